Source: an optimization exercise on an open RTL-to-GDS flow (aim: small area). Production flows keep margins and buffers that such runs may drop.
RTL that was checked went through simulation tests only; none was proved equivalent to the original.
Order is by start time. A run may have started before the one above it ended, and the first run may already hold edits.
Some runs may be left out. An edit can pass the tests and still lose a function that they never use.
For run 1, only the layout was checked, not whether the RTL still works.
Power and IR drop assume default switching activity.

==> flow/design.v <==
module exponent_multiplier (
    i_clk, i_rst_n,
    i_load, i_start, i_select,
    i_A, i_B,
    o_done, led_select, o_P,
	seg_i_A_ten, seg_i_A_unit, 
	seg_i_B_ten, seg_i_B_unit, 
	seg_o_P_thousand, seg_o_P_hundred, seg_o_P_ten, seg_o_P_unit
);
    input wire i_clk, i_rst_n;
    input wire i_load, i_start, i_select;
    input [3:0] i_A, i_B;
    output reg o_done, led_select;
    output reg [29:0] o_P;
	output reg [6:0] seg_i_A_ten, seg_i_A_unit;
	output reg [6:0] seg_i_B_ten, seg_i_B_unit;
	output reg [6:0] seg_o_P_thousand, seg_o_P_hundred, seg_o_P_ten, seg_o_P_unit;
    parameter IDLE = 3'b000, LOAD = 3'b001, CALC = 3'b010, FINISH = 3'b011;
    reg [2:0] current_state;
    reg [3:0] reg_A, reg_B;
	reg [3:0] led_reg_A, led_reg_B;
    reg [19:0] reg_A_shift;
    reg [29:0] reg_P_exp;
    reg [7:0] reg_P_mul;
    reg [3:0] counter_exp;
    reg [2:0] index_bit_B;
    reg exp_done, mul_done;
    always @(posedge i_clk or negedge i_rst_n) begin
        if (!i_rst_n) begin
            reg_A <= 4'b0;
            reg_B <= 4'b0;
            reg_P_exp <= 30'b1;
            reg_P_mul <= 8'b0;
            reg_A_shift <= 20'b0;
			led_reg_A <= 4'b0;	
			led_reg_B <= 4'b0;	
            o_done <= 0;
			led_select <= 0;
            o_P <= 30'b0;
            counter_exp <= 4'b0;
            index_bit_B <= 3'b0;
            exp_done <= 0;
            mul_done <= 0;
            current_state <= IDLE;
        end
        else begin
            case (current_state)
                IDLE: begin
                    reg_A <= 4'b0;
                    reg_B <= 4'b0;
                    reg_P_exp <= 30'b1;
                    reg_P_mul <= 8'b0;
                    reg_A_shift <= 20'b0;
                    o_done <= 0;
					led_select <= 0;
                    o_P <= 30'b0;
                    counter_exp <= 4'b0;
                    index_bit_B <= 3'b0;
                    exp_done <= 0;
                    mul_done <= 0;
                    if (!i_load) begin 
                        reg_A <= i_A;
						led_reg_A <= i_A;
                        reg_B <= i_B;
						led_reg_B <= i_B;
                        reg_A_shift <= {16'b0, i_A};
                        current_state <= LOAD;
                    end                    
                end    
                LOAD: begin                    
                    current_state <= (!i_start) ? CALC : LOAD;
                end
                CALC: begin
                    if (i_start) begin
                        if (!exp_done) begin
                            if (counter_exp < reg_B) begin
                                reg_P_exp <= reg_P_exp * reg_A;
                                counter_exp <= counter_exp + 1;
                            end
                            else begin
                                exp_done <= 1;
                            end
                        end
                        if (!mul_done) begin
                            if (index_bit_B < 4) begin
                                if (reg_B[index_bit_B]) begin
                                    reg_P_mul <= reg_P_mul + reg_A_shift[7:0];
                                end
                                reg_A_shift <= reg_A_shift << 1;
                                index_bit_B <= index_bit_B + 1;
                            end
                            else begin
                                mul_done <= 1;
                            end
                        end
                        if (exp_done && mul_done) begin
                            current_state <= FINISH;
                        end
                    end
                end
                FINISH: begin
                    o_done <= 1;
                    led_select <= !i_select;
                    if (!i_select) begin
                        o_P <= reg_P_exp;
                    end
                    else if (i_select) begin
                        o_P <= {22'b0, reg_P_mul};
                    end
                    if (!i_start) begin
                        current_state <= IDLE;
                    end
                end
            endcase
        end
    end
	always @(*) begin                 
		case (led_reg_A % 10)
			4'd0: seg_i_A_unit = 7'b1000000;
			4'd1: seg_i_A_unit = 7'b1111001;
			4'd2: seg_i_A_unit = 7'b0100100;
			4'd3: seg_i_A_unit = 7'b0110000;
			4'd4: seg_i_A_unit = 7'b0011001;
			4'd5: seg_i_A_unit = 7'b0010010;
			4'd6: seg_i_A_unit = 7'b0000010;
			4'd7: seg_i_A_unit = 7'b1111000;
			4'd8: seg_i_A_unit = 7'b0000000;
			4'd9: seg_i_A_unit = 7'b0010000;
			default: seg_i_A_unit = 7'b1000000;
		endcase
		case (led_reg_A / 10)
			4'd0: seg_i_A_ten = 7'b1000000;
			4'd1: seg_i_A_ten = 7'b1111001;
			4'd2: seg_i_A_ten = 7'b0100100;
			4'd3: seg_i_A_ten = 7'b0110000;
			4'd4: seg_i_A_ten = 7'b0011001;
			4'd5: seg_i_A_ten = 7'b0010010;
			4'd6: seg_i_A_ten = 7'b0000010;
			4'd7: seg_i_A_ten = 7'b1111000;
			4'd8: seg_i_A_ten = 7'b0000000;
			4'd9: seg_i_A_ten = 7'b0010000;
			default: seg_i_A_ten = 7'b1000000;
		endcase
		case (led_reg_B % 10)
			4'd0: seg_i_B_unit = 7'b1000000;
			4'd1: seg_i_B_unit = 7'b1111001;
			4'd2: seg_i_B_unit = 7'b0100100;
			4'd3: seg_i_B_unit = 7'b0110000;
			4'd4: seg_i_B_unit = 7'b0011001;
			4'd5: seg_i_B_unit = 7'b0010010;
			4'd6: seg_i_B_unit = 7'b0000010;
			4'd7: seg_i_B_unit = 7'b1111000;
			4'd8: seg_i_B_unit = 7'b0000000;
			4'd9: seg_i_B_unit = 7'b0010000;
			default: seg_i_B_unit = 7'b1000000;
		endcase
		case (led_reg_B / 10)
			4'd0: seg_i_B_ten = 7'b1000000;
			4'd1: seg_i_B_ten = 7'b1111001;
			4'd2: seg_i_B_ten = 7'b0100100;
			4'd3: seg_i_B_ten = 7'b0110000;
			4'd4: seg_i_B_ten = 7'b0011001;
			4'd5: seg_i_B_ten = 7'b0010010;
			4'd6: seg_i_B_ten = 7'b0000010;
			4'd7: seg_i_B_ten = 7'b1111000;
			4'd8: seg_i_B_ten = 7'b0000000;
			4'd9: seg_i_B_ten = 7'b0010000;
			default: seg_i_B_ten = 7'b1000000;
		endcase
		case (o_P % 10)
			4'd0: seg_o_P_unit = 7'b1000000;
			4'd1: seg_o_P_unit = 7'b1111001;
			4'd2: seg_o_P_unit = 7'b0100100;
			4'd3: seg_o_P_unit = 7'b0110000;
			4'd4: seg_o_P_unit = 7'b0011001;
			4'd5: seg_o_P_unit = 7'b0010010;
			4'd6: seg_o_P_unit = 7'b0000010;
			4'd7: seg_o_P_unit = 7'b1111000;
			4'd8: seg_o_P_unit = 7'b0000000;
			4'd9: seg_o_P_unit = 7'b0010000;
			default: seg_o_P_unit = 7'b1000000;
		endcase
		case ((o_P / 10) % 10)
			4'd0: seg_o_P_ten = 7'b1000000;
			4'd1: seg_o_P_ten = 7'b1111001;
			4'd2: seg_o_P_ten = 7'b0100100;
			4'd3: seg_o_P_ten = 7'b0110000;
			4'd4: seg_o_P_ten = 7'b0011001;
			4'd5: seg_o_P_ten = 7'b0010010;
			4'd6: seg_o_P_ten = 7'b0000010;
			4'd7: seg_o_P_ten = 7'b1111000;
			4'd8: seg_o_P_ten = 7'b0000000;
			4'd9: seg_o_P_ten = 7'b0010000;
			default: seg_o_P_ten = 7'b1000000;
		endcase
		case ((o_P / 100) % 10)
			4'd0: seg_o_P_hundred = 7'b1000000;
			4'd1: seg_o_P_hundred = 7'b1111001;
			4'd2: seg_o_P_hundred = 7'b0100100;
			4'd3: seg_o_P_hundred = 7'b0110000;
			4'd4: seg_o_P_hundred = 7'b0011001;
			4'd5: seg_o_P_hundred = 7'b0010010;
			4'd6: seg_o_P_hundred = 7'b0000010;
			4'd7: seg_o_P_hundred = 7'b1111000;
			4'd8: seg_o_P_hundred = 7'b0000000;
			4'd9: seg_o_P_hundred = 7'b0010000;
			default: seg_o_P_hundred = 7'b1000000;
		endcase
		case ((o_P / 1000) % 10)
			4'd0: seg_o_P_thousand = 7'b1000000;
			4'd1: seg_o_P_thousand = 7'b1111001;
			4'd2: seg_o_P_thousand = 7'b0100100;
			4'd3: seg_o_P_thousand = 7'b0110000;
			4'd4: seg_o_P_thousand = 7'b0011001;
			4'd5: seg_o_P_thousand = 7'b0010010;
			4'd6: seg_o_P_thousand = 7'b0000010;
			4'd7: seg_o_P_thousand = 7'b1111000;
			4'd8: seg_o_P_thousand = 7'b0000000;
			4'd9: seg_o_P_thousand = 7'b0010000;
			default: seg_o_P_thousand = 7'b1000000;		
		endcase
    end
endmodule
==> flow/run.sh <==
#!/bin/bash
# synth_recipe.tcl (not shown) runs the flow's synth.tcl, then flattens the netlist and writes it again
# the make line also repeats each setting of config.mk as NAME=value (left out here)
make -C /OpenROAD-flow-scripts/flow DESIGN_CONFIG=/design/flow/config.mk WORK_HOME=/design/flow/orfs CLKGATE_MAP_FILE= SYNTH_SCRIPT=/design/flow/synth_recipe.tcl finish
==> flow/config.mk <==
export PLATFORM = sky130hd
export DESIGN_NAME = exponent_multiplier
export DESIGN_NICKNAME = exponent_multiplier
export VERILOG_FILES = /design/flow/design.v
export SDC_FILE = /design/flow/constraint.sdc
export NUM_CORES = 4
export LEC_CHECK = 0
export CAP_MARGIN = 20
export CORE_MARGIN = 2
export CORE_UTILIZATION = 40
export PLACE_DENSITY = 0.6
export SLEW_MARGIN = 20
==> flow/constraint.sdc <==
create_clock -name core_clock -period 50.0 [get_ports {i_clk}]
set_input_delay 10.0000 -clock core_clock [delete_from_list [all_inputs] [get_ports {i_clk}]]
set_output_delay 10.0000 -clock core_clock [all_outputs]
set_load 0.01 [all_outputs]
==> flow_summary.json, run 1 <==
{
  "synth_edf_count": 0,
  "first_iter_violations": 4111,
  "fin_cells": 6257,
  "setup_viol": 0,
  "via_per_inst": 6.424,
  "fin_crit_ns": 47.90,
  "track_usage_pct": 25.78,
  "fmax_ghz": 0.02088,
  "critPathCaptureType": "output pin",
  "area_delta_synth_final_pct": 9.095,
  "dp_hpwl_mm": 95.12,
  "outcome": "timing/DRC/antenna clean",
  "top_usage_layer": "met2",
  "die_h_um": 302.0,
  "min_path_type": "flip-flop to flip-flop",
  "core_area_mm2": 0.08824,
  "drive_above_1_share_pct": 10.29,
  "yosysTopAreaCell": "dfrtp_1",
  "arrival_ns": 37.90,
  "antenna_found_initial": 0,
  "pin_count": 101,
  "start_util_pct": 40.25,
  "htree_levels": 3,
  "clkTransAtPathRegs_ns": 0.08,
  "synth.ff_latch_count": 105,
  "ys_types": 160,
  "first_pass_iters": 6,
  "nNetsFinal": 5251,
  "peakVddDrop_mv": 0.04130,
  "insertion_delay_ns": 0.37,
  "drc": 0,
  "slew-limit-headroom_pct": 24.44,
  "syn_area_per_cell_um2": 6.954,
  "worst_pin_slew_ns": 1.133,
  "setup-tns-final_ns": 0,
  "die_x_um": 302.0,
  "clockBufferDepth": 2,
  "grt_util_met1_pct": 36.42,
  "overflow": 0,
  "maxSlewViolCount": 0,
  "slowest_delay_ns": 0.70,
  "vias": 40200,
  "postRouteWirelength_mm": 123.2,
  "ys_seq_area_share_pct": 7.401,
  "final-seq-area_mm2": 0.002634,
  "cap_violations": 0,
  "ctsHoldBuffers": 0,
  "cp_max_fo": 22,
  "cp-start-kind": "flip-flop",
  "cts.sinks": 105,
  "die_area_mm2": 0.09120,
  "hold_violations": 0,
  "ant_nets": 0,
  "grt_use_met3_pct": 2.593,
  "antennaDiodeCount": 0,
  "critPathMostFrequentCell": "buf_4",
  "cts_buffers": 9,
  "grt_pass1_vias": 36450,
  "criticalPathCategory": "flip-flop to output pin",
  "synth_warnings": 1,
  "io_buffers": 94,
  "grt_max_degree": 62,
  "rows": 109,
  "multi_input_area_mm2": 0.03130,
  "fin_skew_ns": 0.008892,
  "cts_tree": "done",
  "use_met2_pct": 42.04,
  "synthArstFlopShare_pct": 100.0,
  "synth_top_area_share_pct": 7.327,
  "synth_area_mm2": 0.03552,
  "route.detailed.wl_per_inst_um": 19.68,
  "cts-root-buf": "clkbuf_16",
  "yosys-top-cells-area": "dfrtp_1, xnor2_1, nand2_1",
  "cp.required_ns": 40.00,
  "grt_pass1_wl_mm": 197.2,
  "power.leakage_uw": 0.01620,
  "fillers": 9111,
  "rrSetupSlack_ns": 42.98,
  "ys.flop_type": "dfrtp_1",
  "syn_inst": 5108,
  "p_per_area_mw_per_mm2": 8.990,
  "placed_cells": 6217,
  "finalCritPeriodShare_pct": 95.80,
  "slowest_stage": "or4b_1",
  "place_congestion": 0.9559
}
flip-flops by register name, indices dropped and copies added (netlist names), named ones only:
register,cells
counter_exp,4
mul_done,1
reg_A_shift,8
exp_done,1
led_reg_A,4
current_state,1
o_P,30
reg_A,4
reg_P_mul,8
index_bit_B,3
o_done,1
led_select,1
reg_B,4
led_reg_B,4
reg_P_exp,30
path summary, 6_finish.rpt:
kind,to,cells after the start,from
max reg2reg,reg_P_exp[29],34,reg_A[3]
max in group asynchronous,o_P[26],2,i_rst_n
min in group asynchronous,reg_P_exp[3],1,i_rst_n
max,seg_o_P_thousand[6],111,o_P[24]
min,led_select,1,led_select
min reg2reg,led_select,1,led_select
critical path, delay by kind of cell (launching register included):
family | cells | cell delay [ns]
muxes | 4 | 1.68
adders and majority gates | 2 | 0.61
buffers and inverters | 11 | 2.93
DFF | 1 | 0.50
xor gates and xnor gates | 4 | 0.97
and+or+nand+nor | 36 | 13.63
AOI/OAI and AO/OA | 54 | 17.15
power breakdown:
group          switching, uW  internal, uW
registers               11.7          96.0
clock network           37.9          34.9
logic                    104          63.9
total                    154           195
cells in the mapped netlist (all sizes together), types with 29 or more instances:
master / n
a2111oi: 42
a211o: 29
a211oi: 74
a21o: 45
a21oi: 335
a22o: 61
a311oi: 42
a31oi: 88
and2: 110
and3: 60
and4: 35
buf: 105
clkbuf: 204
dfrtp: 104
fa: 54
ha: 97
inv: 200
mux2: 36
mux2i: 76
nand2: 556
nand2b: 53
nand3: 196
nand4: 82
nor2: 430
nor2b: 39
nor3: 196
nor4: 105
o211ai: 82
o21a: 52
o21ai: 324
o21bai: 32
o22ai: 48
o31ai: 67
o32ai: 29
or2: 63
or3: 60
or4: 39
xnor2: 271
xor2: 102
final cells by class:
class	count	share of cell area, %
Timing Repair Buffer	273	5.954
Inverter	204	1.976
Clock inverter	7	0.1647
Clock buffer	9	0.5812
Sequential cell	105	6.797
Tap cell	1165	3.762
Multi-Input combinational cell	4494	80.77
stage by stage:
stage	utilization, %	power [uW]	worst slack [ns]	hold slack [ns]	instance area (um2)
final	43.91	348.4	2.099	0.4876	38750
after global routing	43.91	375.5	-0.04497	0.5020	38750
after global placement	42.82	277.3	0.7083	0.4640	37790
after floorplan	-	210.3	7.516	0.4692	35530
after detailed placement	42.83	276.9	0.1970	0.4771	37790
after CTS	43.21	351.7	0.06558	0.4940	38130
cells by family after synthesis:
group	Yosys count	synth area share, %
compound gates	1710	35.37
xor+xnor	375	9.515
fa+ha+maj	166	6.890
buf+inv	513	6.006
flops	105	7.401
mux	114	3.442
other cells	2	0.02114
simple gates	2123	31.35
cell usage in the layout, fill, tap and decap left out, drive strengths merged, types with 105 or more instances in the layout:
master and n:
buf 180, a21oi 335, o21ai 324, and2 110
nand2 556, nor3 196, nor2 430, nor4 105
inv 202, nand3 196, xnor2 271
timing repair:
item,4_1_cts,5_1_grt
endpoints found under the setup margin,7,7
gates resized for setup,4,76
cloned,0,0
setup buffers,3,21
pin swaps,3,8
layer usage:
layer	part of all wire, %	up-vias
met5	0	-
met2	46	1498
li1	-	19370
met1	46	19140
met3	6.2	199
met4	2.2	0
==> run 2, diff against run 1 <==
==> flow/design.v (replaced) <==
module exponent_multiplier (
    i_clk, i_rst_n,
    i_load, i_start, i_select,
    i_A, i_B,
    o_done, led_select, o_P,
    seg_i_A_ten, seg_i_A_unit,
    seg_i_B_ten, seg_i_B_unit,
    seg_o_P_thousand, seg_o_P_hundred, seg_o_P_ten, seg_o_P_unit
);
    input wire i_clk, i_rst_n;
    input wire i_load, i_start, i_select;
    input [3:0] i_A, i_B;
    output reg o_done, led_select;
    output wire [29:0] o_P;
    output reg [6:0] seg_i_A_ten, seg_i_A_unit;
    output reg [6:0] seg_i_B_ten, seg_i_B_unit;
    output wire [6:0] seg_o_P_thousand, seg_o_P_hundred, seg_o_P_ten, seg_o_P_unit;
    reg [1:0] state;
    reg [4:0] cnt;
    reg [3:0] reg_A, reg_B;
    always @(posedge i_clk or negedge i_rst_n) begin
        if (!i_rst_n) begin
            state <= 2'd0;
            cnt <= 5'd0;
            reg_A <= 4'd0;
            reg_B <= 4'd0;
            o_done <= 1'b0;
            led_select <= 1'b0;
        end else begin
            case (state)
            2'd0: begin
                o_done <= 1'b0;
                led_select <= 1'b0;
                cnt <= 5'd0;
                if (!i_load) begin
                    reg_A <= i_A;
                    reg_B <= i_B;
                    state <= 2'd1;
                end
            end
            2'd1: if (!i_start) state <= 2'd2;
            2'd2: if (i_start) begin
                if (cnt > {1'b0, reg_B} && cnt >= 5'd5) state <= 2'd3;
                cnt <= cnt + 5'd1;
            end
            2'd3: begin
                o_done <= 1'b1;
                led_select <= !i_select;
                if (!i_start) state <= 2'd0;
            end
            endcase
        end
    end
    reg [29:0] pexp;
    always @(*) begin
        case ({reg_A, reg_B})
            8'd0: pexp = 30'd1;
            8'd1: pexp = 30'd0;
            8'd2: pexp = 30'd0;
            8'd3: pexp = 30'd0;
            8'd4: pexp = 30'd0;
            8'd5: pexp = 30'd0;
            8'd6: pexp = 30'd0;
            8'd7: pexp = 30'd0;
            8'd8: pexp = 30'd0;
            8'd9: pexp = 30'd0;
            8'd10: pexp = 30'd0;
            8'd11: pexp = 30'd0;
            8'd12: pexp = 30'd0;
            8'd13: pexp = 30'd0;
            8'd14: pexp = 30'd0;
            8'd15: pexp = 30'd0;
            8'd16: pexp = 30'd1;
            8'd17: pexp = 30'd1;
            8'd18: pexp = 30'd1;
            8'd19: pexp = 30'd1;
            8'd20: pexp = 30'd1;
            8'd21: pexp = 30'd1;
            8'd22: pexp = 30'd1;
            8'd23: pexp = 30'd1;
            8'd24: pexp = 30'd1;
            8'd25: pexp = 30'd1;
            8'd26: pexp = 30'd1;
            8'd27: pexp = 30'd1;
            8'd28: pexp = 30'd1;
            8'd29: pexp = 30'd1;
            8'd30: pexp = 30'd1;
            8'd31: pexp = 30'd1;
            8'd32: pexp = 30'd1;
            8'd33: pexp = 30'd2;
            8'd34: pexp = 30'd4;
            8'd35: pexp = 30'd8;
            8'd36: pexp = 30'd16;
            8'd37: pexp = 30'd32;
            8'd38: pexp = 30'd64;
            8'd39: pexp = 30'd128;
            8'd40: pexp = 30'd256;
            8'd41: pexp = 30'd512;
            8'd42: pexp = 30'd1024;
            8'd43: pexp = 30'd2048;
            8'd44: pexp = 30'd4096;
            8'd45: pexp = 30'd8192;
            8'd46: pexp = 30'd16384;
            8'd47: pexp = 30'd32768;
            8'd48: pexp = 30'd1;
            8'd49: pexp = 30'd3;
            8'd50: pexp = 30'd9;
            8'd51: pexp = 30'd27;
            8'd52: pexp = 30'd81;
            8'd53: pexp = 30'd243;
            8'd54: pexp = 30'd729;
            8'd55: pexp = 30'd2187;
            8'd56: pexp = 30'd6561;
            8'd57: pexp = 30'd19683;
            8'd58: pexp = 30'd59049;
            8'd59: pexp = 30'd177147;
            8'd60: pexp = 30'd531441;
            8'd61: pexp = 30'd1594323;
            8'd62: pexp = 30'd4782969;
            8'd63: pexp = 30'd14348907;
            8'd64: pexp = 30'd1;
            8'd65: pexp = 30'd4;
            8'd66: pexp = 30'd16;
            8'd67: pexp = 30'd64;
            8'd68: pexp = 30'd256;
            8'd69: pexp = 30'd1024;
            8'd70: pexp = 30'd4096;
            8'd71: pexp = 30'd16384;
            8'd72: pexp = 30'd65536;
            8'd73: pexp = 30'd262144;
            8'd74: pexp = 30'd1048576;
            8'd75: pexp = 30'd4194304;
            8'd76: pexp = 30'd16777216;
            8'd77: pexp = 30'd67108864;
            8'd78: pexp = 30'd268435456;
            8'd79: pexp = 30'd0;
            8'd80: pexp = 30'd1;
            8'd81: pexp = 30'd5;
            8'd82: pexp = 30'd25;
            8'd83: pexp = 30'd125;
            8'd84: pexp = 30'd625;
            8'd85: pexp = 30'd3125;
            8'd86: pexp = 30'd15625;
            8'd87: pexp = 30'd78125;
            8'd88: pexp = 30'd390625;
            8'd89: pexp = 30'd1953125;
            8'd90: pexp = 30'd9765625;
            8'd91: pexp = 30'd48828125;
            8'd92: pexp = 30'd244140625;
            8'd93: pexp = 30'd146961301;
            8'd94: pexp = 30'd734806505;
            8'd95: pexp = 30'd452807053;
            8'd96: pexp = 30'd1;
            8'd97: pexp = 30'd6;
            8'd98: pexp = 30'd36;
            8'd99: pexp = 30'd216;
            8'd100: pexp = 30'd1296;
            8'd101: pexp = 30'd7776;
            8'd102: pexp = 30'd46656;
            8'd103: pexp = 30'd279936;
            8'd104: pexp = 30'd1679616;
            8'd105: pexp = 30'd10077696;
            8'd106: pexp = 30'd60466176;
            8'd107: pexp = 30'd362797056;
            8'd108: pexp = 30'd29298688;
            8'd109: pexp = 30'd175792128;
            8'd110: pexp = 30'd1054752768;
            8'd111: pexp = 30'd959807488;
            8'd112: pexp = 30'd1;
            8'd113: pexp = 30'd7;
            8'd114: pexp = 30'd49;
            8'd115: pexp = 30'd343;
            8'd116: pexp = 30'd2401;
            8'd117: pexp = 30'd16807;
            8'd118: pexp = 30'd117649;
            8'd119: pexp = 30'd823543;
            8'd120: pexp = 30'd5764801;
            8'd121: pexp = 30'd40353607;
            8'd122: pexp = 30'd282475249;
            8'd123: pexp = 30'd903584919;
            8'd124: pexp = 30'd956385313;
            8'd125: pexp = 30'd252246247;
            8'd126: pexp = 30'd691981905;
            8'd127: pexp = 30'd548906039;
            8'd128: pexp = 30'd1;
            8'd129: pexp = 30'd8;
            8'd130: pexp = 30'd64;
            8'd131: pexp = 30'd512;
            8'd132: pexp = 30'd4096;
            8'd133: pexp = 30'd32768;
            8'd134: pexp = 30'd262144;
            8'd135: pexp = 30'd2097152;
            8'd136: pexp = 30'd16777216;
            8'd137: pexp = 30'd134217728;
            8'd138: pexp = 30'd0;
            8'd139: pexp = 30'd0;
            8'd140: pexp = 30'd0;
            8'd141: pexp = 30'd0;
            8'd142: pexp = 30'd0;
            8'd143: pexp = 30'd0;
            8'd144: pexp = 30'd1;
            8'd145: pexp = 30'd9;
            8'd146: pexp = 30'd81;
            8'd147: pexp = 30'd729;
            8'd148: pexp = 30'd6561;
            8'd149: pexp = 30'd59049;
            8'd150: pexp = 30'd531441;
            8'd151: pexp = 30'd4782969;
            8'd152: pexp = 30'd43046721;
            8'd153: pexp = 30'd387420489;
            8'd154: pexp = 30'd265558929;
            8'd155: pexp = 30'd242546713;
            8'd156: pexp = 30'd35436769;
            8'd157: pexp = 30'd318930921;
            8'd158: pexp = 30'd722894641;
            8'd159: pexp = 30'd63600825;
            8'd160: pexp = 30'd1;
            8'd161: pexp = 30'd10;
            8'd162: pexp = 30'd100;
            8'd163: pexp = 30'd1000;
            8'd164: pexp = 30'd10000;
            8'd165: pexp = 30'd100000;
            8'd166: pexp = 30'd1000000;
            8'd167: pexp = 30'd10000000;
            8'd168: pexp = 30'd100000000;
            8'd169: pexp = 30'd1000000000;
            8'd170: pexp = 30'd336323584;
            8'd171: pexp = 30'd142010368;
            8'd172: pexp = 30'd346361856;
            8'd173: pexp = 30'd242393088;
            8'd174: pexp = 30'd276447232;
            8'd175: pexp = 30'd616988672;
            8'd176: pexp = 30'd1;
            8'd177: pexp = 30'd11;
            8'd178: pexp = 30'd121;
            8'd179: pexp = 30'd1331;
            8'd180: pexp = 30'd14641;
            8'd181: pexp = 30'd161051;
            8'd182: pexp = 30'd1771561;
            8'd183: pexp = 30'd19487171;
            8'd184: pexp = 30'd214358881;
            8'd185: pexp = 30'd210464043;
            8'd186: pexp = 30'd167620825;
            8'd187: pexp = 30'd770087251;
            8'd188: pexp = 30'd954766993;
            8'd189: pexp = 30'd838760507;
            8'd190: pexp = 30'd636430985;
            8'd191: pexp = 30'd558289891;
            8'd192: pexp = 30'd1;
            8'd193: pexp = 30'd12;
            8'd194: pexp = 30'd144;
            8'd195: pexp = 30'd1728;
            8'd196: pexp = 30'd20736;
            8'd197: pexp = 30'd248832;
            8'd198: pexp = 30'd2985984;
            8'd199: pexp = 30'd35831808;
            8'd200: pexp = 30'd429981696;
            8'd201: pexp = 30'd864813056;
            8'd202: pexp = 30'd714080256;
            8'd203: pexp = 30'd1052770304;
            8'd204: pexp = 30'd822083584;
            8'd205: pexp = 30'd201326592;
            8'd206: pexp = 30'd268435456;
            8'd207: pexp = 30'd0;
            8'd208: pexp = 30'd1;
            8'd209: pexp = 30'd13;
            8'd210: pexp = 30'd169;
            8'd211: pexp = 30'd2197;
            8'd212: pexp = 30'd28561;
            8'd213: pexp = 30'd371293;
            8'd214: pexp = 30'd4826809;
            8'd215: pexp = 30'd62748517;
            8'd216: pexp = 30'd815730721;
            8'd217: pexp = 30'd940822957;
            8'd218: pexp = 30'd419538377;
            8'd219: pexp = 30'd85289781;
            8'd220: pexp = 30'd35025329;
            8'd221: pexp = 30'd455329277;
            8'd222: pexp = 30'd550571481;
            8'd223: pexp = 30'd714978309;
            8'd224: pexp = 30'd1;
            8'd225: pexp = 30'd14;
            8'd226: pexp = 30'd196;
            8'd227: pexp = 30'd2744;
            8'd228: pexp = 30'd38416;
            8'd229: pexp = 30'd537824;
            8'd230: pexp = 30'd7529536;
            8'd231: pexp = 30'd105413504;
            8'd232: pexp = 30'd402047232;
            8'd233: pexp = 30'd259952128;
            8'd234: pexp = 30'd418104320;
            8'd235: pexp = 30'd484751360;
            8'd236: pexp = 30'd344068096;
            8'd237: pexp = 30'd521986048;
            8'd238: pexp = 30'd865353728;
            8'd239: pexp = 30'd303792128;
            8'd240: pexp = 30'd1;
            8'd241: pexp = 30'd15;
            8'd242: pexp = 30'd225;
            8'd243: pexp = 30'd3375;
            8'd244: pexp = 30'd50625;
            8'd245: pexp = 30'd759375;
            8'd246: pexp = 30'd11390625;
            8'd247: pexp = 30'd170859375;
            8'd248: pexp = 30'd415406977;
            8'd249: pexp = 30'd862395535;
            8'd250: pexp = 30'd51031137;
            8'd251: pexp = 30'd765467055;
            8'd252: pexp = 30'd744587585;
            8'd253: pexp = 30'd431395535;
            8'd254: pexp = 30'd28482081;
            8'd255: pexp = 30'd427231215;
            default: pexp = 30'd0;
        endcase
    end
    wire [7:0] pmul = reg_A * reg_B;
    assign o_P = o_done ? (led_select ? pexp : {22'd0, pmul}) : 30'd0;
    reg [15:0] dexp, dmul;
    always @(*) begin
        case ({reg_A, reg_B})
            8'd0: begin dexp = 16'h0001; dmul = 16'h0000; end
            8'd1: begin dexp = 16'h0000; dmul = 16'h0000; end
            8'd2: begin dexp = 16'h0000; dmul = 16'h0000; end
            8'd3: begin dexp = 16'h0000; dmul = 16'h0000; end
            8'd4: begin dexp = 16'h0000; dmul = 16'h0000; end
            8'd5: begin dexp = 16'h0000; dmul = 16'h0000; end
            8'd6: begin dexp = 16'h0000; dmul = 16'h0000; end
            8'd7: begin dexp = 16'h0000; dmul = 16'h0000; end
            8'd8: begin dexp = 16'h0000; dmul = 16'h0000; end
            8'd9: begin dexp = 16'h0000; dmul = 16'h0000; end
            8'd10: begin dexp = 16'h0000; dmul = 16'h0000; end
            8'd11: begin dexp = 16'h0000; dmul = 16'h0000; end
            8'd12: begin dexp = 16'h0000; dmul = 16'h0000; end
            8'd13: begin dexp = 16'h0000; dmul = 16'h0000; end
            8'd14: begin dexp = 16'h0000; dmul = 16'h0000; end
            8'd15: begin dexp = 16'h0000; dmul = 16'h0000; end
            8'd16: begin dexp = 16'h0001; dmul = 16'h0000; end
            8'd17: begin dexp = 16'h0001; dmul = 16'h0001; end
            8'd18: begin dexp = 16'h0001; dmul = 16'h0002; end
            8'd19: begin dexp = 16'h0001; dmul = 16'h0003; end
            8'd20: begin dexp = 16'h0001; dmul = 16'h0004; end
            8'd21: begin dexp = 16'h0001; dmul = 16'h0005; end
            8'd22: begin dexp = 16'h0001; dmul = 16'h0006; end
            8'd23: begin dexp = 16'h0001; dmul = 16'h0007; end
            8'd24: begin dexp = 16'h0001; dmul = 16'h0008; end
            8'd25: begin dexp = 16'h0001; dmul = 16'h0009; end
            8'd26: begin dexp = 16'h0001; dmul = 16'h0010; end
            8'd27: begin dexp = 16'h0001; dmul = 16'h0011; end
            8'd28: begin dexp = 16'h0001; dmul = 16'h0012; end
            8'd29: begin dexp = 16'h0001; dmul = 16'h0013; end
            8'd30: begin dexp = 16'h0001; dmul = 16'h0014; end
            8'd31: begin dexp = 16'h0001; dmul = 16'h0015; end
            8'd32: begin dexp = 16'h0001; dmul = 16'h0000; end
            8'd33: begin dexp = 16'h0002; dmul = 16'h0002; end
            8'd34: begin dexp = 16'h0004; dmul = 16'h0004; end
            8'd35: begin dexp = 16'h0008; dmul = 16'h0006; end
            8'd36: begin dexp = 16'h0016; dmul = 16'h0008; end
            8'd37: begin dexp = 16'h0032; dmul = 16'h0010; end
            8'd38: begin dexp = 16'h0064; dmul = 16'h0012; end
            8'd39: begin dexp = 16'h0128; dmul = 16'h0014; end
            8'd40: begin dexp = 16'h0256; dmul = 16'h0016; end
            8'd41: begin dexp = 16'h0512; dmul = 16'h0018; end
            8'd42: begin dexp = 16'h1024; dmul = 16'h0020; end
            8'd43: begin dexp = 16'h2048; dmul = 16'h0022; end
            8'd44: begin dexp = 16'h4096; dmul = 16'h0024; end
            8'd45: begin dexp = 16'h8192; dmul = 16'h0026; end
            8'd46: begin dexp = 16'h6384; dmul = 16'h0028; end
            8'd47: begin dexp = 16'h2768; dmul = 16'h0030; end
            8'd48: begin dexp = 16'h0001; dmul = 16'h0000; end
            8'd49: begin dexp = 16'h0003; dmul = 16'h0003; end
            8'd50: begin dexp = 16'h0009; dmul = 16'h0006; end
            8'd51: begin dexp = 16'h0027; dmul = 16'h0009; end
            8'd52: begin dexp = 16'h0081; dmul = 16'h0012; end
            8'd53: begin dexp = 16'h0243; dmul = 16'h0015; end
            8'd54: begin dexp = 16'h0729; dmul = 16'h0018; end
            8'd55: begin dexp = 16'h2187; dmul = 16'h0021; end
            8'd56: begin dexp = 16'h6561; dmul = 16'h0024; end
            8'd57: begin dexp = 16'h9683; dmul = 16'h0027; end
            8'd58: begin dexp = 16'h9049; dmul = 16'h0030; end
            8'd59: begin dexp = 16'h7147; dmul = 16'h0033; end
            8'd60: begin dexp = 16'h1441; dmul = 16'h0036; end
            8'd61: begin dexp = 16'h4323; dmul = 16'h0039; end
            8'd62: begin dexp = 16'h2969; dmul = 16'h0042; end
            8'd63: begin dexp = 16'h8907; dmul = 16'h0045; end
            8'd64: begin dexp = 16'h0001; dmul = 16'h0000; end
            8'd65: begin dexp = 16'h0004; dmul = 16'h0004; end
            8'd66: begin dexp = 16'h0016; dmul = 16'h0008; end
            8'd67: begin dexp = 16'h0064; dmul = 16'h0012; end
            8'd68: begin dexp = 16'h0256; dmul = 16'h0016; end
            8'd69: begin dexp = 16'h1024; dmul = 16'h0020; end
            8'd70: begin dexp = 16'h4096; dmul = 16'h0024; end
            8'd71: begin dexp = 16'h6384; dmul = 16'h0028; end
            8'd72: begin dexp = 16'h5536; dmul = 16'h0032; end
            8'd73: begin dexp = 16'h2144; dmul = 16'h0036; end
            8'd74: begin dexp = 16'h8576; dmul = 16'h0040; end
            8'd75: begin dexp = 16'h4304; dmul = 16'h0044; end
            8'd76: begin dexp = 16'h7216; dmul = 16'h0048; end
            8'd77: begin dexp = 16'h8864; dmul = 16'h0052; end
            8'd78: begin dexp = 16'h5456; dmul = 16'h0056; end
            8'd79: begin dexp = 16'h0000; dmul = 16'h0060; end
            8'd80: begin dexp = 16'h0001; dmul = 16'h0000; end
            8'd81: begin dexp = 16'h0005; dmul = 16'h0005; end
            8'd82: begin dexp = 16'h0025; dmul = 16'h0010; end
            8'd83: begin dexp = 16'h0125; dmul = 16'h0015; end
            8'd84: begin dexp = 16'h0625; dmul = 16'h0020; end
            8'd85: begin dexp = 16'h3125; dmul = 16'h0025; end
            8'd86: begin dexp = 16'h5625; dmul = 16'h0030; end
            8'd87: begin dexp = 16'h8125; dmul = 16'h0035; end
            8'd88: begin dexp = 16'h0625; dmul = 16'h0040; end
            8'd89: begin dexp = 16'h3125; dmul = 16'h0045; end
            8'd90: begin dexp = 16'h5625; dmul = 16'h0050; end
            8'd91: begin dexp = 16'h8125; dmul = 16'h0055; end
            8'd92: begin dexp = 16'h0625; dmul = 16'h0060; end
            8'd93: begin dexp = 16'h1301; dmul = 16'h0065; end
            8'd94: begin dexp = 16'h6505; dmul = 16'h0070; end
            8'd95: begin dexp = 16'h7053; dmul = 16'h0075; end
            8'd96: begin dexp = 16'h0001; dmul = 16'h0000; end
            8'd97: begin dexp = 16'h0006; dmul = 16'h0006; end
            8'd98: begin dexp = 16'h0036; dmul = 16'h0012; end
            8'd99: begin dexp = 16'h0216; dmul = 16'h0018; end
            8'd100: begin dexp = 16'h1296; dmul = 16'h0024; end
            8'd101: begin dexp = 16'h7776; dmul = 16'h0030; end
            8'd102: begin dexp = 16'h6656; dmul = 16'h0036; end
            8'd103: begin dexp = 16'h9936; dmul = 16'h0042; end
            8'd104: begin dexp = 16'h9616; dmul = 16'h0048; end
            8'd105: begin dexp = 16'h7696; dmul = 16'h0054; end
            8'd106: begin dexp = 16'h6176; dmul = 16'h0060; end
            8'd107: begin dexp = 16'h7056; dmul = 16'h0066; end
            8'd108: begin dexp = 16'h8688; dmul = 16'h0072; end
            8'd109: begin dexp = 16'h2128; dmul = 16'h0078; end
            8'd110: begin dexp = 16'h2768; dmul = 16'h0084; end
            8'd111: begin dexp = 16'h7488; dmul = 16'h0090; end
            8'd112: begin dexp = 16'h0001; dmul = 16'h0000; end
            8'd113: begin dexp = 16'h0007; dmul = 16'h0007; end
            8'd114: begin dexp = 16'h0049; dmul = 16'h0014; end
            8'd115: begin dexp = 16'h0343; dmul = 16'h0021; end
            8'd116: begin dexp = 16'h2401; dmul = 16'h0028; end
            8'd117: begin dexp = 16'h6807; dmul = 16'h0035; end
            8'd118: begin dexp = 16'h7649; dmul = 16'h0042; end
            8'd119: begin dexp = 16'h3543; dmul = 16'h0049; end
            8'd120: begin dexp = 16'h4801; dmul = 16'h0056; end
            8'd121: begin dexp = 16'h3607; dmul = 16'h0063; end
            8'd122: begin dexp = 16'h5249; dmul = 16'h0070; end
            8'd123: begin dexp = 16'h4919; dmul = 16'h0077; end
            8'd124: begin dexp = 16'h5313; dmul = 16'h0084; end
            8'd125: begin dexp = 16'h6247; dmul = 16'h0091; end
            8'd126: begin dexp = 16'h1905; dmul = 16'h0098; end
            8'd127: begin dexp = 16'h6039; dmul = 16'h0105; end
            8'd128: begin dexp = 16'h0001; dmul = 16'h0000; end
            8'd129: begin dexp = 16'h0008; dmul = 16'h0008; end
            8'd130: begin dexp = 16'h0064; dmul = 16'h0016; end
            8'd131: begin dexp = 16'h0512; dmul = 16'h0024; end
            8'd132: begin dexp = 16'h4096; dmul = 16'h0032; end
            8'd133: begin dexp = 16'h2768; dmul = 16'h0040; end
            8'd134: begin dexp = 16'h2144; dmul = 16'h0048; end
            8'd135: begin dexp = 16'h7152; dmul = 16'h0056; end
            8'd136: begin dexp = 16'h7216; dmul = 16'h0064; end
            8'd137: begin dexp = 16'h7728; dmul = 16'h0072; end
            8'd138: begin dexp = 16'h0000; dmul = 16'h0080; end
            8'd139: begin dexp = 16'h0000; dmul = 16'h0088; end
            8'd140: begin dexp = 16'h0000; dmul = 16'h0096; end
            8'd141: begin dexp = 16'h0000; dmul = 16'h0104; end
            8'd142: begin dexp = 16'h0000; dmul = 16'h0112; end
            8'd143: begin dexp = 16'h0000; dmul = 16'h0120; end
            8'd144: begin dexp = 16'h0001; dmul = 16'h0000; end
            8'd145: begin dexp = 16'h0009; dmul = 16'h0009; end
            8'd146: begin dexp = 16'h0081; dmul = 16'h0018; end
            8'd147: begin dexp = 16'h0729; dmul = 16'h0027; end
            8'd148: begin dexp = 16'h6561; dmul = 16'h0036; end
            8'd149: begin dexp = 16'h9049; dmul = 16'h0045; end
            8'd150: begin dexp = 16'h1441; dmul = 16'h0054; end
            8'd151: begin dexp = 16'h2969; dmul = 16'h0063; end
            8'd152: begin dexp = 16'h6721; dmul = 16'h0072; end
            8'd153: begin dexp = 16'h0489; dmul = 16'h0081; end
            8'd154: begin dexp = 16'h8929; dmul = 16'h0090; end
            8'd155: begin dexp = 16'h6713; dmul = 16'h0099; end
            8'd156: begin dexp = 16'h6769; dmul = 16'h0108; end
            8'd157: begin dexp = 16'h0921; dmul = 16'h0117; end
            8'd158: begin dexp = 16'h4641; dmul = 16'h0126; end
            8'd159: begin dexp = 16'h0825; dmul = 16'h0135; end
            8'd160: begin dexp = 16'h0001; dmul = 16'h0000; end
            8'd161: begin dexp = 16'h0010; dmul = 16'h0010; end
            8'd162: begin dexp = 16'h0100; dmul = 16'h0020; end
            8'd163: begin dexp = 16'h1000; dmul = 16'h0030; end
            8'd164: begin dexp = 16'h0000; dmul = 16'h0040; end
            8'd165: begin dexp = 16'h0000; dmul = 16'h0050; end
            8'd166: begin dexp = 16'h0000; dmul = 16'h0060; end
            8'd167: begin dexp = 16'h0000; dmul = 16'h0070; end
            8'd168: begin dexp = 16'h0000; dmul = 16'h0080; end
            8'd169: begin dexp = 16'h0000; dmul = 16'h0090; end
            8'd170: begin dexp = 16'h3584; dmul = 16'h0100; end
            8'd171: begin dexp = 16'h0368; dmul = 16'h0110; end
            8'd172: begin dexp = 16'h1856; dmul = 16'h0120; end
            8'd173: begin dexp = 16'h3088; dmul = 16'h0130; end
            8'd174: begin dexp = 16'h7232; dmul = 16'h0140; end
            8'd175: begin dexp = 16'h8672; dmul = 16'h0150; end
            8'd176: begin dexp = 16'h0001; dmul = 16'h0000; end
            8'd177: begin dexp = 16'h0011; dmul = 16'h0011; end
            8'd178: begin dexp = 16'h0121; dmul = 16'h0022; end
            8'd179: begin dexp = 16'h1331; dmul = 16'h0033; end
            8'd180: begin dexp = 16'h4641; dmul = 16'h0044; end
            8'd181: begin dexp = 16'h1051; dmul = 16'h0055; end
            8'd182: begin dexp = 16'h1561; dmul = 16'h0066; end
            8'd183: begin dexp = 16'h7171; dmul = 16'h0077; end
            8'd184: begin dexp = 16'h8881; dmul = 16'h0088; end
            8'd185: begin dexp = 16'h4043; dmul = 16'h0099; end
            8'd186: begin dexp = 16'h0825; dmul = 16'h0110; end
            8'd187: begin dexp = 16'h7251; dmul = 16'h0121; end
            8'd188: begin dexp = 16'h6993; dmul = 16'h0132; end
            8'd189: begin dexp = 16'h0507; dmul = 16'h0143; end
            8'd190: begin dexp = 16'h0985; dmul = 16'h0154; end
            8'd191: begin dexp = 16'h9891; dmul = 16'h0165; end
            8'd192: begin dexp = 16'h0001; dmul = 16'h0000; end
            8'd193: begin dexp = 16'h0012; dmul = 16'h0012; end
            8'd194: begin dexp = 16'h0144; dmul = 16'h0024; end
            8'd195: begin dexp = 16'h1728; dmul = 16'h0036; end
            8'd196: begin dexp = 16'h0736; dmul = 16'h0048; end
            8'd197: begin dexp = 16'h8832; dmul = 16'h0060; end
            8'd198: begin dexp = 16'h5984; dmul = 16'h0072; end
            8'd199: begin dexp = 16'h1808; dmul = 16'h0084; end
            8'd200: begin dexp = 16'h1696; dmul = 16'h0096; end
            8'd201: begin dexp = 16'h3056; dmul = 16'h0108; end
            8'd202: begin dexp = 16'h0256; dmul = 16'h0120; end
            8'd203: begin dexp = 16'h0304; dmul = 16'h0132; end
            8'd204: begin dexp = 16'h3584; dmul = 16'h0144; end
            8'd205: begin dexp = 16'h6592; dmul = 16'h0156; end
            8'd206: begin dexp = 16'h5456; dmul = 16'h0168; end
            8'd207: begin dexp = 16'h0000; dmul = 16'h0180; end
            8'd208: begin dexp = 16'h0001; dmul = 16'h0000; end
            8'd209: begin dexp = 16'h0013; dmul = 16'h0013; end
            8'd210: begin dexp = 16'h0169; dmul = 16'h0026; end
            8'd211: begin dexp = 16'h2197; dmul = 16'h0039; end
            8'd212: begin dexp = 16'h8561; dmul = 16'h0052; end
            8'd213: begin dexp = 16'h1293; dmul = 16'h0065; end
            8'd214: begin dexp = 16'h6809; dmul = 16'h0078; end
            8'd215: begin dexp = 16'h8517; dmul = 16'h0091; end
            8'd216: begin dexp = 16'h0721; dmul = 16'h0104; end
            8'd217: begin dexp = 16'h2957; dmul = 16'h0117; end
            8'd218: begin dexp = 16'h8377; dmul = 16'h0130; end
            8'd219: begin dexp = 16'h9781; dmul = 16'h0143; end
            8'd220: begin dexp = 16'h5329; dmul = 16'h0156; end
            8'd221: begin dexp = 16'h9277; dmul = 16'h0169; end
            8'd222: begin dexp = 16'h1481; dmul = 16'h0182; end
            8'd223: begin dexp = 16'h8309; dmul = 16'h0195; end
            8'd224: begin dexp = 16'h0001; dmul = 16'h0000; end
            8'd225: begin dexp = 16'h0014; dmul = 16'h0014; end
            8'd226: begin dexp = 16'h0196; dmul = 16'h0028; end
            8'd227: begin dexp = 16'h2744; dmul = 16'h0042; end
            8'd228: begin dexp = 16'h8416; dmul = 16'h0056; end
            8'd229: begin dexp = 16'h7824; dmul = 16'h0070; end
            8'd230: begin dexp = 16'h9536; dmul = 16'h0084; end
            8'd231: begin dexp = 16'h3504; dmul = 16'h0098; end
            8'd232: begin dexp = 16'h7232; dmul = 16'h0112; end
            8'd233: begin dexp = 16'h2128; dmul = 16'h0126; end
            8'd234: begin dexp = 16'h4320; dmul = 16'h0140; end
            8'd235: begin dexp = 16'h1360; dmul = 16'h0154; end
            8'd236: begin dexp = 16'h8096; dmul = 16'h0168; end
            8'd237: begin dexp = 16'h6048; dmul = 16'h0182; end
            8'd238: begin dexp = 16'h3728; dmul = 16'h0196; end
            8'd239: begin dexp = 16'h2128; dmul = 16'h0210; end
            8'd240: begin dexp = 16'h0001; dmul = 16'h0000; end
            8'd241: begin dexp = 16'h0015; dmul = 16'h0015; end
            8'd242: begin dexp = 16'h0225; dmul = 16'h0030; end
            8'd243: begin dexp = 16'h3375; dmul = 16'h0045; end
            8'd244: begin dexp = 16'h0625; dmul = 16'h0060; end
            8'd245: begin dexp = 16'h9375; dmul = 16'h0075; end
            8'd246: begin dexp = 16'h0625; dmul = 16'h0090; end
            8'd247: begin dexp = 16'h9375; dmul = 16'h0105; end
            8'd248: begin dexp = 16'h6977; dmul = 16'h0120; end
            8'd249: begin dexp = 16'h5535; dmul = 16'h0135; end
            8'd250: begin dexp = 16'h1137; dmul = 16'h0150; end
            8'd251: begin dexp = 16'h7055; dmul = 16'h0165; end
            8'd252: begin dexp = 16'h7585; dmul = 16'h0180; end
            8'd253: begin dexp = 16'h5535; dmul = 16'h0195; end
            8'd254: begin dexp = 16'h2081; dmul = 16'h0210; end
            8'd255: begin dexp = 16'h1215; dmul = 16'h0225; end
            default: begin dexp = 16'h0000; dmul = 16'h0000; end
        endcase
    end
    wire [15:0] dig = o_done ? (led_select ? dexp : dmul) : 16'h0000;
    function [6:0] seg7(input [3:0] d);
        case (d)
            4'd0: seg7 = 7'b1000000;
            4'd1: seg7 = 7'b1111001;
            4'd2: seg7 = 7'b0100100;
            4'd3: seg7 = 7'b0110000;
            4'd4: seg7 = 7'b0011001;
            4'd5: seg7 = 7'b0010010;
            4'd6: seg7 = 7'b0000010;
            4'd7: seg7 = 7'b1111000;
            4'd8: seg7 = 7'b0000000;
            4'd9: seg7 = 7'b0010000;
            default: seg7 = 7'b1000000;
        endcase
    endfunction
    assign seg_o_P_thousand = seg7(dig[15:12]);
    assign seg_o_P_hundred  = seg7(dig[11:8]);
    assign seg_o_P_ten      = seg7(dig[7:4]);
    assign seg_o_P_unit     = seg7(dig[3:0]);
    always @(*) begin
        seg_i_A_unit = seg7(reg_A % 10);
        seg_i_A_ten  = seg7(reg_A / 10);
        seg_i_B_unit = seg7(reg_B % 10);
        seg_i_B_ten  = seg7(reg_B / 10);
    end
endmodule
--- a/flow/config.mk
+++ b/flow/config.mk
@@ -5,8 +5,9 @@
 export SDC_FILE = /design/flow/constraint.sdc
 export NUM_CORES = 4
 export LEC_CHECK = 0
+export ABC_AREA = 1
 export CAP_MARGIN = 20
 export CORE_MARGIN = 2
-export CORE_UTILIZATION = 40
-export PLACE_DENSITY = 0.6
+export CORE_UTILIZATION = 60
+export PLACE_DENSITY = 0.75
 export SLEW_MARGIN = 20
==> flow_summary.json, run 2 <==
{
  "outcome": "did not finish",
  "first-error": "ERROR: TCL interpreter returned an error: Source files actually used in the design:",
  "stop_stage": "1_2_yosys",
  "synth_warnings": 1
}
==> run 3, diff against run 2 <==
--- a/flow/config.mk
+++ b/flow/config.mk
@@ -11,3 +11,4 @@
 export CORE_UTILIZATION = 60
 export PLACE_DENSITY = 0.75
 export SLEW_MARGIN = 20
+export SYNTH_MEMORY_MAX_BITS = 100000
==> flow_summary.json, run 3 <==
{
  "post_cts_buffers": 0,
  "synth.ff_latch_count": 17,
  "synth_edf_count": 0,
  "overflow": 166,
  "synth_warnings": 1,
  "synth_most_common_cell": "nand2_1",
  "place_congestion": 1.605,
  "synthArstFlopShare_pct": 100.0,
  "yosys-top-cells-area": "nand2_1, nand3_1, ha_1",
  "cts_resized": 0,
  "grt_max_degree": 71,
  "io_buffers": 94,
  "syn_area_per_cell_um2": 5.162,
  "die_x_um": 135.9,
  "pin_count": 101,
  "ctsHoldBuffers": 0,
  "outcome": "did not finish",
  "dp_hpwl_mm": 45.05,
  "ys.flop_type": "dfrtp_1",
  "first-error": "[ERROR GRT-0116] Global routing finished with congestion. Check the congestion regions in the DRC Viewer.",
  "ys_seq_area_share_pct": 4.076,
  "start_util_pct": 60.77,
  "syn_inst": 2022,
  "grt_pass1_wl_mm": 109.4,
  "placed_area_mm2": 0.01112,
  "htree_levels": 1,
  "track_usage_pct": 80.03,
  "cts-root-buf": "clkbuf_16",
  "synth_top_area_share_pct": 21.65,
  "stop_stage": "5_1_grt",
  "clockBufferDepth": 2,
  "ys_types": 56,
  "grt_pass1_vias": 16670,
  "cts_buffers": 3,
  "rows": 48,
  "synthTopCellsByCount": "nand2_1, nand3_1, nor2_1, inv_1, o21ai_0",
  "cts.sinks": 17,
  "yosysTopAreaCell": "nand2_1",
  "synth_area_mm2": 0.01044,
  "die_h_um": 135.9
}
[run 3: stage by stage]
stage,util [%],setup WS [ns],instances
CTS,65.18,34.69,2242
detailed placement,64.72,34.97,2238
global placement,64.72,35.05,2238
floorplan,-,36.65,2026
[run 3: logic make-up after synthesis]
family | count (synthesis) | share of synthesized area [%]
xor+xnor | 3 | 0.2518
other cells | 2 | 0.07195
simple gates | 1120 | 45.55
buf+inv | 336 | 14.47
flops | 17 | 4.076
compound gates | 468 | 26.18
fa+ha+maj | 76 | 9.398
[run 3: worst max path at each step]
stage | from | end | slack (ns) | depth (start not counted)
3_3_place_gp | reg_B[0] | seg_o_P_ten[3] | 35.05 | 20
3_5_place_dp | reg_B[0] | seg_o_P_ten[3] | 34.97 | 20
4_1_cts | reg_B[0] | seg_o_P_ten[3] | 34.69 | 20
2_1_floorplan | reg_A[2] | o_P[7] | 36.65 | 16
[run 3: metal layers]
layer | GRT overflow | GRT usage, %
met3 | 20 | 72.18
met5 | 4 | 55.00
met2 | 73 | 89.34
met4 | 58 | 75.98
met1 | 11 | 80.91
--- run 4: outline of the changes from run 3 ---
flow/design.v: 606 -> 1958 lines; modules unchanged: 0
  exponent_multiplier: edited, 606 -> 139 lines
  rom_e: new, 1819 lines, shown in part
==> module exponent_multiplier as of run 4 <==
module exponent_multiplier (
    i_clk, i_rst_n,
    i_load, i_start, i_select,
    i_A, i_B,
    o_done, led_select, o_P,
    seg_i_A_ten, seg_i_A_unit,
    seg_i_B_ten, seg_i_B_unit,
    seg_o_P_thousand, seg_o_P_hundred, seg_o_P_ten, seg_o_P_unit
);
    input wire i_clk, i_rst_n;
    input wire i_load, i_start, i_select;
    input [3:0] i_A, i_B;
    output reg o_done, led_select;
    output wire [29:0] o_P;
    output wire [6:0] seg_i_A_ten, seg_i_A_unit;
    output wire [6:0] seg_i_B_ten, seg_i_B_unit;
    output wire [6:0] seg_o_P_thousand, seg_o_P_hundred, seg_o_P_ten, seg_o_P_unit;
    reg [1:0] state;
    reg [4:0] cnt;
    reg [3:0] reg_A, reg_B;
    reg [15:0] dexp;
    wire [29:0] pexp;
    rom_e u_rom (.a(reg_A), .b(reg_B), .e(pexp));
    always @(posedge i_clk or negedge i_rst_n) begin
        if (!i_rst_n) begin
            state <= 2'd0;
            reg_A <= 4'd0;
            reg_B <= 4'd0;
            o_done <= 1'b0;
            led_select <= 1'b0;
        end else begin
            case (state)
            2'd0: begin
                o_done <= 1'b0;
                led_select <= 1'b0;
                if (!i_load) begin
                    reg_A <= i_A;
                    reg_B <= i_B;
                    state <= 2'd1;
                end
            end
            2'd1: if (!i_start) state <= 2'd2;
            2'd2: if (i_start && cnt > {1'b0, reg_B} && cnt >= 5'd5) state <= 2'd3;
            2'd3: begin
                o_done <= 1'b1;
                led_select <= !i_select;
                if (!i_start) state <= 2'd0;
            end
            endcase
        end
    end
    always @(posedge i_clk) begin
        if (state == 2'd0) cnt <= 5'd0;
        else if (state == 2'd2 && i_start) cnt <= cnt + 5'd1;
    end
    function [3:0] add3(input [3:0] d);
        add3 = (d >= 4'd5) ? d + 4'd3 : d;
    endfunction
    function [15:0] dd4(input [15:0] d, input [3:0] c);
        integer i;
        reg [15:0] t;
        begin
            t = d;
            for (i = 3; i >= 0; i = i - 1) begin
                t = {add3(t[15:12]), add3(t[11:8]), add3(t[7:4]), add3(t[3:0])};
                t = {t[14:0], c[i]};
            end
            dd4 = t;
        end
    endfunction
    function [7:0] bcd6(input [5:0] v);
        integer i;
        reg [7:0] t;
        begin
            t = 8'd0;
            for (i = 5; i >= 0; i = i - 1) begin
                t = {add3(t[7:4]), add3(t[3:0])};
                t = {t[6:0], v[i]};
            end
            bcd6 = t;
        end
    endfunction
    reg [3:0] chunk;
    always @(*) begin
        case (cnt[2:0])
            3'd0: chunk = pexp[23:20];
            3'd1: chunk = pexp[19:16];
            3'd2: chunk = pexp[15:12];
            3'd3: chunk = pexp[11:8];
            3'd4: chunk = pexp[7:4];
            default: chunk = pexp[3:0];
        endcase
    end
    always @(posedge i_clk) begin
        if (!state[1]) dexp <= {8'd0, bcd6(pexp[29:24])};
        else if (state == 2'd2 && i_start && cnt < 5'd6) dexp <= dd4(dexp, chunk);
    end
    wire [7:0] pmul = reg_A * reg_B;
    assign o_P = o_done ? (led_select ? pexp : {22'd0, pmul}) : 30'd0;
    function [11:0] bcd8(input [7:0] v);
        integer i;
        reg [11:0] t;
        begin
            t = 12'd0;
            for (i = 7; i >= 0; i = i - 1) begin
                t = {add3(t[11:8]), add3(t[7:4]), add3(t[3:0])};
                t = {t[10:0], v[i]};
            end
            bcd8 = t;
        end
    endfunction
    wire [11:0] dmul = bcd8(pmul);
    wire [15:0] dig = o_done ? (led_select ? dexp : {4'd0, dmul}) : 16'h0000;
    function [6:0] seg7(input [3:0] d);
        case (d)
            4'd0: seg7 = 7'b1000000;
            4'd1: seg7 = 7'b1111001;
            4'd2: seg7 = 7'b0100100;
            4'd3: seg7 = 7'b0110000;
            4'd4: seg7 = 7'b0011001;
            4'd5: seg7 = 7'b0010010;
            4'd6: seg7 = 7'b0000010;
            4'd7: seg7 = 7'b1111000;
            4'd8: seg7 = 7'b0000000;
            4'd9: seg7 = 7'b0010000;
            default: seg7 = 7'b1000000;
        endcase
    endfunction
    assign seg_o_P_thousand = seg7(dig[15:12]);
    assign seg_o_P_hundred  = seg7(dig[11:8]);
    assign seg_o_P_ten      = seg7(dig[7:4]);
    assign seg_o_P_unit     = seg7(dig[3:0]);
    wire a_ge10 = reg_A[3] & (reg_A[2] | reg_A[1]);
    wire b_ge10 = reg_B[3] & (reg_B[2] | reg_B[1]);
    assign seg_i_A_unit = seg7(a_ge10 ? reg_A - 4'd10 : reg_A);
    assign seg_i_A_ten  = seg7({3'd0, a_ge10});
    assign seg_i_B_unit = seg7(b_ge10 ? reg_B - 4'd10 : reg_B);
    assign seg_i_B_ten  = seg7({3'd0, b_ge10});
endmodule
==> module rom_e as of run 4, first 94 of 1819 lines <==
module rom_e(a, b, e);
    input [3:0] a;
    input [3:0] b;
    output [29:0] e;
    wire new_n100;
    wire new_n101;
    wire new_n103;
    wire new_n104;
    wire new_n105;
    wire new_n106;
    wire new_n107;
    wire new_n108;
    wire new_n109;
    wire new_n110;
    wire new_n111;
    wire new_n112;
    wire new_n113;
    wire new_n114;
    wire new_n115;
    wire new_n116;
    wire new_n117;
    wire new_n118;
    wire new_n119;
    wire new_n120;
    wire new_n121;
    wire new_n122;
    wire new_n123;
    wire new_n124;
    wire new_n125;
    wire new_n126;
    wire new_n127;
    wire new_n128;
    wire new_n129;
    wire new_n130;
    wire new_n131;
    wire new_n132;
    wire new_n133;
    wire new_n134;
    wire new_n135;
    wire new_n136;
    wire new_n137;
    wire new_n138;
    wire new_n139;
    wire new_n140;
    wire new_n141;
    wire new_n142;
    wire new_n143;
    wire new_n144;
    wire new_n145;
    wire new_n146;
    wire new_n147;
    wire new_n149;
    wire new_n150;
    wire new_n151;
    wire new_n152;
    wire new_n153;
    wire new_n154;
    wire new_n155;
    wire new_n156;
    wire new_n157;
    wire new_n158;
    wire new_n159;
    wire new_n160;
    wire new_n161;
    wire new_n162;
    wire new_n163;
    wire new_n164;
    wire new_n165;
    wire new_n166;
    wire new_n167;
    wire new_n168;
    wire new_n169;
    wire new_n170;
    wire new_n171;
    wire new_n172;
    wire new_n173;
    wire new_n174;
    wire new_n175;
    wire new_n176;
    wire new_n177;
    wire new_n178;
    wire new_n179;
    wire new_n180;
    wire new_n181;
    wire new_n182;
    wire new_n183;
    wire new_n184;
    wire new_n185;
    wire new_n187;
    wire new_n188;
    wire new_n189;
    wire new_n190;
    wire new_n191;
    wire new_n192;
--- a/flow/config.mk
+++ b/flow/config.mk
@@ -6,9 +6,9 @@
 export NUM_CORES = 4
 export LEC_CHECK = 0
 export ABC_AREA = 1
+export ABC_CLOCK_PERIOD_IN_PS = 50000
 export CAP_MARGIN = 20
 export CORE_MARGIN = 2
-export CORE_UTILIZATION = 60
-export PLACE_DENSITY = 0.75
+export CORE_UTILIZATION = 40
+export PLACE_DENSITY = 0.6
 export SLEW_MARGIN = 20
-export SYNTH_MEMORY_MAX_BITS = 100000
==> flow_summary.json, run 4 <==
{
  "worst_pin_slew_ns": 1.063,
  "cp.required_ns": 40.00,
  "grt_max_degree": 31,
  "overflow": 0,
  "arrival_ns": 8.90,
  "postRouteWirelength_mm": 49.57,
  "synth_edf_count": 8,
  "cts-root-buf": "clkbuf_16",
  "clockBufferDepth": 2,
  "pre_cts_ws_ns": 31.60,
  "syn_area_per_cell_um2": 5.710,
  "yosys-top-cells-area": "ha_1, nand2_1, inv_1",
  "cts_tree": "done",
  "ys_seq_area_share_pct": 8.187,
  "cts.sinks": 33,
  "io_buffers": 94,
  "multi_input_area_mm2": 0.007559,
  "antennaDiodeCount": 0,
  "route.detailed.wl_per_inst_um": 23.48,
  "syn_inst": 1713,
  "synthTopCellsByCount": "nand2_1, inv_1, nor2_1, ha_1, o21ai_0",
  "hold_slack_ns": 0.5011,
  "ys_types": 64,
  "fillers": 2657,
  "core_area_mm2": 0.02418,
  "regMostFlops": "dexp",
  "yosysTopAreaCell": "ha_1",
  "grt_pass1_wl_mm": 73.21,
  "setup-tns-final_ns": 0,
  "first_iter_violations": 1840,
  "slowest_delay_ns": 0.61,
  "setup_viol": 0,
  "critPathMostFrequentCell": "nand2_1",
  "fmax_ghz": 0.05292,
  "cts_resized": 0,
  "synth_warnings": 1,
  "track_usage_pct": 37.76,
  "criticalPathCategory": "flip-flop to output pin",
  "hold_violations": 0,
  "synth_top_area_share_pct": 17.01,
  "synth_area_mm2": 0.009781,
  "htree_levels": 2,
  "start_util_pct": 40.45,
  "insertion_delay_ns": 0.30,
  "layout_setup_ws_ns": 31.10,
  "ctsHoldBuffers": 0,
  "rows": 57,
  "fin_crit_ns": 18.90,
  "fin_skew_ns": 0.01034,
  "final_cell_mix": "nand2_1, inv_1, nor2_1",
  "via_per_inst": 6.039,
  "slew-limit-headroom_pct": 28.51,
  "ant_nets": 0,
  "die_x_um": 160.4,
  "die_area_mm2": 0.02572,
  "area_delta_synth_final_pct": 14.07,
  "outcome": "timing/DRC/antenna clean",
  "synthArstFlopShare_pct": 36.36,
  "place_congestion": 1.157,
  "cp-start-kind": "flip-flop",
  "die_h_um": 160.4,
  "pin_count": 101,
  "ys.flop_type": "dfxtp_1",
  "vias": 12750,
  "rsz0062_at_grt": "false",
  "final-seq-area_um2": 800.8,
  "final_common_cell": "nand2_1",
  "dp_hpwl_mm": 38.93,
  "drive_above_1_share_pct": 5.260,
  "grt_pass1_vias": 12040,
  "antenna_found_initial": 0,
  "slowest_stage": "fa_1",
  "first_pass_iters": 8,
  "cap_violations": 0,
  "finalCritPeriodShare_pct": 37.80,
  "cts_buffers": 5,
  "cp_max_fo": 25,
  "clkTransAtPathRegs_ns": 0.06,
  "synth.ff_latch_count": 33,
  "post_cts_buffers": 0,
  "min_path_type": "flip-flop to flip-flop",
  "critPathCaptureType": "output pin",
  "maxSlewViolCount": 0,
  "drc": 0,
  "synth_most_common_cell": "nand2_1",
  "nNetsFinal": 1936,
  "top_regs": "dexp: 16 flops, cnt: 5 flops",
  "largest_reg_flops": 16
}
[run 4: cell types whose count changed after synthesis, moves of 18 or more]
cell      delta
a31oi_1     -18
nand3_1    -123
o211ai_1    -19
o21ai_0     -24
ha_1        +61
buf_2       -51
a21oi_1     -22
nand2_1    -218
inv_1      +105
[run 4: through the flow]
stage | cells | util [%] | cell area, um2
floorplan | 1717 | - | 9796
global placement | 2103 | 45.44 | 10990
detailed placement | 2103 | 45.44 | 10990
CTS | 2111 | 46.15 | 11160
global route | 2111 | 46.15 | 11160
finish | 2111 | 46.15 | 11160
[run 4: logic make-up after synthesis]
logic type / Yosys count / synth area share, %
adder cells (fa/ha/maj): 137 / 17.83
AND/OR/NAND/NOR: 788 / 34.98
buffers and inverters: 356 / 14.69
XOR/XNOR: 21 / 1.957
AO/OA/AOI/OAI: 376 / 22.28
other: 2 / 0.07678
flip-flops: 33 / 8.187
[run 4: final timing paths]
check	from	depth (start not counted)	slack, ns	endpoint
worst max register to register	reg_B[0]	32	42.65	dexp[2]
max in group asynchronous	i_rst_n	1	39.51	reg_A[1]
worst min-delay path	cnt[3]	1	0.50	cnt[3]
worst max-delay path	reg_B[2]	54	31.10	seg_o_P_ten[4]
worst min register to register	cnt[3]	1	0.50	cnt[3]
min in group asynchronous	i_rst_n	1	10.08	state[0]
[run 4: final cells by class]
class | instances | share of cell area, %
multi-input cells | 1328 | 67.75
inverters | 307 | 10.33
repair buffers | 111 | 9.577
flip-flops and latches | 33 | 7.177
well taps | 324 | 3.633
clock buffers | 5 | 1.121
clock inverters | 3 | 0.4149
[run 4: critical path, delay by kind of cell, from the launching register on]
kind | cells | cell delay, ns
compound gates | 1 | 0.25
simple gates | 27 | 2.74
flops | 1 | 0.32
buf+inv | 15 | 2.36
fa+ha+maj | 11 | 2.90
[run 4: metal layers]
metal | routed length, um | vias up | global-route usage (%)
met5 | 0 | - | 0
met4 | 3231 | 0 | 19.82
met3 | 6737 | 233 | 13.17
met2 | 19380 | 935 | 54.51
met1 | 20220 | 5829 | 49.42
li1 | - | 5751 | -
Power of run 4 is left out: the tool's default activity adds up to more than one toggle a clock period on the data nets, which glitch-free logic cannot reach.
==> run 5, diff against run 4 <==
==> flow/flow/run.sh (new file) <==
#!/bin/bash
# Standard synthesis, then the combinational logic between the standard
# synthesis's registers is re-mapped by ABC for area (registers, their names
# and cell types are kept), then the standard flow from floorplan to finish.
set -euo pipefail
W=$(pwd)
R=$W/orfs/results/$FLOW_PLATFORM/exponent_multiplier/base
YOSYS=$FLOW_HOME/../tools/install/yosys/bin/yosys
bash standard.sh "$R/1_2_yosys.v" > "$W/1_standard_synth.log" 2>&1
cp "$R/1_2_yosys.v" "$W/1_2_yosys.standard.v"
LIBFILE=$FLOW_HOME/platforms/$FLOW_PLATFORM/lib/sky130_fd_sc_hd__tt_025C_1v80.lib \
IN_V=$W/1_2_yosys.standard.v OUT_V=$W/1_2_yosys.reopt.v \
ABC_SCRIPT=$W/flow/area.abc ABC_CONSTR=$W/flow/abc.constr STAT_OUT=$W/reopt_stat.txt \
  "$YOSYS" -c "$W/flow/reopt.tcl" > "$W/2_reopt.log" 2>&1
cp "$W/1_2_yosys.reopt.v" "$R/1_2_yosys.v"
rm -f "$R/1_synth.odb" "$R/1_synth.sdc"
bash standard.sh finish > "$W/3_standard_finish.log" 2>&1
==> flow/flow/abc.constr (new file) <==
set_driving_cell sky130_fd_sc_hd__buf_1
set_load 5
==> flow/flow/area.abc (new file) <==
strash; dc2; &get -n; &deepsyn -T 120; &put; dch; amap; topo; dnsize
==> flow/flow/reopt.tcl (new file) <==
# Re-optimise the combinational logic of the standard synthesis netlist.
# Registers (and tie cells) stay the same instances with the same names.
set lib $::env(LIBFILE)
yosys read_liberty -ignore_miss_func $lib
yosys read_verilog $::env(IN_V)
yosys hierarchy -top exponent_multiplier
yosys select -module exponent_multiplier
yosys select -clear
foreach pat {sky130_fd_sc_hd__df* sky130_fd_sc_hd__edf* sky130_fd_sc_hd__sdf* sky130_fd_sc_hd__conb_1} {
  yosys setattr -mod -set keep_hierarchy 1 $pat
}
yosys flatten
yosys opt_clean -purge
yosys stat
yosys opt -purge
yosys abc -script $::env(ABC_SCRIPT) -liberty $lib -dont_use *probe* -dont_use *lpflow* -dont_use *clkbuf* -dont_use *clkinv* -dont_use *dly* -dont_use *ha_* -dont_use *fa_* -dont_use *fah* -constr $::env(ABC_CONSTR) -D 50000 exponent_multiplier
yosys opt_clean -purge
yosys hilomap -singleton -hicell sky130_fd_sc_hd__conb_1 HI -locell sky130_fd_sc_hd__conb_1 LO exponent_multiplier
yosys splitnets
yosys opt_clean -purge
yosys tee -o $::env(STAT_OUT) stat -liberty $lib exponent_multiplier
yosys select exponent_multiplier
yosys write_verilog -noattr -noexpr -nohex -nodec -selected $::env(OUT_V)
==> flow/standard.sh (new file) <==
#!/bin/bash
# synth_recipe.tcl (not shown) runs the flow's synth.tcl, then flattens the netlist and writes it again
# the make line also repeats each setting of config.mk as NAME=value (left out here)
make -C /OpenROAD-flow-scripts/flow DESIGN_CONFIG=/design/flow/config.mk WORK_HOME=/design/flow/orfs CLKGATE_MAP_FILE= SYNTH_SCRIPT=/design/flow/synth_recipe.tcl "${@:-finish}"
removed: flow/run.sh
==> flow_summary.json, run 5 <==
{
  "top_layer": "met5",
  "clkTransAtPathRegs_ns": 0.06,
  "rsz0062_at_grt": "false",
  "cap_violations": 0,
  "min_path_type": "flip-flop to flip-flop",
  "cts-root-buf": "clkbuf_16",
  "hold_violations": 0,
  "drive_above_1_share_pct": 3.067,
  "grt_pass1_wl_mm": 60.20,
  "die_x_um": 130.8,
  "cts_buffers": 5,
  "rrSetupSlack_ns": 42.34,
  "largest_reg_flops": 16,
  "nNetsFinal": 1349,
  "clockBufferDepth": 2,
  "htree_levels": 2,
  "outcome": "timing/DRC/antenna clean",
  "first_pass_iters": 13,
  "cp-start-kind": "flip-flop",
  "drc": 0,
  "cts_resized": 0,
  "rows": 46,
  "slowest_stage": "clkdlybuf4s50_1",
  "crit_end": "seg_o_P_unit[2]",
  "final-seq-area_um2": 800.8,
  "finalCritPeriodShare_pct": 37.85,
  "setup-tns-final_ns": 0,
  "dp_hpwl_mm": 31.91,
  "r2r-start": "reg_A[3]",
  "route.detailed.wl_per_inst_um": 27.27,
  "setup_viol": 0,
  "pin_count": 101,
  "fillers": 1683,
  "die_area_mm2": 0.01710,
  "slew-limit-headroom_pct": 15.66,
  "syn_area_per_cell_um2": 5.361,
  "critPathCaptureType": "output pin",
  "die_h_um": 130.8,
  "final_cell_mix": "nor2_1, inv_1, o21ai_0",
  "top_regs": "dexp: 16 flops, cnt: 5 flops",
  "vias": 10790,
  "post_cts_buffers": 0,
  "route.met3.wl_mm": 7.769,
  "fmax_ghz": 0.05283,
  "reg2reg_to": "dexp[1]",
  "via_per_inst": 6.943,
  "criticalPathCategory": "flip-flop to output pin",
  "place_congestion": 1.183,
  "synth_warnings": 1,
  "wl_met2_mm": 15.95,
  "slowest_delay_ns": 0.56,
  "synth_area_mm2": 0.006427,
  "postRouteWirelength_mm": 42.38,
  "maxSlewViolCount": 0,
  "utilization_pct": 51.03,
  "met1_length_mm": 14.93,
  "regMostFlops": "dexp",
  "track_usage_pct": 48.28,
  "reg2reg_depth": 34,
  "io_buffers": 94,
  "cts_tree": "done",
  "cp.required_ns": 40.00,
  "multi_input_area_mm2": 0.005077,
  "insertion_delay_ns": 0.28,
  "overflow": 0,
  "grt_max_degree": 44,
  "fin_skew_ns": 0.006189,
  "grt_pass1_vias": 9524,
  "cts.sinks": 33,
  "critPathMostFrequentCell": "nor2_1",
  "syn_inst": 1199,
  "worst_pin_slew_ns": 1.260,
  "arrival_ns": 8.93,
  "start_util_pct": 40.76,
  "cp_max_fo": 19,
  "fin_crit_ns": 18.93,
  "final_common_cell": "nor2_1",
  "crit_start": "reg_B[3]",
  "core_area_mm2": 0.01577,
  "area_delta_synth_final_pct": 25.21,
  "ctsHoldBuffers": 0,
  "hold_slack_ns": 0.5014,
  "first_iter_violations": 2345,
  "ant_nets": 0,
  "antenna_found_initial": 4
}
## run 5: area by class of cell
class | count | area share [%]
inverter | 153 | 7.136
tap | 216 | 3.358
sequential | 33 | 9.950
antenna | 1 | 0.03109
timing repair buffer | 126 | 14.68
clock inverter | 3 | 0.2021
multi-input combinational | 1017 | 63.09
clock buffer | 5 | 1.555
## run 5: layer usage
metal / GRT usage (%) / vias to the layer above
li1: - / 4529
met1: 61.07 / 4786
met2: 64.68 / 1140
met3: 25.45 / 329
met4: 27.97 / 6
met5: 0 / -
## run 5: per-stage QoR
stage / setup WS (ns) / instances / cell area [um2]
2_1_floorplan: 32.70 / 1203 / 6442
3_3_place_gp: 32.38 / 1544 / 7890
3_5_place_dp: 31.83 / 1544 / 7890
4_1_cts: 31.51 / 1552 / 8031
5_1_grt: 30.36 / 1553 / 8045
6_report: 31.07 / 1554 / 8048
## run 5: critical path, delay by kind of cell, from the launching register on
kind	cells	cell delay (ns)
DFF	1	0.32
buffers and inverters	8	1.95
AOI/OAI and AO/OA	17	3.59
and+or+nand+nor	20	2.77
## run 5: how the worst min path moves through the flow
stage / startpoint / endpoint / slack, ns / cells past startpoint
6_report: cnt[4] / cnt[4] / 0.50 / 1
5_1_grt: cnt[4] / cnt[4] / 0.53 / 1
4_1_cts: cnt[4] / cnt[4] / 0.50 / 1
3_5_place_dp: cnt[4] / cnt[4] / 0.49 / 1
3_3_place_gp: cnt[4] / cnt[4] / 0.46 / 1
2_1_floorplan: cnt[4] / cnt[4] / 0.45 / 1
Power of run 5 is left out for the same reason.
==> run 6, diff against run 5 <==
--- a/flow/design.v
+++ b/flow/design.v
@@ -54,7 +54,12 @@
         else if (state == 2'd2 && i_start) cnt <= cnt + 5'd1;
     end
     function [3:0] add3(input [3:0] d);
-        add3 = (d >= 4'd5) ? d + 4'd3 : d;
+        reg ge5;
+        begin
+            ge5 = d[3] | (d[2] & (d[1] | d[0]));
+            add3 = {ge5, (d[2] & ~ge5) | (d[3] & d[0]),
+                    ge5 ? ((d[1] & d[0]) | (d[3] & ~d[0])) : d[1], d[0] ^ ge5};
+        end
     endfunction
     function [15:0] dd4(input [15:0] d, input [3:0] c);
         integer i;
--- a/flow/flow/run.sh
+++ b/flow/flow/run.sh
@@ -14,4 +14,4 @@
   "$YOSYS" -c "$W/flow/reopt.tcl" > "$W/2_reopt.log" 2>&1
 cp "$W/1_2_yosys.reopt.v" "$R/1_2_yosys.v"
 rm -f "$R/1_synth.odb" "$R/1_synth.sdc"
-bash standard.sh finish > "$W/3_standard_finish.log" 2>&1
+bash standard.sh "BUFFER_PORTS_ARGS=-buffer_cell sky130_fd_sc_hd__buf_1" finish > "$W/3_standard_finish.log" 2>&1
--- a/flow/config.mk
+++ b/flow/config.mk
@@ -10,5 +10,6 @@
 export CAP_MARGIN = 20
 export CORE_MARGIN = 2
 export CORE_UTILIZATION = 40
+export CTS_BUF_LIST = sky130_fd_sc_hd__clkbuf_2 sky130_fd_sc_hd__clkbuf_4 sky130_fd_sc_hd__clkbuf_8
 export PLACE_DENSITY = 0.6
 export SLEW_MARGIN = 20
==> flow_summary.json, run 6 <==
{
  "htree_levels": 2,
  "grt_max_degree": 33,
  "design_area_mm2": 0.007228,
  "route.detailed.wl_per_inst_um": 29.21,
  "worst_pin_slew_ns": 1.191,
  "die_x_um": 129.2,
  "syn_area_per_cell_um2": 5.419,
  "crit_start": "reg_B[3]",
  "slew-limit-headroom_pct": 19.50,
  "syn_inst": 1157,
  "hold_violations": 0,
  "largest_reg_flops": 16,
  "postRouteWirelength_mm": 43.97,
  "io_buffers": 94,
  "regMostFlops": "dexp",
  "setup-tns-final_ns": 0,
  "insertion_delay_ns": 0.30,
  "fmax_ghz": 0.05317,
  "first_iter_violations": 2343,
  "layout_setup_ws_ns": 31.19,
  "die_h_um": 129.2,
  "antennaDiodeCount": 0,
  "pre_cts_ws_ns": 32.07,
  "clkTransAtPathRegs_ns": 0.07,
  "fin_skew_ns": 0.01169,
  "cp-start-kind": "flip-flop",
  "ant_nets": 0,
  "arrival_ns": 8.81,
  "top_regs": "dexp: 16 flops, cnt: 5 flops",
  "post_cts_buffers": 0,
  "cts.sinks": 33,
  "cts_resized": 0,
  "hp-start": "cnt[4]",
  "final_cell_mix": "nor2_1, inv_1, nand2_1",
  "r2r-start": "reg_B[3]",
  "nNetsFinal": 1306,
  "dp_hpwl_mm": 32.93,
  "grt_pass1_vias": 9582,
  "drive_above_1_share_pct": 3.091,
  "overflow": 0,
  "fin_crit_ns": 18.81,
  "first_pass_iters": 13,
  "synth_warnings": 1,
  "drc": 0,
  "cts_tree": "done",
  "maxSlewViolCount": 0,
  "final_common_cell": "nor2_1",
  "cts_buffers": 5,
  "slowest_stage": "inv_1",
  "crit_family": "compound AO/OA/AOI/OAI gates",
  "clockBufferDepth": 2,
  "vias": 10850,
  "rows": 45,
  "critPathCaptureType": "output pin",
  "cp_max_fo": 18,
  "placed_area_mm2": 0.007134,
  "start_util_pct": 41.09,
  "critPathMostFrequentCell": "o21ai_0",
  "via_per_inst": 7.211,
  "cts-root-buf": "clkbuf_8",
  "slowest_delay_ns": 0.57,
  "setup_viol": 0,
  "synth_area_mm2": 0.006270,
  "cp.required_ns": 40.00,
  "track_usage_pct": 51.27,
  "grt_pass1_wl_mm": 62.45,
  "hold_slack_ns": 0.4849,
  "cap_violations": 0,
  "core_area_mm2": 0.01526,
  "antenna_found_initial": 0,
  "area_delta_synth_final_pct": 15.29,
  "criticalPathCategory": "flip-flop to output pin",
  "finalCritPeriodShare_pct": 37.62,
  "pin_count": 101,
  "die_area_mm2": 0.01669,
  "min_path_type": "flip-flop to flip-flop",
  "place_congestion": 1.191,
  "ctsHoldBuffers": 0,
  "outcome": "timing/DRC/antenna clean",
  "critPathBufInv": 8,
  "rsz0062_at_grt": "false"
}
## run 6: worst register-to-register path: cells and delay by family, from the launching register on
family / cells / cell delay [ns]
DFF: 1 / 0.36
AOI/OAI and AO/OA: 8 / 1.81
buffers and inverters: 8 / 2.34
and+or+nand+nor: 15 / 3.14
## run 6: path summary, 6_finish.rpt
kind	to	slack, ns	cells after the start
min in group asynchronous	state[0]	9.73	1
max	seg_o_P_unit[2]	31.19	44
max reg2reg	dexp[2]	42.21	31
min	cnt[4]	0.48	1
min reg2reg	cnt[4]	0.48	1
max in group asynchronous	reg_B[2]	39.81	1
## run 6: metal layers
metal	share of wire (%)	track usage, %
met1	34	64.44
met2	37	69.69
met3	19	24.94
met4	9.3	31.71
met5	0.075	0
## run 6: cell type report
type	instances	area (um2)
tap	211	264.0
inverter	162	608.1
fill	1669	8030
timing repair buffer	125	585.6
clock inverter	2	10.01
clock buffer	6	76.32
sequential	33	790.8
multi-input combinational	966	4893
## run 6: stage by stage
step / utilization, % / std cells
2_1_floorplan: - / 1161
3_3_place_gp: 46.76 / 1497
3_5_place_dp: 46.76 / 1497
4_1_cts: 47.32 / 1505
5_1_grt: 47.37 / 1505
6_report: 47.37 / 1505
Power of run 6 is left out for the same reason.
==> run 7: too many edits to list; what changed since run 6 <==
flow/design.v: 1963 -> 1881 lines; modules unchanged: 0
  exponent_multiplier: edited, 144 -> 150 lines
  rom_e: edited, 1819 -> 1731 lines, shown in part
==> module exponent_multiplier, changes in run 7 <==
@@ -101,7 +101,7 @@
         else if (state == 2'd2 && i_start && cnt < 5'd6) dexp <= dd4(dexp, chunk);
     end
     wire [7:0] pmul = reg_A * reg_B;
-    assign o_P = o_done ? (led_select ? pexp : {22'd0, pmul}) : 30'd0;
+    assign o_P = led_select ? pexp : (o_done ? {22'd0, pmul} : 30'd0);
     function [11:0] bcd8(input [7:0] v);
         integer i;
         reg [11:0] t;
@@ -115,7 +115,7 @@
         end
     endfunction
     wire [11:0] dmul = bcd8(pmul);
-    wire [15:0] dig = o_done ? (led_select ? dexp : {4'd0, dmul}) : 16'h0000;
+    wire [15:0] dig = led_select ? dexp : (o_done ? {4'd0, dmul} : 16'h0000);
     function [6:0] seg7(input [3:0] d);
         case (d)
             4'd0: seg7 = 7'b1000000;
@@ -128,6 +128,12 @@
             4'd7: seg7 = 7'b1111000;
             4'd8: seg7 = 7'b0000000;
             4'd9: seg7 = 7'b0010000;
+            4'd10: seg7 = 7'b0100100;
+            4'd11: seg7 = 7'b0110000;
+            4'd12: seg7 = 7'b0011001;
+            4'd13: seg7 = 7'b0010010;
+            4'd14: seg7 = 7'b0000010;
+            4'd15: seg7 = 7'b1111000;
             default: seg7 = 7'b1000000;
         endcase
     endfunction
==> module rom_e, changes in run 7, first 90 of 2223 lines <==
@@ -4,6 +4,7 @@
     output [29:0] e;
     wire new_n100;
     wire new_n101;
+    wire new_n102;
     wire new_n103;
     wire new_n104;
     wire new_n105;
@@ -49,6 +50,7 @@
     wire new_n145;
     wire new_n146;
     wire new_n147;
+    wire new_n148;
     wire new_n149;
     wire new_n150;
     wire new_n151;
@@ -86,6 +88,7 @@
     wire new_n183;
     wire new_n184;
     wire new_n185;
+    wire new_n186;
     wire new_n187;
     wire new_n188;
     wire new_n189;
@@ -94,7 +97,6 @@
     wire new_n192;
     wire new_n193;
     wire new_n194;
-    wire new_n195;
     wire new_n196;
     wire new_n197;
     wire new_n198;
@@ -104,7 +106,6 @@
     wire new_n202;
     wire new_n203;
     wire new_n204;
-    wire new_n205;
     wire new_n206;
     wire new_n207;
     wire new_n208;
@@ -122,12 +123,12 @@
     wire new_n220;
     wire new_n221;
     wire new_n222;
+    wire new_n223;
     wire new_n224;
     wire new_n225;
     wire new_n226;
     wire new_n227;
     wire new_n228;
-    wire new_n229;
     wire new_n230;
     wire new_n231;
     wire new_n232;
@@ -151,6 +152,7 @@
     wire new_n250;
     wire new_n251;
     wire new_n252;
+    wire new_n253;
     wire new_n254;
     wire new_n255;
     wire new_n256;
@@ -179,7 +181,7 @@
     wire new_n279;
     wire new_n280;
     wire new_n281;
-    wire new_n282;
+    wire new_n283;
     wire new_n284;
     wire new_n285;
     wire new_n286;
@@ -190,7 +192,6 @@
     wire new_n291;
     wire new_n292;
     wire new_n293;
-    wire new_n294;
     wire new_n295;
     wire new_n296;
     wire new_n297;
@@ -211,7 +212,6 @@
     wire new_n312;
     wire new_n313;
     wire new_n314;
-    wire new_n315;
     wire new_n316;
     wire new_n317;
     wire new_n318;
@@ -221,10 +221,10 @@
     wire new_n322;
     wire new_n323;
--- a/flow/config.mk
+++ b/flow/config.mk
@@ -9,7 +9,7 @@
 export ABC_CLOCK_PERIOD_IN_PS = 50000
 export CAP_MARGIN = 20
 export CORE_MARGIN = 2
-export CORE_UTILIZATION = 40
+export CORE_UTILIZATION = 30
 export CTS_BUF_LIST = sky130_fd_sc_hd__clkbuf_2 sky130_fd_sc_hd__clkbuf_4 sky130_fd_sc_hd__clkbuf_8
-export PLACE_DENSITY = 0.6
+export PLACE_DENSITY = 0.5
 export SLEW_MARGIN = 20
==> flow_summary.json, run 7 <==
{
  "hold_depth": 1,
  "final_common_cell": "nor2_1",
  "first_pass_iters": 7,
  "final_cell_mix": "nor2_1, inv_1, o21ai_0",
  "cts.sinks": 33,
  "pin_count": 101,
  "reg2reg_depth": 34,
  "min_path_type": "flip-flop to flip-flop",
  "die_x_um": 146.9,
  "cp-start-kind": "flip-flop",
  "worst_pin_slew_ns": 1.299,
  "grt_pass1_wl_mm": 61.85,
  "ctsHoldBuffers": 0,
  "insertion_delay_ns": 0.31,
  "via_per_inst": 6.484,
  "clkTransAtPathRegs_ns": 0.08,
  "arrival_ns": 8.29,
  "largest_reg_flops": 16,
  "start_util_pct": 30.47,
  "fin_skew_ns": 0.007522,
  "cts-root-buf": "clkbuf_8",
  "synth_warnings": 1,
  "slew-limit-headroom_pct": 12.70,
  "htree_levels": 2,
  "area_delta_synth_final_pct": 18.75,
  "drive_above_1_share_pct": 3.994,
  "crit_start": "reg_A[1]",
  "grt_max_degree": 40,
  "hold_violations": 0,
  "cp.required_ns": 40.00,
  "vias": 10040,
  "crit_end": "seg_o_P_unit[5]",
  "die_h_um": 146.9,
  "overflow": 0,
  "rrSetupSlack_ns": 40.55,
  "place_congestion": 1.171,
  "rsz0062_at_grt": "false",
  "drc": 0,
  "cts_tree": "done",
  "cp_max_fo": 19,
  "clockBufferDepth": 2,
  "reg2reg_to": "dexp[3]",
  "antenna_found_initial": 2,
  "cts_resized": 0,
  "fin_crit_ns": 18.29,
  "nNetsFinal": 1289,
  "syn_area_per_cell_um2": 5.431,
  "grt_pass1_vias": 8934,
  "postRouteWirelength_mm": 43.84,
  "core_area_mm2": 0.02010,
  "r2r-start": "reg_A[1]",
  "slowest_stage": "o21ai_0",
  "finalCritPeriodShare_pct": 36.58,
  "synth_area_mm2": 0.006126,
  "cap_violations": 0,
  "regMostFlops": "dexp",
  "critPathCaptureType": "output pin",
  "syn_inst": 1128,
  "top_regs": "dexp: 16 flops, cnt: 5 flops",
  "io_buffers": 94,
  "dp_hpwl_mm": 34.16,
  "post_cts_buffers": 0,
  "setup-tns-final_ns": 0,
  "cts_buffers": 5,
  "die_area_mm2": 0.02158,
  "ant_nets": 0,
  "fmax_ghz": 0.05467,
  "first_iter_violations": 1527,
  "outcome": "timing/DRC/antenna clean",
  "slowest_delay_ns": 0.47,
  "route.detailed.wl_per_inst_um": 28.30,
  "criticalPathCategory": "flip-flop to output pin",
  "setup_viol": 0,
  "maxSlewViolCount": 0,
  "track_usage_pct": 39.14,
  "rows": 52
}
## run 7: worst min path at each step
stage,from,endpoint,slack [ns]
6_report,cnt[4],cnt[4],0.48
3_3_place_gp,cnt[4],cnt[4],0.46
3_5_place_dp,cnt[4],cnt[4],0.47
5_1_grt,cnt[4],cnt[4],0.53
4_1_cts,cnt[4],cnt[4],0.48
2_1_floorplan,cnt[4],cnt[4],0.44
## run 7: final cells by class
type / count / area, um2
diodes: 2 / 5.005
clock buffers: 5 / 68.82
clock inverters: 3 / 45.04
fillers: 2342 / 12830
inverters: 150 / 563.0
multi-input cells: 949 / 4788
flip-flops and latches: 33 / 790.8
well taps: 270 / 337.8
repair buffers: 137 / 675.6
## run 7: worst max-delay path: cells and delay by family, from the launching register on
family / cells / cell delay [ns]
AOI/OAI and AO/OA: 17 / 3.47
and+or+nand+nor: 16 / 2.17
buffers and inverters: 11 / 2.01
DFF: 1 / 0.33
## run 7: per-stage QoR
stage | area [um2] | hold WS, ns | utilization [%] | setup WS, ns | instances
after global placement | 7156 | 0.4637 | 35.59 | 32.36 | 1539
after CTS | 7269 | 0.4799 | 36.16 | 31.90 | 1547
after floorplan | 6141 | 0.4425 | - | 32.84 | 1132
after detailed placement | 7156 | 0.4682 | 35.59 | 32.24 | 1539
final | 7274 | 0.4752 | 36.18 | 31.71 | 1549
after global routing | 7269 | 0.5275 | 36.16 | 30.85 | 1547
## run 7: routing by layer
metal	global-route usage, %	vias to the layer above	wire, um
met2	51.31	848	16120
li1	-	4310	-
met5	0	-	10
met1	53.60	4621	17590
met4	20.05	2	3029
met3	17.08	263	7095
Power of run 7 is left out for the same reason.
==> run 8, diff against run 7 <==
--- a/flow/config.mk
+++ b/flow/config.mk
@@ -10,6 +10,9 @@
 export CAP_MARGIN = 20
 export CORE_MARGIN = 2
 export CORE_UTILIZATION = 30
-export CTS_BUF_LIST = sky130_fd_sc_hd__clkbuf_2 sky130_fd_sc_hd__clkbuf_4 sky130_fd_sc_hd__clkbuf_8
+export CTS_BUF_LIST = sky130_fd_sc_hd__clkbuf_4 sky130_fd_sc_hd__clkbuf_8
+export CTS_CLUSTER_DIAMETER = 300
+export CTS_CLUSTER_SIZE = 40
+export GPL_TIMING_DRIVEN = 0
 export PLACE_DENSITY = 0.5
 export SLEW_MARGIN = 20
==> flow_summary.json, run 8 <==
{
  "outcome": "timing/DRC/antenna clean",
  "cts_buffers": 5,
  "worst_pin_slew_ns": 1.236,
  "hold_slack_ns": 0.4848,
  "cp.required_ns": 40.00,
  "io_buffers": 94,
  "syn_inst": 1128,
  "grt_pass1_vias": 8769,
  "die_x_um": 146.9,
  "rows": 52,
  "criticalPathCategory": "flip-flop to output pin",
  "rsz0062_at_grt": "false",
  "pre_cts_ws_ns": 30.58,
  "cts.sinks": 33,
  "pin_count": 101,
  "critPathBufInv": 10,
  "final_cell_mix": "nor2_1, inv_1, o21ai_0",
  "grt_pass1_wl_mm": 60.08,
  "cap_violations": 0,
  "hold_violations": 0,
  "antenna_found_initial": 2,
  "grt_max_degree": 41,
  "fmax_ghz": 0.04985,
  "slowest_delay_ns": 1.06,
  "track_usage_pct": 38.08,
  "drive_above_1_share_pct": 1.211,
  "insertion_delay_ns": 0.29,
  "setup-tns-final_ns": 0,
  "dp_hpwl_mm": 33.25,
  "cts_resized": 0,
  "post_cts_buffers": 0,
  "cts-root-buf": "clkbuf_8",
  "fin_skew_ns": 0.009050,
  "nNetsFinal": 1251,
  "fin_crit_ns": 20.06,
  "setup_viol": 0,
  "postRouteWirelength_mm": 42.54,
  "die_h_um": 146.9,
  "critPathCaptureType": "output pin",
  "place_congestion": 1.073,
  "crit_family": "compound AO/OA/AOI/OAI gates",
  "ant_nets": 0,
  "synth_area_mm2": 0.006126,
  "r2r-start": "reg_B[2]",
  "core_area_mm2": 0.02010,
  "clockBufferDepth": 2,
  "via_per_inst": 6.389,
  "final_common_cell": "nor2_1",
  "area_delta_synth_final_pct": 14.60,
  "die_area_mm2": 0.02158,
  "slowest_stage": "dfrtp_1",
  "maxSlewViolCount": 0,
  "largest_reg_flops": 16,
  "first_iter_violations": 1265,
  "finalCritPeriodShare_pct": 40.12,
  "start_util_pct": 30.47,
  "utilization_pct": 34.92,
  "cp_max_fo": 24,
  "slew-limit-headroom_pct": 17.30,
  "top_regs": "dexp: 16 flops, cnt: 5 flops",
  "layout_setup_ws_ns": 29.94,
  "first_pass_iters": 6,
  "overflow": 0,
  "route.detailed.wl_per_inst_um": 28.17,
  "arrival_ns": 10.06,
  "cp-start-kind": "flip-flop",
  "hp-start": "cnt[4]",
  "min_path_type": "flip-flop to flip-flop",
  "regMostFlops": "dexp",
  "htree_levels": 2,
  "crit_start": "reg_B[2]",
  "syn_area_per_cell_um2": 5.431,
  "cts_tree": "done",
  "vias": 9648,
  "clkTransAtPathRegs_ns": 0.07,
  "synth_warnings": 1,
  "critPathMostFrequentCell": "inv_1",
  "ctsHoldBuffers": 0,
  "drc": 0
}
[run 8: cell types whose count changed in the layout (fill, tap and decap cells not counted), sizes merged]
cell / change
inv: -1
diode: -1
clkbuf: +1
buf: -38
[run 8: area by class of cell]
cell class	instances	area [um2]
Antenna cell	1	2.502
Fill cell	2405	13080
Inverter	150	563.0
Clock buffer	6	76.32
Tap cell	270	337.8
Clock inverter	2	35.03
Sequential cell	33	790.8
Timing Repair Buffer	99	414.1
Multi-Input combinational cell	949	4801
[run 8: path summary, 6_finish.rpt]
kind / cells after the start / endpoint / slack (ns)
worst max register to register: 32 / dexp[3] / 39.26
worst max-delay path: 43 / seg_o_P_unit[5] / 29.94
min in group asynchronous: 1 / reg_A[1] / 9.69
max in group asynchronous: 1 / o_done / 39.90
worst min-delay path: 1 / cnt[4] / 0.48
worst min register to register: 1 / cnt[4] / 0.48
[run 8: per-stage QoR]
stage | cell area, um2 | cells
floorplan | 6141 | 1132
global placement | 6832 | 1496
detailed placement | 6907 | 1501
CTS | 7018 | 1509
global route | 7018 | 1509
finish | 7020 | 1510
[run 8: worst reg2reg max path: cells and delay by family (launching register included)]
kind            cells  cell delay (ns)
buf+inv             8             2.40
simple gates        7             1.97
flops               1             1.06
compound gates     17             5.08
[run 8: metal layers]
| metal | global-route usage [%] | share of wire, % | wire (um) |
|---|---|---|---|
| met5 | 0 | 0 | 0 |
| met4 | 20.00 | 6.5 | 2765 |
| met3 | 12.76 | 14 | 5899 |
| met2 | 53.33 | 39 | 16580 |
| met1 | 51.56 | 41 | 17290 |
Power of run 8 is left out for the same reason.
==> run 9, diff against run 8 <==
==> flow/design.v (replaced) <==
module exponent_multiplier (
    i_clk, i_rst_n,
    i_load, i_start, i_select,
    i_A, i_B,
    o_done, led_select, o_P,
    seg_i_A_ten, seg_i_A_unit,
    seg_i_B_ten, seg_i_B_unit,
    seg_o_P_thousand, seg_o_P_hundred, seg_o_P_ten, seg_o_P_unit
);
    input wire i_clk, i_rst_n;
    input wire i_load, i_start, i_select;
    input [3:0] i_A, i_B;
    output reg o_done, led_select;
    output wire [29:0] o_P;
    output wire [6:0] seg_i_A_ten, seg_i_A_unit;
    output wire [6:0] seg_i_B_ten, seg_i_B_unit;
    output wire [6:0] seg_o_P_thousand, seg_o_P_hundred, seg_o_P_ten, seg_o_P_unit;
    reg [1:0] state;
    reg [4:0] cnt;
    reg [3:0] reg_A, reg_B;
    reg [15:0] dexp;
    wire [29:0] pexp;
    rom_e u_rom (.a(reg_A), .b(reg_B), .e(pexp));
    always @(posedge i_clk or negedge i_rst_n) begin
        if (!i_rst_n) begin
            state <= 2'd0;
            reg_A <= 4'd0;
            reg_B <= 4'd0;
            o_done <= 1'b0;
            led_select <= 1'b0;
        end else begin
            case (state)
            2'd0: begin
                o_done <= 1'b0;
                led_select <= 1'b0;
                if (!i_load) begin
                    reg_A <= i_A;
                    reg_B <= i_B;
                    state <= 2'd1;
                end
            end
            2'd1: if (!i_start) state <= 2'd2;
            2'd2: if (i_start && cnt > {1'b0, reg_B} && cnt >= 5'd5) state <= 2'd3;
            2'd3: begin
                o_done <= 1'b1;
                led_select <= !i_select;
                if (!i_start) state <= 2'd0;
            end
            endcase
        end
    end
    always @(posedge i_clk) begin
        if (state == 2'd0) cnt <= 5'd0;
        else if (state == 2'd2 && i_start) cnt <= cnt + 5'd1;
    end
    function [3:0] add3(input [3:0] d);
        reg ge5;
        begin
            ge5 = d[3] | (d[2] & (d[1] | d[0]));
            add3 = {ge5, (d[2] & ~ge5) | (d[3] & d[0]),
                    ge5 ? ((d[1] & d[0]) | (d[3] & ~d[0])) : d[1], d[0] ^ ge5};
        end
    endfunction
    function [15:0] dd4(input [15:0] d, input [3:0] c);
        integer i;
        reg [15:0] t;
        begin
            t = d;
            for (i = 3; i >= 0; i = i - 1) begin
                t = {add3(t[15:12]), add3(t[11:8]), add3(t[7:4]), add3(t[3:0])};
                t = {t[14:0], c[i]};
            end
            dd4 = t;
        end
    endfunction
    function [7:0] bcd6(input [5:0] v);
        integer i;
        reg [7:0] t;
        begin
            t = 8'd0;
            for (i = 5; i >= 0; i = i - 1) begin
                t = {add3(t[7:4]), add3(t[3:0])};
                t = {t[6:0], v[i]};
            end
            bcd6 = t;
        end
    endfunction
    reg [3:0] chunk;
    always @(*) begin
        case (cnt[2:0])
            3'd0: chunk = pexp[23:20];
            3'd1: chunk = pexp[19:16];
            3'd2: chunk = pexp[15:12];
            3'd3: chunk = pexp[11:8];
            3'd4: chunk = pexp[7:4];
            default: chunk = pexp[3:0];
        endcase
    end
    always @(posedge i_clk) begin
        if (!state[1]) dexp <= {8'd0, bcd6(pexp[29:24])};
        else if (state == 2'd2 && i_start && cnt < 5'd6) dexp <= dd4(dexp, chunk);
    end
    wire [7:0] pmul = reg_A * reg_B;
    assign o_P = led_select ? pexp : (o_done ? {22'd0, pmul} : 30'd0);
    function [11:0] bcd8(input [7:0] v);
        integer i;
        reg [11:0] t;
        begin
            t = 12'd0;
            for (i = 7; i >= 0; i = i - 1) begin
                t = {add3(t[11:8]), add3(t[7:4]), add3(t[3:0])};
                t = {t[10:0], v[i]};
            end
            bcd8 = t;
        end
    endfunction
    wire [11:0] dmul = bcd8(pmul);
    wire [15:0] dig = led_select ? dexp : (o_done ? {4'd0, dmul} : 16'h0000);
    function [6:0] seg7(input [3:0] d);
        case (d)
            4'd0: seg7 = 7'b1000000;
            4'd1: seg7 = 7'b1111001;
            4'd2: seg7 = 7'b0100100;
            4'd3: seg7 = 7'b0110000;
            4'd4: seg7 = 7'b0011001;
            4'd5: seg7 = 7'b0010010;
            4'd6: seg7 = 7'b0000010;
            4'd7: seg7 = 7'b1111000;
            4'd8: seg7 = 7'b0000000;
            4'd9: seg7 = 7'b0010000;
            4'd10: seg7 = 7'b0100100;
            4'd11: seg7 = 7'b0110000;
            4'd12: seg7 = 7'b0011001;
            4'd13: seg7 = 7'b0010010;
            4'd14: seg7 = 7'b0000010;
            4'd15: seg7 = 7'b1111000;
            default: seg7 = 7'b1000000;
        endcase
    endfunction
    assign seg_o_P_thousand = seg7(dig[15:12]);
    assign seg_o_P_hundred  = seg7(dig[11:8]);
    assign seg_o_P_ten      = seg7(dig[7:4]);
    assign seg_o_P_unit     = seg7(dig[3:0]);
    wire a_ge10 = reg_A[3] & (reg_A[2] | reg_A[1]);
    wire b_ge10 = reg_B[3] & (reg_B[2] | reg_B[1]);
    assign seg_i_A_unit = seg7(a_ge10 ? reg_A - 4'd10 : reg_A);
    assign seg_i_A_ten  = seg7({3'd0, a_ge10});
    assign seg_i_B_unit = seg7(b_ge10 ? reg_B - 4'd10 : reg_B);
    assign seg_i_B_ten  = seg7({3'd0, b_ge10});
endmodule
module rom_e(a, b, e);
    input [3:0] a;
    input [3:0] b;
    output [29:0] e;
    wire new_n100;
    wire new_n101;
    wire new_n102;
    wire new_n103;
    wire new_n104;
    wire new_n105;
    wire new_n106;
    wire new_n107;
    wire new_n108;
    wire new_n109;
    wire new_n110;
    wire new_n111;
    wire new_n112;
    wire new_n113;
    wire new_n114;
    wire new_n115;
    wire new_n116;
    wire new_n117;
    wire new_n118;
    wire new_n119;
    wire new_n120;
    wire new_n121;
    wire new_n122;
    wire new_n123;
    wire new_n124;
    wire new_n125;
    wire new_n126;
    wire new_n127;
    wire new_n128;
    wire new_n129;
    wire new_n130;
    wire new_n131;
    wire new_n132;
    wire new_n133;
    wire new_n134;
    wire new_n135;
    wire new_n136;
    wire new_n137;
    wire new_n138;
    wire new_n139;
    wire new_n140;
    wire new_n141;
    wire new_n142;
    wire new_n143;
    wire new_n144;
    wire new_n145;
    wire new_n146;
    wire new_n147;
    wire new_n148;
    wire new_n149;
    wire new_n150;
    wire new_n151;
    wire new_n152;
    wire new_n153;
    wire new_n154;
    wire new_n155;
    wire new_n156;
    wire new_n157;
    wire new_n158;
    wire new_n159;
    wire new_n160;
    wire new_n161;
    wire new_n162;
    wire new_n163;
    wire new_n164;
    wire new_n165;
    wire new_n166;
    wire new_n167;
    wire new_n168;
    wire new_n169;
    wire new_n170;
    wire new_n171;
    wire new_n172;
    wire new_n173;
    wire new_n174;
    wire new_n175;
    wire new_n176;
    wire new_n177;
    wire new_n178;
    wire new_n179;
    wire new_n180;
    wire new_n181;
    wire new_n182;
    wire new_n183;
    wire new_n184;
    wire new_n185;
    wire new_n186;
    wire new_n187;
    wire new_n188;
    wire new_n189;
    wire new_n190;
    wire new_n191;
    wire new_n192;
    wire new_n193;
    wire new_n194;
    wire new_n196;
    wire new_n197;
    wire new_n198;
    wire new_n199;
    wire new_n200;
    wire new_n201;
    wire new_n202;
    wire new_n203;
    wire new_n204;
    wire new_n205;
    wire new_n206;
    wire new_n207;
    wire new_n208;
    wire new_n209;
    wire new_n210;
    wire new_n211;
    wire new_n212;
    wire new_n213;
    wire new_n214;
    wire new_n215;
    wire new_n216;
    wire new_n217;
    wire new_n218;
    wire new_n219;
    wire new_n220;
    wire new_n221;
    wire new_n222;
    wire new_n223;
    wire new_n224;
    wire new_n225;
    wire new_n226;
    wire new_n227;
    wire new_n228;
    wire new_n229;
    wire new_n231;
    wire new_n232;
    wire new_n233;
    wire new_n234;
    wire new_n235;
    wire new_n236;
    wire new_n237;
    wire new_n238;
    wire new_n239;
    wire new_n240;
    wire new_n241;
    wire new_n242;
    wire new_n243;
    wire new_n244;
    wire new_n245;
    wire new_n246;
    wire new_n247;
    wire new_n248;
    wire new_n249;
    wire new_n250;
    wire new_n252;
    wire new_n253;
    wire new_n254;
    wire new_n255;
    wire new_n256;
    wire new_n257;
    wire new_n258;
    wire new_n259;
    wire new_n260;
    wire new_n261;
    wire new_n262;
    wire new_n263;
    wire new_n264;
    wire new_n265;
    wire new_n266;
    wire new_n267;
    wire new_n268;
    wire new_n269;
    wire new_n270;
    wire new_n271;
    wire new_n272;
    wire new_n273;
    wire new_n274;
    wire new_n275;
    wire new_n276;
    wire new_n277;
    wire new_n278;
    wire new_n279;
    wire new_n280;
    wire new_n281;
    wire new_n282;
    wire new_n283;
    wire new_n285;
    wire new_n286;
    wire new_n287;
    wire new_n288;
    wire new_n289;
    wire new_n290;
    wire new_n291;
    wire new_n292;
    wire new_n293;
    wire new_n294;
    wire new_n295;
    wire new_n296;
    wire new_n297;
    wire new_n298;
    wire new_n299;
    wire new_n300;
    wire new_n301;
    wire new_n302;
    wire new_n303;
    wire new_n304;
    wire new_n305;
    wire new_n306;
    wire new_n308;
    wire new_n309;
    wire new_n310;
    wire new_n311;
    wire new_n312;
    wire new_n313;
    wire new_n314;
    wire new_n315;
    wire new_n317;
    wire new_n318;
    wire new_n319;
    wire new_n320;
    wire new_n321;
    wire new_n322;
    wire new_n323;
    wire new_n324;
    wire new_n325;
    wire new_n326;
    wire new_n327;
    wire new_n328;
    wire new_n330;
    wire new_n331;
    wire new_n332;
    wire new_n333;
    wire new_n334;
    wire new_n335;
    wire new_n336;
    wire new_n337;
    wire new_n338;
    wire new_n339;
    wire new_n340;
    wire new_n341;
    wire new_n342;
    wire new_n343;
    wire new_n344;
    wire new_n345;
    wire new_n346;
    wire new_n347;
    wire new_n348;
    wire new_n349;
    wire new_n350;
    wire new_n351;
    wire new_n352;
    wire new_n353;
    wire new_n354;
    wire new_n355;
    wire new_n356;
    wire new_n357;
    wire new_n358;
    wire new_n359;
    wire new_n360;
    wire new_n361;
    wire new_n362;
    wire new_n363;
    wire new_n364;
    wire new_n365;
    wire new_n366;
    wire new_n367;
    wire new_n368;
    wire new_n369;
    wire new_n370;
    wire new_n371;
    wire new_n372;
    wire new_n373;
    wire new_n374;
    wire new_n375;
    wire new_n376;
    wire new_n377;
    wire new_n378;
    wire new_n380;
    wire new_n381;
    wire new_n382;
    wire new_n383;
    wire new_n384;
    wire new_n385;
    wire new_n386;
    wire new_n387;
    wire new_n388;
    wire new_n389;
    wire new_n39;
    wire new_n390;
    wire new_n391;
    wire new_n392;
    wire new_n393;
    wire new_n394;
    wire new_n395;
    wire new_n396;
    wire new_n397;
    wire new_n398;
    wire new_n40;
    wire new_n400;
    wire new_n401;
    wire new_n402;
    wire new_n403;
    wire new_n404;
    wire new_n405;
    wire new_n406;
    wire new_n407;
    wire new_n408;
    wire new_n409;
    wire new_n41;
    wire new_n410;
    wire new_n411;
    wire new_n412;
    wire new_n413;
    wire new_n414;
    wire new_n415;
    wire new_n416;
    wire new_n417;
    wire new_n418;
    wire new_n419;
    wire new_n42;
    wire new_n420;
    wire new_n421;
    wire new_n422;
    wire new_n423;
    wire new_n424;
    wire new_n425;
    wire new_n426;
    wire new_n427;
    wire new_n428;
    wire new_n429;
    wire new_n43;
    wire new_n430;
    wire new_n431;
    wire new_n432;
    wire new_n433;
    wire new_n434;
    wire new_n435;
    wire new_n436;
    wire new_n437;
    wire new_n438;
    wire new_n44;
    wire new_n440;
    wire new_n441;
    wire new_n442;
    wire new_n443;
    wire new_n444;
    wire new_n445;
    wire new_n446;
    wire new_n447;
    wire new_n448;
    wire new_n449;
    wire new_n45;
    wire new_n450;
    wire new_n451;
    wire new_n452;
    wire new_n453;
    wire new_n454;
    wire new_n455;
    wire new_n456;
    wire new_n457;
    wire new_n458;
    wire new_n459;
    wire new_n46;
    wire new_n460;
    wire new_n461;
    wire new_n462;
    wire new_n463;
    wire new_n464;
    wire new_n465;
    wire new_n466;
    wire new_n467;
    wire new_n468;
    wire new_n469;
    wire new_n47;
    wire new_n470;
    wire new_n471;
    wire new_n472;
    wire new_n474;
    wire new_n475;
    wire new_n476;
    wire new_n477;
    wire new_n478;
    wire new_n479;
    wire new_n48;
    wire new_n480;
    wire new_n481;
    wire new_n482;
    wire new_n483;
    wire new_n484;
    wire new_n485;
    wire new_n486;
    wire new_n487;
    wire new_n488;
    wire new_n489;
    wire new_n49;
    wire new_n490;
    wire new_n491;
    wire new_n492;
    wire new_n493;
    wire new_n494;
    wire new_n495;
    wire new_n496;
    wire new_n497;
    wire new_n498;
    wire new_n499;
    wire new_n50;
    wire new_n500;
    wire new_n501;
    wire new_n502;
    wire new_n503;
    wire new_n504;
    wire new_n505;
    wire new_n506;
    wire new_n507;
    wire new_n508;
    wire new_n509;
    wire new_n51;
    wire new_n511;
    wire new_n512;
    wire new_n513;
    wire new_n514;
    wire new_n515;
    wire new_n516;
    wire new_n517;
    wire new_n518;
    wire new_n519;
    wire new_n52;
    wire new_n520;
    wire new_n521;
    wire new_n522;
    wire new_n523;
    wire new_n524;
    wire new_n525;
    wire new_n526;
    wire new_n527;
    wire new_n528;
    wire new_n529;
    wire new_n53;
    wire new_n530;
    wire new_n531;
    wire new_n532;
    wire new_n533;
    wire new_n534;
    wire new_n535;
    wire new_n536;
    wire new_n537;
    wire new_n538;
    wire new_n539;
    wire new_n54;
    wire new_n540;
    wire new_n541;
    wire new_n542;
    wire new_n543;
    wire new_n544;
    wire new_n545;
    wire new_n546;
    wire new_n547;
    wire new_n548;
    wire new_n549;
    wire new_n55;
    wire new_n551;
    wire new_n552;
    wire new_n553;
    wire new_n554;
    wire new_n555;
    wire new_n556;
    wire new_n557;
    wire new_n558;
    wire new_n559;
    wire new_n56;
    wire new_n560;
    wire new_n561;
    wire new_n562;
    wire new_n563;
    wire new_n564;
    wire new_n565;
    wire new_n566;
    wire new_n567;
    wire new_n568;
    wire new_n569;
    wire new_n57;
    wire new_n570;
    wire new_n571;
    wire new_n572;
    wire new_n573;
    wire new_n574;
    wire new_n575;
    wire new_n576;
    wire new_n577;
    wire new_n578;
    wire new_n58;
    wire new_n580;
    wire new_n581;
    wire new_n582;
    wire new_n583;
    wire new_n584;
    wire new_n585;
    wire new_n586;
    wire new_n587;
    wire new_n588;
    wire new_n589;
    wire new_n59;
    wire new_n590;
    wire new_n591;
    wire new_n592;
    wire new_n593;
    wire new_n594;
    wire new_n595;
    wire new_n597;
    wire new_n598;
    wire new_n599;
    wire new_n60;
    wire new_n600;
    wire new_n601;
    wire new_n602;
    wire new_n603;
    wire new_n604;
    wire new_n605;
    wire new_n606;
    wire new_n607;
    wire new_n608;
    wire new_n609;
    wire new_n61;
    wire new_n610;
    wire new_n611;
    wire new_n612;
    wire new_n613;
    wire new_n614;
    wire new_n615;
    wire new_n616;
    wire new_n617;
    wire new_n618;
    wire new_n619;
    wire new_n62;
    wire new_n620;
    wire new_n621;
    wire new_n622;
    wire new_n623;
    wire new_n624;
    wire new_n625;
    wire new_n626;
    wire new_n627;
    wire new_n629;
    wire new_n63;
    wire new_n630;
    wire new_n631;
    wire new_n632;
    wire new_n633;
    wire new_n634;
    wire new_n635;
    wire new_n636;
    wire new_n637;
    wire new_n638;
    wire new_n639;
    wire new_n64;
    wire new_n640;
    wire new_n641;
    wire new_n642;
    wire new_n643;
    wire new_n644;
    wire new_n645;
    wire new_n646;
    wire new_n647;
    wire new_n648;
    wire new_n649;
    wire new_n65;
    wire new_n650;
    wire new_n651;
    wire new_n652;
    wire new_n653;
    wire new_n654;
    wire new_n655;
    wire new_n656;
    wire new_n657;
    wire new_n658;
    wire new_n659;
    wire new_n66;
    wire new_n660;
    wire new_n661;
    wire new_n662;
    wire new_n664;
    wire new_n665;
    wire new_n666;
    wire new_n667;
    wire new_n668;
    wire new_n669;
    wire new_n67;
    wire new_n670;
    wire new_n671;
    wire new_n672;
    wire new_n673;
    wire new_n674;
    wire new_n675;
    wire new_n676;
    wire new_n677;
    wire new_n678;
    wire new_n679;
    wire new_n68;
    wire new_n680;
    wire new_n682;
    wire new_n683;
    wire new_n684;
    wire new_n685;
    wire new_n686;
    wire new_n687;
    wire new_n688;
    wire new_n689;
    wire new_n69;
    wire new_n690;
    wire new_n691;
    wire new_n692;
    wire new_n693;
    wire new_n694;
    wire new_n695;
    wire new_n696;
    wire new_n697;
    wire new_n698;
    wire new_n699;
    wire new_n70;
    wire new_n700;
    wire new_n701;
    wire new_n702;
    wire new_n703;
    wire new_n704;
    wire new_n705;
    wire new_n706;
    wire new_n707;
    wire new_n708;
    wire new_n709;
    wire new_n71;
    wire new_n710;
    wire new_n711;
    wire new_n712;
    wire new_n713;
    wire new_n714;
    wire new_n715;
    wire new_n716;
    wire new_n717;
    wire new_n718;
    wire new_n72;
    wire new_n720;
    wire new_n721;
    wire new_n722;
    wire new_n723;
    wire new_n724;
    wire new_n725;
    wire new_n726;
    wire new_n727;
    wire new_n728;
    wire new_n729;
    wire new_n73;
    wire new_n730;
    wire new_n731;
    wire new_n732;
    wire new_n733;
    wire new_n734;
    wire new_n735;
    wire new_n736;
    wire new_n737;
    wire new_n738;
    wire new_n739;
    wire new_n74;
    wire new_n741;
    wire new_n742;
    wire new_n743;
    wire new_n744;
    wire new_n745;
    wire new_n746;
    wire new_n747;
    wire new_n748;
    wire new_n749;
    wire new_n75;
    wire new_n750;
    wire new_n751;
    wire new_n752;
    wire new_n753;
    wire new_n754;
    wire new_n755;
    wire new_n756;
    wire new_n757;
    wire new_n758;
    wire new_n759;
    wire new_n76;
    wire new_n760;
    wire new_n761;
    wire new_n762;
    wire new_n763;
    wire new_n764;
    wire new_n765;
    wire new_n767;
    wire new_n768;
    wire new_n769;
    wire new_n77;
    wire new_n770;
    wire new_n771;
    wire new_n772;
    wire new_n773;
    wire new_n774;
    wire new_n775;
    wire new_n776;
    wire new_n777;
    wire new_n778;
    wire new_n779;
    wire new_n78;
    wire new_n780;
    wire new_n781;
    wire new_n782;
    wire new_n783;
    wire new_n784;
    wire new_n785;
    wire new_n786;
    wire new_n787;
    wire new_n788;
    wire new_n789;
    wire new_n79;
    wire new_n790;
    wire new_n791;
    wire new_n792;
    wire new_n793;
    wire new_n794;
    wire new_n795;
    wire new_n797;
    wire new_n798;
    wire new_n799;
    wire new_n80;
    wire new_n800;
    wire new_n801;
    wire new_n802;
    wire new_n803;
    wire new_n804;
    wire new_n805;
    wire new_n806;
    wire new_n807;
    wire new_n808;
    wire new_n809;
    wire new_n81;
    wire new_n810;
    wire new_n811;
    wire new_n812;
    wire new_n813;
    wire new_n814;
    wire new_n815;
    wire new_n816;
    wire new_n817;
    wire new_n818;
    wire new_n819;
    wire new_n82;
    wire new_n820;
    wire new_n821;
    wire new_n822;
    wire new_n823;
    wire new_n824;
    wire new_n825;
    wire new_n827;
    wire new_n828;
    wire new_n829;
    wire new_n83;
    wire new_n830;
    wire new_n831;
    wire new_n832;
    wire new_n833;
    wire new_n834;
    wire new_n835;
    wire new_n836;
    wire new_n837;
    wire new_n838;
    wire new_n839;
    wire new_n84;
    wire new_n840;
    wire new_n841;
    wire new_n842;
    wire new_n843;
    wire new_n844;
    wire new_n845;
    wire new_n846;
    wire new_n848;
    wire new_n849;
    wire new_n85;
    wire new_n850;
    wire new_n851;
    wire new_n852;
    wire new_n853;
    wire new_n854;
    wire new_n855;
    wire new_n856;
    wire new_n857;
    wire new_n858;
    wire new_n859;
    wire new_n86;
    wire new_n860;
    wire new_n861;
    wire new_n862;
    wire new_n863;
    wire new_n864;
    wire new_n865;
    wire new_n866;
    wire new_n867;
    wire new_n868;
    wire new_n87;
    wire new_n870;
    wire new_n871;
    wire new_n872;
    wire new_n873;
    wire new_n874;
    wire new_n875;
    wire new_n876;
    wire new_n877;
    wire new_n879;
    wire new_n88;
    wire new_n880;
    wire new_n882;
    wire new_n883;
    wire new_n884;
    wire new_n885;
    wire new_n887;
    wire new_n888;
    wire new_n89;
    wire new_n90;
    wire new_n91;
    wire new_n92;
    wire new_n93;
    wire new_n94;
    wire new_n95;
    wire new_n96;
    wire new_n97;
    wire new_n98;
    wire new_n99;
    assign new_n39 = (~a[3] & b[2]);
    assign new_n40 = (a[0] & ~b[1]);
    assign new_n41 = (b[0] & new_n40);
    assign new_n42 = (a[2] & a[0]);
    assign new_n43 = (b[2] & new_n42);
    assign new_n44 = (~a[1] & a[0]);
    assign new_n45 = (b[1] & ~new_n44);
    assign new_n46 = (~b[0] & ~new_n45);
    assign new_n47 = (~new_n43 & new_n46);
    assign new_n48 = (~new_n41 & ~new_n47);
    assign new_n49 = (a[2] & b[0]);
    assign new_n50 = (a[1] & b[2]);
    assign new_n51 = (new_n49 & new_n50);
    assign new_n52 = (new_n48 & ~new_n51);
    assign new_n53 = (a[3] & b[2]);
    assign new_n54 = (~a[1] & b[3]);
    assign new_n55 = (new_n53 & ~new_n54);
    assign new_n56 = (a[3] & b[3]);
    assign new_n57 = (a[1] & ~b[3]);
    assign new_n58 = (~new_n56 & ~new_n57);
    assign new_n59 = (a[2] & ~new_n58);
    assign new_n60 = (~new_n55 & ~new_n59);
    assign new_n61 = (b[3] & ~new_n60);
    assign new_n62 = (~new_n52 & new_n61);
    assign new_n63 = (~a[3] & a[2]);
    assign new_n64 = (a[1] & a[0]);
    assign new_n65 = (b[3] & new_n64);
    assign new_n66 = (~b[2] & new_n65);
    assign new_n67 = (new_n63 & new_n66);
    assign new_n68 = (new_n48 & new_n67);
    assign new_n69 = (~b[1] & b[0]);
    assign new_n70 = (a[0] & b[2]);
    assign new_n71 = (a[2] & b[3]);
    assign new_n72 = (a[3] & b[0]);
    assign new_n73 = (~new_n71 & new_n72);
    assign new_n74 = (new_n70 & new_n73);
    assign new_n75 = (~new_n69 & ~new_n74);
    assign new_n76 = (~a[1] & ~a[0]);
    assign new_n77 = (~new_n64 & ~new_n76);
    assign new_n78 = (b[3] & new_n77);
    assign new_n79 = (new_n63 & new_n78);
    assign new_n80 = (a[2] & ~b[2]);
    assign new_n81 = (new_n76 & new_n80);
    assign new_n82 = (a[3] & a[1]);
    assign new_n83 = (~a[2] & ~new_n70);
    assign new_n84 = (new_n82 & ~new_n83);
    assign new_n85 = (~new_n81 & ~new_n84);
    assign new_n86 = (b[3] & new_n69);
    assign new_n87 = (~new_n85 & new_n86);
    assign new_n88 = (~new_n79 & ~new_n87);
    assign new_n89 = (new_n48 & ~new_n88);
    assign new_n90 = (a[0] & b[0]);
    assign new_n91 = (~new_n89 & ~new_n90);
    assign new_n92 = (a[2] & b[2]);
    assign new_n93 = (a[1] & b[3]);
    assign new_n94 = (~a[0] & new_n93);
    assign new_n95 = (a[3] & a[0]);
    assign new_n96 = (a[3] & ~b[1]);
    assign new_n97 = (~a[1] & ~new_n56);
    assign new_n98 = (~new_n96 & ~new_n97);
    assign new_n99 = (new_n95 & new_n98);
    assign new_n100 = (~new_n94 & ~new_n99);
    assign new_n101 = (new_n92 & ~new_n100);
    assign new_n102 = (a[0] & b[3]);
    assign new_n103 = (a[3] & b[1]);
    assign new_n104 = (~a[2] & ~b[2]);
    assign new_n105 = (new_n103 & new_n104);
    assign new_n106 = (new_n102 & new_n105);
    assign new_n107 = (~new_n101 & ~new_n106);
    assign new_n108 = (~new_n91 & ~new_n107);
    assign new_n109 = (new_n69 & new_n94);
    assign new_n110 = (a[3] & new_n109);
    assign new_n111 = (~new_n108 & ~new_n110);
    assign new_n112 = (a[2] & b[1]);
    assign new_n113 = (~new_n102 & ~new_n112);
    assign new_n114 = (a[0] & b[1]);
    assign new_n115 = (new_n71 & new_n114);
    assign new_n116 = (~new_n113 & ~new_n115);
    assign new_n117 = (new_n111 & ~new_n116);
    assign new_n118 = (a[3] & ~new_n80);
    assign new_n119 = (~new_n117 & new_n118);
    assign new_n120 = (~a[1] & new_n119);
    assign new_n121 = (a[1] & b[1]);
    assign new_n122 = (~new_n119 & new_n121);
    assign new_n123 = (b[2] & b[0]);
    assign new_n124 = (~new_n49 & ~new_n123);
    assign new_n125 = (~b[1] & new_n82);
    assign new_n126 = (new_n124 & new_n125);
    assign new_n127 = (a[2] & ~a[0]);
    assign new_n128 = (a[3] & ~a[1]);
    assign new_n129 = (~new_n121 & ~new_n128);
    assign new_n130 = (new_n127 & ~new_n129);
    assign new_n131 = (~new_n126 & ~new_n130);
    assign new_n132 = (a[0] & ~new_n92);
    assign new_n133 = (new_n82 & new_n132);
    assign new_n134 = (new_n131 & ~new_n133);
    assign new_n135 = (b[2] & new_n102);
    assign new_n136 = (~new_n87 & ~new_n135);
    assign new_n137 = (new_n111 & new_n136);
    assign new_n138 = (~new_n134 & ~new_n137);
    assign new_n139 = (~new_n122 & ~new_n138);
    assign new_n140 = (~new_n120 & new_n139);
    assign new_n141 = (~new_n75 & ~new_n140);
    assign new_n142 = (b[1] & b[0]);
    assign new_n143 = (new_n70 & ~new_n142);
    assign new_n144 = (~new_n70 & new_n142);
    assign new_n145 = (~new_n143 & ~new_n144);
    assign new_n146 = (~a[3] & a[1]);
    assign new_n147 = (new_n71 & new_n146);
    assign new_n148 = (~new_n145 & new_n147);
    assign new_n149 = (~new_n141 & ~new_n148);
    assign new_n150 = (~new_n68 & new_n149);
    assign new_n151 = (~new_n48 & new_n51);
    assign new_n152 = (~new_n150 & ~new_n151);
    assign new_n153 = (~new_n62 & ~new_n152);
    assign new_n154 = (new_n39 & ~new_n153);
    assign new_n155 = (~a[3] & ~a[0]);
    assign new_n156 = (new_n89 & ~new_n155);
    assign new_n157 = (~b[3] & b[0]);
    assign new_n158 = (~new_n78 & ~new_n157);
    assign new_n159 = (new_n119 & ~new_n158);
    assign new_n160 = (~new_n156 & ~new_n159);
    assign new_n161 = (b[2] & b[1]);
    assign new_n162 = (~b[0] & new_n161);
    assign new_n163 = (~new_n160 & new_n162);
    assign new_n164 = (a[1] & b[0]);
    assign new_n165 = (new_n115 & new_n164);
    assign new_n166 = (~a[0] & b[0]);
    assign new_n167 = (b[3] & new_n166);
    assign new_n168 = (~a[3] & new_n42);
    assign new_n169 = (~new_n167 & ~new_n168);
    assign new_n170 = (~new_n71 & new_n169);
    assign new_n171 = (~b[2] & ~b[1]);
    assign new_n172 = (new_n42 & ~new_n171);
    assign new_n173 = (a[2] & ~a[1]);
    assign new_n174 = (a[3] & new_n173);
    assign new_n175 = (~new_n172 & new_n174);
    assign new_n176 = (~new_n161 & ~new_n175);
    assign new_n177 = (~new_n170 & ~new_n176);
    assign new_n178 = (~new_n165 & ~new_n177);
    assign new_n179 = (~new_n128 & ~new_n146);
    assign new_n180 = (new_n42 & ~new_n57);
    assign new_n181 = (~new_n102 & ~new_n180);
    assign new_n182 = (~new_n179 & ~new_n181);
    assign new_n183 = (a[3] & ~a[2]);
    assign new_n184 = (a[1] & ~a[0]);
    assign new_n185 = (new_n183 & new_n184);
    assign new_n186 = (~new_n182 & ~new_n185);
    assign new_n187 = (~b[1] & ~b[0]);
    assign new_n188 = (~b[2] & new_n187);
    assign new_n189 = (~new_n123 & ~new_n161);
    assign new_n190 = (~new_n188 & new_n189);
    assign new_n191 = (new_n186 & ~new_n190);
    assign new_n192 = (~new_n178 & ~new_n191);
    assign new_n193 = (~new_n163 & ~new_n192);
    assign new_n194 = (~new_n138 & new_n193);
    assign e[29] = ~((~new_n154 & new_n194));
    assign new_n196 = (a[3] & ~b[2]);
    assign new_n197 = (new_n115 & new_n196);
    assign new_n198 = (a[3] & new_n93);
    assign new_n199 = (new_n131 & new_n198);
    assign new_n200 = (new_n186 & new_n199);
    assign new_n201 = (new_n149 & ~new_n200);
    assign new_n202 = (~new_n197 & new_n201);
    assign new_n203 = (b[1] & ~b[0]);
    assign new_n204 = (a[0] & new_n203);
    assign new_n205 = (~new_n160 & new_n204);
    assign new_n206 = (new_n202 & ~new_n205);
    assign new_n207 = (b[3] & b[1]);
    assign new_n208 = (~new_n166 & new_n207);
    assign new_n209 = (b[3] & new_n196);
    assign new_n210 = (a[2] & new_n209);
    assign new_n211 = (~new_n208 & ~new_n210);
    assign new_n212 = (~new_n82 & ~new_n92);
    assign new_n213 = (new_n208 & new_n212);
    assign new_n214 = (~new_n211 & ~new_n213);
    assign new_n215 = (new_n206 & new_n214);
    assign new_n216 = (new_n153 & ~new_n215);
    assign new_n217 = (~a[1] & ~new_n69);
    assign new_n218 = (a[3] & ~b[0]);
    assign new_n219 = (~new_n40 & new_n218);
    assign new_n220 = (~a[0] & b[2]);
    assign new_n221 = (~new_n219 & ~new_n220);
    assign new_n222 = (new_n56 & new_n221);
    assign new_n223 = (new_n149 & new_n222);
    assign new_n224 = (~new_n217 & new_n223);
    assign new_n225 = (new_n79 & ~new_n132);
    assign new_n226 = (~a[1] & new_n225);
    assign new_n227 = (~new_n224 & ~new_n226);
    assign new_n228 = (a[0] & new_n161);
    assign new_n229 = (new_n227 & new_n228);
    assign e[28] = (~new_n216 & ~new_n229);
    assign new_n231 = (new_n63 & ~new_n203);
    assign new_n232 = (~new_n42 & ~new_n231);
    assign new_n233 = (~new_n40 & ~new_n232);
    assign new_n234 = (~new_n142 & new_n183);
    assign new_n235 = (~new_n233 & ~new_n234);
    assign new_n236 = (~b[0] & ~new_n196);
    assign new_n237 = (new_n92 & new_n187);
    assign new_n238 = (new_n71 & ~new_n161);
    assign new_n239 = (~new_n171 & new_n238);
    assign new_n240 = (~new_n237 & ~new_n239);
    assign new_n241 = (~new_n236 & ~new_n240);
    assign new_n242 = (new_n235 & new_n241);
    assign new_n243 = (new_n227 & ~new_n242);
    assign new_n244 = (b[3] & ~b[2]);
    assign new_n245 = (new_n173 & new_n244);
    assign new_n246 = (new_n219 & new_n245);
    assign new_n247 = (~new_n106 & ~new_n246);
    assign new_n248 = (new_n111 & new_n247);
    assign new_n249 = (~new_n205 & new_n248);
    assign new_n250 = (~new_n154 & new_n249);
    assign e[27] = ~((new_n243 & new_n250));
    assign new_n252 = (b[0] & ~new_n201);
    assign new_n253 = (~new_n138 & ~new_n252);
    assign new_n254 = (new_n153 & ~new_n253);
    assign new_n255 = (~b[2] & new_n142);
    assign new_n256 = (new_n71 & new_n255);
    assign new_n257 = (a[1] & new_n256);
    assign new_n258 = (~b[0] & ~new_n54);
    assign new_n259 = (~b[3] & new_n92);
    assign new_n260 = (new_n103 & new_n184);
    assign new_n261 = (new_n259 & new_n260);
    assign new_n262 = (~new_n106 & ~new_n261);
    assign new_n263 = (~new_n258 & ~new_n262);
    assign new_n264 = (~new_n257 & ~new_n263);
    assign new_n265 = (~b[2] & b[0]);
    assign new_n266 = (~a[0] & ~new_n112);
    assign new_n267 = (~a[2] & ~a[1]);
    assign new_n268 = (~new_n146 & ~new_n267);
    assign new_n269 = (new_n266 & new_n268);
    assign new_n270 = (~new_n265 & new_n269);
    assign new_n271 = (a[0] & new_n183);
    assign new_n272 = (new_n171 & new_n271);
    assign new_n273 = (a[3] & new_n80);
    assign new_n274 = (new_n142 & new_n273);
    assign new_n275 = (~new_n272 & ~new_n274);
    assign new_n276 = (~new_n270 & new_n275);
    assign new_n277 = (~a[1] & ~b[0]);
    assign new_n278 = (b[3] & ~new_n277);
    assign new_n279 = (~new_n162 & new_n278);
    assign new_n280 = (~new_n276 & new_n279);
    assign new_n281 = (new_n264 & ~new_n280);
    assign new_n282 = (new_n40 & new_n89);
    assign new_n283 = (new_n281 & ~new_n282);
    assign e[26] = ~((~new_n254 & new_n283));
    assign new_n285 = (~new_n42 & ~new_n89);
    assign new_n286 = (new_n194 & new_n285);
    assign new_n287 = (~new_n269 & new_n286);
    assign new_n288 = (new_n93 & ~new_n265);
    assign new_n289 = (new_n225 & ~new_n288);
    assign new_n290 = (~new_n142 & ~new_n187);
    assign new_n291 = (new_n56 & ~new_n290);
    assign new_n292 = (~new_n53 & ~new_n291);
    assign new_n293 = (b[2] & ~new_n290);
    assign new_n294 = (new_n65 & ~new_n293);
    assign new_n295 = (~new_n292 & new_n294);
    assign new_n296 = (~new_n289 & ~new_n295);
    assign new_n297 = (~new_n69 & ~new_n186);
    assign new_n298 = (a[2] & a[1]);
    assign new_n299 = (~new_n267 & ~new_n298);
    assign new_n300 = (~new_n103 & new_n299);
    assign new_n301 = (~b[3] & ~new_n299);
    assign new_n302 = (~new_n300 & ~new_n301);
    assign new_n303 = (~new_n293 & new_n302);
    assign new_n304 = (~new_n297 & new_n303);
    assign new_n305 = (new_n296 & new_n304);
    assign new_n306 = (~new_n287 & new_n305);
    assign e[25] = ~((new_n160 & ~new_n306));
    assign new_n308 = (~new_n39 & new_n236);
    assign new_n309 = (new_n306 & new_n308);
    assign new_n310 = (a[2] & ~new_n82);
    assign new_n311 = (new_n220 & ~new_n310);
    assign new_n312 = (b[3] & new_n187);
    assign new_n313 = (~new_n221 & new_n312);
    assign new_n314 = (~new_n311 & new_n313);
    assign new_n315 = (new_n206 & ~new_n314);
    assign e[24] = ~((~new_n309 & new_n315));
    assign new_n317 = (b[1] & new_n123);
    assign new_n318 = (~new_n186 & new_n317);
    assign new_n319 = (new_n40 & new_n209);
    assign new_n320 = (new_n107 & ~new_n319);
    assign new_n321 = (~b[0] & ~new_n320);
    assign new_n322 = (~a[3] & ~b[2]);
    assign new_n323 = (new_n115 & new_n322);
    assign new_n324 = (b[3] & ~new_n92);
    assign new_n325 = (~new_n131 & new_n324);
    assign new_n326 = (~new_n323 & ~new_n325);
    assign new_n327 = (new_n296 & new_n326);
    assign new_n328 = (~new_n321 & new_n327);
    assign e[23] = ~((~new_n318 & new_n328));
    assign new_n330 = (new_n202 & new_n256);
    assign new_n331 = (~new_n127 & ~new_n246);
    assign new_n332 = (new_n302 & ~new_n331);
    assign new_n333 = (a[1] & ~new_n43);
    assign new_n334 = (new_n72 & ~new_n333);
    assign new_n335 = (a[1] & new_n218);
    assign new_n336 = (~a[2] & b[2]);
    assign new_n337 = (new_n335 & ~new_n336);
    assign new_n338 = (~new_n334 & ~new_n337);
    assign new_n339 = (~new_n142 & ~new_n338);
    assign new_n340 = (~new_n332 & ~new_n339);
    assign new_n341 = (~new_n76 & new_n244);
    assign new_n342 = (~b[3] & b[2]);
    assign new_n343 = (~new_n43 & ~new_n342);
    assign new_n344 = (~new_n341 & new_n343);
    assign new_n345 = (~new_n340 & ~new_n344);
    assign new_n346 = (new_n40 & new_n92);
    assign new_n347 = (new_n345 & new_n346);
    assign new_n348 = (~new_n121 & ~new_n347);
    assign new_n349 = (~new_n243 & ~new_n348);
    assign new_n350 = (~new_n224 & ~new_n349);
    assign new_n351 = (~b[0] & ~new_n350);
    assign new_n352 = (new_n95 & new_n267);
    assign new_n353 = (~new_n207 & new_n352);
    assign new_n354 = (~new_n145 & new_n353);
    assign new_n355 = (~new_n184 & ~new_n354);
    assign new_n356 = (new_n291 & ~new_n355);
    assign new_n357 = (~b[1] & new_n306);
    assign new_n358 = (~new_n356 & ~new_n357);
    assign new_n359 = (~b[2] & ~new_n358);
    assign new_n360 = (new_n63 & ~new_n142);
    assign new_n361 = (new_n94 & new_n360);
    assign new_n362 = (~new_n79 & ~new_n198);
    assign new_n363 = (~new_n298 & ~new_n362);
    assign new_n364 = (~new_n361 & ~new_n363);
    assign new_n365 = (b[1] & new_n299);
    assign new_n366 = (new_n72 & new_n365);
    assign new_n367 = (~new_n72 & ~new_n365);
    assign new_n368 = (a[0] & ~new_n367);
    assign new_n369 = (~new_n366 & new_n368);
    assign new_n370 = (~new_n63 & ~new_n96);
    assign new_n371 = (~new_n57 & new_n370);
    assign new_n372 = (new_n369 & new_n371);
    assign new_n373 = (new_n364 & ~new_n372);
    assign new_n374 = (~new_n189 & ~new_n373);
    assign new_n375 = (~new_n67 & new_n262);
    assign new_n376 = (~new_n374 & new_n375);
    assign new_n377 = (~new_n359 & new_n376);
    assign new_n378 = (~new_n351 & new_n377);
    assign e[22] = ~((~new_n330 & new_n378));
    assign new_n380 = (~new_n53 & new_n142);
    assign new_n381 = (~new_n160 & new_n380);
    assign new_n382 = (~b[3] & b[1]);
    assign new_n383 = (~a[0] & new_n382);
    assign new_n384 = (~new_n164 & ~new_n277);
    assign new_n385 = (new_n383 & ~new_n384);
    assign new_n386 = (b[1] & ~new_n72);
    assign new_n387 = (~new_n207 & ~new_n386);
    assign new_n388 = (~new_n385 & new_n387);
    assign new_n389 = (~new_n345 & ~new_n388);
    assign new_n390 = (~new_n161 & ~new_n246);
    assign new_n391 = (~new_n372 & ~new_n390);
    assign new_n392 = (~new_n389 & new_n391);
    assign new_n393 = (~b[2] & ~new_n372);
    assign new_n394 = (new_n93 & ~new_n235);
    assign new_n395 = (~new_n393 & new_n394);
    assign new_n396 = (~new_n392 & ~new_n395);
    assign new_n397 = (~new_n381 & new_n396);
    assign new_n398 = (~new_n349 & new_n397);
    assign e[21] = ~((~new_n359 & new_n398));
    assign new_n400 = (new_n184 & new_n342);
    assign new_n401 = (~new_n290 & new_n400);
    assign new_n402 = (new_n70 & new_n299);
    assign new_n403 = (~new_n401 & ~new_n402);
    assign new_n404 = (new_n164 & ~new_n403);
    assign new_n405 = (~new_n223 & ~new_n404);
    assign new_n406 = (~new_n186 & ~new_n405);
    assign new_n407 = (~new_n76 & new_n92);
    assign new_n408 = (~new_n57 & new_n407);
    assign new_n409 = (~new_n258 & ~new_n408);
    assign new_n410 = (new_n54 & new_n103);
    assign new_n411 = (~new_n142 & ~new_n410);
    assign new_n412 = (~new_n106 & new_n411);
    assign new_n413 = (~new_n409 & ~new_n412);
    assign new_n414 = (~b[2] & b[1]);
    assign new_n415 = (a[1] & ~new_n40);
    assign new_n416 = (~new_n414 & new_n415);
    assign new_n417 = (~new_n293 & new_n416);
    assign new_n418 = (new_n123 & new_n125);
    assign new_n419 = (~new_n69 & ~new_n70);
    assign new_n420 = (new_n146 & new_n419);
    assign new_n421 = (~new_n418 & ~new_n420);
    assign new_n422 = (~new_n417 & new_n421);
    assign new_n423 = (new_n114 & new_n267);
    assign new_n424 = (~b[0] & new_n112);
    assign new_n425 = (~new_n41 & ~new_n424);
    assign new_n426 = (~a[1] & ~b[2]);
    assign new_n427 = (~new_n425 & new_n426);
    assign new_n428 = (~new_n423 & ~new_n427);
    assign new_n429 = (new_n422 & new_n428);
    assign new_n430 = (~new_n372 & ~new_n429);
    assign new_n431 = (~new_n413 & ~new_n430);
    assign new_n432 = (a[0] & new_n299);
    assign new_n433 = (~a[0] & ~new_n299);
    assign new_n434 = (~new_n432 & ~new_n433);
    assign new_n435 = (new_n103 & ~new_n434);
    assign new_n436 = (~new_n56 & ~new_n71);
    assign new_n437 = (~new_n435 & new_n436);
    assign new_n438 = (~new_n431 & ~new_n437);
    assign e[20] = ~((~new_n406 & ~new_n438));
    assign new_n440 = (new_n146 & e[26]);
    assign new_n441 = (~b[1] & new_n265);
    assign new_n442 = (~new_n127 & ~new_n441);
    assign new_n443 = (~new_n364 & ~new_n442);
    assign new_n444 = (~new_n54 & ~new_n57);
    assign new_n445 = (~new_n179 & new_n203);
    assign new_n446 = (new_n444 & new_n445);
    assign new_n447 = (~a[3] & ~new_n114);
    assign new_n448 = (~new_n102 & new_n164);
    assign new_n449 = (~new_n447 & new_n448);
    assign new_n450 = (~new_n446 & ~new_n449);
    assign new_n451 = (new_n92 & ~new_n450);
    assign new_n452 = (~new_n65 & ~new_n103);
    assign new_n453 = (new_n70 & ~new_n452);
    assign new_n454 = (~new_n302 & new_n453);
    assign new_n455 = (~new_n451 & ~new_n454);
    assign new_n456 = (~new_n156 & new_n455);
    assign new_n457 = (~new_n443 & new_n456);
    assign new_n458 = (~new_n93 & new_n142);
    assign new_n459 = (new_n54 & new_n187);
    assign new_n460 = (~new_n458 & ~new_n459);
    assign new_n461 = (new_n53 & ~new_n76);
    assign new_n462 = (~new_n460 & new_n461);
    assign new_n463 = (~new_n346 & new_n462);
    assign new_n464 = (new_n102 & new_n187);
    assign new_n465 = (~new_n74 & ~new_n464);
    assign new_n466 = (new_n173 & ~new_n465);
    assign new_n467 = (new_n121 & new_n218);
    assign new_n468 = (~new_n466 & ~new_n467);
    assign new_n469 = (~new_n209 & ~new_n336);
    assign new_n470 = (~new_n468 & ~new_n469);
    assign new_n471 = (~new_n463 & ~new_n470);
    assign new_n472 = (new_n457 & new_n471);
    assign e[19] = ~((~new_n440 & new_n472));
    assign new_n474 = (~new_n153 & ~new_n290);
    assign new_n475 = (~new_n244 & ~new_n293);
    assign new_n476 = (~new_n193 & ~new_n475);
    assign new_n477 = (new_n193 & new_n475);
    assign new_n478 = (~a[0] & ~b[0]);
    assign new_n479 = (a[3] & ~new_n478);
    assign new_n480 = (~new_n123 & ~new_n479);
    assign new_n481 = (~new_n121 & ~new_n203);
    assign new_n482 = (~new_n480 & new_n481);
    assign new_n483 = (new_n42 & ~new_n482);
    assign new_n484 = (~new_n477 & new_n483);
    assign new_n485 = (~new_n476 & new_n484);
    assign new_n486 = (~new_n474 & new_n485);
    assign new_n487 = (new_n171 & new_n486);
    assign new_n488 = (~new_n194 & new_n317);
    assign new_n489 = (~new_n487 & ~new_n488);
    assign new_n490 = (~new_n64 & new_n119);
    assign new_n491 = (~new_n51 & ~new_n289);
    assign new_n492 = (~new_n119 & new_n491);
    assign new_n493 = (b[1] & ~new_n492);
    assign new_n494 = (~new_n490 & new_n493);
    assign new_n495 = (new_n63 & new_n203);
    assign new_n496 = (new_n281 & ~new_n495);
    assign new_n497 = (new_n102 & ~new_n496);
    assign new_n498 = (new_n218 & new_n382);
    assign new_n499 = (~new_n407 & ~new_n498);
    assign new_n500 = (~new_n59 & new_n220);
    assign new_n501 = (~new_n499 & new_n500);
    assign new_n502 = (~new_n497 & ~new_n501);
    assign new_n503 = (~new_n164 & ~new_n502);
    assign new_n504 = (~new_n92 & new_n356);
    assign new_n505 = (~new_n87 & ~new_n466);
    assign new_n506 = (~new_n504 & new_n505);
    assign new_n507 = (~new_n503 & new_n506);
    assign new_n508 = (~new_n163 & new_n507);
    assign new_n509 = (~new_n494 & new_n508);
    assign e[18] = ~((new_n489 & new_n509));
    assign new_n511 = (~new_n72 & ~new_n121);
    assign new_n512 = (new_n102 & ~new_n511);
    assign new_n513 = (new_n40 & ~new_n444);
    assign new_n514 = (~new_n235 & new_n513);
    assign new_n515 = (~new_n512 & ~new_n514);
    assign new_n516 = (~new_n359 & new_n515);
    assign new_n517 = (new_n153 & ~new_n516);
    assign new_n518 = (~new_n171 & new_n517);
    assign new_n519 = (~new_n289 & ~new_n518);
    assign new_n520 = (new_n69 & ~new_n519);
    assign new_n521 = (new_n49 & ~new_n276);
    assign new_n522 = (~a[2] & ~b[0]);
    assign new_n523 = (new_n93 & ~new_n522);
    assign new_n524 = (~new_n521 & new_n523);
    assign new_n525 = (~new_n520 & ~new_n524);
    assign new_n526 = (~new_n163 & ~new_n346);
    assign new_n527 = (~new_n525 & new_n526);
    assign new_n528 = (new_n102 & new_n300);
    assign new_n529 = (~new_n161 & ~new_n290);
    assign new_n530 = (~new_n217 & ~new_n529);
    assign new_n531 = (new_n528 & new_n530);
    assign new_n532 = (~new_n95 & ~new_n173);
    assign new_n533 = (new_n166 & new_n342);
    assign new_n534 = (~new_n51 & ~new_n533);
    assign new_n535 = (~new_n532 & ~new_n534);
    assign new_n536 = (b[1] & ~new_n336);
    assign new_n537 = (new_n102 & new_n128);
    assign new_n538 = (~new_n536 & new_n537);
    assign new_n539 = (~b[2] & new_n93);
    assign new_n540 = (~new_n538 & ~new_n539);
    assign new_n541 = (~new_n535 & new_n540);
    assign new_n542 = (~new_n531 & new_n541);
    assign new_n543 = (~new_n517 & ~new_n542);
    assign new_n544 = (new_n161 & new_n335);
    assign new_n545 = (~new_n101 & new_n544);
    assign new_n546 = (~new_n543 & ~new_n545);
    assign new_n547 = (~new_n527 & new_n546);
    assign new_n548 = (new_n240 & new_n447);
    assign new_n549 = (new_n378 & new_n548);
    assign e[17] = (~new_n547 & ~new_n549);
    assign new_n551 = (a[1] & ~new_n169);
    assign new_n552 = (~new_n161 & ~new_n209);
    assign new_n553 = (new_n253 & new_n552);
    assign new_n554 = (new_n551 & ~new_n553);
    assign new_n555 = (a[3] & ~new_n433);
    assign new_n556 = (~new_n271 & new_n555);
    assign new_n557 = (~new_n554 & ~new_n556);
    assign new_n558 = (~new_n342 & ~new_n528);
    assign new_n559 = (new_n290 & ~new_n558);
    assign new_n560 = (~new_n557 & new_n559);
    assign new_n561 = (~b[0] & new_n70);
    assign new_n562 = (e[26] & new_n561);
    assign new_n563 = (~new_n63 & ~new_n183);
    assign new_n564 = (new_n93 & ~new_n203);
    assign new_n565 = (~new_n563 & new_n564);
    assign new_n566 = (new_n480 & new_n565);
    assign new_n567 = (~new_n413 & ~new_n566);
    assign new_n568 = (~new_n562 & new_n567);
    assign new_n569 = (new_n57 & new_n453);
    assign new_n570 = (new_n184 & new_n203);
    assign new_n571 = (~new_n41 & ~new_n570);
    assign new_n572 = (new_n209 & ~new_n571);
    assign new_n573 = (new_n102 & ~new_n298);
    assign new_n574 = (~new_n459 & ~new_n573);
    assign new_n575 = (new_n80 & ~new_n574);
    assign new_n576 = (~new_n572 & ~new_n575);
    assign new_n577 = (~new_n569 & new_n576);
    assign new_n578 = (new_n568 & new_n577);
    assign e[16] = ~((~new_n560 & new_n578));
    assign new_n580 = (new_n372 & ~new_n558);
    assign new_n581 = (a[1] & new_n403);
    assign new_n582 = (~a[3] & ~new_n581);
    assign new_n583 = (~new_n155 & new_n403);
    assign new_n584 = (new_n259 & ~new_n583);
    assign new_n585 = (~new_n582 & new_n584);
    assign new_n586 = (~new_n580 & ~new_n585);
    assign new_n587 = (new_n119 & new_n529);
    assign new_n588 = (new_n123 & new_n269);
    assign new_n589 = (~new_n345 & ~new_n588);
    assign new_n590 = (~new_n587 & new_n589);
    assign new_n591 = (new_n586 & new_n590);
    assign new_n592 = (a[2] & ~new_n203);
    assign new_n593 = (~new_n345 & new_n592);
    assign new_n594 = (~new_n591 & ~new_n593);
    assign new_n595 = (~new_n554 & ~new_n594);
    assign e[15] = ~((new_n489 & new_n595));
    assign new_n597 = (~new_n74 & ~new_n531);
    assign new_n598 = (new_n92 & new_n290);
    assign new_n599 = (new_n551 & new_n598);
    assign new_n600 = (~new_n82 & ~new_n93);
    assign new_n601 = (~a[0] & new_n124);
    assign new_n602 = (~new_n600 & new_n601);
    assign new_n603 = (~new_n552 & new_n602);
    assign new_n604 = (~new_n599 & ~new_n603);
    assign new_n605 = (new_n597 & new_n604);
    assign new_n606 = (new_n69 & ~new_n532);
    assign new_n607 = (~new_n466 & new_n606);
    assign new_n608 = (a[2] & new_n335);
    assign new_n609 = (new_n184 & ~new_n370);
    assign new_n610 = (~new_n608 & ~new_n609);
    assign new_n611 = (~new_n607 & new_n610);
    assign new_n612 = (new_n193 & new_n611);
    assign new_n613 = (~a[2] & ~new_n196);
    assign new_n614 = (new_n464 & ~new_n613);
    assign new_n615 = (new_n612 & new_n614);
    assign new_n616 = (new_n259 & ~new_n365);
    assign new_n617 = (new_n556 & new_n616);
    assign new_n618 = (~new_n615 & ~new_n617);
    assign new_n619 = (~new_n163 & ~new_n289);
    assign new_n620 = (new_n618 & new_n619);
    assign new_n621 = (new_n605 & ~new_n620);
    assign new_n622 = (~new_n605 & new_n618);
    assign new_n623 = (~new_n127 & ~new_n281);
    assign new_n624 = (~a[0] & new_n259);
    assign new_n625 = (~new_n623 & ~new_n624);
    assign new_n626 = (new_n458 & ~new_n625);
    assign new_n627 = (~new_n622 & ~new_n626);
    assign e[14] = ~((~new_n621 & new_n627));
    assign new_n629 = (a[1] & new_n135);
    assign new_n630 = (new_n568 & new_n629);
    assign new_n631 = (new_n290 & new_n328);
    assign new_n632 = (new_n66 & ~new_n631);
    assign new_n633 = (~new_n319 & ~new_n632);
    assign new_n634 = (~new_n487 & new_n633);
    assign new_n635 = (~new_n630 & new_n634);
    assign new_n636 = (~new_n520 & new_n635);
    assign new_n637 = (new_n457 & ~new_n636);
    assign new_n638 = (new_n360 & new_n637);
    assign new_n639 = (new_n296 & new_n518);
    assign new_n640 = (~new_n56 & ~new_n177);
    assign new_n641 = (new_n44 & ~new_n291);
    assign new_n642 = (~new_n640 & new_n641);
    assign new_n643 = (b[1] & new_n642);
    assign new_n644 = (~e[23] & new_n643);
    assign new_n645 = (~new_n93 & new_n187);
    assign new_n646 = (~new_n186 & new_n645);
    assign new_n647 = (~b[3] & new_n77);
    assign new_n648 = (new_n424 & new_n647);
    assign new_n649 = (new_n44 & new_n73);
    assign new_n650 = (~new_n109 & ~new_n649);
    assign new_n651 = (~new_n648 & new_n650);
    assign new_n652 = (~new_n646 & new_n651);
    assign new_n653 = (b[2] & ~new_n652);
    assign new_n654 = (~new_n85 & new_n533);
    assign new_n655 = (new_n64 & new_n290);
    assign new_n656 = (~b[2] & new_n478);
    assign new_n657 = (~new_n655 & ~new_n656);
    assign new_n658 = (~new_n364 & ~new_n657);
    assign new_n659 = (~new_n654 & ~new_n658);
    assign new_n660 = (~new_n653 & new_n659);
    assign new_n661 = (~new_n644 & new_n660);
    assign new_n662 = (~new_n639 & new_n661);
    assign e[13] = ~((~new_n638 & new_n662));
    assign new_n664 = (~new_n422 & new_n598);
    assign new_n665 = (new_n177 & new_n664);
    assign new_n666 = (~b[3] & ~new_n218);
    assign new_n667 = (~new_n177 & ~new_n664);
    assign new_n668 = (new_n666 & ~new_n667);
    assign new_n669 = (~new_n665 & new_n668);
    assign new_n670 = (new_n48 & ~new_n528);
    assign new_n671 = (~new_n271 & ~new_n444);
    assign new_n672 = (~new_n301 & new_n671);
    assign new_n673 = (b[2] & ~new_n666);
    assign new_n674 = (~new_n672 & new_n673);
    assign new_n675 = (~new_n670 & new_n674);
    assign new_n676 = (new_n385 & new_n598);
    assign new_n677 = (~new_n462 & ~new_n676);
    assign new_n678 = (new_n264 & new_n677);
    assign new_n679 = (~new_n675 & new_n678);
    assign new_n680 = (~new_n669 & new_n679);
    assign e[12] = ~((~new_n637 & new_n680));
    assign new_n682 = (new_n96 & ~new_n173);
    assign new_n683 = (~new_n384 & new_n682);
    assign new_n684 = (new_n112 & new_n218);
    assign new_n685 = (~new_n231 & ~new_n684);
    assign new_n686 = (~new_n683 & new_n685);
    assign new_n687 = (new_n102 & ~new_n686);
    assign new_n688 = (e[19] & new_n687);
    assign new_n689 = (new_n98 & new_n561);
    assign new_n690 = (~new_n286 & new_n689);
    assign new_n691 = (~new_n39 & new_n93);
    assign new_n692 = (~new_n112 & new_n691);
    assign new_n693 = (~new_n53 & ~new_n93);
    assign new_n694 = (new_n132 & ~new_n164);
    assign new_n695 = (~new_n693 & new_n694);
    assign new_n696 = (~new_n692 & new_n695);
    assign new_n697 = (~new_n345 & new_n696);
    assign new_n698 = (~new_n50 & ~new_n80);
    assign new_n699 = (new_n458 & ~new_n698);
    assign new_n700 = (new_n94 & new_n142);
    assign new_n701 = (~new_n400 & ~new_n700);
    assign new_n702 = (~new_n699 & new_n701);
    assign new_n703 = (~new_n69 & ~new_n95);
    assign new_n704 = (new_n310 & new_n703);
    assign new_n705 = (~new_n311 & ~new_n704);
    assign new_n706 = (~new_n702 & new_n705);
    assign new_n707 = (new_n173 & new_n342);
    assign new_n708 = (~new_n539 & ~new_n707);
    assign new_n709 = (new_n63 & new_n204);
    assign new_n710 = (new_n69 & ~new_n155);
    assign new_n711 = (new_n40 & ~new_n63);
    assign new_n712 = (~new_n710 & ~new_n711);
    assign new_n713 = (~new_n709 & new_n712);
    assign new_n714 = (~new_n708 & ~new_n713);
    assign new_n715 = (new_n264 & ~new_n714);
    assign new_n716 = (~new_n706 & new_n715);
    assign new_n717 = (~new_n697 & new_n716);
    assign new_n718 = (~new_n690 & new_n717);
    assign e[11] = ~((~new_n688 & new_n718));
    assign new_n720 = (~new_n53 & ~new_n162);
    assign new_n721 = (new_n180 & ~new_n720);
    assign new_n722 = (b[0] & ~new_n77);
    assign new_n723 = (new_n555 & new_n722);
    assign new_n724 = (~new_n531 & ~new_n723);
    assign new_n725 = (~b[2] & ~new_n724);
    assign new_n726 = (~new_n721 & ~new_n725);
    assign new_n727 = (new_n590 & new_n726);
    assign new_n728 = (~new_n50 & ~new_n590);
    assign new_n729 = (~new_n727 & ~new_n728);
    assign new_n730 = (new_n612 & new_n729);
    assign new_n731 = (new_n70 & ~new_n179);
    assign new_n732 = (~new_n342 & ~new_n731);
    assign new_n733 = (~new_n612 & ~new_n732);
    assign new_n734 = (~b[1] & new_n49);
    assign new_n735 = (~new_n203 & ~new_n734);
    assign new_n736 = (new_n94 & ~new_n735);
    assign new_n737 = (~new_n687 & ~new_n736);
    assign new_n738 = (~b[2] & ~new_n737);
    assign new_n739 = (~new_n733 & ~new_n738);
    assign e[10] = ~((~new_n730 & new_n739));
    assign new_n741 = (~new_n161 & new_n169);
    assign new_n742 = (new_n93 & ~new_n741);
    assign new_n743 = (~new_n50 & ~new_n255);
    assign new_n744 = (new_n92 & new_n131);
    assign new_n745 = (new_n95 & ~new_n744);
    assign new_n746 = (new_n326 & new_n745);
    assign new_n747 = (~new_n743 & ~new_n746);
    assign new_n748 = (~new_n742 & ~new_n747);
    assign new_n749 = (a[3] & ~b[3]);
    assign new_n750 = (~new_n92 & new_n749);
    assign new_n751 = (~new_n95 & ~new_n750);
    assign new_n752 = (~new_n528 & new_n751);
    assign new_n753 = (new_n747 & new_n752);
    assign new_n754 = (~new_n748 & ~new_n753);
    assign new_n755 = (a[3] & new_n281);
    assign new_n756 = (new_n44 & ~new_n240);
    assign new_n757 = (~new_n755 & new_n756);
    assign new_n758 = (b[0] & new_n354);
    assign new_n759 = (new_n64 & ~new_n103);
    assign new_n760 = (~new_n352 & ~new_n759);
    assign new_n761 = (~b[0] & ~new_n552);
    assign new_n762 = (~new_n760 & new_n761);
    assign new_n763 = (~new_n758 & ~new_n762);
    assign new_n764 = (new_n586 & new_n763);
    assign new_n765 = (~new_n757 & new_n764);
    assign e[9] = ~((~new_n754 & new_n765));
    assign new_n767 = (~new_n299 & new_n342);
    assign new_n768 = (new_n636 & ~new_n767);
    assign new_n769 = (~new_n183 & ~new_n360);
    assign new_n770 = (a[0] & ~new_n288);
    assign new_n771 = (~new_n769 & new_n770);
    assign new_n772 = (new_n338 & new_n771);
    assign new_n773 = (~new_n768 & new_n772);
    assign new_n774 = (~a[2] & new_n82);
    assign new_n775 = (~new_n310 & ~new_n774);
    assign new_n776 = (new_n342 & ~new_n775);
    assign new_n777 = (~new_n539 & ~new_n776);
    assign new_n778 = (~new_n48 & new_n777);
    assign new_n779 = (~new_n290 & ~new_n778);
    assign new_n780 = (~a[0] & ~new_n51);
    assign new_n781 = (~new_n60 & ~new_n780);
    assign new_n782 = (~new_n177 & new_n781);
    assign new_n783 = (new_n42 & ~new_n96);
    assign new_n784 = (new_n82 & new_n783);
    assign new_n785 = (~new_n57 & new_n103);
    assign new_n786 = (new_n104 & ~new_n785);
    assign new_n787 = (~new_n452 & new_n786);
    assign new_n788 = (~new_n784 & ~new_n787);
    assign new_n789 = (~new_n478 & new_n788);
    assign new_n790 = (~new_n782 & new_n789);
    assign new_n791 = (new_n454 & new_n790);
    assign new_n792 = (~new_n779 & new_n791);
    assign new_n793 = (new_n779 & ~new_n790);
    assign new_n794 = (~new_n642 & ~new_n793);
    assign new_n795 = (~new_n792 & new_n794);
    assign e[8] = ~((~new_n773 & new_n795));
    assign new_n797 = (a[3] & new_n533);
    assign new_n798 = (~b[3] & new_n39);
    assign new_n799 = (~new_n173 & ~new_n798);
    assign new_n800 = (~new_n474 & new_n799);
    assign new_n801 = (a[0] & ~new_n800);
    assign new_n802 = (~new_n797 & ~new_n801);
    assign new_n803 = (a[1] & ~new_n187);
    assign new_n804 = (new_n196 & new_n382);
    assign new_n805 = (~new_n803 & ~new_n804);
    assign new_n806 = (~e[22] & new_n805);
    assign new_n807 = (~new_n802 & ~new_n806);
    assign new_n808 = (~new_n254 & new_n262);
    assign new_n809 = (~new_n235 & ~new_n808);
    assign new_n810 = (~new_n322 & new_n734);
    assign new_n811 = (~a[2] & new_n146);
    assign new_n812 = (~new_n161 & new_n811);
    assign new_n813 = (new_n80 & new_n236);
    assign new_n814 = (~new_n812 & ~new_n813);
    assign new_n815 = (~new_n810 & new_n814);
    assign new_n816 = (new_n102 & ~new_n815);
    assign new_n817 = (~new_n164 & ~new_n273);
    assign new_n818 = (new_n383 & ~new_n817);
    assign new_n819 = (new_n814 & new_n818);
    assign new_n820 = (~new_n93 & new_n218);
    assign new_n821 = (new_n172 & new_n820);
    assign new_n822 = (~new_n354 & ~new_n821);
    assign new_n823 = (~new_n819 & new_n822);
    assign new_n824 = (~new_n816 & new_n823);
    assign new_n825 = (~new_n809 & new_n824);
    assign e[7] = ~((~new_n807 & new_n825));
    assign new_n827 = (~new_n141 & ~new_n352);
    assign new_n828 = (new_n382 & ~new_n827);
    assign new_n829 = (new_n65 & ~new_n236);
    assign new_n830 = (new_n612 & new_n829);
    assign new_n831 = (new_n40 & ~new_n92);
    assign new_n832 = (~new_n160 & new_n831);
    assign new_n833 = (b[0] & ~new_n269);
    assign new_n834 = (~new_n173 & new_n804);
    assign new_n835 = (~new_n833 & new_n834);
    assign new_n836 = (new_n400 & ~new_n735);
    assign new_n837 = (~b[3] & new_n265);
    assign new_n838 = (new_n704 & new_n837);
    assign new_n839 = (new_n143 & new_n811);
    assign new_n840 = (~new_n838 & ~new_n839);
    assign new_n841 = (~new_n836 & new_n840);
    assign new_n842 = (~new_n835 & new_n841);
    assign new_n843 = (~new_n347 & new_n842);
    assign new_n844 = (~new_n832 & new_n843);
    assign new_n845 = (~new_n830 & new_n844);
    assign new_n846 = (~new_n828 & new_n845);
    assign e[6] = ~((~new_n486 & new_n846));
    assign new_n848 = (a[2] & new_n57);
    assign new_n849 = (new_n414 & new_n848);
    assign new_n850 = (~new_n573 & ~new_n849);
    assign new_n851 = (new_n80 & ~new_n386);
    assign new_n852 = (a[3] & ~new_n104);
    assign new_n853 = (~new_n112 & ~new_n522);
    assign new_n854 = (new_n852 & new_n853);
    assign new_n855 = (~new_n495 & ~new_n854);
    assign new_n856 = (~new_n851 & new_n855);
    assign new_n857 = (new_n586 & new_n856);
    assign new_n858 = (~new_n850 & ~new_n857);
    assign new_n859 = (~b[2] & ~new_n369);
    assign new_n860 = (~a[3] & new_n203);
    assign new_n861 = (~new_n54 & new_n783);
    assign new_n862 = (new_n57 & new_n69);
    assign new_n863 = (~new_n95 & new_n862);
    assign new_n864 = (~new_n861 & ~new_n863);
    assign new_n865 = (~new_n860 & ~new_n864);
    assign new_n866 = (~new_n859 & new_n865);
    assign new_n867 = (~new_n696 & new_n788);
    assign new_n868 = (~new_n866 & new_n867);
    assign e[5] = ~((~new_n858 & new_n868));
    assign new_n870 = (b[0] & new_n299);
    assign new_n871 = (new_n563 & ~new_n870);
    assign new_n872 = (new_n114 & ~new_n871);
    assign new_n873 = (~new_n385 & ~new_n403);
    assign new_n874 = (~new_n872 & new_n873);
    assign new_n875 = (new_n403 & new_n872);
    assign new_n876 = (new_n80 & new_n385);
    assign new_n877 = (~new_n875 & ~new_n876);
    assign e[4] = ~((~new_n874 & new_n877));
    assign new_n879 = (~new_n96 & ~new_n385);
    assign new_n880 = (new_n837 & ~new_n879);
    assign e[3] = ~((~new_n369 & ~new_n880));
    assign new_n882 = (~new_n570 & ~new_n734);
    assign new_n883 = (~b[3] & ~b[2]);
    assign new_n884 = (~new_n882 & new_n883);
    assign new_n885 = (b[0] & new_n42);
    assign e[2] = ~((~new_n884 & ~new_n885));
    assign new_n887 = (~b[3] & new_n171);
    assign new_n888 = (~a[0] & ~new_n887);
    assign e[1] = (new_n164 & ~new_n888);
    assign e[0] = (~new_n166 & ~new_n888);
endmodule
--- a/flow/flow/run.sh
+++ b/flow/flow/run.sh
@@ -14,4 +14,7 @@
   "$YOSYS" -c "$W/flow/reopt.tcl" > "$W/2_reopt.log" 2>&1
 cp "$W/1_2_yosys.reopt.v" "$R/1_2_yosys.v"
 rm -f "$R/1_synth.odb" "$R/1_synth.sdc"
-bash standard.sh "BUFFER_PORTS_ARGS=-buffer_cell sky130_fd_sc_hd__buf_1" finish > "$W/3_standard_finish.log" 2>&1
+# Port buffers: the smallest buffer. Clock tree: clkbuf_4 buffers, no dummy loads.
+bash standard.sh "BUFFER_PORTS_ARGS=-buffer_cell sky130_fd_sc_hd__buf_1" \
+  "CTS_ARGS=-sink_clustering_enable -repair_clock_nets -dont_use_dummy_load -buf_list sky130_fd_sc_hd__clkbuf_4 -root_buf sky130_fd_sc_hd__clkbuf_4" \
+  finish > "$W/3_standard_finish.log" 2>&1
==> flow/flow/area.abc (replaced) <==
strash; dc2; &get -n; &deepsyn -T 120; &put; dch -f; amap; topo; dnsize
--- a/flow/config.mk
+++ b/flow/config.mk
@@ -10,9 +10,6 @@
 export CAP_MARGIN = 20
 export CORE_MARGIN = 2
 export CORE_UTILIZATION = 30
-export CTS_BUF_LIST = sky130_fd_sc_hd__clkbuf_4 sky130_fd_sc_hd__clkbuf_8
-export CTS_CLUSTER_DIAMETER = 300
-export CTS_CLUSTER_SIZE = 40
 export GPL_TIMING_DRIVEN = 0
 export PLACE_DENSITY = 0.5
 export SLEW_MARGIN = 20
==> flow_summary.json, run 9 <==
{
  "clkTransAtPathRegs_ns": 0.12,
  "cts_tree": "done",
  "min_path_type": "flip-flop to flip-flop",
  "top_regs": "dexp: 16 flops, cnt: 5 flops",
  "outcome": "timing/DRC/antenna clean",
  "fmax_ghz": 0.04609,
  "core_area_mm2": 0.02004,
  "htree_levels": 2,
  "cap_violations": 0,
  "die_area_mm2": 0.02142,
  "nNetsFinal": 1236,
  "setup-tns-final_ns": 0,
  "setup_viol": 0,
  "syn_area_per_cell_um2": 5.442,
  "worst_pin_slew_ns": 1.188,
  "rows": 52,
  "io_buffers": 94,
  "slowest_delay_ns": 1.30,
  "final_cell_mix": "nor2_1, inv_1, buf_1",
  "hold_violations": 0,
  "ctsHoldBuffers": 0,
  "finalCritPeriodShare_pct": 43.40,
  "fin_crit_ns": 21.70,
  "cts_resized": 0,
  "slowest_stage": "nor2_1",
  "route.detailed.wl_per_inst_um": 27.60,
  "place_congestion": 1.104,
  "cts-root-buf": "clkbuf_4",
  "via_per_inst": 6.395,
  "track_usage_pct": 37.14,
  "maxSlewViolCount": 0,
  "area_delta_synth_final_pct": 12.58,
  "arrival_ns": 11.70,
  "insertion_delay_ns": 0.37,
  "cp-start-kind": "flip-flop",
  "die_h_um": 146.3,
  "criticalPathCategory": "flip-flop to output pin",
  "reg2reg_depth": 42,
  "pin_count": 101,
  "ant_nets": 0,
  "final_common_cell": "nor2_1",
  "cts.sinks": 33,
  "hold_depth": 1,
  "slew-limit-headroom_pct": 20.52,
  "synth_warnings": 1,
  "synth_area_mm2": 0.006078,
  "overflow": 0,
  "grt_max_degree": 43,
  "syn_inst": 1117,
  "drive_above_1_share_pct": 0.9009,
  "clockBufferDepth": 2,
  "postRouteWirelength_mm": 41.18,
  "cp_max_fo": 25,
  "first_iter_violations": 1270,
  "grt_pass1_wl_mm": 58.66,
  "dp_hpwl_mm": 31.65,
  "critPathCaptureType": "output pin",
  "start_util_pct": 30.33,
  "cts_buffers": 5,
  "die_x_um": 146.3,
  "regMostFlops": "dexp",
  "vias": 9541,
  "drc": 0,
  "first_pass_iters": 5,
  "largest_reg_flops": 16,
  "fin_skew_ns": 0.03215,
  "post_cts_buffers": 0,
  "cp.required_ns": 40.00,
  "rsz0062_at_grt": "false",
  "antenna_found_initial": 1,
  "critPathMostFrequentCell": "o21ai_0",
  "grt_pass1_vias": 8672
}
run 9: path summary, 6_finish.rpt:
path	start	to	slack (ns)
worst min-delay path	cnt[4]	cnt[4]	0.49
worst min register to register	cnt[4]	cnt[4]	0.49
worst max register to register	reg_B[0]	dexp[2]	36.19
min in group asynchronous	i_rst_n	state[1]	9.62
worst max-delay path	reg_B[0]	o_P[8]	28.30
max in group asynchronous	i_rst_n	reg_B[2]	39.88
run 9: layer usage:
layer	global-route usage, %	vias up	share of wire [%]	wire (um)
met5	0	-	0	0
met4	18.83	0	6.1	2522
met3	14.44	164	15	5997
met2	49.46	763	37	15400
met1	51.33	4422	42	17260
li1	-	4192	-	-
run 9: cell type report:
| cell class | count | area [um2] |
|---|---|---|
| Antenna cell | 1 | 2.502 |
| Clock buffer | 5 | 37.54 |
| Fill cell | 2440 | 13200 |
| Inverter | 160 | 600.6 |
| Multi-Input combinational cell | 928 | 4716 |
| Sequential cell | 33 | 792.0 |
| Tap cell | 270 | 337.8 |
| Timing Repair Buffer | 95 | 356.6 |
run 9: metrics by stage:
step / hold slack [ns] / util (%) / std cells / setup slack, ns / instance area (um2)
2_1_floorplan: 0.4534 / - / 1121 / 33.84 / 6093
3_3_place_gp: 0.4704 / 33.85 / 1485 / 28.74 / 6784
3_5_place_dp: 0.4718 / 33.91 / 1486 / 30.00 / 6795
4_1_cts: 0.4902 / 34.10 / 1491 / 29.58 / 6833
5_1_grt: 0.5102 / 34.13 / 1491 / 27.98 / 6840
6_report: 0.4885 / 34.15 / 1492 / 28.30 / 6843
run 9: worst max-delay path: cells and delay by family (launching register included):
kind | cells | cell delay [ns]
compound gates | 12 | 4.01
simple gates | 11 | 4.21
flops | 1 | 0.88
buf+inv | 5 | 2.23
Power of run 9 is left out for the same reason.
==> run 10, diff against run 9 <==
--- a/flow/design.v
+++ b/flow/design.v
@@ -73,32 +73,22 @@
             dd4 = t;
         end
     endfunction
-    function [7:0] bcd6(input [5:0] v);
-        integer i;
-        reg [7:0] t;
-        begin
-            t = 8'd0;
-            for (i = 5; i >= 0; i = i - 1) begin
-                t = {add3(t[7:4]), add3(t[3:0])};
-                t = {t[6:0], v[i]};
-            end
-            bcd6 = t;
-        end
-    endfunction
     reg [3:0] chunk;
     always @(*) begin
-        case (cnt[2:0])
-            3'd0: chunk = pexp[23:20];
-            3'd1: chunk = pexp[19:16];
-            3'd2: chunk = pexp[15:12];
-            3'd3: chunk = pexp[11:8];
-            3'd4: chunk = pexp[7:4];
-            default: chunk = pexp[3:0];
+        if (state[0]) chunk = pexp[3:0];
+        else case (cnt[2:0])
+            3'd0: chunk = pexp[27:24];
+            3'd1: chunk = pexp[23:20];
+            3'd2: chunk = pexp[19:16];
+            3'd3: chunk = pexp[15:12];
+            3'd4: chunk = pexp[11:8];
+            default: chunk = pexp[7:4];
         endcase
     end
     always @(posedge i_clk) begin
-        if (!state[1]) dexp <= {8'd0, bcd6(pexp[29:24])};
-        else if (state == 2'd2 && i_start && cnt < 5'd6) dexp <= dd4(dexp, chunk);
+        if (!state[1]) dexp <= {14'd0, pexp[29:28]};
+        else if ((state == 2'd2 && i_start && cnt < 5'd6) || (state == 2'd3 && !o_done))
+            dexp <= dd4(dexp, chunk);
     end
     wire [7:0] pmul = reg_A * reg_B;
     assign o_P = led_select ? pexp : (o_done ? {22'd0, pmul} : 30'd0);
==> flow_summary.json, run 10 <==
{
  "multi_input_area_mm2": 0.004613,
  "die_x_um": 144.5,
  "final_cell_mix": "nor2_1, inv_1, o21ai_0",
  "core_area_mm2": 0.01940,
  "final-seq-area_um2": 742.0,
  "slowest_stage": "a31oi_1",
  "placed_cells": 1466,
  "first_iter_violations": 1670,
  "critPathMostFrequentCell": "inv_1",
  "cp.required_ns": 40.00,
  "cts_buffers": 5,
  "grt_pass1_wl_mm": 57.58,
  "final_common_cell": "nor2_1",
  "synth_warnings": 1,
  "cts-root-buf": "clkbuf_4",
  "rsz0062_at_grt": "false",
  "postRouteWirelength_mm": 41.70,
  "cp_max_fo": 20,
  "fmax_ghz": 0.04866,
  "outcome": "timing/DRC/antenna clean",
  "cts_resized": 0,
  "start_util_pct": 30.52,
  "fin_crit_ns": 20.55,
  "regMostFlops": "dexp",
  "cts.sinks": 33,
  "maxSlewViolCount": 0,
  "drc": 0,
  "layout_setup_ws_ns": 29.45,
  "synth_area_mm2": 0.005921,
  "via_per_inst": 6.381,
  "fillers": 2348,
  "fin_cells": 1474,
  "die_area_mm2": 0.02088,
  "cap_violations": 0,
  "slowest_delay_ns": 0.84,
  "min_path_type": "flip-flop to flip-flop",
  "setup-tns-final_ns": 0,
  "htree_levels": 2,
  "critPathCaptureType": "output pin",
  "antenna_found_initial": 2,
  "clockBufferDepth": 2,
  "largest_reg_flops": 16,
  "cp-start-kind": "flip-flop",
  "nNetsFinal": 1222,
  "track_usage_pct": 38.74,
  "design_area_mm2": 0.006726,
  "grt_max_degree": 45,
  "route.detailed.wl_per_inst_um": 28.29,
  "slew-limit-headroom_pct": 8.798,
  "rows": 51,
  "arrival_ns": 10.55,
  "criticalPathCategory": "flip-flop to output pin",
  "syn_area_per_cell_um2": 5.387,
  "io_buffers": 94,
  "cts_tree": "done",
  "finalCritPeriodShare_pct": 41.10,
  "top_regs": "dexp: 16 flops, cnt: 5 flops",
  "first_pass_iters": 7,
  "grt_pass1_vias": 8349,
  "pin_count": 101,
  "clkTransAtPathRegs_ns": 0.11,
  "overflow": 0,
  "drive_above_1_share_pct": 1.243,
  "place_congestion": 1.106,
  "syn_inst": 1099,
  "area_delta_synth_final_pct": 13.61,
  "ctsHoldBuffers": 0,
  "dp_hpwl_mm": 32.01,
  "vias": 9406,
  "worst_pin_slew_ns": 1.363,
  "post_cts_buffers": 0,
  "hold_violations": 0,
  "ant_nets": 0,
  "fin_skew_ns": 0.02707,
  "die_h_um": 144.5,
  "setup_viol": 0,
  "pre_cts_ws_ns": 30.61,
  "insertion_delay_ns": 0.34,
  "placed_area_mm2": 0.006676
}
## run 10: metrics by stage
stage | hold slack (ns) | utilization (%)
global route | 0.5494 | 34.65
detailed placement | 0.4959 | 34.42
floorplan | 0.4545 | -
global placement | 0.4858 | 34.13
finish | 0.5156 | 34.67
CTS | 0.5147 | 34.61
## run 10: layout make-up
| type | count | area share [%] |
|---|---|---|
| Antenna cell | 2 | 0.07440 |
| Clock buffer | 5 | 0.5580 |
| Inverter | 158 | 8.817 |
| Multi-Input combinational cell | 912 | 68.58 |
| Sequential cell | 33 | 11.03 |
| Tap cell | 265 | 4.929 |
| Timing Repair Buffer | 99 | 6.008 |
## run 10: per-layer routing
metal / up-vias / global-route usage [%] / part of all wire, %
met5: - / 0 / 0
met4: 0 / 17.83 / 5.9
met3: 180 / 12.78 / 13
met2: 721 / 52.76 / 38
met1: 4388 / 54.49 / 43
li1: 4117 / - / -
## run 10: final timing paths
kind / startpoint / to / slack [ns] / depth (start not counted)
hold / removal: cnt[4] / cnt[4] / 0.52 / 1
hold reg to reg: cnt[4] / cnt[4] / 0.52 / 1
max in group asynchronous: i_rst_n / reg_B[2] / 39.88 / 1
setup / recovery: reg_A[2] / o_P[12] / 29.45 / 32
setup reg to reg: reg_A[2] / dexp[5] / 37.54 / 43
min in group asynchronous: i_rst_n / state[0] / 9.65 / 1
## run 10: critical path, delay by kind of cell, from the launching register on
family	cells	cell delay, ns
buf+inv	7	1.75
flops	1	0.80
compound gates	15	4.80
simple gates	10	2.83
Power of run 10 is left out for the same reason.
==> run 11, diff against run 10 <==
--- a/flow/flow/run.sh
+++ b/flow/flow/run.sh
@@ -14,7 +14,7 @@
   "$YOSYS" -c "$W/flow/reopt.tcl" > "$W/2_reopt.log" 2>&1
 cp "$W/1_2_yosys.reopt.v" "$R/1_2_yosys.v"
 rm -f "$R/1_synth.odb" "$R/1_synth.sdc"
-# Port buffers: the smallest buffer. Clock tree: clkbuf_4 buffers, no dummy loads.
+# Port buffers: the smallest buffer. Clock tree: clkbuf_8 buffers, no dummy loads.
 bash standard.sh "BUFFER_PORTS_ARGS=-buffer_cell sky130_fd_sc_hd__buf_1" \
-  "CTS_ARGS=-sink_clustering_enable -repair_clock_nets -dont_use_dummy_load -buf_list sky130_fd_sc_hd__clkbuf_4 -root_buf sky130_fd_sc_hd__clkbuf_4" \
+  "CTS_ARGS=-sink_clustering_enable -repair_clock_nets -dont_use_dummy_load -buf_list sky130_fd_sc_hd__clkbuf_8 -root_buf sky130_fd_sc_hd__clkbuf_8" \
   finish > "$W/3_standard_finish.log" 2>&1
==> flow_summary.json, run 11 <==
{
  "overflow": 0,
  "syn_inst": 1099,
  "final_common_cell": "nor2_1",
  "grt_pass1_vias": 8345,
  "rsz0062_at_grt": "false",
  "cts-root-buf": "clkbuf_8",
  "fin_crit_ns": 20.51,
  "start_util_pct": 30.52,
  "die_x_um": 144.5,
  "fin_skew_ns": 0.01553,
  "rows": 51,
  "critPathMostFrequentCell": "inv_1",
  "r2r-start": "reg_A[2]",
  "cts_buffers": 5,
  "via_per_inst": 6.387,
  "grt_util_met1_pct": 54.51,
  "cts_resized": 0,
  "rrSetupSlack_ns": 37.52,
  "antenna_found_initial": 2,
  "clockBufferDepth": 2,
  "htree_levels": 2,
  "track_usage_pct": 38.75,
  "hold_depth": 1,
  "reg2reg_depth": 43,
  "min_path_type": "flip-flop to flip-flop",
  "reg2reg_to": "dexp[5]",
  "final_cell_mix": "nor2_1, inv_1, o21ai_0",
  "placed_cells": 1466,
  "setup_viol": 0,
  "first_pass_iters": 9,
  "synth_area_mm2": 0.005921,
  "fmax_ghz": 0.04876,
  "top_regs": "dexp: 16 flops, cnt: 5 flops",
  "slowest_delay_ns": 0.88,
  "clkTransAtPathRegs_ns": 0.07,
  "pin_count": 101,
  "post_cts_buffers": 0,
  "placed_area_mm2": 0.006676,
  "ctsHoldBuffers": 0,
  "dp_hpwl_mm": 32.01,
  "nNetsFinal": 1222,
  "design_area_mm2": 0.006755,
  "criticalPathCategory": "flip-flop to output pin",
  "drive_above_1_share_pct": 1.243,
  "ant_nets": 0,
  "cap_violations": 0,
  "use_met2_pct": 52.76,
  "route.detailed.wl_per_inst_um": 28.25,
  "first_iter_violations": 1781,
  "slowest_stage": "a31oi_1",
  "cp-start-kind": "flip-flop",
  "largest_reg_flops": 16,
  "io_buffers": 94,
  "postRouteWirelength_mm": 41.61,
  "die_h_um": 144.5,
  "maxSlewViolCount": 0,
  "drc": 0,
  "regMostFlops": "dexp",
  "cts_tree": "done",
  "cp_max_fo": 20,
  "synth_warnings": 1,
  "hold_violations": 0,
  "hp-start": "cnt[4]",
  "area_delta_synth_final_pct": 14.10,
  "critPathCaptureType": "output pin",
  "core_area_mm2": 0.01940,
  "top_usage_layer": "met1",
  "arrival_ns": 10.51,
  "cts.sinks": 33,
  "hold_slack_ns": 0.5132,
  "slew-limit-headroom_pct": 8.901,
  "cp.required_ns": 40.00,
  "insertion_delay_ns": 0.29,
  "finalCritPeriodShare_pct": 41.02,
  "critPathBufInv": 7,
  "crit_family": "compound AO/OA/AOI/OAI gates",
  "fin_cells": 1473,
  "outcome": "timing/DRC/antenna clean",
  "vias": 9408,
  "grt_use_met3_pct": 12.78,
  "syn_area_per_cell_um2": 5.387,
  "die_area_mm2": 0.02088,
  "place_congestion": 1.106,
  "worstHoldEndpoint": "cnt[4]",
  "grt_max_degree": 45,
  "setup-tns-final_ns": 0,
  "worst_pin_slew_ns": 1.361,
  "grt_pass1_wl_mm": 57.59
}
-- run 11: worst max-delay path by stage --
stage,depth (start not counted),from,to,slack (ns)
2_1_floorplan,40,reg_B[2],seg_o_P_unit[0],33.33
3_3_place_gp,32,reg_A[2],o_P[12],30.12
3_5_place_dp,32,reg_A[2],o_P[12],30.61
4_1_cts,32,reg_A[2],o_P[12],30.26
5_1_grt,32,reg_A[2],o_P[12],29.57
6_report,32,reg_A[2],o_P[12],29.49
-- run 11: cell type report --
type / instances / area (um2)
Multi-Input combinational cell: 912 / 4613
Tap cell: 265 / 331.6
Inverter: 158 / 593.1
Clock buffer: 5 / 68.82
Sequential cell: 33 / 742.0
Antenna cell: 1 / 2.502
Timing Repair Buffer: 99 / 404.1
Fill cell: 2344 / 12640
-- run 11: through the flow --
step / setup WS (ns) / utilization (%)
global route: 29.57 / 34.81
CTS: 30.26 / 34.77
finish: 29.49 / 34.82
floorplan: 33.33 / -
detailed placement: 30.61 / 34.42
global placement: 30.12 / 34.13
-- run 11: metal layers --
metal	routed length (um)	vias to the layer above
met4	2536	0
met5	0	-
met2	15900	736
met1	17630	4364
met3	5544	185
li1	-	4123
-- run 11: worst register-to-register path, delay by kind of cell, from the launching register on --
family          cells  cell delay (ns)
compound gates     23             7.39
buf+inv             9             1.92
simple gates       11             2.29
flops               1             0.78
Power of run 11 is left out for the same reason.
==> run 12, diff against run 11 <==
--- a/flow/flow/run.sh
+++ b/flow/flow/run.sh
@@ -8,11 +8,20 @@
 YOSYS=$FLOW_HOME/../tools/install/yosys/bin/yosys
 bash standard.sh "$R/1_2_yosys.v" > "$W/1_standard_synth.log" 2>&1
 cp "$R/1_2_yosys.v" "$W/1_2_yosys.standard.v"
-LIBFILE=$FLOW_HOME/platforms/$FLOW_PLATFORM/lib/sky130_fd_sc_hd__tt_025C_1v80.lib \
-IN_V=$W/1_2_yosys.standard.v OUT_V=$W/1_2_yosys.reopt.v \
-ABC_SCRIPT=$W/flow/area.abc ABC_CONSTR=$W/flow/abc.constr STAT_OUT=$W/reopt_stat.txt \
-  "$YOSYS" -c "$W/flow/reopt.tcl" > "$W/2_reopt.log" 2>&1
-cp "$W/1_2_yosys.reopt.v" "$R/1_2_yosys.v"
+# three ABC runs with different random seeds, in parallel; the smallest is kept
+for s in 0 1 2; do
+  LIBFILE=$FLOW_HOME/platforms/$FLOW_PLATFORM/lib/sky130_fd_sc_hd__tt_025C_1v80.lib \
+  IN_V=$W/1_2_yosys.standard.v OUT_V=$W/1_2_yosys.reopt$s.v \
+  ABC_SCRIPT=$W/flow/area$s.abc ABC_CONSTR=$W/flow/abc.constr STAT_OUT=$W/reopt_stat$s.txt \
+    "$YOSYS" -c "$W/flow/reopt.tcl" > "$W/2_reopt$s.log" 2>&1 &
+done
+wait
+best=$(for s in 0 1 2; do
+  a=$(awk '/Chip area/ {print $NF}' "$W/reopt_stat$s.txt")
+  [[ -n "$a" ]] && echo "$a $s"
+done | sort -g | head -1 | awk '{print $2}')
+echo "kept ABC run $best" > "$W/2_reopt_choice.log"
+cp "$W/1_2_yosys.reopt$best.v" "$R/1_2_yosys.v"
 rm -f "$R/1_synth.odb" "$R/1_synth.sdc"
 # Port buffers: the smallest buffer. Clock tree: clkbuf_8 buffers, no dummy loads.
 bash standard.sh "BUFFER_PORTS_ARGS=-buffer_cell sky130_fd_sc_hd__buf_1" \
==> flow/flow/area0.abc (new file) <==
strash; dc2; &get -n; &deepsyn -T 120 -S 0; &put; dch -f; amap; topo; dnsize
==> flow/flow/area1.abc (new file) <==
strash; dc2; &get -n; &deepsyn -T 120 -S 1; &put; dch -f; amap; topo; dnsize
==> flow/flow/area2.abc (new file) <==
strash; dc2; &get -n; &deepsyn -T 120 -S 3; &put; dch -f; amap; topo; dnsize
removed: flow/flow/area.abc
==> flow_summary.json, run 12 <==
{
  "route.detailed.wl_per_inst_um": 28.50,
  "cp_max_fo": 22,
  "worst_pin_slew_ns": 1.246,
  "die_x_um": 144.0,
  "insertion_delay_ns": 0.29,
  "postRouteWirelength_mm": 41.27,
  "regMostFlops": "dexp",
  "core_area_mm2": 0.01933,
  "via_per_inst": 6.456,
  "min_path_type": "flip-flop to flip-flop",
  "antenna_found_initial": 2,
  "antennaDiodeCount": 0,
  "fillers": 2291,
  "crit_family": "compound AO/OA/AOI/OAI gates",
  "design_area_mm2": 0.006705,
  "pre_cts_ws_ns": 30.53,
  "fin_crit_ns": 20.61,
  "nNetsFinal": 1198,
  "fmax_ghz": 0.04852,
  "io_buffers": 94,
  "final_cell_mix": "nor2_1, inv_1, a21oi_1",
  "cap_violations": 0,
  "outcome": "timing/DRC/antenna clean",
  "drc": 0,
  "slowest_delay_ns": 1.10,
  "arrival_ns": 10.61,
  "setup_viol": 0,
  "setup-tns-final_ns": 0,
  "layout_setup_ws_ns": 29.39,
  "syn_area_per_cell_um2": 5.456,
  "die_h_um": 144.0,
  "slowest_stage": "dfrtp_1",
  "pin_count": 101,
  "cp.required_ns": 40.00,
  "cp-start-kind": "flip-flop",
  "synth_area_mm2": 0.005882,
  "cts_buffers": 5,
  "grt_max_degree": 41,
  "slew-limit-headroom_pct": 16.14,
  "utilization_pct": 34.68,
  "ctsHoldBuffers": 0,
  "critPathMostFrequentCell": "nor2_1",
  "clockBufferDepth": 2,
  "first_pass_iters": 6,
  "area_delta_synth_final_pct": 14.00,
  "rows": 51,
  "maxSlewViolCount": 0,
  "dp_hpwl_mm": 32.10,
  "drive_above_1_share_pct": 1.352,
  "final_common_cell": "nor2_1",
  "largest_reg_flops": 16,
  "grt_pass1_vias": 8210,
  "htree_levels": 2,
  "synth_warnings": 1,
  "critPathCaptureType": "output pin",
  "vias": 9349,
  "cts_tree": "done",
  "clkTransAtPathRegs_ns": 0.07,
  "cts-root-buf": "clkbuf_8",
  "first_iter_violations": 1319,
  "start_util_pct": 30.42,
  "place_congestion": 1.138,
  "ant_nets": 0,
  "overflow": 0,
  "post_cts_buffers": 0,
  "die_area_mm2": 0.02074,
  "rsz0062_at_grt": "false",
  "finalCritPeriodShare_pct": 41.22,
  "cts.sinks": 33,
  "critPathBufInv": 4,
  "syn_inst": 1078,
  "top_regs": "dexp: 16 flops, cnt: 5 flops",
  "grt_pass1_wl_mm": 57.54,
  "criticalPathCategory": "flip-flop to output pin",
  "track_usage_pct": 39.07,
  "fin_skew_ns": 0.008754,
  "cts_resized": 0,
  "placed_area_mm2": 0.006628,
  "hold_violations": 0
}
run 12: path summary, 6_finish.rpt:
check,startpoint,slack (ns),to,depth (start not counted)
min reg2reg,cnt[4],0.48,cnt[4],1
max,reg_A[0],29.39,o_P[12],26
min,cnt[4],0.48,cnt[4],1
min in group asynchronous,i_rst_n,9.78,o_done,1
max reg2reg,reg_A[0],38.32,dexp[5],42
max in group asynchronous,i_rst_n,39.72,state[0],1
run 12: per-layer routing:
layer,part of all wire (%),global-route usage [%],vias up,wire (um)
li1,-,-,4089,-
met1,40,52.42,4370,16590
met2,40,55.14,686,16370
met3,13,11.69,200,5396
met4,7.0,22.55,4,2887
met5,0.065,0,-,27
run 12: through the flow:
step	std cells	hold slack, ns
after floorplan	1082	0.4445
after global placement	1441	0.4624
after detailed placement	1443	0.4766
after CTS	1448	0.4846
after global routing	1448	0.5057
final	1448	0.4791
run 12: final cells by class:
| cell class | count | area [um2] | share of cell area [%] |
|---|---|---|---|
| multi-input cells | 901 | 4636 | 69.14 |
| repair buffers | 96 | 372.9 | 5.561 |
| clock buffers | 5 | 68.82 | 1.026 |
| inverters | 148 | 555.5 | 8.285 |
| flip-flops and latches | 33 | 740.7 | 11.05 |
| well taps | 265 | 331.6 | 4.945 |
Power of run 12 is left out for the same reason.
==> run 13, diff against run 12 <==
==> flow/design.v (replaced) <==
module exponent_multiplier (
    i_clk, i_rst_n,
    i_load, i_start, i_select,
    i_A, i_B,
    o_done, led_select, o_P,
    seg_i_A_ten, seg_i_A_unit,
    seg_i_B_ten, seg_i_B_unit,
    seg_o_P_thousand, seg_o_P_hundred, seg_o_P_ten, seg_o_P_unit
);
    input wire i_clk, i_rst_n;
    input wire i_load, i_start, i_select;
    input [3:0] i_A, i_B;
    output reg o_done, led_select;
    output wire [29:0] o_P;
    output wire [6:0] seg_i_A_ten, seg_i_A_unit;
    output wire [6:0] seg_i_B_ten, seg_i_B_unit;
    output wire [6:0] seg_o_P_thousand, seg_o_P_hundred, seg_o_P_ten, seg_o_P_unit;
    reg [1:0] state;
    reg [4:0] cnt;
    reg [3:0] reg_A, reg_B;
    reg [15:0] dexp;
    wire [29:0] pexp;
    rom_e u_rom (.a(reg_A), .b(reg_B), .e(pexp));
    always @(posedge i_clk or negedge i_rst_n) begin
        if (!i_rst_n) begin
            state <= 2'd0;
            reg_A <= 4'd0;
            reg_B <= 4'd0;
            o_done <= 1'b0;
            led_select <= 1'b0;
        end else begin
            case (state)
            2'd0: begin
                o_done <= 1'b0;
                led_select <= 1'b0;
                if (!i_load) begin
                    reg_A <= i_A;
                    reg_B <= i_B;
                    state <= 2'd1;
                end
            end
            2'd1: if (!i_start) state <= 2'd2;
            2'd2: if (i_start && cnt > {1'b0, reg_B} && cnt >= 5'd5) state <= 2'd3;
            2'd3: begin
                o_done <= 1'b1;
                led_select <= !i_select;
                if (!i_start) state <= 2'd0;
            end
            endcase
        end
    end
    always @(posedge i_clk) begin
        if (state == 2'd0) cnt <= 5'd0;
        else if (state == 2'd2 && i_start) cnt <= cnt + 5'd1;
    end
    function [3:0] add3(input [3:0] d);
        reg ge5;
        begin
            ge5 = d[3] | (d[2] & (d[1] | d[0]));
            add3 = {ge5, (d[2] & ~ge5) | (d[3] & d[0]),
                    ge5 ? ((d[1] & d[0]) | (d[3] & ~d[0])) : d[1], d[0] ^ ge5};
        end
    endfunction
    function [15:0] dd4(input [15:0] d, input [3:0] c);
        integer i;
        reg [15:0] t;
        begin
            t = d;
            for (i = 3; i >= 0; i = i - 1) begin
                t = {add3(t[15:12]), add3(t[11:8]), add3(t[7:4]), add3(t[3:0])};
                t = {t[14:0], c[i]};
            end
            dd4 = t;
        end
    endfunction
    reg [3:0] chunk;
    always @(*) begin
        if (state[0]) chunk = pexp[3:0];
        else case (cnt[2:0])
            3'd0: chunk = pexp[27:24];
            3'd1: chunk = pexp[23:20];
            3'd2: chunk = pexp[19:16];
            3'd3: chunk = pexp[15:12];
            3'd4: chunk = pexp[11:8];
            default: chunk = pexp[7:4];
        endcase
    end
    always @(posedge i_clk) begin
        if (!state[1]) dexp <= {14'd0, pexp[29:28]};
        else if ((state == 2'd2 && i_start && cnt < 5'd6) || (state == 2'd3 && !o_done))
            dexp <= dd4(dexp, chunk);
    end
    wire [7:0] pmul = reg_A * reg_B;
    assign o_P = led_select ? pexp : (o_done ? {22'd0, pmul} : 30'd0);
    function [11:0] bcd8(input [7:0] v);
        integer i;
        reg [11:0] t;
        begin
            t = 12'd0;
            for (i = 7; i >= 0; i = i - 1) begin
                t = {add3(t[11:8]), add3(t[7:4]), add3(t[3:0])};
                t = {t[10:0], v[i]};
            end
            bcd8 = t;
        end
    endfunction
    wire [11:0] dmul = bcd8(pmul);
    wire [15:0] dig = led_select ? dexp : (o_done ? {4'd0, dmul} : 16'h0000);
    function [6:0] seg7(input [3:0] d);
        case (d)
            4'd0: seg7 = 7'b1000000;
            4'd1: seg7 = 7'b1111001;
            4'd2: seg7 = 7'b0100100;
            4'd3: seg7 = 7'b0110000;
            4'd4: seg7 = 7'b0011001;
            4'd5: seg7 = 7'b0010010;
            4'd6: seg7 = 7'b0000010;
            4'd7: seg7 = 7'b1111000;
            4'd8: seg7 = 7'b0000000;
            4'd9: seg7 = 7'b0010000;
            4'd10: seg7 = 7'b0100100;
            4'd11: seg7 = 7'b0110000;
            4'd12: seg7 = 7'b0011001;
            4'd13: seg7 = 7'b0010010;
            4'd14: seg7 = 7'b0000010;
            4'd15: seg7 = 7'b1111000;
            default: seg7 = 7'b1000000;
        endcase
    endfunction
    assign seg_o_P_thousand = seg7(dig[15:12]);
    assign seg_o_P_hundred  = seg7(dig[11:8]);
    assign seg_o_P_ten      = seg7(dig[7:4]);
    assign seg_o_P_unit     = seg7(dig[3:0]);
    wire a_ge10 = reg_A[3] & (reg_A[2] | reg_A[1]);
    wire b_ge10 = reg_B[3] & (reg_B[2] | reg_B[1]);
    assign seg_i_A_unit = seg7(a_ge10 ? reg_A - 4'd10 : reg_A);
    assign seg_i_A_ten  = seg7({3'd0, a_ge10});
    assign seg_i_B_unit = seg7(b_ge10 ? reg_B - 4'd10 : reg_B);
    assign seg_i_B_ten  = seg7({3'd0, b_ge10});
endmodule
module rom_e(a, b, e);
    input [3:0] a;
    input [3:0] b;
    output [29:0] e;
    wire new_n100;
    wire new_n101;
    wire new_n102;
    wire new_n103;
    wire new_n104;
    wire new_n105;
    wire new_n106;
    wire new_n107;
    wire new_n108;
    wire new_n109;
    wire new_n110;
    wire new_n111;
    wire new_n112;
    wire new_n113;
    wire new_n114;
    wire new_n115;
    wire new_n116;
    wire new_n117;
    wire new_n118;
    wire new_n119;
    wire new_n120;
    wire new_n121;
    wire new_n122;
    wire new_n123;
    wire new_n124;
    wire new_n125;
    wire new_n126;
    wire new_n127;
    wire new_n128;
    wire new_n129;
    wire new_n130;
    wire new_n131;
    wire new_n132;
    wire new_n133;
    wire new_n134;
    wire new_n135;
    wire new_n136;
    wire new_n137;
    wire new_n138;
    wire new_n139;
    wire new_n140;
    wire new_n141;
    wire new_n142;
    wire new_n143;
    wire new_n144;
    wire new_n145;
    wire new_n146;
    wire new_n147;
    wire new_n148;
    wire new_n149;
    wire new_n150;
    wire new_n151;
    wire new_n152;
    wire new_n153;
    wire new_n154;
    wire new_n155;
    wire new_n156;
    wire new_n157;
    wire new_n158;
    wire new_n159;
    wire new_n160;
    wire new_n161;
    wire new_n162;
    wire new_n163;
    wire new_n164;
    wire new_n165;
    wire new_n166;
    wire new_n167;
    wire new_n168;
    wire new_n169;
    wire new_n170;
    wire new_n171;
    wire new_n172;
    wire new_n173;
    wire new_n174;
    wire new_n175;
    wire new_n176;
    wire new_n177;
    wire new_n178;
    wire new_n179;
    wire new_n180;
    wire new_n181;
    wire new_n182;
    wire new_n183;
    wire new_n184;
    wire new_n185;
    wire new_n186;
    wire new_n187;
    wire new_n188;
    wire new_n189;
    wire new_n190;
    wire new_n191;
    wire new_n192;
    wire new_n193;
    wire new_n194;
    wire new_n195;
    wire new_n196;
    wire new_n197;
    wire new_n198;
    wire new_n199;
    wire new_n200;
    wire new_n201;
    wire new_n202;
    wire new_n203;
    wire new_n205;
    wire new_n206;
    wire new_n207;
    wire new_n208;
    wire new_n209;
    wire new_n210;
    wire new_n211;
    wire new_n212;
    wire new_n213;
    wire new_n214;
    wire new_n215;
    wire new_n216;
    wire new_n217;
    wire new_n218;
    wire new_n219;
    wire new_n220;
    wire new_n221;
    wire new_n222;
    wire new_n223;
    wire new_n224;
    wire new_n225;
    wire new_n226;
    wire new_n227;
    wire new_n228;
    wire new_n229;
    wire new_n230;
    wire new_n231;
    wire new_n232;
    wire new_n233;
    wire new_n235;
    wire new_n236;
    wire new_n237;
    wire new_n238;
    wire new_n239;
    wire new_n240;
    wire new_n241;
    wire new_n242;
    wire new_n243;
    wire new_n244;
    wire new_n245;
    wire new_n246;
    wire new_n247;
    wire new_n248;
    wire new_n249;
    wire new_n250;
    wire new_n251;
    wire new_n252;
    wire new_n253;
    wire new_n254;
    wire new_n255;
    wire new_n256;
    wire new_n257;
    wire new_n258;
    wire new_n259;
    wire new_n260;
    wire new_n261;
    wire new_n262;
    wire new_n263;
    wire new_n264;
    wire new_n265;
    wire new_n266;
    wire new_n267;
    wire new_n268;
    wire new_n269;
    wire new_n270;
    wire new_n271;
    wire new_n272;
    wire new_n273;
    wire new_n274;
    wire new_n275;
    wire new_n276;
    wire new_n278;
    wire new_n279;
    wire new_n280;
    wire new_n281;
    wire new_n282;
    wire new_n283;
    wire new_n284;
    wire new_n285;
    wire new_n286;
    wire new_n287;
    wire new_n289;
    wire new_n290;
    wire new_n291;
    wire new_n292;
    wire new_n293;
    wire new_n294;
    wire new_n295;
    wire new_n296;
    wire new_n297;
    wire new_n298;
    wire new_n299;
    wire new_n300;
    wire new_n301;
    wire new_n302;
    wire new_n303;
    wire new_n304;
    wire new_n305;
    wire new_n306;
    wire new_n307;
    wire new_n308;
    wire new_n309;
    wire new_n310;
    wire new_n311;
    wire new_n312;
    wire new_n313;
    wire new_n314;
    wire new_n315;
    wire new_n316;
    wire new_n317;
    wire new_n318;
    wire new_n319;
    wire new_n322;
    wire new_n323;
    wire new_n324;
    wire new_n325;
    wire new_n326;
    wire new_n327;
    wire new_n328;
    wire new_n329;
    wire new_n330;
    wire new_n331;
    wire new_n332;
    wire new_n334;
    wire new_n335;
    wire new_n336;
    wire new_n337;
    wire new_n338;
    wire new_n339;
    wire new_n340;
    wire new_n341;
    wire new_n342;
    wire new_n343;
    wire new_n344;
    wire new_n345;
    wire new_n346;
    wire new_n347;
    wire new_n348;
    wire new_n349;
    wire new_n350;
    wire new_n351;
    wire new_n352;
    wire new_n353;
    wire new_n354;
    wire new_n355;
    wire new_n356;
    wire new_n357;
    wire new_n358;
    wire new_n359;
    wire new_n360;
    wire new_n361;
    wire new_n362;
    wire new_n363;
    wire new_n364;
    wire new_n365;
    wire new_n366;
    wire new_n367;
    wire new_n369;
    wire new_n370;
    wire new_n371;
    wire new_n372;
    wire new_n373;
    wire new_n374;
    wire new_n375;
    wire new_n376;
    wire new_n377;
    wire new_n378;
    wire new_n379;
    wire new_n380;
    wire new_n381;
    wire new_n382;
    wire new_n383;
    wire new_n384;
    wire new_n385;
    wire new_n386;
    wire new_n387;
    wire new_n388;
    wire new_n389;
    wire new_n39;
    wire new_n390;
    wire new_n391;
    wire new_n392;
    wire new_n393;
    wire new_n395;
    wire new_n396;
    wire new_n397;
    wire new_n398;
    wire new_n399;
    wire new_n40;
    wire new_n400;
    wire new_n401;
    wire new_n402;
    wire new_n403;
    wire new_n404;
    wire new_n405;
    wire new_n406;
    wire new_n407;
    wire new_n408;
    wire new_n409;
    wire new_n41;
    wire new_n410;
    wire new_n411;
    wire new_n412;
    wire new_n413;
    wire new_n414;
    wire new_n415;
    wire new_n416;
    wire new_n417;
    wire new_n418;
    wire new_n419;
    wire new_n42;
    wire new_n420;
    wire new_n421;
    wire new_n422;
    wire new_n423;
    wire new_n424;
    wire new_n425;
    wire new_n426;
    wire new_n427;
    wire new_n428;
    wire new_n429;
    wire new_n43;
    wire new_n430;
    wire new_n431;
    wire new_n432;
    wire new_n433;
    wire new_n434;
    wire new_n436;
    wire new_n437;
    wire new_n438;
    wire new_n439;
    wire new_n44;
    wire new_n440;
    wire new_n441;
    wire new_n442;
    wire new_n443;
    wire new_n444;
    wire new_n445;
    wire new_n446;
    wire new_n447;
    wire new_n448;
    wire new_n449;
    wire new_n45;
    wire new_n450;
    wire new_n451;
    wire new_n452;
    wire new_n453;
    wire new_n454;
    wire new_n455;
    wire new_n456;
    wire new_n457;
    wire new_n458;
    wire new_n459;
    wire new_n46;
    wire new_n460;
    wire new_n461;
    wire new_n462;
    wire new_n463;
    wire new_n464;
    wire new_n465;
    wire new_n466;
    wire new_n467;
    wire new_n468;
    wire new_n469;
    wire new_n47;
    wire new_n470;
    wire new_n471;
    wire new_n472;
    wire new_n473;
    wire new_n474;
    wire new_n475;
    wire new_n476;
    wire new_n477;
    wire new_n478;
    wire new_n479;
    wire new_n48;
    wire new_n480;
    wire new_n482;
    wire new_n483;
    wire new_n484;
    wire new_n485;
    wire new_n486;
    wire new_n487;
    wire new_n488;
    wire new_n489;
    wire new_n49;
    wire new_n490;
    wire new_n491;
    wire new_n492;
    wire new_n493;
    wire new_n494;
    wire new_n495;
    wire new_n496;
    wire new_n497;
    wire new_n498;
    wire new_n499;
    wire new_n50;
    wire new_n500;
    wire new_n501;
    wire new_n502;
    wire new_n503;
    wire new_n504;
    wire new_n505;
    wire new_n506;
    wire new_n507;
    wire new_n508;
    wire new_n509;
    wire new_n51;
    wire new_n510;
    wire new_n512;
    wire new_n513;
    wire new_n514;
    wire new_n515;
    wire new_n516;
    wire new_n517;
    wire new_n518;
    wire new_n519;
    wire new_n52;
    wire new_n520;
    wire new_n521;
    wire new_n522;
    wire new_n523;
    wire new_n524;
    wire new_n525;
    wire new_n526;
    wire new_n527;
    wire new_n528;
    wire new_n529;
    wire new_n53;
    wire new_n530;
    wire new_n531;
    wire new_n532;
    wire new_n533;
    wire new_n534;
    wire new_n535;
    wire new_n536;
    wire new_n537;
    wire new_n538;
    wire new_n539;
    wire new_n54;
    wire new_n540;
    wire new_n541;
    wire new_n542;
    wire new_n543;
    wire new_n544;
    wire new_n545;
    wire new_n546;
    wire new_n547;
    wire new_n548;
    wire new_n549;
    wire new_n55;
    wire new_n550;
    wire new_n551;
    wire new_n552;
    wire new_n554;
    wire new_n555;
    wire new_n556;
    wire new_n557;
    wire new_n558;
    wire new_n559;
    wire new_n56;
    wire new_n560;
    wire new_n561;
    wire new_n562;
    wire new_n563;
    wire new_n564;
    wire new_n565;
    wire new_n566;
    wire new_n567;
    wire new_n568;
    wire new_n569;
    wire new_n57;
    wire new_n570;
    wire new_n571;
    wire new_n572;
    wire new_n573;
    wire new_n574;
    wire new_n575;
    wire new_n576;
    wire new_n578;
    wire new_n579;
    wire new_n58;
    wire new_n580;
    wire new_n581;
    wire new_n582;
    wire new_n583;
    wire new_n584;
    wire new_n585;
    wire new_n586;
    wire new_n587;
    wire new_n588;
    wire new_n589;
    wire new_n59;
    wire new_n590;
    wire new_n591;
    wire new_n592;
    wire new_n593;
    wire new_n594;
    wire new_n595;
    wire new_n596;
    wire new_n597;
    wire new_n598;
    wire new_n599;
    wire new_n60;
    wire new_n600;
    wire new_n601;
    wire new_n603;
    wire new_n604;
    wire new_n605;
    wire new_n606;
    wire new_n607;
    wire new_n608;
    wire new_n609;
    wire new_n61;
    wire new_n610;
    wire new_n611;
    wire new_n612;
    wire new_n613;
    wire new_n614;
    wire new_n615;
    wire new_n616;
    wire new_n617;
    wire new_n618;
    wire new_n619;
    wire new_n62;
    wire new_n620;
    wire new_n621;
    wire new_n622;
    wire new_n623;
    wire new_n624;
    wire new_n625;
    wire new_n626;
    wire new_n627;
    wire new_n628;
    wire new_n629;
    wire new_n63;
    wire new_n630;
    wire new_n631;
    wire new_n632;
    wire new_n634;
    wire new_n635;
    wire new_n636;
    wire new_n637;
    wire new_n638;
    wire new_n639;
    wire new_n64;
    wire new_n640;
    wire new_n641;
    wire new_n642;
    wire new_n643;
    wire new_n644;
    wire new_n645;
    wire new_n646;
    wire new_n647;
    wire new_n648;
    wire new_n649;
    wire new_n65;
    wire new_n650;
    wire new_n651;
    wire new_n652;
    wire new_n653;
    wire new_n654;
    wire new_n655;
    wire new_n656;
    wire new_n657;
    wire new_n658;
    wire new_n659;
    wire new_n66;
    wire new_n660;
    wire new_n661;
    wire new_n662;
    wire new_n663;
    wire new_n664;
    wire new_n665;
    wire new_n666;
    wire new_n667;
    wire new_n668;
    wire new_n67;
    wire new_n670;
    wire new_n671;
    wire new_n672;
    wire new_n673;
    wire new_n674;
    wire new_n675;
    wire new_n676;
    wire new_n677;
    wire new_n678;
    wire new_n679;
    wire new_n68;
    wire new_n680;
    wire new_n681;
    wire new_n682;
    wire new_n683;
    wire new_n684;
    wire new_n685;
    wire new_n687;
    wire new_n688;
    wire new_n689;
    wire new_n69;
    wire new_n690;
    wire new_n691;
    wire new_n692;
    wire new_n693;
    wire new_n694;
    wire new_n695;
    wire new_n696;
    wire new_n697;
    wire new_n698;
    wire new_n699;
    wire new_n70;
    wire new_n700;
    wire new_n701;
    wire new_n702;
    wire new_n703;
    wire new_n704;
    wire new_n705;
    wire new_n706;
    wire new_n707;
    wire new_n708;
    wire new_n709;
    wire new_n71;
    wire new_n710;
    wire new_n711;
    wire new_n712;
    wire new_n713;
    wire new_n714;
    wire new_n715;
    wire new_n716;
    wire new_n717;
    wire new_n718;
    wire new_n719;
    wire new_n72;
    wire new_n720;
    wire new_n722;
    wire new_n723;
    wire new_n724;
    wire new_n725;
    wire new_n726;
    wire new_n727;
    wire new_n728;
    wire new_n729;
    wire new_n73;
    wire new_n730;
    wire new_n731;
    wire new_n732;
    wire new_n733;
    wire new_n734;
    wire new_n735;
    wire new_n737;
    wire new_n738;
    wire new_n739;
    wire new_n74;
    wire new_n740;
    wire new_n741;
    wire new_n742;
    wire new_n743;
    wire new_n744;
    wire new_n745;
    wire new_n746;
    wire new_n747;
    wire new_n748;
    wire new_n749;
    wire new_n75;
    wire new_n750;
    wire new_n751;
    wire new_n752;
    wire new_n754;
    wire new_n755;
    wire new_n756;
    wire new_n757;
    wire new_n758;
    wire new_n759;
    wire new_n76;
    wire new_n760;
    wire new_n761;
    wire new_n762;
    wire new_n763;
    wire new_n764;
    wire new_n765;
    wire new_n766;
    wire new_n767;
    wire new_n768;
    wire new_n769;
    wire new_n77;
    wire new_n770;
    wire new_n771;
    wire new_n772;
    wire new_n773;
    wire new_n774;
    wire new_n775;
    wire new_n776;
    wire new_n777;
    wire new_n778;
    wire new_n779;
    wire new_n78;
    wire new_n780;
    wire new_n781;
    wire new_n782;
    wire new_n784;
    wire new_n785;
    wire new_n786;
    wire new_n787;
    wire new_n788;
    wire new_n789;
    wire new_n79;
    wire new_n790;
    wire new_n791;
    wire new_n792;
    wire new_n793;
    wire new_n794;
    wire new_n795;
    wire new_n796;
    wire new_n797;
    wire new_n798;
    wire new_n799;
    wire new_n80;
    wire new_n800;
    wire new_n801;
    wire new_n802;
    wire new_n803;
    wire new_n804;
    wire new_n805;
    wire new_n806;
    wire new_n807;
    wire new_n808;
    wire new_n809;
    wire new_n81;
    wire new_n810;
    wire new_n811;
    wire new_n812;
    wire new_n813;
    wire new_n814;
    wire new_n816;
    wire new_n817;
    wire new_n818;
    wire new_n819;
    wire new_n82;
    wire new_n820;
    wire new_n821;
    wire new_n822;
    wire new_n823;
    wire new_n824;
    wire new_n825;
    wire new_n826;
    wire new_n827;
    wire new_n828;
    wire new_n829;
    wire new_n83;
    wire new_n830;
    wire new_n831;
    wire new_n832;
    wire new_n833;
    wire new_n834;
    wire new_n835;
    wire new_n836;
    wire new_n837;
    wire new_n838;
    wire new_n839;
    wire new_n84;
    wire new_n840;
    wire new_n842;
    wire new_n843;
    wire new_n844;
    wire new_n845;
    wire new_n846;
    wire new_n847;
    wire new_n848;
    wire new_n849;
    wire new_n85;
    wire new_n850;
    wire new_n851;
    wire new_n852;
    wire new_n853;
    wire new_n854;
    wire new_n855;
    wire new_n856;
    wire new_n857;
    wire new_n858;
    wire new_n859;
    wire new_n86;
    wire new_n860;
    wire new_n861;
    wire new_n863;
    wire new_n864;
    wire new_n865;
    wire new_n866;
    wire new_n867;
    wire new_n868;
    wire new_n869;
    wire new_n87;
    wire new_n870;
    wire new_n871;
    wire new_n872;
    wire new_n873;
    wire new_n875;
    wire new_n877;
    wire new_n878;
    wire new_n88;
    wire new_n880;
    wire new_n89;
    wire new_n90;
    wire new_n91;
    wire new_n92;
    wire new_n93;
    wire new_n94;
    wire new_n95;
    wire new_n96;
    wire new_n97;
    wire new_n98;
    wire new_n99;
    assign new_n39 = (~b[1] & b[0]);
    assign new_n40 = (a[3] & ~a[0]);
    assign new_n41 = (~new_n39 & new_n40);
    assign new_n42 = (~b[2] & ~b[1]);
    assign new_n43 = (~new_n41 & ~new_n42);
    assign new_n44 = (b[3] & ~new_n43);
    assign new_n45 = (b[2] & b[0]);
    assign new_n46 = (~a[0] & ~new_n45);
    assign new_n47 = (a[0] & b[2]);
    assign new_n48 = (a[1] & b[0]);
    assign new_n49 = (~new_n47 & ~new_n48);
    assign new_n50 = (b[3] & b[1]);
    assign new_n51 = (~new_n49 & new_n50);
    assign new_n52 = (~new_n46 & new_n51);
    assign new_n53 = (~new_n44 & ~new_n52);
    assign new_n54 = (b[1] & ~b[0]);
    assign new_n55 = (a[2] & ~b[2]);
    assign new_n56 = (~a[0] & new_n55);
    assign new_n57 = (~a[1] & ~new_n56);
    assign new_n58 = (a[1] & ~a[0]);
    assign new_n59 = (a[3] & a[2]);
    assign new_n60 = (new_n58 & ~new_n59);
    assign new_n61 = (a[3] & b[2]);
    assign new_n62 = (~new_n55 & ~new_n61);
    assign new_n63 = (new_n39 & ~new_n62);
    assign new_n64 = (~new_n60 & new_n63);
    assign new_n65 = (~new_n57 & new_n64);
    assign new_n66 = (b[3] & new_n65);
    assign new_n67 = (~a[3] & a[2]);
    assign new_n68 = (~a[1] & a[0]);
    assign new_n69 = (~new_n58 & ~new_n68);
    assign new_n70 = (b[3] & ~new_n69);
    assign new_n71 = (new_n67 & new_n70);
    assign new_n72 = (~new_n66 & ~new_n71);
    assign new_n73 = (~a[2] & a[1]);
    assign new_n74 = (a[2] & ~a[1]);
    assign new_n75 = (~new_n73 & ~new_n74);
    assign new_n76 = (b[2] & ~new_n75);
    assign new_n77 = (a[0] & ~new_n76);
    assign new_n78 = (~a[1] & ~b[0]);
    assign new_n79 = (new_n77 & new_n78);
    assign new_n80 = (a[0] & new_n39);
    assign new_n81 = (~b[1] & ~b[0]);
    assign new_n82 = (a[2] & a[0]);
    assign new_n83 = (b[2] & new_n82);
    assign new_n84 = (new_n81 & ~new_n83);
    assign new_n85 = (~new_n80 & ~new_n84);
    assign new_n86 = (~new_n79 & new_n85);
    assign new_n87 = (~new_n72 & new_n86);
    assign new_n88 = (~a[3] & ~a[0]);
    assign new_n89 = (new_n87 & ~new_n88);
    assign new_n90 = (~b[3] & b[0]);
    assign new_n91 = (~new_n70 & ~new_n90);
    assign new_n92 = (a[1] & b[3]);
    assign new_n93 = (new_n67 & new_n92);
    assign new_n94 = (a[0] & b[3]);
    assign new_n95 = (b[3] & ~b[2]);
    assign new_n96 = (a[3] & ~new_n75);
    assign new_n97 = (new_n69 & new_n96);
    assign new_n98 = (a[2] & ~b[1]);
    assign new_n99 = (b[0] & new_n98);
    assign new_n100 = (~new_n54 & ~new_n99);
    assign new_n101 = (b[1] & b[0]);
    assign new_n102 = (a[3] & a[1]);
    assign new_n103 = (~new_n101 & new_n102);
    assign new_n104 = (new_n100 & new_n103);
    assign new_n105 = (a[2] & b[1]);
    assign new_n106 = (~a[3] & a[0]);
    assign new_n107 = (~new_n58 & ~new_n106);
    assign new_n108 = (new_n105 & ~new_n107);
    assign new_n109 = (a[3] & a[0]);
    assign new_n110 = (~b[0] & ~new_n105);
    assign new_n111 = (new_n109 & new_n110);
    assign new_n112 = (~new_n108 & ~new_n111);
    assign new_n113 = (~new_n104 & new_n112);
    assign new_n114 = (~new_n97 & new_n113);
    assign new_n115 = (new_n95 & ~new_n114);
    assign new_n116 = (~a[1] & new_n94);
    assign new_n117 = (b[2] & new_n116);
    assign new_n118 = (~a[0] & b[0]);
    assign new_n119 = (a[1] & new_n95);
    assign new_n120 = (new_n118 & new_n119);
    assign new_n121 = (~new_n117 & ~new_n120);
    assign new_n122 = (new_n67 & ~new_n121);
    assign new_n123 = (~new_n81 & ~new_n101);
    assign new_n124 = (~b[2] & new_n123);
    assign new_n125 = (b[2] & ~new_n123);
    assign new_n126 = (~new_n124 & ~new_n125);
    assign new_n127 = (new_n92 & new_n109);
    assign new_n128 = (new_n126 & new_n127);
    assign new_n129 = (~new_n122 & ~new_n128);
    assign new_n130 = (~new_n115 & new_n129);
    assign new_n131 = (new_n94 & ~new_n130);
    assign new_n132 = (b[2] & ~new_n101);
    assign new_n133 = (~new_n94 & new_n101);
    assign new_n134 = (~new_n132 & ~new_n133);
    assign new_n135 = (~new_n131 & new_n134);
    assign new_n136 = (new_n93 & ~new_n135);
    assign new_n137 = (~a[0] & ~b[1]);
    assign new_n138 = (new_n136 & ~new_n137);
    assign new_n139 = (new_n39 & new_n92);
    assign new_n140 = (a[0] & b[1]);
    assign new_n141 = (~a[1] & ~b[3]);
    assign new_n142 = (a[3] & b[0]);
    assign new_n143 = (~new_n141 & new_n142);
    assign new_n144 = (new_n140 & new_n143);
    assign new_n145 = (~new_n139 & ~new_n144);
    assign new_n146 = (~new_n122 & new_n145);
    assign new_n147 = (~new_n138 & new_n146);
    assign new_n148 = (~b[3] & ~new_n59);
    assign new_n149 = (~b[3] & b[2]);
    assign new_n150 = (new_n58 & new_n149);
    assign new_n151 = (~a[2] & new_n109);
    assign new_n152 = (~new_n150 & ~new_n151);
    assign new_n153 = (~new_n148 & ~new_n152);
    assign new_n154 = (~a[2] & b[2]);
    assign new_n155 = (b[1] & ~new_n154);
    assign new_n156 = (new_n153 & new_n155);
    assign new_n157 = (a[2] & b[2]);
    assign new_n158 = (~new_n40 & ~new_n157);
    assign new_n159 = (~new_n156 & new_n158);
    assign new_n160 = (~new_n147 & ~new_n159);
    assign new_n161 = (new_n94 & ~new_n105);
    assign new_n162 = (~new_n94 & new_n105);
    assign new_n163 = (~new_n161 & ~new_n162);
    assign new_n164 = (~new_n160 & new_n163);
    assign new_n165 = (a[3] & ~new_n55);
    assign new_n166 = (~new_n164 & new_n165);
    assign new_n167 = (~new_n91 & new_n166);
    assign new_n168 = (~new_n89 & ~new_n167);
    assign new_n169 = (new_n54 & ~new_n168);
    assign new_n170 = (a[1] & ~new_n52);
    assign new_n171 = (~new_n69 & new_n96);
    assign new_n172 = (b[2] & b[1]);
    assign new_n173 = (~new_n42 & ~new_n172);
    assign new_n174 = (a[2] & new_n173);
    assign new_n175 = (a[1] & a[0]);
    assign new_n176 = (new_n67 & new_n175);
    assign new_n177 = (~new_n174 & ~new_n176);
    assign new_n178 = (~new_n171 & new_n177);
    assign new_n179 = (~new_n170 & ~new_n178);
    assign new_n180 = (~new_n169 & ~new_n179);
    assign new_n181 = (~new_n53 & ~new_n180);
    assign new_n182 = (a[3] & b[3]);
    assign new_n183 = (~new_n47 & ~new_n65);
    assign new_n184 = (new_n182 & ~new_n183);
    assign new_n185 = (~new_n160 & ~new_n184);
    assign new_n186 = (b[1] & ~new_n48);
    assign new_n187 = (~new_n154 & ~new_n186);
    assign new_n188 = (new_n114 & ~new_n187);
    assign new_n189 = (b[3] & ~new_n188);
    assign new_n190 = (a[1] & ~b[0]);
    assign new_n191 = (b[2] & ~new_n82);
    assign new_n192 = (new_n190 & new_n191);
    assign new_n193 = (new_n189 & new_n192);
    assign new_n194 = (new_n83 & ~new_n141);
    assign new_n195 = (new_n188 & new_n194);
    assign new_n196 = (~new_n193 & ~new_n195);
    assign new_n197 = (b[1] & new_n45);
    assign new_n198 = (new_n92 & new_n106);
    assign new_n199 = (new_n68 & new_n182);
    assign new_n200 = (~new_n198 & ~new_n199);
    assign new_n201 = (~new_n171 & new_n200);
    assign new_n202 = (new_n197 & ~new_n201);
    assign new_n203 = (new_n130 & ~new_n202);
    assign e[23] = ~((new_n196 & new_n203));
    assign new_n205 = (new_n160 & ~e[23]);
    assign new_n206 = (new_n82 & e[23]);
    assign new_n207 = (~new_n68 & ~new_n206);
    assign new_n208 = (~new_n205 & new_n207);
    assign new_n209 = (~new_n185 & new_n208);
    assign new_n210 = (~new_n181 & ~new_n209);
    assign new_n211 = (~a[1] & new_n166);
    assign new_n212 = (~new_n209 & ~new_n211);
    assign new_n213 = (~new_n39 & ~new_n75);
    assign new_n214 = (new_n212 & ~new_n213);
    assign new_n215 = (a[2] & b[3]);
    assign new_n216 = (new_n47 & new_n142);
    assign new_n217 = (~new_n215 & new_n216);
    assign new_n218 = (~new_n39 & ~new_n217);
    assign new_n219 = (~new_n214 & ~new_n218);
    assign new_n220 = (~a[0] & b[1]);
    assign new_n221 = (a[2] & ~new_n220);
    assign new_n222 = (~new_n87 & ~new_n221);
    assign new_n223 = (new_n210 & new_n222);
    assign new_n224 = (~new_n59 & ~new_n99);
    assign new_n225 = (new_n92 & ~new_n224);
    assign new_n226 = (~new_n220 & ~new_n225);
    assign new_n227 = (new_n129 & ~new_n226);
    assign new_n228 = (~new_n223 & new_n227);
    assign new_n229 = (~new_n125 & new_n228);
    assign new_n230 = (new_n138 & ~new_n229);
    assign new_n231 = (~new_n219 & ~new_n230);
    assign new_n232 = (~a[3] & b[2]);
    assign new_n233 = (~new_n231 & new_n232);
    assign e[29] = ~((new_n210 & ~new_n233));
    assign new_n235 = (new_n92 & new_n118);
    assign new_n236 = (~new_n176 & ~new_n235);
    assign new_n237 = (b[2] & ~new_n236);
    assign new_n238 = (a[2] & new_n123);
    assign new_n239 = (new_n237 & new_n238);
    assign new_n240 = (~new_n75 & new_n94);
    assign new_n241 = (a[3] & b[1]);
    assign new_n242 = (~new_n105 & ~new_n241);
    assign new_n243 = (new_n240 & new_n242);
    assign new_n244 = (~b[2] & new_n101);
    assign new_n245 = (~new_n81 & ~new_n244);
    assign new_n246 = (new_n243 & new_n245);
    assign new_n247 = (~new_n217 & ~new_n246);
    assign new_n248 = (~new_n239 & new_n247);
    assign new_n249 = (b[1] & ~new_n248);
    assign new_n250 = (new_n48 & new_n157);
    assign new_n251 = (new_n86 & ~new_n250);
    assign new_n252 = (~a[2] & ~new_n76);
    assign new_n253 = (new_n182 & ~new_n252);
    assign new_n254 = (~new_n251 & new_n253);
    assign new_n255 = (new_n231 & ~new_n254);
    assign new_n256 = (~new_n249 & ~new_n255);
    assign new_n257 = (a[0] & new_n169);
    assign new_n258 = (~new_n47 & new_n123);
    assign new_n259 = (new_n136 & ~new_n258);
    assign new_n260 = (~new_n99 & ~new_n140);
    assign new_n261 = (new_n92 & ~new_n260);
    assign new_n262 = (a[3] & new_n261);
    assign new_n263 = (~new_n259 & ~new_n262);
    assign new_n264 = (new_n55 & new_n94);
    assign new_n265 = (new_n188 & new_n264);
    assign new_n266 = (new_n263 & ~new_n265);
    assign new_n267 = (~new_n219 & new_n266);
    assign new_n268 = (~new_n257 & new_n267);
    assign new_n269 = (~new_n102 & ~new_n157);
    assign new_n270 = (~new_n118 & ~new_n269);
    assign new_n271 = (new_n56 & new_n142);
    assign new_n272 = (~new_n270 & ~new_n271);
    assign new_n273 = (~new_n109 & ~new_n175);
    assign new_n274 = (new_n50 & new_n273);
    assign new_n275 = (~new_n272 & new_n274);
    assign new_n276 = (new_n268 & new_n275);
    assign e[28] = ~((~new_n256 & ~new_n276));
    assign new_n278 = (new_n78 & ~new_n181);
    assign new_n279 = (~new_n255 & new_n278);
    assign new_n280 = (new_n81 & ~new_n175);
    assign new_n281 = (a[3] & ~new_n172);
    assign new_n282 = (~new_n157 & new_n219);
    assign new_n283 = (new_n189 & ~new_n282);
    assign new_n284 = (new_n281 & new_n283);
    assign new_n285 = (~new_n280 & new_n284);
    assign new_n286 = (~new_n160 & ~new_n257);
    assign new_n287 = (~new_n285 & new_n286);
    assign e[27] = ~((~new_n279 & new_n287));
    assign new_n289 = (b[0] & ~new_n263);
    assign new_n290 = (~new_n209 & ~new_n289);
    assign new_n291 = (new_n255 & ~new_n290);
    assign new_n292 = (b[0] & new_n105);
    assign new_n293 = (new_n119 & new_n292);
    assign new_n294 = (new_n156 & ~new_n190);
    assign new_n295 = (~new_n293 & ~new_n294);
    assign new_n296 = (a[1] & ~b[1]);
    assign new_n297 = (~new_n284 & new_n296);
    assign new_n298 = (~a[2] & new_n281);
    assign new_n299 = (~new_n296 & new_n298);
    assign new_n300 = (new_n283 & new_n299);
    assign new_n301 = (~new_n45 & ~new_n81);
    assign new_n302 = (~a[0] & ~new_n301);
    assign new_n303 = (~a[2] & ~b[2]);
    assign new_n304 = (~new_n101 & new_n303);
    assign new_n305 = (~new_n292 & ~new_n304);
    assign new_n306 = (~new_n302 & new_n305);
    assign new_n307 = (a[3] & ~b[2]);
    assign new_n308 = (~a[2] & ~a[0]);
    assign new_n309 = (new_n102 & new_n308);
    assign new_n310 = (~new_n307 & ~new_n309);
    assign new_n311 = (~new_n98 & new_n310);
    assign new_n312 = (b[3] & ~new_n78);
    assign new_n313 = (~new_n311 & new_n312);
    assign new_n314 = (~new_n306 & new_n313);
    assign new_n315 = (~new_n300 & new_n314);
    assign new_n316 = (~new_n297 & new_n315);
    assign new_n317 = (new_n295 & ~new_n316);
    assign new_n318 = (new_n81 & new_n87);
    assign new_n319 = (new_n317 & ~new_n318);
    assign e[26] = ~((~new_n291 & new_n319));
    assign e[25] = ~((new_n168 & ~new_n229));
    assign new_n322 = (new_n81 & ~new_n109);
    assign new_n323 = (a[1] & ~new_n94);
    assign new_n324 = (~new_n322 & ~new_n323);
    assign new_n325 = (~new_n160 & ~new_n324);
    assign new_n326 = (~new_n42 & new_n74);
    assign new_n327 = (a[3] & ~b[1]);
    assign new_n328 = (~b[2] & new_n327);
    assign new_n329 = (~new_n326 & ~new_n328);
    assign new_n330 = (b[3] & ~new_n329);
    assign new_n331 = (~new_n229 & ~new_n330);
    assign new_n332 = (new_n325 & ~new_n331);
    assign e[24] = ~((new_n268 & ~new_n332));
    assign new_n334 = (~a[0] & ~new_n123);
    assign new_n335 = (new_n95 & new_n102);
    assign new_n336 = (new_n334 & new_n335);
    assign new_n337 = (new_n42 & new_n228);
    assign new_n338 = (~new_n336 & ~new_n337);
    assign new_n339 = (new_n190 & new_n285);
    assign new_n340 = (~new_n68 & ~new_n92);
    assign new_n341 = (~new_n273 & ~new_n340);
    assign new_n342 = (~new_n75 & ~new_n142);
    assign new_n343 = (new_n75 & new_n142);
    assign new_n344 = (~new_n342 & ~new_n343);
    assign new_n345 = (new_n140 & ~new_n344);
    assign new_n346 = (new_n341 & new_n345);
    assign new_n347 = (~a[3] & ~b[1]);
    assign new_n348 = (~new_n190 & ~new_n347);
    assign new_n349 = (~new_n39 & ~new_n58);
    assign new_n350 = (new_n348 & ~new_n349);
    assign new_n351 = (new_n71 & ~new_n350);
    assign new_n352 = (new_n73 & new_n182);
    assign new_n353 = (~new_n351 & ~new_n352);
    assign new_n354 = (~new_n346 & new_n353);
    assign new_n355 = (b[2] & ~new_n81);
    assign new_n356 = (~new_n354 & new_n355);
    assign new_n357 = (new_n95 & new_n176);
    assign new_n358 = (~new_n156 & ~new_n357);
    assign new_n359 = (~new_n356 & new_n358);
    assign new_n360 = (~new_n339 & new_n359);
    assign new_n361 = (new_n338 & new_n360);
    assign new_n362 = (~new_n81 & new_n109);
    assign new_n363 = (~new_n42 & ~new_n362);
    assign new_n364 = (a[2] & b[0]);
    assign new_n365 = (new_n95 & new_n364);
    assign new_n366 = (new_n363 & new_n365);
    assign new_n367 = (new_n263 & new_n366);
    assign e[22] = ~((new_n361 & ~new_n367));
    assign new_n369 = (new_n149 & new_n241);
    assign new_n370 = (~a[2] & ~b[0]);
    assign new_n371 = (new_n369 & ~new_n370);
    assign new_n372 = (~new_n350 & new_n371);
    assign new_n373 = (~new_n279 & ~new_n372);
    assign new_n374 = (~new_n346 & ~new_n373);
    assign new_n375 = (~new_n61 & new_n101);
    assign new_n376 = (~new_n168 & new_n375);
    assign new_n377 = (new_n54 & new_n67);
    assign new_n378 = (~new_n59 & ~new_n377);
    assign new_n379 = (~a[0] & ~new_n378);
    assign new_n380 = (a[2] & a[1]);
    assign new_n381 = (~new_n103 & ~new_n380);
    assign new_n382 = (b[3] & b[2]);
    assign new_n383 = (new_n94 & new_n98);
    assign new_n384 = (~new_n61 & new_n383);
    assign new_n385 = (new_n382 & ~new_n384);
    assign new_n386 = (~new_n381 & new_n385);
    assign new_n387 = (~new_n379 & new_n386);
    assign new_n388 = (~new_n376 & ~new_n387);
    assign new_n389 = (new_n338 & new_n388);
    assign new_n390 = (a[1] & b[1]);
    assign new_n391 = (~new_n47 & ~new_n390);
    assign new_n392 = (new_n285 & ~new_n391);
    assign new_n393 = (new_n389 & ~new_n392);
    assign e[21] = ~((~new_n374 & new_n393));
    assign new_n395 = (~a[3] & ~a[2]);
    assign new_n396 = (b[3] & ~new_n395);
    assign new_n397 = (new_n45 & ~new_n327);
    assign new_n398 = (~new_n396 & new_n397);
    assign new_n399 = (~new_n39 & new_n396);
    assign new_n400 = (new_n126 & new_n399);
    assign new_n401 = (~new_n398 & ~new_n400);
    assign new_n402 = (~new_n201 & ~new_n401);
    assign new_n403 = (~new_n130 & ~new_n212);
    assign new_n404 = (new_n268 & new_n403);
    assign new_n405 = (~new_n100 & ~new_n349);
    assign new_n406 = (~new_n80 & ~new_n405);
    assign new_n407 = (new_n119 & ~new_n406);
    assign new_n408 = (~new_n54 & ~new_n67);
    assign new_n409 = (new_n174 & new_n408);
    assign new_n410 = (new_n61 & ~new_n105);
    assign new_n411 = (~new_n370 & new_n410);
    assign new_n412 = (~new_n377 & ~new_n411);
    assign new_n413 = (~new_n409 & new_n412);
    assign new_n414 = (new_n264 & ~new_n327);
    assign new_n415 = (new_n413 & new_n414);
    assign new_n416 = (~new_n407 & ~new_n415);
    assign new_n417 = (~new_n404 & new_n416);
    assign new_n418 = (new_n54 & ~new_n308);
    assign new_n419 = (new_n417 & new_n418);
    assign new_n420 = (new_n199 & new_n363);
    assign new_n421 = (new_n45 & new_n103);
    assign new_n422 = (~new_n42 & ~new_n88);
    assign new_n423 = (~new_n69 & ~new_n422);
    assign new_n424 = (new_n172 & new_n364);
    assign new_n425 = (~new_n340 & new_n424);
    assign new_n426 = (~new_n423 & ~new_n425);
    assign new_n427 = (~new_n421 & new_n426);
    assign new_n428 = (~new_n420 & new_n427);
    assign new_n429 = (~new_n419 & new_n428);
    assign new_n430 = (~new_n380 & ~new_n401);
    assign new_n431 = (new_n192 & new_n241);
    assign new_n432 = (~new_n396 & ~new_n431);
    assign new_n433 = (~new_n430 & ~new_n432);
    assign new_n434 = (~new_n429 & new_n433);
    assign e[20] = ~((~new_n402 & ~new_n434));
    assign new_n436 = (new_n136 & e[26]);
    assign new_n437 = (new_n67 & new_n94);
    assign new_n438 = (new_n40 & new_n149);
    assign new_n439 = (~new_n380 & new_n438);
    assign new_n440 = (~new_n437 & ~new_n439);
    assign new_n441 = (~new_n160 & new_n440);
    assign new_n442 = (new_n54 & ~new_n441);
    assign new_n443 = (~a[3] & ~new_n140);
    assign new_n444 = (b[0] & new_n323);
    assign new_n445 = (~new_n443 & new_n444);
    assign new_n446 = (~new_n442 & ~new_n445);
    assign new_n447 = (new_n157 & ~new_n446);
    assign new_n448 = (~b[3] & new_n241);
    assign new_n449 = (b[3] & new_n73);
    assign new_n450 = (~new_n241 & new_n449);
    assign new_n451 = (~new_n448 & ~new_n450);
    assign new_n452 = (new_n47 & ~new_n451);
    assign new_n453 = (~new_n76 & ~new_n213);
    assign new_n454 = (~new_n353 & new_n453);
    assign new_n455 = (~new_n452 & ~new_n454);
    assign new_n456 = (~new_n89 & new_n455);
    assign new_n457 = (~new_n447 & new_n456);
    assign new_n458 = (new_n81 & new_n94);
    assign new_n459 = (~new_n217 & ~new_n458);
    assign new_n460 = (new_n74 & ~new_n459);
    assign new_n461 = (~new_n66 & ~new_n460);
    assign new_n462 = (~new_n390 & new_n461);
    assign new_n463 = (~b[3] & ~b[2]);
    assign new_n464 = (a[3] & ~b[0]);
    assign new_n465 = (~new_n157 & new_n464);
    assign new_n466 = (~new_n463 & new_n465);
    assign new_n467 = (~new_n462 & new_n466);
    assign new_n468 = (~new_n241 & ~new_n347);
    assign new_n469 = (~a[0] & new_n48);
    assign new_n470 = (~new_n468 & new_n469);
    assign new_n471 = (~a[0] & new_n190);
    assign new_n472 = (new_n468 & new_n471);
    assign new_n473 = (~new_n362 & ~new_n472);
    assign new_n474 = (~new_n470 & new_n473);
    assign new_n475 = (~new_n92 & new_n197);
    assign new_n476 = (~new_n474 & new_n475);
    assign new_n477 = (~new_n420 & ~new_n476);
    assign new_n478 = (new_n461 & ~new_n477);
    assign new_n479 = (~new_n467 & ~new_n478);
    assign new_n480 = (new_n457 & new_n479);
    assign e[19] = ~((~new_n436 & new_n480));
    assign new_n482 = (new_n197 & ~new_n210);
    assign new_n483 = (~a[1] & b[0]);
    assign new_n484 = (b[1] & ~new_n483);
    assign new_n485 = (~a[3] & ~new_n45);
    assign new_n486 = (new_n231 & new_n485);
    assign new_n487 = (~new_n484 & ~new_n486);
    assign new_n488 = (~new_n95 & ~new_n125);
    assign new_n489 = (new_n181 & ~new_n488);
    assign new_n490 = (~new_n181 & new_n488);
    assign new_n491 = (new_n82 & ~new_n490);
    assign new_n492 = (~new_n489 & new_n491);
    assign new_n493 = (~new_n487 & new_n492);
    assign new_n494 = (new_n42 & new_n493);
    assign new_n495 = (~new_n482 & ~new_n494);
    assign new_n496 = (a[0] & ~new_n48);
    assign new_n497 = (~new_n317 & new_n496);
    assign new_n498 = (~new_n122 & ~new_n250);
    assign new_n499 = (b[1] & ~new_n498);
    assign new_n500 = (~new_n166 & new_n499);
    assign new_n501 = (a[1] & new_n140);
    assign new_n502 = (new_n166 & new_n501);
    assign new_n503 = (~new_n442 & new_n461);
    assign new_n504 = (~new_n502 & new_n503);
    assign new_n505 = (~new_n500 & new_n504);
    assign new_n506 = (~new_n169 & new_n505);
    assign new_n507 = (~new_n497 & new_n506);
    assign new_n508 = (new_n334 & ~new_n389);
    assign new_n509 = (~new_n420 & ~new_n508);
    assign new_n510 = (new_n507 & new_n509);
    assign e[18] = ~((new_n495 & new_n510));
    assign new_n512 = (~new_n160 & ~new_n268);
    assign new_n513 = (~a[2] & ~new_n212);
    assign new_n514 = (~new_n512 & new_n513);
    assign new_n515 = (~b[3] & new_n296);
    assign new_n516 = (new_n151 & new_n515);
    assign new_n517 = (~new_n261 & ~new_n516);
    assign new_n518 = (~new_n514 & new_n517);
    assign new_n519 = (new_n338 & new_n518);
    assign new_n520 = (new_n255 & ~new_n519);
    assign new_n521 = (a[2] & new_n149);
    assign new_n522 = (new_n118 & ~new_n380);
    assign new_n523 = (b[0] & ~new_n149);
    assign new_n524 = (~new_n522 & ~new_n523);
    assign new_n525 = (new_n73 & new_n463);
    assign new_n526 = (~new_n175 & ~new_n264);
    assign new_n527 = (~new_n525 & new_n526);
    assign new_n528 = (~new_n524 & new_n527);
    assign new_n529 = (new_n521 & new_n528);
    assign new_n530 = (a[3] & new_n82);
    assign new_n531 = (~new_n483 & new_n530);
    assign new_n532 = (new_n45 & new_n531);
    assign new_n533 = (new_n154 & new_n199);
    assign new_n534 = (~b[1] & new_n116);
    assign new_n535 = (~new_n119 & ~new_n534);
    assign new_n536 = (~new_n533 & new_n535);
    assign new_n537 = (~new_n532 & new_n536);
    assign new_n538 = (~new_n529 & new_n537);
    assign new_n539 = (~new_n520 & new_n538);
    assign new_n540 = (~new_n65 & new_n520);
    assign new_n541 = (new_n196 & new_n443);
    assign new_n542 = (new_n361 & new_n541);
    assign new_n543 = (new_n114 & new_n542);
    assign new_n544 = (~new_n540 & ~new_n543);
    assign new_n545 = (~new_n539 & new_n544);
    assign new_n546 = (a[2] & new_n285);
    assign new_n547 = (new_n92 & ~new_n370);
    assign new_n548 = (~new_n431 & ~new_n547);
    assign new_n549 = (new_n431 & new_n547);
    assign new_n550 = (~new_n548 & ~new_n549);
    assign new_n551 = (~new_n546 & new_n550);
    assign new_n552 = (~new_n542 & new_n551);
    assign e[17] = ~((~new_n545 & ~new_n552));
    assign new_n554 = (~new_n47 & ~new_n308);
    assign new_n555 = (e[26] & ~new_n554);
    assign new_n556 = (~new_n54 & new_n93);
    assign new_n557 = (~new_n555 & ~new_n556);
    assign new_n558 = (~new_n45 & ~new_n557);
    assign new_n559 = (~new_n172 & new_n290);
    assign new_n560 = (~new_n236 & ~new_n559);
    assign new_n561 = (~new_n58 & new_n59);
    assign new_n562 = (~new_n309 & ~new_n561);
    assign new_n563 = (~new_n560 & new_n562);
    assign new_n564 = (~new_n335 & new_n563);
    assign new_n565 = (~new_n117 & ~new_n149);
    assign new_n566 = (~new_n563 & new_n565);
    assign new_n567 = (new_n123 & ~new_n566);
    assign new_n568 = (~new_n564 & new_n567);
    assign new_n569 = (~new_n74 & ~new_n350);
    assign new_n570 = (~a[0] & ~new_n81);
    assign new_n571 = (new_n95 & ~new_n570);
    assign new_n572 = (~new_n569 & new_n571);
    assign new_n573 = (new_n175 & new_n369);
    assign new_n574 = (~new_n425 & ~new_n573);
    assign new_n575 = (~new_n572 & new_n574);
    assign new_n576 = (~new_n568 & new_n575);
    assign e[16] = ~((~new_n558 & new_n576));
    assign new_n578 = (~new_n199 & ~new_n521);
    assign new_n579 = (~new_n47 & ~new_n578);
    assign new_n580 = (~new_n373 & new_n579);
    assign new_n581 = (a[2] & ~new_n474);
    assign new_n582 = (~new_n346 & ~new_n581);
    assign new_n583 = (~new_n149 & ~new_n474);
    assign new_n584 = (~new_n582 & ~new_n583);
    assign new_n585 = (new_n61 & new_n469);
    assign new_n586 = (~new_n584 & ~new_n585);
    assign new_n587 = (~new_n364 & ~new_n586);
    assign new_n588 = (new_n58 & ~new_n395);
    assign new_n589 = (~new_n464 & ~new_n588);
    assign new_n590 = (new_n119 & ~new_n589);
    assign new_n591 = (~new_n78 & new_n132);
    assign new_n592 = (~new_n82 & ~new_n141);
    assign new_n593 = (new_n591 & ~new_n592);
    assign new_n594 = (new_n301 & new_n534);
    assign new_n595 = (~new_n593 & ~new_n594);
    assign new_n596 = (a[3] & ~new_n595);
    assign new_n597 = (~new_n590 & ~new_n596);
    assign new_n598 = (~new_n587 & new_n597);
    assign new_n599 = (~new_n560 & new_n598);
    assign new_n600 = (~new_n514 & new_n599);
    assign new_n601 = (~new_n580 & new_n600);
    assign e[15] = ~((new_n495 & new_n601));
    assign new_n603 = (new_n149 & new_n561);
    assign new_n604 = (new_n212 & new_n603);
    assign new_n605 = (a[1] & ~new_n81);
    assign new_n606 = (~e[22] & ~new_n605);
    assign new_n607 = (~a[3] & ~new_n382);
    assign new_n608 = (~new_n364 & ~new_n463);
    assign new_n609 = (new_n46 & new_n608);
    assign new_n610 = (~new_n607 & new_n609);
    assign new_n611 = (~new_n606 & new_n610);
    assign new_n612 = (~a[2] & a[0]);
    assign new_n613 = (~new_n309 & ~new_n612);
    assign new_n614 = (new_n350 & ~new_n613);
    assign new_n615 = (new_n99 & new_n273);
    assign new_n616 = (~new_n241 & new_n588);
    assign new_n617 = (new_n103 & ~new_n370);
    assign new_n618 = (~new_n616 & ~new_n617);
    assign new_n619 = (~new_n615 & new_n618);
    assign new_n620 = (~new_n614 & new_n619);
    assign new_n621 = (~new_n181 & new_n620);
    assign new_n622 = (~new_n311 & new_n458);
    assign new_n623 = (new_n621 & new_n622);
    assign new_n624 = (new_n248 & ~new_n623);
    assign new_n625 = (~new_n611 & new_n624);
    assign new_n626 = (~new_n604 & ~new_n625);
    assign new_n627 = (~new_n122 & ~new_n604);
    assign new_n628 = (new_n625 & ~new_n627);
    assign new_n629 = (new_n101 & new_n579);
    assign new_n630 = (new_n169 & ~new_n579);
    assign new_n631 = (~new_n629 & ~new_n630);
    assign new_n632 = (~new_n628 & new_n631);
    assign e[14] = ~((~new_n626 & new_n632));
    assign new_n634 = (~new_n42 & new_n520);
    assign new_n635 = (b[2] & ~b[1]);
    assign new_n636 = (new_n67 & ~new_n635);
    assign new_n637 = (~new_n298 & ~new_n636);
    assign new_n638 = (~new_n95 & ~new_n149);
    assign new_n639 = (~b[0] & ~new_n638);
    assign new_n640 = (~new_n637 & new_n639);
    assign new_n641 = (new_n39 & new_n382);
    assign new_n642 = (a[1] & ~new_n641);
    assign new_n643 = (~new_n640 & new_n642);
    assign new_n644 = (~new_n39 & new_n68);
    assign new_n645 = (new_n157 & new_n644);
    assign new_n646 = (~new_n58 & ~new_n645);
    assign new_n647 = (~new_n493 & ~new_n646);
    assign new_n648 = (~new_n217 & new_n266);
    assign new_n649 = (~new_n647 & new_n648);
    assign new_n650 = (~new_n643 & ~new_n649);
    assign new_n651 = (~new_n634 & ~new_n650);
    assign new_n652 = (new_n129 & ~new_n651);
    assign new_n653 = (~b[2] & new_n109);
    assign new_n654 = (~new_n323 & ~new_n653);
    assign new_n655 = (a[1] & new_n654);
    assign new_n656 = (~a[2] & ~new_n123);
    assign new_n657 = (~new_n238 & ~new_n656);
    assign new_n658 = (new_n655 & ~new_n657);
    assign new_n659 = (~new_n151 & ~new_n384);
    assign new_n660 = (~new_n483 & new_n638);
    assign new_n661 = (~new_n141 & ~new_n660);
    assign new_n662 = (~new_n659 & new_n661);
    assign new_n663 = (~new_n658 & ~new_n662);
    assign new_n664 = (new_n457 & ~new_n663);
    assign new_n665 = (new_n67 & new_n664);
    assign new_n666 = (~new_n81 & new_n153);
    assign new_n667 = (~new_n664 & new_n666);
    assign new_n668 = (~new_n665 & ~new_n667);
    assign e[13] = ~((~new_n652 & new_n668));
    assign new_n670 = (~new_n94 & ~new_n141);
    assign new_n671 = (new_n464 & ~new_n670);
    assign new_n672 = (a[1] & ~new_n148);
    assign new_n673 = (~new_n671 & ~new_n672);
    assign new_n674 = (new_n86 & ~new_n243);
    assign new_n675 = (b[2] & ~new_n674);
    assign new_n676 = (new_n295 & ~new_n675);
    assign new_n677 = (~new_n673 & ~new_n676);
    assign new_n678 = (b[1] & ~new_n118);
    assign new_n679 = (new_n521 & new_n678);
    assign new_n680 = (new_n595 & new_n679);
    assign new_n681 = (new_n359 & new_n680);
    assign new_n682 = (new_n99 & new_n150);
    assign new_n683 = (~new_n476 & ~new_n682);
    assign new_n684 = (~new_n681 & new_n683);
    assign new_n685 = (~new_n677 & new_n684);
    assign e[12] = ~((~new_n664 & new_n685));
    assign new_n687 = (~new_n82 & ~new_n348);
    assign new_n688 = (new_n348 & new_n388);
    assign new_n689 = (~new_n687 & ~new_n688);
    assign new_n690 = (e[19] & new_n689);
    assign new_n691 = (new_n124 & ~new_n223);
    assign new_n692 = (~new_n124 & new_n223);
    assign new_n693 = (~new_n691 & ~new_n692);
    assign new_n694 = (new_n94 & new_n190);
    assign new_n695 = (~new_n693 & new_n694);
    assign new_n696 = (~new_n48 & new_n151);
    assign new_n697 = (~new_n565 & new_n696);
    assign new_n698 = (~new_n695 & ~new_n697);
    assign new_n699 = (new_n595 & ~new_n698);
    assign new_n700 = (new_n88 & new_n521);
    assign new_n701 = (new_n101 & ~new_n302);
    assign new_n702 = (~new_n700 & ~new_n701);
    assign new_n703 = (~new_n241 & new_n521);
    assign new_n704 = (a[1] & new_n42);
    assign new_n705 = (~new_n703 & ~new_n704);
    assign new_n706 = (~new_n325 & ~new_n705);
    assign new_n707 = (~new_n39 & new_n67);
    assign new_n708 = (~a[2] & new_n463);
    assign new_n709 = (~new_n707 & ~new_n708);
    assign new_n710 = (~new_n654 & new_n709);
    assign new_n711 = (~new_n50 & new_n237);
    assign new_n712 = (new_n94 & new_n241);
    assign new_n713 = (~new_n711 & ~new_n712);
    assign new_n714 = (~new_n710 & ~new_n713);
    assign new_n715 = (~new_n706 & ~new_n714);
    assign new_n716 = (new_n702 & ~new_n715);
    assign new_n717 = (~new_n702 & new_n710);
    assign new_n718 = (new_n295 & ~new_n717);
    assign new_n719 = (~new_n716 & new_n718);
    assign new_n720 = (~new_n699 & new_n719);
    assign e[11] = ~((~new_n690 & new_n720));
    assign new_n722 = (new_n69 & new_n523);
    assign new_n723 = (~new_n644 & ~new_n722);
    assign new_n724 = (new_n243 & new_n693);
    assign new_n725 = (new_n723 & ~new_n724);
    assign new_n726 = (new_n83 & new_n378);
    assign new_n727 = (~new_n161 & ~new_n272);
    assign new_n728 = (~new_n726 & new_n727);
    assign new_n729 = (~new_n723 & ~new_n728);
    assign new_n730 = (new_n621 & ~new_n729);
    assign new_n731 = (~new_n725 & new_n730);
    assign new_n732 = (new_n47 & ~new_n200);
    assign new_n733 = (~new_n149 & ~new_n732);
    assign new_n734 = (~new_n621 & ~new_n733);
    assign new_n735 = (new_n417 & ~new_n734);
    assign e[10] = ~((~new_n731 & new_n735));
    assign new_n737 = (~new_n74 & ~new_n605);
    assign new_n738 = (new_n109 & ~new_n737);
    assign new_n739 = (~new_n135 & ~new_n738);
    assign new_n740 = (~new_n235 & ~new_n655);
    assign new_n741 = (~new_n243 & ~new_n740);
    assign new_n742 = (~new_n739 & ~new_n741);
    assign new_n743 = (~b[3] & ~new_n310);
    assign new_n744 = (new_n140 & new_n190);
    assign new_n745 = (new_n363 & ~new_n744);
    assign new_n746 = (~new_n243 & new_n745);
    assign new_n747 = (~new_n743 & new_n746);
    assign new_n748 = (~new_n742 & ~new_n747);
    assign new_n749 = (~new_n638 & new_n644);
    assign new_n750 = (new_n174 & new_n749);
    assign new_n751 = (~new_n584 & ~new_n750);
    assign new_n752 = (~new_n279 & ~new_n751);
    assign e[9] = ~((~new_n748 & ~new_n752));
    assign new_n754 = (~new_n48 & ~new_n78);
    assign new_n755 = (new_n662 & ~new_n754);
    assign new_n756 = (new_n255 & new_n755);
    assign new_n757 = (~b[2] & ~new_n215);
    assign new_n758 = (new_n106 & ~new_n757);
    assign new_n759 = (~b[3] & new_n395);
    assign new_n760 = (~new_n758 & ~new_n759);
    assign new_n761 = (~new_n528 & new_n760);
    assign new_n762 = (a[3] & ~new_n74);
    assign new_n763 = (new_n149 & ~new_n762);
    assign new_n764 = (a[1] & ~new_n157);
    assign new_n765 = (~new_n638 & new_n764);
    assign new_n766 = (~new_n763 & ~new_n765);
    assign new_n767 = (~new_n86 & new_n766);
    assign new_n768 = (~new_n123 & ~new_n767);
    assign new_n769 = (new_n761 & new_n768);
    assign new_n770 = (new_n243 & ~new_n761);
    assign new_n771 = (~new_n768 & new_n770);
    assign new_n772 = (new_n68 & ~new_n182);
    assign new_n773 = (new_n466 & new_n772);
    assign new_n774 = (~new_n186 & ~new_n296);
    assign new_n775 = (~new_n92 & new_n232);
    assign new_n776 = (new_n82 & new_n775);
    assign new_n777 = (~new_n774 & new_n776);
    assign new_n778 = (new_n123 & new_n199);
    assign new_n779 = (~new_n777 & ~new_n778);
    assign new_n780 = (~new_n773 & new_n779);
    assign new_n781 = (~new_n771 & new_n780);
    assign new_n782 = (~new_n769 & new_n781);
    assign e[8] = ~((~new_n756 & new_n782));
    assign new_n784 = (new_n156 & new_n291);
    assign new_n785 = (~new_n156 & ~new_n291);
    assign new_n786 = (~new_n130 & ~new_n785);
    assign new_n787 = (~new_n784 & new_n786);
    assign new_n788 = (~new_n123 & ~new_n255);
    assign new_n789 = (~new_n775 & ~new_n788);
    assign new_n790 = (a[0] & ~new_n606);
    assign new_n791 = (~new_n789 & new_n790);
    assign new_n792 = (b[1] & ~new_n464);
    assign new_n793 = (new_n154 & ~new_n792);
    assign new_n794 = (~b[2] & new_n395);
    assign new_n795 = (b[0] & new_n173);
    assign new_n796 = (~new_n794 & ~new_n795);
    assign new_n797 = (~new_n793 & new_n796);
    assign new_n798 = (new_n341 & ~new_n797);
    assign new_n799 = (new_n507 & new_n798);
    assign new_n800 = (~a[0] & ~new_n463);
    assign new_n801 = (new_n59 & ~new_n800);
    assign new_n802 = (~new_n48 & ~new_n801);
    assign new_n803 = (~b[1] & ~new_n61);
    assign new_n804 = (a[0] & b[0]);
    assign new_n805 = (~new_n92 & ~new_n804);
    assign new_n806 = (~new_n794 & new_n805);
    assign new_n807 = (~new_n803 & new_n806);
    assign new_n808 = (~new_n802 & new_n807);
    assign new_n809 = (new_n142 & new_n383);
    assign new_n810 = (new_n264 & new_n707);
    assign new_n811 = (~new_n809 & ~new_n810);
    assign new_n812 = (~new_n808 & new_n811);
    assign new_n813 = (~new_n799 & new_n812);
    assign new_n814 = (~new_n791 & new_n813);
    assign e[7] = ~((~new_n787 & new_n814));
    assign new_n816 = (~new_n653 & ~new_n804);
    assign new_n817 = (new_n92 & ~new_n816);
    assign new_n818 = (new_n621 & new_n817);
    assign new_n819 = (~b[3] & new_n219);
    assign new_n820 = (~new_n364 & ~new_n762);
    assign new_n821 = (~new_n142 & ~new_n820);
    assign new_n822 = (new_n74 & new_n118);
    assign new_n823 = (~new_n309 & ~new_n822);
    assign new_n824 = (~new_n821 & new_n823);
    assign new_n825 = (b[1] & new_n463);
    assign new_n826 = (~new_n824 & new_n825);
    assign new_n827 = (a[1] & new_n132);
    assign new_n828 = (~b[1] & new_n182);
    assign new_n829 = (~new_n448 & ~new_n828);
    assign new_n830 = (~new_n827 & new_n829);
    assign new_n831 = (~new_n102 & new_n612);
    assign new_n832 = (~new_n830 & new_n831);
    assign new_n833 = (~new_n100 & new_n150);
    assign new_n834 = (new_n82 & new_n327);
    assign new_n835 = (new_n591 & new_n834);
    assign new_n836 = (~new_n833 & ~new_n835);
    assign new_n837 = (~new_n832 & new_n836);
    assign new_n838 = (~new_n826 & new_n837);
    assign new_n839 = (~new_n819 & new_n838);
    assign new_n840 = (~new_n818 & new_n839);
    assign e[6] = ~((~new_n493 & new_n840));
    assign new_n842 = (new_n82 & new_n483);
    assign new_n843 = (~new_n59 & ~new_n842);
    assign new_n844 = (new_n140 & ~new_n843);
    assign new_n845 = (~b[1] & new_n149);
    assign new_n846 = (new_n48 & ~new_n109);
    assign new_n847 = (new_n845 & new_n846);
    assign new_n848 = (new_n241 & new_n525);
    assign new_n849 = (~new_n847 & ~new_n848);
    assign new_n850 = (~new_n726 & new_n849);
    assign new_n851 = (~new_n844 & new_n850);
    assign new_n852 = (~new_n240 & new_n851);
    assign new_n853 = (~new_n413 & new_n463);
    assign new_n854 = (~new_n852 & ~new_n853);
    assign new_n855 = (new_n75 & new_n463);
    assign new_n856 = (~new_n854 & ~new_n855);
    assign new_n857 = (~new_n116 & ~new_n851);
    assign new_n858 = (~new_n44 & new_n413);
    assign new_n859 = (~new_n857 & new_n858);
    assign new_n860 = (~new_n584 & new_n859);
    assign new_n861 = (~new_n856 & ~new_n860);
    assign e[5] = ~((new_n698 & ~new_n861));
    assign new_n863 = (~new_n48 & new_n395);
    assign new_n864 = (b[1] & ~new_n863);
    assign new_n865 = (~new_n531 & new_n864);
    assign new_n866 = (a[0] & ~new_n865);
    assign new_n867 = (new_n190 & new_n845);
    assign new_n868 = (~new_n866 & ~new_n867);
    assign new_n869 = (a[2] & new_n463);
    assign new_n870 = (~new_n754 & new_n869);
    assign new_n871 = (~new_n77 & ~new_n870);
    assign new_n872 = (~new_n868 & new_n871);
    assign new_n873 = (new_n865 & ~new_n871);
    assign e[4] = ~((~new_n872 & ~new_n873));
    assign new_n875 = (new_n350 & ~new_n800);
    assign e[3] = ~((~new_n345 & ~new_n875));
    assign new_n877 = (new_n405 & new_n463);
    assign new_n878 = (b[0] & new_n82);
    assign e[2] = ~((~new_n877 & ~new_n878));
    assign new_n880 = (new_n48 & ~new_n220);
    assign e[1] = (~new_n800 & new_n880);
    assign e[0] = (~new_n570 & ~new_n800);
endmodule
--- a/flow/flow/run.sh
+++ b/flow/flow/run.sh
@@ -8,19 +8,28 @@
 YOSYS=$FLOW_HOME/../tools/install/yosys/bin/yosys
 bash standard.sh "$R/1_2_yosys.v" > "$W/1_standard_synth.log" 2>&1
 cp "$R/1_2_yosys.v" "$W/1_2_yosys.standard.v"
-# three ABC runs with different random seeds, in parallel; the smallest is kept
-for s in 0 1 2; do
+# ABC runs with different random seeds (four at a time); the smallest is kept
+reopt() {
+  sed "s/SEED/$1/" "$W/flow/area.abc" > "$W/area$1.abc"
   LIBFILE=$FLOW_HOME/platforms/$FLOW_PLATFORM/lib/sky130_fd_sc_hd__tt_025C_1v80.lib \
-  IN_V=$W/1_2_yosys.standard.v OUT_V=$W/1_2_yosys.reopt$s.v \
-  ABC_SCRIPT=$W/flow/area$s.abc ABC_CONSTR=$W/flow/abc.constr STAT_OUT=$W/reopt_stat$s.txt \
-    "$YOSYS" -c "$W/flow/reopt.tcl" > "$W/2_reopt$s.log" 2>&1 &
+  IN_V=$W/1_2_yosys.standard.v OUT_V=$W/1_2_yosys.reopt$1.v \
+  ABC_SCRIPT=$W/area$1.abc ABC_CONSTR=$W/flow/abc.constr STAT_OUT=$W/reopt_stat$1.txt \
+    "$YOSYS" -c "$W/flow/reopt.tcl" > "$W/2_reopt$1.log" 2>&1
+}
+SEEDS="0 1 2 3 4 5 6 8"
+n=0
+for s in $SEEDS; do
+  reopt $s &
+  n=$((n + 1))
+  if (( n % 4 == 0 )); then wait; fi
 done
 wait
-best=$(for s in 0 1 2; do
-  a=$(awk '/Chip area/ {print $NF}' "$W/reopt_stat$s.txt")
+best=$(for s in $SEEDS; do
+  a=$(awk '/Chip area/ {print $NF}' "$W/reopt_stat$s.txt" 2>/dev/null || true)
   [[ -n "$a" ]] && echo "$a $s"
 done | sort -g | head -1 | awk '{print $2}')
-echo "kept ABC run $best" > "$W/2_reopt_choice.log"
+grep -H "Chip area" "$W"/reopt_stat*.txt > "$W/2_reopt_choice.log" || true
+echo "kept ABC run $best" >> "$W/2_reopt_choice.log"
 cp "$W/1_2_yosys.reopt$best.v" "$R/1_2_yosys.v"
 rm -f "$R/1_synth.odb" "$R/1_synth.sdc"
 # Port buffers: the smallest buffer. Clock tree: clkbuf_8 buffers, no dummy loads.
==> flow/flow/area.abc (new file) <==
strash; dc2; &get -n; &deepsyn -T 120 -S SEED; &put; dch -f; amap; topo; dnsize
removed: flow/flow/area0.abc
removed: flow/flow/area1.abc
removed: flow/flow/area2.abc
==> flow_summary.json, run 13 <==
{
  "io_buffers": 94,
  "drive_above_1_share_pct": 1.121,
  "grt_max_degree": 46,
  "post_cts_buffers": 0,
  "arrival_ns": 13.38,
  "first_iter_violations": 1728,
  "first_pass_iters": 8,
  "finalCritPeriodShare_pct": 46.76,
  "syn_area_per_cell_um2": 5.523,
  "maxSlewViolCount": 0,
  "rrSetupSlack_ns": 34.58,
  "route.detailed.wl_per_inst_um": 28.69,
  "syn_inst": 1053,
  "hold_slack_ns": 0.4540,
  "grt_pass1_vias": 8172,
  "drc": 0,
  "ant_nets": 0,
  "outcome": "timing/DRC/antenna clean",
  "die_h_um": 143.2,
  "cp_max_fo": 22,
  "hold_depth": 1,
  "reg2reg_to": "dexp[6]",
  "pin_count": 101,
  "critPathCaptureType": "output pin",
  "antenna_found_initial": 0,
  "track_usage_pct": 38.59,
  "reg2reg_depth": 46,
  "top_regs": "dexp: 16 flops, cnt: 5 flops",
  "insertion_delay_ns": 0.29,
  "die_x_um": 143.2,
  "htree_levels": 2,
  "fmax_ghz": 0.04277,
  "hold_violations": 0,
  "ctsHoldBuffers": 0,
  "postRouteWirelength_mm": 40.77,
  "synth_area_mm2": 0.005816,
  "min_path_type": "flip-flop to flip-flop",
  "clockBufferDepth": 2,
  "cp.required_ns": 40.00,
  "vias": 9350,
  "criticalPathCategory": "flip-flop to output pin",
  "setup_viol": 0,
  "area_delta_synth_final_pct": 14.22,
  "nNetsFinal": 1175,
  "overflow": 0,
  "start_util_pct": 30.78,
  "hp-start": "cnt[4]",
  "core_area_mm2": 0.01889,
  "die_area_mm2": 0.02051,
  "rsz0062_at_grt": "false",
  "cts-root-buf": "clkbuf_8",
  "critPathMostFrequentCell": "nor2_1",
  "dp_hpwl_mm": 31.61,
  "cp-start-kind": "flip-flop",
  "rows": 50,
  "cts_resized": 0,
  "cts.sinks": 33,
  "via_per_inst": 6.580,
  "setup-tns-final_ns": 0,
  "grt_pass1_wl_mm": 56.67,
  "largest_reg_flops": 16,
  "fin_skew_ns": 0.01590,
  "fillers": 2252,
  "final_cell_mix": "nor2_1, inv_1, o21ai_0",
  "regMostFlops": "dexp",
  "cap_violations": 0,
  "r2r-start": "reg_A[0]",
  "cts_tree": "done",
  "worstHoldEndpoint": "cnt[4]",
  "worst_pin_slew_ns": 1.328,
  "slew-limit-headroom_pct": 9.197,
  "multi_input_area_mm2": 0.004547,
  "clkTransAtPathRegs_ns": 0.07,
  "place_congestion": 1.078,
  "synth_warnings": 1,
  "final_common_cell": "nor2_1",
  "fin_crit_ns": 23.38,
  "cts_buffers": 5,
  "slowest_delay_ns": 1.04,
  "final-seq-area_um2": 740.7,
  "slowest_stage": "dfrtp_1"
}
## run 13: cell count changes in the layout (fill, tap and decap cells not counted), moves of 4 or more
cell and change:
a211oi_1 +7, o21ai_0 +24, nor2_1 -39, nor2b_1 +4, nor3_1 +20, a21oi_1 -25, or2_0 -4, o32ai_1 -4
nand3_1 -7, o31ai_1 -4
## run 13: layout make-up
cell class | instances | area share (%)
Timing Repair Buffer | 98 | 5.952
Multi-Input combinational cell | 874 | 68.45
Clock buffer | 5 | 1.036
Tap cell | 260 | 4.897
Inverter | 150 | 8.476
Antenna cell | 1 | 0.03767
Sequential cell | 33 | 11.15
## run 13: routing by layer
metal / up-vias / track usage (%) / part of all wire, % / routed length (um)
met4: 0 / 18.32 / 5.9 / 2402
li1: 4030 / - / - / -
met3: 171 / 11.44 / 14 / 5582
met1: 4379 / 54.67 / 42 / 17090
met5: - / 0 / 0 / 0
met2: 770 / 52.81 / 38 / 15700
## run 13: through the flow
step	setup WS, ns	util (%)	cell area, um2	std cells
global placement	27.02	34.45	6509	1411
detailed placement	28.31	34.70	6556	1414
floorplan	33.26	-	5831	1057
CTS	27.97	35.07	6625	1419
global route	27.09	35.15	6640	1420
finish	26.62	35.16	6643	1421
## run 13: how the worst max path moves through the flow
stage               startpoint               to  slack (ns)  cells after the start
detailed placement    reg_A[0]          o_P[13]       28.31                     35
floorplan             reg_A[0]  seg_o_P_unit[0]       33.26                     41
CTS                   reg_A[0]          o_P[13]       27.97                     35
global route          reg_A[0]          o_P[13]       27.09                     35
global placement      reg_A[0]          o_P[13]       27.02                     35
finish                reg_A[0]          o_P[13]       26.62                     35
## run 13: worst max-delay path: cells and delay by family, from the launching register on
kind            cells  cell delay [ns]
compound gates     16             5.56
buf+inv             6             2.14
flops               1             1.04
simple gates       13             4.31
Power of run 13 is left out for the same reason.
==> run 14, diff against run 13 <==
--- a/flow/flow/run.sh
+++ b/flow/flow/run.sh
@@ -32,7 +32,7 @@
 echo "kept ABC run $best" >> "$W/2_reopt_choice.log"
 cp "$W/1_2_yosys.reopt$best.v" "$R/1_2_yosys.v"
 rm -f "$R/1_synth.odb" "$R/1_synth.sdc"
-# Port buffers: the smallest buffer. Clock tree: clkbuf_8 buffers, no dummy loads.
+# Port buffers: the smallest buffer. Clock tree: clkbuf_4 buffers, no dummy loads.
 bash standard.sh "BUFFER_PORTS_ARGS=-buffer_cell sky130_fd_sc_hd__buf_1" \
-  "CTS_ARGS=-sink_clustering_enable -repair_clock_nets -dont_use_dummy_load -buf_list sky130_fd_sc_hd__clkbuf_8 -root_buf sky130_fd_sc_hd__clkbuf_8" \
+  "CTS_ARGS=-sink_clustering_enable -repair_clock_nets -dont_use_dummy_load -buf_list sky130_fd_sc_hd__clkbuf_4 -root_buf sky130_fd_sc_hd__clkbuf_4" \
   finish > "$W/3_standard_finish.log" 2>&1
==> flow_summary.json, run 14 <==
{
  "outcome": "timing/DRC/antenna clean",
  "dp_hpwl_mm": 31.61,
  "cap_violations": 0,
  "syn_area_per_cell_um2": 5.523,
  "place_congestion": 1.078,
  "final_cell_mix": "nor2_1, inv_1, o21ai_0",
  "slowest_delay_ns": 1.04,
  "hold_violations": 0,
  "cp.required_ns": 40.00,
  "hp-start": "cnt[4]",
  "syn_inst": 1053,
  "clkTransAtPathRegs_ns": 0.12,
  "post_cts_buffers": 0,
  "ant_nets": 0,
  "postRouteWirelength_mm": 40.90,
  "synth_area_mm2": 0.005816,
  "rrSetupSlack_ns": 34.57,
  "fmax_ghz": 0.04265,
  "cts_buffers": 5,
  "grt_max_degree": 46,
  "cts.sinks": 33,
  "first_pass_iters": 7,
  "die_area_mm2": 0.02051,
  "die_x_um": 143.2,
  "fin_skew_ns": 0.02596,
  "min_path_type": "flip-flop to flip-flop",
  "io_buffers": 94,
  "setup-tns-final_ns": 0,
  "rsz0062_at_grt": "false",
  "worst_pin_slew_ns": 1.276,
  "start_util_pct": 30.78,
  "largest_reg_flops": 16,
  "final_common_cell": "nor2_1",
  "first_iter_violations": 1495,
  "antenna_found_initial": 0,
  "cts-root-buf": "clkbuf_4",
  "finalCritPeriodShare_pct": 46.89,
  "cts_resized": 0,
  "critPathCaptureType": "output pin",
  "clockBufferDepth": 2,
  "grt_pass1_vias": 8180,
  "cp-start-kind": "flip-flop",
  "slowest_stage": "dfrtp_1",
  "die_h_um": 143.2,
  "criticalPathCategory": "flip-flop to output pin",
  "ctsHoldBuffers": 0,
  "setup_viol": 0,
  "regMostFlops": "dexp",
  "pin_count": 101,
  "track_usage_pct": 38.62,
  "arrival_ns": 13.45,
  "insertion_delay_ns": 0.36,
  "route.detailed.wl_per_inst_um": 28.78,
  "cts_tree": "done",
  "htree_levels": 2,
  "nNetsFinal": 1175,
  "area_delta_synth_final_pct": 13.68,
  "worstHoldEndpoint": "cnt[4]",
  "r2r-start": "reg_A[0]",
  "reg2reg_depth": 46,
  "vias": 9389,
  "hold_depth": 1,
  "reg2reg_to": "dexp[6]",
  "top_regs": "dexp: 16 flops, cnt: 5 flops",
  "drc": 0,
  "rows": 50,
  "via_per_inst": 6.607,
  "overflow": 0,
  "slew-limit-headroom_pct": 12.70,
  "maxSlewViolCount": 0,
  "synth_warnings": 1,
  "drive_above_1_share_pct": 1.121,
  "core_area_mm2": 0.01889,
  "fin_crit_ns": 23.45,
  "cp_max_fo": 22,
  "critPathMostFrequentCell": "nor2_1",
  "grt_pass1_wl_mm": 56.68
}
[run 14: how the worst max path moves through the flow]
stage / startpoint / to / slack [ns] / cells past startpoint
final: reg_A[0] / o_P[13] / 26.55 / 35
after CTS: reg_A[0] / o_P[13] / 27.90 / 35
after global placement: reg_A[0] / o_P[13] / 27.02 / 35
after detailed placement: reg_A[0] / o_P[13] / 28.31 / 35
after global routing: reg_A[0] / o_P[13] / 27.01 / 35
after floorplan: reg_A[0] / seg_o_P_unit[0] / 33.26 / 41
[run 14: area by class of cell]
type                            instances  area, um2
Antenna cell                            1      2.502
Clock buffer                            5      37.54
Fill cell                            2253      12280
Inverter                              150      563.0
Multi-Input combinational cell        874       4547
Sequential cell                        33      740.7
Tap cell                              260      325.3
Timing Repair Buffer                   98      395.4
[run 14: metrics by stage]
step	util, %	worst slack [ns]	instances	hold slack, ns	instance area (um2)
2_1_floorplan	-	33.26	1057	0.4290	5831
3_3_place_gp	34.45	27.02	1411	0.4412	6509
3_5_place_dp	34.70	28.31	1414	0.4448	6556
4_1_cts	34.90	27.90	1419	0.4621	6594
5_1_grt	34.98	27.01	1420	0.4817	6609
6_report	34.99	26.55	1421	0.4596	6611
[run 14: metal layers]
layer | vias to the layer above | share of wire (%) | global-route usage (%)
li1 | 4025 | - | -
met1 | 4402 | 42 | 54.59
met2 | 789 | 39 | 52.78
met3 | 173 | 14 | 11.44
met4 | 0 | 5.6 | 18.78
met5 | - | 0 | 0
[run 14: critical path: cells and delay by family, from the launching register on]
family	cells	cell delay, ns
AO/OA/AOI/OAI	16	5.53
buffers and inverters	6	2.13
flip-flops	1	1.04
AND/OR/NAND/NOR	13	4.35
Power of run 14 is left out for the same reason.
==> run 15, diff against run 14 <==
==> flow/design.v (replaced) <==
module exponent_multiplier (
    i_clk, i_rst_n,
    i_load, i_start, i_select,
    i_A, i_B,
    o_done, led_select, o_P,
    seg_i_A_ten, seg_i_A_unit,
    seg_i_B_ten, seg_i_B_unit,
    seg_o_P_thousand, seg_o_P_hundred, seg_o_P_ten, seg_o_P_unit
);
    input wire i_clk, i_rst_n;
    input wire i_load, i_start, i_select;
    input [3:0] i_A, i_B;
    output reg o_done, led_select;
    output wire [29:0] o_P;
    output wire [6:0] seg_i_A_ten, seg_i_A_unit;
    output wire [6:0] seg_i_B_ten, seg_i_B_unit;
    output wire [6:0] seg_o_P_thousand, seg_o_P_hundred, seg_o_P_ten, seg_o_P_unit;
    reg [1:0] state;
    reg [4:0] cnt;
    reg [3:0] reg_A, reg_B;
    reg [15:0] dexp;
    wire [29:0] pexp;
    rom_e u_rom (.a(reg_A), .b(reg_B), .e(pexp));
    always @(posedge i_clk or negedge i_rst_n) begin
        if (!i_rst_n) begin
            state <= 2'd0;
            reg_A <= 4'd0;
            reg_B <= 4'd0;
            o_done <= 1'b0;
            led_select <= 1'b0;
        end else begin
            case (state)
            2'd0: begin
                o_done <= 1'b0;
                led_select <= 1'b0;
                if (!i_load) begin
                    reg_A <= i_A;
                    reg_B <= i_B;
                    state <= 2'd1;
                end
            end
            2'd1: if (!i_start) state <= 2'd2;
            2'd2: if (i_start && cnt > {1'b0, reg_B} && cnt >= 5'd5) state <= 2'd3;
            2'd3: begin
                o_done <= 1'b1;
                led_select <= !i_select;
                if (!i_start) state <= 2'd0;
            end
            endcase
        end
    end
    always @(posedge i_clk) begin
        if (state == 2'd0) cnt <= 5'd0;
        else if (state == 2'd2 && i_start) cnt <= cnt + 5'd1;
    end
    function [3:0] add3(input [3:0] d);
        reg ge5;
        begin
            ge5 = d[3] | (d[2] & (d[1] | d[0]));
            add3 = {ge5, (d[2] & ~ge5) | (d[3] & d[0]),
                    ge5 ? ((d[1] & d[0]) | (d[3] & ~d[0])) : d[1], d[0] ^ ge5};
        end
    endfunction
    function [15:0] dd4(input [15:0] d, input [3:0] c);
        integer i;
        reg [15:0] t;
        begin
            t = d;
            for (i = 3; i >= 0; i = i - 1) begin
                t = {add3(t[15:12]), add3(t[11:8]), add3(t[7:4]), add3(t[3:0])};
                t = {t[14:0], c[i]};
            end
            dd4 = t;
        end
    endfunction
    reg [3:0] chunk;
    always @(*) begin
        if (state[0]) chunk = pexp[3:0];
        else case (cnt[2:0])
            3'd0: chunk = pexp[27:24];
            3'd1: chunk = pexp[23:20];
            3'd2: chunk = pexp[19:16];
            3'd3: chunk = pexp[15:12];
            3'd4: chunk = pexp[11:8];
            default: chunk = pexp[7:4];
        endcase
    end
    always @(posedge i_clk) begin
        if (!state[1]) dexp <= {14'd0, pexp[29:28]};
        else if ((state == 2'd2 && i_start && cnt < 5'd6) || (state == 2'd3 && !o_done))
            dexp <= dd4(dexp, chunk);
    end
    wire [7:0] pmul = reg_A * reg_B;
    assign o_P = led_select ? pexp : (o_done ? {22'd0, pmul} : 30'd0);
    function [11:0] bcd8(input [7:0] v);
        integer i;
        reg [11:0] t;
        begin
            t = 12'd0;
            for (i = 7; i >= 0; i = i - 1) begin
                t = {add3(t[11:8]), add3(t[7:4]), add3(t[3:0])};
                t = {t[10:0], v[i]};
            end
            bcd8 = t;
        end
    endfunction
    wire [11:0] dmul = bcd8(pmul);
    wire [15:0] dig = led_select ? dexp : (o_done ? {4'd0, dmul} : 16'h0000);
    function [6:0] seg7(input [3:0] d);
        case (d)
            4'd0: seg7 = 7'b1000000;
            4'd1: seg7 = 7'b1111001;
            4'd2: seg7 = 7'b0100100;
            4'd3: seg7 = 7'b0110000;
            4'd4: seg7 = 7'b0011001;
            4'd5: seg7 = 7'b0010010;
            4'd6: seg7 = 7'b0000010;
            4'd7: seg7 = 7'b1111000;
            4'd8: seg7 = 7'b0000000;
            4'd9: seg7 = 7'b0010000;
            4'd10: seg7 = 7'b0100100;
            4'd11: seg7 = 7'b0110000;
            4'd12: seg7 = 7'b0011001;
            4'd13: seg7 = 7'b0010010;
            4'd14: seg7 = 7'b0000010;
            4'd15: seg7 = 7'b1111000;
            default: seg7 = 7'b1000000;
        endcase
    endfunction
    assign seg_o_P_thousand = seg7(dig[15:12]);
    assign seg_o_P_hundred  = seg7(dig[11:8]);
    assign seg_o_P_ten      = seg7(dig[7:4]);
    assign seg_o_P_unit     = seg7(dig[3:0]);
    wire a_ge10 = reg_A[3] & (reg_A[2] | reg_A[1]);
    wire b_ge10 = reg_B[3] & (reg_B[2] | reg_B[1]);
    assign seg_i_A_unit = seg7(a_ge10 ? reg_A - 4'd10 : reg_A);
    assign seg_i_A_ten  = seg7({3'd0, a_ge10});
    assign seg_i_B_unit = seg7(b_ge10 ? reg_B - 4'd10 : reg_B);
    assign seg_i_B_ten  = seg7({3'd0, b_ge10});
endmodule
module rom_e(a, b, e);
    input [3:0] a;
    input [3:0] b;
    output [29:0] e;
    wire new_n100;
    wire new_n101;
    wire new_n102;
    wire new_n103;
    wire new_n104;
    wire new_n105;
    wire new_n106;
    wire new_n107;
    wire new_n108;
    wire new_n109;
    wire new_n110;
    wire new_n111;
    wire new_n112;
    wire new_n113;
    wire new_n114;
    wire new_n115;
    wire new_n116;
    wire new_n117;
    wire new_n118;
    wire new_n119;
    wire new_n120;
    wire new_n121;
    wire new_n122;
    wire new_n123;
    wire new_n124;
    wire new_n125;
    wire new_n126;
    wire new_n127;
    wire new_n128;
    wire new_n129;
    wire new_n130;
    wire new_n131;
    wire new_n132;
    wire new_n133;
    wire new_n134;
    wire new_n135;
    wire new_n136;
    wire new_n137;
    wire new_n138;
    wire new_n139;
    wire new_n140;
    wire new_n141;
    wire new_n142;
    wire new_n143;
    wire new_n144;
    wire new_n145;
    wire new_n146;
    wire new_n147;
    wire new_n148;
    wire new_n149;
    wire new_n150;
    wire new_n151;
    wire new_n152;
    wire new_n153;
    wire new_n154;
    wire new_n155;
    wire new_n156;
    wire new_n157;
    wire new_n158;
    wire new_n159;
    wire new_n160;
    wire new_n161;
    wire new_n162;
    wire new_n163;
    wire new_n164;
    wire new_n165;
    wire new_n166;
    wire new_n167;
    wire new_n168;
    wire new_n169;
    wire new_n170;
    wire new_n171;
    wire new_n172;
    wire new_n173;
    wire new_n174;
    wire new_n175;
    wire new_n176;
    wire new_n177;
    wire new_n178;
    wire new_n179;
    wire new_n180;
    wire new_n181;
    wire new_n182;
    wire new_n183;
    wire new_n184;
    wire new_n185;
    wire new_n186;
    wire new_n187;
    wire new_n188;
    wire new_n189;
    wire new_n190;
    wire new_n191;
    wire new_n192;
    wire new_n193;
    wire new_n194;
    wire new_n195;
    wire new_n196;
    wire new_n197;
    wire new_n198;
    wire new_n199;
    wire new_n200;
    wire new_n201;
    wire new_n202;
    wire new_n203;
    wire new_n205;
    wire new_n206;
    wire new_n207;
    wire new_n208;
    wire new_n209;
    wire new_n210;
    wire new_n211;
    wire new_n212;
    wire new_n213;
    wire new_n214;
    wire new_n215;
    wire new_n216;
    wire new_n217;
    wire new_n218;
    wire new_n219;
    wire new_n220;
    wire new_n221;
    wire new_n222;
    wire new_n223;
    wire new_n224;
    wire new_n225;
    wire new_n226;
    wire new_n227;
    wire new_n228;
    wire new_n229;
    wire new_n230;
    wire new_n231;
    wire new_n232;
    wire new_n233;
    wire new_n235;
    wire new_n236;
    wire new_n237;
    wire new_n238;
    wire new_n239;
    wire new_n240;
    wire new_n241;
    wire new_n242;
    wire new_n243;
    wire new_n244;
    wire new_n245;
    wire new_n246;
    wire new_n247;
    wire new_n248;
    wire new_n249;
    wire new_n250;
    wire new_n251;
    wire new_n252;
    wire new_n253;
    wire new_n254;
    wire new_n255;
    wire new_n256;
    wire new_n257;
    wire new_n258;
    wire new_n259;
    wire new_n260;
    wire new_n261;
    wire new_n262;
    wire new_n263;
    wire new_n264;
    wire new_n265;
    wire new_n266;
    wire new_n267;
    wire new_n268;
    wire new_n269;
    wire new_n270;
    wire new_n271;
    wire new_n272;
    wire new_n273;
    wire new_n274;
    wire new_n275;
    wire new_n277;
    wire new_n278;
    wire new_n279;
    wire new_n280;
    wire new_n281;
    wire new_n282;
    wire new_n283;
    wire new_n284;
    wire new_n285;
    wire new_n286;
    wire new_n288;
    wire new_n289;
    wire new_n290;
    wire new_n291;
    wire new_n292;
    wire new_n293;
    wire new_n294;
    wire new_n295;
    wire new_n296;
    wire new_n297;
    wire new_n298;
    wire new_n299;
    wire new_n300;
    wire new_n301;
    wire new_n302;
    wire new_n303;
    wire new_n304;
    wire new_n305;
    wire new_n306;
    wire new_n307;
    wire new_n308;
    wire new_n309;
    wire new_n310;
    wire new_n311;
    wire new_n312;
    wire new_n313;
    wire new_n314;
    wire new_n315;
    wire new_n316;
    wire new_n317;
    wire new_n318;
    wire new_n321;
    wire new_n322;
    wire new_n323;
    wire new_n324;
    wire new_n325;
    wire new_n326;
    wire new_n327;
    wire new_n328;
    wire new_n330;
    wire new_n331;
    wire new_n332;
    wire new_n333;
    wire new_n334;
    wire new_n335;
    wire new_n336;
    wire new_n337;
    wire new_n338;
    wire new_n339;
    wire new_n340;
    wire new_n341;
    wire new_n342;
    wire new_n343;
    wire new_n344;
    wire new_n345;
    wire new_n346;
    wire new_n347;
    wire new_n348;
    wire new_n349;
    wire new_n350;
    wire new_n351;
    wire new_n352;
    wire new_n353;
    wire new_n354;
    wire new_n355;
    wire new_n356;
    wire new_n357;
    wire new_n358;
    wire new_n359;
    wire new_n360;
    wire new_n361;
    wire new_n363;
    wire new_n364;
    wire new_n365;
    wire new_n366;
    wire new_n367;
    wire new_n368;
    wire new_n369;
    wire new_n370;
    wire new_n371;
    wire new_n372;
    wire new_n373;
    wire new_n374;
    wire new_n375;
    wire new_n376;
    wire new_n377;
    wire new_n378;
    wire new_n379;
    wire new_n380;
    wire new_n381;
    wire new_n382;
    wire new_n383;
    wire new_n384;
    wire new_n385;
    wire new_n386;
    wire new_n388;
    wire new_n389;
    wire new_n39;
    wire new_n390;
    wire new_n391;
    wire new_n392;
    wire new_n393;
    wire new_n394;
    wire new_n395;
    wire new_n396;
    wire new_n397;
    wire new_n398;
    wire new_n399;
    wire new_n40;
    wire new_n400;
    wire new_n401;
    wire new_n402;
    wire new_n403;
    wire new_n404;
    wire new_n405;
    wire new_n406;
    wire new_n407;
    wire new_n408;
    wire new_n409;
    wire new_n41;
    wire new_n410;
    wire new_n411;
    wire new_n412;
    wire new_n413;
    wire new_n414;
    wire new_n415;
    wire new_n416;
    wire new_n417;
    wire new_n418;
    wire new_n419;
    wire new_n42;
    wire new_n420;
    wire new_n421;
    wire new_n422;
    wire new_n423;
    wire new_n424;
    wire new_n425;
    wire new_n426;
    wire new_n427;
    wire new_n428;
    wire new_n429;
    wire new_n43;
    wire new_n430;
    wire new_n432;
    wire new_n433;
    wire new_n434;
    wire new_n435;
    wire new_n436;
    wire new_n437;
    wire new_n438;
    wire new_n439;
    wire new_n44;
    wire new_n440;
    wire new_n441;
    wire new_n442;
    wire new_n443;
    wire new_n444;
    wire new_n445;
    wire new_n446;
    wire new_n447;
    wire new_n448;
    wire new_n449;
    wire new_n45;
    wire new_n450;
    wire new_n451;
    wire new_n452;
    wire new_n453;
    wire new_n454;
    wire new_n455;
    wire new_n456;
    wire new_n457;
    wire new_n458;
    wire new_n459;
    wire new_n46;
    wire new_n460;
    wire new_n461;
    wire new_n462;
    wire new_n463;
    wire new_n464;
    wire new_n465;
    wire new_n466;
    wire new_n467;
    wire new_n468;
    wire new_n469;
    wire new_n47;
    wire new_n470;
    wire new_n471;
    wire new_n472;
    wire new_n473;
    wire new_n475;
    wire new_n476;
    wire new_n477;
    wire new_n478;
    wire new_n479;
    wire new_n48;
    wire new_n480;
    wire new_n481;
    wire new_n482;
    wire new_n483;
    wire new_n484;
    wire new_n485;
    wire new_n486;
    wire new_n487;
    wire new_n488;
    wire new_n489;
    wire new_n49;
    wire new_n490;
    wire new_n491;
    wire new_n492;
    wire new_n493;
    wire new_n494;
    wire new_n495;
    wire new_n496;
    wire new_n497;
    wire new_n498;
    wire new_n499;
    wire new_n50;
    wire new_n500;
    wire new_n501;
    wire new_n502;
    wire new_n503;
    wire new_n505;
    wire new_n506;
    wire new_n507;
    wire new_n508;
    wire new_n509;
    wire new_n51;
    wire new_n510;
    wire new_n511;
    wire new_n512;
    wire new_n513;
    wire new_n514;
    wire new_n515;
    wire new_n516;
    wire new_n517;
    wire new_n518;
    wire new_n519;
    wire new_n52;
    wire new_n520;
    wire new_n521;
    wire new_n522;
    wire new_n523;
    wire new_n524;
    wire new_n525;
    wire new_n526;
    wire new_n527;
    wire new_n528;
    wire new_n529;
    wire new_n53;
    wire new_n530;
    wire new_n531;
    wire new_n532;
    wire new_n533;
    wire new_n534;
    wire new_n535;
    wire new_n536;
    wire new_n537;
    wire new_n538;
    wire new_n539;
    wire new_n54;
    wire new_n540;
    wire new_n541;
    wire new_n542;
    wire new_n543;
    wire new_n544;
    wire new_n545;
    wire new_n547;
    wire new_n548;
    wire new_n549;
    wire new_n55;
    wire new_n550;
    wire new_n551;
    wire new_n552;
    wire new_n553;
    wire new_n554;
    wire new_n555;
    wire new_n556;
    wire new_n557;
    wire new_n558;
    wire new_n559;
    wire new_n56;
    wire new_n560;
    wire new_n561;
    wire new_n562;
    wire new_n563;
    wire new_n564;
    wire new_n565;
    wire new_n566;
    wire new_n567;
    wire new_n568;
    wire new_n569;
    wire new_n57;
    wire new_n571;
    wire new_n572;
    wire new_n573;
    wire new_n574;
    wire new_n575;
    wire new_n576;
    wire new_n577;
    wire new_n578;
    wire new_n579;
    wire new_n58;
    wire new_n580;
    wire new_n581;
    wire new_n582;
    wire new_n583;
    wire new_n584;
    wire new_n585;
    wire new_n586;
    wire new_n587;
    wire new_n588;
    wire new_n589;
    wire new_n59;
    wire new_n590;
    wire new_n591;
    wire new_n592;
    wire new_n593;
    wire new_n594;
    wire new_n595;
    wire new_n597;
    wire new_n598;
    wire new_n599;
    wire new_n60;
    wire new_n600;
    wire new_n601;
    wire new_n602;
    wire new_n603;
    wire new_n604;
    wire new_n605;
    wire new_n606;
    wire new_n607;
    wire new_n608;
    wire new_n609;
    wire new_n61;
    wire new_n610;
    wire new_n611;
    wire new_n612;
    wire new_n613;
    wire new_n614;
    wire new_n615;
    wire new_n616;
    wire new_n617;
    wire new_n618;
    wire new_n619;
    wire new_n62;
    wire new_n620;
    wire new_n621;
    wire new_n622;
    wire new_n623;
    wire new_n624;
    wire new_n625;
    wire new_n626;
    wire new_n627;
    wire new_n629;
    wire new_n63;
    wire new_n630;
    wire new_n631;
    wire new_n632;
    wire new_n633;
    wire new_n634;
    wire new_n635;
    wire new_n636;
    wire new_n637;
    wire new_n638;
    wire new_n639;
    wire new_n64;
    wire new_n640;
    wire new_n641;
    wire new_n642;
    wire new_n643;
    wire new_n644;
    wire new_n645;
    wire new_n646;
    wire new_n647;
    wire new_n648;
    wire new_n649;
    wire new_n65;
    wire new_n650;
    wire new_n651;
    wire new_n652;
    wire new_n653;
    wire new_n654;
    wire new_n655;
    wire new_n656;
    wire new_n657;
    wire new_n658;
    wire new_n659;
    wire new_n66;
    wire new_n660;
    wire new_n661;
    wire new_n662;
    wire new_n663;
    wire new_n664;
    wire new_n666;
    wire new_n667;
    wire new_n668;
    wire new_n669;
    wire new_n67;
    wire new_n670;
    wire new_n671;
    wire new_n672;
    wire new_n673;
    wire new_n674;
    wire new_n675;
    wire new_n676;
    wire new_n677;
    wire new_n678;
    wire new_n679;
    wire new_n68;
    wire new_n680;
    wire new_n681;
    wire new_n683;
    wire new_n684;
    wire new_n685;
    wire new_n686;
    wire new_n687;
    wire new_n688;
    wire new_n689;
    wire new_n69;
    wire new_n690;
    wire new_n691;
    wire new_n692;
    wire new_n693;
    wire new_n694;
    wire new_n695;
    wire new_n696;
    wire new_n697;
    wire new_n698;
    wire new_n699;
    wire new_n70;
    wire new_n700;
    wire new_n701;
    wire new_n702;
    wire new_n703;
    wire new_n704;
    wire new_n705;
    wire new_n706;
    wire new_n707;
    wire new_n708;
    wire new_n709;
    wire new_n71;
    wire new_n710;
    wire new_n711;
    wire new_n712;
    wire new_n713;
    wire new_n714;
    wire new_n715;
    wire new_n716;
    wire new_n718;
    wire new_n719;
    wire new_n72;
    wire new_n720;
    wire new_n721;
    wire new_n722;
    wire new_n723;
    wire new_n724;
    wire new_n725;
    wire new_n726;
    wire new_n727;
    wire new_n728;
    wire new_n729;
    wire new_n73;
    wire new_n730;
    wire new_n731;
    wire new_n733;
    wire new_n734;
    wire new_n735;
    wire new_n736;
    wire new_n737;
    wire new_n738;
    wire new_n739;
    wire new_n74;
    wire new_n740;
    wire new_n741;
    wire new_n742;
    wire new_n743;
    wire new_n744;
    wire new_n745;
    wire new_n746;
    wire new_n747;
    wire new_n748;
    wire new_n75;
    wire new_n750;
    wire new_n751;
    wire new_n752;
    wire new_n753;
    wire new_n754;
    wire new_n755;
    wire new_n756;
    wire new_n757;
    wire new_n758;
    wire new_n759;
    wire new_n76;
    wire new_n760;
    wire new_n761;
    wire new_n762;
    wire new_n763;
    wire new_n764;
    wire new_n765;
    wire new_n766;
    wire new_n767;
    wire new_n768;
    wire new_n769;
    wire new_n77;
    wire new_n770;
    wire new_n771;
    wire new_n772;
    wire new_n773;
    wire new_n774;
    wire new_n775;
    wire new_n776;
    wire new_n777;
    wire new_n778;
    wire new_n78;
    wire new_n780;
    wire new_n781;
    wire new_n782;
    wire new_n783;
    wire new_n784;
    wire new_n785;
    wire new_n786;
    wire new_n787;
    wire new_n788;
    wire new_n789;
    wire new_n79;
    wire new_n790;
    wire new_n791;
    wire new_n792;
    wire new_n793;
    wire new_n794;
    wire new_n795;
    wire new_n796;
    wire new_n797;
    wire new_n798;
    wire new_n799;
    wire new_n80;
    wire new_n800;
    wire new_n801;
    wire new_n802;
    wire new_n803;
    wire new_n804;
    wire new_n805;
    wire new_n806;
    wire new_n807;
    wire new_n808;
    wire new_n809;
    wire new_n81;
    wire new_n811;
    wire new_n812;
    wire new_n813;
    wire new_n814;
    wire new_n815;
    wire new_n816;
    wire new_n817;
    wire new_n818;
    wire new_n819;
    wire new_n82;
    wire new_n820;
    wire new_n821;
    wire new_n822;
    wire new_n823;
    wire new_n824;
    wire new_n825;
    wire new_n826;
    wire new_n827;
    wire new_n828;
    wire new_n829;
    wire new_n83;
    wire new_n830;
    wire new_n831;
    wire new_n832;
    wire new_n833;
    wire new_n834;
    wire new_n836;
    wire new_n837;
    wire new_n838;
    wire new_n839;
    wire new_n84;
    wire new_n840;
    wire new_n841;
    wire new_n842;
    wire new_n843;
    wire new_n844;
    wire new_n845;
    wire new_n846;
    wire new_n847;
    wire new_n848;
    wire new_n849;
    wire new_n85;
    wire new_n850;
    wire new_n851;
    wire new_n852;
    wire new_n853;
    wire new_n854;
    wire new_n855;
    wire new_n856;
    wire new_n858;
    wire new_n859;
    wire new_n86;
    wire new_n860;
    wire new_n861;
    wire new_n862;
    wire new_n863;
    wire new_n864;
    wire new_n865;
    wire new_n866;
    wire new_n867;
    wire new_n868;
    wire new_n87;
    wire new_n870;
    wire new_n872;
    wire new_n874;
    wire new_n88;
    wire new_n89;
    wire new_n90;
    wire new_n91;
    wire new_n92;
    wire new_n93;
    wire new_n94;
    wire new_n95;
    wire new_n96;
    wire new_n97;
    wire new_n98;
    wire new_n99;
    assign new_n39 = (~b[2] & ~b[1]);
    assign new_n40 = (~b[1] & b[0]);
    assign new_n41 = (a[3] & ~a[0]);
    assign new_n42 = (~new_n40 & new_n41);
    assign new_n43 = (~new_n39 & ~new_n42);
    assign new_n44 = (b[3] & ~new_n43);
    assign new_n45 = (a[0] & b[2]);
    assign new_n46 = (a[1] & b[0]);
    assign new_n47 = (~new_n45 & ~new_n46);
    assign new_n48 = (b[3] & b[1]);
    assign new_n49 = (~a[0] & ~b[2]);
    assign new_n50 = (new_n48 & ~new_n49);
    assign new_n51 = (~new_n47 & new_n50);
    assign new_n52 = (~new_n44 & ~new_n51);
    assign new_n53 = (b[1] & ~b[0]);
    assign new_n54 = (~a[3] & a[2]);
    assign new_n55 = (a[1] & ~a[0]);
    assign new_n56 = (~a[1] & a[0]);
    assign new_n57 = (~new_n55 & ~new_n56);
    assign new_n58 = (b[3] & ~new_n57);
    assign new_n59 = (new_n54 & new_n58);
    assign new_n60 = (a[2] & ~b[2]);
    assign new_n61 = (a[3] & b[2]);
    assign new_n62 = (~new_n60 & ~new_n61);
    assign new_n63 = (new_n40 & ~new_n62);
    assign new_n64 = (~a[1] & ~new_n49);
    assign new_n65 = (a[3] & a[2]);
    assign new_n66 = (new_n55 & ~new_n65);
    assign new_n67 = (~new_n64 & ~new_n66);
    assign new_n68 = (new_n63 & new_n67);
    assign new_n69 = (b[3] & new_n68);
    assign new_n70 = (~new_n59 & ~new_n69);
    assign new_n71 = (~a[1] & ~b[0]);
    assign new_n72 = (~a[2] & a[1]);
    assign new_n73 = (a[2] & ~a[1]);
    assign new_n74 = (~new_n72 & ~new_n73);
    assign new_n75 = (b[2] & ~new_n74);
    assign new_n76 = (a[0] & ~new_n75);
    assign new_n77 = (new_n71 & new_n76);
    assign new_n78 = (a[0] & new_n40);
    assign new_n79 = (a[2] & b[2]);
    assign new_n80 = (a[0] & new_n79);
    assign new_n81 = (~b[1] & ~b[0]);
    assign new_n82 = (~new_n80 & new_n81);
    assign new_n83 = (~new_n78 & ~new_n82);
    assign new_n84 = (~new_n77 & new_n83);
    assign new_n85 = (~new_n70 & new_n84);
    assign new_n86 = (~a[3] & ~a[0]);
    assign new_n87 = (new_n85 & ~new_n86);
    assign new_n88 = (~b[3] & b[0]);
    assign new_n89 = (~new_n58 & ~new_n88);
    assign new_n90 = (~new_n41 & ~new_n79);
    assign new_n91 = (~b[3] & ~new_n65);
    assign new_n92 = (a[3] & a[0]);
    assign new_n93 = (~a[2] & new_n92);
    assign new_n94 = (~b[3] & b[2]);
    assign new_n95 = (new_n55 & new_n94);
    assign new_n96 = (~new_n93 & ~new_n95);
    assign new_n97 = (~new_n91 & ~new_n96);
    assign new_n98 = (~a[2] & b[2]);
    assign new_n99 = (b[1] & ~new_n98);
    assign new_n100 = (new_n97 & new_n99);
    assign new_n101 = (new_n90 & ~new_n100);
    assign new_n102 = (a[1] & b[3]);
    assign new_n103 = (new_n54 & new_n102);
    assign new_n104 = (a[0] & b[3]);
    assign new_n105 = (b[3] & ~b[2]);
    assign new_n106 = (a[3] & ~new_n74);
    assign new_n107 = (new_n57 & new_n106);
    assign new_n108 = (a[2] & b[0]);
    assign new_n109 = (~b[1] & new_n108);
    assign new_n110 = (~new_n53 & ~new_n109);
    assign new_n111 = (b[1] & b[0]);
    assign new_n112 = (a[3] & a[1]);
    assign new_n113 = (~new_n111 & new_n112);
    assign new_n114 = (new_n110 & new_n113);
    assign new_n115 = (a[2] & b[1]);
    assign new_n116 = (a[0] & ~new_n115);
    assign new_n117 = (a[3] & ~b[0]);
    assign new_n118 = (new_n116 & new_n117);
    assign new_n119 = (~a[3] & a[0]);
    assign new_n120 = (~new_n55 & ~new_n119);
    assign new_n121 = (new_n115 & ~new_n120);
    assign new_n122 = (~new_n118 & ~new_n121);
    assign new_n123 = (~new_n114 & new_n122);
    assign new_n124 = (~new_n107 & new_n123);
    assign new_n125 = (new_n105 & ~new_n124);
    assign new_n126 = (~b[2] & new_n102);
    assign new_n127 = (b[3] & new_n56);
    assign new_n128 = (~new_n126 & ~new_n127);
    assign new_n129 = (~a[0] & b[0]);
    assign new_n130 = (new_n105 & ~new_n129);
    assign new_n131 = (new_n54 & ~new_n130);
    assign new_n132 = (~new_n128 & new_n131);
    assign new_n133 = (~new_n81 & ~new_n111);
    assign new_n134 = (~b[2] & new_n133);
    assign new_n135 = (b[2] & ~new_n133);
    assign new_n136 = (~new_n134 & ~new_n135);
    assign new_n137 = (new_n92 & new_n102);
    assign new_n138 = (new_n136 & new_n137);
    assign new_n139 = (~new_n132 & ~new_n138);
    assign new_n140 = (~new_n125 & new_n139);
    assign new_n141 = (new_n104 & ~new_n140);
    assign new_n142 = (b[2] & ~new_n111);
    assign new_n143 = (~new_n104 & new_n111);
    assign new_n144 = (~new_n142 & ~new_n143);
    assign new_n145 = (~new_n141 & new_n144);
    assign new_n146 = (new_n103 & ~new_n145);
    assign new_n147 = (~a[0] & ~b[1]);
    assign new_n148 = (new_n146 & ~new_n147);
    assign new_n149 = (new_n40 & new_n102);
    assign new_n150 = (~a[1] & ~b[3]);
    assign new_n151 = (a[0] & b[1]);
    assign new_n152 = (a[3] & b[0]);
    assign new_n153 = (new_n151 & new_n152);
    assign new_n154 = (~new_n150 & new_n153);
    assign new_n155 = (~new_n149 & ~new_n154);
    assign new_n156 = (~new_n132 & new_n155);
    assign new_n157 = (~new_n148 & new_n156);
    assign new_n158 = (~new_n101 & ~new_n157);
    assign new_n159 = (b[3] & new_n116);
    assign new_n160 = (~new_n104 & new_n115);
    assign new_n161 = (~new_n159 & ~new_n160);
    assign new_n162 = (~new_n158 & new_n161);
    assign new_n163 = (a[3] & ~new_n60);
    assign new_n164 = (~new_n162 & new_n163);
    assign new_n165 = (~new_n89 & new_n164);
    assign new_n166 = (~new_n87 & ~new_n165);
    assign new_n167 = (new_n53 & ~new_n166);
    assign new_n168 = (a[1] & ~new_n51);
    assign new_n169 = (~new_n57 & new_n106);
    assign new_n170 = (b[2] & b[1]);
    assign new_n171 = (~new_n39 & ~new_n170);
    assign new_n172 = (a[2] & new_n171);
    assign new_n173 = (a[1] & a[0]);
    assign new_n174 = (new_n54 & new_n173);
    assign new_n175 = (~new_n172 & ~new_n174);
    assign new_n176 = (~new_n169 & new_n175);
    assign new_n177 = (~new_n168 & ~new_n176);
    assign new_n178 = (~new_n167 & ~new_n177);
    assign new_n179 = (~new_n52 & ~new_n178);
    assign new_n180 = (a[3] & b[3]);
    assign new_n181 = (~new_n45 & ~new_n68);
    assign new_n182 = (new_n180 & ~new_n181);
    assign new_n183 = (~new_n158 & ~new_n182);
    assign new_n184 = (b[1] & ~new_n46);
    assign new_n185 = (~new_n98 & ~new_n184);
    assign new_n186 = (new_n124 & ~new_n185);
    assign new_n187 = (b[3] & ~new_n186);
    assign new_n188 = (a[1] & ~b[0]);
    assign new_n189 = (a[2] & a[0]);
    assign new_n190 = (b[2] & ~new_n189);
    assign new_n191 = (new_n188 & new_n190);
    assign new_n192 = (new_n187 & new_n191);
    assign new_n193 = (new_n80 & ~new_n150);
    assign new_n194 = (new_n186 & new_n193);
    assign new_n195 = (~new_n192 & ~new_n194);
    assign new_n196 = (b[2] & b[0]);
    assign new_n197 = (b[1] & new_n196);
    assign new_n198 = (~new_n92 & ~new_n173);
    assign new_n199 = (b[3] & ~new_n112);
    assign new_n200 = (~new_n198 & new_n199);
    assign new_n201 = (~new_n169 & ~new_n200);
    assign new_n202 = (new_n197 & ~new_n201);
    assign new_n203 = (new_n140 & ~new_n202);
    assign e[23] = ~((new_n195 & new_n203));
    assign new_n205 = (new_n158 & ~e[23]);
    assign new_n206 = (new_n189 & e[23]);
    assign new_n207 = (~new_n56 & ~new_n206);
    assign new_n208 = (~new_n205 & new_n207);
    assign new_n209 = (~new_n183 & new_n208);
    assign new_n210 = (~new_n179 & ~new_n209);
    assign new_n211 = (~a[3] & b[2]);
    assign new_n212 = (b[3] & ~new_n90);
    assign new_n213 = (new_n45 & new_n152);
    assign new_n214 = (~new_n212 & new_n213);
    assign new_n215 = (~new_n40 & ~new_n214);
    assign new_n216 = (~a[1] & new_n164);
    assign new_n217 = (~new_n209 & ~new_n216);
    assign new_n218 = (~new_n40 & ~new_n74);
    assign new_n219 = (new_n217 & ~new_n218);
    assign new_n220 = (~new_n215 & ~new_n219);
    assign new_n221 = (~a[0] & b[1]);
    assign new_n222 = (a[2] & ~new_n221);
    assign new_n223 = (~new_n85 & ~new_n222);
    assign new_n224 = (new_n210 & new_n223);
    assign new_n225 = (~new_n65 & ~new_n109);
    assign new_n226 = (new_n102 & ~new_n225);
    assign new_n227 = (~new_n221 & ~new_n226);
    assign new_n228 = (new_n139 & ~new_n227);
    assign new_n229 = (~new_n224 & new_n228);
    assign new_n230 = (~new_n135 & new_n229);
    assign new_n231 = (new_n148 & ~new_n230);
    assign new_n232 = (~new_n220 & ~new_n231);
    assign new_n233 = (new_n211 & ~new_n232);
    assign e[29] = ~((new_n210 & ~new_n233));
    assign new_n235 = (a[3] & b[1]);
    assign new_n236 = (~new_n74 & ~new_n235);
    assign new_n237 = (new_n159 & new_n236);
    assign new_n238 = (~new_n133 & ~new_n170);
    assign new_n239 = (new_n237 & ~new_n238);
    assign new_n240 = (new_n102 & new_n129);
    assign new_n241 = (~new_n174 & ~new_n240);
    assign new_n242 = (b[2] & ~new_n241);
    assign new_n243 = (a[2] & new_n133);
    assign new_n244 = (new_n242 & new_n243);
    assign new_n245 = (~new_n214 & ~new_n244);
    assign new_n246 = (~new_n239 & new_n245);
    assign new_n247 = (b[1] & ~new_n246);
    assign new_n248 = (new_n46 & new_n79);
    assign new_n249 = (new_n84 & ~new_n248);
    assign new_n250 = (~a[2] & ~new_n75);
    assign new_n251 = (new_n180 & ~new_n250);
    assign new_n252 = (~new_n249 & new_n251);
    assign new_n253 = (new_n232 & ~new_n252);
    assign new_n254 = (~new_n247 & ~new_n253);
    assign new_n255 = (a[0] & new_n167);
    assign new_n256 = (~new_n45 & new_n133);
    assign new_n257 = (new_n146 & ~new_n256);
    assign new_n258 = (~new_n109 & ~new_n151);
    assign new_n259 = (new_n102 & ~new_n258);
    assign new_n260 = (a[3] & new_n259);
    assign new_n261 = (~new_n257 & ~new_n260);
    assign new_n262 = (new_n105 & new_n189);
    assign new_n263 = (new_n186 & new_n262);
    assign new_n264 = (new_n261 & ~new_n263);
    assign new_n265 = (~new_n220 & new_n264);
    assign new_n266 = (~new_n255 & new_n265);
    assign new_n267 = (~new_n79 & ~new_n112);
    assign new_n268 = (~new_n129 & ~new_n267);
    assign new_n269 = (a[3] & ~b[2]);
    assign new_n270 = (~new_n92 & new_n108);
    assign new_n271 = (new_n269 & new_n270);
    assign new_n272 = (~new_n268 & ~new_n271);
    assign new_n273 = (new_n48 & new_n198);
    assign new_n274 = (~new_n272 & new_n273);
    assign new_n275 = (new_n266 & new_n274);
    assign e[28] = ~((~new_n254 & ~new_n275));
    assign new_n277 = (new_n71 & ~new_n179);
    assign new_n278 = (~new_n253 & new_n277);
    assign new_n279 = (new_n81 & ~new_n173);
    assign new_n280 = (~new_n79 & new_n220);
    assign new_n281 = (a[3] & ~new_n170);
    assign new_n282 = (new_n187 & new_n281);
    assign new_n283 = (~new_n280 & new_n282);
    assign new_n284 = (~new_n279 & new_n283);
    assign new_n285 = (~new_n158 & ~new_n255);
    assign new_n286 = (~new_n284 & new_n285);
    assign e[27] = ~((~new_n278 & new_n286));
    assign new_n288 = (b[0] & ~new_n261);
    assign new_n289 = (~new_n209 & ~new_n288);
    assign new_n290 = (new_n253 & ~new_n289);
    assign new_n291 = (new_n105 & new_n108);
    assign new_n292 = (a[1] & b[1]);
    assign new_n293 = (new_n291 & new_n292);
    assign new_n294 = (new_n100 & ~new_n188);
    assign new_n295 = (~new_n293 & ~new_n294);
    assign new_n296 = (~new_n81 & ~new_n196);
    assign new_n297 = (~a[0] & ~new_n296);
    assign new_n298 = (~b[2] & ~new_n111);
    assign new_n299 = (~new_n297 & ~new_n298);
    assign new_n300 = (a[1] & ~b[1]);
    assign new_n301 = (new_n283 & ~new_n300);
    assign new_n302 = (~new_n299 & ~new_n301);
    assign new_n303 = (~a[2] & ~new_n302);
    assign new_n304 = (~new_n283 & new_n300);
    assign new_n305 = (a[2] & ~new_n111);
    assign new_n306 = (~new_n297 & new_n305);
    assign new_n307 = (new_n41 & new_n72);
    assign new_n308 = (~new_n269 & ~new_n307);
    assign new_n309 = (a[2] & ~b[1]);
    assign new_n310 = (new_n308 & ~new_n309);
    assign new_n311 = (b[3] & ~new_n71);
    assign new_n312 = (~new_n310 & new_n311);
    assign new_n313 = (~new_n306 & new_n312);
    assign new_n314 = (~new_n304 & new_n313);
    assign new_n315 = (~new_n303 & new_n314);
    assign new_n316 = (new_n295 & ~new_n315);
    assign new_n317 = (new_n81 & new_n85);
    assign new_n318 = (new_n316 & ~new_n317);
    assign e[26] = ~((~new_n290 & new_n318));
    assign e[25] = ~((new_n166 & ~new_n230));
    assign new_n321 = (new_n81 & ~new_n92);
    assign new_n322 = (a[1] & ~new_n104);
    assign new_n323 = (~new_n321 & ~new_n322);
    assign new_n324 = (~new_n158 & ~new_n323);
    assign new_n325 = (~new_n39 & ~new_n73);
    assign new_n326 = (new_n212 & ~new_n325);
    assign new_n327 = (~new_n230 & ~new_n326);
    assign new_n328 = (new_n324 & ~new_n327);
    assign e[24] = ~((new_n266 & ~new_n328));
    assign new_n330 = (~a[0] & ~new_n133);
    assign new_n331 = (new_n105 & new_n112);
    assign new_n332 = (new_n330 & new_n331);
    assign new_n333 = (new_n39 & new_n229);
    assign new_n334 = (~new_n332 & ~new_n333);
    assign new_n335 = (new_n188 & new_n284);
    assign new_n336 = (new_n72 & new_n180);
    assign new_n337 = (~a[3] & ~b[1]);
    assign new_n338 = (~new_n188 & ~new_n337);
    assign new_n339 = (~new_n40 & ~new_n55);
    assign new_n340 = (new_n338 & ~new_n339);
    assign new_n341 = (new_n59 & ~new_n340);
    assign new_n342 = (~new_n336 & ~new_n341);
    assign new_n343 = (~new_n56 & ~new_n102);
    assign new_n344 = (~new_n198 & ~new_n343);
    assign new_n345 = (~new_n74 & new_n152);
    assign new_n346 = (new_n74 & ~new_n152);
    assign new_n347 = (new_n151 & ~new_n346);
    assign new_n348 = (~new_n345 & new_n347);
    assign new_n349 = (new_n344 & new_n348);
    assign new_n350 = (new_n342 & ~new_n349);
    assign new_n351 = (b[2] & ~new_n81);
    assign new_n352 = (~new_n350 & new_n351);
    assign new_n353 = (new_n105 & new_n174);
    assign new_n354 = (~new_n100 & ~new_n353);
    assign new_n355 = (~new_n352 & new_n354);
    assign new_n356 = (~new_n335 & new_n355);
    assign new_n357 = (new_n334 & new_n356);
    assign new_n358 = (~new_n81 & new_n92);
    assign new_n359 = (~new_n39 & ~new_n358);
    assign new_n360 = (new_n291 & new_n359);
    assign new_n361 = (new_n261 & new_n360);
    assign e[22] = ~((new_n357 & ~new_n361));
    assign new_n363 = (new_n94 & new_n235);
    assign new_n364 = (~a[2] & ~b[0]);
    assign new_n365 = (new_n363 & ~new_n364);
    assign new_n366 = (~new_n340 & new_n365);
    assign new_n367 = (~new_n278 & ~new_n366);
    assign new_n368 = (~new_n349 & ~new_n367);
    assign new_n369 = (~new_n61 & new_n111);
    assign new_n370 = (~new_n166 & new_n369);
    assign new_n371 = (new_n53 & new_n54);
    assign new_n372 = (~new_n65 & ~new_n371);
    assign new_n373 = (~a[0] & ~new_n372);
    assign new_n374 = (a[2] & a[1]);
    assign new_n375 = (~new_n113 & ~new_n374);
    assign new_n376 = (b[3] & b[2]);
    assign new_n377 = (new_n104 & new_n309);
    assign new_n378 = (~new_n61 & new_n377);
    assign new_n379 = (new_n376 & ~new_n378);
    assign new_n380 = (~new_n375 & new_n379);
    assign new_n381 = (~new_n373 & new_n380);
    assign new_n382 = (~new_n370 & ~new_n381);
    assign new_n383 = (new_n334 & new_n382);
    assign new_n384 = (~new_n45 & ~new_n292);
    assign new_n385 = (new_n284 & ~new_n384);
    assign new_n386 = (new_n383 & ~new_n385);
    assign e[21] = ~((~new_n368 & new_n386));
    assign new_n388 = (~a[3] & ~a[2]);
    assign new_n389 = (b[3] & ~new_n388);
    assign new_n390 = (a[3] & ~b[1]);
    assign new_n391 = (new_n196 & ~new_n390);
    assign new_n392 = (~new_n389 & new_n391);
    assign new_n393 = (~new_n40 & new_n389);
    assign new_n394 = (new_n136 & new_n393);
    assign new_n395 = (~new_n392 & ~new_n394);
    assign new_n396 = (~new_n201 & ~new_n395);
    assign new_n397 = (~new_n140 & ~new_n217);
    assign new_n398 = (new_n266 & new_n397);
    assign new_n399 = (~new_n110 & ~new_n339);
    assign new_n400 = (~new_n78 & ~new_n399);
    assign new_n401 = (new_n126 & ~new_n400);
    assign new_n402 = (a[3] & ~new_n53);
    assign new_n403 = (new_n172 & new_n402);
    assign new_n404 = (new_n98 & new_n152);
    assign new_n405 = (~new_n371 & ~new_n404);
    assign new_n406 = (~new_n403 & new_n405);
    assign new_n407 = (new_n262 & ~new_n390);
    assign new_n408 = (new_n406 & new_n407);
    assign new_n409 = (~new_n401 & ~new_n408);
    assign new_n410 = (~new_n398 & new_n409);
    assign new_n411 = (~a[2] & ~a[0]);
    assign new_n412 = (new_n53 & ~new_n411);
    assign new_n413 = (new_n410 & new_n412);
    assign new_n414 = (new_n56 & new_n180);
    assign new_n415 = (new_n359 & new_n414);
    assign new_n416 = (new_n113 & new_n196);
    assign new_n417 = (~a[3] & new_n55);
    assign new_n418 = (~new_n416 & ~new_n417);
    assign new_n419 = (new_n108 & new_n170);
    assign new_n420 = (~new_n343 & new_n419);
    assign new_n421 = (new_n39 & ~new_n57);
    assign new_n422 = (~new_n420 & ~new_n421);
    assign new_n423 = (new_n418 & new_n422);
    assign new_n424 = (~new_n415 & new_n423);
    assign new_n425 = (~new_n413 & new_n424);
    assign new_n426 = (new_n191 & new_n235);
    assign new_n427 = (~new_n389 & ~new_n426);
    assign new_n428 = (~new_n374 & ~new_n395);
    assign new_n429 = (~new_n427 & ~new_n428);
    assign new_n430 = (~new_n425 & new_n429);
    assign e[20] = ~((~new_n396 & ~new_n430));
    assign new_n432 = (new_n146 & e[26]);
    assign new_n433 = (new_n54 & new_n104);
    assign new_n434 = (new_n41 & new_n94);
    assign new_n435 = (~new_n374 & new_n434);
    assign new_n436 = (~new_n433 & ~new_n435);
    assign new_n437 = (~new_n158 & new_n436);
    assign new_n438 = (new_n53 & ~new_n437);
    assign new_n439 = (~a[3] & ~new_n151);
    assign new_n440 = (b[0] & new_n322);
    assign new_n441 = (~new_n439 & new_n440);
    assign new_n442 = (~new_n438 & ~new_n441);
    assign new_n443 = (new_n79 & ~new_n442);
    assign new_n444 = (~b[3] & new_n235);
    assign new_n445 = (new_n102 & new_n236);
    assign new_n446 = (~new_n444 & ~new_n445);
    assign new_n447 = (new_n45 & ~new_n446);
    assign new_n448 = (~new_n75 & ~new_n218);
    assign new_n449 = (~new_n342 & new_n448);
    assign new_n450 = (~new_n447 & ~new_n449);
    assign new_n451 = (~new_n87 & new_n450);
    assign new_n452 = (~new_n443 & new_n451);
    assign new_n453 = (new_n81 & new_n104);
    assign new_n454 = (~new_n214 & ~new_n453);
    assign new_n455 = (new_n73 & ~new_n454);
    assign new_n456 = (~new_n69 & ~new_n455);
    assign new_n457 = (~new_n235 & ~new_n337);
    assign new_n458 = (~b[0] & ~new_n457);
    assign new_n459 = (b[0] & new_n457);
    assign new_n460 = (new_n55 & ~new_n459);
    assign new_n461 = (~new_n458 & new_n460);
    assign new_n462 = (~new_n358 & ~new_n461);
    assign new_n463 = (~new_n102 & new_n197);
    assign new_n464 = (~new_n462 & new_n463);
    assign new_n465 = (~new_n415 & ~new_n464);
    assign new_n466 = (new_n456 & ~new_n465);
    assign new_n467 = (~new_n292 & new_n456);
    assign new_n468 = (~b[3] & ~b[2]);
    assign new_n469 = (~new_n79 & new_n117);
    assign new_n470 = (~new_n468 & new_n469);
    assign new_n471 = (~new_n467 & new_n470);
    assign new_n472 = (~new_n466 & ~new_n471);
    assign new_n473 = (new_n452 & new_n472);
    assign e[19] = ~((~new_n432 & new_n473));
    assign new_n475 = (new_n197 & ~new_n210);
    assign new_n476 = (~a[1] & b[0]);
    assign new_n477 = (b[1] & ~new_n476);
    assign new_n478 = (~a[3] & ~new_n196);
    assign new_n479 = (new_n232 & new_n478);
    assign new_n480 = (~new_n477 & ~new_n479);
    assign new_n481 = (~new_n105 & ~new_n135);
    assign new_n482 = (new_n179 & ~new_n481);
    assign new_n483 = (~new_n179 & new_n481);
    assign new_n484 = (new_n189 & ~new_n483);
    assign new_n485 = (~new_n482 & new_n484);
    assign new_n486 = (~new_n480 & new_n485);
    assign new_n487 = (new_n39 & new_n486);
    assign new_n488 = (~new_n475 & ~new_n487);
    assign new_n489 = (a[0] & ~new_n46);
    assign new_n490 = (~new_n316 & new_n489);
    assign new_n491 = (a[1] & new_n151);
    assign new_n492 = (new_n164 & new_n491);
    assign new_n493 = (~new_n132 & ~new_n248);
    assign new_n494 = (b[1] & ~new_n493);
    assign new_n495 = (~new_n164 & new_n494);
    assign new_n496 = (~new_n438 & new_n456);
    assign new_n497 = (~new_n495 & new_n496);
    assign new_n498 = (~new_n492 & new_n497);
    assign new_n499 = (~new_n167 & new_n498);
    assign new_n500 = (~new_n490 & new_n499);
    assign new_n501 = (new_n330 & ~new_n383);
    assign new_n502 = (~new_n415 & ~new_n501);
    assign new_n503 = (new_n500 & new_n502);
    assign e[18] = ~((new_n488 & new_n503));
    assign new_n505 = (~new_n158 & ~new_n266);
    assign new_n506 = (~a[2] & ~new_n217);
    assign new_n507 = (~new_n505 & new_n506);
    assign new_n508 = (~b[3] & new_n300);
    assign new_n509 = (new_n93 & new_n508);
    assign new_n510 = (~new_n259 & ~new_n509);
    assign new_n511 = (~new_n507 & new_n510);
    assign new_n512 = (new_n334 & new_n511);
    assign new_n513 = (new_n253 & ~new_n512);
    assign new_n514 = (a[2] & new_n94);
    assign new_n515 = (b[0] & ~new_n94);
    assign new_n516 = (new_n129 & ~new_n374);
    assign new_n517 = (~new_n515 & ~new_n516);
    assign new_n518 = (new_n72 & new_n468);
    assign new_n519 = (~new_n173 & ~new_n262);
    assign new_n520 = (~new_n518 & new_n519);
    assign new_n521 = (~new_n517 & new_n520);
    assign new_n522 = (new_n514 & new_n521);
    assign new_n523 = (a[3] & new_n189);
    assign new_n524 = (~new_n476 & new_n523);
    assign new_n525 = (new_n196 & new_n524);
    assign new_n526 = (new_n98 & new_n414);
    assign new_n527 = (~b[1] & new_n127);
    assign new_n528 = (~new_n126 & ~new_n527);
    assign new_n529 = (~new_n526 & new_n528);
    assign new_n530 = (~new_n525 & new_n529);
    assign new_n531 = (~new_n522 & new_n530);
    assign new_n532 = (~new_n513 & new_n531);
    assign new_n533 = (~new_n68 & new_n513);
    assign new_n534 = (new_n195 & new_n439);
    assign new_n535 = (new_n357 & new_n534);
    assign new_n536 = (new_n124 & new_n535);
    assign new_n537 = (~new_n533 & ~new_n536);
    assign new_n538 = (~new_n532 & new_n537);
    assign new_n539 = (a[2] & new_n284);
    assign new_n540 = (new_n102 & ~new_n364);
    assign new_n541 = (~new_n426 & ~new_n540);
    assign new_n542 = (new_n426 & new_n540);
    assign new_n543 = (~new_n541 & ~new_n542);
    assign new_n544 = (~new_n539 & new_n543);
    assign new_n545 = (~new_n535 & new_n544);
    assign e[17] = ~((~new_n538 & ~new_n545));
    assign new_n547 = (~new_n45 & ~new_n411);
    assign new_n548 = (e[26] & ~new_n547);
    assign new_n549 = (~new_n53 & new_n103);
    assign new_n550 = (~new_n548 & ~new_n549);
    assign new_n551 = (~new_n196 & ~new_n550);
    assign new_n552 = (~new_n170 & new_n289);
    assign new_n553 = (~new_n241 & ~new_n552);
    assign new_n554 = (~new_n55 & new_n65);
    assign new_n555 = (~new_n307 & ~new_n554);
    assign new_n556 = (~new_n553 & new_n555);
    assign new_n557 = (~new_n331 & new_n556);
    assign new_n558 = (b[3] & ~new_n56);
    assign new_n559 = (b[2] & ~new_n558);
    assign new_n560 = (~new_n556 & ~new_n559);
    assign new_n561 = (new_n133 & ~new_n560);
    assign new_n562 = (~new_n557 & new_n561);
    assign new_n563 = (~new_n73 & ~new_n340);
    assign new_n564 = (new_n130 & ~new_n221);
    assign new_n565 = (~new_n563 & new_n564);
    assign new_n566 = (new_n173 & new_n363);
    assign new_n567 = (~new_n420 & ~new_n566);
    assign new_n568 = (~new_n565 & new_n567);
    assign new_n569 = (~new_n562 & new_n568);
    assign e[16] = ~((~new_n551 & new_n569));
    assign new_n571 = (~new_n414 & ~new_n514);
    assign new_n572 = (~new_n45 & ~new_n571);
    assign new_n573 = (~new_n367 & new_n572);
    assign new_n574 = (~new_n94 & ~new_n462);
    assign new_n575 = (a[2] & ~new_n462);
    assign new_n576 = (~new_n349 & ~new_n575);
    assign new_n577 = (~new_n574 & ~new_n576);
    assign new_n578 = (new_n46 & ~new_n92);
    assign new_n579 = (new_n61 & new_n578);
    assign new_n580 = (~new_n577 & ~new_n579);
    assign new_n581 = (~new_n108 & ~new_n580);
    assign new_n582 = (new_n55 & ~new_n388);
    assign new_n583 = (~new_n117 & ~new_n582);
    assign new_n584 = (new_n126 & ~new_n583);
    assign new_n585 = (~new_n71 & new_n142);
    assign new_n586 = (~new_n150 & ~new_n189);
    assign new_n587 = (new_n585 & ~new_n586);
    assign new_n588 = (new_n296 & new_n527);
    assign new_n589 = (~new_n587 & ~new_n588);
    assign new_n590 = (a[3] & ~new_n589);
    assign new_n591 = (~new_n584 & ~new_n590);
    assign new_n592 = (~new_n581 & new_n591);
    assign new_n593 = (~new_n553 & new_n592);
    assign new_n594 = (~new_n507 & new_n593);
    assign new_n595 = (~new_n573 & new_n594);
    assign e[15] = ~((new_n488 & new_n595));
    assign new_n597 = (a[1] & ~new_n81);
    assign new_n598 = (~e[22] & ~new_n597);
    assign new_n599 = (~a[0] & ~new_n468);
    assign new_n600 = (~a[3] & ~new_n376);
    assign new_n601 = (~new_n108 & ~new_n196);
    assign new_n602 = (~new_n600 & new_n601);
    assign new_n603 = (new_n599 & new_n602);
    assign new_n604 = (~new_n598 & new_n603);
    assign new_n605 = (~a[2] & a[0]);
    assign new_n606 = (~new_n307 & ~new_n605);
    assign new_n607 = (new_n340 & ~new_n606);
    assign new_n608 = (~new_n235 & new_n582);
    assign new_n609 = (a[2] & new_n113);
    assign new_n610 = (new_n109 & new_n198);
    assign new_n611 = (~new_n609 & ~new_n610);
    assign new_n612 = (~new_n608 & new_n611);
    assign new_n613 = (~new_n607 & new_n612);
    assign new_n614 = (~new_n179 & new_n613);
    assign new_n615 = (~new_n310 & new_n453);
    assign new_n616 = (new_n614 & new_n615);
    assign new_n617 = (new_n246 & ~new_n616);
    assign new_n618 = (~new_n604 & new_n617);
    assign new_n619 = (new_n94 & new_n554);
    assign new_n620 = (new_n217 & new_n619);
    assign new_n621 = (~new_n132 & ~new_n620);
    assign new_n622 = (new_n618 & ~new_n621);
    assign new_n623 = (~new_n618 & ~new_n620);
    assign new_n624 = (new_n111 & new_n572);
    assign new_n625 = (new_n167 & ~new_n572);
    assign new_n626 = (~new_n624 & ~new_n625);
    assign new_n627 = (~new_n623 & new_n626);
    assign e[14] = ~((~new_n622 & new_n627));
    assign new_n629 = (~new_n39 & new_n513);
    assign new_n630 = (~new_n39 & ~new_n390);
    assign new_n631 = (~new_n99 & new_n630);
    assign new_n632 = (~new_n376 & ~new_n468);
    assign new_n633 = (~b[0] & ~new_n65);
    assign new_n634 = (~new_n388 & new_n633);
    assign new_n635 = (new_n632 & new_n634);
    assign new_n636 = (~new_n631 & new_n635);
    assign new_n637 = (new_n40 & new_n376);
    assign new_n638 = (a[1] & ~new_n637);
    assign new_n639 = (~new_n636 & new_n638);
    assign new_n640 = (~new_n40 & new_n56);
    assign new_n641 = (new_n79 & new_n640);
    assign new_n642 = (~new_n55 & ~new_n641);
    assign new_n643 = (~new_n486 & ~new_n642);
    assign new_n644 = (~new_n214 & new_n264);
    assign new_n645 = (~new_n643 & new_n644);
    assign new_n646 = (~new_n639 & ~new_n645);
    assign new_n647 = (~new_n629 & ~new_n646);
    assign new_n648 = (new_n139 & ~new_n647);
    assign new_n649 = (~b[2] & new_n92);
    assign new_n650 = (~new_n322 & ~new_n649);
    assign new_n651 = (a[1] & new_n650);
    assign new_n652 = (~a[2] & ~new_n133);
    assign new_n653 = (~new_n243 & ~new_n652);
    assign new_n654 = (new_n651 & ~new_n653);
    assign new_n655 = (~new_n93 & ~new_n378);
    assign new_n656 = (~new_n476 & ~new_n632);
    assign new_n657 = (~new_n150 & ~new_n656);
    assign new_n658 = (~new_n655 & new_n657);
    assign new_n659 = (~new_n654 & ~new_n658);
    assign new_n660 = (new_n452 & ~new_n659);
    assign new_n661 = (new_n54 & new_n660);
    assign new_n662 = (~new_n81 & new_n97);
    assign new_n663 = (~new_n660 & new_n662);
    assign new_n664 = (~new_n661 & ~new_n663);
    assign e[13] = ~((~new_n648 & new_n664));
    assign new_n666 = (b[1] & ~new_n129);
    assign new_n667 = (new_n514 & new_n666);
    assign new_n668 = (new_n589 & new_n667);
    assign new_n669 = (new_n355 & new_n668);
    assign new_n670 = (new_n84 & ~new_n237);
    assign new_n671 = (b[2] & ~new_n670);
    assign new_n672 = (new_n295 & ~new_n671);
    assign new_n673 = (~new_n104 & ~new_n150);
    assign new_n674 = (new_n117 & ~new_n673);
    assign new_n675 = (a[1] & ~new_n91);
    assign new_n676 = (~new_n674 & ~new_n675);
    assign new_n677 = (~new_n672 & ~new_n676);
    assign new_n678 = (new_n95 & new_n109);
    assign new_n679 = (~new_n464 & ~new_n678);
    assign new_n680 = (~new_n677 & new_n679);
    assign new_n681 = (~new_n669 & new_n680);
    assign e[12] = ~((~new_n660 & new_n681));
    assign new_n683 = (~new_n189 & ~new_n338);
    assign new_n684 = (new_n338 & new_n382);
    assign new_n685 = (~new_n683 & ~new_n684);
    assign new_n686 = (e[19] & new_n685);
    assign new_n687 = (new_n134 & ~new_n224);
    assign new_n688 = (~new_n134 & new_n224);
    assign new_n689 = (~new_n687 & ~new_n688);
    assign new_n690 = (new_n104 & new_n188);
    assign new_n691 = (~new_n689 & new_n690);
    assign new_n692 = (~new_n46 & new_n93);
    assign new_n693 = (new_n559 & new_n692);
    assign new_n694 = (~new_n691 & ~new_n693);
    assign new_n695 = (new_n589 & ~new_n694);
    assign new_n696 = (new_n111 & ~new_n297);
    assign new_n697 = (new_n86 & new_n514);
    assign new_n698 = (~new_n696 & ~new_n697);
    assign new_n699 = (~new_n235 & new_n514);
    assign new_n700 = (a[1] & new_n39);
    assign new_n701 = (~new_n699 & ~new_n700);
    assign new_n702 = (~new_n324 & ~new_n701);
    assign new_n703 = (~new_n40 & new_n54);
    assign new_n704 = (~a[2] & new_n468);
    assign new_n705 = (~new_n703 & ~new_n704);
    assign new_n706 = (~new_n650 & new_n705);
    assign new_n707 = (~new_n48 & new_n242);
    assign new_n708 = (new_n151 & new_n180);
    assign new_n709 = (~new_n707 & ~new_n708);
    assign new_n710 = (~new_n706 & ~new_n709);
    assign new_n711 = (~new_n702 & ~new_n710);
    assign new_n712 = (new_n698 & ~new_n711);
    assign new_n713 = (~new_n698 & new_n706);
    assign new_n714 = (new_n295 & ~new_n713);
    assign new_n715 = (~new_n712 & new_n714);
    assign new_n716 = (~new_n695 & new_n715);
    assign e[11] = ~((~new_n686 & new_n716));
    assign new_n718 = (new_n57 & new_n515);
    assign new_n719 = (~new_n640 & ~new_n718);
    assign new_n720 = (new_n237 & new_n719);
    assign new_n721 = (new_n689 & new_n720);
    assign new_n722 = (~new_n159 & ~new_n272);
    assign new_n723 = (new_n80 & new_n372);
    assign new_n724 = (~new_n719 & ~new_n723);
    assign new_n725 = (new_n722 & new_n724);
    assign new_n726 = (new_n614 & ~new_n725);
    assign new_n727 = (~new_n721 & new_n726);
    assign new_n728 = (new_n45 & new_n200);
    assign new_n729 = (~new_n94 & ~new_n728);
    assign new_n730 = (~new_n614 & new_n729);
    assign new_n731 = (~new_n727 & ~new_n730);
    assign e[10] = ~((new_n410 & ~new_n731));
    assign new_n733 = (~new_n73 & ~new_n597);
    assign new_n734 = (new_n92 & ~new_n733);
    assign new_n735 = (~new_n145 & ~new_n734);
    assign new_n736 = (~new_n240 & ~new_n651);
    assign new_n737 = (~new_n237 & ~new_n736);
    assign new_n738 = (~new_n735 & ~new_n737);
    assign new_n739 = (~b[3] & ~new_n308);
    assign new_n740 = (~b[0] & new_n491);
    assign new_n741 = (new_n359 & ~new_n740);
    assign new_n742 = (~new_n237 & new_n741);
    assign new_n743 = (~new_n739 & new_n742);
    assign new_n744 = (~new_n738 & ~new_n743);
    assign new_n745 = (new_n632 & new_n640);
    assign new_n746 = (new_n172 & new_n745);
    assign new_n747 = (~new_n577 & ~new_n746);
    assign new_n748 = (~new_n278 & ~new_n747);
    assign e[9] = ~((~new_n744 & ~new_n748));
    assign new_n750 = (~new_n46 & ~new_n71);
    assign new_n751 = (new_n658 & ~new_n750);
    assign new_n752 = (new_n253 & new_n751);
    assign new_n753 = (~b[3] & new_n388);
    assign new_n754 = (a[0] & new_n211);
    assign new_n755 = (~new_n433 & ~new_n754);
    assign new_n756 = (~new_n753 & new_n755);
    assign new_n757 = (~new_n521 & new_n756);
    assign new_n758 = (a[3] & ~new_n73);
    assign new_n759 = (new_n94 & ~new_n758);
    assign new_n760 = (a[1] & ~new_n79);
    assign new_n761 = (new_n632 & new_n760);
    assign new_n762 = (~new_n759 & ~new_n761);
    assign new_n763 = (~new_n84 & new_n762);
    assign new_n764 = (~new_n133 & ~new_n763);
    assign new_n765 = (new_n757 & new_n764);
    assign new_n766 = (new_n237 & ~new_n757);
    assign new_n767 = (~new_n764 & new_n766);
    assign new_n768 = (~new_n184 & ~new_n300);
    assign new_n769 = (~new_n102 & new_n211);
    assign new_n770 = (new_n189 & new_n769);
    assign new_n771 = (~new_n768 & new_n770);
    assign new_n772 = (new_n133 & new_n414);
    assign new_n773 = (new_n56 & ~new_n180);
    assign new_n774 = (new_n470 & new_n773);
    assign new_n775 = (~new_n772 & ~new_n774);
    assign new_n776 = (~new_n771 & new_n775);
    assign new_n777 = (~new_n767 & new_n776);
    assign new_n778 = (~new_n765 & new_n777);
    assign e[8] = ~((~new_n752 & new_n778));
    assign new_n780 = (new_n100 & new_n290);
    assign new_n781 = (~new_n100 & ~new_n290);
    assign new_n782 = (~new_n140 & ~new_n781);
    assign new_n783 = (~new_n780 & new_n782);
    assign new_n784 = (~new_n133 & ~new_n253);
    assign new_n785 = (~new_n769 & ~new_n784);
    assign new_n786 = (a[0] & ~new_n598);
    assign new_n787 = (~new_n785 & new_n786);
    assign new_n788 = (b[1] & ~new_n117);
    assign new_n789 = (new_n98 & ~new_n788);
    assign new_n790 = (~b[2] & new_n388);
    assign new_n791 = (b[0] & new_n171);
    assign new_n792 = (~new_n790 & ~new_n791);
    assign new_n793 = (~new_n789 & new_n792);
    assign new_n794 = (new_n344 & ~new_n793);
    assign new_n795 = (new_n500 & new_n794);
    assign new_n796 = (new_n65 & ~new_n599);
    assign new_n797 = (~new_n46 & ~new_n796);
    assign new_n798 = (~new_n39 & ~new_n102);
    assign new_n799 = (a[0] & b[0]);
    assign new_n800 = (~new_n337 & ~new_n799);
    assign new_n801 = (new_n798 & new_n800);
    assign new_n802 = (~new_n790 & new_n801);
    assign new_n803 = (~new_n797 & new_n802);
    assign new_n804 = (new_n152 & new_n377);
    assign new_n805 = (new_n262 & new_n703);
    assign new_n806 = (~new_n804 & ~new_n805);
    assign new_n807 = (~new_n803 & new_n806);
    assign new_n808 = (~new_n795 & new_n807);
    assign new_n809 = (~new_n787 & new_n808);
    assign e[7] = ~((~new_n783 & new_n809));
    assign new_n811 = (~new_n649 & ~new_n799);
    assign new_n812 = (new_n102 & ~new_n811);
    assign new_n813 = (new_n614 & new_n812);
    assign new_n814 = (~b[3] & new_n220);
    assign new_n815 = (new_n270 & ~new_n758);
    assign new_n816 = (~new_n73 & new_n117);
    assign new_n817 = (~new_n307 & ~new_n816);
    assign new_n818 = (~new_n815 & new_n817);
    assign new_n819 = (b[1] & new_n468);
    assign new_n820 = (~new_n818 & new_n819);
    assign new_n821 = (a[1] & new_n142);
    assign new_n822 = (~b[1] & new_n180);
    assign new_n823 = (~new_n444 & ~new_n822);
    assign new_n824 = (~new_n821 & new_n823);
    assign new_n825 = (~new_n112 & new_n605);
    assign new_n826 = (~new_n824 & new_n825);
    assign new_n827 = (new_n95 & ~new_n110);
    assign new_n828 = (new_n189 & new_n390);
    assign new_n829 = (new_n585 & new_n828);
    assign new_n830 = (~new_n827 & ~new_n829);
    assign new_n831 = (~new_n826 & new_n830);
    assign new_n832 = (~new_n820 & new_n831);
    assign new_n833 = (~new_n814 & new_n832);
    assign new_n834 = (~new_n813 & new_n833);
    assign e[6] = ~((~new_n486 & new_n834));
    assign new_n836 = (~new_n74 & new_n104);
    assign new_n837 = (b[0] & new_n189);
    assign new_n838 = (~a[1] & new_n837);
    assign new_n839 = (~new_n65 & ~new_n838);
    assign new_n840 = (new_n151 & ~new_n839);
    assign new_n841 = (~b[1] & new_n94);
    assign new_n842 = (new_n578 & new_n841);
    assign new_n843 = (new_n235 & new_n518);
    assign new_n844 = (~new_n842 & ~new_n843);
    assign new_n845 = (~new_n723 & new_n844);
    assign new_n846 = (~new_n840 & new_n845);
    assign new_n847 = (~new_n836 & new_n846);
    assign new_n848 = (~new_n406 & new_n468);
    assign new_n849 = (~new_n847 & ~new_n848);
    assign new_n850 = (new_n74 & new_n468);
    assign new_n851 = (~new_n849 & ~new_n850);
    assign new_n852 = (~new_n127 & ~new_n846);
    assign new_n853 = (~new_n44 & new_n406);
    assign new_n854 = (~new_n852 & new_n853);
    assign new_n855 = (~new_n577 & new_n854);
    assign new_n856 = (~new_n851 & ~new_n855);
    assign e[5] = ~((new_n694 & ~new_n856));
    assign new_n858 = (~new_n46 & new_n388);
    assign new_n859 = (b[1] & ~new_n858);
    assign new_n860 = (~new_n524 & new_n859);
    assign new_n861 = (a[0] & ~new_n860);
    assign new_n862 = (new_n188 & new_n841);
    assign new_n863 = (~new_n861 & ~new_n862);
    assign new_n864 = (a[2] & new_n468);
    assign new_n865 = (~new_n750 & new_n864);
    assign new_n866 = (~new_n76 & ~new_n865);
    assign new_n867 = (~new_n863 & new_n866);
    assign new_n868 = (new_n860 & ~new_n866);
    assign e[4] = ~((~new_n867 & ~new_n868));
    assign new_n870 = (new_n340 & ~new_n599);
    assign e[3] = ~((~new_n348 & ~new_n870));
    assign new_n872 = (new_n399 & new_n468);
    assign e[2] = ~((~new_n837 & ~new_n872));
    assign new_n874 = (~new_n221 & ~new_n599);
    assign e[1] = (new_n46 & new_n874);
    assign e[0] = (~new_n129 & new_n874);
endmodule
==> flow_summary.json, run 15 <==
{
  "htree_levels": 2,
  "hold_violations": 0,
  "postRouteWirelength_mm": 36.97,
  "rrSetupSlack_ns": 36.35,
  "clockBufferDepth": 2,
  "synth_warnings": 1,
  "fin_skew_ns": 0.02758,
  "post_cts_buffers": 0,
  "min_path_type": "flip-flop to flip-flop",
  "final_cell_mix": "nor2_1, inv_1, o21ai_0",
  "slowest_delay_ns": 0.94,
  "hold_depth": 1,
  "cts.sinks": 33,
  "top_regs": "dexp: 16 flops, cnt: 5 flops",
  "place_congestion": 1.123,
  "dp_hpwl_mm": 28.26,
  "setup-tns-final_ns": 0,
  "antenna_found_initial": 3,
  "area_delta_synth_final_pct": 13.08,
  "cp-start-kind": "flip-flop",
  "final_common_cell": "nor2_1",
  "outcome": "timing/DRC/antenna clean",
  "arrival_ns": 11.64,
  "finalCritPeriodShare_pct": 43.28,
  "vias": 9225,
  "fin_crit_ns": 21.64,
  "io_buffers": 94,
  "reg2reg_to": "dexp[1]",
  "die_area_mm2": 0.02048,
  "slew-limit-headroom_pct": 15.43,
  "criticalPathCategory": "flip-flop to output pin",
  "overflow": 0,
  "route.detailed.wl_per_inst_um": 26.00,
  "drc": 0,
  "fin_cells": 1422,
  "cap_violations": 0,
  "cts_tree": "done",
  "syn_area_per_cell_um2": 5.491,
  "core_area_mm2": 0.01883,
  "track_usage_pct": 35.52,
  "design_area_mm2": 0.006564,
  "grt_pass1_wl_mm": 53.52,
  "drive_above_1_share_pct": 0.8613,
  "pin_count": 101,
  "fmax_ghz": 0.04621,
  "ant_nets": 0,
  "die_x_um": 143.1,
  "reg2reg_depth": 40,
  "fillers": 2201,
  "critPathCaptureType": "output pin",
  "start_util_pct": 30.82,
  "placed_area_mm2": 0.006524,
  "die_h_um": 143.1,
  "worstHoldEndpoint": "cnt[4]",
  "cts_resized": 0,
  "crit_family": "compound AO/OA/AOI/OAI gates",
  "setup_viol": 0,
  "grt_max_degree": 39,
  "regMostFlops": "dexp",
  "rows": 50,
  "hp-start": "cnt[4]",
  "grt_pass1_vias": 8411,
  "pre_cts_ws_ns": 29.68,
  "via_per_inst": 6.487,
  "layout_setup_ws_ns": 28.36,
  "cp_max_fo": 19,
  "syn_inst": 1057,
  "worst_pin_slew_ns": 1.251,
  "critPathBufInv": 6,
  "insertion_delay_ns": 0.36,
  "slowest_stage": "dfrtp_1",
  "cts-root-buf": "clkbuf_4",
  "cp.required_ns": 40.00,
  "rsz0062_at_grt": "false",
  "ctsHoldBuffers": 0,
  "largest_reg_flops": 16,
  "maxSlewViolCount": 0,
  "clkTransAtPathRegs_ns": 0.10,
  "synth_area_mm2": 0.005804,
  "placed_cells": 1416,
  "first_pass_iters": 8,
  "r2r-start": "reg_A[1]",
  "nNetsFinal": 1176,
  "first_iter_violations": 1342,
  "cts_buffers": 5
}
==> run 15: worst max path at each step <==
stage	startpoint	endpoint	cells past startpoint
detailed placement	reg_A[1]	o_P[13]	32
global placement	reg_A[1]	o_P[13]	32
floorplan	reg_A[0]	seg_o_P_unit[0]	39
global route	reg_A[1]	o_P[13]	32
finish	reg_A[1]	o_P[13]	32
CTS	reg_A[1]	o_P[13]	32
==> run 15: routing by layer <==
metal  wire length (um)  share of wire (%)  GRT usage (%)  vias up
met5                 37               0.10              0        -
met4               2485                6.7          19.70        6
met3               5009                 14          11.37      221
met2              14730                 40          51.25      800
met1              14710                 40          46.50     4191
li1                   -                  -              -     4007
==> run 15: cell type report <==
type	count	area (um2)	area share [%]
Timing Repair Buffer	95	360.3	5.490
Multi-Input combinational cell	881	4546	69.25
Antenna cell	1	2.502	0.03812
Tap cell	260	325.3	4.956
Inverter	147	551.8	8.406
Clock buffer	5	37.54	0.5719
Sequential cell	33	740.7	11.28
==> run 15: stage by stage <==
stage	utilization [%]	hold slack [ns]
after global routing	34.84	0.5078
after detailed placement	34.64	0.4556
after CTS	34.84	0.4732
after global placement	34.51	0.4390
after floorplan	-	0.4290
final	34.86	0.4661
Power of run 15 is left out for the same reason.
==> run 16, diff against run 15 <==
--- a/flow/flow/run.sh
+++ b/flow/flow/run.sh
@@ -32,7 +32,7 @@
 echo "kept ABC run $best" >> "$W/2_reopt_choice.log"
 cp "$W/1_2_yosys.reopt$best.v" "$R/1_2_yosys.v"
 rm -f "$R/1_synth.odb" "$R/1_synth.sdc"
-# Port buffers: the smallest buffer. Clock tree: clkbuf_4 buffers, no dummy loads.
+# Port buffers: the smallest buffer. Clock tree: clkbuf_8 buffers, no dummy loads.
 bash standard.sh "BUFFER_PORTS_ARGS=-buffer_cell sky130_fd_sc_hd__buf_1" \
-  "CTS_ARGS=-sink_clustering_enable -repair_clock_nets -dont_use_dummy_load -buf_list sky130_fd_sc_hd__clkbuf_4 -root_buf sky130_fd_sc_hd__clkbuf_4" \
+  "CTS_ARGS=-sink_clustering_enable -repair_clock_nets -dont_use_dummy_load -buf_list sky130_fd_sc_hd__clkbuf_8 -root_buf sky130_fd_sc_hd__clkbuf_8" \
   finish > "$W/3_standard_finish.log" 2>&1
==> flow_summary.json, run 16 <==
{
  "outcome": "timing/DRC/antenna clean",
  "syn_area_per_cell_um2": 5.491,
  "arrival_ns": 11.64,
  "track_usage_pct": 35.52,
  "slowest_delay_ns": 0.96,
  "criticalPathCategory": "flip-flop to output pin",
  "ant_nets": 0,
  "drc": 0,
  "grt_util_met1_pct": 46.42,
  "top_usage_layer": "met2",
  "slowest_stage": "dfrtp_1",
  "first_iter_violations": 1347,
  "finalCritPeriodShare_pct": 43.29,
  "die_h_um": 143.1,
  "fin_crit_ns": 21.64,
  "place_congestion": 1.123,
  "placed_area_mm2": 0.006524,
  "cts-root-buf": "clkbuf_8",
  "via_per_inst": 6.418,
  "route.detailed.wl_per_inst_um": 26.04,
  "setup_viol": 0,
  "clockBufferDepth": 2,
  "top_regs": "dexp: 16 flops, cnt: 5 flops",
  "core_area_mm2": 0.01883,
  "cts_resized": 0,
  "antenna_found_initial": 3,
  "cts_tree": "done",
  "cp.required_ns": 40.00,
  "ctsHoldBuffers": 0,
  "synth_area_mm2": 0.005804,
  "rows": 50,
  "worst_pin_slew_ns": 1.215,
  "overflow": 0,
  "die_area_mm2": 0.02048,
  "min_path_type": "flip-flop to flip-flop",
  "post_cts_buffers": 0,
  "fin_skew_ns": 0.01380,
  "hold_slack_ns": 0.4600,
  "grt_pass1_wl_mm": 53.41,
  "final_common_cell": "nor2_1",
  "final_cell_mix": "nor2_1, inv_1, o21ai_0",
  "largest_reg_flops": 16,
  "postRouteWirelength_mm": 37.01,
  "regMostFlops": "dexp",
  "antennaDiodeCount": 0,
  "start_util_pct": 30.82,
  "io_buffers": 94,
  "grt_pass1_vias": 8405,
  "cp-start-kind": "flip-flop",
  "grt_use_met3_pct": 11.57,
  "synth_warnings": 1,
  "nNetsFinal": 1176,
  "cp_max_fo": 19,
  "rsz0062_at_grt": "false",
  "fmax_ghz": 0.04621,
  "critPathCaptureType": "output pin",
  "cts_buffers": 5,
  "use_met2_pct": 51.10,
  "cap_violations": 0,
  "dp_hpwl_mm": 28.26,
  "setup-tns-final_ns": 0,
  "maxSlewViolCount": 0,
  "pin_count": 101,
  "clkTransAtPathRegs_ns": 0.07,
  "design_area_mm2": 0.006593,
  "hold_violations": 0,
  "cts.sinks": 33,
  "slew-limit-headroom_pct": 18.88,
  "area_delta_synth_final_pct": 13.58,
  "htree_levels": 2,
  "insertion_delay_ns": 0.30,
  "drive_above_1_share_pct": 0.8613,
  "grt_max_degree": 39,
  "first_pass_iters": 7,
  "syn_inst": 1057,
  "vias": 9120,
  "die_x_um": 143.1
}
==> run 16: critical path, delay by kind of cell, from the launching register on <==
family                 cells  cell delay (ns)
AOI/OAI and AO/OA         16             5.21
buffers and inverters      6             1.78
and+or+nand+nor           10             3.35
DFF                        1             0.96
==> run 16: layout make-up <==
class / instances / area (um2)
clock buffer: 5 / 68.82
timing repair buffer: 95 / 360.3
sequential: 33 / 740.7
inverter: 147 / 551.8
multi-input combinational: 881 / 4546
tap: 260 / 325.3
fill: 2196 / 12240
==> run 16: metrics by stage <==
step | cells | util, % | worst slack (ns)
finish | 1421 | 35.01 | 28.36
global route | 1421 | 35.01 | 28.48
CTS | 1421 | 35.01 | 29.31
detailed placement | 1416 | 34.64 | 29.68
global placement | 1415 | 34.51 | 28.40
floorplan | 1061 | - | 33.19
==> run 16: path summary, 6_finish.rpt <==
kind                                from  cells after the start        to  slack (ns)
worst max-delay path            reg_A[1]                     32   o_P[13]       28.36
worst min-delay path              cnt[4]                      1    cnt[4]        0.46
worst max register to register  reg_A[1]                     40   dexp[1]       36.23
worst min register to register    cnt[4]                      1    cnt[4]        0.46
max in group asynchronous        i_rst_n                      1  reg_A[2]       39.79
min in group asynchronous        i_rst_n                      1    o_done        9.73
==> run 16: metal layers <==
| metal | routed length, um | part of all wire, % | vias up |
|---|---|---|---|
| met3 | 4862 | 13 | 201 |
| met1 | 14840 | 40 | 4173 |
| met5 | 23 | 0.062 | - |
| met2 | 14850 | 40 | 747 |
| met4 | 2430 | 6.6 | 4 |
| li1 | - | - | 3995 |
Power of run 16 is left out for the same reason.

==> separate check: timing with driven ports <==
Ports are ideal in the flow. The routed layouts listed here were re-timed in OpenROAD.
Step 1 (the two cells are an assumption about what drives the block):
set clk [get_ports {i_clk}]
set_driving_cell -lib_cell sky130_fd_sc_hd__clkbuf_16 $clk
set_driving_cell -lib_cell sky130_fd_sc_hd__buf_2 [delete_from_list [all_inputs] $clk]
Step 2, shift: input delay + t, output delay - t, t = (earliest + latest rising clock arrival at the registers) / 2. This alone moves slack from input paths to output paths.
a / b / c = no drivers / after step 1 / after step 2; a / b = the first two.
run	t, ns	slack for setup (ns)	worst setup path at the end
run 1	0.413	2.099 / 2.052 / 2.466	register to output
run 4	0.345	31.102 / 31.056 / 31.401	register to output
run 5	0.311	31.073 / 31.040 / 31.351	register to output
run 6	0.324	31.192 / 31.158 / 31.482	register to output
run 7	0.333	31.710 / 31.681 / 32.013	register to output
run 8	0.321	29.939 / 29.907 / 30.228	register to output
run 9	0.389	28.302 / 28.270 / 28.659	register to output
run 10	0.356	29.451 / 29.425 / 29.780	register to output
run 11	0.311	29.490 / 29.462 / 29.773	register to output
run 12	0.320	29.389 / 29.355 / 29.675	register to output
run 13	0.313	26.620 / 26.588 / 26.901	register to output
run 14	0.375	26.555 / 26.525 / 26.900	register to output
run 15	0.377	28.361 / 28.332 / 28.709	register to output
run 16	0.321	28.357 / 28.326 / 28.647	register to output
After both steps setup and hold are still met in every run listed.
